Source: an optimization exercise on an open RTL-to-GDS flow (aim: small area, a short achievable clock period and few clock cycles). Production flows keep margins and buffers that such runs may drop. Where RTL was checked, it was by simulation tests only, not by an equivalence proof against the original. Order is by start time. A run may have started before the one above it ended, and the first run may already hold edits. Some runs may be left out. An edit can pass the tests and still lose a function that they never use. Function not checked in runs 3 to 6, 9 to 11, 13, 16, 19, 23 to 25, 30, 32 to 34, 37, 39, 41 to 44 and 47 to 57: the RTL went through the layout flow alone. Power and IR drop assume default switching activity.

### design/flow/run.sh
#!/bin/bash
# synth_recipe.tcl (not shown) runs the flow's synth.tcl, then flattens the netlist and writes it again
# the make line also repeats each setting of config.mk as NAME=value (left out here)
make -C /OpenROAD-flow-scripts/flow DESIGN_CONFIG=/design/flow/config.mk WORK_HOME=/design/flow/orfs CLKGATE_MAP_FILE= SYNTH_SCRIPT=/design/flow/synth_recipe.tcl finish
### design/flow/config.mk
export PLATFORM = sky130hd
export DESIGN_NAME = maze
export DESIGN_NICKNAME = maze
export VERILOG_FILES = /design/flow/design.v
export SDC_FILE = /design/flow/constraint.sdc
export NUM_CORES = 4
export LEC_CHECK = 0
export CAP_MARGIN = 20
export CORE_MARGIN = 2
export CORE_UTILIZATION = 40
export SLEW_MARGIN = 20
### design/flow/constraint.sdc
create_clock -name core_clock -period 3.7 [get_ports {clk}]
set_input_delay 0.7400 -clock core_clock [delete_from_list [all_inputs] [get_ports {clk}]]
set_output_delay 0.7400 -clock core_clock [all_outputs]
set_load 0.01 [all_outputs]
### design/flow/design.v
module maze(clk, reset, start_i, row_i, action_o, coord_o);
    input clk,reset, start_i;
    input [15:0] row_i;
    output reg [1:0] action_o;
    output reg [5:0] coord_o;
    reg [1:0] map [64-1:0];
    reg [1:0] direction [64-1:0];
    (* fsm_encoding = "none" *) reg [1:0] state;
    reg [5:0] cnt;
    reg [5:0] START, END;
    reg [7:0] i;
    always @(posedge clk or posedge reset) begin
        if(reset) begin
            state <= 2'd0;
            action_o <= 2'b00;
        end
        else begin
            case (state)
                2'd0: begin
                   state <= start_i ? 2'd1 : 2'd0;
                   action_o <= start_i ? 2'b01 : 2'b00;
                   cnt <= 1'b0;
                   coord_o <= 6'b0; 
                end
                2'd1: begin
                    if(cnt!=8) begin
                        for(i = 0; i != 8; i = i + 1) begin
                            map[cnt + (i << 3)] <= row_i >> (14 - (i << 1)); 
                        end
                    end
                    else begin
                        START <= ((row_i[15:12]) << 3) + (row_i[11:8]);
                        END <= ((row_i[7:4]) << 3) + (row_i[3:0]);
                        state <= 2'd2;
                        action_o <= 2'b10;
                    end
                    cnt <= cnt + 1;
                end
                2'd2: begin
                    for (i = 0; i != 64; i = i + 1) begin
                        if(map[i] == 2'b11) begin
                            if(i < 56) begin
                                if(map[i+8] == 2'b00) begin
                                    map[i+8] <= 2'b11;
                                    direction[i+8] <= 2'b10;
                                end
                                if(map[i+8] == 2'b10) begin
                                    direction[i+8] <= 2'b10;
                                    state <= 2'd3;
                                    action_o <= 2'b11;
                                    coord_o  <= START;
                                end
                            end
                            if(i > 7) begin
                                if(map[i-8] == 2'b00) begin
                                    map[i-8] <= 2'b11;
                                    direction[i-8] <= 2'b11;
                                end
                                if(map[i-8] == 2'b10) begin
                                    direction[i-8] <= 2'b11;
                                    state <= 2'd3;
                                    action_o <= 2'b11;
                                    coord_o  <= START;
                                end
                            end
                            if(i[2:0] != 0) begin
                                if(map[i-1] == 2'b00) begin
                                    map[i-1] <= 2'b11;
                                    direction[i-1] <= 2'b01;
                                end
                                if(map[i-1] == 2'b10) begin
                                    direction[i-1] <= 2'b01;
                                    state <= 2'd3;
                                    action_o <= 2'b11;
                                    coord_o  <= START;
                                end
                            end
                            if(i[2:0] != 7) begin
                                if(map[i+1] == 2'b00) begin
                                    map[i+1] <= 2'b11;
                                    direction[i+1] <= 2'b00;
                                end
                                if(map[i+1] == 2'b10) begin
                                    direction[i+1] <= 2'b00;
                                    state <= 2'd3;
                                    action_o <= 2'b11;
                                    coord_o  <= START;
                                end
                            end
                            map[i] <= 2'b01;
                        end
                    end
                end
                2'd3: begin
                    if(coord_o != END) begin
                        if(direction[coord_o] == 2'b00) begin
                            coord_o <= coord_o - 1;
                        end
                        else if(direction[coord_o] == 2'b01) begin
                            coord_o <= coord_o + 1;
                        end
                        else if(direction[coord_o] == 2'b10) begin
                            coord_o <= coord_o - 8;
                        end
                        else if(direction[coord_o] == 2'b11) begin
                            coord_o <= coord_o + 8;
                        end
                    end
                    else begin
                        action_o <= 2'b00;
                        state <= 2'd0;
                    end
                end
                default: begin
                end
            endcase
        end
    end
endmodule
==> parameters.txt, run 1 <==
Parameter                              Value

Yosys
  Post-synth ARST share ... 0.0141
  Fraction of synthesized cell area taken by the top area cell type ... 0.301
  Register bit total from synthesis ... 284
  Largest area contributor in the synthesized netlist ... sky130_fd_sc_hd__edfxtp_1
  Sequential cell area fraction in the yosys report ... 0.304
  Count of mapped cells out of synthesis ... 3735
  Mapped cell area ... 28000 um2
  Total nets after synthesis ... 3775
  Largest cells by area after synthesis ... sky130_fd_sc_hd__edfxtp_1, sky130_fd_sc_hd__a21oi_1, sky130_fd_sc_hd__nor2_1, sky130_fd_sc_hd__a211oi_1, sky130_fd_sc_hd__mux2i_1
  Yosys warning total ... 3
  Distinct cell type count of the synthesized netlist ... 76
  Dominant synthesized flop cell ... sky130_fd_sc_hd__edfxtp_1
  Average instance area after synthesis ... 7.49 um2
  Number of enable flip-flop cells after synthesis ... 280

STA
  Minimum clock period ... 3.57 ns
  Final hold violation count ... 0
  Final Setup Violations ... 0
  Final number of max-transition violations ... 0
  Timing-limited maximum frequency ... 280 MHz
  RSZ-0062 raised after global routing ... false
  Rel. slew slack ... 0.236
  Largest clock skew in the final design ... 0.0273 ns
  Part of the cycle the worst path needs ... 0.964
  Post-route setup TNS ... 0 ns
  Transition time of the tightest slew-check pin ... 1.15 ns

Power and ir drop
  Leakage power ... 11.6 nW
  Worst vdd ir ... 0.474 mV
  Pwr Density ... 815 nW/um2

Placement
  Global placement routability congestion ... 1.05
  Placed Instances ... 4591
  Area after detailed placement ... 30300 um2
  Placed wire-length estimate ... 97700 um
  Count of port buffers added during placement ... 26

CTS
  Clk sinks ... 284
  Clock transition at the registers of the reported paths ... 0.06 ns
  Number of setup buffers added after CTS ... 0
  Deepest level of the CTS H-tree ... 2
  Source-to-sink clock delay at the later pin of the worst-skew pair ... 0.58 ns
  CTS Buf Count ... 37
  Count of instances resized after the clock tree is built ... 0
  Clock tree from TritonCTS ... yes
  Maximum clock insertion buffer count ... 3
  Cell at the root of the clock tree ... sky130_fd_sc_hd__clkbuf_16
  CTS hold repair buffers ... 0

Hold path
  Min-Delay Path Class ... input pin to asynchronous set/reset pin

Finish
  Net count reported at finish ... 3739
  Commonest non-fill, non-tap cell in the layout ... sky130_fd_sc_hd__nor2_1
  Total inserted antenna cells ... 0
  Leading cell types in the layout, fill and taps excluded ... sky130_fd_sc_hd__nor2_1, sky130_fd_sc_hd__a21oi_1, sky130_fd_sc_hd__nand2_1, sky130_fd_sc_hd__edfxtp_1, sky130_fd_sc_hd__a211oi_1
  Fraction of final layout cells with drive strength greater than 1 ... 0.104
  Post-Layout Cell Count ... 4659
  Area Growth Syn to Fin ... 12.6%
  Final standard cell area without fillers ... 31500 um2

Worst setup path
  Type of the worst setup path ... flop to flop
  Worst R2R Path Depth ... 10
  CP max FO ... 17
  Slack of the worst reg-to-reg path ... 0.13 ns
  Worst setup EP type ... flop
  Startpoint of the lowest-slack register-to-register path ... coord_o[5]$_DFFE_PP_
  Signal arrival time at the worst endpoint ... 3.90 ns
  Endpoint of the lowest-slack register-to-register path ... coord_o[3]$_DFFE_PP_
  Worst Path Required ... 4.03 ns
  Kind of launch point of the worst setup path ... flop

Global routing
  Largest net degree at the start of global routing ... 115
  Wire length of the first global-routing pass ... 193000 um
  Overall track demand over capacity in global routing ... 0.359
  Number of global-route vias before repair ... 27900
  Number of antenna violations at the first check in global routing ... 0
  GR Overflow Total ... 0

Floorplan
  Std-Cell Rows ... 96
  Die Height ... 268 um
  Count of boundary I/O pins ... 27
  Core ar. ... 68900 um2
  Initial core utilization ... 0.406
  Die width ... 268 um
  Die area ... 72100 um2

Flow run
  Max-Cap Viols ... 0

Routing
  Drt drc ... 0
  Vias ... 31500
  DRC violation total after the first TritonRoute iteration ... 5616
  Number of antenna-violating nets in the routed design ... 0
  Final routed wirelength across all metal layers ... 132000 um
  Mean routed wirelength per cell ... 28.4 um
  Number of detailed-route iterations in the first pass ... 8
  Per-cell via count in the routed design ... 6.76

Run status
  Outcome ... finished clean
==> where the power goes <==
group          switching [W]  internal, W  total [W]
logic                 0.0103      0.00507     0.0154
registers            0.00138      0.00515    0.00653
clock network        0.00160      0.00218    0.00377
total                 0.0133       0.0124     0.0257
==> cell type report <==
cell class / instances / area, um2
Inverter: 87 / 327
Clock inverter: 20 / 219
Clock buffer: 48 / 1020
Sequential cell: 284 / 8510
Multi-Input combinational cell: 3012 / 17800
Tap cell: 931 / 1160
Fill cell: 6914 / 37400
Timing Repair Buffer: 277 / 2440
==> Yosys cell counts (all sizes together), types with 9 or more instances <==
library cell	count
o21ai	179
o21bai	25
a221oi	51
nand3b	13
xnor2	10
nor3	76
o22ai	33
clkbuf	304
edfxtp	280
buf	48
and3b	9
mux2	16
nor4	13
a22oi	92
nand2	308
mux2i	172
and3	16
a31oi	55
a41oi	32
nand2b	80
a211o	31
nand3	99
inv	87
o41ai	59
a21oi	487
and2	42
a211oi	230
o31ai	23
a221o	13
nand4	14
o32a	27
ha	21
nor2b	40
nor2	640
==> per-layer routing <==
layer  up-vias  part of all wire  track usage
li1      14000                 -            -
met1     14700              0.41        0.511
met2      2449              0.40        0.504
met3       348              0.14        0.104
met4         0             0.048        0.149
met5         -                 0            0
==> critical path, stage by stage (launching register included) <==
cell and delay [ns]:
sky130_fd_sc_hd__edfxtp_1 0.65, sky130_fd_sc_hd__buf_4 0.36, sky130_fd_sc_hd__mux2i_1 0.41, sky130_fd_sc_hd__o22ai_1 0.19, sky130_fd_sc_hd__a32o_1 0.29, sky130_fd_sc_hd__a21o_1 0.18
sky130_fd_sc_hd__nor3_1 0.19, sky130_fd_sc_hd__a41o_1 0.27, sky130_fd_sc_hd__mux2i_1 0.35, sky130_fd_sc_hd__nand3_1 0.12, sky130_fd_sc_hd__a32o_1 0.29
==> through the flow <==
stage          power (W)  hold slack (ns)   util  setup slack (ns)
3_5_place_dp      0.0211            0.485  0.439             0.140
2_1_floorplan     0.0151            0.520      -             0.389
6_report          0.0257            0.503  0.457             0.133
5_1_grt           0.0267            0.535  0.457            0.0142
4_1_cts           0.0249            0.502  0.457             0.107
3_3_place_gp      0.0211            0.491  0.439             0.220
==> cells by family (layout without fill, tap and decap cells) <==
family | Yosys count | count (layout) | share of synthesized area
compound gates | 1410 | 1410 | 0.329
buf+inv | 439 | 432 | 0.0609
fa+ha+maj | 21 | 21 | 0.00939
flops | 284 | 284 | 0.304
simple gates | 1375 | 1375 | 0.223
xor+xnor | 18 | 18 | 0.00590
mux | 188 | 188 | 0.0680
==> how the worst max path moves through the flow <==
stage                               from              endpoint  slack [ns]  cells after the start
floorplan           cnt[3]$_SDFFCE_PN0P_  map[47][0]$_DFFE_PP_        0.39                     13
global placement    coord_o[0]$_DFFE_PP_  coord_o[2]$_DFFE_PP_        0.22                     10
detailed placement  coord_o[0]$_DFFE_PP_  coord_o[0]$_DFFE_PP_        0.14                     10
CTS                 coord_o[0]$_DFFE_PP_  coord_o[1]$_DFFE_PP_        0.11                     10
global route        coord_o[5]$_DFFE_PP_  coord_o[3]$_DFFE_PP_        0.01                     10
finish              coord_o[5]$_DFFE_PP_  coord_o[3]$_DFFE_PP_        0.13                     10
==> run 2, diff against run 1 <==
==> design/flow/design.v (replaced) <==
module maze(clk, reset, start_i, row_i, action_o, coord_o);
    input clk, reset, start_i;
    input [15:0] row_i;
    output reg [1:0] action_o;
    output reg [5:0] coord_o;
    localparam [1:0] A_IDLE = 2'b00, A_IN = 2'b01, A_CAL = 2'b10, A_OUT = 2'b11;
    reg [63:0] s1, s0;
    reg [3:0]  cnt;
    reg [1:0]  T;       
    reg [1:0]  dm;      
    reg        tgt;     
    reg        pe;      
    reg [5:0]  endc;
    wire load = (action_o == A_IN) & ~cnt[3];
    wire w8   = (action_o == A_IN) &  cnt[3];
    wire [63:0] ROW0 = 64'h0101010101010101;
    wire [63:0] ROW7 = 64'h8080808080808080;
    function [63:0] nbor(input [63:0] v);
        nbor = ((v >> 1) & ~ROW7) | ((v << 1) & ~ROW0) | (v >> 8) | (v << 8);
    endfunction
    wire        lab  = w8 ? 1'b0 : (T[1] ^ T[0]);       
    wire [63:0] nw   = nbor(s1) & ~s1 & ~s0;
    wire [63:0] v1   = s1 | nw;
    wire [7:0] in1, in0, isst;
    genvar g;
    generate for (g = 0; g < 8; g = g + 1) begin : col
        assign in1[g]  =  row_i[15-2*g] &  row_i[14-2*g];
        assign in0[g]  = ~row_i[15-2*g] &  row_i[14-2*g];
        assign isst[g] =  row_i[15-2*g] & ~row_i[14-2*g];
    end endgenerate
    wire [2:0] stcol = {|isst[7:4], isst[2]|isst[3]|isst[6]|isst[7], isst[1]|isst[3]|isst[5]|isst[7]};
    reg [63:0] sh1, sh0;
    integer k;
    always @* begin
        for (k = 0; k < 64; k = k + 1) begin
            if (k[2:0] == 3'd7) begin
                sh1[k] = in1[k >> 3];
                sh0[k] = in0[k >> 3];
            end else begin
                sh1[k] = s1[k+1];
                sh0[k] = s0[k+1];
            end
        end
    end
    always @(posedge clk) begin
        if (load) begin
            s1 <= sh1;
            s0 <= sh0;
        end else begin
            s1 <= v1;
            s0 <= s0 | (nw & {64{lab}});
        end
    end
    wire [2:0] cc = coord_o[5:3];
    wire [2:0] cr = coord_o[2:0];
    wire [63:0] n1 = nbor(v1);
    wire reach = n1[coord_o];
    wire [63:0] G = s1 & ~(s0 ^ {64{tgt}});
    wire up   = (cr != 3'd0) & G[{cc, cr - 3'd1}];
    wire down = (cr != 3'd7) & G[{cc, cr + 3'd1}];
    wire left = (cc != 3'd0) & G[{cc - 3'd1, cr}];
    wire [2:0] nrow = up ? cr - 3'd1 : down ? cr + 3'd1 : cr;
    wire [2:0] ncol = (up | down) ? cc : left ? cc - 3'd1 : cc + 3'd1;
    wire [1:0] d0 = w8 ? 2'd1 + {1'b0, ~(coord_o[3] ^ coord_o[0] ^ row_i[4] ^ row_i[0])} : T + 2'd2;
    wire [1:0] dn = d0 - 2'd1;
    always @(posedge clk) begin
        T <= w8 ? 2'd1 : T + 2'd1;
        if (w8) begin
            endc <= {row_i[6:4], row_i[2:0]};
            pe   <= row_i[4] ^ row_i[0];
        end
        case (action_o)
            A_IN: if (~cnt[3] & |isst) coord_o <= {stcol, cnt[2:0]};
            A_OUT: coord_o <= {ncol, nrow};
            default: ;
        endcase
        if (action_o == A_OUT) begin
            dm  <= dm - 2'd1;
            tgt <= ~dm[1];
        end else begin
            dm  <= d0;
            tgt <= dn[1];
        end
    end
    always @(posedge clk or posedge reset) begin
        if (reset) begin
            action_o <= A_IDLE;
            cnt <= 4'd0;
        end else begin
            case (action_o)
                A_IDLE: begin
                    cnt <= 4'd0;
                    if (start_i) action_o <= A_IN;
                end
                A_IN: begin
                    cnt <= cnt + 4'd1;
                    if (cnt[3]) action_o <= reach ? A_OUT : A_CAL;
                end
                A_CAL: if (reach) action_o <= A_OUT;
                A_OUT: if (coord_o == endc) action_o <= A_IDLE;
            endcase
        end
    end
endmodule
==> run 2 against run 1 <==
  * Still clean on timing, DRC and antenna
  * Clock skew decreased by 0.016 ns
  * Register-to-register slack improved by 0.08 ns
  * Setup slack improved by 0.082 ns
  * Sequential share of layout area increased by 1.2 points
  * Via count decreased by 68%
  * Critical path type unchanged
  * Highest routed layer unchanged
==> parameters.txt, run 2 <==
Parameter                              Value

STA
  Post-route setup TNS ... 0 ns (unchanged)
  RSZ-0062 raised after global routing ... false (unchanged)
  Least setup slack across all paths after layout ... 0.215 ns (was 0.133 ns)
  Rel. slew slack ... 0.303 (was 0.236)
  Timing-limited maximum frequency ... 287 MHz (was 280 MHz)
  Final Setup Violations ... 0 (unchanged)

Yosys
  Largest area contributor in the synthesized netlist ... sky130_fd_sc_hd__dfxtp_1 (was sky130_fd_sc_hd__edfxtp_1)
  Dominant synthesized flop cell ... sky130_fd_sc_hd__dfxtp_1 (was sky130_fd_sc_hd__edfxtp_1)
  Post-synth ARST share ... 0.0397 (was 0.0141)

Worst setup path
  CP max stage cell ... sky130_fd_sc_hd__mux4_2 (was sky130_fd_sc_hd__edfxtp_1)
  Worst Path Required ... 3.81 ns (was 4.03 ns)
  CP max FO ... 9 (was 17)
  First element of the critical path ... coord_o[0]$_DFFE_PP_ (was coord_o[5]$_DFFE_PP_)
  Type of the worst setup path ... flop to flop (unchanged)

Floorplan
  Core ar. ... 25000 um2 (was 68900 um2)
  Initial core utilization ... 0.406 (about the same)
  Die area ... 26700 um2 (was 72100 um2)
  Count of boundary I/O pins ... 27 (unchanged)

CTS
  Deepest level of the CTS H-tree ... 4 (was 2)
  Number of setup buffers added after CTS ... 0 (unchanged)
  Maximum clock insertion buffer count ... 2 (was 3)
  Cell at the root of the clock tree ... sky130_fd_sc_hd__clkbuf_16 (unchanged)
  Clock transition at the registers of the reported paths ... 0.06 ns (about the same)

Routing
  Per-cell via count in the routed design ... 6.06 (was 6.76)
  Number of antenna-violating nets in the routed design ... 0 (unchanged)
  Drt drc ... 0 (unchanged)
  Number of detailed-route iterations in the first pass ... 5 (was 8)

Global routing
  Wire length of the first global-routing pass ... 54400 um (was 193000 um)
  Number of antenna violations at the first check in global routing ... 0 (unchanged)

Placement
  Area after detailed placement ... 10600 um2 (was 30300 um2)
  Count of port buffers added during placement ... 26 (unchanged)

Run status
  Outcome ... finished clean (unchanged)

Hold path
  Min-Delay Path Class ... flop to flop (was input pin to asynchronous set/reset pin)

Finish
  Net count reported at finish ... 1346 (was 3739)
[run 2: cell types whose count changed in the layout (fill, tap and decap cells not counted), moves of 132 or more]
cell	change
sky130_fd_sc_hd__a211oi_1	-226
sky130_fd_sc_hd__a21oi_1	-370
sky130_fd_sc_hd__buf_4	-197
sky130_fd_sc_hd__dfxtp_1	+132
sky130_fd_sc_hd__edfxtp_1	-268
sky130_fd_sc_hd__mux2i_1	-166
sky130_fd_sc_hd__nand2_1	-174
sky130_fd_sc_hd__nor2_1	-360
[run 2: metal layers]
metal  track usage  vias up  routed length (um)
met1         0.375     4790               15400
li1              -     4727                   -
met2         0.400      449               15600
met3        0.0343       80                2370
met5             0        -                   0
met4         0.113        0                1210
[run 2: through the flow]
| stage | instances | hold slack [ns] | util |
|---|---|---|---|
| global route | 1658 | 0.426 | 0.450 |
| finish | 1658 | 0.414 | 0.450 |
| detailed placement | 1626 | 0.403 | 0.425 |
| floorplan | 1356 | 0.385 | - |
| global placement | 1626 | 0.397 | 0.425 |
| CTS | 1658 | 0.417 | 0.450 |
[run 2: final timing paths]
check                                          endpoint  slack, ns  cells after the start
worst max-delay path               coord_o[3]$_DFFE_PP_       0.21                      9
max in group asynchronous       action_o[0]$_DFFE_PP0P_       2.99                      2
min in group asynchronous            cnt[0]$_DFFE_PP0P_       0.51                      2
worst min register to register          T[0]$_SDFF_PP1_       0.41                      1
worst min-delay path                    T[0]$_SDFF_PP1_       0.41                      1
worst max register to register     coord_o[3]$_DFFE_PP_       0.21                      9
[run 2: area by class of cell]
type                    instances  area [um2]
fillers                      2549       13800
multi-input cells            1066        6440
flip-flops and latches        151        3180
repair buffers                 54         508
clock buffers                  21         472
well taps                     330         413
clock inverters                11         148
inverters                      25        93.8
[run 2: critical path: cells and delay by family (launching register included)]
kind                     cells  cell delay, ns
multiplexers                 3            1.29
AO/OA/AOI/OAI                3            0.59
flip-flops                   1            0.47
XOR/XNOR                     1            0.45
adder cells (fa/ha/maj)      1            0.24
buffers and inverters        1            0.11
Testbench counts for the RTL of run 2, summed over its fixed seeds: cycles 39,396.
Power of run 2 is not shown: the default activity estimate is doubtful for this run.
==> run 3, diff against run 2 <==
--- a/design/flow/design.v
+++ b/design/flow/design.v
@@ -9,18 +9,14 @@
     reg [1:0]  T;       
     reg [1:0]  dm;      
     reg        tgt;     
-    reg        pe;      
     reg [5:0]  endc;
     wire load = (action_o == A_IN) & ~cnt[3];
-    wire w8   = (action_o == A_IN) &  cnt[3];
+    wire walk = (action_o == A_OUT);
     wire [63:0] ROW0 = 64'h0101010101010101;
     wire [63:0] ROW7 = 64'h8080808080808080;
-    function [63:0] nbor(input [63:0] v);
-        nbor = ((v >> 1) & ~ROW7) | ((v << 1) & ~ROW0) | (v >> 8) | (v << 8);
-    endfunction
-    wire        lab  = w8 ? 1'b0 : (T[1] ^ T[0]);       
-    wire [63:0] nw   = nbor(s1) & ~s1 & ~s0;
-    wire [63:0] v1   = s1 | nw;
+    wire [63:0] nb  = ((s1 >> 1) & ~ROW7) | ((s1 << 1) & ~ROW0) | (s1 >> 8) | (s1 << 8);
+    wire [63:0] nw  = nb & ~s1 & ~s0;
+    wire        lab = T[1] ^ T[0];       
     wire [7:0] in1, in0, isst;
     genvar g;
     generate for (g = 0; g < 8; g = g + 1) begin : col
@@ -47,39 +43,47 @@
             s1 <= sh1;
             s0 <= sh0;
         end else begin
-            s1 <= v1;
+            s1 <= s1 | nw;
             s0 <= s0 | (nw & {64{lab}});
         end
     end
     wire [2:0] cc = coord_o[5:3];
     wire [2:0] cr = coord_o[2:0];
-    wire [63:0] n1 = nbor(v1);
-    wire reach = n1[coord_o];
+    wire [7:0] cdec = 8'd1 << cc;
+    wire [7:0] rdec = 8'd1 << cr;
     wire [63:0] G = s1 & ~(s0 ^ {64{tgt}});
-    wire up   = (cr != 3'd0) & G[{cc, cr - 3'd1}];
-    wire down = (cr != 3'd7) & G[{cc, cr + 3'd1}];
-    wire left = (cc != 3'd0) & G[{cc - 3'd1, cr}];
+    reg  [7:0] cv, rv;    
+    integer a, b;
+    always @* begin
+        for (a = 0; a < 8; a = a + 1) begin
+            cv[a] = 1'b0;
+            rv[a] = 1'b0;
+            for (b = 0; b < 8; b = b + 1) begin
+                cv[a] = cv[a] | (cdec[b] & G[b*8+a]);
+                rv[a] = rv[a] | (rdec[b] & G[a*8+b]);
+            end
+        end
+    end
+    wire up    = |(rdec[7:1] & cv[6:0]);
+    wire down  = |(rdec[6:0] & cv[7:1]);
+    wire left  = |(cdec[7:1] & rv[6:0]);
+    wire right = |(cdec[6:0] & rv[7:1]);
+    wire reach = up | down | left | right;
     wire [2:0] nrow = up ? cr - 3'd1 : down ? cr + 3'd1 : cr;
     wire [2:0] ncol = (up | down) ? cc : left ? cc - 3'd1 : cc + 3'd1;
-    wire [1:0] d0 = w8 ? 2'd1 + {1'b0, ~(coord_o[3] ^ coord_o[0] ^ row_i[4] ^ row_i[0])} : T + 2'd2;
-    wire [1:0] dn = d0 - 2'd1;
     always @(posedge clk) begin
-        T <= w8 ? 2'd1 : T + 2'd1;
-        if (w8) begin
-            endc <= {row_i[6:4], row_i[2:0]};
-            pe   <= row_i[4] ^ row_i[0];
-        end
-        case (action_o)
-            A_IN: if (~cnt[3] & |isst) coord_o <= {stcol, cnt[2:0]};
-            A_OUT: coord_o <= {ncol, nrow};
-            default: ;
-        endcase
-        if (action_o == A_OUT) begin
+        if (load) T <= 2'd0;
+        else      T <= T + 2'd1;
+        if (action_o == A_IN & cnt[3]) endc <= {row_i[6:4], row_i[2:0]};
+        if (load & |isst) coord_o <= {stcol, cnt[2:0]};
+        else if (walk)    coord_o <= {ncol, nrow};
+        if (walk) begin
             dm  <= dm - 2'd1;
             tgt <= ~dm[1];
         end else begin
-            dm  <= d0;
-            tgt <= dn[1];
+            dm  <= T + 2'd1;
+            if (load)       tgt <= 1'b0;
+            else if (!reach) tgt <= lab;
         end
     end
     always @(posedge clk or posedge reset) begin
--- a/design/flow/config.mk
+++ b/design/flow/config.mk
@@ -8,4 +8,5 @@
 export CAP_MARGIN = 20
 export CORE_MARGIN = 2
 export CORE_UTILIZATION = 40
+export SETUP_SLACK_MARGIN = 1.5
 export SLEW_MARGIN = 20
==> run 3 against run 2 <==
  * Still clean on timing, DRC and antenna
  * Synthesized cell count is 9.6% lower
  * Flip-flop and latch count stayed put
  * Routed wire length is 12% lower
  * Design area is 2.9% lower
  * Setup slack better by 0.38 ns
  * Synthesized area is 14% lower
  * Worst hold slack better by 0.050 ns
  * Clock skew is 0.0031 ns higher
  * First-iteration DRC count is 19% lower
  * Utilization is 5.4 points higher
  * Via count is 10% lower
  * Final cell count is 6.9% lower
  * Critical endpoint is now coord_o[5]$_DFFE_PP_
  * Highest routed layer unchanged
==> parameters.txt, run 3 <==
Parameter                              Value

Routing
  Number of antenna-violating nets in the routed design ... 0 (unchanged)
  Mean routed wirelength per cell ... 19.8 um (was 20.9 um)
  Drt drc ... 0 (unchanged)
  DRC violation total after the first TritonRoute iteration ... 958 (was 1180)
  Number of detailed-route iterations in the first pass ... 7 (was 5)
  Final routed wirelength across all metal layers ... 30500 um (was 34600 um)

CTS
  Source-to-sink clock delay at the later pin of the worst-skew pair ... 0.44 ns (about the same)
  Deepest level of the CTS H-tree ... 4 (unchanged)
  Clock tree from TritonCTS ... yes (unchanged)
  Number of setup buffers added after CTS ... 47 (was 0)
  Clock transition at the registers of the reported paths ... 0.07 ns (was 0.06 ns)
  CTS Buf Count ... 17 (unchanged)
  Clk sinks ... 151 (unchanged)
  Maximum clock insertion buffer count ... 2 (unchanged)

Yosys
  Total nets after synthesis ... 1252 (was 1387)
  Post-synth ARST share ... 0.0397 (unchanged)
  Mapped cell area ... 8770 um2 (was 10200 um2)
  Average instance area after synthesis ... 7.15 um2 (was 7.50 um2)
  Dominant synthesized flop cell ... sky130_fd_sc_hd__dfxtp_1 (unchanged)
  Largest cells by area after synthesis ... sky130_fd_sc_hd__dfxtp_1, sky130_fd_sc_hd__nor2_1, sky130_fd_sc_hd__nor3_1, sky130_fd_sc_hd__nand3_1, sky130_fd_sc_hd__xnor2_1 (was sky130_fd_sc_hd__dfxtp_1, sky130_fd_sc_hd__nor2_1, sky130_fd_sc_hd__mux4_2, sky130_fd_sc_hd__xnor2_1, sky130_fd_sc_hd__a21oi_1)
  Most frequent cell after synthesis ... sky130_fd_sc_hd__nor2_1 (unchanged)

Global routing
  Met2 global-route usage ... 0.415 (was 0.400)
  Largest net degree at the start of global routing ... 74 (was 102)
  Global-route track usage on met3 ... 0.0414 (was 0.0343)
  Most used routing layer in global routing ... met2 (unchanged)
  Number of global-route vias before repair ... 8345 (was 9293)
  GR Overflow Total ... 0 (unchanged)

Worst setup path
  Delay of the slowest cell on the worst path ... 0.47 ns (was 0.58 ns)
  Endpoint of the lowest-slack register-to-register path ... coord_o[5]$_DFFE_PP_ (was coord_o[3]$_DFFE_PP_)
  End point of the critical path ... coord_o[5]$_DFFE_PP_ (was coord_o[3]$_DFFE_PP_)
  Worst path top cell family by delay ... simple AND/OR/NAND/NOR gates (was multiplexers)
  Type of the worst setup path ... flop to flop (unchanged)
  Kind of launch point of the worst setup path ... flop (unchanged)
  Worst Path Required ... 3.89 ns (was 3.81 ns)
  Bufs and invs on worst path ... 2 (was 1)
  WP depth ... 12 (was 9)

Floorplan
  Die width ... 152 um (was 163 um)
  Die Height ... 152 um (was 163 um)
  Die area ... 23100 um2 (was 26700 um2)

Run status
  Outcome ... finished clean (unchanged)

STA
  Rel. slew slack ... 0.497 (was 0.303)
  Transition time of the tightest slew-check pin ... 0.755 ns (was 1.04 ns)
  Least setup slack across all paths after layout ... 0.597 ns (was 0.215 ns)
  Minimum clock period ... 3.10 ns (was 3.49 ns)
  Timing-limited maximum frequency ... 322 MHz (was 287 MHz)

Finish
  Fraction of final layout cells with drive strength greater than 1 ... 0.162 (was 0.0828)
  Net count reported at finish ... 1276 (was 1346)
  Total inserted antenna cells ... 0 (unchanged)

Placement
  Global placement routability congestion ... 0.966 (was 0.924)
run 3: cell count changes in the layout (fill, tap and decap cells not counted), sizes merged, moves of 8 or more:
| cell | before | now |
|---|---|---|
| nor3 | 52 | 199 |
| nand3 | 39 | 131 |
| a21oi | 117 | 27 |
| nand2 | 134 | 52 |
| o21ai | 115 | 42 |
| buf | 28 | 91 |
| o21bai | 46 | 1 |
| mux4 | 38 | 0 |
| nor4 | 57 | 37 |
| nand4 | 8 | 25 |
| clkdlybuf4s50 | 26 | 18 |
| nor3b | 0 | 8 |
run 3: through the flow:
| step | cell area, um2 | util |
|---|---|---|
| after floorplan | 8900 | - |
| after global placement | 9120 | 0.421 |
| after detailed placement | 9120 | 0.421 |
| after CTS | 10500 | 0.483 |
| after global routing | 10900 | 0.504 |
| final | 10900 | 0.504 |
run 3: cell families after synthesis:
logic type | after synthesis | share of synthesized area
AOI/OAI and AO/OA | 102 | 0.0688
xor gates and xnor gates | 77 | 0.0769
muxes | 7 | 0.00856
DFF | 151 | 0.363
adders and majority gates | 7 | 0.0117
buffers and inverters | 129 | 0.0641
and+or+nand+nor | 753 | 0.407
run 3: routing by layer:
metal | up-vias | routed length (um)
li1 | 4326 | -
met1 | 4297 | 13500
met3 | 67 | 2000
met4 | 0 | 739
met2 | 341 | 14300
met5 | - | 0
run 3: worst reg2reg max path, delay by kind of cell (launching register included):
family	cells	cell delay (ns)
AO/OA/AOI/OAI	2	0.47
XOR/XNOR	3	0.50
adder cells (fa/ha/maj)	1	0.38
buffers and inverters	2	0.38
flip-flops	1	0.47
multiplexers	1	0.10
AND/OR/NAND/NOR	3	0.55
run 3: cell type report:
class / count / area, um2
repair buffers: 115 / 1140
inverters: 19 / 71.3
clock buffers: 18 / 429
fillers: 2157 / 10800
well taps: 280 / 350
multi-input cells: 946 / 5610
clock inverters: 14 / 143
flip-flops and latches: 151 / 3180
Power of run 3 is not shown: the default activity estimate is doubtful for this run.
==> run 4, diff against run 3 <==
--- a/design/flow/config.mk
+++ b/design/flow/config.mk
@@ -8,5 +8,4 @@
 export CAP_MARGIN = 20
 export CORE_MARGIN = 2
 export CORE_UTILIZATION = 40
-export SETUP_SLACK_MARGIN = 1.5
 export SLEW_MARGIN = 20
==> run 4 against run 3 <==
  * Still clean
  * Global-route usage is 0.81 points lower
  * Non-clock buffer count is 64 lower
  * Die area stayed put
  * Flip-flop and latch count stayed put
  * Maximum frequency is 10% lower
  * Register-to-register slack worse by 0.36 ns
  * Critical path depth is 4 lower
  * Design area is 11% lower
  * Clock skew is 0.00063 ns lower
  * Synthesized cell count stayed put
  * Sequential share of layout area is 3.6 points higher
  * First-iteration DRC count is 15% lower
==> parameters.txt, run 4 <==
Parameter                              Value

Finish
  Total inserted antenna cells ... 0 (unchanged)
  Commonest non-fill, non-tap cell in the layout ... sky130_fd_sc_hd__nor2_1 (unchanged)
  Final standard cell area without fillers ... 9720 um2 (was 10900 um2)
  Fraction of final layout cells with drive strength greater than 1 ... 0.0601 (was 0.162)

Yosys
  Total nets after synthesis ... 1252 (unchanged)
  Count of mapped cells out of synthesis ... 1226 (unchanged)
  Average instance area after synthesis ... 7.15 um2 (unchanged)
  Largest cells by area after synthesis ... sky130_fd_sc_hd__dfxtp_1, sky130_fd_sc_hd__nor2_1, sky130_fd_sc_hd__nor3_1, sky130_fd_sc_hd__nand3_1, sky130_fd_sc_hd__xnor2_1 (unchanged)
  Dominant synthesized flop cell ... sky130_fd_sc_hd__dfxtp_1 (unchanged)

Global routing
  Number of global-route vias before repair ... 8020 (was 8345)
  Largest net degree at the start of global routing ... 70 (was 74)
  Number of antenna violations at the first check in global routing ... 0 (unchanged)

Worst setup path
  Worst Path Required ... 3.88 ns (was 3.89 ns)
  Type of the worst setup path ... flop to flop (unchanged)
  Endpoint of the lowest-slack register-to-register path ... coord_o[1]$_DFFE_PP_ (was coord_o[5]$_DFFE_PP_)
  Worst setup EP type ... flop (unchanged)
  Cell breakdown of the critical path ... nor3b_1 -> nand3_1 -> nand4_1 -> o21ai_0 -> nand3_1 -> or2_2 -> fa_1 -> mux2_2 (was buf_6 -> buf_16 -> xnor2_4 -> nand3_1 -> nand2_1 -> nor3_2 -> o32ai_2 -> a211o_1 -> fa_2 -> xor2_2 -> xnor2_1 -> mux2i_1)
  Slack of the worst reg-to-reg path ... 0.24 ns (was 0.60 ns)
  Delay of the slowest cell on the worst path ... 0.98 ns (was 0.47 ns)

STA
  RSZ-0062 raised after global routing ... false (was true)

Routing
  Drt drc ... 0 (unchanged)
  Max layer used ... met4 (unchanged)
  DRC violation total after the first TritonRoute iteration ... 813 (was 958)
  Final routed wirelength across all metal layers ... 28900 um (was 30500 um)
  Mean routed wirelength per cell ... 19.6 um (was 19.8 um)

CTS
  Clock tree from TritonCTS ... yes (unchanged)
  Maximum clock insertion buffer count ... 2 (unchanged)
  Source-to-sink clock delay at the later pin of the worst-skew pair ... 0.44 ns (about the same)
  CTS hold repair buffers ... 0 (unchanged)

Hold path
  Number of stages on the worst hold path ... 1 (unchanged)

Placement
  Count of port buffers added during placement ... 26 (unchanged)

Run status
  Outcome ... finished clean (unchanged)

Floorplan
  Initial core utilization ... 0.404 (unchanged)
  Die area ... 23100 um2 (unchanged)
[run 4: routing by layer]
layer,vias up,global-route usage
met1,3972,0.348
met4,0,0.0779
met3,38,0.0425
met2,285,0.395
li1,4175,-
met5,-,0
[run 4: cell families after synthesis]
kind of cell | synth area share
AND/OR/NAND/NOR | 0.407
flip-flops | 0.363
buffers and inverters | 0.0641
AO/OA/AOI/OAI | 0.0688
XOR/XNOR | 0.0769
multiplexers | 0.00856
adder cells (fa/ha/maj) | 0.0117
[run 4: layout make-up]
class / instances / area, um2
clock buffers: 18 / 429
well taps: 280 / 350
clock inverters: 14 / 149
repair buffers: 51 / 485
fillers: 2218 / 12000
multi-input cells: 946 / 5050
inverters: 19 / 71.3
flip-flops and latches: 151 / 3180
[run 4: worst max path at each step]
stage                          from              endpoint  cells past startpoint
2_1_floorplan  coord_o[4]$_DFFE_PP_  coord_o[2]$_DFFE_PP_                     12
3_3_place_gp   coord_o[4]$_DFFE_PP_  coord_o[2]$_DFFE_PP_                     11
3_5_place_dp   coord_o[4]$_DFFE_PP_  coord_o[2]$_DFFE_PP_                     11
4_1_cts        coord_o[4]$_DFFE_PP_  coord_o[2]$_DFFE_PP_                     11
5_1_grt        coord_o[4]$_DFFE_PP_  coord_o[2]$_DFFE_PP_                     11
6_report       coord_o[5]$_DFFE_PP_  coord_o[1]$_DFFE_PP_                      8
[run 4: worst reg2reg max path, cell delays in order, from the launching register on]
cell	delay [ns]
sky130_fd_sc_hd__edfxtp_1	0.65
sky130_fd_sc_hd__nor3b_1	0.98
sky130_fd_sc_hd__nand3_1	0.24
sky130_fd_sc_hd__nand4_1	0.19
sky130_fd_sc_hd__o21ai_0	0.12
sky130_fd_sc_hd__nand3_1	0.17
sky130_fd_sc_hd__or2_2	0.17
sky130_fd_sc_hd__fa_1	0.41
sky130_fd_sc_hd__mux2_2	0.28
Power of run 4 is not shown: the default activity estimate is doubtful for this run.
==> run 5, diff against run 4 <==
--- a/design/flow/design.v
+++ b/design/flow/design.v
@@ -10,6 +10,7 @@
     reg [1:0]  dm;      
     reg        tgt;     
     reg [5:0]  endc;
+    reg [7:0]  cpos, rpos;
     wire load = (action_o == A_IN) & ~cnt[3];
     wire walk = (action_o == A_OUT);
     wire [63:0] ROW0 = 64'h0101010101010101;
@@ -47,10 +48,6 @@
             s0 <= s0 | (nw & {64{lab}});
         end
     end
-    wire [2:0] cc = coord_o[5:3];
-    wire [2:0] cr = coord_o[2:0];
-    wire [7:0] cdec = 8'd1 << cc;
-    wire [7:0] rdec = 8'd1 << cr;
     wire [63:0] G = s1 & ~(s0 ^ {64{tgt}});
     reg  [7:0] cv, rv;    
     integer a, b;
@@ -59,24 +56,34 @@
             cv[a] = 1'b0;
             rv[a] = 1'b0;
             for (b = 0; b < 8; b = b + 1) begin
-                cv[a] = cv[a] | (cdec[b] & G[b*8+a]);
-                rv[a] = rv[a] | (rdec[b] & G[a*8+b]);
+                cv[a] = cv[a] | (cpos[b] & G[b*8+a]);
+                rv[a] = rv[a] | (rpos[b] & G[a*8+b]);
             end
         end
     end
-    wire up    = |(rdec[7:1] & cv[6:0]);
-    wire down  = |(rdec[6:0] & cv[7:1]);
-    wire left  = |(cdec[7:1] & rv[6:0]);
-    wire right = |(cdec[6:0] & rv[7:1]);
+    wire up    = |(rpos[7:1] & cv[6:0]);
+    wire down  = |(rpos[6:0] & cv[7:1]);
+    wire left  = |(cpos[7:1] & rv[6:0]);
+    wire right = |(cpos[6:0] & rv[7:1]);
     wire reach = up | down | left | right;
-    wire [2:0] nrow = up ? cr - 3'd1 : down ? cr + 3'd1 : cr;
-    wire [2:0] ncol = (up | down) ? cc : left ? cc - 3'd1 : cc + 3'd1;
+    wire [2:0] cc = coord_o[5:3];
+    wire [2:0] cr = coord_o[2:0];
+    wire [2:0] crm = cr - 3'd1, crp = cr + 3'd1, ccm = cc - 3'd1, ccp = cc + 3'd1;
+    wire       vert = up | down;
     always @(posedge clk) begin
         if (load) T <= 2'd0;
         else      T <= T + 2'd1;
         if (action_o == A_IN & cnt[3]) endc <= {row_i[6:4], row_i[2:0]};
-        if (load & |isst) coord_o <= {stcol, cnt[2:0]};
-        else if (walk)    coord_o <= {ncol, nrow};
+        if (load & |isst) begin
+            coord_o <= {stcol, cnt[2:0]};
+            cpos    <= isst;
+            rpos    <= 8'd1 << cnt[2:0];
+        end else if (walk) begin
+            coord_o[2:0] <= up ? crm : down ? crp : cr;
+            coord_o[5:3] <= vert ? cc : left ? ccm : ccp;
+            rpos <= up ? rpos >> 1 : down ? rpos << 1 : rpos;
+            cpos <= vert ? cpos : left ? cpos >> 1 : cpos << 1;
+        end
         if (walk) begin
             dm  <= dm - 2'd1;
             tgt <= ~dm[1];
==> run 5 against run 4 <==
  * Utilization rose by 0.41 points
  * First-iteration DRC count is 20% higher
  * Clock skew grew 0.0042 ns
  * Register-to-register slack about the same
  * Routed wire length increased by 2.1%
  * Via count rose by 4.5%
  * Die area up 6.8%
  * Sequential share of layout area rose by 2.1 points
  * Global-route usage down 0.55 points
  * Count of clock-buffer cells in the layout unchanged
  * Flip-flop and latch count increased by 16
  * Non-clock buffer count up 16
  * Critical path type unchanged
==> parameters.txt, run 5 <==
Parameter                              Value

Finish
  Commonest non-fill, non-tap cell in the layout ... sky130_fd_sc_hd__nor2_1 (unchanged)
  Total inserted antenna cells ... 0 (unchanged)
  Multi-input gate area ... 5230 um2 (was 5050 um2)
  Leading cell types in the layout, fill and taps excluded ... sky130_fd_sc_hd__nor2_1, sky130_fd_sc_hd__nor3_1, sky130_fd_sc_hd__dfxtp_1, sky130_fd_sc_hd__nand3_1, sky130_fd_sc_hd__xnor2_1 (unchanged)
  Area Growth Syn to Fin ... 12.1% (was 10.8%)

Routing
  Final routed wirelength across all metal layers ... 29500 um (was 28900 um)
  Drt drc ... 0 (unchanged)
  Vias ... 8852 (was 8470)

Yosys
  Most frequent cell after synthesis ... sky130_fd_sc_hd__nor2_1 (unchanged)
  Mapped cell area ... 9390 um2 (was 8770 um2)
  Average instance area after synthesis ... 7.57 um2 (was 7.15 um2)
  Number of enable flip-flop cells after synthesis ... 29 (was 13)
  Count of mapped cells out of synthesis ... 1240 (was 1226)
  Sequential cell area fraction in the yosys report ... 0.390 (was 0.363)
  Dominant synthesized flop cell ... sky130_fd_sc_hd__dfxtp_1 (unchanged)
  Synth top cells by count ... sky130_fd_sc_hd__nor2_1, sky130_fd_sc_hd__nor3_1, sky130_fd_sc_hd__dfxtp_1 (unchanged)
  Largest area contributor in the synthesized netlist ... sky130_fd_sc_hd__dfxtp_1 (unchanged)
  Distinct cell type count of the synthesized netlist ... 53 (was 56)
  Post-synth ARST share ... 0.0359 (was 0.0397)

Hold path
  Min-Delay Path Class ... flop to flop (unchanged)
  Number of stages on the worst hold path ... 1 (unchanged)

STA
  RSZ-0062 raised after global routing ... false (unchanged)
  Post-route setup TNS ... 0 ns (unchanged)
  Rel. slew slack ... 0.434 (was 0.267)
  Largest clock skew in the final design ... 0.0181 ns (was 0.0139 ns)
  Final Setup Violations ... 0 (unchanged)
  Minimum clock period ... 3.45 ns (was 3.46 ns)
  Timing-limited maximum frequency ... 290 MHz (was 289 MHz)
  Transition time of the tightest slew-check pin ... 0.844 ns (was 1.10 ns)

Run status
  Outcome ... finished clean (unchanged)

CTS
  Deepest level of the CTS H-tree ... 4 (unchanged)
  CTS hold repair buffers ... 0 (unchanged)

Worst setup path
  Worst path most repeated cell ... sky130_fd_sc_hd__xnor2_1 (was sky130_fd_sc_hd__nand3_1)
  Signal arrival time at the worst endpoint ... 3.62 ns (was 3.64 ns)
  Delay of the slowest cell on the worst path ... 0.42 ns (was 0.98 ns)
  Worst Path Required ... 3.87 ns (was 3.88 ns)
  CP max stage cell ... sky130_fd_sc_hd__edfxtp_1 (was sky130_fd_sc_hd__nor3b_1)
  Startpoint of the lowest-slack register-to-register path ... tgt$_DFFE_PP_ (was coord_o[5]$_DFFE_PP_)
  Type of the worst setup path ... flop to flop (unchanged)
  WP depth ... 12 (was 8)
  CP max FO ... 33 (was 15)

Floorplan
  Die width ... 157 um (was 152 um)
  Die area ... 24700 um2 (was 23100 um2)
  Initial core utilization ... 0.404 (about the same)

Global routing
  Number of global-route vias before repair ... 8270 (was 8020)
  GR Overflow Total ... 0 (unchanged)
  Overall track demand over capacity in global routing ... 0.244 (was 0.249)

Placement
  Global placement routability congestion ... 0.999 (was 0.983)
  Count of port buffers added during placement ... 26 (unchanged)
-- run 5: cell count changes after synthesis, sizes merged, moves of 10 or more --
cell,previous run,this run
nand3,131,85
edfxtp,13,29
nand4,25,12
clkbuf,76,101
a32o,0,12
nor3,199,187
and4,1,11
buf,34,12
and2,2,22
-- run 5: routing by layer --
metal / wire length (um) / vias to the layer above / share of wire / track usage
met5: 0 / - / 0 / 0
li1: - / 4288 / - / -
met4: 939 / 0 / 0.032 / 0.0991
met2: 13600 / 344 / 0.46 / 0.388
met1: 13500 / 4155 / 0.46 / 0.335
met3: 1540 / 65 / 0.052 / 0.0306
-- run 5: worst register-to-register path: cells and delay by family, from the launching register on --
kind	cells	cell delay [ns]
compound gates	5	1.34
buf+inv	3	0.54
xor+xnor	3	0.49
flops	1	0.42
fa+ha+maj	1	0.39
-- run 5: cell families after synthesis --
logic type	Yosys count	share of synthesized area
muxes	15	0.0164
adders and majority gates	12	0.0176
DFF	167	0.390
AOI/OAI and AO/OA	132	0.0938
buffers and inverters	130	0.0569
xor gates and xnor gates	77	0.0718
and+or+nand+nor	707	0.353
-- run 5: metrics by stage --
| step | cells | setup slack (ns) | hold slack (ns) | instance area (um2) | util |
|---|---|---|---|---|---|
| 2_1_floorplan | 1240 | 0.408 | 0.436 | 9390 | - |
| 3_3_place_gp | 1513 | 0.226 | 0.453 | 9920 | 0.426 |
| 3_5_place_dp | 1513 | 0.248 | 0.457 | 9920 | 0.426 |
| 4_1_cts | 1545 | 0.220 | 0.467 | 10500 | 0.452 |
| 5_1_grt | 1545 | 0.0602 | 0.499 | 10500 | 0.452 |
| 6_report | 1545 | 0.249 | 0.462 | 10500 | 0.452 |
-- run 5: area by class of cell --
cell class,count,share of cell area
Tap cell,319,0.0379
Clock buffer,18,0.0408
Timing Repair Buffer,67,0.0552
Sequential cell,167,0.348
Clock inverter,14,0.0149
Multi-Input combinational cell,943,0.497
Inverter,17,0.00607
Power of run 5 is not shown: the default activity estimate is doubtful for this run.
==> run 6, diff against run 5 <==
--- a/design/flow/config.mk
+++ b/design/flow/config.mk
@@ -8,4 +8,5 @@
 export CAP_MARGIN = 20
 export CORE_MARGIN = 2
 export CORE_UTILIZATION = 40
+export SETUP_SLACK_MARGIN = 2.0
 export SLEW_MARGIN = 20
==> run 6 against run 5 <==
  * Design area grew 21%
  * Count of clock-buffer cells in the layout grew 2
  * Register-to-register slack gained 0.15 ns
  * First-iteration DRC count grew 21%
  * Synthesized cell count is the same
  * Highest routed layer unchanged
  * Clock skew shrank 0.0044 ns
  * Final cell count grew 4.8%
  * Still clean
  * Flip-flop and latch count is the same
  * Critical path type unchanged
==> parameters.txt, run 6 <==
Parameter                              Value

Worst setup path
  Kind of launch point of the worst setup path ... flop (unchanged)
  Endpoint of the lowest-slack register-to-register path ... coord_o[5]$_DFFE_PP_ (unchanged)
  Worst R2R Path Depth ... 14 (was 12)
  Type of the worst setup path ... flop to flop (unchanged)
  Worst path top cell family by delay ... buffers and inverters (was compound AO/OA/AOI/OAI gates)
  Worst path most repeated cell ... sky130_fd_sc_hd__buf_12 (was sky130_fd_sc_hd__xnor2_1)
  Delay of the slowest cell on the worst path ... 0.44 ns (was 0.42 ns)

CTS
  Source-to-sink clock delay at the later pin of the worst-skew pair ... 0.44 ns (about the same)
  CTS hold repair buffers ... 0 (unchanged)
  Deepest level of the CTS H-tree ... 4 (unchanged)

Global routing
  Wire length of the first global-routing pass ... 51100 um (was 46800 um)
  Number of antenna violations at the first check in global routing ... 0 (unchanged)
  GR Overflow Total ... 0 (unchanged)

Yosys
  Largest family of logic cells by synthesized area ... simple AND/OR/NAND/NOR gates (unchanged)
  Share of the synthesized netlist area taken by xor and xnor gates ... 0.0718 (unchanged)
  Proportion of synthesized area in mux cells ... 0.0164 (unchanged)
  Most frequent cell after synthesis ... sky130_fd_sc_hd__nor2_1 (unchanged)
  Post-synth ARST share ... 0.0359 (unchanged)
  Synth top cells by count ... sky130_fd_sc_hd__nor2_1, sky130_fd_sc_hd__nor3_1, sky130_fd_sc_hd__dfxtp_1 (unchanged)
  Adder-cell area share of the yosys netlist ... 0.0176 (unchanged)
  Mapped cell area ... 9390 um2 (unchanged)
  Area fraction in and, or, nand and nor cells after synthesis ... 0.353 (unchanged)
  Number of enable flip-flop cells after synthesis ... 29 (unchanged)
  Yosys warning total ... 1 (unchanged)

Finish
  Area Growth Syn to Fin ... 35.9% (was 12.1%)
  Total inserted antenna cells ... 0 (unchanged)
  Multi-input combinational gate total ... 946 (was 943)
  Number of signal-net inverters in the final layout ... 17 (unchanged)
  Commonest non-fill, non-tap cell in the layout ... sky130_fd_sc_hd__nor2_1 (unchanged)
  Layout sequential cell count ... 167 (unchanged)
  Layout non-clock buf frac ... 0.132 (was 0.0552)
  Plain + repair buffers ... 138 (was 67)
  Proportion of cell area occupied by multi-input gates ... 0.495 (was 0.497)
  Multi-input gate area ... 6310 um2 (was 5230 um2)

Routing
  Drt drc ... 0 (unchanged)
  Final routed wirelength across all metal layers ... 34800 um (was 29500 um)
  Number of antenna-violating nets in the routed design ... 0 (unchanged)

STA
  Worst hold-check slack ... 0.477 ns (was 0.462 ns)
  Final number of max-transition violations ... 0 (unchanged)
  Part of the cycle the worst path needs ... 0.891 (was 0.933)
  Final Setup Violations ... 0 (unchanged)
  Rel. slew slack ... 0.568 (was 0.434)

Hold path
  Min-Delay Path Class ... flop to flop (unchanged)

Floorplan
  Count of boundary I/O pins ... 27 (unchanged)
  Tap cells ... 319 (unchanged)
  Core ar. ... 23300 um2 (unchanged)
  Die width ... 157 um (unchanged)

Run status
  Outcome ... finished clean (unchanged)

Flow run
  Max-Cap Viols ... 0 (unchanged)
[run 6: changes by cell type in the layout (fill, tap and decap cells not counted), sizes merged, moves of 2 or more]
cell and change:
nand2 +3, clkdlybuf4s15 +2, clkbuf +11, inv -4, clkdlybuf4s50 -22, dlymetal6s2s +4
buf +70, dlygate4sd2 +7
[run 6: through the flow]
stage | std cells | util | instance area, um2 | setup WS, ns
after floorplan | 1240 | - | 9590 | 0.569
after global placement | 1499 | 0.427 | 9930 | 0.300
after detailed placement | 1499 | 0.427 | 9930 | 0.198
after CTS | 1590 | 0.508 | 11800 | 0.508
after global routing | 1619 | 0.548 | 12800 | 0.276
final | 1619 | 0.548 | 12800 | 0.404
[run 6: worst max path at each step]
| stage | start | to | slack [ns] | depth (start not counted) |
|---|---|---|---|---|
| 5_1_grt | tgt$_DFFE_PP_ | coord_o[5]$_DFFE_PP_ | 0.28 | 14 |
| 3_5_place_dp | tgt$_DFFE_PP_ | coord_o[5]$_DFFE_PP_ | 0.20 | 12 |
| 3_3_place_gp | tgt$_DFFE_PP_ | coord_o[5]$_DFFE_PP_ | 0.30 | 12 |
| 6_report | tgt$_DFFE_PP_ | coord_o[5]$_DFFE_PP_ | 0.40 | 14 |
| 2_1_floorplan | tgt$_DFFE_PP_ | coord_o[5]$_DFFE_PP_ | 0.57 | 13 |
| 4_1_cts | tgt$_DFFE_PP_ | coord_o[5]$_DFFE_PP_ | 0.51 | 13 |
[run 6: cell families after synthesis]
logic type	count (synthesis)
AOI/OAI and AO/OA	132
DFF	167
adders and majority gates	12
xor gates and xnor gates	77
buffers and inverters	130
muxes	15
and+or+nand+nor	707
[run 6: routing by layer]
layer	track usage	vias to the layer above	share of wire
met5	0	-	0
li1	-	4455	-
met3	0.0372	103	0.079
met4	0.118	0	0.039
met2	0.424	552	0.46
met1	0.365	4677	0.42
[run 6: timing repair]
item	4_1_cts	5_1_grt
resized for setup	182	129
setup endpoints to repair	187	183
setup buffers	47	16
cloned	12	13
endpoints found under the hold margin	0	0
pin swaps	39	23
Power of run 6 is not shown: the default activity estimate is doubtful for this run.
==> run 7, diff against run 6 <==
--- a/design/flow/design.v
+++ b/design/flow/design.v
@@ -26,6 +26,7 @@
         assign isst[g] =  row_i[15-2*g] & ~row_i[14-2*g];
     end endgenerate
     wire [2:0] stcol = {|isst[7:4], isst[2]|isst[3]|isst[6]|isst[7], isst[1]|isst[3]|isst[5]|isst[7]};
+    wire       found = load & |isst;
     reg [63:0] sh1, sh0;
     integer k;
     always @* begin
@@ -66,32 +67,44 @@
     wire left  = |(cpos[7:1] & rv[6:0]);
     wire right = |(cpos[6:0] & rv[7:1]);
     wire reach = up | down | left | right;
+    function [2:0] dec3(input [2:0] x);
+        case (x)
+            3'd0: dec3 = 3'd7; 3'd1: dec3 = 3'd0; 3'd2: dec3 = 3'd1; 3'd3: dec3 = 3'd2;
+            3'd4: dec3 = 3'd3; 3'd5: dec3 = 3'd4; 3'd6: dec3 = 3'd5; default: dec3 = 3'd6;
+        endcase
+    endfunction
+    function [2:0] inc3(input [2:0] x);
+        case (x)
+            3'd0: inc3 = 3'd1; 3'd1: inc3 = 3'd2; 3'd2: inc3 = 3'd3; 3'd3: inc3 = 3'd4;
+            3'd4: inc3 = 3'd5; 3'd5: inc3 = 3'd6; 3'd6: inc3 = 3'd7; default: inc3 = 3'd0;
+        endcase
+    endfunction
     wire [2:0] cc = coord_o[5:3];
     wire [2:0] cr = coord_o[2:0];
-    wire [2:0] crm = cr - 3'd1, crp = cr + 3'd1, ccm = cc - 3'd1, ccp = cc + 3'd1;
-    wire       vert = up | down;
+    wire [2:0] crm = dec3(cr), crp = inc3(cr), ccm = dec3(cc), ccp = inc3(cc);
+    wire mu = walk & up;
+    wire md = walk & ~up & down;
+    wire mv = walk & ~(up | down);           
+    wire ml = mv & left;
+    wire mr = mv & ~left;
+    wire hold = ~found & ~walk;
+    always @(posedge clk) begin
+        rpos <= ({8{found}} & (8'd1 << cnt[2:0])) | ({8{hold | mv}} & rpos)
+              | ({8{mu}} & (rpos >> 1)) | ({8{md}} & (rpos << 1));
+        cpos <= ({8{found}} & isst) | ({8{hold | mu | md}} & cpos)
+              | ({8{ml}} & (cpos >> 1)) | ({8{mr}} & (cpos << 1));
+        coord_o[2:0] <= ({3{found}} & cnt[2:0]) | ({3{hold | mv}} & cr)
+                      | ({3{mu}} & crm) | ({3{md}} & crp);
+        coord_o[5:3] <= ({3{found}} & stcol) | ({3{hold | mu | md}} & cc)
+                      | ({3{ml}} & ccm) | ({3{mr}} & ccp);
+    end
     always @(posedge clk) begin
         if (load) T <= 2'd0;
         else      T <= T + 2'd1;
         if (action_o == A_IN & cnt[3]) endc <= {row_i[6:4], row_i[2:0]};
-        if (load & |isst) begin
-            coord_o <= {stcol, cnt[2:0]};
-            cpos    <= isst;
-            rpos    <= 8'd1 << cnt[2:0];
-        end else if (walk) begin
-            coord_o[2:0] <= up ? crm : down ? crp : cr;
-            coord_o[5:3] <= vert ? cc : left ? ccm : ccp;
-            rpos <= up ? rpos >> 1 : down ? rpos << 1 : rpos;
-            cpos <= vert ? cpos : left ? cpos >> 1 : cpos << 1;
-        end
-        if (walk) begin
-            dm  <= dm - 2'd1;
-            tgt <= ~dm[1];
-        end else begin
-            dm  <= T + 2'd1;
-            if (load)       tgt <= 1'b0;
-            else if (!reach) tgt <= lab;
-        end
+        if (walk) dm <= dm - 2'd1;
+        else      dm <= T + 2'd1;
+        tgt <= (walk & ~dm[1]) | (~walk & ~load & ((reach & tgt) | (~reach & lab)));
     end
     always @(posedge clk or posedge reset) begin
         if (reset) begin
--- a/design/flow/config.mk
+++ b/design/flow/config.mk
@@ -8,5 +8,4 @@
 export CAP_MARGIN = 20
 export CORE_MARGIN = 2
 export CORE_UTILIZATION = 40
-export SETUP_SLACK_MARGIN = 2.0
 export SLEW_MARGIN = 20
==> run 7 against run 6 <==
  * Clock skew up 0.0078 ns
  * Maximum frequency is 5.5% higher
  * Non-clock buffer count fell by 95
  * Global-route usage shrank 2.2 points
  * Critical path type unchanged
  * Critical endpoint is now action_o[1]$_DFFE_PP0P_
  * Largest cell class unchanged
  * Highest routed layer is now met5
==> parameters.txt, run 7 <==
Parameter                              Value

STA
  Final number of max-transition violations ... 0 (unchanged)
  Rel. slew slack ... 0.429 (was 0.568)
  Final Setup Violations ... 0 (unchanged)
  Largest clock skew in the final design ... 0.0215 ns (was 0.0137 ns)
  Part of the cycle the worst path needs ... 0.844 (was 0.891)
  Minimum clock period ... 3.12 ns (was 3.30 ns)
  Timing-limited maximum frequency ... 320 MHz (was 303 MHz)
  Worst hold-check slack ... 0.475 ns (was 0.477 ns)

Global routing
  Wire length of the first global-routing pass ... 49600 um (was 51100 um)
  Number of antenna violations at the first check in global routing ... 2 (was 0)

Flow run
  Max-Cap Viols ... 0 (unchanged)

Routing
  Drt drc ... 0 (unchanged)
  Final routed wirelength across all metal layers ... 31400 um (was 34800 um)
  Vias ... 9238 (was 9787)
  Number of antenna-violating nets in the routed design ... 0 (unchanged)
  DRC violation total after the first TritonRoute iteration ... 1014 (was 1181)

Worst setup path
  Cell breakdown of the critical path ... buf_12 -> buf_4 -> xor2_1 -> o22ai_1 -> nor3_2 -> a21oi_1 -> nor3_2 -> nand4_4 -> o31a_1 -> mux2_4 (was buf_6 -> buf_12 -> buf_12 -> buf_12 -> xnor2_1 -> a31oi_1 -> nand4_1 -> a2111oi_4 -> buf_4 -> inv_2 -> fa_2 -> xnor2_2 -> xnor2_1 -> a21oi_1)
  CP max stage cell ... sky130_fd_sc_hd__dfxtp_4 (was sky130_fd_sc_hd__a2111oi_4)
  Worst R2R Path Depth ... 10 (was 14)
  Worst Path Required ... 4.04 ns (was 3.88 ns)
  Delay of the slowest cell on the worst path ... 0.62 ns (was 0.44 ns)
  Endpoint of the lowest-slack register-to-register path ... action_o[1]$_DFFE_PP0P_ (was coord_o[5]$_DFFE_PP_)
  CP max FO ... 24 (was 8)
  Signal arrival time at the worst endpoint ... 3.47 ns (about the same)
  Worst setup EP type ... flop (unchanged)

Placement
  Global placement routability congestion ... 0.973 (was 0.985)
  Area after detailed placement ... 9980 um2 (was 9930 um2)
  Count of port buffers added during placement ... 26 (unchanged)
  Placed Instances ... 1545 (was 1499)

Floorplan
  Core ar. ... 23600 um2 (was 23300 um2)
  Die area ... 25500 um2 (was 24700 um2)
  Die width ... 160 um (was 157 um)
  Count of boundary I/O pins ... 27 (unchanged)

CTS
  CTS hold repair buffers ... 0 (unchanged)
  CTS Buf Count ... 17 (unchanged)
  Clock transition at the registers of the reported paths ... 0.07 ns (about the same)
  Cell at the root of the clock tree ... sky130_fd_sc_hd__clkbuf_16 (unchanged)

Finish
  Final standard cell area without fillers ... 10600 um2 (was 12800 um2)
  Post-Layout Cell Count ... 1577 (was 1619)
  Total inserted antenna cells ... 0 (unchanged)
  Net count reported at finish ... 1274 (was 1318)

Yosys
  Largest cells by area after synthesis ... sky130_fd_sc_hd__dfxtp_1, sky130_fd_sc_hd__nor2_1, sky130_fd_sc_hd__nor3_1, sky130_fd_sc_hd__xnor2_1, sky130_fd_sc_hd__clkbuf_1 (was sky130_fd_sc_hd__dfxtp_1, sky130_fd_sc_hd__nor2_1, sky130_fd_sc_hd__nor3_1, sky130_fd_sc_hd__edfxtp_1, sky130_fd_sc_hd__xnor2_1)
  Total nets after synthesis ... 1332 (was 1271)
  Register bit total from synthesis ... 167 (unchanged)
  Synth top cells by count ... sky130_fd_sc_hd__nor2_1, sky130_fd_sc_hd__nor3_1, sky130_fd_sc_hd__dfxtp_1 (unchanged)
  Count of mapped cells out of synthesis ... 1303 (was 1240)
  Yosys warning total ... 1 (unchanged)
  Distinct cell type count of the synthesized netlist ... 68 (was 53)

Run status
  Outcome ... finished clean (unchanged)
-- run 7: worst max-delay path, delay by kind of cell, from the launching register on --
kind | cells | cell delay, ns
compound gates | 3 | 0.70
xor+xnor | 1 | 0.20
buf+inv | 2 | 0.43
flops | 1 | 0.62
mux | 1 | 0.30
simple gates | 3 | 0.75
-- run 7: final cells by class --
type                            instances  area (um2)
Fill cell                            2408       13000
Multi-Input combinational cell        993        5660
Sequential cell                       167        3440
Clock buffer                           17         425
Timing Repair Buffer                   43         400
Tap cell                              319         399
Clock inverter                         15         174
Inverter                               23        86.3
-- run 7: logic make-up (layout without fill, tap and decap cells) --
group / count (synthesis) / in the layout / share of synthesized area
simple gates: 733 / 733 / 0.369
flops: 167 / 167 / 0.354
compound gates: 166 / 166 / 0.121
buf+inv: 143 / 98 / 0.0645
xor+xnor: 76 / 76 / 0.0702
fa+ha+maj: 10 / 10 / 0.0129
mux: 8 / 8 / 0.00877
-- run 7: worst min-delay path by stage --
stage                       start             to  cells after the start
CTS                 dm[0]$_DFF_P_  dm[0]$_DFF_P_                      1
global placement    dm[0]$_DFF_P_  dm[0]$_DFF_P_                      1
floorplan           dm[0]$_DFF_P_  dm[0]$_DFF_P_                      1
finish              dm[0]$_DFF_P_  dm[0]$_DFF_P_                      1
detailed placement  dm[0]$_DFF_P_  dm[0]$_DFF_P_                      1
global route        dm[0]$_DFF_P_  dm[0]$_DFF_P_                      1
-- run 7: stage by stage --
stage          utilization  setup WS [ns]
2_1_floorplan            -           1.18
3_3_place_gp         0.423          0.673
3_5_place_dp         0.423          0.598
4_1_cts              0.448          0.592
5_1_grt              0.448          0.385
6_report             0.448          0.576
-- run 7: routing by layer --
layer	vias up	GRT usage	share of wire
li1	4479	-	-
met1	4398	0.351	0.47
met2	316	0.376	0.44
met3	43	0.0506	0.069
met4	2	0.0669	0.017
met5	-	0	0.00041
Testbench counts for the RTL of run 7, summed over its fixed seeds: cycles 40,888.
Power of run 7 is not shown: the default activity estimate is doubtful for this run.
==> run 8, diff against run 7 <==
--- a/design/flow/config.mk
+++ b/design/flow/config.mk
@@ -8,4 +8,5 @@
 export CAP_MARGIN = 20
 export CORE_MARGIN = 2
 export CORE_UTILIZATION = 40
+export SETUP_SLACK_MARGIN = 2.0
 export SLEW_MARGIN = 20
==> run 8 against run 7 <==
  * Routed wire length rose by 37%
  * Setup slack gained 0.22 ns
  * First-iteration DRC count is 42% higher
  * Utilization up 15 points
  * Maximum frequency rose by 7.5%
  * Non-clock buffer count up 100
  * Design area increased by 34%
  * Sequential share of layout area is 8.1 points lower
  * Register-to-register slack better by 0.22 ns
  * Global-route usage is 6.5 points higher
  * Critical endpoint unchanged
  * Clock skew decreased by 0.011 ns
==> parameters.txt, run 8 <==
Parameter                              Value

Yosys
  Share of the synthesized netlist area taken by xor and xnor gates ... 0.0702 (unchanged)
  Post-synth ARST share ... 0.0359 (unchanged)
  Average instance area after synthesis ... 7.44 um2 (unchanged)
  Count of mapped cells out of synthesis ... 1303 (unchanged)
  Proportion of synthesized area in mux cells ... 0.00877 (unchanged)
  Synth top cells by count ... sky130_fd_sc_hd__nor2_1, sky130_fd_sc_hd__nor3_1, sky130_fd_sc_hd__dfxtp_1 (unchanged)
  Register bit total from synthesis ... 167 (unchanged)
  Area fraction in and, or, nand and nor cells after synthesis ... 0.369 (unchanged)
  Yosys warning total ... 1 (unchanged)
  Sequential cell area fraction in the yosys report ... 0.354 (unchanged)
  Number of enable flip-flop cells after synthesis ... 6 (unchanged)
  Adder-cell area share of the yosys netlist ... 0.0129 (unchanged)

STA
  Timing-limited maximum frequency ... 344 MHz (was 320 MHz)
  Final Setup Violations ... 0 (unchanged)
  Rel. slew slack ... 0.462 (was 0.429)
  Least setup slack across all paths after layout ... 0.793 ns (was 0.576 ns)
  Part of the cycle the worst path needs ... 0.786 (was 0.844)
  Final number of max-transition violations ... 0 (unchanged)
  Transition time of the tightest slew-check pin ... 0.807 ns (was 0.856 ns)
  Post-route setup TNS ... 0 ns (unchanged)

Finish
  Fraction of final layout cells with drive strength greater than 1 ... 0.281 (was 0.0588)
  Sequential cell area in the final layout ... 3460 um2 (was 3440 um2)
  Post-Layout Cell Count ... 1677 (was 1577)

Floorplan
  Initial core utilization ... 0.411 (unchanged)
  Die area ... 25500 um2 (unchanged)
  Die Height ... 160 um (unchanged)

Placement
  Placed wire-length estimate ... 21900 um (was 22300 um)
  Global placement routability congestion ... 1.02 (was 0.973)
  Area after detailed placement ... 9990 um2 (was 9980 um2)
  Worst slack at placement ... 0.710 ns (was 0.598 ns)

Routing
  Mean routed wirelength per cell ... 25.6 um (was 19.9 um)
  Drt drc ... 0 (unchanged)
  Vias ... 11000 (was 9238)
  Final routed wirelength across all metal layers ... 42900 um (was 31400 um)
  Number of antenna-violating nets in the routed design ... 0 (unchanged)

Global routing
  GR Overflow Total ... 0 (unchanged)
  Number of antenna violations at the first check in global routing ... 0 (was 2)
  Largest net degree at the start of global routing ... 65 (was 78)

CTS
  Clock transition at the registers of the reported paths ... 0.07 ns (about the same)
  Clk sinks ... 167 (unchanged)
  Cell at the root of the clock tree ... sky130_fd_sc_hd__clkbuf_16 (unchanged)
  Source-to-sink clock delay at the later pin of the worst-skew pair ... 0.44 ns (was 0.45 ns)

Worst setup path
  Worst setup EP type ... flop (unchanged)
  Type of the worst setup path ... flop to flop (unchanged)
  First element of the critical path ... tgt$_DFF_P_ (unchanged)
  Startpoint of the lowest-slack register-to-register path ... tgt$_DFF_P_ (unchanged)

Hold path
  Worst Hold Launch ... dm[0]$_DFF_P_ (unchanged)
  Min-Delay Path Class ... flop to flop (unchanged)

Run status
  Outcome ... finished clean (unchanged)
run 8: what timing repair did:
| action | CTS | global route |
|---|---|---|
| setup endpoints to repair | 169 | 164 |
| pin swaps | 102 | 66 |
| gates cloned | 30 | 6 |
| resized for setup | 291 | 161 |
| setup buffers | 54 | 16 |
run 8: kinds of logic (layout without fill, tap and decap cells):
family,after synthesis,in the layout
simple gates,733,733
flops,167,167
fa+ha+maj,10,10
xor+xnor,76,76
buf+inv,143,198
compound gates,166,166
mux,8,8
run 8: per-layer routing:
metal | vias up | share of wire | global-route usage
li1 | 4688 | - | -
met1 | 5287 | 0.38 | 0.424
met2 | 767 | 0.43 | 0.457
met3 | 213 | 0.13 | 0.0795
met4 | 0 | 0.063 | 0.152
met5 | - | 0 | 0
run 8: worst max-delay path, cell delays in order (launching register included):
cell	delay (ns)
sky130_fd_sc_hd__dfxtp_4	0.44
sky130_fd_sc_hd__buf_12	0.15
sky130_fd_sc_hd__buf_6	0.19
sky130_fd_sc_hd__xor2_4	0.21
sky130_fd_sc_hd__nor2_1	0.07
sky130_fd_sc_hd__nand4b_1	0.20
sky130_fd_sc_hd__o21ai_0	0.39
sky130_fd_sc_hd__and4_4	0.34
sky130_fd_sc_hd__nand3_2	0.15
sky130_fd_sc_hd__o31a_1	0.32
sky130_fd_sc_hd__mux2_4	0.32
run 8: cell type report:
class | count | share of cell area
Multi-Input combinational cell | 993 | 0.512
Sequential cell | 167 | 0.243
Timing Repair Buffer | 143 | 0.161
Clock buffer | 23 | 0.0366
Tap cell | 319 | 0.0281
Clock inverter | 9 | 0.0128
Inverter | 23 | 0.00625
run 8: final timing paths:
kind / to / slack [ns]
min: dm[0]$_DFF_P_ / 0.46
max: action_o[1]$_DFFE_PP0P_ / 0.79
min in group asynchronous: cnt[3]$_DFFE_PP0P_ / 0.52
min reg2reg: dm[0]$_DFF_P_ / 0.46
max reg2reg: action_o[1]$_DFFE_PP0P_ / 0.79
max in group asynchronous: action_o[0]$_DFFE_PP0P_ / 2.97
Power of run 8 is not shown: the default activity estimate is doubtful for this run.
==> run 9, diff against run 8 <==
--- a/design/flow/design.v
+++ b/design/flow/design.v
@@ -13,11 +13,6 @@
     reg [7:0]  cpos, rpos;
     wire load = (action_o == A_IN) & ~cnt[3];
     wire walk = (action_o == A_OUT);
-    wire [63:0] ROW0 = 64'h0101010101010101;
-    wire [63:0] ROW7 = 64'h8080808080808080;
-    wire [63:0] nb  = ((s1 >> 1) & ~ROW7) | ((s1 << 1) & ~ROW0) | (s1 >> 8) | (s1 << 8);
-    wire [63:0] nw  = nb & ~s1 & ~s0;
-    wire        lab = T[1] ^ T[0];       
     wire [7:0] in1, in0, isst;
     genvar g;
     generate for (g = 0; g < 8; g = g + 1) begin : col
@@ -27,26 +22,32 @@
     end endgenerate
     wire [2:0] stcol = {|isst[7:4], isst[2]|isst[3]|isst[6]|isst[7], isst[1]|isst[3]|isst[5]|isst[7]};
     wire       found = load & |isst;
-    reg [63:0] sh1, sh0;
+    wire       last  = load & (cnt[2:0] == 3'd7);    
+    wire [7:0] ldr   = {8{load}} & (8'd1 << cnt[2:0]);
+    reg [63:0] x1, x0;
     integer k;
     always @* begin
-        for (k = 0; k < 64; k = k + 1) begin
-            if (k[2:0] == 3'd7) begin
-                sh1[k] = in1[k >> 3];
-                sh0[k] = in0[k >> 3];
-            end else begin
-                sh1[k] = s1[k+1];
-                sh0[k] = s0[k+1];
-            end
+        x1 = s1;
+        x0 = s0;
+        for (k = 7; k < 64; k = k + 8) begin
+            x1[k] = last ? in1[k >> 3] : s1[k];
+            x0[k] = last ? in0[k >> 3] : s0[k];
         end
     end
+    wire [63:0] ROW0 = 64'h0101010101010101;
+    wire [63:0] ROW7 = 64'h8080808080808080;
+    wire [63:0] nb  = ((x1 >> 1) & ~ROW7) | ((x1 << 1) & ~ROW0) | (x1 >> 8) | (x1 << 8);
+    wire [63:0] nw  = nb & ~x1 & ~x0 & {64{~load | last}};
+    wire        lab = T[1] ^ T[0];       
     always @(posedge clk) begin
-        if (load) begin
-            s1 <= sh1;
-            s0 <= sh0;
-        end else begin
-            s1 <= s1 | nw;
-            s0 <= s0 | (nw & {64{lab}});
+        for (k = 0; k < 64; k = k + 1) begin
+            if (ldr[k & 7] & ((k & 7) != 7)) begin
+                s1[k] <= in1[k >> 3];
+                s0[k] <= in0[k >> 3];
+            end else begin
+                s1[k] <= x1[k] | nw[k];
+                s0[k] <= x0[k] | (nw[k] & lab);
+            end
         end
     end
     wire [63:0] G = s1 & ~(s0 ^ {64{tgt}});
@@ -88,6 +89,7 @@
     wire ml = mv & left;
     wire mr = mv & ~left;
     wire hold = ~found & ~walk;
+    wire pd = cc[0] ^ cr[0] ^ row_i[4] ^ row_i[0];    
     always @(posedge clk) begin
         rpos <= ({8{found}} & (8'd1 << cnt[2:0])) | ({8{hold | mv}} & rpos)
               | ({8{mu}} & (rpos >> 1)) | ({8{md}} & (rpos << 1));
@@ -99,11 +101,12 @@
                       | ({3{ml}} & ccm) | ({3{mr}} & ccp);
     end
     always @(posedge clk) begin
-        if (load) T <= 2'd0;
-        else      T <= T + 2'd1;
+        if (load & ~last) T <= 2'd0;
+        else              T <= T + 2'd1;
         if (action_o == A_IN & cnt[3]) endc <= {row_i[6:4], row_i[2:0]};
-        if (walk) dm <= dm - 2'd1;
-        else      dm <= T + 2'd1;
+        if (walk)                  dm <= dm - 2'd1;
+        else if (action_o == A_IN) dm <= {~pd, pd};
+        else                       dm <= T + 2'd1;
         tgt <= (walk & ~dm[1]) | (~walk & ~load & ((reach & tgt) | (~reach & lab)));
     end
     always @(posedge clk or posedge reset) begin
--- a/design/flow/config.mk
+++ b/design/flow/config.mk
@@ -8,5 +8,5 @@
 export CAP_MARGIN = 20
 export CORE_MARGIN = 2
 export CORE_UTILIZATION = 40
-export SETUP_SLACK_MARGIN = 2.0
+export SETUP_SLACK_MARGIN = 1.5
 export SLEW_MARGIN = 20
==> run 9 against run 8 <==
  * Count of clock-buffer cells in the layout shrank 1
  * Still clean on timing, DRC and antenna
  * Non-clock buffer count stayed put
  * Via count fell by 7.4%
  * Largest cell class unchanged
  * Critical endpoint unchanged
  * Final cell count decreased by 4.7%
  * Setup slack worse by 0.12 ns
  * Highest routed layer unchanged
==> parameters.txt, run 9 <==
Parameter                              Value

Run status
  Outcome ... finished clean (unchanged)

Yosys
  Fraction of synthesized cell area taken by the top area cell type ... 0.330 (was 0.320)
  Sequential cell area fraction in the yosys report ... 0.365 (was 0.354)
  Largest cells by area after synthesis ... sky130_fd_sc_hd__dfxtp_1, sky130_fd_sc_hd__xnor2_1, sky130_fd_sc_hd__o21ai_0, sky130_fd_sc_hd__a21oi_1, sky130_fd_sc_hd__nor3_1 (was sky130_fd_sc_hd__dfxtp_1, sky130_fd_sc_hd__nor2_1, sky130_fd_sc_hd__nor3_1, sky130_fd_sc_hd__xnor2_1, sky130_fd_sc_hd__clkbuf_1)
  Synth top cells by count ... sky130_fd_sc_hd__dfxtp_1, sky130_fd_sc_hd__o21ai_0, sky130_fd_sc_hd__a21oi_1 (was sky130_fd_sc_hd__nor2_1, sky130_fd_sc_hd__nor3_1, sky130_fd_sc_hd__dfxtp_1)
  Count of mapped cells out of synthesis ... 1198 (was 1303)
  Total nets after synthesis ... 1227 (was 1332)
  Post-synth ARST share ... 0.0359 (unchanged)
  Dominant synthesized flop cell ... sky130_fd_sc_hd__dfxtp_1 (unchanged)

Finish
  End-of-flow core utilization ... 0.532 (was 0.602)

Hold path
  Hold Crit Endpoint ... dm[0]$_DFF_P_ (unchanged)

STA
  Final number of max-transition violations ... 0 (unchanged)
  Timing-limited maximum frequency ... 330 MHz (was 344 MHz)
  RSZ-0062 raised after global routing ... true (unchanged)

CTS
  Clk sinks ... 167 (unchanged)
  Source-to-sink clock delay at the later pin of the worst-skew pair ... 0.44 ns (about the same)
  Clock tree from TritonCTS ... yes (unchanged)
  Cell at the root of the clock tree ... sky130_fd_sc_hd__clkbuf_16 (unchanged)

Floorplan
  Die Height ... 157 um (was 160 um)
  Die width ... 157 um (was 160 um)
  Core ar. ... 23300 um2 (was 23600 um2)
  Std-Cell Rows ... 56 (unchanged)
  Initial core utilization ... 0.404 (was 0.411)

Routing
  Per-cell via count in the routed design ... 6.35 (was 6.53)
  DRC violation total after the first TritonRoute iteration ... 1286 (was 1437)
  Number of detailed-route iterations in the first pass ... 5 (was 9)
  Mean routed wirelength per cell ... 23.5 um (was 25.6 um)
  Final routed wirelength across all metal layers ... 37600 um (was 42900 um)
  Drt drc ... 0 (unchanged)

Worst setup path
  Startpoint of the lowest-slack register-to-register path ... tgt$_DFF_P_ (unchanged)
  Delay of the slowest cell on the worst path ... 0.51 ns (was 0.44 ns)
  Worst R2R Path Depth ... 11 (was 10)

Global routing
  Wire length of the first global-routing pass ... 54600 um (was 61100 um)

Placement
  Placed wire-length estimate ... 24300 um (was 21900 um)
-- run 9: worst max path at each step --
stage	end	cells past startpoint
6_report	action_o[1]$_DFFE_PP0P_	11
2_1_floorplan	coord_o[2]$_DFF_P_	12
5_1_grt	action_o[1]$_DFFE_PP0P_	12
4_1_cts	tgt$_DFF_P_	13
3_3_place_gp	coord_o[2]$_DFF_P_	10
3_5_place_dp	action_o[1]$_DFFE_PP0P_	10
-- run 9: logic make-up (layout without fill, tap and decap cells) --
kind of cell / Yosys count / after routing / synth area share
multiplexers: 18 / 18 / 0.0202
XOR/XNOR: 77 / 77 / 0.0718
buffers and inverters: 118 / 197 / 0.0538
adder cells (fa/ha/maj): 10 / 10 / 0.0133
flip-flops: 167 / 167 / 0.365
AND/OR/NAND/NOR: 490 / 492 / 0.272
AO/OA/AOI/OAI: 318 / 318 / 0.203
-- run 9: area by class of cell --
cell class,count,area (um2),area share
repair buffers,143,1470,0.119
flip-flops and latches,167,3460,0.280
inverters,23,86.3,0.00698
clock inverters,9,103,0.00830
multi-input cells,915,6390,0.517
well taps,319,399,0.0323
clock buffers,22,454,0.0367
-- run 9: what timing repair did --
item | CTS | global route
endpoints found under the setup margin | 161 | 114
setup buffers | 38 | 42
gates resized for setup | 97 | 140
pin swaps | 21 | 57
hold endpoints to repair | 0 | 0
cloned | 3 | 7
-- run 9: per-layer routing --
layer | GRT usage | vias to the layer above | part of all wire | wire (um)
li1 | - | 4566 | - | -
met1 | 0.401 | 4875 | 0.42 | 15700
met2 | 0.453 | 596 | 0.45 | 16800
met3 | 0.0515 | 105 | 0.096 | 3600
met4 | 0.0983 | 0 | 0.037 | 1400
met5 | 0 | - | 0 | 0
-- run 9: per-stage QoR --
stage,area (um2),hold slack [ns],cells
global placement,9940,0.450,1477
CTS,11200,0.485,1549
finish,12400,0.483,1598
floorplan,9450,0.431,1198
global route,12400,0.501,1598
detailed placement,9940,0.476,1477
Power of run 9 is not shown: the default activity estimate is doubtful for this run.
==> run 10, diff against run 9 <==
--- a/design/flow/config.mk
+++ b/design/flow/config.mk
@@ -8,5 +8,5 @@
 export CAP_MARGIN = 20
 export CORE_MARGIN = 2
 export CORE_UTILIZATION = 40
-export SETUP_SLACK_MARGIN = 1.5
+export SETUP_SLACK_MARGIN = 1.0
 export SLEW_MARGIN = 20
==> run 10 against run 9 <==
  * Critical endpoint is now coord_o[2]$_DFF_P_
  * Synthesized cell count unchanged
  * Clock skew down 0.00085 ns
  * Final cell count fell by 3.3%
  * Sequential share of layout area grew 2.3 points
  * Via count fell by 3.6%
  * Worst hold slack worse by 0.0067 ns
  * Count of clock-buffer cells in the layout down 1
  * Critical path type unchanged
  * Still clean
  * Utilization is 4.3 points lower
  * First-iteration DRC count shrank 16%
==> parameters.txt, run 10 <==
Parameter                              Value

CTS
  CTS Buf Count ... 17 (unchanged)
  Count of instances resized after the clock tree is built ... 26 (was 97)

Yosys
  Post-synth ARST share ... 0.0359 (unchanged)
  Most frequent cell after synthesis ... sky130_fd_sc_hd__dfxtp_1 (unchanged)
  Distinct cell type count of the synthesized netlist ... 62 (unchanged)
  Dominant synthesized flop cell ... sky130_fd_sc_hd__dfxtp_1 (unchanged)
  Adder-cell area share of the yosys netlist ... 0.0133 (unchanged)
  Largest area contributor in the synthesized netlist ... sky130_fd_sc_hd__dfxtp_1 (unchanged)
  Total nets after synthesis ... 1227 (unchanged)
  Register bit total from synthesis ... 167 (unchanged)
  Sequential cell area fraction in the yosys report ... 0.365 (unchanged)
  Share of the synthesized netlist area taken by xor and xnor gates ... 0.0718 (unchanged)
  Number of enable flip-flop cells after synthesis ... 6 (unchanged)

Worst setup path
  Kind of launch point of the worst setup path ... flop (unchanged)
  Startpoint of the lowest-slack register-to-register path ... tgt$_DFF_P_ (unchanged)
  Worst R2R Path Depth ... 11 (unchanged)
  Worst Path Required ... 4.01 ns (about the same)
  WP depth ... 11 (unchanged)
  End point of the critical path ... coord_o[2]$_DFF_P_ (was action_o[1]$_DFFE_PP0P_)
  Cell breakdown of the critical path ... buf_12 -> clkbuf_16 -> xnor2_1 -> nand3_1 -> nand4_1 -> nand4b_1 -> a2111o_1 -> a211o_4 -> nand2_4 -> nor4_1 -> or4_1 (was buf_12 -> xnor2_1 -> nand3_1 -> nand4_1 -> o21a_1 -> a2111o_1 -> a211o_4 -> nor4_4 -> buf_4 -> a21oi_2 -> mux2_4)
  Bufs and invs on worst path ... 2 (unchanged)
  Signal arrival time at the worst endpoint ... 3.29 ns (was 3.34 ns)

Run status
  Outcome ... finished clean (unchanged)

STA
  Minimum clock period ... 2.98 ns (was 3.03 ns)
  Timing-limited maximum frequency ... 335 MHz (was 330 MHz)
  Final hold violation count ... 0 (unchanged)
  Part of the cycle the worst path needs ... 0.806 (was 0.818)

Placement
  Count of port buffers added during placement ... 26 (unchanged)

Finish
  Net count reported at finish ... 1244 (was 1296)

Routing
  Mean routed wirelength per cell ... 22.9 um (was 23.5 um)
  Final routed wirelength across all metal layers ... 35400 um (was 37600 um)

Global routing
  GR Overflow Total ... 0 (unchanged)

Floorplan
  Core ar. ... 23300 um2 (unchanged)
  Die Height ... 157 um (unchanged)
==> run 10: cell count changes in the layout (fill, tap and decap cells not counted), moves of 9 or more <==
cell and change:
sky130_fd_sc_hd__a2111oi_0 +12, sky130_fd_sc_hd__buf_4 -34, sky130_fd_sc_hd__nand2_1 +9, sky130_fd_sc_hd__nor4_1 +13
sky130_fd_sc_hd__nor4_2 -9, sky130_fd_sc_hd__o21ai_0 +11
==> run 10: final cells by class <==
type / instances / share of cell area
multi-input cells: 914 / 0.520
flip-flops and latches: 167 / 0.303
repair buffers: 92 / 0.0817
clock buffers: 21 / 0.0423
well taps: 319 / 0.0351
clock inverters: 10 / 0.0106
inverters: 23 / 0.00760
==> run 10: stage by stage <==
step / area (um2) / worst slack, ns / util / hold slack [ns] / instances
after floorplan: 9410 / 1.00 / - / 0.431 / 1198
after global placement: 9940 / 0.495 / 0.427 / 0.456 / 1478
after detailed placement: 9940 / 0.436 / 0.427 / 0.457 / 1478
after CTS: 10800 / 0.812 / 0.466 / 0.469 / 1530
after global routing: 11400 / 0.656 / 0.489 / 0.502 / 1546
final: 11400 / 0.719 / 0.489 / 0.477 / 1546
==> run 10: worst min path at each step <==
stage                        startpoint            end  cells past startpoint
after floorplan           dm[0]$_DFF_P_  dm[0]$_DFF_P_                      1
after global placement    dm[0]$_DFF_P_  dm[0]$_DFF_P_                      1
after detailed placement  dm[0]$_DFF_P_  dm[0]$_DFF_P_                      1
after CTS                 dm[0]$_DFF_P_  dm[0]$_DFF_P_                      1
after global routing      dm[1]$_DFF_P_    tgt$_DFF_P_                      1
final                     dm[0]$_DFF_P_  dm[0]$_DFF_P_                      1
==> run 10: metal layers <==
metal	part of all wire	routed length (um)	vias up	track usage
met5	0	0	-	0
met4	0.039	1380	0	0.111
met3	0.10	3640	103	0.0653
met2	0.44	15400	569	0.433
met1	0.42	14900	4650	0.382
li1	-	-	4459	-
Power of run 10 is not shown: the default activity estimate is doubtful for this run.
==> run 11, diff against run 10 <==
--- a/design/flow/design.v
+++ b/design/flow/design.v
@@ -50,19 +50,24 @@
             end
         end
     end
-    wire [63:0] G = s1 & ~(s0 ^ {64{tgt}});
-    reg  [7:0] cv, rv;    
+    wire [63:0] P = s1 &  s0;      
+    wire [63:0] Q = s1 & ~s0;      
+    reg  [7:0] cv1, cv0, rv1, rv0;    
     integer a, b;
     always @* begin
         for (a = 0; a < 8; a = a + 1) begin
-            cv[a] = 1'b0;
-            rv[a] = 1'b0;
+            cv1[a] = 1'b0; cv0[a] = 1'b0;
+            rv1[a] = 1'b0; rv0[a] = 1'b0;
             for (b = 0; b < 8; b = b + 1) begin
-                cv[a] = cv[a] | (cpos[b] & G[b*8+a]);
-                rv[a] = rv[a] | (rpos[b] & G[a*8+b]);
+                cv1[a] = cv1[a] | (cpos[b] & P[b*8+a]);
+                cv0[a] = cv0[a] | (cpos[b] & Q[b*8+a]);
+                rv1[a] = rv1[a] | (rpos[b] & P[a*8+b]);
+                rv0[a] = rv0[a] | (rpos[b] & Q[a*8+b]);
             end
         end
     end
+    wire [7:0] cv = tgt ? cv1 : cv0;
+    wire [7:0] rv = tgt ? rv1 : rv0;
     wire up    = |(rpos[7:1] & cv[6:0]);
     wire down  = |(rpos[6:0] & cv[7:1]);
     wire left  = |(cpos[7:1] & rv[6:0]);
==> run 11 against run 10 <==
  * Still clean on timing, DRC and antenna
  * Setup slack improved by 0.26 ns
  * First-iteration DRC count rose by 54%
  * Sequential share of layout area fell by 0.49 points
  * Critical path type unchanged
  * Largest cell class unchanged
==> parameters.txt, run 11 <==
Parameter                              Value

Run status
  Outcome ... finished clean (unchanged)

CTS
  Cell at the root of the clock tree ... sky130_fd_sc_hd__clkbuf_16 (unchanged)

Routing
  DRC violation total after the first TritonRoute iteration ... 1665 (was 1080)
  Number of detailed-route iterations in the first pass ... 6 (unchanged)

Placement
  Placed wire-length estimate ... 30300 um (was 23900 um)
  Count of port buffers added during placement ... 26 (unchanged)
  Area after detailed placement ... 10700 um2 (was 9940 um2)
  Placed Instances ... 1690 (was 1478)

Global routing
  Wire length of the first global-routing pass ... 65800 um (was 52900 um)
  Number of antenna violations at the first check in global routing ... 0 (unchanged)
  Largest net degree at the start of global routing ... 58 (was 48)
  Overall track demand over capacity in global routing ... 0.320 (was 0.282)
  GR Overflow Total ... 0 (unchanged)

Floorplan
  Die area ... 27300 um2 (was 24700 um2)
  Count of boundary I/O pins ... 27 (unchanged)
  Die width ... 165 um (was 157 um)
  Core ar. ... 25800 um2 (was 23300 um2)

Flow run
  Max-Cap Viols ... 0 (unchanged)

STA
  Timing-limited maximum frequency ... 367 MHz (was 335 MHz)
  Part of the cycle the worst path needs ... 0.737 (was 0.806)
  Rel. slew slack ... 0.382 (was 0.392)
  Worst hold-check slack ... 0.475 ns (was 0.477 ns)
  Minimum clock period ... 2.73 ns (was 2.98 ns)
  Transition time of the tightest slew-check pin ... 0.925 ns (was 0.909 ns)
  Final number of max-transition violations ... 0 (unchanged)

Worst setup path
  Worst setup EP type ... flop (unchanged)
  Cell breakdown of the critical path ... buf_6 -> nand2_1 -> o22ai_1 -> nor4_2 -> a31oi_2 -> a222oi_1 -> buf_4 -> nand2_2 -> nor4_4 -> buf_4 -> a21o_1 -> mux2_1 (was buf_12 -> clkbuf_16 -> xnor2_1 -> nand3_1 -> nand4_1 -> nand4b_1 -> a2111o_1 -> a211o_4 -> nand2_4 -> nor4_1 -> or4_1)
  Type of the worst setup path ... flop to flop (unchanged)
  Slack of the worst reg-to-reg path ... 0.97 ns (was 0.72 ns)
  End point of the critical path ... action_o[1]$_DFFE_PP0P_ (was coord_o[2]$_DFF_P_)
  Startpoint of the lowest-slack register-to-register path ... rpos[0]$_DFF_P_ (was tgt$_DFF_P_)
  First element of the critical path ... rpos[0]$_DFF_P_ (was tgt$_DFF_P_)
  Worst path top cell family by delay ... compound AO/OA/AOI/OAI gates (was simple AND/OR/NAND/NOR gates)
  Worst path most repeated cell ... sky130_fd_sc_hd__buf_4
  Worst Path Required ... 4.04 ns (was 4.01 ns)

Yosys
  Sequential cell area fraction in the yosys report ... 0.330 (was 0.365)
  Register bit total from synthesis ... 167 (unchanged)
  Yosys warning total ... 1 (unchanged)
  Total nets after synthesis ... 1469 (was 1227)
  Most frequent cell after synthesis ... sky130_fd_sc_hd__nand2_1 (was sky130_fd_sc_hd__dfxtp_1)
  Fraction of synthesized cell area taken by the top area cell type ... 0.298 (was 0.330)
  Proportion of synthesized area in mux cells ... 0.0177 (was 0.0202)
  Largest area contributor in the synthesized netlist ... sky130_fd_sc_hd__dfxtp_1 (unchanged)
  Dominant synthesized flop cell ... sky130_fd_sc_hd__dfxtp_1 (unchanged)
  Post-synth ARST share ... 0.0359 (unchanged)

Hold path
  Min-Delay Path Class ... flop to flop (unchanged)
  Number of stages on the worst hold path ... 1 (unchanged)

Finish
  Net count reported at finish ... 1433 (was 1244)
  End-of-flow core utilization ... 0.464 (was 0.489)
## run 11: area by class of cell
| class | instances | area, um2 |
|---|---|---|
| Multi-Input combinational cell | 1098 | 6460 |
| Fill cell | 2619 | 13800 |
| Timing Repair inverter | 1 | 6.26 |
| Tap cell | 335 | 419 |
| Clock buffer | 18 | 429 |
| Clock inverter | 14 | 168 |
| Timing Repair Buffer | 91 | 830 |
| Sequential cell | 167 | 3570 |
| Inverter | 28 | 110 |
## run 11: repair_timing
| item | in CTS | in global routing |
|---|---|---|
| setup endpoints to repair | 25 | 34 |
| setup buffers | 14 | 15 |
| pin swaps | 12 | 26 |
| gates resized for setup | 57 | 111 |
| gates cloned | 0 | 1 |
## run 11: how the worst min path moves through the flow
stage / from / end
after floorplan: dm[0]$_DFF_P_ / dm[0]$_DFF_P_
after global placement: dm[0]$_DFF_P_ / dm[0]$_DFF_P_
after detailed placement: dm[0]$_DFF_P_ / dm[0]$_DFF_P_
after CTS: dm[0]$_DFF_P_ / dm[0]$_DFF_P_
after global routing: dm[0]$_DFF_P_ / dm[0]$_DFF_P_
final: dm[0]$_DFF_P_ / dm[0]$_DFF_P_
## run 11: logic make-up (layout without fill, tap and decap cells)
kind of cell    after synthesis  count (layout)
fa+ha+maj                    10              10
buf+inv                     175             152
mux                          18              18
flops                       167             167
compound gates              329             329
simple gates                728             728
xor+xnor                     13              13
## run 11: routing by layer
| layer | vias up | global-route usage | routed length [um] |
|---|---|---|---|
| li1 | 5202 | - | - |
| met1 | 5589 | 0.441 | 18300 |
| met2 | 692 | 0.493 | 19500 |
| met3 | 143 | 0.0490 | 4210 |
| met4 | 0 | 0.146 | 2050 |
| met5 | - | 0 | 0 |
Power of run 11 is not shown: the default activity estimate is doubtful for this run.
==> run 12, diff against run 11 <==
==> design/flow/design.v: back to that of run 7 <==
==> run 12 against run 11 <==
  * Non-clock buffer count fell by 34
  * First-iteration DRC count fell by 43%
  * Worst hold slack got worse by 0.0011 ns
  * Global-route usage fell by 7.2 points
  * Design area fell by 9.0%
  * Utilization fell by 0.17 points
  * Count of clock-buffer cells in the layout fell by 1
==> parameters.txt, run 12 <==
Parameter                              Value

Yosys
  Average instance area after synthesis ... 7.44 um2 (was 7.23 um2)
  Largest area contributor in the synthesized netlist ... sky130_fd_sc_hd__dfxtp_1 (unchanged)
  Fraction of synthesized cell area taken by the top area cell type ... 0.320 (was 0.298)
  Synth top cells by count ... sky130_fd_sc_hd__nor2_1, sky130_fd_sc_hd__nor3_1, sky130_fd_sc_hd__dfxtp_1 (was sky130_fd_sc_hd__nand2_1, sky130_fd_sc_hd__nor3_1, sky130_fd_sc_hd__dfxtp_1)
  Largest cells by area after synthesis ... sky130_fd_sc_hd__dfxtp_1, sky130_fd_sc_hd__nor2_1, sky130_fd_sc_hd__nor3_1, sky130_fd_sc_hd__xnor2_1, sky130_fd_sc_hd__clkbuf_1 (was sky130_fd_sc_hd__dfxtp_1, sky130_fd_sc_hd__nor3_1, sky130_fd_sc_hd__nand2_1, sky130_fd_sc_hd__nand3_1, sky130_fd_sc_hd__o21ai_0)
  Register bit total from synthesis ... 167 (unchanged)
  Dominant synthesized flop cell ... sky130_fd_sc_hd__dfxtp_1 (unchanged)

Finish
  Final standard cell area without fillers ... 10900 um2 (was 12000 um2)
  Sequential cell area in the final layout ... 3440 um2 (was 3570 um2)
  Commonest non-fill, non-tap cell in the layout ... sky130_fd_sc_hd__nor2_1 (was sky130_fd_sc_hd__nand2_1)
  End-of-flow core utilization ... 0.463 (was 0.464)

Global routing
  Wire length of the first global-routing pass ... 50100 um (was 65800 um)
  Met2 global-route usage ... 0.379 (was 0.493)
  Met1 Use GR ... 0.355 (was 0.441)
  Overall track demand over capacity in global routing ... 0.249 (was 0.320)

Run status
  Outcome ... finished clean (unchanged)

Flow run
  Max-Cap Viols ... 0 (unchanged)

Worst setup path
  Signal arrival time at the worst endpoint ... 3.05 ns (was 3.06 ns)
  CP max FO ... 10 (was 6)
  Bufs and invs on worst path ... 3 (unchanged)
  First element of the critical path ... tgt$_DFF_P_ (was rpos[0]$_DFF_P_)
  Startpoint of the lowest-slack register-to-register path ... tgt$_DFF_P_ (was rpos[0]$_DFF_P_)
  Type of the worst setup path ... flop to flop (unchanged)
  Worst Path Required ... 4.02 ns (was 4.04 ns)

Routing
  Max layer used ... met5 (was met4)
  Total routed wire length on the met1 layer ... 14800 um (was 18300 um)
  Routed met3 length ... 2400 um (was 4210 um)
  Per-cell via count in the routed design ... 5.87 (was 6.64)
  Final routed wirelength across all metal layers ... 32000 um (was 44000 um)
  Vias ... 9344 (was 11600)

Floorplan
  Initial core utilization ... 0.411 (was 0.403)
  Die area ... 25500 um2 (was 27300 um2)
  Std-Cell Rows ... 56 (was 59)
  Core ar. ... 23600 um2 (was 25800 um2)
  Count of boundary I/O pins ... 27 (unchanged)

STA
  RSZ-0062 raised after global routing ... true (unchanged)
  Minimum clock period ... 2.74 ns (was 2.73 ns)
  Timing-limited maximum frequency ... 365 MHz (was 367 MHz)
  Post-route setup TNS ... 0 ns (unchanged)
  Part of the cycle the worst path needs ... 0.740 (was 0.737)
  Transition time of the tightest slew-check pin ... 0.851 ns (was 0.925 ns)
  Final hold violation count ... 0 (unchanged)

CTS
  Clk sinks ... 167 (unchanged)
  Maximum clock insertion buffer count ... 2 (unchanged)
  Clock tree from TritonCTS ... yes (unchanged)
  CTS Buf Count ... 17 (unchanged)
  Deepest level of the CTS H-tree ... 4 (unchanged)

Hold path
  Worst Hold Launch ... dm[0]$_DFF_P_ (unchanged)

Placement
  Global placement routability congestion ... 0.973 (was 1.02)
==> run 12: changes by cell type in the layout (fill, tap and decap cells not counted), moves of 27 or more <==
cell,before,now
sky130_fd_sc_hd__o21ai_0,93,31
sky130_fd_sc_hd__buf_4,51,21
sky130_fd_sc_hd__nor3_1,163,190
sky130_fd_sc_hd__dfxtp_1,82,154
sky130_fd_sc_hd__dfxtp_2,55,0
sky130_fd_sc_hd__nand2_1,187,66
sky130_fd_sc_hd__a21oi_1,76,25
sky130_fd_sc_hd__xnor2_1,4,52
sky130_fd_sc_hd__nor2_1,76,268
sky130_fd_sc_hd__nand3_1,104,71
sky130_fd_sc_hd__nand3b_1,45,15
==> run 12: cell families after synthesis <==
| group | after synthesis | synth area share |
|---|---|---|
| xor gates and xnor gates | 76 | 0.0702 |
| buffers and inverters | 143 | 0.0645 |
| AOI/OAI and AO/OA | 166 | 0.121 |
| and+or+nand+nor | 733 | 0.369 |
| muxes | 8 | 0.00877 |
| adders and majority gates | 10 | 0.0129 |
| DFF | 167 | 0.354 |
==> run 12: path summary, 6_finish.rpt <==
path                                           end  slack [ns]  cells past startpoint
max                             coord_o[5]$_DFF_P_        0.96                     11
min                                  dm[0]$_DFF_P_        0.47                      1
max reg2reg                     coord_o[5]$_DFF_P_        0.96                     11
min reg2reg                          dm[0]$_DFF_P_        0.47                      1
max in group asynchronous       cnt[0]$_DFFE_PP0P_        2.97                      2
min in group asynchronous  action_o[1]$_DFFE_PP0P_        0.52                      2
==> run 12: area by class of cell <==
| class | instances | share of cell area |
|---|---|---|
| Multi-Input combinational cell | 993 | 0.534 |
| Sequential cell | 167 | 0.315 |
| Timing Repair Buffer | 57 | 0.0519 |
| Clock buffer | 17 | 0.0390 |
| Tap cell | 319 | 0.0365 |
| Clock inverter | 15 | 0.0159 |
| Inverter | 23 | 0.00790 |
Testbench counts for the RTL of run 12, summed over its fixed seeds: cycles 40,888.
Power of run 12 is not shown: the default activity estimate is doubtful for this run.
==> run 13, diff against run 12 <==
==> design/flow/design.v: back to that of run 11 <==
--- a/design/flow/config.mk
+++ b/design/flow/config.mk
@@ -8,5 +8,5 @@
 export CAP_MARGIN = 20
 export CORE_MARGIN = 2
 export CORE_UTILIZATION = 40
-export SETUP_SLACK_MARGIN = 1.0
+export SETUP_SLACK_MARGIN = 1.3
 export SLEW_MARGIN = 20
==> run 13 against run 12 <==
  * Still clean on timing, DRC and antenna
  * Worst hold slack lost 0.014 ns
  * Synthesized area grew 7.4%
  * Synthesized cell count grew 11%
  * Maximum frequency grew 3.4%
  * Critical path depth shrank 2
  * Routed wire length grew 45%
==> parameters.txt, run 13 <==
Parameter                              Value

Global routing
  Number of global-route vias before repair ... 11100 (was 8531)
  Wire length of the first global-routing pass ... 68500 um (was 50100 um)
  Most used routing layer in global routing ... met2 (unchanged)
  Met2 global-route usage ... 0.525 (was 0.379)
  Overall track demand over capacity in global routing ... 0.336 (was 0.249)
  Global-route track usage on met3 ... 0.0579 (was 0.0494)

Yosys
  Yosys warning total ... 1 (unchanged)
  Count of mapped cells out of synthesis ... 1440 (was 1303)
  Register bit total from synthesis ... 167 (unchanged)
  Synth top cells by count ... sky130_fd_sc_hd__nand2_1, sky130_fd_sc_hd__nor3_1, sky130_fd_sc_hd__dfxtp_1 (was sky130_fd_sc_hd__nor2_1, sky130_fd_sc_hd__nor3_1, sky130_fd_sc_hd__dfxtp_1)
  Dominant synthesized flop cell ... sky130_fd_sc_hd__dfxtp_1 (unchanged)
  Total nets after synthesis ... 1469 (was 1332)
  Average instance area after synthesis ... 7.23 um2 (was 7.44 um2)

Run status
  Outcome ... finished clean (unchanged)

Floorplan
  Core ar. ... 25800 um2 (was 23600 um2)
  Die area ... 27300 um2 (was 25500 um2)
  Die Height ... 165 um (was 160 um)
  Count of boundary I/O pins ... 27 (unchanged)
  Die width ... 165 um (was 160 um)

STA
  Largest clock skew in the final design ... 0.0205 ns (was 0.0220 ns)

Finish
  Sequential cell area in the final layout ... 3610 um2 (was 3440 um2)
  Leading cell types in the layout, fill and taps excluded ... sky130_fd_sc_hd__nand2_1, sky130_fd_sc_hd__nor3_1, sky130_fd_sc_hd__nand3_1, sky130_fd_sc_hd__o21ai_0, sky130_fd_sc_hd__nor2_1 (was sky130_fd_sc_hd__nor2_1, sky130_fd_sc_hd__nor3_1, sky130_fd_sc_hd__dfxtp_1, sky130_fd_sc_hd__nand3_1, sky130_fd_sc_hd__nand2_1)
  Area Growth Syn to Fin ... 23.3% (was 12.6%)
  Commonest non-fill, non-tap cell in the layout ... sky130_fd_sc_hd__nand2_1 (was sky130_fd_sc_hd__nor2_1)
  Net count reported at finish ... 1474 (was 1288)

Routing
  Number of detailed-route iterations in the first pass ... 8 (was 5)
  Per-cell via count in the routed design ... 6.65 (was 5.87)
  Final routed wirelength across all metal layers ... 46300 um (was 32000 um)
  Drt drc ... 0 (unchanged)

Worst setup path
  Worst setup EP type ... flop (unchanged)
  Type of the worst setup path ... flop to flop (unchanged)

CTS
  Maximum clock insertion buffer count ... 2 (unchanged)
  Clock tree from TritonCTS ... yes (unchanged)

Placement
  Placed Instances ... 1687 (was 1545)
## run 13: timing repair
action / 4_1_cts / 5_1_grt
cloned: 0 / 1
setup endpoints to repair: 148 / 47
gates resized for setup: 200 / 91
pin swaps: 30 / 22
setup buffers: 48 / 25
## run 13: layout make-up
type,instances,share of cell area
timing repair buffer,133,0.101
tap,335,0.0326
multi-input combinational,1098,0.532
clock inverter,11,0.00896
clock buffer,21,0.0366
inverter,28,0.00857
sequential,167,0.281
## run 13: path summary, 6_finish.rpt
check                                     from                      end  slack, ns  cells after the start
worst max-delay path            s0[55]$_DFF_P_  action_o[1]$_DFFE_PP0P_       1.05                      9
worst max register to register  s0[55]$_DFF_P_  action_o[1]$_DFFE_PP0P_       1.05                      9
min in group asynchronous                reset       cnt[0]$_DFFE_PP0P_       0.53                      2
worst min-delay path             dm[0]$_DFF_P_            dm[0]$_DFF_P_       0.46                      1
worst min register to register   dm[0]$_DFF_P_            dm[0]$_DFF_P_       0.46                      1
max in group asynchronous                reset       cnt[0]$_DFFE_PP0P_       2.91                      2
## run 13: stage by stage
| stage | hold slack (ns) | area (um2) | util |
|---|---|---|---|
| final | 0.461 | 12800 | 0.497 |
| after global routing | 0.496 | 12800 | 0.497 |
| after CTS | 0.467 | 12300 | 0.475 |
| after detailed placement | 0.454 | 10700 | 0.413 |
| after global placement | 0.450 | 10700 | 0.413 |
| after floorplan | 0.431 | 10400 | - |
## run 13: worst max-delay path, delay by kind of cell, from the launching register on
kind | cells | cell delay, ns
AO/OA/AOI/OAI | 2 | 0.53
flip-flops | 1 | 0.40
multiplexers | 1 | 0.30
AND/OR/NAND/NOR | 6 | 1.29
## run 13: logic make-up (layout without fill, tap and decap cells)
group                    count (synthesis)  count (layout)  synth area share
AND/OR/NAND/NOR                        728             728             0.352
AO/OA/AOI/OAI                          329             329             0.197
buffers and inverters                  175             193            0.0809
flip-flops                             167             167             0.330
multiplexers                            18              18            0.0177
XOR/XNOR                                13              13            0.0109
adder cells (fa/ha/maj)                 10              10            0.0120
Power of run 13 is not shown: the default activity estimate is doubtful for this run.
==> run 14, diff against run 13 <==
==> design/flow/design.v (replaced) <==
module maze(clk, reset, start_i, row_i, action_o, coord_o);
    input clk, reset, start_i;
    input [15:0] row_i;
    output reg [1:0] action_o;
    output [5:0] coord_o;
    localparam [1:0] A_IDLE = 2'b00, A_IN = 2'b01, A_CAL = 2'b10, A_OUT = 2'b11;
    reg [63:0] s1, s0;
    reg [3:0]  cnt;
    reg [1:0]  T;       
    reg [1:0]  dm;      
    reg        tgt;     
    reg [7:0]  cpos, rpos;
    wire load = (action_o == A_IN) & ~cnt[3];
    wire walk = (action_o == A_OUT);
    wire [7:0] in1, in0, isst;
    genvar g;
    generate for (g = 0; g < 8; g = g + 1) begin : col
        assign in1[g]  =  row_i[15-2*g] &  row_i[14-2*g];
        assign in0[g]  = ~row_i[15-2*g] &  row_i[14-2*g];
        assign isst[g] =  row_i[15-2*g] & ~row_i[14-2*g];
    end endgenerate
    wire       found = load & |isst;
    wire       last  = load & (cnt[2:0] == 3'd7);    
    wire [7:0] ldr   = {8{load}} & (8'd1 << cnt[2:0]);
    reg [63:0] x1, x0;
    integer k;
    always @* begin
        x1 = s1;
        x0 = s0;
        for (k = 7; k < 64; k = k + 8) begin
            x1[k] = last ? in1[k >> 3] : s1[k];
            x0[k] = last ? in0[k >> 3] : s0[k];
        end
    end
    wire [63:0] ROW0 = 64'h0101010101010101;
    wire [63:0] ROW7 = 64'h8080808080808080;
    wire [63:0] nb  = ((x1 >> 1) & ~ROW7) | ((x1 << 1) & ~ROW0) | (x1 >> 8) | (x1 << 8);
    wire [63:0] nw  = nb & ~x1 & ~x0 & {64{~load | last}};
    wire        lab = T[1] ^ T[0];       
    always @(posedge clk) begin
        for (k = 0; k < 64; k = k + 1) begin
            if (ldr[k & 7] & ((k & 7) != 7)) begin
                s1[k] <= in1[k >> 3];
                s0[k] <= in0[k >> 3];
            end else begin
                s1[k] <= x1[k] | nw[k];
                s0[k] <= x0[k] | (nw[k] & lab);
            end
        end
    end
    wire [63:0] G = s1 & ~(s0 ^ {64{tgt}});
    reg  [7:0] cv, rv;    
    integer a, b;
    always @* begin
        for (a = 0; a < 8; a = a + 1) begin
            cv[a] = 1'b0;
            rv[a] = 1'b0;
            for (b = 0; b < 8; b = b + 1) begin
                cv[a] = cv[a] | (cpos[b] & G[b*8+a]);
                rv[a] = rv[a] | (rpos[b] & G[a*8+b]);
            end
        end
    end
    wire up    = |(rpos[7:1] & cv[6:0]);
    wire down  = |(rpos[6:0] & cv[7:1]);
    wire left  = |(cpos[7:1] & rv[6:0]);
    wire right = |(cpos[6:0] & rv[7:1]);
    wire reach = up | down | left | right;
    function [2:0] enc(input [7:0] x);
        enc = {|x[7:4], x[2] | x[3] | x[6] | x[7], x[1] | x[3] | x[5] | x[7]};
    endfunction
    wire [2:0] cc = enc(cpos);
    wire [2:0] cr = enc(rpos);
    assign coord_o = {cc, cr};
    wire mu = walk & up;
    wire md = walk & ~up & down;
    wire mv = walk & ~(up | down);           
    wire ml = mv & left;
    wire mr = mv & ~left;
    wire hold = ~found & ~walk;
    wire pd = cc[0] ^ cr[0] ^ row_i[4] ^ row_i[0];    
    always @(posedge clk) begin
        rpos <= ({8{found}} & (8'd1 << cnt[2:0])) | ({8{hold | mv}} & rpos)
              | ({8{mu}} & (rpos >> 1)) | ({8{md}} & (rpos << 1));
        cpos <= ({8{found}} & isst) | ({8{hold | mu | md}} & cpos)
              | ({8{ml}} & (cpos >> 1)) | ({8{mr}} & (cpos << 1));
    end
    always @(posedge clk) begin
        if (load & ~last) T <= 2'd0;
        else              T <= T + 2'd1;
        if (walk)                  dm <= dm - 2'd1;
        else if (action_o == A_IN) dm <= {~pd, pd};
        else                       dm <= T + 2'd1;
        tgt <= (walk & ~dm[1]) | (~walk & ~load & ((reach & tgt) | (~reach & lab)));
    end
    always @(posedge clk or posedge reset) begin
        if (reset) begin
            action_o <= A_IDLE;
            cnt <= 4'd0;
        end else begin
            case (action_o)
                A_IDLE: begin
                    cnt <= 4'd0;
                    if (start_i) action_o <= A_IN;
                end
                A_IN: begin
                    cnt <= cnt + 4'd1;
                    if (cnt[3]) action_o <= reach ? A_OUT : A_CAL;
                end
                A_CAL: if (reach) action_o <= A_OUT;
                A_OUT: if (!reach) action_o <= A_IDLE;    
            endcase
        end
    end
endmodule
--- a/design/flow/config.mk
+++ b/design/flow/config.mk
@@ -8,5 +8,5 @@
 export CAP_MARGIN = 20
 export CORE_MARGIN = 2
 export CORE_UTILIZATION = 40
-export SETUP_SLACK_MARGIN = 1.3
+export SETUP_SLACK_MARGIN = 1.0
 export SLEW_MARGIN = 20
==> run 14 against run 13 <==
  * Still clean
  * Global-route usage decreased by 4.3 points
  * Critical path depth increased by 4
  * Design area decreased by 20%
  * Die area decreased by 16%
  * Utilization decreased by 0.95 points
  * Critical path type unchanged
==> parameters.txt, run 14 <==
Parameter                              Value

Finish
  Area Growth Syn to Fin ... 19.1% (was 23.3%)
  Net count reported at finish ... 1168 (was 1474)
  Multi-input combinational gate total ... 867 (was 1098)
  Number of filler cells placed in the layout ... 2053 (was 2569)
  End-of-flow core utilization ... 0.488 (was 0.497)
  Leading cell types in the layout, fill and taps excluded ... sky130_fd_sc_hd__dfxtp_1, sky130_fd_sc_hd__o21ai_0, sky130_fd_sc_hd__nand3_1, sky130_fd_sc_hd__a21oi_1, sky130_fd_sc_hd__nand2_1 (was sky130_fd_sc_hd__nand2_1, sky130_fd_sc_hd__nor3_1, sky130_fd_sc_hd__nand3_1, sky130_fd_sc_hd__o21ai_0, sky130_fd_sc_hd__nor2_1)
  Sequential fraction of total cell area ... 0.305 (was 0.281)
  Largest cell class by area ... multi-input gates (unchanged)

Placement
  Worst slack at placement ... 0.405 ns (was 0.565 ns)
  Area after detailed placement ... 9100 um2 (was 10700 um2)
  Global placement routability congestion ... 1.02 (about the same)

Floorplan
  Core ar. ... 21200 um2 (was 25800 um2)
  Initial core utilization ... 0.409 (was 0.403)
  Count of boundary I/O pins ... 27 (unchanged)
  Die width ... 151 um (was 165 um)
  Die Height ... 151 um (was 165 um)

Yosys
  Share of the synthesized netlist area taken by xor and xnor gates ... 0.0714 (was 0.0109)
  Largest cells by area after synthesis ... sky130_fd_sc_hd__dfxtp_1, sky130_fd_sc_hd__o21ai_0, sky130_fd_sc_hd__xnor2_1, sky130_fd_sc_hd__nand3_1, sky130_fd_sc_hd__a21oi_1 (was sky130_fd_sc_hd__dfxtp_1, sky130_fd_sc_hd__nor3_1, sky130_fd_sc_hd__nand2_1, sky130_fd_sc_hd__nand3_1, sky130_fd_sc_hd__o21ai_0)
  Largest family of logic cells by synthesized area ... simple AND/OR/NAND/NOR gates (unchanged)
  Average instance area after synthesis ... 7.60 um2 (was 7.23 um2)
  Distinct cell type count of the synthesized netlist ... 51 (was 71)
  Most frequent cell after synthesis ... sky130_fd_sc_hd__dfxtp_1 (was sky130_fd_sc_hd__nand2_1)
  Largest area contributor in the synthesized netlist ... sky130_fd_sc_hd__dfxtp_1 (unchanged)
  Proportion of synthesized area in mux cells ... 0.0105 (was 0.0177)
  Register bit total from synthesis ... 155 (was 167)
  Number of enable flip-flop cells after synthesis ... 0 (was 6)

STA
  Largest clock skew in the final design ... 0.0113 ns (was 0.0205 ns)
  Final number of max-transition violations ... 0 (unchanged)
  Post-route setup TNS ... 0 ns (unchanged)
  Rel. slew slack ... 0.346 (was 0.273)
  Transition time of the tightest slew-check pin ... 0.979 ns (was 1.09 ns)

CTS
  CTS hold repair buffers ... 0 (unchanged)
  Clock tree from TritonCTS ... yes (unchanged)
  CTS Buf Count ... 17 (unchanged)
  Clk sinks ... 155 (was 167)

Worst setup path
  Cell breakdown of the critical path ... buf_6 -> xnor2_2 -> and3_4 -> nor4_4 -> nand4_1 -> buf_4 -> a22oi_1 -> nand4_1 -> nor4_4 -> buf_6 -> mux2i_4 -> a21oi_2 -> a31o_1 (was nand3b_1 -> nand4_1 -> nor4_4 -> nor2_1 -> a221oi_2 -> nand3_2 -> nor4_4 -> a21o_1 -> mux2_4)
  Worst Path Required ... 4.04 ns (was 4.03 ns)
  Type of the worst setup path ... flop to flop (unchanged)
  CP max FO ... 7 (was 6)
  CP max stage cell ... sky130_fd_sc_hd__dfxtp_4 (was sky130_fd_sc_hd__dfxtp_2)
  Signal arrival time at the worst endpoint ... 3.31 ns (was 2.97 ns)
  Bufs and invs on worst path ... 3 (was 0)
  Kind of launch point of the worst setup path ... flop (unchanged)

Global routing
  Number of global-route vias before repair ... 8240 (was 11100)
  Largest net degree at the start of global routing ... 58 (was 57)

Routing
  Per-cell via count in the routed design ... 6.37 (was 6.65)

Hold path
  Min-Delay Path Class ... flop to flop (unchanged)

Run status
  Outcome ... finished clean (unchanged)

Flow run
  Max-Cap Viols ... 0 (unchanged)
-- run 14: worst paths after layout --
kind,startpoint,to,slack [ns]
max,tgt$_DFF_P_,action_o[1]$_DFFE_PP0P_,0.74
min,dm[0]$_DFF_P_,dm[0]$_DFF_P_,0.48
max reg2reg,tgt$_DFF_P_,action_o[1]$_DFFE_PP0P_,0.74
min in group asynchronous,reset,action_o[0]$_DFFE_PP0P_,0.51
min reg2reg,dm[0]$_DFF_P_,dm[0]$_DFF_P_,0.48
max in group asynchronous,reset,cnt[0]$_DFFE_PP0P_,2.99
-- run 14: worst register-to-register path, stage by stage, from the launching register on --
cell                      delay, ns
sky130_fd_sc_hd__dfxtp_4       0.47
sky130_fd_sc_hd__buf_6         0.17
sky130_fd_sc_hd__xnor2_2       0.08
sky130_fd_sc_hd__and3_4        0.19
sky130_fd_sc_hd__nor4_4        0.28
sky130_fd_sc_hd__nand4_1       0.18
sky130_fd_sc_hd__buf_4         0.18
sky130_fd_sc_hd__a22oi_1       0.13
sky130_fd_sc_hd__nand4_1       0.26
sky130_fd_sc_hd__nor4_4        0.23
sky130_fd_sc_hd__buf_6         0.16
sky130_fd_sc_hd__mux2i_4       0.26
sky130_fd_sc_hd__a21oi_2       0.08
sky130_fd_sc_hd__a31o_1        0.20
-- run 14: per-layer routing --
| layer | global-route usage | share of wire |
|---|---|---|
| met1 | 0.404 | 0.44 |
| met3 | 0.0596 | 0.083 |
| met4 | 0.126 | 0.037 |
| met2 | 0.444 | 0.44 |
| met5 | 0 | 0 |
-- run 14: timing repair --
item	4_1_cts	5_1_grt
hold endpoints to repair	0	0
buffers inserted	9	15
cloned	1	1
pin swaps	11	11
resized for setup	35	42
endpoints found under the setup margin	34	60
Testbench counts for the RTL of run 14, summed over its fixed seeds: cycles 39,396.
Power of run 14 is not shown: the default activity estimate is doubtful for this run.
==> run 15, diff against run 14 <==
--- a/design/flow/config.mk
+++ b/design/flow/config.mk
@@ -8,5 +8,5 @@
 export CAP_MARGIN = 20
 export CORE_MARGIN = 2
 export CORE_UTILIZATION = 40
-export SETUP_SLACK_MARGIN = 1.0
+export SETUP_SLACK_MARGIN = 1.3
 export SLEW_MARGIN = 20
==> run 15 against run 14 <==
  * Utilization rose by 1.4 points
  * Synthesized cell count did not move
  * Final cell count rose by 0.70%
  * Still clean on timing, DRC and antenna
  * Die area did not move
  * Clock skew fell by 0.0025 ns
  * Count of clock-buffer cells in the layout rose by 3
  * Flip-flop and latch count did not move
  * Critical path type unchanged
  * Sequential share of layout area fell by 0.66 points
  * Routed wire length rose by 2.3%
  * Synthesized area did not move
==> parameters.txt, run 15 <==
Parameter                              Value

Finish
  Leading cell types in the layout, fill and taps excluded ... sky130_fd_sc_hd__dfxtp_1, sky130_fd_sc_hd__o21ai_0, sky130_fd_sc_hd__nand3_1, sky130_fd_sc_hd__a21oi_1, sky130_fd_sc_hd__nand2_1 (unchanged)
  Sequential cell area in the final layout ... 3170 um2 (was 3150 um2)
  Net count reported at finish ... 1178 (was 1168)
  Area Growth Syn to Fin ... 22.6% (was 19.1%)
  Multi-input gate area ... 5570 um2 (was 5330 um2)
  Final standard cell area without fillers ... 10600 um2 (was 10300 um2)

Yosys
  Yosys warning total ... 1 (unchanged)
  Largest area contributor in the synthesized netlist ... sky130_fd_sc_hd__dfxtp_1 (unchanged)
  Synth top cells by count ... sky130_fd_sc_hd__dfxtp_1, sky130_fd_sc_hd__o21ai_0, sky130_fd_sc_hd__nand3_1 (unchanged)
  Number of enable flip-flop cells after synthesis ... 0 (unchanged)
  Count of mapped cells out of synthesis ... 1139 (unchanged)
  Sequential cell area fraction in the yosys report ... 0.362 (unchanged)
  Total nets after synthesis ... 1168 (unchanged)
  Mapped cell area ... 8660 um2 (unchanged)

Worst setup path
  Type of the worst setup path ... flop to flop (unchanged)
  Worst setup EP type ... flop (unchanged)
  CP max FO ... 12 (was 7)

Flow run
  Max-Cap Viols ... 0 (unchanged)

STA
  Final hold violation count ... 0 (unchanged)
  Timing-limited maximum frequency ... 337 MHz (about the same)
  Rel. slew slack ... 0.417 (was 0.346)
  Part of the cycle the worst path needs ... 0.802 (was 0.801)
  Least setup slack across all paths after layout ... 0.733 ns (was 0.735 ns)
  Final Setup Violations ... 0 (unchanged)
  Largest clock skew in the final design ... 0.00887 ns (was 0.0113 ns)
  RSZ-0062 raised after global routing ... true (unchanged)

Floorplan
  Die Height ... 151 um (unchanged)
  Die width ... 151 um (unchanged)
  Std-Cell Rows ... 53 (unchanged)
  Initial core utilization ... 0.409 (unchanged)

Placement
  Count of port buffers added during placement ... 26 (unchanged)
  Area after detailed placement ... 9140 um2 (was 9100 um2)
  Worst slack at placement ... 0.477 ns (was 0.405 ns)
  Placed wire-length estimate ... 23100 um (was 23000 um)

Routing
  Mean routed wirelength per cell ... 23.7 um (was 23.3 um)
  Vias ... 9218 (was 9094)
  Drt drc ... 0 (unchanged)
  DRC violation total after the first TritonRoute iteration ... 1076 (was 1184)
  Number of antenna-violating nets in the routed design ... 0 (unchanged)

Global routing
  GR Overflow Total ... 0 (unchanged)
  Met2 global-route usage ... 0.455 (was 0.444)
  Overall track demand over capacity in global routing ... 0.294 (was 0.293)

CTS
  Clock tree from TritonCTS ... yes (unchanged)
  Clock transition at the registers of the reported paths ... 0.07 ns (about the same)
  Clk sinks ... 155 (unchanged)
  Deepest level of the CTS H-tree ... 4 (unchanged)

Run status
  Outcome ... finished clean (unchanged)

Hold path
  Number of stages on the worst hold path ... 1 (unchanged)
  Min-Delay Path Class ... flop to flop (unchanged)
-- run 15: cell counts after synthesis --
No cell type changed its count.
-- run 15: per-layer routing --
layer  wire, um  part of all wire
met4       1030             0.030
met2      15300              0.45
met5          0                 0
met1      14800              0.43
met3       2910             0.085
-- run 15: logic make-up (layout without fill, tap and decap cells) --
group / count (synthesis) / after routing / share of synthesized area
fa+ha+maj: 10 / 10 / 0.0145
flops: 155 / 155 / 0.362
xor+xnor: 69 / 69 / 0.0714
mux: 9 / 9 / 0.0105
simple gates: 490 / 492 / 0.293
buf+inv: 117 / 138 / 0.0571
compound gates: 289 / 289 / 0.192
-- run 15: worst max-delay path, stage by stage, from the launching register on --
cell and delay (ns):
sky130_fd_sc_hd__dfxtp_4 0.39, sky130_fd_sc_hd__buf_12 0.16, sky130_fd_sc_hd__xnor2_1 0.14, sky130_fd_sc_hd__and3_1 0.22, sky130_fd_sc_hd__a31oi_1 0.16, sky130_fd_sc_hd__nand4b_1 0.16, sky130_fd_sc_hd__a222oi_1 0.39, sky130_fd_sc_hd__nand4_1 0.22
sky130_fd_sc_hd__nor4_4 0.38, sky130_fd_sc_hd__buf_4 0.22, sky130_fd_sc_hd__nand4b_1 0.09, sky130_fd_sc_hd__a31oi_1 0.17, sky130_fd_sc_hd__mux2i_1 0.11
-- run 15: worst paths after layout --
path	from	to
worst min-delay path	dm[0]$_DFF_P_	dm[0]$_DFF_P_
worst max register to register	tgt$_DFF_P_	action_o[0]$_DFFE_PP0P_
worst min register to register	dm[0]$_DFF_P_	dm[0]$_DFF_P_
max in group asynchronous	reset	action_o[0]$_DFFE_PP0P_
min in group asynchronous	reset	cnt[3]$_DFFE_PP0P_
worst max-delay path	tgt$_DFF_P_	action_o[0]$_DFFE_PP0P_
-- run 15: final cells by class --
cell class | count | area share
clock inverters | 9 | 0.00802
inverters | 22 | 0.00825
well taps | 275 | 0.0324
multi-input cells | 869 | 0.525
clock buffers | 23 | 0.0479
repair buffers | 84 | 0.0798
flip-flops and latches | 155 | 0.299
Power of run 15 is not shown: the default activity estimate is doubtful for this run.
==> run 16, diff against run 15 <==
--- a/design/flow/design.v
+++ b/design/flow/design.v
@@ -6,11 +6,10 @@
     localparam [1:0] A_IDLE = 2'b00, A_IN = 2'b01, A_CAL = 2'b10, A_OUT = 2'b11;
     reg [63:0] s1, s0;
     reg [3:0]  cnt;
-    reg [1:0]  T;       
-    reg [1:0]  dm;      
     reg        tgt;     
     reg [7:0]  cpos, rpos;
-    wire load = (action_o == A_IN) & ~cnt[3];
+    wire in   = (action_o == A_IN);
+    wire load = in & ~cnt[3];
     wire walk = (action_o == A_OUT);
     wire [7:0] in1, in0, isst;
     genvar g;
@@ -35,8 +34,9 @@
     wire [63:0] ROW0 = 64'h0101010101010101;
     wire [63:0] ROW7 = 64'h8080808080808080;
     wire [63:0] nb  = ((x1 >> 1) & ~ROW7) | ((x1 << 1) & ~ROW0) | (x1 >> 8) | (x1 << 8);
-    wire [63:0] nw  = nb & ~x1 & ~x0 & {64{~load | last}};
-    wire        lab = T[1] ^ T[0];       
+    wire        en  = (~load | last) & ~walk;
+    wire [63:0] nw  = nb & ~x1 & ~x0 & {64{en}};
+    wire        lab = ~cnt[1];           
     always @(posedge clk) begin
         for (k = 0; k < 64; k = k + 1) begin
             if (ldr[k & 7] & ((k & 7) != 7)) begin
@@ -78,37 +78,32 @@
     wire ml = mv & left;
     wire mr = mv & ~left;
     wire hold = ~found & ~walk;
-    wire pd = cc[0] ^ cr[0] ^ row_i[4] ^ row_i[0];    
     always @(posedge clk) begin
         rpos <= ({8{found}} & (8'd1 << cnt[2:0])) | ({8{hold | mv}} & rpos)
               | ({8{mu}} & (rpos >> 1)) | ({8{md}} & (rpos << 1));
         cpos <= ({8{found}} & isst) | ({8{hold | mu | md}} & cpos)
               | ({8{ml}} & (cpos >> 1)) | ({8{mr}} & (cpos << 1));
     end
+    wire       pd   = cc[0] ^ cr[0] ^ row_i[4] ^ row_i[0];
+    wire       w8   = in & cnt[3];
+    wire [3:0] cinc = cnt + 4'd1;
+    wire [3:0] cdec = cnt - 4'd1;
     always @(posedge clk) begin
-        if (load & ~last) T <= 2'd0;
-        else              T <= T + 2'd1;
-        if (walk)                  dm <= dm - 2'd1;
-        else if (action_o == A_IN) dm <= {~pd, pd};
-        else                       dm <= T + 2'd1;
-        tgt <= (walk & ~dm[1]) | (~walk & ~load & ((reach & tgt) | (~reach & lab)));
+        if (action_o == A_IDLE)  cnt <= 4'd0;
+        else if (walk)           cnt <= cdec;
+        else if (w8 & reach)     cnt <= {3'd0, ~pd};
+        else                     cnt <= cinc;
+        tgt <= (walk & (cnt[1] ^ ~cnt[0])) | (~walk & ((reach & ~load & tgt) | (~(reach & ~load) & ~cnt[1])));
     end
     always @(posedge clk or posedge reset) begin
         if (reset) begin
             action_o <= A_IDLE;
-            cnt <= 4'd0;
         end else begin
             case (action_o)
-                A_IDLE: begin
-                    cnt <= 4'd0;
-                    if (start_i) action_o <= A_IN;
-                end
-                A_IN: begin
-                    cnt <= cnt + 4'd1;
-                    if (cnt[3]) action_o <= reach ? A_OUT : A_CAL;
-                end
-                A_CAL: if (reach) action_o <= A_OUT;
-                A_OUT: if (!reach) action_o <= A_IDLE;    
+                A_IDLE: if (start_i) action_o <= A_IN;
+                A_IN:   if (cnt[3]) action_o <= reach ? A_OUT : A_CAL;
+                A_CAL:  if (reach) action_o <= A_OUT;
+                A_OUT:  if (!reach) action_o <= A_IDLE;
             endcase
         end
     end
--- a/design/flow/config.mk
+++ b/design/flow/config.mk
@@ -8,5 +8,5 @@
 export CAP_MARGIN = 20
 export CORE_MARGIN = 2
 export CORE_UTILIZATION = 40
-export SETUP_SLACK_MARGIN = 1.3
+export SETUP_SLACK_MARGIN = 1.0
 export SLEW_MARGIN = 20
==> run 16 against run 15 <==
  * Final cell count increased by 0.42%
  * Flip-flop and latch count decreased by 4
  * Routed wire length is 1.7% lower
  * Highest routed layer unchanged
==> parameters.txt, run 16 <==
Parameter                              Value

Placement
  Count of port buffers added during placement ... 26 (unchanged)
  Placed wire-length estimate ... 23300 um (was 23100 um)
  Global placement routability congestion ... 0.987 (was 0.980)
  Worst slack at placement ... 0.382 ns (was 0.477 ns)

Global routing
  Largest net degree at the start of global routing ... 46 (was 48)
  Number of global-route vias before repair ... 8305 (was 8288)
  Number of antenna violations at the first check in global routing ... 0 (unchanged)
  Wire length of the first global-routing pass ... 51100 um (was 50300 um)
  GR Overflow Total ... 0 (unchanged)

Yosys
  Mapped cell area ... 8810 um2 (was 8660 um2)
  Register bit total from synthesis ... 151 (was 155)
  Largest family of logic cells by synthesized area ... simple AND/OR/NAND/NOR gates (unchanged)
  Largest area contributor in the synthesized netlist ... sky130_fd_sc_hd__dfxtp_1 (unchanged)
  Proportion of synthesized area in mux cells ... 0.0277 (was 0.0105)
  Total nets after synthesis ... 1179 (was 1168)
  Most frequent cell after synthesis ... sky130_fd_sc_hd__dfxtp_1 (unchanged)
  Count of mapped cells out of synthesis ... 1149 (was 1139)
  Yosys warning total ... 1 (unchanged)
  Number of enable flip-flop cells after synthesis ... 1 (was 0)
  Adder-cell area share of the yosys netlist ... 0.0156 (was 0.0145)
  Largest cells by area after synthesis ... sky130_fd_sc_hd__dfxtp_1, sky130_fd_sc_hd__xnor2_1, sky130_fd_sc_hd__nand3_1, sky130_fd_sc_hd__o21ai_0, sky130_fd_sc_hd__a21oi_1 (was sky130_fd_sc_hd__dfxtp_1, sky130_fd_sc_hd__o21ai_0, sky130_fd_sc_hd__xnor2_1, sky130_fd_sc_hd__nand3_1, sky130_fd_sc_hd__a21oi_1)

Run status
  Outcome ... finished clean (unchanged)

CTS
  Clock transition at the registers of the reported paths ... 0.06 ns (was 0.07 ns)
  Cell at the root of the clock tree ... sky130_fd_sc_hd__clkbuf_16 (unchanged)
  Source-to-sink clock delay at the later pin of the worst-skew pair ... 0.44 ns (about the same)
  Clk sinks ... 151 (was 155)

Routing
  Per-cell via count in the routed design ... 6.35 (was 6.41)
  Vias ... 9162 (was 9218)
  Number of antenna-violating nets in the routed design ... 0 (unchanged)
  Mean routed wirelength per cell ... 23.2 um (was 23.7 um)

Floorplan
  Die Height ... 152 um (was 151 um)
  Die width ... 152 um (was 151 um)
  Core ar. ... 21800 um2 (was 21200 um2)
  Die area ... 23200 um2 (was 22800 um2)
  Count of boundary I/O pins ... 27 (unchanged)

Finish
  Fraction of final layout cells with drive strength greater than 1 ... 0.149 (was 0.165)
  Area Growth Syn to Fin ... 19.7% (was 22.6%)
  Total inserted antenna cells ... 0 (unchanged)
  Net count reported at finish ... 1181 (was 1178)

Worst setup path
  Worst R2R Path Depth ... 15 (was 12)
  Worst Path Required ... 4.06 ns (was 4.01 ns)
  Worst path top cell family by delay ... buffers and inverters (was simple AND/OR/NAND/NOR gates)
  Signal arrival time at the worst endpoint ... 3.71 ns (was 3.28 ns)
  Bufs and invs on worst path ... 6 (was 2)

Flow run
  Max-Cap Viols ... 0 (unchanged)

STA
  Least setup slack across all paths after layout ... 0.345 ns (was 0.733 ns)
  Rel. slew slack ... 0.388 (was 0.417)
  Final Setup Violations ... 0 (unchanged)

Hold path
  Min-Delay Path Class ... input pin to asynchronous set/reset pin (was flop to flop)
==> run 16: cell types whose count changed after synthesis, sizes merged, moves of 6 or more <==
cell	change
a21o	+12
inv	-7
mux2	+18
nand2	-18
nand4	-6
nor2	+53
nor3	-39
o21ai	-26
or4	+16
==> run 16: repair_timing <==
action	4_1_cts	5_1_grt
resized for setup	44	53
endpoints found under the hold margin	0	0
gates cloned	3	1
pin swaps	22	17
buffers inserted	12	9
setup endpoints to repair	35	112
==> run 16: worst max path at each step <==
stage,start,endpoint,depth (start not counted)
2_1_floorplan,flop,action_o[1]$_DFFE_PP0P_,12
3_3_place_gp,flop,action_o[0]$_DFFE_PP0P_,11
3_5_place_dp,flop,action_o[0]$_DFFE_PP0P_,11
4_1_cts,flop,action_o[1]$_DFFE_PP0P_,13
5_1_grt,flop,action_o[1]$_DFFE_PP0P_,13
6_report,flop,action_o[0]$_DFFE_PP0P_,15
==> run 16: final cells by class <==
cell class | instances | area [um2]
Multi-Input combinational cell | 882 | 5580
Tap cell | 280 | 350
Timing Repair Buffer | 82 | 886
Fill cell | 2155 | 11200
Clock buffer | 17 | 425
Sequential cell | 151 | 3070
Clock inverter | 14 | 174
Inverter | 17 | 63.8
==> run 16: cells by family after synthesis <==
logic type	count (synthesis)
xor gates and xnor gates	68
and+or+nand+nor	495
muxes	22
DFF	151
adders and majority gates	11
buffers and inverters	116
AOI/OAI and AO/OA	286
==> run 16: metrics by stage <==
step                      instances  hold WS [ns]  instance area, um2   util
after floorplan                1149         0.480                8830      -
after global placement         1387         0.510                9290  0.427
after detailed placement       1387         0.534                9290  0.427
after CTS                      1433         0.448               10300  0.471
after global routing           1443         0.479               10600  0.485
final                          1443         0.455               10600  0.485
==> run 16: layer usage <==
layer / vias to the layer above / routed length [um] / track usage
li1: 4250 / - / -
met1: 4432 / 14900 / 0.393
met2: 415 / 15200 / 0.441
met3: 65 / 2510 / 0.0415
met4: 0 / 860 / 0.0908
met5: - / 0 / 0
Power of run 16 is not shown: the default activity estimate is doubtful for this run.
==> run 17, diff against run 16 <==
==> design/flow/design.v: back to that of run 14 <==
--- a/design/flow/config.mk
+++ b/design/flow/config.mk
@@ -5,8 +5,9 @@
 export SDC_FILE = /design/flow/constraint.sdc
 export NUM_CORES = 4
 export LEC_CHECK = 0
+export ABC_AREA = 1
 export CAP_MARGIN = 20
 export CORE_MARGIN = 2
 export CORE_UTILIZATION = 40
-export SETUP_SLACK_MARGIN = 1.0
+export SETUP_SLACK_MARGIN = 1.3
 export SLEW_MARGIN = 20
==> run 17 against run 16 <==
  * Via count rose by 17%
  * Setup slack improved by 0.81 ns
  * Non-clock buffer count rose by 10
  * Routed wire length rose by 13%
  * First-iteration DRC count rose by 5.2%
  * Highest routed layer unchanged
  * Critical path type unchanged
  * Synthesized cell count rose by 26%
==> parameters.txt, run 17 <==
Parameter                              Value

Run status
  Outcome ... finished clean (unchanged)

Worst setup path
  CP max FO ... 8 (unchanged)
  Endpoint of the lowest-slack register-to-register path ... cpos[6]$_DFF_P_ (was action_o[0]$_DFFE_PP0P_)
  Worst Path Required ... 4.08 ns (was 4.06 ns)
  Slack of the worst reg-to-reg path ... 1.16 ns (was 0.35 ns)
  Type of the worst setup path ... flop to flop (unchanged)
  Signal arrival time at the worst endpoint ... 2.92 ns (was 3.71 ns)
  Kind of launch point of the worst setup path ... flop (unchanged)

CTS
  CTS Buf Count ... 17 (unchanged)
  Source-to-sink clock delay at the later pin of the worst-skew pair ... 0.43 ns (was 0.44 ns)
  CTS hold repair buffers ... 0 (unchanged)
  Deepest level of the CTS H-tree ... 4 (unchanged)
  Clk sinks ... 155 (was 151)

STA
  Worst hold-check slack ... 0.460 ns (was 0.455 ns)
  Final hold violation count ... 0 (unchanged)
  Part of the cycle the worst path needs ... 0.688 (was 0.907)
  Least setup slack across all paths after layout ... 1.16 ns (was 0.345 ns)
  Largest clock skew in the final design ... 0.0132 ns (was 0.0121 ns)
  Rel. slew slack ... 0.561 (was 0.388)

Finish
  Sequential cell area in the final layout ... 3180 um2 (was 3070 um2)
  Final standard cell area without fillers ... 11300 um2 (was 10600 um2)
  Post-Layout Cell Count ... 1814 (was 1443)
  Area Growth Syn to Fin ... 20.5% (was 19.7%)
  Net count reported at finish ... 1517 (was 1181)

Yosys
  Number of enable flip-flop cells after synthesis ... 0 (was 1)
  Dominant synthesized flop cell ... sky130_fd_sc_hd__dfxtp_1 (unchanged)
  Fraction of synthesized cell area taken by the top area cell type ... 0.319 (was 0.336)
  Largest area contributor in the synthesized netlist ... sky130_fd_sc_hd__dfxtp_1 (unchanged)
  Largest family of logic cells by synthesized area ... simple AND/OR/NAND/NOR gates (unchanged)
  Sequential cell area fraction in the yosys report ... 0.335 (was 0.345)
  Count of mapped cells out of synthesis ... 1444 (was 1149)
  Area fraction in and, or, nand and nor cells after synthesis ... 0.378 (was 0.290)
  Adder-cell area share of the yosys netlist ... 0.0134 (was 0.0156)
  Synth top cells by count ... sky130_fd_sc_hd__nand2_1, sky130_fd_sc_hd__inv_1, sky130_fd_sc_hd__dfxtp_1 (was sky130_fd_sc_hd__dfxtp_1, sky130_fd_sc_hd__nor2_1, sky130_fd_sc_hd__nand3_1)
  Post-synth ARST share ... 0.0387 (was 0.0132)
  Yosys warning total ... 1 (unchanged)

Routing
  Per-cell via count in the routed design ... 5.91 (was 6.35)
  DRC violation total after the first TritonRoute iteration ... 1325 (was 1260)
  Number of antenna-violating nets in the routed design ... 0 (unchanged)
  Final routed wirelength across all metal layers ... 37700 um (was 33500 um)
  Vias ... 10700 (was 9162)

Global routing
  Wire length of the first global-routing pass ... 55900 um (was 51100 um)

Floorplan
  Std-Cell Rows ... 55 (was 54)
  Initial core utilization ... 0.410 (was 0.405)
  Die width ... 157 um (was 152 um)

Placement
  Global placement routability congestion ... 0.897 (was 0.987)
  Placed Instances ... 1737 (was 1387)
  Placed wire-length estimate ... 24600 um (was 23300 um)
  Worst slack at placement ... 0.776 ns (was 0.382 ns)
[run 17: cell types whose count changed in the layout (fill, tap and decap cells not counted), moves of 27 or more]
cell,delta
sky130_fd_sc_hd__nand2_1,+279
sky130_fd_sc_hd__nand4_1,+92
sky130_fd_sc_hd__inv_1,+146
sky130_fd_sc_hd__a21oi_1,-30
sky130_fd_sc_hd__xnor2_1,-55
sky130_fd_sc_hd__o21ai_0,+49
sky130_fd_sc_hd__nand3_1,-27
[run 17: final cells by class]
type                            instances  share of cell area
Timing Repair Buffer                   92              0.0887
Multi-Input combinational cell       1052               0.483
Inverter                              170              0.0595
Tap cell                              313              0.0348
Sequential cell                       155               0.282
Clock inverter                         13              0.0119
Clock buffer                           19              0.0402
[run 17: what timing repair did]
| item | CTS | global route |
|---|---|---|
| setup buffers | 18 | 18 |
| gates cloned | 7 | 2 |
| pin swaps | 24 | 26 |
| endpoints found under the setup margin | 89 | 88 |
| resized for setup | 67 | 44 |
[run 17: worst max-delay path: stages (launching register included)]
cell and delay [ns]:
sky130_fd_sc_hd__dfxtp_4 0.46, sky130_fd_sc_hd__buf_8 0.16, sky130_fd_sc_hd__buf_12 0.16, sky130_fd_sc_hd__nand2_4 0.05, sky130_fd_sc_hd__nand4_1 0.09, sky130_fd_sc_hd__nand2_1 0.10, sky130_fd_sc_hd__nor2_1 0.14, sky130_fd_sc_hd__nand2_1 0.14
sky130_fd_sc_hd__nand2_1 0.09, sky130_fd_sc_hd__nand2_1 0.06, sky130_fd_sc_hd__nor2_2 0.11, sky130_fd_sc_hd__nand2_2 0.10, sky130_fd_sc_hd__nor2_4 0.26, sky130_fd_sc_hd__nand2_4 0.16, sky130_fd_sc_hd__clkinv_4 0.12, sky130_fd_sc_hd__buf_4 0.11
sky130_fd_sc_hd__nand3_1 0.06, sky130_fd_sc_hd__nand3_1 0.08
[run 17: routing by layer]
layer  vias to the layer above  track usage
li1                       5065            -
met4                         0        0.122
met2                       646        0.456
met5                         -            0
met3                        74       0.0551
met1                      4940        0.419
Testbench counts for the RTL of run 17, summed over its fixed seeds: cycles 39,396.
Power of run 17 is not shown: the default activity estimate is doubtful for this run.
==> run 18, diff against run 17 <==
--- a/design/flow/config.mk
+++ b/design/flow/config.mk
@@ -9,5 +9,5 @@
 export CAP_MARGIN = 20
 export CORE_MARGIN = 2
 export CORE_UTILIZATION = 40
-export SETUP_SLACK_MARGIN = 1.3
+export SETUP_SLACK_MARGIN = 1.6
 export SLEW_MARGIN = 20
==> run 18 against run 17 <==
  * Still clean on timing, DRC and antenna
  * Via count increased by 2.9%
  * Sequential share of layout area decreased by 1.8 points
  * Maximum frequency increased by 4.6%
  * Register-to-register slack improved by 0.11 ns
  * First-iteration DRC count grew 7.5%
  * Non-clock buffer count up 32
  * Routed wire length rose by 4.6%
  * Final cell count is 1.9% higher
  * Count of clock-buffer cells in the layout did not move
  * Global-route usage is 1.4 points higher
  * Critical path type unchanged
  * Largest cell class unchanged
  * Highest routed layer unchanged
==> parameters.txt, run 18 <==
Parameter                              Value

Hold path
  Min-Delay Path Class ... flop to flop (unchanged)

Yosys
  Average instance area after synthesis ... 6.47 um2 (unchanged)
  Proportion of synthesized area in mux cells ... 0 (unchanged)
  Share of the synthesized netlist area taken by xor and xnor gates ... 0.00562 (unchanged)
  Sequential cell area fraction in the yosys report ... 0.335 (unchanged)
  Number of enable flip-flop cells after synthesis ... 0 (unchanged)
  Synth top cells by count ... sky130_fd_sc_hd__nand2_1, sky130_fd_sc_hd__inv_1, sky130_fd_sc_hd__dfxtp_1 (unchanged)
  Count of mapped cells out of synthesis ... 1444 (unchanged)
  Post-synth ARST share ... 0.0387 (unchanged)
  Adder-cell area share of the yosys netlist ... 0.0134 (unchanged)

Finish
  Number of filler cells placed in the layout ... 2286 (was 2292)
  Post-Layout Cell Count ... 1848 (was 1814)
  End-of-flow core utilization ... 0.529 (was 0.495)

Power and ir drop
  Comb power frac ... 0.540
  Sequential cell fraction of total power ... 0.296
  Switching part of the total ... 0.496
  P_sw ... 0.00611 W
  Total Power ... 0.0123 W

Global routing
  Number of antenna violations at the first check in global routing ... 1 (was 0)
  Met2 global-route usage ... 0.480 (was 0.456)
  Met1 Use GR ... 0.424 (was 0.419)
  GR Overflow Total ... 0 (unchanged)
  Most used routing layer in global routing ... met2 (unchanged)

CTS
  CTS Buf Count ... 17 (unchanged)
  Clock tree from TritonCTS ... yes (unchanged)
  Cell at the root of the clock tree ... sky130_fd_sc_hd__clkbuf_16 (unchanged)
  Deepest level of the CTS H-tree ... 4 (unchanged)

Routing
  Drt drc ... 0 (unchanged)
  Number of antenna-violating nets in the routed design ... 0 (unchanged)
  Routed met3 length ... 4360 um (was 4510 um)
  Total routed wire length on the met1 layer ... 16100 um (was 15600 um)
  Vias ... 11000 (was 10700)

Placement
  Global placement routability congestion ... 0.979 (was 0.897)
  Count of port buffers added during placement ... 26 (unchanged)

Worst setup path
  CP max FO ... 13 (was 8)
  Bufs and invs on worst path ... 2 (was 4)
  Delay of the slowest cell on the worst path ... 0.45 ns (was 0.46 ns)
  Slack of the worst reg-to-reg path ... 1.27 ns (was 1.16 ns)
  Worst path top cell family by delay ... simple AND/OR/NAND/NOR gates (unchanged)
  Startpoint of the lowest-slack register-to-register path ... tgt$_DFF_P_ (unchanged)
  Worst Path Required ... 4.01 ns (was 4.08 ns)

Floorplan
  Std-Cell Rows ... 55 (unchanged)
  Core ar. ... 22800 um2 (unchanged)

STA
  Transition time of the tightest slew-check pin ... 0.728 ns (was 0.658 ns)
  Post-route setup TNS ... 0 ns (unchanged)
  Part of the cycle the worst path needs ... 0.657 (was 0.688)
  Least setup slack across all paths after layout ... 1.27 ns (was 1.16 ns)

Flow run
  Max-Cap Viols ... 0 (unchanged)

Run status
  Outcome ... finished clean (unchanged)
[run 18: cell type report]
| type | count | area, um2 | area share |
|---|---|---|---|
| antenna | 1 | 2.50 | 0.000208 |
| clock buffer | 19 | 453 | 0.0376 |
| clock inverter | 13 | 214 | 0.0178 |
| inverter | 170 | 723 | 0.0600 |
| multi-input combinational | 1052 | 5730 | 0.476 |
| sequential | 155 | 3180 | 0.264 |
| tap | 313 | 392 | 0.0325 |
| timing repair buffer | 124 | 1350 | 0.112 |
| timing repair inverter | 1 | 6.26 | 0.000519 |
[run 18: kinds of logic after synthesis]
family                     Yosys count
buffers and inverters              238
AOI/OAI and AO/OA                  278
and+or+nand+nor                    757
xor gates and xnor gates             6
adders and majority gates           10
DFF                                155
[run 18: timing repair]
item | 4_1_cts | 5_1_grt
gates cloned | 7 | 4
setup buffers | 30 | 35
resized for setup | 107 | 156
pin swaps | 31 | 39
endpoints found under the setup margin | 155 | 88
[run 18: power groups by stage]
stage	Clock (W)	Combinational, W	Sequential, W
2_1_floorplan	0	0.00376	0.00306
3_3_place_gp	0	0.00496	0.00363
3_5_place_dp	0	0.00503	0.00363
4_1_cts	0.00201	0.00578	0.00354
5_1_grt	0.00209	0.00722	0.00373
6_report	0.00201	0.00665	0.00365
[run 18: how the worst max path moves through the flow]
| stage | endpoint | cells after the start | start | slack [ns] |
|---|---|---|---|---|
| 4_1_cts | cpos[0]$_DFF_P_ | 17 | tgt$_DFF_P_ | 1.36 |
| 3_3_place_gp | s0[54]$_DFF_P_ | 12 | action_o[0]$_DFFE_PP0P_ | 0.88 |
| 3_5_place_dp | cpos[0]$_DFF_P_ | 16 | tgt$_DFF_P_ | 0.91 |
| 2_1_floorplan | s0[62]$_DFF_P_ | 13 | action_o[0]$_DFFE_PP0P_ | 1.61 |
| 6_report | rpos[0]$_DFF_P_ | 14 | tgt$_DFF_P_ | 1.27 |
| 5_1_grt | action_o[0]$_DFFE_PP0P_ | 18 | tgt$_DFF_P_ | 1.14 |
==> run 19, diff against run 18 <==
--- a/design/flow/design.v
+++ b/design/flow/design.v
@@ -48,19 +48,24 @@
             end
         end
     end
-    wire [63:0] G = s1 & ~(s0 ^ {64{tgt}});
-    reg  [7:0] cv, rv;    
+    wire [63:0] P = s1 &  s0;      
+    wire [63:0] Q = s1 & ~s0;      
+    reg  [7:0] cv1, cv0, rv1, rv0;    
     integer a, b;
     always @* begin
         for (a = 0; a < 8; a = a + 1) begin
-            cv[a] = 1'b0;
-            rv[a] = 1'b0;
+            cv1[a] = 1'b0; cv0[a] = 1'b0;
+            rv1[a] = 1'b0; rv0[a] = 1'b0;
             for (b = 0; b < 8; b = b + 1) begin
-                cv[a] = cv[a] | (cpos[b] & G[b*8+a]);
-                rv[a] = rv[a] | (rpos[b] & G[a*8+b]);
+                cv1[a] = cv1[a] | (cpos[b] & P[b*8+a]);
+                cv0[a] = cv0[a] | (cpos[b] & Q[b*8+a]);
+                rv1[a] = rv1[a] | (rpos[b] & P[a*8+b]);
+                rv0[a] = rv0[a] | (rpos[b] & Q[a*8+b]);
             end
         end
     end
+    wire [7:0] cv = tgt ? cv1 : cv0;
+    wire [7:0] rv = tgt ? rv1 : rv0;
     wire up    = |(rpos[7:1] & cv[6:0]);
     wire down  = |(rpos[6:0] & cv[7:1]);
     wire left  = |(cpos[7:1] & rv[6:0]);
--- a/design/flow/config.mk
+++ b/design/flow/config.mk
@@ -9,5 +9,5 @@
 export CAP_MARGIN = 20
 export CORE_MARGIN = 2
 export CORE_UTILIZATION = 40
-export SETUP_SLACK_MARGIN = 1.6
+export SETUP_SLACK_MARGIN = 1.0
 export SLEW_MARGIN = 20
==> run 19 against run 18 <==
  * Clock skew fell by 0.0013 ns
  * First-iteration DRC count increased by 8.8%
  * Final cell count grew 4.0%
  * Synthesized cell count rose by 8.0%
  * Synthesized area increased by 7.7%
  * Register-to-register slack worse by 0.09 ns
  * Die area grew 7.5%
  * Total power fell by 12%
  * Via count rose by 5.9%
==> parameters.txt, run 19 <==
Parameter                              Value

Run status
  Outcome ... finished clean (unchanged)

Global routing
  GR Overflow Total ... 0 (unchanged)
  Wire length of the first global-routing pass ... 62500 um (was 58300 um)
  Number of antenna violations at the first check in global routing ... 1 (unchanged)

Finish
  Total inserted antenna cells ... 0 (was 1)
  End-of-flow core utilization ... 0.454 (was 0.529)
  Fraction of final layout cells with drive strength greater than 1 ... 0.0773 (was 0.185)
  Net count reported at finish ... 1608 (was 1550)
  Final standard cell area without fillers ... 11300 um2 (was 12000 um2)

Floorplan
  Die Height ... 163 um (was 157 um)
  Std-Cell Rows ... 58 (was 55)

CTS
  Deepest level of the CTS H-tree ... 4 (unchanged)
  CTS Buf Count ... 17 (unchanged)
  Cell at the root of the clock tree ... sky130_fd_sc_hd__clkbuf_16 (unchanged)
  Clock transition at the registers of the reported paths ... 0.07 ns (was 0.06 ns)
  Clock tree from TritonCTS ... yes (unchanged)
  CTS hold repair buffers ... 0 (unchanged)

Power and ir drop
  Comb power frac ... 0.514 (was 0.540)
  P_seq ... 0.00338 W (was 0.00365 W)
  P_sw ... 0.00565 W (was 0.00611 W)
  Clock network fraction of design power ... 0.175 (was 0.163)
  Total Power ... 0.0109 W (was 0.0123 W)
  Group drawing the most power ... combinational logic (unchanged)
  Pwr Density ... 960 nW/um2 (was 1020 nW/um2)

Routing
  Vias ... 11700 (was 11000)
  DRC violation total after the first TritonRoute iteration ... 1549 (was 1424)
  Number of antenna-violating nets in the routed design ... 0 (unchanged)
  Max layer used ... met4 (unchanged)
  Drt drc ... 0 (unchanged)

Yosys
  Most frequent cell after synthesis ... sky130_fd_sc_hd__nand3_1 (was sky130_fd_sc_hd__nand2_1)
  Synth top cells by count ... sky130_fd_sc_hd__nand3_1, sky130_fd_sc_hd__nand2_1, sky130_fd_sc_hd__inv_1 (was sky130_fd_sc_hd__nand2_1, sky130_fd_sc_hd__inv_1, sky130_fd_sc_hd__dfxtp_1)
  Number of enable flip-flop cells after synthesis ... 0 (unchanged)
  Area fraction in and, or, nand and nor cells after synthesis ... 0.429 (was 0.378)
  Register bit total from synthesis ... 155 (unchanged)
  Share of the synthesized area in compound gates (AO/OA/AOI/OAI) ... 0.130 (was 0.165)
  Dominant synthesized flop cell ... sky130_fd_sc_hd__dfxtp_1 (unchanged)
  Yosys warning total ... 1 (unchanged)
  Adder-cell area share of the yosys netlist ... 0.0124 (was 0.0134)
  Largest area contributor in the synthesized netlist ... sky130_fd_sc_hd__dfxtp_1 (unchanged)

Worst setup path
  CP max stage cell ... sky130_fd_sc_hd__clkdlybuf4s50_1 (was sky130_fd_sc_hd__dfxtp_4)
  Signal arrival time at the worst endpoint ... 2.05 ns (was 2.74 ns)
  Cell breakdown of the critical path ... buf_4 -> inv_1 -> nand4_1 -> clkdlybuf4s50_1 (was clkinv_8 -> buf_8 -> nand2_1 -> nand4_1 -> nand2_1 -> nor2_1 -> a21boi_1 -> nor2_2 -> nand2_2 -> nor2_4 -> nand2_4 -> o21ai_4 -> nand2_1 -> nand3_1)
  Delay of the slowest cell on the worst path ... 0.60 ns (was 0.45 ns)
  Worst path top cell family by delay ... buffers and inverters (was simple AND/OR/NAND/NOR gates)

Placement
  Placed wire-length estimate ... 31600 um (was 26200 um)
  Area after detailed placement ... 10600 um2 (was 9900 um2)

Flow run
  Max-Cap Viols ... 0 (unchanged)

STA
  RSZ-0062 raised after global routing ... true (unchanged)
  Transition time of the tightest slew-check pin ... 0.890 ns (was 0.728 ns)
[run 19: changes by cell type in the layout (fill, tap and decap cells not counted), moves of 29 or more]
| cell | delta |
|---|---|
| sky130_fd_sc_hd__nor4_1 | -44 |
| sky130_fd_sc_hd__nor2_1 | +88 |
| sky130_fd_sc_hd__a31oi_1 | +36 |
| sky130_fd_sc_hd__inv_1 | +43 |
| sky130_fd_sc_hd__o21ai_0 | -82 |
| sky130_fd_sc_hd__nand3_1 | +308 |
| sky130_fd_sc_hd__nand2_1 | -78 |
| sky130_fd_sc_hd__a311oi_1 | +36 |
| sky130_fd_sc_hd__nand4_1 | -55 |
| sky130_fd_sc_hd__buf_4 | -29 |
[run 19: cell type report]
type | count | share of cell area
multi-input cells | 1139 | 0.513
flip-flops and latches | 155 | 0.279
inverters | 202 | 0.0683
repair buffers | 63 | 0.0486
clock buffers | 21 | 0.0406
well taps | 330 | 0.0364
clock inverters | 11 | 0.0139
repair inverters | 1 | 0.000662
[run 19: through the flow]
step	hold slack, ns	setup WS, ns	std cells
2_1_floorplan	0.433	1.62	1560
3_3_place_gp	0.451	0.757	1886
3_5_place_dp	0.461	0.694	1886
4_1_cts	0.469	0.864	1918
5_1_grt	0.504	0.879	1922
6_report	0.465	0.907	1922
[run 19: worst paths after layout]
kind	start	endpoint	slack (ns)
hold / removal	dm[1]$_DFF_P_	tgt$_DFF_P_	0.46
hold reg to reg	dm[1]$_DFF_P_	tgt$_DFF_P_	0.46
max in group asynchronous	reset	cnt[3]$_DFFE_PP0P_	3.00
min in group asynchronous	reset	action_o[0]$_DFFE_PP0P_	0.51
setup reg to reg	action_o[1]$_DFFE_PP0P_	s1[40]$_DFF_P_	1.18
setup / recovery	rpos[1]$_DFF_P_	coord_o[0]	0.91
[run 19: repair_timing]
item / in CTS / in global routing
pin swaps: 0 / 2
buffers inserted: 0 / 3
resized for setup: 11 / 17
endpoints found under the setup margin: 112 / 101
cloned: 0 / 1
==> run 20, diff against run 19 <==
--- a/design/flow/design.v
+++ b/design/flow/design.v
@@ -48,24 +48,19 @@
             end
         end
     end
-    wire [63:0] P = s1 &  s0;      
-    wire [63:0] Q = s1 & ~s0;      
-    reg  [7:0] cv1, cv0, rv1, rv0;    
+    wire [63:0] G = s1 & ~(s0 ^ {64{tgt}});
+    reg  [7:0] cv, rv;    
     integer a, b;
     always @* begin
         for (a = 0; a < 8; a = a + 1) begin
-            cv1[a] = 1'b0; cv0[a] = 1'b0;
-            rv1[a] = 1'b0; rv0[a] = 1'b0;
+            cv[a] = 1'b0;
+            rv[a] = 1'b0;
             for (b = 0; b < 8; b = b + 1) begin
-                cv1[a] = cv1[a] | (cpos[b] & P[b*8+a]);
-                cv0[a] = cv0[a] | (cpos[b] & Q[b*8+a]);
-                rv1[a] = rv1[a] | (rpos[b] & P[a*8+b]);
-                rv0[a] = rv0[a] | (rpos[b] & Q[a*8+b]);
+                cv[a] = cv[a] | (cpos[b] & G[b*8+a]);
+                rv[a] = rv[a] | (rpos[b] & G[a*8+b]);
             end
         end
     end
-    wire [7:0] cv = tgt ? cv1 : cv0;
-    wire [7:0] rv = tgt ? rv1 : rv0;
     wire up    = |(rpos[7:1] & cv[6:0]);
     wire down  = |(rpos[6:0] & cv[7:1]);
     wire left  = |(cpos[7:1] & rv[6:0]);
==> run 20 against run 19 <==
  * Still clean on timing, DRC and antenna
  * First-iteration DRC count shrank 9.8%
  * Worst hold slack got worse by 0.0046 ns
  * Synthesized area down 7.2%
  * Total power is 0.20% lower
  * Critical path depth did not move
  * Flip-flop and latch count unchanged
  * Global-route usage shrank 2.8 points
  * Die area shrank 7.0%
  * Final cell count is 7.5% lower
  * Largest power group unchanged
  * Highest routed layer unchanged
==> parameters.txt, run 20 <==
Parameter                              Value

Power and ir drop
  Switching part of the total ... 0.520 (was 0.519)
  Total Power ... 0.0109 W (about the same)

Routing
  Max layer used ... met4 (unchanged)
  Total routed wire length on the met1 layer ... 15500 um (was 17000 um)
  Mean routed wirelength per cell ... 20.0 um (was 21.5 um)
  DRC violation total after the first TritonRoute iteration ... 1397 (was 1549)
  Vias ... 10400 (was 11700)
  Final routed wirelength across all metal layers ... 35500 um (was 41400 um)

STA
  Worst hold-check slack ... 0.460 ns (was 0.465 ns)

Worst setup path
  Bufs and invs on worst path ... 3 (unchanged)

Floorplan
  Tap cells ... 313 (was 330)
  Std-Cell Rows ... 55 (was 58)
  Initial core utilization ... 0.410 (was 0.403)

Finish
  Total inserted antenna cells ... 0 (unchanged)
  Layout sequential cell count ... 155 (unchanged)
  Final standard cell area without fillers ... 10700 um2 (was 11300 um2)
  Multi-input combinational gate total ... 1052 (was 1139)
  Post-Layout Cell Count ... 1777 (was 1922)
  Leading cell types in the layout, fill and taps excluded ... sky130_fd_sc_hd__nand2_1, sky130_fd_sc_hd__inv_1, sky130_fd_sc_hd__dfxtp_1, sky130_fd_sc_hd__o21ai_0, sky130_fd_sc_hd__nand4_1 (was sky130_fd_sc_hd__nand3_1, sky130_fd_sc_hd__nand2_1, sky130_fd_sc_hd__inv_1, sky130_fd_sc_hd__nor2_1, sky130_fd_sc_hd__dfxtp_1)
  Sequential fraction of total cell area ... 0.296 (was 0.279)

Yosys
  Sequential cell area fraction in the yosys report ... 0.335 (was 0.311)
  Yosys warning total ... 1 (unchanged)
  Post-synth ARST share ... 0.0387 (unchanged)
  Dominant synthesized flop cell ... sky130_fd_sc_hd__dfxtp_1 (unchanged)
  Total nets after synthesis ... 1473 (was 1589)

Run status
  Outcome ... finished clean (unchanged)

Global routing
  Met1 Use GR ... 0.403 (was 0.415)
  Most used routing layer in global routing ... met2 (unchanged)
  Largest net degree at the start of global routing ... 66 (was 35)
  Wire length of the first global-routing pass ... 53400 um (was 62500 um)

CTS
  Source-to-sink clock delay at the later pin of the worst-skew pair ... 0.43 ns (was 0.44 ns)
  Clock tree from TritonCTS ... yes (unchanged)
  CTS Buf Count ... 17 (unchanged)

Placement
  Placed wire-length estimate ... 24600 um (was 31600 um)
run 20: cell types whose count changed after synthesis, moves of 11 or more:
cell and delta:
sky130_fd_sc_hd__a211oi_1 +12, sky130_fd_sc_hd__nor2_1 -62, sky130_fd_sc_hd__buf_6 -11, sky130_fd_sc_hd__nand3_1 -297, sky130_fd_sc_hd__nand2_1 +99, sky130_fd_sc_hd__buf_2 -33, sky130_fd_sc_hd__o21ai_0 +105, sky130_fd_sc_hd__nand4_1 +55
sky130_fd_sc_hd__a311oi_1 -36, sky130_fd_sc_hd__a31oi_1 -35, sky130_fd_sc_hd__buf_4 +11, sky130_fd_sc_hd__clkbuf_1 +36, sky130_fd_sc_hd__inv_1 -27, sky130_fd_sc_hd__nor4_1 +49
run 20: final timing paths:
kind / startpoint / end / slack (ns) / depth (start not counted)
min in group asynchronous: reset / cnt[0]$_DFFE_PP0P_ / 0.51 / 2
min: dm[0]$_DFF_P_ / dm[0]$_DFF_P_ / 0.46 / 1
min reg2reg: dm[0]$_DFF_P_ / dm[0]$_DFF_P_ / 0.46 / 1
max: cpos[3]$_DFF_P_ / coord_o[3] / 1.02 / 4
max reg2reg: tgt$_DFF_P_ / cpos[1]$_DFF_P_ / 1.12 / 18
max in group asynchronous: reset / cnt[2]$_DFFE_PP0P_ / 3.00 / 2
run 20: cell families (layout without fill, tap and decap cells):
family                   after synthesis  count (layout)  share of synthesized area
flip-flops                           155             155                      0.335
AO/OA/AOI/OAI                        278             278                      0.165
AND/OR/NAND/NOR                      757             758                      0.378
XOR/XNOR                               6               6                    0.00562
buffers and inverters                238             257                      0.103
adder cells (fa/ha/maj)               10              10                     0.0134
run 20: power groups by stage:
stage / combinational, W / clock [W] / sequential, W
final: 0.00540 / 0.00178 / 0.00367
after global placement: 0.00495 / 0 / 0.00360
after detailed placement: 0.00499 / 0 / 0.00360
after CTS: 0.00502 / 0.00179 / 0.00358
after global routing: 0.00595 / 0.00186 / 0.00376
after floorplan: 0.00375 / 0 / 0.00305
Testbench counts for the RTL of run 20, summed over its fixed seeds: cycles 39,396.
==> run 21, diff against run 20 <==
--- a/design/flow/config.mk
+++ b/design/flow/config.mk
@@ -8,6 +8,7 @@
 export ABC_AREA = 1
 export CAP_MARGIN = 20
 export CORE_MARGIN = 2
-export CORE_UTILIZATION = 40
+export CORE_UTILIZATION = 60
+export PLACE_DENSITY = 0.75
 export SETUP_SLACK_MARGIN = 1.0
 export SLEW_MARGIN = 20
==> run 21 against run 20 <==
  * Still clean on timing, DRC and antenna
  * Routed wire length fell by 4.5%
  * Synthesized area did not move
  * Flip-flop and latch count did not move
  * Worst hold slack improved by 0.0032 ns
  * Via count rose by 4.4%
  * Combinational power fell by 0.7%
  * Clock power rose by 8%
  * Critical path depth did not move
  * Die area fell by 33%
  * Largest power group unchanged
==> parameters.txt, run 21 <==
Parameter                              Value

CTS
  CTS Buf Count ... 17 (unchanged)
  Maximum clock insertion buffer count ... 2 (unchanged)
  Clock tree from TritonCTS ... yes (unchanged)
  Deepest level of the CTS H-tree ... 4 (unchanged)
  Clock transition at the registers of the reported paths ... 0.07 ns (about the same)

STA
  Minimum clock period ... 2.67 ns (was 2.68 ns)
  RSZ-0062 raised after global routing ... false (was true)
  Transition time of the tightest slew-check pin ... 0.722 ns (was 0.709 ns)
  Final Setup Violations ... 0 (unchanged)
  Least setup slack across all paths after layout ... 1.03 ns (was 1.02 ns)

Finish
  End-of-flow core utilization ... 0.693 (was 0.468)
  Final standard cell area without fillers ... 10500 um2 (was 10700 um2)
  Number of filler cells placed in the layout ... 1367 (was 2350)
  Area Growth Syn to Fin ... 12.6% (was 14.0%)
  Leading cell types in the layout, fill and taps excluded ... sky130_fd_sc_hd__nand2_1, sky130_fd_sc_hd__inv_1, sky130_fd_sc_hd__dfxtp_1, sky130_fd_sc_hd__o21ai_0, sky130_fd_sc_hd__nand4_1 (unchanged)
  Fraction of final layout cells with drive strength greater than 1 ... 0.0710 (was 0.0751)
  Post-Layout Cell Count ... 1653 (was 1777)

Yosys
  Synth top cells by count ... sky130_fd_sc_hd__nand2_1, sky130_fd_sc_hd__inv_1, sky130_fd_sc_hd__dfxtp_1 (unchanged)
  Yosys warning total ... 1 (unchanged)
  Sequential cell area fraction in the yosys report ... 0.335 (unchanged)
  Most frequent cell after synthesis ... sky130_fd_sc_hd__nand2_1 (unchanged)
  Number of enable flip-flop cells after synthesis ... 0 (unchanged)
  Register bit total from synthesis ... 155 (unchanged)
  Post-synth ARST share ... 0.0387 (unchanged)
  Fraction of synthesized cell area taken by the top area cell type ... 0.319 (unchanged)
  Total nets after synthesis ... 1473 (unchanged)
  Distinct cell type count of the synthesized netlist ... 44 (unchanged)

Global routing
  Overall track demand over capacity in global routing ... 0.403 (was 0.284)
  Number of global-route vias before repair ... 9574 (was 9244)
  Largest net degree at the start of global routing ... 65 (was 66)
  Wire length of the first global-routing pass ... 51700 um (was 53400 um)
  GR Overflow Total ... 0 (unchanged)

Power and ir drop
  Worst vdd ir ... 1.03 mV (was 0.358 mV)
  P_sw ... 0.00552 W (was 0.00564 W)
  Clock group ... 0.00193 W (was 0.00178 W)

Worst setup path
  Type of the worst setup path ... flop to output pin (unchanged)
  Cell breakdown of the critical path ... buf_4 -> inv_1 -> nand4_1 -> clkdlybuf4s50_1 (was buf_6 -> inv_1 -> nand4_1 -> clkdlybuf4s50_1)
  Kind of launch point of the worst setup path ... flop (unchanged)
  Worst setup EP type ... output pin (unchanged)
  CP max FO ... 11 (was 9)

Run status
  Outcome ... finished clean (unchanged)

Placement
  Count of port buffers added during placement ... 26 (unchanged)

Floorplan
  Die width ... 129 um (was 157 um)
  Die Height ... 129 um (was 157 um)
  Core ar. ... 15200 um2 (was 22800 um2)

Routing
  Vias ... 10800 (was 10400)
  Number of detailed-route iterations in the first pass ... 6 (unchanged)

Flow run
  Max-Cap Viols ... 0 (unchanged)

Hold path
  Min-Delay Path Class ... flop to flop (unchanged)
==> run 21: cell types whose count changed in the layout (fill, tap and decap cells not counted), sizes merged <==
cell      before  now
clkinvlp       5    2
clkbuf        22   24
clkinv         2    4
bufinv         1    4
nand2        361  360
inv          175  171
buf           26   28
==> run 21: path summary, 6_finish.rpt <==
path / start / endpoint / cells after the start
setup / recovery: cpos[7]$_DFF_P_ / coord_o[3] / 4
hold reg to reg: dm[0]$_DFF_P_ / dm[0]$_DFF_P_ / 1
max in group asynchronous: reset / cnt[1]$_DFFE_PP0P_ / 2
hold / removal: dm[0]$_DFF_P_ / dm[0]$_DFF_P_ / 1
setup reg to reg: tgt$_DFF_P_ / action_o[1]$_DFFE_PP0P_ / 17
min in group asynchronous: reset / action_o[0]$_DFFE_PP0P_ / 2
==> run 21: logic make-up (layout without fill, tap and decap cells) <==
group                    Yosys count  after routing  synth area share
AO/OA/AOI/OAI                    278            278             0.165
AND/OR/NAND/NOR                  757            757             0.378
XOR/XNOR                           6              6           0.00562
adder cells (fa/ha/maj)           10             10            0.0134
buffers and inverters            238            259             0.103
flip-flops                       155            155             0.335
==> run 21: what timing repair did <==
action                                  CTS  global route
buffers inserted                          3             3
pin swaps                                 1             2
gates resized for setup                  10            17
endpoints found under the setup margin   26            82
gates cloned                              0             3
hold buffers                              0             0
==> run 21: routing by layer <==
metal / vias up / GRT usage / share of wire
met5: - / 0 / 0.00080
met4: 2 / 0.205 / 0.048
met3: 130 / 0.0886 / 0.12
met2: 721 / 0.610 / 0.44
met1: 4952 / 0.542 / 0.40
li1: 5000 / - / -
==> run 21: final cells by class <==
type / count / share of cell area
Clock buffer: 22 / 0.0450
Multi-Input combinational cell: 1051 / 0.501
Clock inverter: 10 / 0.0155
Timing Repair Buffer: 56 / 0.0541
Inverter: 170 / 0.0623
Sequential cell: 155 / 0.299
Tap cell: 188 / 0.0223
Timing Repair inverter: 1 / 0.000832
==> run 22, diff against run 21 <==
--- a/design/flow/config.mk
+++ b/design/flow/config.mk
@@ -8,7 +8,9 @@
 export ABC_AREA = 1
 export CAP_MARGIN = 20
 export CORE_MARGIN = 2
-export CORE_UTILIZATION = 60
-export PLACE_DENSITY = 0.75
+export CORE_UTILIZATION = 40
+export CTS_BUF_LIST = sky130_fd_sc_hd__clkbuf_4 sky130_fd_sc_hd__clkbuf_8
+export CTS_CLUSTER_DIAMETER = 80
+export CTS_CLUSTER_SIZE = 30
 export SETUP_SLACK_MARGIN = 1.0
 export SLEW_MARGIN = 20
==> run 22 against run 21 <==
  * Count of clock-buffer cells in the layout shrank 3
  * Worst hold slack got worse by 0.0033 ns
  * First-iteration DRC count down 21%
  * Global-route usage shrank 12 points
  * Non-clock buffer count is 1 lower
  * Highest routed layer is now met4
==> parameters.txt, run 22 <==
Parameter                              Value

Power and ir drop
  Sequential cell fraction of total power ... 0.354 (was 0.332)
  Worst vdd ir ... 0.313 mV (was 1.03 mV)
  Internal portion of total power ... 0.00479 W (was 0.00540 W)

Yosys
  Fraction of synthesized cell area taken by the top area cell type ... 0.319 (unchanged)
  Average instance area after synthesis ... 6.47 um2 (unchanged)
  Post-synth ARST share ... 0.0387 (unchanged)
  Number of enable flip-flop cells after synthesis ... 0 (unchanged)
  Mapped cell area ... 9350 um2 (unchanged)
  Yosys warning total ... 1 (unchanged)

Worst setup path
  Worst R2R Path Depth ... 17 (unchanged)
  CP max stage cell ... sky130_fd_sc_hd__clkdlybuf4s50_1 (unchanged)
  CP max FO ... 9 (was 11)
  Endpoint of the lowest-slack register-to-register path ... cpos[7]$_DFF_P_ (was action_o[1]$_DFFE_PP0P_)
  Slack of the worst reg-to-reg path ... 1.10 ns (was 1.13 ns)
  Worst Path Required ... 2.96 ns (about the same)
  Delay of the slowest cell on the worst path ... 0.58 ns (was 0.57 ns)
  Type of the worst setup path ... flop to output pin (unchanged)

STA
  Final hold violation count ... 0 (unchanged)
  Timing-limited maximum frequency ... 366 MHz (was 374 MHz)
  Rel. slew slack ... 0.531 (was 0.506)
  Final number of max-transition violations ... 0 (unchanged)
  RSZ-0062 raised after global routing ... true (was false)

Routing
  Per-cell via count in the routed design ... 5.82 (was 6.54)
  Vias ... 10300 (was 10800)
  Drt drc ... 0 (unchanged)
  DRC violation total after the first TritonRoute iteration ... 1224 (was 1546)
  Number of antenna-violating nets in the routed design ... 0 (unchanged)

CTS
  Clock transition at the registers of the reported paths ... 0.10 ns (was 0.07 ns)
  Source-to-sink clock delay at the later pin of the worst-skew pair ... 0.47 ns (was 0.45 ns)
  Clk sinks ... 155 (unchanged)
  Cell at the root of the clock tree ... sky130_fd_sc_hd__clkbuf_8 (was sky130_fd_sc_hd__clkbuf_16)
  Deepest level of the CTS H-tree ... 4 (unchanged)
  Clock tree from TritonCTS ... yes (unchanged)

Placement
  Global placement routability congestion ... 0.897 (was 1.02)
  Placed wire-length estimate ... 24600 um (was 23000 um)
  Worst slack at placement ... 0.776 ns (was 0.912 ns)

Finish
  Total inserted antenna cells ... 0 (unchanged)
  Net count reported at finish ... 1479 (was 1481)
  Leading cell types in the layout, fill and taps excluded ... sky130_fd_sc_hd__nand2_1, sky130_fd_sc_hd__inv_1, sky130_fd_sc_hd__dfxtp_1, sky130_fd_sc_hd__o21ai_0, sky130_fd_sc_hd__nand4_1 (unchanged)
  Area Growth Syn to Fin ... 11.9% (was 12.6%)
  Commonest non-fill, non-tap cell in the layout ... sky130_fd_sc_hd__nand2_1 (unchanged)
  Final standard cell area without fillers ... 10500 um2 (about the same)

Run status
  Outcome ... finished clean (unchanged)

Global routing
  Overall track demand over capacity in global routing ... 0.284 (was 0.403)

Hold path
  Min-Delay Path Class ... input pin to asynchronous set/reset pin (was flop to flop)

Flow run
  Max-Cap Viols ... 0 (unchanged)

Floorplan
  Die Height ... 157 um (was 129 um)
  Die width ... 157 um (was 129 um)
  Die area ... 24600 um2 (was 16600 um2)
run 22: cell counts after synthesis:
Identical to the previous run, type by type.
run 22: logic make-up (layout without fill, tap and decap cells):
group | Yosys count | after routing | share of synthesized area
simple gates | 757 | 757 | 0.378
compound gates | 278 | 278 | 0.165
buf+inv | 238 | 257 | 0.103
flops | 155 | 155 | 0.335
fa+ha+maj | 10 | 10 | 0.0134
xor+xnor | 6 | 6 | 0.00562
run 22: timing repair:
item	4_1_cts	5_1_grt
pin swaps	1	1
hold buffers	0	0
gates cloned	0	4
gates resized for setup	18	17
buffers inserted	3	0
endpoints found under the setup margin	14	30
run 22: final cells by class:
class,count,area [um2],area share
Multi-Input combinational cell,1051,5290,0.506
Clock buffer,19,262,0.0250
Timing Repair Buffer,55,571,0.0546
Inverter,170,649,0.0621
Tap cell,313,392,0.0374
Sequential cell,155,3160,0.302
Clock inverter,13,134,0.0128
run 22: power groups by stage:
stage	sequential (W)	clock [W]	combinational (W)
floorplan	0.00305	0	0.00375
global placement	0.00360	0	0.00495
detailed placement	0.00360	0	0.00499
CTS	0.00358	0.00135	0.00503
global route	0.00376	0.00141	0.00589
finish	0.00367	0.00134	0.00536
run 22: worst max path at each step:
stage | slack (ns) | cells after the start | from | endpoint
after floorplan | 1.50 | 11 | action_o[1]$_DFFE_PP0P_ | s1[58]$_DFF_P_
after global placement | 0.87 | 11 | action_o[1]$_DFFE_PP0P_ | s0[6]$_DFF_P_
after detailed placement | 0.78 | 11 | action_o[1]$_DFFE_PP0P_ | s0[6]$_DFF_P_
after CTS | 0.85 | 3 | cpos[7]$_DFF_P_ | coord_o[3]
after global routing | 0.94 | 4 | cpos[3]$_DFF_P_ | coord_o[3]
final | 0.97 | 4 | cpos[3]$_DFF_P_ | coord_o[3]
run 22: metal layers:
metal	GRT usage	wire length, um	up-vias
li1	-	-	4974
met4	0.113	1190	0
met1	0.409	15600	4784
met2	0.423	15400	527
met5	0	0	-
met3	0.0457	3410	55
==> run 23, diff against run 22 <==
--- a/design/flow/design.v
+++ b/design/flow/design.v
@@ -48,19 +48,22 @@
             end
         end
     end
-    wire [63:0] G = s1 & ~(s0 ^ {64{tgt}});
-    reg  [7:0] cv, rv;    
+    reg  [7:0] c1, c0, r1, r0;    
     integer a, b;
     always @* begin
         for (a = 0; a < 8; a = a + 1) begin
-            cv[a] = 1'b0;
-            rv[a] = 1'b0;
+            c1[a] = 1'b0; c0[a] = 1'b0;
+            r1[a] = 1'b0; r0[a] = 1'b0;
             for (b = 0; b < 8; b = b + 1) begin
-                cv[a] = cv[a] | (cpos[b] & G[b*8+a]);
-                rv[a] = rv[a] | (rpos[b] & G[a*8+b]);
+                c1[a] = c1[a] | (cpos[b] & s1[b*8+a]);
+                c0[a] = c0[a] | (cpos[b] & s0[b*8+a]);
+                r1[a] = r1[a] | (rpos[b] & s1[a*8+b]);
+                r0[a] = r0[a] | (rpos[b] & s0[a*8+b]);
             end
         end
     end
+    wire [7:0] cv = c1 & ~(c0 ^ {8{tgt}});
+    wire [7:0] rv = r1 & ~(r0 ^ {8{tgt}});
     wire up    = |(rpos[7:1] & cv[6:0]);
     wire down  = |(rpos[6:0] & cv[7:1]);
     wire left  = |(cpos[7:1] & rv[6:0]);
--- a/design/flow/config.mk
+++ b/design/flow/config.mk
@@ -9,8 +9,5 @@
 export CAP_MARGIN = 20
 export CORE_MARGIN = 2
 export CORE_UTILIZATION = 40
-export CTS_BUF_LIST = sky130_fd_sc_hd__clkbuf_4 sky130_fd_sc_hd__clkbuf_8
-export CTS_CLUSTER_DIAMETER = 80
-export CTS_CLUSTER_SIZE = 30
 export SETUP_SLACK_MARGIN = 1.0
 export SLEW_MARGIN = 20
==> run 23 against run 22 <==
  * Routed wire length increased by 7.7%
  * Setup slack improved by 0.089 ns
  * Design area up 3.3%
  * Sequential share of layout area shrank 0.89 points
  * First-iteration DRC count shrank 6.5%
  * Global-route usage grew 1.4 points
  * Utilization about the same
  * Clock skew down 0.0068 ns
  * Critical path type unchanged
  * Critical endpoint unchanged
  * Highest routed layer unchanged
==> parameters.txt, run 23 <==
Parameter                              Value

Finish
  Clk cell area share ... 0.0499 (was 0.0378)
  Total inserted antenna cells ... 0 (unchanged)
  Multi-input gate area ... 5630 um2 (was 5290 um2)
  Multi-input combinational gate total ... 1176 (was 1051)
  Commonest non-fill, non-tap cell in the layout ... sky130_fd_sc_hd__nand2_1 (unchanged)
  Proportion of cell area occupied by multi-input gates ... 0.521 (was 0.506)
  Fraction of final layout cells with drive strength greater than 1 ... 0.0837 (was 0.0752)
  Largest cell class by area ... multi-input gates (unchanged)
  Sequential fraction of total cell area ... 0.293 (was 0.302)

Worst setup path
  Worst Path Required ... 2.96 ns (about the same)
  Worst setup EP type ... output pin (unchanged)
  CP max FO ... 12 (was 9)

CTS
  Clock transition at the registers of the reported paths ... 0.07 ns (was 0.10 ns)
  Deepest level of the CTS H-tree ... 4 (unchanged)
  CTS Buf Count ... 17 (unchanged)
  Cell at the root of the clock tree ... sky130_fd_sc_hd__clkbuf_16 (was sky130_fd_sc_hd__clkbuf_8)
  Maximum clock insertion buffer count ... 2 (unchanged)

STA
  Part of the cycle the worst path needs ... 0.715 (was 0.739)
  Rel. slew slack ... 0.345 (was 0.531)
  RSZ-0062 raised after global routing ... false (was true)
  Post-route setup TNS ... 0 ns (unchanged)
  Transition time of the tightest slew-check pin ... 0.979 ns (was 0.702 ns)

Yosys
  Adder-cell area share of the yosys netlist ... 0.0130 (was 0.0134)
  Average instance area after synthesis ... 6.29 um2 (was 6.47 um2)
  Share of the synthesized netlist area taken by xor and xnor gates ... 0.00454 (was 0.00562)
  Largest cells by area after synthesis ... sky130_fd_sc_hd__dfxtp_1, sky130_fd_sc_hd__nand2_1, sky130_fd_sc_hd__o21ai_0, sky130_fd_sc_hd__nor2_1, sky130_fd_sc_hd__inv_1 (was sky130_fd_sc_hd__dfxtp_1, sky130_fd_sc_hd__nand2_1, sky130_fd_sc_hd__nand4_1, sky130_fd_sc_hd__o21ai_0, sky130_fd_sc_hd__inv_1)
  Count of mapped cells out of synthesis ... 1533 (was 1444)
  Mapped cell area ... 9640 um2 (was 9350 um2)
  Largest area contributor in the synthesized netlist ... sky130_fd_sc_hd__dfxtp_1 (unchanged)
  Total nets after synthesis ... 1562 (was 1473)
  Distinct cell type count of the synthesized netlist ... 45 (was 44)
  Fraction of synthesized cell area taken by the top area cell type ... 0.309 (was 0.319)
  Synth top cells by count ... sky130_fd_sc_hd__nand2_1, sky130_fd_sc_hd__nor2_1, sky130_fd_sc_hd__dfxtp_1 (was sky130_fd_sc_hd__nand2_1, sky130_fd_sc_hd__inv_1, sky130_fd_sc_hd__dfxtp_1)
  Post-synth ARST share ... 0.0387 (unchanged)

Routing
  Number of detailed-route iterations in the first pass ... 5 (was 6)
  Per-cell via count in the routed design ... 5.76 (was 5.82)
  Drt drc ... 0 (unchanged)
  Final routed wirelength across all metal layers ... 38300 um (was 35500 um)
  DRC violation total after the first TritonRoute iteration ... 1145 (was 1224)
  Mean routed wirelength per cell ... 20.4 um (was 20.0 um)
  Total routed wire length on the met1 layer ... 16800 um (was 15600 um)

Hold path
  Min-Delay Path Class ... flop to flop (was input pin to asynchronous set/reset pin)

Run status
  Outcome ... finished clean (unchanged)

Global routing
  Global-route track usage on met3 ... 0.0547 (was 0.0457)
  Number of global-route vias before repair ... 10000 (was 9231)
  Met1 Use GR ... 0.407 (was 0.409)

Floorplan
  Count of boundary I/O pins ... 27 (unchanged)
  Tap cells ... 319 (was 313)
  Std-Cell Rows ... 56 (was 55)
==> run 23: cell types whose count changed after synthesis, moves of 13 or more <==
cell                       previous run  this run
sky130_fd_sc_hd__nand2_1            357       511
sky130_fd_sc_hd__inv_1              164       119
sky130_fd_sc_hd__buf_2                5        21
sky130_fd_sc_hd__clkbuf_1            49        36
sky130_fd_sc_hd__nand4_1            115        40
sky130_fd_sc_hd__a31oi_1             28        46
sky130_fd_sc_hd__a21oi_1             60        40
sky130_fd_sc_hd__nor2_1             103       150
==> run 23: repair_timing <==
action	CTS	global route
cloned	0	3
resized for setup	17	25
setup buffers	4	7
endpoints found under the setup margin	16	112
==> run 23: worst paths after layout <==
| check | cells after the start | end | start | slack, ns |
|---|---|---|---|---|
| worst max-delay path | 3 | coord_o[3] | cpos[3]$_DFF_P_ | 1.06 |
| worst min-delay path | 1 | dm[0]$_DFF_P_ | dm[0]$_DFF_P_ | 0.46 |
| worst max register to register | 12 | s0[20]$_DFF_P_ | action_o[1]$_DFFE_PP0P_ | 1.20 |
| worst min register to register | 1 | dm[0]$_DFF_P_ | dm[0]$_DFF_P_ | 0.46 |
| max in group asynchronous | 2 | cnt[0]$_DFFE_PP0P_ | reset | 2.98 |
| min in group asynchronous | 2 | action_o[1]$_DFFE_PP0P_ | reset | 0.52 |
==> run 23: critical path: stages, from the launching register on <==
cell,delay [ns]
sky130_fd_sc_hd__dfxtp_4,0.46
sky130_fd_sc_hd__inv_1,0.13
sky130_fd_sc_hd__nand4_1,0.26
sky130_fd_sc_hd__clkdlybuf4s50_1,0.60
==> run 23: stage by stage <==
step	hold slack, ns	instances	cell area (um2)	util
2_1_floorplan	0.433	1533	9640	-
3_3_place_gp	0.459	1827	10100	0.427
3_5_place_dp	0.452	1827	10100	0.427
4_1_cts	0.465	1862	10700	0.453
5_1_grt	0.521	1872	10800	0.459
6_report	0.457	1872	10800	0.459
Power of run 23 is not shown: the default activity estimate is doubtful for this run.
==> run 24, diff against run 23 <==
--- a/design/flow/config.mk
+++ b/design/flow/config.mk
@@ -9,5 +9,5 @@
 export CAP_MARGIN = 20
 export CORE_MARGIN = 2
 export CORE_UTILIZATION = 40
-export SETUP_SLACK_MARGIN = 1.0
+export SETUP_SLACK_MARGIN = 1.3
 export SLEW_MARGIN = 20
==> run 24 against run 23 <==
  * Still clean on timing, DRC and antenna
  * Worst hold slack got worse by 0.00068 ns
  * Register-to-register slack improved by 0.17 ns
  * Synthesized area unchanged
  * Setup slack improved by 0.27 ns
  * Flip-flop and latch count unchanged
  * Via count increased by 3.1%
  * Non-clock buffer count increased by 30
  * Critical path depth unchanged
  * Routed wire length increased by 5.5%
  * Critical path type unchanged
==> parameters.txt, run 24 <==
Parameter                              Value

Yosys
  Mapped cell area ... 9640 um2 (unchanged)
  Dominant synthesized flop cell ... sky130_fd_sc_hd__dfxtp_1 (unchanged)
  Synth top cells by count ... sky130_fd_sc_hd__nand2_1, sky130_fd_sc_hd__nor2_1, sky130_fd_sc_hd__dfxtp_1 (unchanged)
  Sequential cell area fraction in the yosys report ... 0.325 (unchanged)
  Register bit total from synthesis ... 155 (unchanged)
  Count of mapped cells out of synthesis ... 1533 (unchanged)
  Proportion of synthesized area in mux cells ... 0.0114 (unchanged)
  Average instance area after synthesis ... 6.29 um2 (unchanged)
  Number of enable flip-flop cells after synthesis ... 0 (unchanged)
  Post-synth ARST share ... 0.0387 (unchanged)

Worst setup path
  Worst setup EP type ... output pin (unchanged)
  Worst Path Required ... 2.96 ns (about the same)
  CP max FO ... 12 (unchanged)
  Worst path top cell family by delay ... buffers and inverters (unchanged)
  Kind of launch point of the worst setup path ... flop (unchanged)
  CP max stage cell ... sky130_fd_sc_hd__clkdlybuf4s50_1 (unchanged)

Routing
  Drt drc ... 0 (unchanged)
  Per-cell via count in the routed design ... 5.84 (was 5.76)
  Number of detailed-route iterations in the first pass ... 6 (was 5)
  Mean routed wirelength per cell ... 21.2 um (was 20.4 um)
  Final routed wirelength across all metal layers ... 40400 um (was 38300 um)

Placement
  Global placement routability congestion ... 0.970 (unchanged)
  Area after detailed placement ... 10100 um2 (unchanged)
  Placed wire-length estimate ... 27600 um (unchanged)
  Count of port buffers added during placement ... 26 (unchanged)

STA
  Minimum clock period ... 2.38 ns (was 2.64 ns)
  Post-route setup TNS ... 0 ns (unchanged)
  Part of the cycle the worst path needs ... 0.642 (was 0.715)
  Largest clock skew in the final design ... 0.00942 ns (was 0.00985 ns)

Global routing
  Number of global-route vias before repair ... 10300 (was 10000)
  GR Overflow Total ... 0 (unchanged)

Flow run
  Max-Cap Viols ... 0 (unchanged)

Floorplan
  Die Height ... 159 um (unchanged)
  Std-Cell Rows ... 56 (unchanged)
  Core ar. ... 23500 um2 (unchanged)
  Initial core utilization ... 0.410 (unchanged)

CTS
  Deepest level of the CTS H-tree ... 4 (unchanged)
  Cell at the root of the clock tree ... sky130_fd_sc_hd__clkbuf_16 (unchanged)
  CTS hold repair buffers ... 0 (unchanged)
  Clock transition at the registers of the reported paths ... 0.07 ns (about the same)
  Clk sinks ... 155 (unchanged)

Finish
  Number of filler cells placed in the layout ... 2466 (was 2520)
  Sequential cell area in the final layout ... 3190 um2 (was 3170 um2)
  Fraction of final layout cells with drive strength greater than 1 ... 0.124 (was 0.0837)
  End-of-flow core utilization ... 0.482 (was 0.459)
  Total inserted antenna cells ... 0 (unchanged)
  Final standard cell area without fillers ... 11300 um2 (was 10800 um2)
  Commonest non-fill, non-tap cell in the layout ... sky130_fd_sc_hd__nand2_1 (unchanged)

Run status
  Outcome ... finished clean (unchanged)
run 24: cell types whose count changed in the layout (fill, tap and decap cells not counted), sizes merged:
cell / change
buf: +30
clkdlybuf4s15: +1
clkdlybuf4s50: -6
clkinvlp: -1
dlygate4sd2: +1
dlymetal6s2s: +4
nand2: +1
run 24: path summary, 6_finish.rpt:
path	startpoint	endpoint	slack, ns	depth (start not counted)
max	rpos[6]$_DFF_P_	coord_o[1]	1.32	3
min	dm[0]$_DFF_P_	dm[0]$_DFF_P_	0.46	1
max reg2reg	action_o[1]$_DFFE_PP0P_	s1[48]$_DFF_P_	1.37	12
min reg2reg	dm[0]$_DFF_P_	dm[0]$_DFF_P_	0.46	1
max in group asynchronous	reset	cnt[0]$_DFFE_PP0P_	2.96	2
min in group asynchronous	reset	action_o[1]$_DFFE_PP0P_	0.51	2
run 24: layout make-up:
cell class,count,area share
Clock buffer,17,0.0375
Clock inverter,14,0.0100
Timing Repair inverter,2,0.00132
Sequential cell,155,0.281
Multi-Input combinational cell,1177,0.514
Tap cell,319,0.0352
Timing Repair Buffer,92,0.0774
Inverter,126,0.0433
run 24: kinds of logic (layout without fill, tap and decap cells):
logic type,after synthesis,in the layout
adder cells (fa/ha/maj),10,10
multiplexers,11,11
AND/OR/NAND/NOR,882,883
AO/OA/AOI/OAI,268,268
XOR/XNOR,5,5
flip-flops,155,155
buffers and inverters,202,251
run 24: layer usage:
| metal | GRT usage | vias up | share of wire |
|---|---|---|---|
| met5 | 0 | - | 0 |
| met4 | 0.138 | 0 | 0.049 |
| met3 | 0.0534 | 124 | 0.10 |
| met2 | 0.483 | 649 | 0.43 |
| met1 | 0.421 | 5155 | 0.42 |
| li1 | - | 5187 | - |
run 24: timing repair:
item,4_1_cts,5_1_grt
setup endpoints to repair,133,129
resized for setup,48,69
gates cloned,1,4
buffers inserted,22,17
pin swaps,1,19
Power of run 24 is not shown: the default activity estimate is doubtful for this run.
==> run 25, diff against run 24 <==
--- a/design/flow/config.mk
+++ b/design/flow/config.mk
@@ -9,5 +9,8 @@
 export CAP_MARGIN = 20
 export CORE_MARGIN = 2
 export CORE_UTILIZATION = 40
-export SETUP_SLACK_MARGIN = 1.3
+export CTS_BUF_LIST = sky130_fd_sc_hd__clkbuf_4 sky130_fd_sc_hd__clkbuf_8
+export CTS_CLUSTER_DIAMETER = 80
+export CTS_CLUSTER_SIZE = 30
+export SETUP_SLACK_MARGIN = 1.6
 export SLEW_MARGIN = 20
==> run 25 against run 24 <==
  * Still clean
  * Count of clock-buffer cells in the layout unchanged
  * Maximum frequency increased by 4.1%
  * Die area unchanged
  * Clock skew increased by 0.011 ns
  * Sequential share of layout area decreased by 3.0 points
  * Worst hold slack got worse by 0.0043 ns
  * Register-to-register slack improved by 0.05 ns
  * Critical path type is now flop to flop
==> parameters.txt, run 25 <==
Parameter                              Value

STA
  Rel. slew slack ... 0.341 (was 0.368)
  Post-route setup TNS ... 0 ns (unchanged)
  Part of the cycle the worst path needs ... 0.617 (was 0.642)
  Final hold violation count ... 0 (unchanged)
  Transition time of the tightest slew-check pin ... 0.984 ns (was 0.945 ns)
  Worst hold-check slack ... 0.452 ns (was 0.456 ns)
  Timing-limited maximum frequency ... 438 MHz (was 421 MHz)
  Largest clock skew in the final design ... 0.0203 ns (was 0.00942 ns)
  RSZ-0062 raised after global routing ... true (was false)

Floorplan
  Die width ... 159 um (unchanged)
  Die Height ... 159 um (unchanged)
  Die area ... 25400 um2 (unchanged)
  Std-Cell Rows ... 56 (unchanged)

Yosys
  Post-synth ARST share ... 0.0387 (unchanged)
  Sequential cell area fraction in the yosys report ... 0.325 (unchanged)
  Register bit total from synthesis ... 155 (unchanged)
  Total nets after synthesis ... 1562 (unchanged)
  Largest cells by area after synthesis ... sky130_fd_sc_hd__dfxtp_1, sky130_fd_sc_hd__nand2_1, sky130_fd_sc_hd__o21ai_0, sky130_fd_sc_hd__nor2_1, sky130_fd_sc_hd__inv_1 (unchanged)
  Fraction of synthesized cell area taken by the top area cell type ... 0.309 (unchanged)
  Synth top cells by count ... sky130_fd_sc_hd__nand2_1, sky130_fd_sc_hd__nor2_1, sky130_fd_sc_hd__dfxtp_1 (unchanged)
  Most frequent cell after synthesis ... sky130_fd_sc_hd__nand2_1 (unchanged)
  Average instance area after synthesis ... 6.29 um2 (unchanged)

Worst setup path
  CP max stage cell ... sky130_fd_sc_hd__dfxtp_4 (was sky130_fd_sc_hd__clkdlybuf4s50_1)
  Type of the worst setup path ... flop to flop (was flop to output pin)
  Worst Path Required ... 4.08 ns (was 2.96 ns)
  CP max FO ... 11 (was 12)
  Worst path most repeated cell ... sky130_fd_sc_hd__nand2_1
  Bufs and invs on worst path ... 3 (was 1)
  Worst path top cell family by delay ... simple AND/OR/NAND/NOR gates (was buffers and inverters)

CTS
  CTS hold repair buffers ... 0 (unchanged)
  Cell at the root of the clock tree ... sky130_fd_sc_hd__clkbuf_8 (was sky130_fd_sc_hd__clkbuf_16)
  Deepest level of the CTS H-tree ... 4 (unchanged)
  Clock tree from TritonCTS ... yes (unchanged)
  Clk sinks ... 155 (unchanged)

Global routing
  Number of antenna violations at the first check in global routing ... 0 (was 1)
  Wire length of the first global-routing pass ... 63400 um (was 61000 um)
  Largest net degree at the start of global routing ... 45 (unchanged)
  Overall track demand over capacity in global routing ... 0.325 (was 0.310)

Routing
  Vias ... 11700 (was 11100)
  DRC violation total after the first TritonRoute iteration ... 1534 (was 1511)
  Met2 Wirelength ... 18900 um (was 17500 um)
  Number of detailed-route iterations in the first pass ... 8 (was 6)

Finish
  Total inserted antenna cells ... 0 (unchanged)
  Net count reported at finish ... 1659 (was 1600)
  Final standard cell area without fillers ... 12700 um2 (was 11300 um2)
  Commonest non-fill, non-tap cell in the layout ... sky130_fd_sc_hd__nand2_1 (unchanged)

Run status
  Outcome ... finished clean (unchanged)

Placement
  Count of port buffers added during placement ... 26 (unchanged)

Hold path
  Min-Delay Path Class ... flop to flop (unchanged)
## run 25: cell families after synthesis
family          Yosys count  synth area share
flops                   155             0.325
mux                      11            0.0114
buf+inv                 202            0.0938
compound gates          268             0.155
fa+ha+maj                10            0.0130
xor+xnor                  5           0.00454
simple gates            882             0.398
## run 25: cell type report
type	instances	area, um2
fill	2331	10800
multi-input combinational	1177	6510
sequential	155	3190
timing repair buffer	152	1740
inverter	126	519
tap	319	399
clock buffer	17	234
clock inverter	14	114
timing repair inverter	1	7.51
## run 25: through the flow
| stage | utilization | cells | setup slack, ns |
|---|---|---|---|
| global placement | 0.427 | 1827 | 0.817 |
| global route | 0.540 | 1961 | 1.33 |
| floorplan | - | 1533 | 1.67 |
| detailed placement | 0.427 | 1827 | 0.743 |
| finish | 0.540 | 1961 | 1.42 |
| CTS | 0.492 | 1927 | 1.48 |
## run 25: path summary, 6_finish.rpt
path,startpoint,endpoint,slack (ns),cells past startpoint
max,cpos[5]$_DFF_P_,action_o[1]$_DFFE_PP0P_,1.42,17
min,dm[0]$_DFF_P_,dm[0]$_DFF_P_,0.45,1
max reg2reg,cpos[5]$_DFF_P_,action_o[1]$_DFFE_PP0P_,1.42,17
min reg2reg,dm[0]$_DFF_P_,dm[0]$_DFF_P_,0.45,1
max in group asynchronous,reset,cnt[2]$_DFFE_PP0P_,3.00,2
min in group asynchronous,reset,action_o[1]$_DFFE_PP0P_,0.47,2
## run 25: routing by layer
metal,track usage,up-vias
li1,-,5303
met1,0.435,5449
met2,0.502,792
met3,0.0565,173
met4,0.167,0
met5,0,-
## run 25: timing repair
action / CTS / global route
buffers inserted: 64 / 26
endpoints found under the setup margin: 159 / 151
resized for setup: 212 / 197
gates cloned: 5 / 8
pin swaps: 54 / 95
## run 25: worst reg2reg max path, delay by kind of cell (launching register included)
family | cells | cell delay, ns
buffers and inverters | 3 | 0.45
and+or+nand+nor | 14 | 1.35
DFF | 1 | 0.37
Power of run 25 is not shown: the default activity estimate is doubtful for this run.
==> run 26, diff against run 25 <==
--- a/design/flow/design.v
+++ b/design/flow/design.v
@@ -5,12 +5,13 @@
     output [5:0] coord_o;
     localparam [1:0] A_IDLE = 2'b00, A_IN = 2'b01, A_CAL = 2'b10, A_OUT = 2'b11;
     reg [63:0] s1, s0;
-    reg [3:0]  cnt;
+    reg [8:0]  ph;      
+    reg        ld;      
     reg [1:0]  T;       
     reg [1:0]  dm;      
     reg        tgt;     
     reg [7:0]  cpos, rpos;
-    wire load = (action_o == A_IN) & ~cnt[3];
+    wire load = ld | ph[7];
     wire walk = (action_o == A_OUT);
     wire [7:0] in1, in0, isst;
     genvar g;
@@ -20,8 +21,8 @@
         assign isst[g] =  row_i[15-2*g] & ~row_i[14-2*g];
     end endgenerate
     wire       found = load & |isst;
-    wire       last  = load & (cnt[2:0] == 3'd7);    
-    wire [7:0] ldr   = {8{load}} & (8'd1 << cnt[2:0]);
+    wire       last  = ph[7];    
+    wire [7:0] ldr   = ph[7:0];
     reg [63:0] x1, x0;
     integer k;
     always @* begin
@@ -35,7 +36,7 @@
     wire [63:0] ROW0 = 64'h0101010101010101;
     wire [63:0] ROW7 = 64'h8080808080808080;
     wire [63:0] nb  = ((x1 >> 1) & ~ROW7) | ((x1 << 1) & ~ROW0) | (x1 >> 8) | (x1 << 8);
-    wire [63:0] nw  = nb & ~x1 & ~x0 & {64{~load | last}};
+    wire [63:0] nw  = nb & ~x1 & ~x0 & {64{~ld}};
     wire        lab = T[1] ^ T[0];       
     always @(posedge clk) begin
         for (k = 0; k < 64; k = k + 1) begin
@@ -83,33 +84,33 @@
     wire hold = ~found & ~walk;
     wire pd = cc[0] ^ cr[0] ^ row_i[4] ^ row_i[0];    
     always @(posedge clk) begin
-        rpos <= ({8{found}} & (8'd1 << cnt[2:0])) | ({8{hold | mv}} & rpos)
+        rpos <= ({8{found}} & ph[7:0]) | ({8{hold | mv}} & rpos)
               | ({8{mu}} & (rpos >> 1)) | ({8{md}} & (rpos << 1));
         cpos <= ({8{found}} & isst) | ({8{hold | mu | md}} & cpos)
               | ({8{ml}} & (cpos >> 1)) | ({8{mr}} & (cpos << 1));
     end
     always @(posedge clk) begin
-        if (load & ~last) T <= 2'd0;
-        else              T <= T + 2'd1;
+        if (ld) T <= 2'd0;
+        else    T <= T + 2'd1;
         if (walk)                  dm <= dm - 2'd1;
         else if (action_o == A_IN) dm <= {~pd, pd};
         else                       dm <= T + 2'd1;
         tgt <= (walk & ~dm[1]) | (~walk & ~load & ((reach & tgt) | (~reach & lab)));
     end
+    always @(posedge clk) begin
+        case (action_o)
+            A_IDLE:  begin ph <= {8'd0, start_i}; ld <= start_i; end
+            A_IN:    begin ph <= ph << 1;         ld <= ld & ~ph[6]; end
+            default: begin ph <= 9'd0;            ld <= 1'b0; end
+        endcase
+    end
     always @(posedge clk or posedge reset) begin
         if (reset) begin
             action_o <= A_IDLE;
-            cnt <= 4'd0;
         end else begin
             case (action_o)
-                A_IDLE: begin
-                    cnt <= 4'd0;
-                    if (start_i) action_o <= A_IN;
-                end
-                A_IN: begin
-                    cnt <= cnt + 4'd1;
-                    if (cnt[3]) action_o <= reach ? A_OUT : A_CAL;
-                end
+                A_IDLE: if (start_i) action_o <= A_IN;
+                A_IN:   if (ph[8]) action_o <= reach ? A_OUT : A_CAL;
                 A_CAL: if (reach) action_o <= A_OUT;
                 A_OUT: if (!reach) action_o <= A_IDLE;    
             endcase
==> design/flow/config.mk (replaced) <==
export PLATFORM = sky130hd
export DESIGN_NAME = maze
export DESIGN_NICKNAME = maze
export VERILOG_FILES = /design/flow/design.v
export SDC_FILE = /design/flow/constraint.sdc
export NUM_CORES = 4
export LEC_CHECK = 0
export ABC_AREA = 1
export CAP_MARGIN = 20
export CORE_MARGIN = 2
export CORE_UTILIZATION = 40
export SETUP_SLACK_MARGIN = 1.0
export SLEW_MARGIN = 20
==> run 26 against run 25 <==
  * Utilization down 8.9 points
  * Synthesized cell count up 0.13%
  * Largest cell class unchanged
  * Flip-flop and latch count is 6 higher
  * First-iteration DRC count down 2.3%
  * Critical path type is now flop to output pin
  * Final cell count is 5.9% lower
==> parameters.txt, run 26 <==
Parameter                              Value

Run status
  Outcome ... finished clean (unchanged)

Worst setup path
  Worst Path Required ... 2.96 ns (was 4.08 ns)
  Delay of the slowest cell on the worst path ... 0.58 ns (was 0.37 ns)
  Kind of launch point of the worst setup path ... flop (unchanged)
  Worst setup EP type ... output pin (was flop)
  Worst R2R Path Depth ... 16 (was 17)
  Type of the worst setup path ... flop to output pin (was flop to flop)
  CP max FO ... 20 (was 11)
  CP max stage cell ... sky130_fd_sc_hd__clkdlybuf4s50_1 (was sky130_fd_sc_hd__dfxtp_4)

Flow run
  Max-Cap Viols ... 0 (unchanged)

Yosys
  Share of the synthesized netlist area taken by xor and xnor gates ... 0.00459 (was 0.00454)
  Synth top cells by count ... sky130_fd_sc_hd__nand2_1, sky130_fd_sc_hd__nor2_1, sky130_fd_sc_hd__dfxtp_1 (unchanged)
  Largest family of logic cells by synthesized area ... simple AND/OR/NAND/NOR gates (unchanged)
  Distinct cell type count of the synthesized netlist ... 42 (was 45)
  Proportion of synthesized area in mux cells ... 0 (was 0.0114)
  Area fraction in and, or, nand and nor cells after synthesis ... 0.429 (was 0.398)
  Most frequent cell after synthesis ... sky130_fd_sc_hd__nand2_1 (unchanged)
  Adder-cell area share of the yosys netlist ... 0.00525 (was 0.0130)
  Average instance area after synthesis ... 6.22 um2 (was 6.29 um2)
  Dominant synthesized flop cell ... sky130_fd_sc_hd__dfxtp_1 (unchanged)

Global routing
  Largest net degree at the start of global routing ... 52 (was 45)
  Wire length of the first global-routing pass ... 59000 um (was 63400 um)
  Number of global-route vias before repair ... 9587 (was 10600)
  GR Overflow Total ... 0 (unchanged)
  Number of antenna violations at the first check in global routing ... 0 (unchanged)

STA
  Final Setup Violations ... 0 (unchanged)
  Timing-limited maximum frequency ... 368 MHz (was 438 MHz)
  Transition time of the tightest slew-check pin ... 1.12 ns (was 0.984 ns)
  Final hold violation count ... 0 (unchanged)
  Least setup slack across all paths after layout ... 0.983 ns (was 1.42 ns)

Finish
  Fraction of final layout cells with drive strength greater than 1 ... 0.0721 (was 0.232)
  End-of-flow core utilization ... 0.451 (was 0.540)
  Commonest non-fill, non-tap cell in the layout ... sky130_fd_sc_hd__nand2_1 (unchanged)

Routing
  Number of antenna-violating nets in the routed design ... 0 (unchanged)
  Drt drc ... 0 (unchanged)
  DRC violation total after the first TritonRoute iteration ... 1499 (was 1534)
  Number of detailed-route iterations in the first pass ... 6 (was 8)

CTS
  Count of instances resized after the clock tree is built ... 15 (was 212)
  Source-to-sink clock delay at the later pin of the worst-skew pair ... 0.44 ns (was 0.49 ns)
  CTS hold repair buffers ... 0 (unchanged)
  Clock transition at the registers of the reported paths ... 0.07 ns (was 0.10 ns)

Power and ir drop
  Switching part of the total ... 0.500
  Clock network fraction of design power ... 0.185
  Leakage power ... 4.73 nW

Hold path
  Min-Delay Path Class ... input pin to asynchronous set/reset pin (was flop to flop)

Floorplan
  Die Height ... 158 um (was 159 um)
  Initial core utilization ... 0.406 (was 0.410)
  Die area ... 25100 um2 (was 25400 um2)
  Std-Cell Rows ... 56 (unchanged)
-- run 26: cell count changes in the layout (fill, tap and decap cells not counted), moves of 28 or more --
cell and change:
sky130_fd_sc_hd__o21ai_0 +44, sky130_fd_sc_hd__a31oi_1 -39, sky130_fd_sc_hd__nand2_1 +100, sky130_fd_sc_hd__nor4_1 +53
sky130_fd_sc_hd__nor2_1 +38, sky130_fd_sc_hd__a22oi_1 +45, sky130_fd_sc_hd__o21ai_1 -51, sky130_fd_sc_hd__inv_1 -31
sky130_fd_sc_hd__nand2_2 -28, sky130_fd_sc_hd__buf_6 -32
-- run 26: logic make-up (layout without fill, tap and decap cells) --
family / count (synthesis) / count (layout)
fa+ha+maj: 4 / 4
flops: 161 / 161
simple gates: 954 / 954
xor+xnor: 5 / 5
buf+inv: 185 / 176
compound gates: 226 / 226
-- run 26: power by group through the flow --
stage,logic [W],clock network [W],registers [W]
after global routing,0.00430,0.00182,0.00385
final,0.00388,0.00175,0.00380
after floorplan,0.00320,0,0.00286
after CTS,0.00380,0.00175,0.00371
after detailed placement,0.00379,0,0.00374
after global placement,0.00375,0,0.00372
-- run 26: per-stage QoR --
stage	power [W]	std cells
4_1_cts	0.00926	1845
3_3_place_gp	0.00747	1813
5_1_grt	0.00998	1845
3_5_place_dp	0.00753	1813
2_1_floorplan	0.00605	1535
6_report	0.00943	1845
-- run 26: area by class of cell --
type / count / area [um2] / area share
Multi-Input combinational cell: 1189 / 5510 / 0.520
Sequential cell: 161 / 3270 / 0.309
Timing Repair Buffer: 64 / 553 / 0.0522
Clock buffer: 23 / 478 / 0.0451
Tap cell: 319 / 399 / 0.0377
Inverter: 80 / 300 / 0.0284
Clock inverter: 9 / 81.3 / 0.00768
-- run 26: layer usage --
layer,vias up,global-route usage,wire length [um]
met1,5019,0.430,16500
met4,0,0.147,1680
met5,-,0,0
li1,5057,-,-
met2,640,0.484,17100
met3,109,0.0626,3880
Testbench counts for the RTL of run 26, summed over its fixed seeds: cycles 39,396.
==> run 27, diff against run 26 <==
--- a/design/flow/config.mk
+++ b/design/flow/config.mk
@@ -9,5 +9,5 @@
 export CAP_MARGIN = 20
 export CORE_MARGIN = 2
 export CORE_UTILIZATION = 40
-export SETUP_SLACK_MARGIN = 1.0
+export SETUP_SLACK_MARGIN = 1.3
 export SLEW_MARGIN = 20
==> run 27 against run 26 <==
  * Count of clock-buffer cells in the layout stayed put
  * Synthesized area unchanged
  * Routed wire length grew 2.9%
  * Critical endpoint is now coord_o[4]
  * Still clean on timing, DRC and antenna
  * Sequential share of layout area is 0.72 points lower
  * Combinational power rose by 11%
  * Maximum frequency is 14% higher
  * Critical path type unchanged
  * Total power up 3.1%
==> parameters.txt, run 27 <==
Parameter                              Value

Run status
  Outcome ... finished clean (unchanged)

Floorplan
  Die Height ... 158 um (unchanged)
  Die area ... 25100 um2 (unchanged)

Flow run
  Max-Cap Viols ... 0 (unchanged)

STA
  Final Setup Violations ... 0 (unchanged)
  Largest clock skew in the final design ... 0.0117 ns (was 0.0103 ns)
  Transition time of the tightest slew-check pin ... 1.13 ns (was 1.12 ns)
  Timing-limited maximum frequency ... 421 MHz (was 368 MHz)
  Final number of max-transition violations ... 0 (unchanged)
  Rel. slew slack ... 0.244 (was 0.251)
  RSZ-0062 raised after global routing ... true (unchanged)

Global routing
  GR Overflow Total ... 0 (unchanged)
  Number of antenna violations at the first check in global routing ... 0 (unchanged)
  Wire length of the first global-routing pass ... 60000 um (was 59000 um)
  Largest net degree at the start of global routing ... 52 (unchanged)

Worst setup path
  First element of the critical path ... cpos[3]$_DFF_P_ (unchanged)
  Signal arrival time at the worst endpoint ... 1.63 ns (was 1.98 ns)
  Worst Path Required ... 2.96 ns (about the same)
  Kind of launch point of the worst setup path ... flop (unchanged)
  Cell breakdown of the critical path ... buf_12 -> clkinvlp_4 -> nand3_1 -> dlygate4sd2_1 (was buf_8 -> inv_1 -> nand4_1 -> clkdlybuf4s50_1)
  Type of the worst setup path ... flop to output pin (unchanged)

Yosys
  Yosys warning total ... 1 (unchanged)
  Dominant synthesized flop cell ... sky130_fd_sc_hd__dfxtp_1 (unchanged)
  Fraction of synthesized cell area taken by the top area cell type ... 0.334 (unchanged)
  Number of enable flip-flop cells after synthesis ... 0 (unchanged)
  Share of the synthesized netlist area taken by xor and xnor gates ... 0.00459 (unchanged)
  Largest area contributor in the synthesized netlist ... sky130_fd_sc_hd__dfxtp_1 (unchanged)
  Synth top cells by count ... sky130_fd_sc_hd__nand2_1, sky130_fd_sc_hd__nor2_1, sky130_fd_sc_hd__dfxtp_1 (unchanged)
  Distinct cell type count of the synthesized netlist ... 42 (unchanged)
  Proportion of synthesized area in mux cells ... 0 (unchanged)
  Share of the synthesized area in compound gates (AO/OA/AOI/OAI) ... 0.138 (unchanged)
  Largest family of logic cells by synthesized area ... simple AND/OR/NAND/NOR gates (unchanged)
  Count of mapped cells out of synthesis ... 1535 (unchanged)
  Total nets after synthesis ... 1558 (unchanged)

Routing
  Per-cell via count in the routed design ... 5.89 (was 5.87)
  Number of antenna-violating nets in the routed design ... 0 (unchanged)
  Drt drc ... 0 (unchanged)
  Mean routed wirelength per cell ... 21.6 um (was 21.2 um)
  Number of detailed-route iterations in the first pass ... 6 (unchanged)

Power and ir drop
  Total Power ... 0.00973 W (was 0.00943 W)
  Internal portion of total power ... 0.00487 W (was 0.00472 W)
  Pwr Density ... 892 nW/um2 (was 890 nW/um2)
  Leakage power ... 4.90 nW (was 4.73 nW)

Finish
  Area Growth Syn to Fin ... 14.2% (was 11.0%)
  Commonest non-fill, non-tap cell in the layout ... sky130_fd_sc_hd__nand2_1 (unchanged)

CTS
  Maximum clock insertion buffer count ... 2 (unchanged)
  Cell at the root of the clock tree ... sky130_fd_sc_hd__clkbuf_16 (unchanged)
  Clock transition at the registers of the reported paths ... 0.07 ns (about the same)
  Source-to-sink clock delay at the later pin of the worst-skew pair ... 0.44 ns (about the same)
## run 27: cell counts after synthesis
No cell type changed its count.
## run 27: area by class of cell
| cell class | count | area, um2 |
|---|---|---|
| fillers | 2471 | 12600 |
| well taps | 319 | 399 |
| inverters | 80 | 308 |
| clock buffers | 23 | 478 |
| clock inverters | 9 | 81.3 |
| repair buffers | 87 | 761 |
| flip-flops and latches | 161 | 3290 |
| multi-input cells | 1190 | 5580 |
## run 27: cells by family (layout without fill, tap and decap cells)
| logic type | after synthesis | count (layout) |
|---|---|---|
| compound gates | 226 | 226 |
| xor+xnor | 5 | 5 |
| fa+ha+maj | 4 | 4 |
| buf+inv | 185 | 199 |
| flops | 161 | 161 |
| simple gates | 954 | 955 |
## run 27: routing by layer
metal | track usage | wire [um] | part of all wire | up-vias
met4 | 0.164 | 2030 | 0.050 | 0
met1 | 0.439 | 16700 | 0.41 | 5071
met5 | 0 | 0 | 0 | -
met2 | 0.485 | 17300 | 0.43 | 699
li1 | - | - | - | 5099
met3 | 0.0683 | 4270 | 0.11 | 137
## run 27: through the flow
step / std cells / worst slack [ns] / utilization / cell area [um2] / hold WS (ns)
finish: 1869 / 1.33 / 0.464 / 10900 / 0.443
global route: 1869 / 1.28 / 0.464 / 10900 / 0.454
CTS: 1860 / 1.30 / 0.458 / 10700 / 0.447
detailed placement: 1813 / 0.896 / 0.426 / 9990 / 0.461
global placement: 1813 / 0.888 / 0.426 / 9990 / 0.447
floorplan: 1535 / 1.87 / - / 9540 / 0.410
## run 27: worst max-delay path, delay by kind of cell (launching register included)
family	cells	cell delay, ns
DFF	1	0.36
and+or+nand+nor	1	0.17
buffers and inverters	3	0.66
## run 27: timing repair
action,4_1_cts,5_1_grt
cloned,0,1
pin swaps,1,7
buffers inserted,15,8
setup endpoints to repair,25,24
hold buffers,0,0
gates resized for setup,36,24
==> run 28, diff against run 27 <==
--- a/design/flow/config.mk
+++ b/design/flow/config.mk
@@ -9,5 +9,5 @@
 export CAP_MARGIN = 20
 export CORE_MARGIN = 2
 export CORE_UTILIZATION = 40
-export SETUP_SLACK_MARGIN = 1.3
+export SETUP_SLACK_MARGIN = 1.5
 export SLEW_MARGIN = 20
==> run 28 against run 27 <==
  * Clock skew is essentially flat
  * Via count grew 2.2%
  * Clock power is essentially flat
  * Maximum frequency grew 3.2%
  * Flip-flop and latch count is the same
  * Routed wire length grew 3.0%
  * Count of clock-buffer cells in the layout is the same
  * Design area grew 4.7%
  * Critical endpoint is now cpos[5]$_DFF_P_
  * Largest power group unchanged
  * First-iteration DRC count grew 6.2%
  * Die area is the same
  * Utilization grew 2.2 points
  * Largest cell class unchanged
  * Setup slack gained 0.073 ns
==> parameters.txt, run 28 <==
Parameter                              Value

Run status
  Outcome ... finished clean (unchanged)

Worst setup path
  CP max FO ... 7 (was 20)
  Bufs and invs on worst path ... 3 (unchanged)
  Worst R2R Path Depth ... 15 (unchanged)
  Delay of the slowest cell on the worst path ... 0.35 ns (was 0.36 ns)
  Kind of launch point of the worst setup path ... flop (unchanged)
  Type of the worst setup path ... flop to flop (was flop to output pin)
  CP max stage cell ... sky130_fd_sc_hd__dfxtp_4 (was sky130_fd_sc_hd__dfxtp_1)

Finish
  Area Growth Syn to Fin ... 19.6% (was 14.2%)
  Commonest non-fill, non-tap cell in the layout ... sky130_fd_sc_hd__nand2_1 (unchanged)
  Leading cell types in the layout, fill and taps excluded ... sky130_fd_sc_hd__nand2_1, sky130_fd_sc_hd__dfxtp_1, sky130_fd_sc_hd__nor2_1, sky130_fd_sc_hd__o21ai_0, sky130_fd_sc_hd__nor4_1 (was sky130_fd_sc_hd__nand2_1, sky130_fd_sc_hd__nor2_1, sky130_fd_sc_hd__dfxtp_1, sky130_fd_sc_hd__o21ai_0, sky130_fd_sc_hd__nor4_1)
  Number of filler cells placed in the layout ... 2407 (was 2471)
  Fraction of final layout cells with drive strength greater than 1 ... 0.150 (was 0.0974)
  Net count reported at finish ... 1578 (was 1560)

Yosys
  Largest area contributor in the synthesized netlist ... sky130_fd_sc_hd__dfxtp_1 (unchanged)
  Average instance area after synthesis ... 6.22 um2 (unchanged)
  Register bit total from synthesis ... 161 (unchanged)
  Count of mapped cells out of synthesis ... 1535 (unchanged)
  Total nets after synthesis ... 1558 (unchanged)
  Distinct cell type count of the synthesized netlist ... 42 (unchanged)

CTS
  Clock tree from TritonCTS ... yes (unchanged)
  Clock transition at the registers of the reported paths ... 0.07 ns (about the same)

STA
  Post-route setup TNS ... 0 ns (unchanged)
  Part of the cycle the worst path needs ... 0.622 (was 0.642)
  Timing-limited maximum frequency ... 435 MHz (was 421 MHz)
  Final hold violation count ... 0 (unchanged)
  Largest clock skew in the final design ... 0.0116 ns (was 0.0117 ns)
  Worst hold-check slack ... 0.443 ns (about the same)
  Transition time of the tightest slew-check pin ... 1.13 ns (about the same)

Power and ir drop
  Clock network fraction of design power ... 0.171 (was 0.179)
  Logic power comb ... 0.00480 W (was 0.00431 W)
  Clock group ... 0.00175 W (about the same)
  Switching part of the total ... 0.499 (about the same)
  Worst vdd ir ... 0.425 mV (was 0.453 mV)

Floorplan
  Die Height ... 158 um (unchanged)
  Die width ... 158 um (unchanged)
  Die area ... 25100 um2 (unchanged)
  Initial core utilization ... 0.406 (unchanged)
  Core ar. ... 23500 um2 (unchanged)

Placement
  Count of port buffers added during placement ... 26 (unchanged)
  Global placement routability congestion ... 1.00 (unchanged)

Global routing
  Overall track demand over capacity in global routing ... 0.328 (was 0.324)
  Wire length of the first global-routing pass ... 60900 um (was 60000 um)

Routing
  Number of antenna-violating nets in the routed design ... 0 (unchanged)
  DRC violation total after the first TritonRoute iteration ... 1778 (was 1674)
  Vias ... 11200 (was 11000)
  Per-cell via count in the routed design ... 5.96 (was 5.89)

Hold path
  Min-Delay Path Class ... input pin to asynchronous set/reset pin (unchanged)

Flow run
  Max-Cap Viols ... 0 (unchanged)
run 28: final cells by class:
class | instances | area [um2] | share of cell area
Sequential cell | 161 | 3290 | 0.289
Inverter | 80 | 310 | 0.0272
Clock inverter | 9 | 81.3 | 0.00713
Timing Repair Buffer | 105 | 1010 | 0.0890
Tap cell | 319 | 399 | 0.0350
Multi-Input combinational cell | 1190 | 5830 | 0.511
Clock buffer | 23 | 478 | 0.0419
run 28: per-stage QoR:
stage	instances	power (W)	cell area (um2)	utilization
3_5_place_dp	1813	0.00753	9990	0.426
3_3_place_gp	1813	0.00747	9990	0.426
5_1_grt	1887	0.0108	11400	0.486
6_report	1887	0.0102	11400	0.486
4_1_cts	1873	0.00958	10900	0.466
2_1_floorplan	1535	0.00605	9540	-
run 28: path summary, 6_finish.rpt:
kind	start	endpoint	slack, ns
max in group asynchronous	reset	action_o[0]$_DFFE_PP0P_	3.15
max reg2reg	cpos[3]$_DFF_P_	cpos[5]$_DFF_P_	1.40
max	cpos[3]$_DFF_P_	cpos[5]$_DFF_P_	1.40
min	reset	action_o[1]$_DFFE_PP0P_	0.44
min in group core_clock	dm[0]$_DFF_P_	dm[0]$_DFF_P_	0.47
min reg2reg	dm[0]$_DFF_P_	dm[0]$_DFF_P_	0.47
run 28: repair_timing:
item	in CTS	in global routing
resized for setup	64	109
endpoints found under the setup margin	30	31
hold buffers	0	0
cloned	2	1
buffers inserted	26	13
pin swaps	7	54
run 28: kinds of logic (layout without fill, tap and decap cells):
kind of cell    after synthesis  in the layout  synth area share
compound gates              226            226             0.138
xor+xnor                      5              5           0.00459
fa+ha+maj                     4              4           0.00525
buf+inv                     185            217            0.0837
flops                       161            161             0.339
simple gates                954            955             0.429
run 28: metal layers:
layer,part of all wire,routed length (um),GRT usage,up-vias
li1,-,-,-,5153
met4,0.054,2240,0.181,0
met5,0,0,0,-
met3,0.11,4630,0.0724,140
met2,0.43,17700,0.485,753
met1,0.41,17000,0.443,5200
==> run 29, diff against run 28 <==
--- a/design/flow/config.mk
+++ b/design/flow/config.mk
@@ -9,5 +9,8 @@
 export CAP_MARGIN = 20
 export CORE_MARGIN = 2
 export CORE_UTILIZATION = 40
-export SETUP_SLACK_MARGIN = 1.5
+export CTS_BUF_LIST = sky130_fd_sc_hd__clkbuf_4 sky130_fd_sc_hd__clkbuf_8
+export CTS_CLUSTER_DIAMETER = 80
+export CTS_CLUSTER_SIZE = 30
+export SETUP_SLACK_MARGIN = 1.3
 export SLEW_MARGIN = 20
==> run 29 against run 28 <==
  * Clock power is 25% lower
  * Synthesized area stayed put
  * Flip-flop and latch count stayed put
  * Via count is 2.3% lower
  * Register-to-register slack worse by 0.03 ns
  * Combinational power is 11% lower
  * Final cell count is 1.2% lower
  * Count of clock-buffer cells in the layout stayed put
  * Largest cell class unchanged
==> parameters.txt, run 29 <==
Parameter                              Value

Run status
  Outcome ... finished clean (unchanged)

STA
  Worst hold-check slack ... 0.383 ns (was 0.443 ns)
  Least setup slack across all paths after layout ... 1.32 ns (was 1.40 ns)
  Minimum clock period ... 2.38 ns (was 2.30 ns)
  Transition time of the tightest slew-check pin ... 1.13 ns (about the same)
  Part of the cycle the worst path needs ... 0.644 (was 0.622)
  Largest clock skew in the final design ... 0.0182 ns (was 0.0116 ns)

Yosys
  Share of the synthesized netlist area taken by xor and xnor gates ... 0.00459 (unchanged)
  Register bit total from synthesis ... 161 (unchanged)
  Fraction of synthesized cell area taken by the top area cell type ... 0.334 (unchanged)
  Dominant synthesized flop cell ... sky130_fd_sc_hd__dfxtp_1 (unchanged)
  Synth top cells by count ... sky130_fd_sc_hd__nand2_1, sky130_fd_sc_hd__nor2_1, sky130_fd_sc_hd__dfxtp_1 (unchanged)
  Largest area contributor in the synthesized netlist ... sky130_fd_sc_hd__dfxtp_1 (unchanged)
  Most frequent cell after synthesis ... sky130_fd_sc_hd__nand2_1 (unchanged)
  Total nets after synthesis ... 1558 (unchanged)

Worst setup path
  CP max stage cell ... sky130_fd_sc_hd__dfxtp_4 (unchanged)
  End point of the critical path ... coord_o[4] (was cpos[5]$_DFF_P_)
  Signal arrival time at the worst endpoint ... 1.64 ns (was 2.67 ns)
  First element of the critical path ... cpos[3]$_DFF_P_ (unchanged)
  WP depth ... 4 (was 15)
  Bufs and invs on worst path ... 3 (unchanged)
  Slack of the worst reg-to-reg path ... 1.37 ns (was 1.40 ns)

Power and ir drop
  Sequential cell fraction of total power ... 0.395 (was 0.359)
  Clock group ... 0.00132 W (was 0.00175 W)
  P_seq ... 0.00366 W (was 0.00368 W)
  Group drawing the most power ... combinational logic (unchanged)
  Worst vdd ir ... 0.443 mV (was 0.425 mV)
  Clock network fraction of design power ... 0.143 (was 0.171)

Global routing
  GR Overflow Total ... 0 (unchanged)
  Overall track demand over capacity in global routing ... 0.325 (was 0.328)
  Wire length of the first global-routing pass ... 60200 um (was 60900 um)

CTS
  Source-to-sink clock delay at the later pin of the worst-skew pair ... 0.49 ns (was 0.44 ns)
  Deepest level of the CTS H-tree ... 4 (unchanged)
  Clock tree from TritonCTS ... yes (unchanged)
  CTS Buf Count ... 17 (unchanged)

Finish
  Leading cell types in the layout, fill and taps excluded ... sky130_fd_sc_hd__nand2_1, sky130_fd_sc_hd__nor2_1, sky130_fd_sc_hd__dfxtp_1, sky130_fd_sc_hd__o21ai_0, sky130_fd_sc_hd__nor4_1 (was sky130_fd_sc_hd__nand2_1, sky130_fd_sc_hd__dfxtp_1, sky130_fd_sc_hd__nor2_1, sky130_fd_sc_hd__o21ai_0, sky130_fd_sc_hd__nor4_1)
  Commonest non-fill, non-tap cell in the layout ... sky130_fd_sc_hd__nand2_1 (unchanged)
  End-of-flow core utilization ... 0.455 (was 0.486)
  Final standard cell area without fillers ... 10700 um2 (was 11400 um2)
  Net count reported at finish ... 1556 (was 1578)
  Fraction of final layout cells with drive strength greater than 1 ... 0.0977 (was 0.150)

Routing
  Drt drc ... 0 (unchanged)
  Number of detailed-route iterations in the first pass ... 6 (was 8)
  Per-cell via count in the routed design ... 5.89 (was 5.96)
  Vias ... 11000 (was 11200)

Placement
  Global placement routability congestion ... 1.00 (unchanged)

Hold path
  Min-Delay Path Class ... input pin to asynchronous set/reset pin (unchanged)

Flow run
  Max-Cap Viols ... 0 (unchanged)

Floorplan
  Std-Cell Rows ... 56 (unchanged)
[run 29: metal layers]
| layer | vias up | share of wire | global-route usage |
|---|---|---|---|
| met1 | 5060 | 0.41 | 0.445 |
| met2 | 701 | 0.43 | 0.486 |
| met3 | 129 | 0.12 | 0.0705 |
| met5 | - | 0 | 0 |
| li1 | 5095 | - | - |
| met4 | 0 | 0.048 | 0.154 |
[run 29: worst register-to-register path: stages (launching register included)]
cell and delay (ns):
sky130_fd_sc_hd__dfxtp_4 0.40, sky130_fd_sc_hd__buf_12 0.16, sky130_fd_sc_hd__clkinvlp_4 0.16, sky130_fd_sc_hd__buf_4 0.17
sky130_fd_sc_hd__o21ai_1 0.13, sky130_fd_sc_hd__nor2_1 0.08, sky130_fd_sc_hd__nand2_1 0.08, sky130_fd_sc_hd__nand4_1 0.23
sky130_fd_sc_hd__nand2_2 0.16, sky130_fd_sc_hd__nor2_4 0.06, sky130_fd_sc_hd__nand2_4 0.11, sky130_fd_sc_hd__nor2_4 0.06
sky130_fd_sc_hd__nand2_8 0.14, sky130_fd_sc_hd__o21ai_4 0.12, sky130_fd_sc_hd__nand2_1 0.09, sky130_fd_sc_hd__nand4_1 0.08
[run 29: final cells by class]
| class | count | area (um2) |
|---|---|---|
| fillers | 2503 | 12800 |
| multi-input cells | 1189 | 5570 |
| flip-flops and latches | 161 | 3290 |
| repair buffers | 84 | 729 |
| well taps | 319 | 399 |
| inverters | 80 | 308 |
| clock buffers | 23 | 298 |
| clock inverters | 9 | 81.3 |
[run 29: kinds of logic (layout without fill, tap and decap cells)]
family,after synthesis,in the layout
AOI/OAI and AO/OA,226,226
adders and majority gates,4,4
and+or+nand+nor,954,954
xor gates and xnor gates,5,5
DFF,161,161
buffers and inverters,185,196
[run 29: timing repair]
item                                    CTS  global route
pin swaps                                 1             4
gates cloned                              0             1
endpoints found under the setup margin   25            24
resized for setup                        37            25
buffers inserted                         17             2
==> run 30, diff against run 29 <==
--- a/design/flow/design.v
+++ b/design/flow/design.v
@@ -2,7 +2,7 @@
     input clk, reset, start_i;
     input [15:0] row_i;
     output reg [1:0] action_o;
-    output [5:0] coord_o;
+    output reg [5:0] coord_o;
     localparam [1:0] A_IDLE = 2'b00, A_IN = 2'b01, A_CAL = 2'b10, A_OUT = 2'b11;
     reg [63:0] s1, s0;
     reg [8:0]  ph;      
@@ -73,9 +73,21 @@
     function [2:0] enc(input [7:0] x);
         enc = {|x[7:4], x[2] | x[3] | x[6] | x[7], x[1] | x[3] | x[5] | x[7]};
     endfunction
-    wire [2:0] cc = enc(cpos);
-    wire [2:0] cr = enc(rpos);
-    assign coord_o = {cc, cr};
+    function [2:0] dec3(input [2:0] x);
+        case (x)
+            3'd0: dec3 = 3'd7; 3'd1: dec3 = 3'd0; 3'd2: dec3 = 3'd1; 3'd3: dec3 = 3'd2;
+            3'd4: dec3 = 3'd3; 3'd5: dec3 = 3'd4; 3'd6: dec3 = 3'd5; default: dec3 = 3'd6;
+        endcase
+    endfunction
+    function [2:0] inc3(input [2:0] x);
+        case (x)
+            3'd0: inc3 = 3'd1; 3'd1: inc3 = 3'd2; 3'd2: inc3 = 3'd3; 3'd3: inc3 = 3'd4;
+            3'd4: inc3 = 3'd5; 3'd5: inc3 = 3'd6; 3'd6: inc3 = 3'd7; default: inc3 = 3'd0;
+        endcase
+    endfunction
+    wire [2:0] cc = coord_o[5:3];
+    wire [2:0] cr = coord_o[2:0];
+    wire [2:0] crm = dec3(cr), crp = inc3(cr), ccm = dec3(cc), ccp = inc3(cc);
     wire mu = walk & up;
     wire md = walk & ~up & down;
     wire mv = walk & ~(up | down);           
@@ -88,6 +100,10 @@
               | ({8{mu}} & (rpos >> 1)) | ({8{md}} & (rpos << 1));
         cpos <= ({8{found}} & isst) | ({8{hold | mu | md}} & cpos)
               | ({8{ml}} & (cpos >> 1)) | ({8{mr}} & (cpos << 1));
+        coord_o[2:0] <= ({3{found}} & enc(ph[7:0])) | ({3{hold | mv}} & cr)
+                      | ({3{mu}} & crm) | ({3{md}} & crp);
+        coord_o[5:3] <= ({3{found}} & enc(isst)) | ({3{hold | mu | md}} & cc)
+                      | ({3{ml}} & ccm) | ({3{mr}} & ccp);
     end
     always @(posedge clk) begin
         if (ld) T <= 2'd0;
--- a/design/flow/config.mk
+++ b/design/flow/config.mk
@@ -9,8 +9,5 @@
 export CAP_MARGIN = 20
 export CORE_MARGIN = 2
 export CORE_UTILIZATION = 40
-export CTS_BUF_LIST = sky130_fd_sc_hd__clkbuf_4 sky130_fd_sc_hd__clkbuf_8
-export CTS_CLUSTER_DIAMETER = 80
-export CTS_CLUSTER_SIZE = 30
 export SETUP_SLACK_MARGIN = 1.3
 export SLEW_MARGIN = 20
==> run 30 against run 29 <==
  * First-iteration DRC count decreased by 11%
  * Total power increased by 5.4%
  * Flip-flop and latch count increased by 6
  * Utilization about the same
  * Worst hold slack improved by 0.048 ns
  * Sequential power increased by 6.0%
  * Register-to-register slack improved by 0.02 ns
  * Synthesized area increased by 3.3%
  * Non-clock buffer count decreased by 16
==> parameters.txt, run 30 <==
Parameter                              Value

Yosys
  Dominant synthesized flop cell ... sky130_fd_sc_hd__dfxtp_1 (unchanged)
  Synth top cells by count ... sky130_fd_sc_hd__nand2_1, sky130_fd_sc_hd__nor2_1, sky130_fd_sc_hd__dfxtp_1 (unchanged)
  Fraction of synthesized cell area taken by the top area cell type ... 0.335 (was 0.334)
  Mapped cell area ... 9860 um2 (was 9540 um2)
  Post-synth ARST share ... 0.0120 (was 0.0124)
  Register bit total from synthesis ... 167 (was 161)
  Largest cells by area after synthesis ... sky130_fd_sc_hd__dfxtp_1, sky130_fd_sc_hd__nand2_1, sky130_fd_sc_hd__o21ai_0, sky130_fd_sc_hd__nor2_1, sky130_fd_sc_hd__nor4_1 (unchanged)
  Average instance area after synthesis ... 6.23 um2 (was 6.22 um2)

Finish
  Commonest non-fill, non-tap cell in the layout ... sky130_fd_sc_hd__nand2_1 (unchanged)
  Final standard cell area without fillers ... 11000 um2 (was 10700 um2)
  Area Growth Syn to Fin ... 11.9% (about the same)
  Leading cell types in the layout, fill and taps excluded ... sky130_fd_sc_hd__nand2_1, sky130_fd_sc_hd__nor2_1, sky130_fd_sc_hd__dfxtp_1, sky130_fd_sc_hd__o21ai_0, sky130_fd_sc_hd__inv_1 (was sky130_fd_sc_hd__nand2_1, sky130_fd_sc_hd__nor2_1, sky130_fd_sc_hd__dfxtp_1, sky130_fd_sc_hd__o21ai_0, sky130_fd_sc_hd__nor4_1)

Worst setup path
  Delay of the slowest cell on the worst path ... 0.58 ns (was 0.40 ns)
  CP max FO ... 19 (was 10)
  Worst path top cell family by delay ... compound AO/OA/AOI/OAI gates (was buffers and inverters)
  Worst setup EP type ... flop (was output pin)
  Kind of launch point of the worst setup path ... flop (unchanged)
  Type of the worst setup path ... flop to flop (was flop to output pin)
  Worst Path Required ... 4.04 ns (was 2.96 ns)
  Signal arrival time at the worst endpoint ... 2.65 ns (was 1.64 ns)

Floorplan
  Core ar. ... 24200 um2 (was 23500 um2)
  Count of boundary I/O pins ... 27 (unchanged)
  Die Height ... 161 um (was 158 um)
  Die area ... 25900 um2 (was 25100 um2)

Power and ir drop
  Leakage power ... 4.88 nW (was 4.79 nW)

CTS
  CTS Buf Count ... 17 (unchanged)
  Deepest level of the CTS H-tree ... 4 (unchanged)
  Clock tree from TritonCTS ... yes (unchanged)
  Clock transition at the registers of the reported paths ... 0.08 ns (was 0.10 ns)
  Clk sinks ... 167 (was 161)

Global routing
  Largest net degree at the start of global routing ... 52 (unchanged)
  Wire length of the first global-routing pass ... 60600 um (was 60200 um)
  Met1 Use GR ... 0.427 (was 0.445)
  GR Overflow Total ... 0 (unchanged)
  Met2 global-route usage ... 0.461 (was 0.486)
  Number of antenna violations at the first check in global routing ... 0 (unchanged)
  Most used routing layer in global routing ... met2 (unchanged)

STA
  Minimum clock period ... 2.31 ns (was 2.38 ns)
  Least setup slack across all paths after layout ... 1.39 ns (was 1.32 ns)
  Transition time of the tightest slew-check pin ... 0.994 ns (was 1.13 ns)
  Rel. slew slack ... 0.335 (was 0.246)
  Final number of max-transition violations ... 0 (unchanged)
  Largest clock skew in the final design ... 0.0113 ns (was 0.0182 ns)

Placement
  Area after detailed placement ... 10300 um2 (was 9990 um2)
  Placed Instances ... 1866 (was 1813)
  Worst slack at placement ... 0.896 ns (about the same)

Routing
  Per-cell via count in the routed design ... 5.83 (was 5.89)
  Vias ... 11100 (was 11000)

Run status
  Outcome ... finished clean (unchanged)
==> run 30: area by class of cell <==
class | instances | area, um2
antenna | 1 | 2.50
clock buffer | 20 | 457
sequential | 167 | 3400
inverter | 83 | 319
multi-input combinational | 1231 | 5740
timing repair buffer | 68 | 583
tap | 324 | 405
timing repair inverter | 1 | 7.51
fill | 2604 | 13200
clock inverter | 12 | 118
==> run 30: power breakdown <==
| group | switching [W] | total, W | internal [W] | leakage [nW] |
|---|---|---|---|---|
| clock | 0.000837 | 0.00181 | 0.000972 | 0.270 |
| combinational | 0.00268 | 0.00406 | 0.00138 | 3.21 |
| sequential | 0.00135 | 0.00388 | 0.00253 | 1.40 |
==> run 30: layer usage <==
layer | wire length, um | vias to the layer above
met3 | 3860 | 82
met5 | 0 | -
met4 | 1190 | 0
met2 | 17000 | 611
met1 | 17200 | 5178
li1 | - | 5250
==> run 30: worst paths after layout <==
path	from	cells past startpoint	end	slack, ns
max	ph[7]$_DFF_P_	6	s0[54]$_DFF_P_	1.39
min	reset	2	action_o[1]$_DFFE_PP0P_	0.43
max reg2reg	ph[7]$_DFF_P_	6	s0[54]$_DFF_P_	1.39
min reg2reg	T[0]$_SDFF_PP0_	1	T[0]$_SDFF_PP0_	0.46
max in group asynchronous	reset	2	action_o[0]$_DFFE_PP0P_	3.16
min in group core_clock	T[0]$_SDFF_PP0_	1	T[0]$_SDFF_PP0_	0.46
==> run 30: logic make-up (layout without fill, tap and decap cells) <==
logic type	after synthesis	count (layout)	synth area share
fa+ha+maj	4	4	0.00508
compound gates	248	248	0.147
xor+xnor	6	6	0.00533
simple gates	973	973	0.418
buf+inv	184	184	0.0848
other cells	0	1	0
flops	167	167	0.340
==> run 30: repair_timing <==
item                       CTS  global route
gates resized for setup     18            33
setup endpoints to repair   26            26
cloned                       0             1
buffers inserted             4             3
pin swaps                    2             4
hold endpoints to repair     0             0
==> run 31, diff against run 30 <==
--- a/design/flow/design.v
+++ b/design/flow/design.v
@@ -2,7 +2,7 @@
     input clk, reset, start_i;
     input [15:0] row_i;
     output reg [1:0] action_o;
-    output reg [5:0] coord_o;
+    output [5:0] coord_o;
     localparam [1:0] A_IDLE = 2'b00, A_IN = 2'b01, A_CAL = 2'b10, A_OUT = 2'b11;
     reg [63:0] s1, s0;
     reg [8:0]  ph;      
@@ -73,21 +73,9 @@
     function [2:0] enc(input [7:0] x);
         enc = {|x[7:4], x[2] | x[3] | x[6] | x[7], x[1] | x[3] | x[5] | x[7]};
     endfunction
-    function [2:0] dec3(input [2:0] x);
-        case (x)
-            3'd0: dec3 = 3'd7; 3'd1: dec3 = 3'd0; 3'd2: dec3 = 3'd1; 3'd3: dec3 = 3'd2;
-            3'd4: dec3 = 3'd3; 3'd5: dec3 = 3'd4; 3'd6: dec3 = 3'd5; default: dec3 = 3'd6;
-        endcase
-    endfunction
-    function [2:0] inc3(input [2:0] x);
-        case (x)
-            3'd0: inc3 = 3'd1; 3'd1: inc3 = 3'd2; 3'd2: inc3 = 3'd3; 3'd3: inc3 = 3'd4;
-            3'd4: inc3 = 3'd5; 3'd5: inc3 = 3'd6; 3'd6: inc3 = 3'd7; default: inc3 = 3'd0;
-        endcase
-    endfunction
-    wire [2:0] cc = coord_o[5:3];
-    wire [2:0] cr = coord_o[2:0];
-    wire [2:0] crm = dec3(cr), crp = inc3(cr), ccm = dec3(cc), ccp = inc3(cc);
+    wire [2:0] cc = enc(cpos);
+    wire [2:0] cr = enc(rpos);
+    assign coord_o = {cc, cr};
     wire mu = walk & up;
     wire md = walk & ~up & down;
     wire mv = walk & ~(up | down);           
@@ -100,10 +88,6 @@
               | ({8{mu}} & (rpos >> 1)) | ({8{md}} & (rpos << 1));
         cpos <= ({8{found}} & isst) | ({8{hold | mu | md}} & cpos)
               | ({8{ml}} & (cpos >> 1)) | ({8{mr}} & (cpos << 1));
-        coord_o[2:0] <= ({3{found}} & enc(ph[7:0])) | ({3{hold | mv}} & cr)
-                      | ({3{mu}} & crm) | ({3{md}} & crp);
-        coord_o[5:3] <= ({3{found}} & enc(isst)) | ({3{hold | mu | md}} & cc)
-                      | ({3{ml}} & ccm) | ({3{mr}} & ccp);
     end
     always @(posedge clk) begin
         if (ld) T <= 2'd0;
--- a/design/flow/config.mk
+++ b/design/flow/config.mk
@@ -9,5 +9,9 @@
 export CAP_MARGIN = 20
 export CORE_MARGIN = 2
 export CORE_UTILIZATION = 40
+export CTS_BUF_LIST = sky130_fd_sc_hd__clkbuf_4 sky130_fd_sc_hd__clkbuf_8
+export CTS_CLUSTER_DIAMETER = 80
+export CTS_CLUSTER_SIZE = 30
+export GPL_ROUTABILITY_DRIVEN = 0
 export SETUP_SLACK_MARGIN = 1.3
 export SLEW_MARGIN = 20
==> run 31 against run 30 <==
  * Flip-flop and latch count decreased by 6
  * Still clean
  * Critical path type unchanged
  * Sequential share of layout area decreased by 0.063 points
  * Synthesized cell count decreased by 3.0%
  * Global-route usage increased by 1.8 points
  * Register-to-register slack about the same
==> parameters.txt, run 31 <==
Parameter                              Value

Flow run
  Max-Cap Viols ... 0 (unchanged)

Finish
  Final standard cell area without fillers ... 10700 um2 (was 11000 um2)
  Net count reported at finish ... 1553 (was 1592)
  End-of-flow core utilization ... 0.456 (was 0.455)
  Area Growth Syn to Fin ... 12.1% (was 11.9%)
  Commonest non-fill, non-tap cell in the layout ... sky130_fd_sc_hd__nand2_1 (unchanged)

Power and ir drop
  Pwr Density ... 868 nW/um2 (was 884 nW/um2)
  Total Power ... 0.00929 W (was 0.00975 W)

Worst setup path
  Worst Path Required ... 4.12 ns (was 4.04 ns)
  Type of the worst setup path ... flop to flop (unchanged)
  Bufs and invs on worst path ... 1 (unchanged)
  Slack of the worst reg-to-reg path ... 1.37 ns (was 1.39 ns)

STA
  Final number of max-transition violations ... 0 (unchanged)
  Transition time of the tightest slew-check pin ... 1.00 ns (was 0.994 ns)
  Worst hold-check slack ... 0.395 ns (was 0.431 ns)
  Timing-limited maximum frequency ... 430 MHz (was 432 MHz)
  Post-route setup TNS ... 0 ns (unchanged)
  Minimum clock period ... 2.33 ns (was 2.31 ns)
  Least setup slack across all paths after layout ... 1.37 ns (was 1.39 ns)

CTS
  Deepest level of the CTS H-tree ... 4 (unchanged)
  Source-to-sink clock delay at the later pin of the worst-skew pair ... 0.48 ns (was 0.45 ns)
  CTS Buf Count ... 17 (unchanged)
  Maximum clock insertion buffer count ... 2 (unchanged)

Routing
  Per-cell via count in the routed design ... 5.82 (was 5.83)
  Number of detailed-route iterations in the first pass ... 6 (unchanged)
  Vias ... 10800 (was 11100)
  Mean routed wirelength per cell ... 21.3 um (was 20.6 um)
  Drt drc ... 0 (unchanged)
  Final routed wirelength across all metal layers ... 39600 um (was 39200 um)
  Met2 Wirelength ... 17100 um (was 17000 um)

Yosys
  Largest area contributor in the synthesized netlist ... sky130_fd_sc_hd__dfxtp_1 (unchanged)
  Sequential cell area fraction in the yosys report ... 0.339 (was 0.340)
  Distinct cell type count of the synthesized netlist ... 42 (was 47)
  Synth top cells by count ... sky130_fd_sc_hd__nand2_1, sky130_fd_sc_hd__nor2_1, sky130_fd_sc_hd__dfxtp_1 (unchanged)
  Mapped cell area ... 9540 um2 (was 9860 um2)
  Average instance area after synthesis ... 6.22 um2 (was 6.23 um2)
  Register bit total from synthesis ... 161 (was 167)
  Most frequent cell after synthesis ... sky130_fd_sc_hd__nand2_1 (unchanged)
  Largest cells by area after synthesis ... sky130_fd_sc_hd__dfxtp_1, sky130_fd_sc_hd__nand2_1, sky130_fd_sc_hd__o21ai_0, sky130_fd_sc_hd__nor2_1, sky130_fd_sc_hd__nor4_1 (unchanged)

Global routing
  Number of global-route vias before repair ... 9728 (was 10200)
  GR Overflow Total ... 0 (unchanged)
  Wire length of the first global-routing pass ... 60000 um (was 60600 um)
  Number of antenna violations at the first check in global routing ... 0 (unchanged)

Placement
  Area after detailed placement ... 9960 um2 (was 10300 um2)
  Count of port buffers added during placement ... 26 (unchanged)

Floorplan
  Std-Cell Rows ... 56 (was 57)
  Count of boundary I/O pins ... 27 (unchanged)
  Core ar. ... 23500 um2 (was 24200 um2)

Run status
  Outcome ... finished clean (unchanged)
-- run 31: changes by cell type in the layout (fill, tap and decap cells not counted), sizes merged, moves of 9 or more --
cell	change
nand4	-9
a21oi	-9
nand3	+10
nor4	+12
buf	+12
nor2	-15
nand2	-14
-- run 31: cells by family after synthesis --
| family | share of synthesized area |
|---|---|
| buf+inv | 0.0837 |
| flops | 0.339 |
| xor+xnor | 0.00459 |
| fa+ha+maj | 0.00525 |
| simple gates | 0.429 |
| compound gates | 0.138 |
-- run 31: power by group --
part,switching (W),total (W),internal (W)
combinational,0.00281,0.00423,0.00142
clock,0.000719,0.00141,0.000694
sequential,0.00121,0.00365,0.00243
total,0.00474,0.00929,0.00454
-- run 31: area by class of cell --
type | instances | area (um2)
well taps | 319 | 399
fillers | 2525 | 12800
clock inverters | 13 | 161
repair buffers | 81 | 732
clock buffers | 19 | 255
flip-flops and latches | 161 | 3290
inverters | 80 | 304
multi-input cells | 1189 | 5560
-- run 31: layer usage --
metal  vias to the layer above  track usage
li1                       5083            -
met2                       648        0.486
met1                      4990        0.433
met3                       119       0.0740
met4                         0        0.157
met5                         -            0
-- run 31: repair_timing --
action | CTS | global route
setup endpoints to repair | 25 | 22
setup buffers | 16 | 3
endpoints found under the hold margin | 0 | 0
cloned | 1 | 0
gates resized for setup | 40 | 18
-- run 31: worst max path at each step --
stage                          startpoint                       to
final                     rpos[0]$_DFF_P_  action_o[0]$_DFFE_PP0P_
after detailed placement         row_i[5]          cpos[2]$_DFF_P_
after CTS                 cpos[7]$_DFF_P_               coord_o[3]
after global placement           row_i[5]          cpos[1]$_DFF_P_
after global routing      cpos[2]$_DFF_P_          rpos[4]$_DFF_P_
after floorplan                  row_i[2]           s0[54]$_DFF_P_
Testbench counts for the RTL of run 31, summed over its fixed seeds: cycles 39,396.
==> run 32, diff against run 31 <==
--- a/design/flow/design.v
+++ b/design/flow/design.v
@@ -49,22 +49,19 @@
             end
         end
     end
-    reg  [7:0] c1, c0, r1, r0;    
+    wire [63:0] G = s1 & ~(s0 ^ {64{tgt}});
+    reg  [7:0] cv, rv;    
     integer a, b;
     always @* begin
         for (a = 0; a < 8; a = a + 1) begin
-            c1[a] = 1'b0; c0[a] = 1'b0;
-            r1[a] = 1'b0; r0[a] = 1'b0;
+            cv[a] = 1'b0;
+            rv[a] = 1'b0;
             for (b = 0; b < 8; b = b + 1) begin
-                c1[a] = c1[a] | (cpos[b] & s1[b*8+a]);
-                c0[a] = c0[a] | (cpos[b] & s0[b*8+a]);
-                r1[a] = r1[a] | (rpos[b] & s1[a*8+b]);
-                r0[a] = r0[a] | (rpos[b] & s0[a*8+b]);
+                cv[a] = cv[a] | (cpos[b] & G[b*8+a]);
+                rv[a] = rv[a] | (rpos[b] & G[a*8+b]);
             end
         end
     end
-    wire [7:0] cv = c1 & ~(c0 ^ {8{tgt}});
-    wire [7:0] rv = r1 & ~(r0 ^ {8{tgt}});
     wire up    = |(rpos[7:1] & cv[6:0]);
     wire down  = |(rpos[6:0] & cv[7:1]);
     wire left  = |(cpos[7:1] & rv[6:0]);
--- a/design/flow/config.mk
+++ b/design/flow/config.mk
@@ -12,6 +12,5 @@
 export CTS_BUF_LIST = sky130_fd_sc_hd__clkbuf_4 sky130_fd_sc_hd__clkbuf_8
 export CTS_CLUSTER_DIAMETER = 80
 export CTS_CLUSTER_SIZE = 30
-export GPL_ROUTABILITY_DRIVEN = 0
 export SETUP_SLACK_MARGIN = 1.3
 export SLEW_MARGIN = 20
==> run 32 against run 31 <==
  * Clock skew up 0.0044 ns
  * Routed wire length fell by 12%
  * Combinational power rose by about 20%
  * Synthesized cell count fell by 5.5%
  * Register-to-register slack worse by 0.12 ns
  * Maximum frequency down 5.1%
  * Worst hold slack improved by 0.0092 ns
  * Final cell count is 4.3% lower
  * Count of clock-buffer cells in the layout increased by 1
  * Non-clock buffer count is 4 lower
  * Utilization up 2.3 points
  * Sequential power shrank 6.6%
  * Critical path type unchanged
  * Critical endpoint is now action_o[1]$_DFFE_PP0P_
  * Highest routed layer unchanged
==> parameters.txt, run 32 <==
Parameter                              Value

Floorplan
  Die Height ... 157 um (was 158 um)
  Std-Cell Rows ... 55 (was 56)
  Core ar. ... 22800 um2 (was 23500 um2)

Worst setup path
  Delay of the slowest cell on the worst path ... 0.47 ns (was 0.56 ns)
  Signal arrival time at the worst endpoint ... 2.83 ns (was 2.75 ns)
  Slack of the worst reg-to-reg path ... 1.25 ns (was 1.37 ns)
  Kind of launch point of the worst setup path ... flop (unchanged)
  Endpoint of the lowest-slack register-to-register path ... action_o[1]$_DFFE_PP0P_ (was action_o[0]$_DFFE_PP0P_)
  Worst path top cell family by delay ... simple AND/OR/NAND/NOR gates (unchanged)

Yosys
  Dominant synthesized flop cell ... sky130_fd_sc_hd__dfxtp_1 (unchanged)
  Post-synth ARST share ... 0.0124 (unchanged)
  Synth top cells by count ... sky130_fd_sc_hd__nand2_1, sky130_fd_sc_hd__dfxtp_1, sky130_fd_sc_hd__nor2_1 (was sky130_fd_sc_hd__nand2_1, sky130_fd_sc_hd__nor2_1, sky130_fd_sc_hd__dfxtp_1)
  Average instance area after synthesis ... 6.43 um2 (was 6.22 um2)
  Total nets after synthesis ... 1473 (was 1558)
  Largest cells by area after synthesis ... sky130_fd_sc_hd__dfxtp_1, sky130_fd_sc_hd__nand2_1, sky130_fd_sc_hd__nand4_1, sky130_fd_sc_hd__o21ai_0, sky130_fd_sc_hd__nor2_1 (was sky130_fd_sc_hd__dfxtp_1, sky130_fd_sc_hd__nand2_1, sky130_fd_sc_hd__o21ai_0, sky130_fd_sc_hd__nor2_1, sky130_fd_sc_hd__nor4_1)

CTS
  Maximum clock insertion buffer count ... 2 (unchanged)
  CTS hold repair buffers ... 0 (unchanged)
  CTS Buf Count ... 17 (unchanged)

Global routing
  Overall track demand over capacity in global routing ... 0.269 (was 0.322)
  GR Overflow Total ... 0 (unchanged)
  Most used routing layer in global routing ... met2 (unchanged)
  Largest net degree at the start of global routing ... 65 (was 52)
  Wire length of the first global-routing pass ... 51500 um (was 60000 um)

Power and ir drop
  Pwr Density ... 904 nW/um2 (was 868 nW/um2)
  Internal portion of total power ... 0.00491 W (was 0.00454 W)
  Comb power frac ... 0.517 (was 0.455)
  Sequential cell fraction of total power ... 0.346 (was 0.393)
  Switching part of the total ... 0.502 (was 0.511)
  Clock network fraction of design power ... 0.137 (was 0.152)

Placement
  Placed wire-length estimate ... 22300 um (was 27200 um)

Run status
  Outcome ... finished clean (unchanged)

Finish
  Area Growth Syn to Fin ... 16.9% (was 12.1%)
  Fraction of final layout cells with drive strength greater than 1 ... 0.122 (was 0.0946)

STA
  Largest clock skew in the final design ... 0.0144 ns (was 0.0101 ns)
-- run 32: cell types whose count changed after synthesis, moves of 11 or more --
cell                      change
sky130_fd_sc_hd__nand2_1    -173
sky130_fd_sc_hd__nand4_1     +69
sky130_fd_sc_hd__inv_1       +55
sky130_fd_sc_hd__a31oi_1     +44
sky130_fd_sc_hd__a22oi_1     -38
sky130_fd_sc_hd__nor2_1      -28
sky130_fd_sc_hd__buf_2       -25
sky130_fd_sc_hd__nand3_1     +17
sky130_fd_sc_hd__nor4_1      -11
-- run 32: through the flow --
step,setup WS [ns],instances,total power [W],utilization,area [um2]
3_3_place_gp,0.954,1714,0.00730,0.425,9690
3_5_place_dp,0.920,1714,0.00733,0.425,9690
6_report,1.25,1782,0.00986,0.479,10900
4_1_cts,1.22,1756,0.00880,0.450,10200
5_1_grt,1.12,1782,0.0105,0.479,10900
2_1_floorplan,1.80,1450,0.00604,-,9320
-- run 32: worst max-delay path by stage --
| stage | to | slack, ns | cells after the start |
|---|---|---|---|
| floorplan | action_o[0]$_DFFE_PP0P_ | 1.80 | 19 |
| CTS | coord_o[3] | 1.22 | 3 |
| global placement | cpos[6]$_DFF_P_ | 0.95 | 11 |
| detailed placement | cpos[6]$_DFF_P_ | 0.92 | 11 |
| finish | action_o[1]$_DFFE_PP0P_ | 1.25 | 17 |
| global route | action_o[0]$_DFFE_PP0P_ | 1.12 | 19 |
-- run 32: kinds of logic (layout without fill, tap and decap cells) --
logic type	after synthesis	in the layout	share of synthesized area
compound gates	232	232	0.141
xor+xnor	5	5	0.00470
fa+ha+maj	4	4	0.00537
buf+inv	226	244	0.100
flops	161	161	0.347
simple gates	822	823	0.402
-- run 32: cell type report --
class / instances / area (um2) / share of cell area
clock buffer: 20 / 263 / 0.0241
clock inverter: 12 / 135 / 0.0124
inverter: 135 / 532 / 0.0488
multi-input combinational: 1064 / 5430 / 0.498
sequential: 161 / 3280 / 0.301
tap: 313 / 392 / 0.0359
timing repair buffer: 77 / 871 / 0.0799
==> run 33, diff against run 32 <==
--- a/design/flow/design.v
+++ b/design/flow/design.v
@@ -10,7 +10,8 @@
     reg [1:0]  T;       
     reg [1:0]  dm;      
     reg        tgt;     
-    reg [7:0]  cpos, rpos;
+    reg [7:0]  cpos, rpos;    
+    reg [7:0]  cq, rq;        
     wire load = ld | ph[7];
     wire walk = (action_o == A_OUT);
     wire [7:0] in1, in0, isst;
@@ -49,29 +50,32 @@
             end
         end
     end
-    wire [63:0] G = s1 & ~(s0 ^ {64{tgt}});
-    reg  [7:0] cv, rv;    
+    reg  [7:0] c1, c0, r1, r0;    
     integer a, b;
     always @* begin
         for (a = 0; a < 8; a = a + 1) begin
-            cv[a] = 1'b0;
-            rv[a] = 1'b0;
+            c1[a] = 1'b0; c0[a] = 1'b0;
+            r1[a] = 1'b0; r0[a] = 1'b0;
             for (b = 0; b < 8; b = b + 1) begin
-                cv[a] = cv[a] | (cpos[b] & G[b*8+a]);
-                rv[a] = rv[a] | (rpos[b] & G[a*8+b]);
+                c1[a] = c1[a] | (cpos[b] & s1[b*8+a]);
+                c0[a] = c0[a] | (cpos[b] & s0[b*8+a]);
+                r1[a] = r1[a] | (rpos[b] & s1[a*8+b]);
+                r0[a] = r0[a] | (rpos[b] & s0[a*8+b]);
             end
         end
     end
-    wire up    = |(rpos[7:1] & cv[6:0]);
-    wire down  = |(rpos[6:0] & cv[7:1]);
-    wire left  = |(cpos[7:1] & rv[6:0]);
-    wire right = |(cpos[6:0] & rv[7:1]);
+    wire [7:0] cv = c1 & ~(c0 ^ {8{tgt}});
+    wire [7:0] rv = r1 & ~(r0 ^ {8{tgt}});
+    wire up    = |(rq[7:1] & cv[6:0]);
+    wire down  = |(rq[6:0] & cv[7:1]);
+    wire left  = |(cq[7:1] & rv[6:0]);
+    wire right = |(cq[6:0] & rv[7:1]);
     wire reach = up | down | left | right;
     function [2:0] enc(input [7:0] x);
         enc = {|x[7:4], x[2] | x[3] | x[6] | x[7], x[1] | x[3] | x[5] | x[7]};
     endfunction
-    wire [2:0] cc = enc(cpos);
-    wire [2:0] cr = enc(rpos);
+    wire [2:0] cc = enc(cq);
+    wire [2:0] cr = enc(rq);
     assign coord_o = {cc, cr};
     wire mu = walk & up;
     wire md = walk & ~up & down;
@@ -85,6 +89,10 @@
               | ({8{mu}} & (rpos >> 1)) | ({8{md}} & (rpos << 1));
         cpos <= ({8{found}} & isst) | ({8{hold | mu | md}} & cpos)
               | ({8{ml}} & (cpos >> 1)) | ({8{mr}} & (cpos << 1));
+        rq   <= ({8{found}} & ph[7:0]) | ({8{hold | mv}} & rq)
+              | ({8{mu}} & (rq >> 1)) | ({8{md}} & (rq << 1));
+        cq   <= ({8{found}} & isst) | ({8{hold | mu | md}} & cq)
+              | ({8{ml}} & (cq >> 1)) | ({8{mr}} & (cq << 1));
     end
     always @(posedge clk) begin
         if (ld) T <= 2'd0;
--- a/design/flow/config.mk
+++ b/design/flow/config.mk
@@ -12,5 +12,5 @@
 export CTS_BUF_LIST = sky130_fd_sc_hd__clkbuf_4 sky130_fd_sc_hd__clkbuf_8
 export CTS_CLUSTER_DIAMETER = 80
 export CTS_CLUSTER_SIZE = 30
-export SETUP_SLACK_MARGIN = 1.3
+export SETUP_SLACK_MARGIN = 1.5
 export SLEW_MARGIN = 20
==> run 33 against run 32 <==
  * Sequential share of layout area grew 1.1 points
  * Utilization decreased by 1.2 points
  * Largest cell class unchanged
  * Still clean
  * Register-to-register slack improved by 0.23 ns
  * Flip-flop and latch count rose by 16
  * Critical path depth shrank 1
  * Die area increased by 9.9%
  * Maximum frequency increased by 10%
  * First-iteration DRC count increased by 18%
  * Clock power increased by 16%
  * Design area rose by 7.8%
  * Via count increased by 9.2%
  * Routed wire length rose by 19%
==> parameters.txt, run 33 <==
Parameter                              Value

Run status
  Outcome ... finished clean (unchanged)

Placement
  Placed wire-length estimate ... 29100 um (was 22300 um)
  Area after detailed placement ... 10600 um2 (was 9690 um2)
  Global placement routability congestion ... 0.967 (was 0.901)

Floorplan
  Die width ... 164 um (was 157 um)
  Std-Cell Rows ... 58 (was 55)
  Count of boundary I/O pins ... 27 (unchanged)

CTS
  Clk sinks ... 177 (was 161)
  Cell at the root of the clock tree ... sky130_fd_sc_hd__clkbuf_8 (unchanged)
  Clock tree from TritonCTS ... yes (unchanged)
  CTS hold repair buffers ... 0 (unchanged)
  Source-to-sink clock delay at the later pin of the worst-skew pair ... 0.49 ns (was 0.47 ns)
  Clock transition at the registers of the reported paths ... 0.11 ns (was 0.10 ns)
  Deepest level of the CTS H-tree ... 4 (unchanged)

Power and ir drop
  Internal portion of total power ... 0.00514 W (was 0.00491 W)
  Logic power comb ... 0.00465 W (was 0.00509 W)
  Switching part of the total ... 0.499 (was 0.502)
  Leakage power ... 5.17 nW (was 4.89 nW)
  P_seq ... 0.00404 W (was 0.00341 W)
  Comb power frac ... 0.453 (was 0.517)
  P_sw ... 0.00513 W (was 0.00495 W)
  Group drawing the most power ... combinational logic (unchanged)
  Pwr Density ... 873 nW/um2 (was 904 nW/um2)

Worst setup path
  Startpoint of the lowest-slack register-to-register path ... cpos[4]$_DFF_P_ (was tgt$_DFF_P_)
  Kind of launch point of the worst setup path ... flop (unchanged)
  Worst R2R Path Depth ... 16 (was 17)
  Type of the worst setup path ... flop to flop (unchanged)
  Worst setup EP type ... flop (unchanged)

STA
  Final Setup Violations ... 0 (unchanged)
  Timing-limited maximum frequency ... 450 MHz (was 408 MHz)
  Post-route setup TNS ... 0 ns (unchanged)
  Transition time of the tightest slew-check pin ... 1.12 ns (was 0.957 ns)
  Least setup slack across all paths after layout ... 1.48 ns (was 1.25 ns)
  Final number of max-transition violations ... 0 (unchanged)
  Rel. slew slack ... 0.256 (was 0.362)

Global routing
  GR Overflow Total ... 0 (unchanged)
  Wire length of the first global-routing pass ... 61800 um (was 51500 um)
  Largest net degree at the start of global routing ... 52 (was 65)

Routing
  DRC violation total after the first TritonRoute iteration ... 1596 (was 1356)
  Number of antenna-violating nets in the routed design ... 0 (unchanged)

Hold path
  Min-Delay Path Class ... input pin to asynchronous set/reset pin (unchanged)

Yosys
  Register bit total from synthesis ... 177 (was 161)
  Dominant synthesized flop cell ... sky130_fd_sc_hd__dfxtp_1 (unchanged)
  Yosys warning total ... 1 (unchanged)
  Post-synth ARST share ... 0.0113 (was 0.0124)
  Largest area contributor in the synthesized netlist ... sky130_fd_sc_hd__dfxtp_1 (unchanged)

Finish
  Commonest non-fill, non-tap cell in the layout ... sky130_fd_sc_hd__nand2_1 (unchanged)
  Post-Layout Cell Count ... 1949 (was 1782)
  Total inserted antenna cells ... 0 (unchanged)
run 33: cell count changes after synthesis, sizes merged, moves of 5 or more:
| cell | previous run | this run |
|---|---|---|
| inv | 131 | 74 |
| buf | 17 | 47 |
| nand4 | 115 | 59 |
| nand2 | 409 | 623 |
| o21ai | 141 | 134 |
| dfxtp | 159 | 175 |
| nor2 | 140 | 178 |
| a22oi | 8 | 46 |
| clkbuf | 74 | 58 |
| a31oi | 50 | 5 |
| a21oi | 11 | 16 |
run 33: kinds of logic after synthesis:
kind of cell    count (synthesis)  synth area share
flops                         177             0.346
buf+inv                       181            0.0845
compound gates                223             0.129
xor+xnor                        5           0.00426
simple gates                 1019             0.432
fa+ha+maj                       4           0.00487
run 33: layout make-up:
cell class	instances	area, um2
fillers	2568	13400
multi-input cells	1251	6100
flip-flops and latches	177	3660
repair buffers	83	832
well taps	330	413
inverters	76	295
clock buffers	19	255
clock inverters	13	198
run 33: routing by layer:
metal	share of wire	vias up	track usage
met5	0	-	0
met4	0.039	0	0.130
met3	0.096	85	0.0533
met2	0.43	622	0.446
met1	0.44	5349	0.436
li1	-	5350	-
run 33: worst max-delay path: stages (launching register included):
cell                      delay (ns)
sky130_fd_sc_hd__dfxtp_4        0.48
sky130_fd_sc_hd__buf_6          0.14
sky130_fd_sc_hd__buf_4          0.10
sky130_fd_sc_hd__nand2_1        0.04
sky130_fd_sc_hd__nand2_1        0.07
sky130_fd_sc_hd__nor2_1         0.04
sky130_fd_sc_hd__nand2_1        0.10
sky130_fd_sc_hd__nand4_1        0.18
sky130_fd_sc_hd__nand2_1        0.10
sky130_fd_sc_hd__nor2_1         0.05
sky130_fd_sc_hd__nand2_2        0.13
sky130_fd_sc_hd__inv_4          0.06
sky130_fd_sc_hd__buf_4          0.14
sky130_fd_sc_hd__nor3_4         0.19
sky130_fd_sc_hd__buf_12         0.16
sky130_fd_sc_hd__nand2_1        0.07
sky130_fd_sc_hd__nand4_2        0.09
==> run 34, diff against run 33 <==
--- a/design/flow/config.mk
+++ b/design/flow/config.mk
@@ -12,5 +12,5 @@
 export CTS_BUF_LIST = sky130_fd_sc_hd__clkbuf_4 sky130_fd_sc_hd__clkbuf_8
 export CTS_CLUSTER_DIAMETER = 80
 export CTS_CLUSTER_SIZE = 30
-export SETUP_SLACK_MARGIN = 1.5
+export SETUP_SLACK_MARGIN = 1.3
 export SLEW_MARGIN = 20
==> run 34 against run 33 <==
  * Count of clock-buffer cells in the layout did not move
  * Worst hold slack improved by 0.0021 ns
  * Setup slack got worse by 0.13 ns
  * Clock skew rose by 0.0021 ns
  * Largest power group unchanged
  * Utilization fell by 1.7 points
  * Die area did not move
  * Register-to-register slack got worse by 0.06 ns
  * Design area fell by 3.7%
==> parameters.txt, run 34 <==
Parameter                              Value

Power and ir drop
  P_seq ... 0.00404 W (about the same)
  Comb power frac ... 0.426 (was 0.453)
  P_sw ... 0.00490 W (was 0.00513 W)
  Switching part of the total ... 0.500 (was 0.499)
  Leakage power ... 5.00 nW (was 5.17 nW)
  Worst vdd ir ... 0.474 mV (was 0.472 mV)

CTS
  Maximum clock insertion buffer count ... 2 (unchanged)
  Cell at the root of the clock tree ... sky130_fd_sc_hd__clkbuf_8 (unchanged)
  Clk sinks ... 177 (unchanged)

Floorplan
  Die Height ... 164 um (unchanged)
  Initial core utilization ... 0.408 (unchanged)
  Core ar. ... 25200 um2 (unchanged)

STA
  Largest clock skew in the final design ... 0.0182 ns (was 0.0161 ns)
  RSZ-0062 raised after global routing ... true (unchanged)
  Final Setup Violations ... 0 (unchanged)
  Final hold violation count ... 0 (unchanged)
  Transition time of the tightest slew-check pin ... 1.15 ns (was 1.12 ns)
  Post-route setup TNS ... 0 ns (unchanged)
  Minimum clock period ... 2.35 ns (was 2.22 ns)
  Rel. slew slack ... 0.232 (was 0.256)
  Worst hold-check slack ... 0.395 ns (was 0.393 ns)
  Final number of max-transition violations ... 0 (unchanged)
  Least setup slack across all paths after layout ... 1.35 ns (was 1.48 ns)

Finish
  Area Growth Syn to Fin ... 10.2% (was 14.4%)
  Multi-input gate area ... 5910 um2 (was 6100 um2)
  Net count reported at finish ... 1614 (was 1629)

Worst setup path
  Startpoint of the lowest-slack register-to-register path ... cpos[4]$_DFF_P_ (unchanged)
  Kind of launch point of the worst setup path ... flop (unchanged)
  Worst R2R Path Depth ... 16 (unchanged)
  Signal arrival time at the worst endpoint ... 1.61 ns (was 2.64 ns)

Flow run
  Max-Cap Viols ... 0 (unchanged)

Routing
  Per-cell via count in the routed design ... 5.84 (was 5.85)
  Max layer used ... met4 (unchanged)
  Drt drc ... 0 (unchanged)
  Met2 Wirelength ... 17200 um (was 17900 um)
  Total routed wire length on the met1 layer ... 17800 um (was 18100 um)
  DRC violation total after the first TritonRoute iteration ... 1557 (was 1596)
  Number of antenna-violating nets in the routed design ... 0 (unchanged)

Yosys
  Largest area contributor in the synthesized netlist ... sky130_fd_sc_hd__dfxtp_1 (unchanged)
  Yosys warning total ... 1 (unchanged)
  Post-synth ARST share ... 0.0113 (unchanged)
  Average instance area after synthesis ... 6.39 um2 (unchanged)

Placement
  Placed wire-length estimate ... 29100 um (unchanged)
  Global placement routability congestion ... 0.967 (unchanged)
  Placed Instances ... 1892 (unchanged)

Global routing
  Largest net degree at the start of global routing ... 52 (unchanged)
  Overall track demand over capacity in global routing ... 0.300 (was 0.304)
  Wire length of the first global-routing pass ... 60900 um (was 61800 um)

Run status
  Outcome ... finished clean (unchanged)
run 34: changes by cell type in the layout (fill, tap and decap cells not counted), moves of 5 or more:
cell / delta
sky130_fd_sc_hd__nor2_2: -6
sky130_fd_sc_hd__nor2_1: +14
sky130_fd_sc_hd__nand3_2: -7
sky130_fd_sc_hd__nand2_1: +22
sky130_fd_sc_hd__nand2_2: -17
sky130_fd_sc_hd__buf_4: -7
sky130_fd_sc_hd__nor2_4: -8
sky130_fd_sc_hd__nand3_1: +7
sky130_fd_sc_hd__nand2_4: -5
sky130_fd_sc_hd__buf_12: -5
run 34: repair_timing:
item                                    in CTS  in global routing
endpoints found under the setup margin      41                 40
pin swaps                                    2                  1
hold buffers                                 0                  0
resized for setup                           40                 34
buffers inserted                             4                  6
run 34: cells by family after synthesis:
family                     Yosys count  synth area share
adders and majority gates            4           0.00487
buffers and inverters              181            0.0845
DFF                                177             0.346
and+or+nand+nor                   1019             0.432
AOI/OAI and AO/OA                  223             0.129
xor gates and xnor gates             5           0.00426
run 34: worst min-delay path by stage:
stage	to	slack (ns)
final	action_o[1]$_DFFE_PP0P_	0.40
after global routing	action_o[0]$_DFFE_PP0P_	0.40
after CTS	action_o[1]$_DFFE_PP0P_	0.38
after detailed placement	T[0]$_SDFF_PP0_	0.45
after global placement	T[0]$_SDFF_PP0_	0.45
after floorplan	T[0]$_SDFF_PP0_	0.41
run 34: critical path: stages (launching register included):
cell	delay, ns
sky130_fd_sc_hd__dfxtp_2	0.43
sky130_fd_sc_hd__nor2_1	0.08
sky130_fd_sc_hd__nand2_1	0.09
sky130_fd_sc_hd__clkdlybuf4s50_1	0.53
run 34: final cells by class:
class                   count  share of cell area
flip-flops and latches    177               0.322
clock inverters            13              0.0175
well taps                 330              0.0365
diodes                      1            0.000221
inverters                  76              0.0257
repair buffers             68              0.0542
clock buffers              19              0.0225
multi-input cells        1251               0.521
==> run 35, diff against run 34 <==
--- a/design/flow/design.v
+++ b/design/flow/design.v
@@ -10,8 +10,7 @@
     reg [1:0]  T;       
     reg [1:0]  dm;      
     reg        tgt;     
-    reg [7:0]  cpos, rpos;    
-    reg [7:0]  cq, rq;        
+    reg [7:0]  cpos, rpos;
     wire load = ld | ph[7];
     wire walk = (action_o == A_OUT);
     wire [7:0] in1, in0, isst;
@@ -66,16 +65,16 @@
     end
     wire [7:0] cv = c1 & ~(c0 ^ {8{tgt}});
     wire [7:0] rv = r1 & ~(r0 ^ {8{tgt}});
-    wire up    = |(rq[7:1] & cv[6:0]);
-    wire down  = |(rq[6:0] & cv[7:1]);
-    wire left  = |(cq[7:1] & rv[6:0]);
-    wire right = |(cq[6:0] & rv[7:1]);
+    wire up    = |(rpos[7:1] & cv[6:0]);
+    wire down  = |(rpos[6:0] & cv[7:1]);
+    wire left  = |(cpos[7:1] & rv[6:0]);
+    wire right = |(cpos[6:0] & rv[7:1]);
     wire reach = up | down | left | right;
     function [2:0] enc(input [7:0] x);
         enc = {|x[7:4], x[2] | x[3] | x[6] | x[7], x[1] | x[3] | x[5] | x[7]};
     endfunction
-    wire [2:0] cc = enc(cq);
-    wire [2:0] cr = enc(rq);
+    wire [2:0] cc = enc(cpos);
+    wire [2:0] cr = enc(rpos);
     assign coord_o = {cc, cr};
     wire mu = walk & up;
     wire md = walk & ~up & down;
@@ -89,10 +88,6 @@
               | ({8{mu}} & (rpos >> 1)) | ({8{md}} & (rpos << 1));
         cpos <= ({8{found}} & isst) | ({8{hold | mu | md}} & cpos)
               | ({8{ml}} & (cpos >> 1)) | ({8{mr}} & (cpos << 1));
-        rq   <= ({8{found}} & ph[7:0]) | ({8{hold | mv}} & rq)
-              | ({8{mu}} & (rq >> 1)) | ({8{md}} & (rq << 1));
-        cq   <= ({8{found}} & isst) | ({8{hold | mu | md}} & cq)
-              | ({8{ml}} & (cq >> 1)) | ({8{mr}} & (cq << 1));
     end
     always @(posedge clk) begin
         if (ld) T <= 2'd0;
--- a/design/flow/config.mk
+++ b/design/flow/config.mk
@@ -12,5 +12,5 @@
 export CTS_BUF_LIST = sky130_fd_sc_hd__clkbuf_4 sky130_fd_sc_hd__clkbuf_8
 export CTS_CLUSTER_DIAMETER = 80
 export CTS_CLUSTER_SIZE = 30
-export SETUP_SLACK_MARGIN = 1.3
+export SETUP_SLACK_MARGIN = 1.5
 export SLEW_MARGIN = 20
==> run 35 against run 34 <==
  * Still clean on timing, DRC and antenna
  * Total power grew 1.4%
  * Largest power group unchanged
  * Sequential share of layout area fell by 3.1 points
  * Register-to-register slack better by 0.04 ns
  * Largest cell class unchanged
  * Critical path depth is 1 higher
==> parameters.txt, run 35 <==
Parameter                              Value

Routing
  Number of antenna-violating nets in the routed design ... 0 (unchanged)
  Vias ... 11300 (about the same)
  Final routed wirelength across all metal layers ... 42000 um (was 40300 um)
  Mean routed wirelength per cell ... 22.2 um (was 20.8 um)
  Drt drc ... 0 (unchanged)

Finish
  Layout sequential cell count ... 161 (was 177)
  Final standard cell area without fillers ... 11300 um2 (about the same)
  Fraction of final layout cells with drive strength greater than 1 ... 0.160 (was 0.0960)
  Clk cell area share ... 0.0335 (was 0.0400)
  Plain + repair buffers ... 111 (was 68)
  Leading cell types in the layout, fill and taps excluded ... sky130_fd_sc_hd__nand2_1, sky130_fd_sc_hd__dfxtp_1, sky130_fd_sc_hd__nor2_1, sky130_fd_sc_hd__o21ai_0, sky130_fd_sc_hd__nor4_1 (was sky130_fd_sc_hd__nand2_1, sky130_fd_sc_hd__nor2_1, sky130_fd_sc_hd__dfxtp_1, sky130_fd_sc_hd__o21ai_0, sky130_fd_sc_hd__nand3_1)
  Post-Layout Cell Count ... 1893 (was 1935)
  Number of filler cells placed in the layout ... 2449 (was 2623)
  Net count reported at finish ... 1584 (was 1614)
  Multi-input gate area ... 5850 um2 (was 5910 um2)
  Commonest non-fill, non-tap cell in the layout ... sky130_fd_sc_hd__nand2_1 (unchanged)
  Area Growth Syn to Fin ... 18.5% (was 10.2%)
  Layout non-clock buf frac ... 0.0948 (was 0.0542)
  Proportion of cell area occupied by multi-input gates ... 0.517 (was 0.521)
  End-of-flow core utilization ... 0.482 (was 0.450)

STA
  Rel. slew slack ... 0.241 (was 0.232)
  Least setup slack across all paths after layout ... 1.43 ns (was 1.35 ns)
  Final hold violation count ... 0 (unchanged)
  Final number of max-transition violations ... 0 (unchanged)
  Timing-limited maximum frequency ... 441 MHz (was 426 MHz)

Run status
  Outcome ... finished clean (unchanged)

Yosys
  Adder-cell area share of the yosys netlist ... 0.00525 (was 0.00487)
  Fraction of synthesized cell area taken by the top area cell type ... 0.334 (was 0.341)
  Register bit total from synthesis ... 161 (was 177)
  Yosys warning total ... 1 (unchanged)
  Share of the synthesized area in compound gates (AO/OA/AOI/OAI) ... 0.138 (was 0.129)
  Mapped cell area ... 9540 um2 (was 10300 um2)

Placement
  Placed Instances ... 1813 (was 1892)
  Placed wire-length estimate ... 27800 um (was 29100 um)
  Global placement routability congestion ... 1.00 (was 0.967)

Global routing
  Largest net degree at the start of global routing ... 52 (unchanged)
  Met2 global-route usage ... 0.490 (was 0.438)
  Number of global-route vias before repair ... 9798 (was 10000)

Worst setup path
  Slack of the worst reg-to-reg path ... 1.46 ns (was 1.42 ns)
  Kind of launch point of the worst setup path ... flop (unchanged)
  Type of the worst setup path ... flop to output pin (unchanged)

Floorplan
  Die area ... 25100 um2 (was 27000 um2)
  Std-Cell Rows ... 56 (was 58)
  Core ar. ... 23500 um2 (was 25200 um2)

Power and ir drop
  Total Power ... 0.00993 W (was 0.00979 W)
  Worst vdd ir ... 0.412 mV (was 0.474 mV)

CTS
  Source-to-sink clock delay at the later pin of the worst-skew pair ... 0.49 ns (about the same)
  Cell at the root of the clock tree ... sky130_fd_sc_hd__clkbuf_8 (unchanged)
  CTS Buf Count ... 17 (unchanged)
==> run 35: changes by cell type in the layout (fill, tap and decap cells not counted), moves of 11 or more <==
cell                      change
sky130_fd_sc_hd__nor2_4      +11
sky130_fd_sc_hd__nand3_1     -32
sky130_fd_sc_hd__nand2_2     +26
sky130_fd_sc_hd__buf_4       +23
sky130_fd_sc_hd__nand3_2     +13
sky130_fd_sc_hd__nor4_1      +11
sky130_fd_sc_hd__nor2_1      -28
sky130_fd_sc_hd__nand2_1     -65
sky130_fd_sc_hd__nor2_2      +12
==> run 35: layer usage <==
| layer | vias to the layer above | share of wire |
|---|---|---|
| met4 | 0 | 0.054 |
| li1 | 5161 | - |
| met3 | 157 | 0.12 |
| met5 | - | 0 |
| met2 | 771 | 0.42 |
| met1 | 5222 | 0.41 |
==> run 35: timing repair <==
item                       4_1_cts  5_1_grt
gates resized for setup         75      120
buffers inserted                30       15
setup endpoints to repair       30       29
hold buffers                     0        0
cloned                           2        1
pin swaps                        6       59
==> run 35: where the power goes <==
group	leakage [nW]	total (W)	internal, W	switching [W]
clock network	0.192	0.00133	0.000605	0.000722
logic	3.50	0.00495	0.00177	0.00318
registers	1.35	0.00365	0.00243	0.00122
total	5.05	0.00993	0.00481	0.00512
==> run 35: critical path, stage by stage (launching register included) <==
cell and delay, ns:
sky130_fd_sc_hd__dfxtp_4 0.36, sky130_fd_sc_hd__buf_12 0.14, sky130_fd_sc_hd__clkinvlp_4 0.12, sky130_fd_sc_hd__nand4_1 0.21, sky130_fd_sc_hd__buf_2 0.21
==> run 35: worst paths after layout <==
check,start,end,cells after the start
worst min register to register,dm[0]$_DFF_P_,dm[0]$_DFF_P_,1
max in group asynchronous,reset,action_o[0]$_DFFE_PP0P_,2
worst max-delay path,cpos[3]$_DFF_P_,coord_o[3],4
min in group core_clock,dm[0]$_DFF_P_,dm[0]$_DFF_P_,1
worst max register to register,cpos[4]$_DFF_P_,cpos[6]$_DFF_P_,15
worst min-delay path,reset,action_o[1]$_DFFE_PP0P_,2
Testbench counts for the RTL of run 35, summed over its fixed seeds: cycles 39,396.
==> run 36, diff against run 35 <==
--- a/design/flow/config.mk
+++ b/design/flow/config.mk
@@ -12,5 +12,5 @@
 export CTS_BUF_LIST = sky130_fd_sc_hd__clkbuf_4 sky130_fd_sc_hd__clkbuf_8
 export CTS_CLUSTER_DIAMETER = 80
 export CTS_CLUSTER_SIZE = 30
-export SETUP_SLACK_MARGIN = 1.5
+export SETUP_SLACK_MARGIN = 1.4
 export SLEW_MARGIN = 20
==> run 36 against run 35 <==
  * Still clean
  * Design area fell by 3.3%
  * Flip-flop and latch count did not move
  * Die area did not move
  * Sequential power barely moved
  * Clock skew rose by 0.0033 ns
==> parameters.txt, run 36 <==
Parameter                              Value

Run status
  Outcome ... finished clean (unchanged)

Global routing
  Largest net degree at the start of global routing ... 52 (unchanged)
  Number of antenna violations at the first check in global routing ... 0 (unchanged)
  Number of global-route vias before repair ... 9721 (was 9798)
  Wire length of the first global-routing pass ... 60500 um (was 60900 um)

Placement
  Placed Instances ... 1813 (unchanged)
  Area after detailed placement ... 9990 um2 (unchanged)
  Worst slack at placement ... 0.896 ns (unchanged)

Finish
  Plain + repair buffers ... 94 (was 111)
  Final standard cell area without fillers ... 10900 um2 (was 11300 um2)
  Layout non-clock buf frac ... 0.0826 (was 0.0948)
  Multi-input gate area ... 5650 um2 (was 5850 um2)
  Sequential fraction of total cell area ... 0.301 (was 0.291)
  Number of filler cells placed in the layout ... 2474 (was 2449)
  Clk cell area share ... 0.0347 (was 0.0335)
  Largest cell class by area ... multi-input gates (unchanged)
  Layout sequential cell count ... 161 (unchanged)
  Total inserted antenna cells ... 0 (unchanged)

STA
  Final number of max-transition violations ... 0 (unchanged)
  Post-route setup TNS ... 0 ns (unchanged)
  RSZ-0062 raised after global routing ... true (unchanged)
  Transition time of the tightest slew-check pin ... 1.14 ns (about the same)
  Final hold violation count ... 0 (unchanged)
  Largest clock skew in the final design ... 0.0221 ns (was 0.0188 ns)

CTS
  Deepest level of the CTS H-tree ... 4 (unchanged)
  Clk sinks ... 161 (unchanged)
  Source-to-sink clock delay at the later pin of the worst-skew pair ... 0.49 ns (about the same)
  CTS hold repair buffers ... 0 (unchanged)

Floorplan
  Core ar. ... 23500 um2 (unchanged)
  Die Height ... 158 um (unchanged)
  Count of boundary I/O pins ... 27 (unchanged)

Yosys
  Average instance area after synthesis ... 6.22 um2 (unchanged)
  Largest area contributor in the synthesized netlist ... sky130_fd_sc_hd__dfxtp_1 (unchanged)
  Fraction of synthesized cell area taken by the top area cell type ... 0.334 (unchanged)
  Sequential cell area fraction in the yosys report ... 0.339 (unchanged)
  Largest cells by area after synthesis ... sky130_fd_sc_hd__dfxtp_1, sky130_fd_sc_hd__nand2_1, sky130_fd_sc_hd__o21ai_0, sky130_fd_sc_hd__nor2_1, sky130_fd_sc_hd__nor4_1 (unchanged)

Power and ir drop
  P_sw ... 0.00490 W (was 0.00512 W)
  Comb power frac ... 0.476 (was 0.499)
  Worst vdd ir ... 0.450 mV (was 0.412 mV)
  Clock network fraction of design power ... 0.139 (was 0.134)
  Logic power comb ... 0.00454 W (was 0.00495 W)
  Pwr Density ... 872 nW/um2 (was 878 nW/um2)
  Total Power ... 0.00953 W (was 0.00993 W)

Routing
  Drt drc ... 0 (unchanged)
  Final routed wirelength across all metal layers ... 40900 um (was 42000 um)
  Mean routed wirelength per cell ... 21.8 um (was 22.2 um)

Flow run
  Max-Cap Viols ... 0 (unchanged)

Worst setup path
  Signal arrival time at the worst endpoint ... 1.56 ns (was 1.53 ns)
  Type of the worst setup path ... flop to output pin (unchanged)
## run 36: cell counts after synthesis
Identical to the previous run, type by type.
## run 36: final timing paths
kind | cells after the start | endpoint | slack (ns) | start
setup reg to reg | 15 | cpos[1]$_DFF_P_ | 1.44 | cpos[3]$_DFF_P_
max in group asynchronous | 2 | action_o[0]$_DFFE_PP0P_ | 3.19 | reset
min in group core_clock | 1 | dm[0]$_DFF_P_ | 0.48 | dm[0]$_DFF_P_
setup / recovery | 4 | coord_o[4] | 1.40 | cpos[3]$_DFF_P_
hold reg to reg | 1 | dm[0]$_DFF_P_ | 0.48 | dm[0]$_DFF_P_
hold / removal | 2 | action_o[1]$_DFFE_PP0P_ | 0.38 | reset
## run 36: worst max-delay path: stages (launching register included)
cell and delay (ns):
sky130_fd_sc_hd__dfxtp_4 0.39, sky130_fd_sc_hd__buf_12 0.14, sky130_fd_sc_hd__clkinvlp_4 0.15, sky130_fd_sc_hd__nand3_1 0.14, sky130_fd_sc_hd__clkdlybuf4s15_2 0.24
## run 36: metal layers
| layer | GRT usage | vias up | routed length [um] |
|---|---|---|---|
| li1 | - | 5117 | - |
| met1 | 0.447 | 5148 | 17100 |
| met2 | 0.490 | 707 | 17300 |
| met3 | 0.0738 | 147 | 4370 |
| met4 | 0.150 | 0 | 2090 |
| met5 | 0 | - | 0 |
## run 36: logic make-up (layout without fill, tap and decap cells)
group / Yosys count / in the layout / share of synthesized area
AO/OA/AOI/OAI: 226 / 226 / 0.138
XOR/XNOR: 5 / 5 / 0.00459
adder cells (fa/ha/maj): 4 / 4 / 0.00525
buffers and inverters: 185 / 206 / 0.0837
flip-flops: 161 / 161 / 0.339
AND/OR/NAND/NOR: 954 / 955 / 0.429
## run 36: repair_timing
item,4_1_cts,5_1_grt
gates resized for setup,48,60
setup buffers,18,9
endpoints found under the hold margin,0,0
cloned,1,3
pin swaps,1,24
setup endpoints to repair,27,27
==> run 37, diff against run 36 <==
--- a/design/flow/design.v
+++ b/design/flow/design.v
@@ -8,7 +8,7 @@
     reg [8:0]  ph;      
     reg        ld;      
     reg [1:0]  T;       
-    reg [1:0]  dm;      
+    reg        lab;     
     reg        tgt;     
     reg [7:0]  cpos, rpos;
     wire load = ld | ph[7];
@@ -36,8 +36,7 @@
     wire [63:0] ROW0 = 64'h0101010101010101;
     wire [63:0] ROW7 = 64'h8080808080808080;
     wire [63:0] nb  = ((x1 >> 1) & ~ROW7) | ((x1 << 1) & ~ROW0) | (x1 >> 8) | (x1 << 8);
-    wire [63:0] nw  = nb & ~x1 & ~x0 & {64{~ld}};
-    wire        lab = T[1] ^ T[0];       
+    wire [63:0] nw  = nb & ~x1 & ~x0 & {64{~ld & ~walk}};
     always @(posedge clk) begin
         for (k = 0; k < 64; k = k + 1) begin
             if (ldr[k & 7] & ((k & 7) != 7)) begin
@@ -90,12 +89,12 @@
               | ({8{ml}} & (cpos >> 1)) | ({8{mr}} & (cpos << 1));
     end
     always @(posedge clk) begin
-        if (ld) T <= 2'd0;
-        else    T <= T + 2'd1;
-        if (walk)                  dm <= dm - 2'd1;
-        else if (action_o == A_IN) dm <= {~pd, pd};
-        else                       dm <= T + 2'd1;
-        tgt <= (walk & ~dm[1]) | (~walk & ~load & ((reach & tgt) | (~reach & lab)));
+        if (ld)                      T <= 2'd0;
+        else if (walk)               T <= T - 2'd1;
+        else if (ph[8] & reach)      T <= {~pd, pd};
+        else                         T <= T + 2'd1;
+        lab <= ~ld & ~T[1];
+        tgt <= (walk & ~T[1]) | (~walk & ~load & ((reach & tgt) | (~reach & lab)));
     end
     always @(posedge clk) begin
         case (action_o)
==> run 37 against run 36 <==
  * Clock skew decreased by 0.0072 ns
  * Sequential share of layout area decreased by 0.57 points
  * Die area decreased by 1.1%
  * Highest routed layer unchanged
  * Largest power group unchanged
==> parameters.txt, run 37 <==
Parameter                              Value

Power and ir drop
  Logic power comb ... 0.00473 W (was 0.00454 W)
  Leakage power ... 4.74 nW (was 4.89 nW)
  Clock network fraction of design power ... 0.131 (was 0.139)
  Total Power ... 0.00970 W (was 0.00953 W)
  Comb power frac ... 0.488 (was 0.476)
  P_seq ... 0.00370 W (was 0.00367 W)

Worst setup path
  Worst path most repeated cell ... sky130_fd_sc_hd__nand2_1
  Endpoint of the lowest-slack register-to-register path ... cpos[7]$_DFF_P_ (was cpos[1]$_DFF_P_)
  First element of the critical path ... cpos[2]$_DFF_P_ (was cpos[3]$_DFF_P_)
  Slack of the worst reg-to-reg path ... 1.41 ns (was 1.44 ns)
  Worst Path Required ... 4.10 ns (was 2.96 ns)
  Worst path top cell family by delay ... simple AND/OR/NAND/NOR gates (was buffers and inverters)
  CP max FO ... 9 (was 5)
  Type of the worst setup path ... flop to flop (was flop to output pin)
  CP max stage cell ... sky130_fd_sc_hd__dfxtp_4 (unchanged)

STA
  Worst hold-check slack ... 0.401 ns (was 0.384 ns)
  Rel. slew slack ... 0.489 (was 0.239)
  Final hold violation count ... 0 (unchanged)
  Part of the cycle the worst path needs ... 0.619 (was 0.620)
  Final Setup Violations ... 0 (unchanged)

Routing
  Per-cell via count in the routed design ... 5.90 (was 5.93)
  Mean routed wirelength per cell ... 21.1 um (was 21.8 um)
  DRC violation total after the first TritonRoute iteration ... 1412 (was 1706)
  Vias ... 11000 (was 11100)

Floorplan
  Initial core utilization ... 0.404 (was 0.406)
  Die Height ... 158 um (about the same)

Placement
  Area after detailed placement ... 9920 um2 (was 9990 um2)
  Placed Instances ... 1797 (was 1813)
  Count of port buffers added during placement ... 26 (unchanged)
  Placed wire-length estimate ... 27800 um (about the same)

Yosys
  Number of enable flip-flop cells after synthesis ... 0 (unchanged)
  Sequential cell area fraction in the yosys report ... 0.341 (was 0.339)
  Fraction of synthesized cell area taken by the top area cell type ... 0.335 (was 0.334)
  Register bit total from synthesis ... 160 (was 161)
  Synth top cells by count ... sky130_fd_sc_hd__nand2_1, sky130_fd_sc_hd__dfxtp_1, sky130_fd_sc_hd__nor2_1 (was sky130_fd_sc_hd__nand2_1, sky130_fd_sc_hd__nor2_1, sky130_fd_sc_hd__dfxtp_1)
  Largest area contributor in the synthesized netlist ... sky130_fd_sc_hd__dfxtp_1 (unchanged)
  Mapped cell area ... 9440 um2 (was 9540 um2)
  Total nets after synthesis ... 1530 (was 1558)

Hold path
  Min-Delay Path Class ... input pin to asynchronous set/reset pin (unchanged)

CTS
  CTS Buf Count ... 17 (unchanged)
  Cell at the root of the clock tree ... sky130_fd_sc_hd__clkbuf_8 (unchanged)
  Source-to-sink clock delay at the later pin of the worst-skew pair ... 0.48 ns (was 0.49 ns)

Finish
  Total inserted antenna cells ... 0 (unchanged)
  Post-Layout Cell Count ... 1861 (was 1876)

Global routing
  Met2 global-route usage ... 0.481 (was 0.490)
  Wire length of the first global-routing pass ... 58700 um (was 60500 um)
  Most used routing layer in global routing ... met2 (unchanged)
  Met1 Use GR ... 0.441 (was 0.447)

Run status
  Outcome ... finished clean (unchanged)
-- run 37: cell types whose count changed after synthesis, moves of 8 or more --
cell | before | now
sky130_fd_sc_hd__nand2_1 | 575 | 553
sky130_fd_sc_hd__clkbuf_1 | 67 | 47
sky130_fd_sc_hd__nand4_1 | 46 | 62
sky130_fd_sc_hd__buf_1 | 2 | 11
sky130_fd_sc_hd__nor2_1 | 161 | 153
sky130_fd_sc_hd__nor4_1 | 75 | 67
-- run 37: layer usage --
metal | up-vias | part of all wire
met4 | 0 | 0.048
li1 | 5092 | -
met3 | 134 | 0.10
met5 | - | 0
met1 | 5102 | 0.42
met2 | 647 | 0.43
-- run 37: cell type report --
type / count / area, um2
timing repair buffer: 97 / 915
fill: 2425 / 12300
tap: 319 / 399
clock buffer: 19 / 249
clock inverter: 13 / 106
sequential: 160 / 3270
inverter: 82 / 325
multi-input combinational: 1171 / 5780
-- run 37: worst min path at each step --
stage	to	cells after the start	from
floorplan	lab$_DFF_P_	1	T[1]$_SDFF_PP0_
global placement	T[0]$_SDFF_PP0_	1	T[0]$_SDFF_PP0_
detailed placement	lab$_DFF_P_	1	T[1]$_SDFF_PP0_
CTS	action_o[1]$_DFFE_PP0P_	2	reset
global route	action_o[0]$_DFFE_PP0P_	2	reset
finish	action_o[1]$_DFFE_PP0P_	2	reset
-- run 37: cell families after synthesis --
| kind of cell | synth area share |
|---|---|
| AND/OR/NAND/NOR | 0.424 |
| AO/OA/AOI/OAI | 0.144 |
| buffers and inverters | 0.0826 |
| flip-flops | 0.341 |
| XOR/XNOR | 0.00371 |
| adder cells (fa/ha/maj) | 0.00530 |
-- run 37: what timing repair did --
action,CTS,global route
resized for setup,62,95
gates cloned,1,1
hold buffers,0,0
setup buffers,12,18
hold endpoints to repair,0,0
endpoints found under the setup margin,32,118
pin swaps,6,11
==> run 38, diff against run 37 <==
--- a/design/flow/design.v
+++ b/design/flow/design.v
@@ -8,7 +8,7 @@
     reg [8:0]  ph;      
     reg        ld;      
     reg [1:0]  T;       
-    reg        lab;     
+    reg [1:0]  dm;      
     reg        tgt;     
     reg [7:0]  cpos, rpos;
     wire load = ld | ph[7];
@@ -36,7 +36,8 @@
     wire [63:0] ROW0 = 64'h0101010101010101;
     wire [63:0] ROW7 = 64'h8080808080808080;
     wire [63:0] nb  = ((x1 >> 1) & ~ROW7) | ((x1 << 1) & ~ROW0) | (x1 >> 8) | (x1 << 8);
-    wire [63:0] nw  = nb & ~x1 & ~x0 & {64{~ld & ~walk}};
+    wire [63:0] nw  = nb & ~x1 & ~x0 & {64{~ld}};
+    wire        lab = T[1] ^ T[0];       
     always @(posedge clk) begin
         for (k = 0; k < 64; k = k + 1) begin
             if (ldr[k & 7] & ((k & 7) != 7)) begin
@@ -89,12 +90,12 @@
               | ({8{ml}} & (cpos >> 1)) | ({8{mr}} & (cpos << 1));
     end
     always @(posedge clk) begin
-        if (ld)                      T <= 2'd0;
-        else if (walk)               T <= T - 2'd1;
-        else if (ph[8] & reach)      T <= {~pd, pd};
-        else                         T <= T + 2'd1;
-        lab <= ~ld & ~T[1];
-        tgt <= (walk & ~T[1]) | (~walk & ~load & ((reach & tgt) | (~reach & lab)));
+        if (ld) T <= 2'd0;
+        else    T <= T + 2'd1;
+        if (walk)                  dm <= dm - 2'd1;
+        else if (action_o == A_IN) dm <= {~pd, pd};
+        else                       dm <= T + 2'd1;
+        tgt <= (walk & ~dm[1]) | (~walk & ~load & ((reach & tgt) | (~reach & lab)));
     end
     always @(posedge clk) begin
         case (action_o)
--- a/design/flow/config.mk
+++ b/design/flow/config.mk
@@ -8,9 +8,10 @@
 export ABC_AREA = 1
 export CAP_MARGIN = 20
 export CORE_MARGIN = 2
-export CORE_UTILIZATION = 40
+export CORE_UTILIZATION = 65
 export CTS_BUF_LIST = sky130_fd_sc_hd__clkbuf_4 sky130_fd_sc_hd__clkbuf_8
 export CTS_CLUSTER_DIAMETER = 80
 export CTS_CLUSTER_SIZE = 30
+export PLACE_DENSITY = 0.85
 export SETUP_SLACK_MARGIN = 1.4
 export SLEW_MARGIN = 20
==> run 38 against run 37 <==
  * First-iteration DRC count rose by 42%
  * Sequential power barely moved
  * Register-to-register slack got worse by 0.02 ns
  * Critical endpoint is now rpos[1]$_DFF_P_
  * Largest cell class unchanged
  * Largest power group unchanged
==> parameters.txt, run 38 <==
Parameter                              Value

Yosys
  Count of mapped cells out of synthesis ... 1535 (was 1507)
  Largest cells by area after synthesis ... sky130_fd_sc_hd__dfxtp_1, sky130_fd_sc_hd__nand2_1, sky130_fd_sc_hd__o21ai_0, sky130_fd_sc_hd__nor2_1, sky130_fd_sc_hd__nor4_1 (unchanged)
  Number of enable flip-flop cells after synthesis ... 0 (unchanged)
  Post-synth ARST share ... 0.0124 (was 0.0125)
  Distinct cell type count of the synthesized netlist ... 42 (was 40)
  Most frequent cell after synthesis ... sky130_fd_sc_hd__nand2_1 (unchanged)
  Yosys warning total ... 1 (unchanged)
  Mapped cell area ... 9540 um2 (was 9440 um2)

CTS
  Maximum clock insertion buffer count ... 2 (unchanged)
  Number of setup buffers added after CTS ... 18 (was 12)
  Clock transition at the registers of the reported paths ... 0.09 ns (was 0.10 ns)
  Clock tree from TritonCTS ... yes (unchanged)
  Cell at the root of the clock tree ... sky130_fd_sc_hd__clkbuf_8 (unchanged)
  Count of instances resized after the clock tree is built ... 39 (was 62)

STA
  Final number of max-transition violations ... 0 (unchanged)
  Timing-limited maximum frequency ... 432 MHz (was 437 MHz)
  Largest clock skew in the final design ... 0.0173 ns (was 0.0148 ns)
  Least setup slack across all paths after layout ... 1.39 ns (was 1.41 ns)
  Final Setup Violations ... 0 (unchanged)
  Final hold violation count ... 0 (unchanged)
  Transition time of the tightest slew-check pin ... 1.01 ns (was 0.765 ns)
  Part of the cycle the worst path needs ... 0.626 (was 0.619)

Power and ir drop
  Pwr Density ... 888 nW/um2 (was 879 nW/um2)
  P_sw ... 0.00485 W (was 0.00505 W)
  Comb power frac ... 0.462 (was 0.488)
  P_seq ... 0.00368 W (was 0.00370 W)

Floorplan
  Die width ... 125 um (was 158 um)

Finish
  Fraction of final layout cells with drive strength greater than 1 ... 0.105 (was 0.133)
  Net count reported at finish ... 1550 (was 1552)

Worst setup path
  Slack of the worst reg-to-reg path ... 1.39 ns (was 1.41 ns)
  Worst path most repeated cell ... sky130_fd_sc_hd__nand2_1 (unchanged)
  Cell breakdown of the critical path ... buf_4 -> nand2_1 -> nand2_1 -> nor2_2 -> nand3_1 -> nand4_1 -> nand2_1 -> nor2_2 -> nand2_2 -> nor2_4 -> nand2_8 -> o21ai_4 -> nand2_1 -> nand4_1 (was buf_12 -> buf_8 -> nand2_1 -> nand2_1 -> nor2_1 -> nand2_1 -> nand4_1 -> nand2_1 -> nor2_4 -> nand2_4 -> nor2_8 -> buf_6 -> nand2_8 -> nor2_4 -> nand2_1 -> o211ai_1)
  Worst Path Required ... 4.10 ns (about the same)
  Type of the worst setup path ... flop to flop (unchanged)

Routing
  Met2 Wirelength ... 16200 um (was 16800 um)
  Routed met3 length ... 5650 um (was 4070 um)
  Drt drc ... 0 (unchanged)
  Max layer used ... met4 (unchanged)
  Number of detailed-route iterations in the first pass ... 9 (was 5)
  DRC violation total after the first TritonRoute iteration ... 2010 (was 1412)

Global routing
  Met1 Use GR ... 0.613 (was 0.441)
  Number of antenna violations at the first check in global routing ... 0 (unchanged)
  Largest net degree at the start of global routing ... 52 (was 35)
  Wire length of the first global-routing pass ... 57200 um (was 58700 um)
  Met2 global-route usage ... 0.715 (was 0.481)

Flow run
  Max-Cap Viols ... 0 (unchanged)

Run status
  Outcome ... finished clean (unchanged)

Placement
  Placed wire-length estimate ... 25500 um (was 27800 um)
  Area after detailed placement ... 9740 um2 (was 9920 um2)
## run 38: cell count changes after synthesis, sizes merged, moves of 6 or more
cell / change
buf: -10
nand2: +25
clkbuf: +20
nor4: +8
nand4: -16
a22oi: -6
nor2: +10
## run 38: stage by stage
stage	std cells	utilization	power (W)	hold slack [ns]
2_1_floorplan	1535	-	0.00605	0.410
3_3_place_gp	1667	0.675	0.00730	0.433
3_5_place_dp	1667	0.675	0.00739	0.459
4_1_cts	1717	0.718	0.00887	0.399
5_1_grt	1724	0.733	0.00986	0.399
6_report	1724	0.733	0.00938	0.406
## run 38: layout make-up
class,count,area [um2],area share
Clock buffer,19,255,0.0242
Clock inverter,13,153,0.0144
Inverter,80,314,0.0297
Multi-Input combinational cell,1190,5630,0.533
Sequential cell,161,3290,0.311
Tap cell,184,230,0.0218
Timing Repair Buffer,77,698,0.0661
## run 38: final timing paths
kind | startpoint | endpoint | cells after the start
worst max-delay path | cpos[0]$_DFF_P_ | rpos[1]$_DFF_P_ | 14
worst min-delay path | reset | action_o[1]$_DFFE_PP0P_ | 2
worst max register to register | cpos[0]$_DFF_P_ | rpos[1]$_DFF_P_ | 14
worst min register to register | dm[0]$_DFF_P_ | dm[0]$_DFF_P_ | 1
max in group asynchronous | reset | action_o[0]$_DFFE_PP0P_ | 2
min in group core_clock | dm[0]$_DFF_P_ | dm[0]$_DFF_P_ | 1
## run 38: worst max-delay path, delay by kind of cell (launching register included)
kind | cells | cell delay [ns]
flops | 1 | 0.41
buf+inv | 1 | 0.18
simple gates | 12 | 1.52
compound gates | 1 | 0.13
## run 38: kinds of logic after synthesis
| kind of cell | count (synthesis) | synth area share |
|---|---|---|
| buffers and inverters | 185 | 0.0837 |
| AOI/OAI and AO/OA | 226 | 0.138 |
| adders and majority gates | 4 | 0.00525 |
| and+or+nand+nor | 954 | 0.429 |
| xor gates and xnor gates | 5 | 0.00459 |
| DFF | 161 | 0.339 |
Testbench counts for the RTL of run 38, summed over its fixed seeds: cycles 39,396.
==> run 39, diff against run 38 <==
--- a/design/flow/design.v
+++ b/design/flow/design.v
@@ -8,7 +8,7 @@
     reg [8:0]  ph;      
     reg        ld;      
     reg [1:0]  T;       
-    reg [1:0]  dm;      
+    reg        lab;     
     reg        tgt;     
     reg [7:0]  cpos, rpos;
     wire load = ld | ph[7];
@@ -36,8 +36,7 @@
     wire [63:0] ROW0 = 64'h0101010101010101;
     wire [63:0] ROW7 = 64'h8080808080808080;
     wire [63:0] nb  = ((x1 >> 1) & ~ROW7) | ((x1 << 1) & ~ROW0) | (x1 >> 8) | (x1 << 8);
-    wire [63:0] nw  = nb & ~x1 & ~x0 & {64{~ld}};
-    wire        lab = T[1] ^ T[0];       
+    wire [63:0] nw  = nb & ~x1 & ~x0 & {64{~ld & ~walk}};
     always @(posedge clk) begin
         for (k = 0; k < 64; k = k + 1) begin
             if (ldr[k & 7] & ((k & 7) != 7)) begin
@@ -90,12 +89,12 @@
               | ({8{ml}} & (cpos >> 1)) | ({8{mr}} & (cpos << 1));
     end
     always @(posedge clk) begin
-        if (ld) T <= 2'd0;
-        else    T <= T + 2'd1;
-        if (walk)                  dm <= dm - 2'd1;
-        else if (action_o == A_IN) dm <= {~pd, pd};
-        else                       dm <= T + 2'd1;
-        tgt <= (walk & ~dm[1]) | (~walk & ~load & ((reach & tgt) | (~reach & lab)));
+        if (ld)                      T <= 2'd0;
+        else if (walk)               T <= T - 2'd1;
+        else if (ph[8] & reach)      T <= {~pd, pd};
+        else                         T <= T + 2'd1;
+        lab <= ~ld & ~T[1];
+        tgt <= (walk & ~T[1]) | (~walk & ~load & ((reach & tgt) | (~reach & lab)));
     end
     always @(posedge clk) begin
         case (action_o)
--- a/design/flow/config.mk
+++ b/design/flow/config.mk
@@ -8,10 +8,10 @@
 export ABC_AREA = 1
 export CAP_MARGIN = 20
 export CORE_MARGIN = 2
-export CORE_UTILIZATION = 65
+export CORE_UTILIZATION = 55
 export CTS_BUF_LIST = sky130_fd_sc_hd__clkbuf_4 sky130_fd_sc_hd__clkbuf_8
 export CTS_CLUSTER_DIAMETER = 80
 export CTS_CLUSTER_SIZE = 30
-export PLACE_DENSITY = 0.85
+export PLACE_DENSITY = 0.75
 export SETUP_SLACK_MARGIN = 1.4
 export SLEW_MARGIN = 20
==> run 39 against run 38 <==
  * Critical path type unchanged
  * Clock skew about the same
  * Die area rose by 16%
  * Maximum frequency is 2.2% higher
  * Utilization shrank 9.5 points
  * Critical path depth rose by 2
  * Setup slack improved by 0.049 ns
==> parameters.txt, run 39 <==
Parameter                              Value

Worst setup path
  Signal arrival time at the worst endpoint ... 2.65 ns (was 2.72 ns)
  Kind of launch point of the worst setup path ... flop (unchanged)
  Worst setup EP type ... flop (unchanged)
  CP max FO ... 10 (was 9)
  Worst path top cell family by delay ... simple AND/OR/NAND/NOR gates (unchanged)
  Cell breakdown of the critical path ... buf_6 -> buf_4 -> nand2_1 -> nand2_1 -> nor2_1 -> nand3_1 -> nand4_1 -> nand2_1 -> nor2_2 -> nand2_4 -> nor2_4 -> nand3_1 -> nand2_1 -> nor2_1 -> nand2_1 -> nand2_1 (was buf_4 -> nand2_1 -> nand2_1 -> nor2_2 -> nand3_1 -> nand4_1 -> nand2_1 -> nor2_2 -> nand2_2 -> nor2_4 -> nand2_8 -> o21ai_4 -> nand2_1 -> nand4_1)

CTS
  Clock tree from TritonCTS ... yes (unchanged)
  Clk sinks ... 160 (was 161)
  CTS hold repair buffers ... 0 (unchanged)
  Clock transition at the registers of the reported paths ... 0.09 ns (about the same)

Placement
  Placed wire-length estimate ... 26000 um (was 25500 um)
  Global placement routability congestion ... 1.06 (was 1.03)
  Count of port buffers added during placement ... 26 (unchanged)
  Placed Instances ... 1685 (was 1667)

Routing
  Drt drc ... 0 (unchanged)
  Per-cell via count in the routed design ... 6.49 (was 6.64)
  Mean routed wirelength per cell ... 22.2 um (was 22.1 um)
  Number of antenna-violating nets in the routed design ... 0 (unchanged)

Run status
  Outcome ... finished clean (unchanged)

Yosys
  Total nets after synthesis ... 1530 (was 1558)
  Fraction of synthesized cell area taken by the top area cell type ... 0.335 (was 0.334)
  Dominant synthesized flop cell ... sky130_fd_sc_hd__dfxtp_1 (unchanged)
  Proportion of synthesized area in mux cells ... 0 (unchanged)

STA
  Part of the cycle the worst path needs ... 0.612 (was 0.626)
  Minimum clock period ... 2.27 ns (was 2.31 ns)
  Worst hold-check slack ... 0.391 ns (was 0.406 ns)

Global routing
  Number of antenna violations at the first check in global routing ... 1 (was 0)
  Wire length of the first global-routing pass ... 58500 um (was 57200 um)

Finish
  Area Growth Syn to Fin ... 12.8% (was 10.8%)
  Fraction of final layout cells with drive strength greater than 1 ... 0.102 (was 0.105)
  Number of filler cells placed in the layout ... 1589 (was 1214)
  Leading cell types in the layout, fill and taps excluded ... sky130_fd_sc_hd__nand2_1, sky130_fd_sc_hd__dfxtp_1, sky130_fd_sc_hd__nor2_1, sky130_fd_sc_hd__o21ai_0, sky130_fd_sc_hd__inv_1 (was sky130_fd_sc_hd__nand2_1, sky130_fd_sc_hd__nor2_1, sky130_fd_sc_hd__dfxtp_1, sky130_fd_sc_hd__o21ai_0, sky130_fd_sc_hd__nor4_1)

Floorplan
  Die width ... 135 um (was 125 um)

Power and ir drop
  Pwr Density ... 900 nW/um2 (was 888 nW/um2)
==> run 39: cell types whose count changed after synthesis, sizes merged, moves of 8 or more <==
cell / change
clkbuf: -20
nand4: +16
nor4: -8
buf: +10
nor2: -10
nand2: -25
==> run 39: power breakdown <==
part	internal, W	switching [W]	total (W)
combinational	0.00152	0.00290	0.00442
clock	0.000763	0.000745	0.00151
sequential	0.00242	0.00122	0.00365
total	0.00471	0.00487	0.00958
==> run 39: per-layer routing <==
metal	share of wire	vias up	global-route usage	routed length (um)
li1	-	5065	-	-
met1	0.37	5134	0.553	14600
met2	0.42	934	0.626	16300
met3	0.15	203	0.145	5700
met4	0.059	0	0.233	2300
met5	0	-	0	0
==> run 39: how the worst max path moves through the flow <==
stage / from / slack, ns / depth (start not counted) / to
CTS: cpos[3]$_DFF_P_ / 1.38 / 3 / coord_o[3]
global placement: cpos[5]$_DFF_P_ / 1.05 / 3 / coord_o[3]
finish: rpos[4]$_DFF_P_ / 1.43 / 16 / action_o[0]$_DFFE_PP0P_
detailed placement: row_i[13] / 1.01 / 10 / cpos[7]$_DFF_P_
floorplan: action_o[0]$_DFFE_PP0P_ / 1.63 / 9 / s0[29]$_DFF_P_
global route: rpos[5]$_DFF_P_ / 1.36 / 16 / action_o[0]$_DFFE_PP0P_
==> run 39: timing repair <==
item | CTS | global route
setup endpoints to repair | 27 | 53
cloned | 1 | 0
pin swaps | 7 | 22
gates resized for setup | 53 | 50
setup buffers | 23 | 5
==> run 39: metrics by stage <==
stage	instance area (um2)	power, W
4_1_cts	10500	0.00912
5_1_grt	10600	0.0101
3_3_place_gp	9700	0.00732
2_1_floorplan	9440	0.00605
6_report	10600	0.00958
3_5_place_dp	9700	0.00741
==> run 39: final cells by class <==
class                      count  area, um2  area share
multi-input combinational   1171       5580       0.524
clock inverter                14        201      0.0189
clock buffer                  18        248      0.0233
inverter                      82        319      0.0300
antenna                        2       5.00    0.000470
timing repair buffer          81        741      0.0696
sequential                   160       3270       0.308
tap                          220        275      0.0259
==> run 40, diff against run 39 <==
--- a/design/flow/design.v
+++ b/design/flow/design.v
@@ -8,7 +8,7 @@
     reg [8:0]  ph;      
     reg        ld;      
     reg [1:0]  T;       
-    reg        lab;     
+    reg [1:0]  dm;      
     reg        tgt;     
     reg [7:0]  cpos, rpos;
     wire load = ld | ph[7];
@@ -36,7 +36,8 @@
     wire [63:0] ROW0 = 64'h0101010101010101;
     wire [63:0] ROW7 = 64'h8080808080808080;
     wire [63:0] nb  = ((x1 >> 1) & ~ROW7) | ((x1 << 1) & ~ROW0) | (x1 >> 8) | (x1 << 8);
-    wire [63:0] nw  = nb & ~x1 & ~x0 & {64{~ld & ~walk}};
+    wire [63:0] nw  = nb & ~x1 & ~x0 & {64{~ld}};
+    wire        lab = T[1] ^ T[0];       
     always @(posedge clk) begin
         for (k = 0; k < 64; k = k + 1) begin
             if (ldr[k & 7] & ((k & 7) != 7)) begin
@@ -89,12 +90,12 @@
               | ({8{ml}} & (cpos >> 1)) | ({8{mr}} & (cpos << 1));
     end
     always @(posedge clk) begin
-        if (ld)                      T <= 2'd0;
-        else if (walk)               T <= T - 2'd1;
-        else if (ph[8] & reach)      T <= {~pd, pd};
-        else                         T <= T + 2'd1;
-        lab <= ~ld & ~T[1];
-        tgt <= (walk & ~T[1]) | (~walk & ~load & ((reach & tgt) | (~reach & lab)));
+        if (ld) T <= 2'd0;
+        else    T <= T + 2'd1;
+        if (walk)                  dm <= dm - 2'd1;
+        else if (action_o == A_IN) dm <= {~pd, pd};
+        else                       dm <= T + 2'd1;
+        tgt <= (walk & ~dm[1]) | (~walk & ~load & ((reach & tgt) | (~reach & lab)));
     end
     always @(posedge clk) begin
         case (action_o)
==> run 40 against run 39 <==
  * Flip-flop and latch count grew 1
  * Global-route usage shrank 1.3 points
  * Critical endpoint is now coord_o[3]
  * Still clean on timing, DRC and antenna
  * Design area grew 0.58%
  * Synthesized cell count grew 1.9%
  * Routed wire length shrank 2.2%
==> parameters.txt, run 40 <==
Parameter                              Value

Finish
  Commonest non-fill, non-tap cell in the layout ... sky130_fd_sc_hd__nand2_1 (unchanged)
  Total inserted antenna cells ... 0 (was 2)
  Fraction of final layout cells with drive strength greater than 1 ... 0.104 (was 0.102)

Global routing
  Met1 Use GR ... 0.552 (was 0.553)
  Overall track demand over capacity in global routing ... 0.414 (was 0.427)
  Global-route track usage on met3 ... 0.0954 (was 0.145)
  Wire length of the first global-routing pass ... 57600 um (was 58500 um)
  Met2 global-route usage ... 0.625 (was 0.626)
  GR Overflow Total ... 0 (unchanged)

STA
  Part of the cycle the worst path needs ... 0.607 (was 0.612)
  Minimum clock period ... 2.24 ns (was 2.27 ns)
  Post-route setup TNS ... 0 ns (unchanged)
  Worst hold-check slack ... 0.389 ns (was 0.391 ns)
  Largest clock skew in the final design ... 0.0162 ns (was 0.0168 ns)
  RSZ-0062 raised after global routing ... false (was true)
  Final Setup Violations ... 0 (unchanged)
  Timing-limited maximum frequency ... 445 MHz (was 441 MHz)

Power and ir drop
  Pwr Density ... 882 nW/um2 (was 900 nW/um2)
  Leakage power ... 4.81 nW (was 4.68 nW)

Yosys
  Mapped cell area ... 9540 um2 (was 9440 um2)
  Average instance area after synthesis ... 6.22 um2 (was 6.26 um2)
  Yosys warning total ... 1 (unchanged)
  Sequential cell area fraction in the yosys report ... 0.339 (was 0.341)
  Distinct cell type count of the synthesized netlist ... 42 (was 40)
  Total nets after synthesis ... 1558 (was 1530)
  Largest cells by area after synthesis ... sky130_fd_sc_hd__dfxtp_1, sky130_fd_sc_hd__nand2_1, sky130_fd_sc_hd__o21ai_0, sky130_fd_sc_hd__nor2_1, sky130_fd_sc_hd__nor4_1 (unchanged)
  Number of enable flip-flop cells after synthesis ... 0 (unchanged)
  Count of mapped cells out of synthesis ... 1535 (was 1507)

CTS
  Number of setup buffers added after CTS ... 10 (was 23)
  Source-to-sink clock delay at the later pin of the worst-skew pair ... 0.49 ns (about the same)
  Deepest level of the CTS H-tree ... 4 (unchanged)
  CTS Buf Count ... 17 (unchanged)
  Clock tree from TritonCTS ... yes (unchanged)
  Clock transition at the registers of the reported paths ... 0.10 ns (was 0.09 ns)
  Clk sinks ... 161 (was 160)

Floorplan
  Core ar. ... 17100 um2 (was 16700 um2)
  Die area ... 18400 um2 (was 18200 um2)

Routing
  DRC violation total after the first TritonRoute iteration ... 1704 (was 1839)
  Number of antenna-violating nets in the routed design ... 0 (unchanged)
  Drt drc ... 0 (unchanged)

Worst setup path
  Worst path top cell family by delay ... buffers and inverters (was simple AND/OR/NAND/NOR gates)
  Worst setup EP type ... output pin (was flop)
  Cell breakdown of the critical path ... inv_1 -> nand4_1 -> clkdlybuf4s15_1 (was buf_6 -> buf_4 -> nand2_1 -> nand2_1 -> nor2_1 -> nand3_1 -> nand4_1 -> nand2_1 -> nor2_2 -> nand2_4 -> nor2_4 -> nand3_1 -> nand2_1 -> nor2_1 -> nand2_1 -> nand2_1)
  Type of the worst setup path ... flop to output pin (was flop to flop)
  Bufs and invs on worst path ... 2 (unchanged)
  CP max stage cell ... sky130_fd_sc_hd__dfxtp_4 (unchanged)

Run status
  Outcome ... finished clean (unchanged)

Placement
  Area after detailed placement ... 9810 um2 (was 9700 um2)

Flow run
  Max-Cap Viols ... 0 (unchanged)
-- run 40: kinds of logic after synthesis --
| kind of cell | count (synthesis) | synth area share |
|---|---|---|
| AND/OR/NAND/NOR | 954 | 0.429 |
| AO/OA/AOI/OAI | 226 | 0.138 |
| buffers and inverters | 185 | 0.0837 |
| flip-flops | 161 | 0.339 |
| XOR/XNOR | 5 | 0.00459 |
| adder cells (fa/ha/maj) | 4 | 0.00525 |
-- run 40: layout make-up --
class | instances | area (um2)
fill | 1674 | 6410
multi-input combinational | 1190 | 5640
sequential | 161 | 3290
timing repair buffer | 78 | 774
inverter | 80 | 312
tap | 225 | 282
clock buffer | 18 | 248
clock inverter | 14 | 155
-- run 40: per-layer routing --
metal / vias to the layer above / routed length, um
li1: 5076 / -
met1: 5129 / 15200
met2: 802 / 16300
met3: 171 / 4450
met4: 0 / 2030
met5: - / 0
-- run 40: power by group --
part,internal [W],total (W),switching [W]
Clock,0.000626,0.00137,0.000747
Combinational,0.00153,0.00447,0.00295
Sequential,0.00243,0.00359,0.00116
-- run 40: through the flow --
step                std cells  utilization  worst slack (ns)  total power, W
CTS                      1755        0.609              1.40         0.00891
detailed placement       1711        0.573             0.954         0.00746
global route             1766        0.625              1.38         0.00997
global placement         1711        0.573             0.995         0.00738
finish                   1766        0.625              1.46         0.00944
floorplan                1535            -              1.87         0.00605
-- run 40: path summary, 6_finish.rpt --
kind	start	to	slack, ns	cells after the start
max reg2reg	rpos[5]$_DFF_P_	action_o[1]$_DFFE_PP0P_	1.46	15
min in group core_clock	T[0]$_SDFF_PP0_	T[0]$_SDFF_PP0_	0.46	1
min reg2reg	T[0]$_SDFF_PP0_	T[0]$_SDFF_PP0_	0.46	1
max	cpos[1]$_DFF_P_	coord_o[3]	1.46	3
max in group asynchronous	reset	action_o[1]$_DFFE_PP0P_	3.19	2
min	reset	action_o[0]$_DFFE_PP0P_	0.39	2
Testbench counts for the RTL of run 40, summed over its fixed seeds: cycles 39,396.
==> run 41, diff against run 40 <==
--- a/design/flow/design.v
+++ b/design/flow/design.v
@@ -2,7 +2,7 @@
     input clk, reset, start_i;
     input [15:0] row_i;
     output reg [1:0] action_o;
-    output [5:0] coord_o;
+    output reg [5:0] coord_o;
     localparam [1:0] A_IDLE = 2'b00, A_IN = 2'b01, A_CAL = 2'b10, A_OUT = 2'b11;
     reg [63:0] s1, s0;
     reg [8:0]  ph;      
@@ -73,9 +73,21 @@
     function [2:0] enc(input [7:0] x);
         enc = {|x[7:4], x[2] | x[3] | x[6] | x[7], x[1] | x[3] | x[5] | x[7]};
     endfunction
-    wire [2:0] cc = enc(cpos);
-    wire [2:0] cr = enc(rpos);
-    assign coord_o = {cc, cr};
+    function [2:0] dec3(input [2:0] x);
+        case (x)
+            3'd0: dec3 = 3'd7; 3'd1: dec3 = 3'd0; 3'd2: dec3 = 3'd1; 3'd3: dec3 = 3'd2;
+            3'd4: dec3 = 3'd3; 3'd5: dec3 = 3'd4; 3'd6: dec3 = 3'd5; default: dec3 = 3'd6;
+        endcase
+    endfunction
+    function [2:0] inc3(input [2:0] x);
+        case (x)
+            3'd0: inc3 = 3'd1; 3'd1: inc3 = 3'd2; 3'd2: inc3 = 3'd3; 3'd3: inc3 = 3'd4;
+            3'd4: inc3 = 3'd5; 3'd5: inc3 = 3'd6; 3'd6: inc3 = 3'd7; default: inc3 = 3'd0;
+        endcase
+    endfunction
+    wire [2:0] cc = coord_o[5:3];
+    wire [2:0] cr = coord_o[2:0];
+    wire [2:0] crm = dec3(cr), crp = inc3(cr), ccm = dec3(cc), ccp = inc3(cc);
     wire mu = walk & up;
     wire md = walk & ~up & down;
     wire mv = walk & ~(up | down);           
@@ -88,6 +100,10 @@
               | ({8{mu}} & (rpos >> 1)) | ({8{md}} & (rpos << 1));
         cpos <= ({8{found}} & isst) | ({8{hold | mu | md}} & cpos)
               | ({8{ml}} & (cpos >> 1)) | ({8{mr}} & (cpos << 1));
+        coord_o[2:0] <= ({3{found}} & enc(ph[7:0])) | ({3{hold | mv}} & cr)
+                      | ({3{mu}} & crm) | ({3{md}} & crp);
+        coord_o[5:3] <= ({3{found}} & enc(isst)) | ({3{hold | mu | md}} & cc)
+                      | ({3{ml}} & ccm) | ({3{mr}} & ccp);
     end
     always @(posedge clk) begin
         if (ld) T <= 2'd0;
==> run 41 against run 40 <==
  * Still clean
  * Worst hold slack gained 0.052 ns
  * Final cell count increased by 2.7%
  * Utilization down 0.21 points
  * Routed wire length decreased by 1.7%
  * Critical path type is now flop to flop
  * Highest routed layer unchanged
==> parameters.txt, run 41 <==
Parameter                              Value

Routing
  Number of detailed-route iterations in the first pass ... 8 (was 12)
  DRC violation total after the first TritonRoute iteration ... 1721 (was 1704)
  Met2 Wirelength ... 15500 um (was 16300 um)
  Number of antenna-violating nets in the routed design ... 0 (unchanged)
  Routed met3 length ... 4910 um (was 4450 um)
  Total routed wire length on the met1 layer ... 14900 um (was 15200 um)
  Per-cell via count in the routed design ... 6.25 (was 6.33)
  Vias ... 11300 (was 11200)

Global routing
  Largest net degree at the start of global routing ... 52 (unchanged)
  Global-route track usage on met3 ... 0.102 (was 0.0954)
  Number of antenna violations at the first check in global routing ... 1 (was 0)
  Met2 global-route usage ... 0.586 (was 0.625)
  Most used routing layer in global routing ... met2 (unchanged)
  Number of global-route vias before repair ... 10100 (was 10200)

CTS
  Source-to-sink clock delay at the later pin of the worst-skew pair ... 0.48 ns (was 0.49 ns)
  Maximum clock insertion buffer count ... 2 (unchanged)
  Deepest level of the CTS H-tree ... 4 (unchanged)
  Cell at the root of the clock tree ... sky130_fd_sc_hd__clkbuf_8 (unchanged)
  CTS Buf Count ... 17 (unchanged)
  Clock transition at the registers of the reported paths ... 0.10 ns (about the same)

STA
  RSZ-0062 raised after global routing ... true (was false)
  Rel. slew slack ... 0.241 (was 0.270)
  Post-route setup TNS ... 0 ns (unchanged)
  Final Setup Violations ... 0 (unchanged)

Worst setup path
  CP max FO ... 9 (was 4)
  Kind of launch point of the worst setup path ... flop (unchanged)
  Worst R2R Path Depth ... 14 (was 15)
  WP depth ... 14 (was 3)

Run status
  Outcome ... finished clean (unchanged)

Power and ir drop
  Sequential cell fraction of total power ... 0.401 (was 0.381)
  Internal portion of total power ... 0.00465 W (was 0.00459 W)
  Leakage power ... 4.86 nW (was 4.81 nW)
  Switching part of the total ... 0.508 (was 0.514)
  P_seq ... 0.00378 W (was 0.00359 W)
  Worst vdd ir ... 0.550 mV (was 0.732 mV)
  Pwr Density ... 869 nW/um2 (was 882 nW/um2)
  Clock network fraction of design power ... 0.149 (was 0.145)

Flow run
  Max-Cap Viols ... 0 (unchanged)

Yosys
  Distinct cell type count of the synthesized netlist ... 47 (was 42)
  Total nets after synthesis ... 1605 (was 1558)
  Register bit total from synthesis ... 167 (was 161)
  Count of mapped cells out of synthesis ... 1582 (was 1535)
  Fraction of synthesized cell area taken by the top area cell type ... 0.335 (was 0.334)

Placement
  Global placement routability congestion ... 1.03 (was 1.02)

Floorplan
  Std-Cell Rows ... 48 (unchanged)
  Count of boundary I/O pins ... 27 (unchanged)
  Die area ... 19000 um2 (was 18400 um2)
  Die Height ... 138 um (was 136 um)

Finish
  Net count reported at finish ... 1597 (was 1551)
## run 41: cell count changes in the layout (fill, tap and decap cells not counted), sizes merged, moves of 9 or more
cell / delta
nor2: +15
nand4: +9
nand3: -10
nand2: +13
a21oi: +9
nor4: -12
## run 41: final timing paths
kind,end,slack [ns],start
worst max-delay path,cpos[7]$_DFF_P_,1.44,cpos[0]$_DFF_P_
worst min-delay path,action_o[1]$_DFFE_PP0P_,0.44,reset
worst max register to register,cpos[7]$_DFF_P_,1.44,cpos[0]$_DFF_P_
worst min register to register,T[0]$_SDFF_PP0_,0.46,T[0]$_SDFF_PP0_
max in group asynchronous,action_o[1]$_DFFE_PP0P_,3.13,reset
min in group core_clock,T[0]$_SDFF_PP0_,0.46,T[0]$_SDFF_PP0_
## run 41: area by class of cell
class                           instances  area, um2
Clock buffer                           18        248
Antenna cell                            1       2.50
Timing Repair Buffer                   74        657
Inverter                               83        318
Tap cell                              225        282
Multi-Input combinational cell       1231       5780
Fill cell                            1649       6560
Sequential cell                       167       3400
Clock inverter                         14        164
## run 41: kinds of logic after synthesis
| kind of cell | count (synthesis) | share of synthesized area |
|---|---|---|
| simple gates | 973 | 0.418 |
| compound gates | 248 | 0.147 |
| buf+inv | 184 | 0.0848 |
| flops | 167 | 0.340 |
| xor+xnor | 6 | 0.00533 |
| fa+ha+maj | 4 | 0.00508 |
## run 41: repair_timing
item,CTS,global route
endpoints found under the setup margin,27,33
pin swaps,1,8
gates resized for setup,22,50
buffers inserted,4,6
hold buffers,0,0
## run 41: through the flow
step / hold slack [ns] / cell area (um2) / power, W / worst slack [ns] / std cells
finish: 0.441 / 10900 / 0.00944 / 1.44 / 1813
detailed placement: 0.434 / 10200 / 0.00758 / 0.911 / 1770
global placement: 0.429 / 10200 / 0.00749 / 0.973 / 1770
global route: 0.445 / 10900 / 0.0100 / 1.30 / 1812
floorplan: 0.410 / 9860 / 0.00621 / 1.66 / 1582
CTS: 0.435 / 10700 / 0.00903 / 1.40 / 1806
==> run 42, diff against run 41 <==
--- a/design/flow/config.mk
+++ b/design/flow/config.mk
@@ -13,5 +13,5 @@
 export CTS_CLUSTER_DIAMETER = 80
 export CTS_CLUSTER_SIZE = 30
 export PLACE_DENSITY = 0.75
-export SETUP_SLACK_MARGIN = 1.4
+export SETUP_SLACK_MARGIN = 1.6
 export SLEW_MARGIN = 20
==> run 42 against run 41 <==
  * Sequential share of layout area down 1.7 points
  * Via count up 5.7%
  * Critical path type unchanged
  * First-iteration DRC count up 19%
  * Critical endpoint is now cpos[4]$_DFF_P_
  * Count of clock-buffer cells in the layout is the same
  * Die area unchanged
  * Setup slack got worse by 0.068 ns
  * Sequential power about the same
  * Critical path depth rose by 3
  * Still clean on timing, DRC and antenna
==> parameters.txt, run 42 <==
Parameter                              Value

Placement
  Count of port buffers added during placement ... 26 (unchanged)
  Worst slack at placement ... 0.911 ns (unchanged)

Run status
  Outcome ... finished clean (unchanged)

Yosys
  Largest area contributor in the synthesized netlist ... sky130_fd_sc_hd__dfxtp_1 (unchanged)
  Fraction of synthesized cell area taken by the top area cell type ... 0.335 (unchanged)
  Dominant synthesized flop cell ... sky130_fd_sc_hd__dfxtp_1 (unchanged)
  Area fraction in and, or, nand and nor cells after synthesis ... 0.418 (unchanged)
  Total nets after synthesis ... 1605 (unchanged)
  Adder-cell area share of the yosys netlist ... 0.00508 (unchanged)

STA
  Least setup slack across all paths after layout ... 1.37 ns (was 1.44 ns)
  Largest clock skew in the final design ... 0.0131 ns (was 0.0124 ns)
  Final Setup Violations ... 0 (unchanged)
  Timing-limited maximum frequency ... 429 MHz (was 442 MHz)

Flow run
  Max-Cap Viols ... 0 (unchanged)

Worst setup path
  Worst path top cell family by delay ... simple AND/OR/NAND/NOR gates (unchanged)
  Delay of the slowest cell on the worst path ... 0.45 ns (was 0.39 ns)
  Signal arrival time at the worst endpoint ... 2.77 ns (was 2.66 ns)

CTS
  Clock tree from TritonCTS ... yes (unchanged)
  Cell at the root of the clock tree ... sky130_fd_sc_hd__clkbuf_8 (unchanged)
  Maximum clock insertion buffer count ... 2 (unchanged)
  Deepest level of the CTS H-tree ... 4 (unchanged)
  CTS hold repair buffers ... 0 (unchanged)

Finish
  Net count reported at finish ... 1636 (was 1597)
  Fraction of final layout cells with drive strength greater than 1 ... 0.148 (was 0.0945)

Floorplan
  Std-Cell Rows ... 48 (unchanged)
  Count of boundary I/O pins ... 27 (unchanged)

Global routing
  GR Overflow Total ... 0 (unchanged)
  Overall track demand over capacity in global routing ... 0.403 (was 0.399)
  Wire length of the first global-routing pass ... 57600 um (was 56900 um)
  Number of antenna violations at the first check in global routing ... 1 (unchanged)

Routing
  DRC violation total after the first TritonRoute iteration ... 2041 (was 1721)
  Final routed wirelength across all metal layers ... 41000 um (was 37300 um)
  Total routed wire length on the met1 layer ... 15300 um (was 14900 um)
  Max layer used ... met4 (unchanged)
[run 42: how the worst max path moves through the flow]
stage                          startpoint                  to  slack (ns)  cells after the start
after floorplan                  row_i[1]  coord_o[0]$_DFF_P_        1.66                      9
after detailed placement         row_i[0]     rpos[7]$_DFF_P_        0.91                      8
after CTS                 cpos[0]$_DFF_P_  coord_o[2]$_DFF_P_        1.56                     13
final                     cpos[6]$_DFF_P_     cpos[4]$_DFF_P_        1.37                     17
after global routing      cpos[6]$_DFF_P_     cpos[4]$_DFF_P_        1.34                     17
after global placement           row_i[0]     rpos[7]$_DFF_P_        0.97                      8
[run 42: layout make-up]
type | count | area [um2]
Antenna cell | 2 | 5.00
Clock buffer | 18 | 248
Clock inverter | 14 | 164
Fill cell | 1548 | 5880
Inverter | 83 | 334
Multi-Input combinational cell | 1232 | 5990
Sequential cell | 167 | 3420
Tap cell | 225 | 282
Timing Repair Buffer | 112 | 1100
[run 42: kinds of logic after synthesis]
kind of cell    count (synthesis)
xor+xnor                        6
simple gates                  973
fa+ha+maj                       4
compound gates                248
buf+inv                       184
flops                         167
[run 42: layer usage]
layer,up-vias,global-route usage
li1,5333,-
met1,5402,0.547
met2,1010,0.592
met3,224,0.103
met4,0,0.200
met5,-,0
[run 42: metrics by stage]
step,cells,area (um2),total power (W),utilization
6_report,1853,11500,0.0103,0.662
5_1_grt,1851,11500,0.0108,0.662
4_1_cts,1816,10900,0.00920,0.625
3_5_place_dp,1770,10200,0.00758,0.584
3_3_place_gp,1770,10200,0.00749,0.584
2_1_floorplan,1582,9860,0.00621,-
[run 42: what timing repair did]
item | 4_1_cts | 5_1_grt
pin swaps | 13 | 50
resized for setup | 81 | 93
buffers inserted | 14 | 31
cloned | 0 | 4
setup endpoints to repair | 39 | 31
[run 42: report_power, final]
part | switching, W | internal (W) | total [W]
clock | 0.000778 | 0.000635 | 0.00141
sequential | 0.00122 | 0.00254 | 0.00376
combinational | 0.00327 | 0.00185 | 0.00513
total | 0.00527 | 0.00503 | 0.0103
==> run 43, diff against run 42 <==
--- a/design/flow/design.v
+++ b/design/flow/design.v
@@ -2,7 +2,7 @@
     input clk, reset, start_i;
     input [15:0] row_i;
     output reg [1:0] action_o;
-    output reg [5:0] coord_o;
+    output [5:0] coord_o;
     localparam [1:0] A_IDLE = 2'b00, A_IN = 2'b01, A_CAL = 2'b10, A_OUT = 2'b11;
     reg [63:0] s1, s0;
     reg [8:0]  ph;      
@@ -63,31 +63,20 @@
             end
         end
     end
-    wire [7:0] cv = c1 & ~(c0 ^ {8{tgt}});
-    wire [7:0] rv = r1 & ~(r0 ^ {8{tgt}});
-    wire up    = |(rpos[7:1] & cv[6:0]);
-    wire down  = |(rpos[6:0] & cv[7:1]);
-    wire left  = |(cpos[7:1] & rv[6:0]);
-    wire right = |(cpos[6:0] & rv[7:1]);
+    wire [7:0] cv1 = c1 & c0, cv0 = c1 & ~c0, rv1 = r1 & r0, rv0 = r1 & ~r0;
+    wire [7:0] rt = rpos & {8{tgt}}, rn = rpos & {8{~tgt}};
+    wire [7:0] ct = cpos & {8{tgt}}, cn = cpos & {8{~tgt}};
+    wire up    = |(rt[7:1] & cv1[6:0]) | |(rn[7:1] & cv0[6:0]);
+    wire down  = |(rt[6:0] & cv1[7:1]) | |(rn[6:0] & cv0[7:1]);
+    wire left  = |(ct[7:1] & rv1[6:0]) | |(cn[7:1] & rv0[6:0]);
+    wire right = |(ct[6:0] & rv1[7:1]) | |(cn[6:0] & rv0[7:1]);
     wire reach = up | down | left | right;
     function [2:0] enc(input [7:0] x);
         enc = {|x[7:4], x[2] | x[3] | x[6] | x[7], x[1] | x[3] | x[5] | x[7]};
     endfunction
-    function [2:0] dec3(input [2:0] x);
-        case (x)
-            3'd0: dec3 = 3'd7; 3'd1: dec3 = 3'd0; 3'd2: dec3 = 3'd1; 3'd3: dec3 = 3'd2;
-            3'd4: dec3 = 3'd3; 3'd5: dec3 = 3'd4; 3'd6: dec3 = 3'd5; default: dec3 = 3'd6;
-        endcase
-    endfunction
-    function [2:0] inc3(input [2:0] x);
-        case (x)
-            3'd0: inc3 = 3'd1; 3'd1: inc3 = 3'd2; 3'd2: inc3 = 3'd3; 3'd3: inc3 = 3'd4;
-            3'd4: inc3 = 3'd5; 3'd5: inc3 = 3'd6; 3'd6: inc3 = 3'd7; default: inc3 = 3'd0;
-        endcase
-    endfunction
-    wire [2:0] cc = coord_o[5:3];
-    wire [2:0] cr = coord_o[2:0];
-    wire [2:0] crm = dec3(cr), crp = inc3(cr), ccm = dec3(cc), ccp = inc3(cc);
+    wire [2:0] cc = enc(cpos);
+    wire [2:0] cr = enc(rpos);
+    assign coord_o = {cc, cr};
     wire mu = walk & up;
     wire md = walk & ~up & down;
     wire mv = walk & ~(up | down);           
@@ -100,10 +89,6 @@
               | ({8{mu}} & (rpos >> 1)) | ({8{md}} & (rpos << 1));
         cpos <= ({8{found}} & isst) | ({8{hold | mu | md}} & cpos)
               | ({8{ml}} & (cpos >> 1)) | ({8{mr}} & (cpos << 1));
-        coord_o[2:0] <= ({3{found}} & enc(ph[7:0])) | ({3{hold | mv}} & cr)
-                      | ({3{mu}} & crm) | ({3{md}} & crp);
-        coord_o[5:3] <= ({3{found}} & enc(isst)) | ({3{hold | mu | md}} & cc)
-                      | ({3{ml}} & ccm) | ({3{mr}} & ccp);
     end
     always @(posedge clk) begin
         if (ld) T <= 2'd0;
--- a/design/flow/config.mk
+++ b/design/flow/config.mk
@@ -8,10 +8,9 @@
 export ABC_AREA = 1
 export CAP_MARGIN = 20
 export CORE_MARGIN = 2
-export CORE_UTILIZATION = 55
+export CORE_UTILIZATION = 40
 export CTS_BUF_LIST = sky130_fd_sc_hd__clkbuf_4 sky130_fd_sc_hd__clkbuf_8
 export CTS_CLUSTER_DIAMETER = 80
 export CTS_CLUSTER_SIZE = 30
-export PLACE_DENSITY = 0.75
-export SETUP_SLACK_MARGIN = 1.6
+export SETUP_SLACK_MARGIN = 1.4
 export SLEW_MARGIN = 20
==> run 43 against run 42 <==
  * Non-clock buffer count is 10 lower
  * Largest power group unchanged
  * Design area is 1.9% higher
  * Setup slack better by 0.070 ns
  * Count of clock-buffer cells in the layout is 3 higher
  * Routed wire length is 4.5% higher
  * Still clean on timing, DRC and antenna
  * Clock skew is 0.0017 ns lower
  * Clock power is 4% higher
  * First-iteration DRC count is 8.9% lower
  * Final cell count is 7.5% higher
==> parameters.txt, run 43 <==
Parameter                              Value

Power and ir drop
  Pwr Density ... 859 nW/um2 (was 893 nW/um2)
  Worst vdd ir ... 0.533 mV (was 0.654 mV)

Routing
  Vias ... 11700 (was 12000)
  Mean routed wirelength per cell ... 21.5 um (was 22.1 um)

Yosys
  Sequential cell area fraction in the yosys report ... 0.325 (was 0.340)
  Proportion of synthesized area in mux cells ... 0 (unchanged)
  Fraction of synthesized cell area taken by the top area cell type ... 0.320 (was 0.335)
  Distinct cell type count of the synthesized netlist ... 44 (was 47)
  Number of enable flip-flop cells after synthesis ... 0 (unchanged)
  Share of the synthesized netlist area taken by xor and xnor gates ... 0.00440 (was 0.00533)
  Synth top cells by count ... sky130_fd_sc_hd__nand2_1, sky130_fd_sc_hd__nor2_1, sky130_fd_sc_hd__dfxtp_1 (unchanged)
  Area fraction in and, or, nand and nor cells after synthesis ... 0.449 (was 0.418)

CTS
  CTS hold repair buffers ... 0 (unchanged)
  Clk sinks ... 161 (was 167)

Global routing
  Largest net degree at the start of global routing ... 52 (unchanged)
  Overall track demand over capacity in global routing ... 0.319 (was 0.403)
  Wire length of the first global-routing pass ... 63200 um (was 57600 um)

Placement
  Placed wire-length estimate ... 29000 um (was 26400 um)
  Count of port buffers added during placement ... 26 (unchanged)

Finish
  Post-Layout Cell Count ... 1992 (was 1853)
  Commonest non-fill, non-tap cell in the layout ... sky130_fd_sc_hd__nand2_1 (unchanged)
  Fraction of final layout cells with drive strength greater than 1 ... 0.154 (was 0.148)
  Leading cell types in the layout, fill and taps excluded ... sky130_fd_sc_hd__nand2_1, sky130_fd_sc_hd__nor2_1, sky130_fd_sc_hd__dfxtp_1, sky130_fd_sc_hd__o21ai_0, sky130_fd_sc_hd__inv_1 (unchanged)

Hold path
  Min-Delay Path Class ... input pin to asynchronous set/reset pin (unchanged)

STA
  Final Setup Violations ... 0 (unchanged)
  Post-route setup TNS ... 0 ns (unchanged)

Worst setup path
  CP max FO ... 6 (unchanged)
  Worst path top cell family by delay ... buffers and inverters (was simple AND/OR/NAND/NOR gates)
  Kind of launch point of the worst setup path ... flop (unchanged)
  CP max stage cell ... sky130_fd_sc_hd__dfxtp_4 (unchanged)
  Type of the worst setup path ... flop to output pin (was flop to flop)
  Worst setup EP type ... output pin (was flop)

Run status
  Outcome ... finished clean (unchanged)

Flow run
  Max-Cap Viols ... 0 (unchanged)
[run 43: layout make-up]
class / count / area, um2
clock inverters: 10 / 150
multi-input cells: 1270 / 6150
repair inverters: 1 / 5.00
clock buffers: 21 / 277
well taps: 324 / 405
fillers: 2567 / 12600
inverters: 103 / 390
repair buffers: 102 / 1070
flip-flops and latches: 161 / 3300
[run 43: worst paths after layout]
path / endpoint / slack (ns) / cells past startpoint / from
worst max-delay path: coord_o[3] / 1.44 / 3 / cpos[1]$_DFF_P_
worst min-delay path: action_o[1]$_DFFE_PP0P_ / 0.40 / 2 / reset
worst max register to register: action_o[0]$_DFFE_PP0P_ / 1.46 / 17 / cpos[4]$_DFF_P_
worst min register to register: dm[0]$_DFF_P_ / 0.47 / 1 / dm[0]$_DFF_P_
max in group asynchronous: action_o[0]$_DFFE_PP0P_ / 3.19 / 2 / reset
min in group core_clock: dm[0]$_DFF_P_ / 0.47 / 1 / dm[0]$_DFF_P_
[run 43: per-layer routing]
layer	share of wire	global-route usage	routed length (um)	up-vias
li1	-	-	-	5381
met1	0.41	0.427	17600	5416
met2	0.43	0.492	18400	742
met3	0.10	0.0651	4460	168
met4	0.056	0.154	2410	0
met5	0	0	0	-
[run 43: timing repair]
item / in CTS / in global routing
buffers inserted: 30 / 16
pin swaps: 4 / 56
gates cloned: 0 / 6
endpoints found under the setup margin: 26 / 28
resized for setup: 45 / 130
[run 43: power by group]
part / internal, W / switching [W] / total [W]
Sequential: 0.00243 / 0.00126 / 0.00369
Clock: 0.000726 / 0.000733 / 0.00146
Combinational: 0.00169 / 0.00326 / 0.00494
[run 43: stage by stage]
stage	worst slack (ns)	utilization	cell area (um2)	hold WS (ns)	total power [W]
2_1_floorplan	1.84	-	9950	0.410	0.00611
3_3_place_gp	0.991	0.422	10300	0.457	0.00762
3_5_place_dp	0.970	0.422	10300	0.452	0.00765
4_1_cts	1.20	0.453	11000	0.386	0.00929
5_1_grt	1.34	0.482	11800	0.399	0.0106
6_report	1.44	0.482	11800	0.402	0.0101
==> run 44, diff against run 43 <==
--- a/design/flow/config.mk
+++ b/design/flow/config.mk
@@ -8,9 +8,10 @@
 export ABC_AREA = 1
 export CAP_MARGIN = 20
 export CORE_MARGIN = 2
-export CORE_UTILIZATION = 40
+export CORE_UTILIZATION = 55
 export CTS_BUF_LIST = sky130_fd_sc_hd__clkbuf_4 sky130_fd_sc_hd__clkbuf_8
 export CTS_CLUSTER_DIAMETER = 80
 export CTS_CLUSTER_SIZE = 30
+export PLACE_DENSITY = 0.75
 export SETUP_SLACK_MARGIN = 1.4
 export SLEW_MARGIN = 20
==> run 44 against run 43 <==
  * Routed wire length shrank 5.9%
  * Still clean on timing, DRC and antenna
  * Combinational power shrank 4.5%
  * Critical path depth grew 13
  * Highest routed layer unchanged
  * Via count grew 1.4%
  * Synthesized cell count is the same
==> parameters.txt, run 44 <==
Parameter                              Value

Power and ir drop
  P_seq ... 0.00363 W (was 0.00369 W)
  Leakage power ... 5.32 nW (was 5.41 nW)
  Sequential cell fraction of total power ... 0.374 (was 0.365)
  P_sw ... 0.00510 W (was 0.00524 W)
  Comb power frac ... 0.486 (was 0.490)
  Worst vdd ir ... 0.690 mV (was 0.533 mV)
  Total Power ... 0.00970 W (was 0.0101 W)
  Group drawing the most power ... combinational logic (unchanged)

STA
  RSZ-0062 raised after global routing ... true (unchanged)
  Final Setup Violations ... 0 (unchanged)
  Largest clock skew in the final design ... 0.0174 ns (was 0.0113 ns)
  Transition time of the tightest slew-check pin ... 1.10 ns (was 0.852 ns)
  Final hold violation count ... 0 (unchanged)

Routing
  Routed met3 length ... 5550 um (was 4460 um)
  Number of antenna-violating nets in the routed design ... 0 (unchanged)
  Mean routed wirelength per cell ... 21.4 um (was 21.5 um)
  DRC violation total after the first TritonRoute iteration ... 1905 (was 1859)
  Max layer used ... met4 (unchanged)
  Total routed wire length on the met1 layer ... 14900 um (was 17600 um)

CTS
  CTS Buf Count ... 17 (unchanged)
  CTS hold repair buffers ... 0 (unchanged)
  Cell at the root of the clock tree ... sky130_fd_sc_hd__clkbuf_8 (unchanged)

Finish
  Number of filler cells placed in the layout ... 1616 (was 2567)
  Area Growth Syn to Fin ... 14.6% (was 18.1%)
  Leading cell types in the layout, fill and taps excluded ... sky130_fd_sc_hd__nand2_1, sky130_fd_sc_hd__nor2_1, sky130_fd_sc_hd__dfxtp_1, sky130_fd_sc_hd__o21ai_0, sky130_fd_sc_hd__inv_1 (unchanged)

Run status
  Outcome ... finished clean (unchanged)

Global routing
  Met1 Use GR ... 0.524 (was 0.427)
  Number of global-route vias before repair ... 10400 (was 10500)
  Met2 global-route usage ... 0.590 (was 0.492)
  Global-route track usage on met3 ... 0.0991 (was 0.0651)
  Number of antenna violations at the first check in global routing ... 0 (unchanged)

Flow run
  Max-Cap Viols ... 0 (unchanged)

Placement
  Worst slack at placement ... 0.993 ns (was 0.970 ns)

Worst setup path
  Worst Path Required ... 4.12 ns (was 2.96 ns)
  CP max FO ... 7 (was 6)
  Type of the worst setup path ... flop to flop (was flop to output pin)

Floorplan
  Core ar. ... 17800 um2 (was 24400 um2)
  Initial core utilization ... 0.558 (was 0.408)
  Count of boundary I/O pins ... 27 (unchanged)

Yosys
  Post-synth ARST share ... 0.0124 (unchanged)
  Mapped cell area ... 9950 um2 (unchanged)
  Largest area contributor in the synthesized netlist ... sky130_fd_sc_hd__dfxtp_1 (unchanged)
  Share of the synthesized netlist area taken by xor and xnor gates ... 0.00440 (unchanged)
  Adder-cell area share of the yosys netlist ... 0.00503 (unchanged)
  Distinct cell type count of the synthesized netlist ... 44 (unchanged)
  Average instance area after synthesis ... 6.09 um2 (unchanged)
  Number of enable flip-flop cells after synthesis ... 0 (unchanged)
  Sequential cell area fraction in the yosys report ... 0.325 (unchanged)
  Register bit total from synthesis ... 161 (unchanged)
## run 44: area by class of cell
type	count	area (um2)	area share
Clock buffer	20	275	0.0241
Inverter	103	387	0.0339
Timing Repair Buffer	92	945	0.0828
Clock inverter	12	123	0.0107
Sequential cell	161	3300	0.289
Tap cell	229	287	0.0251
Multi-Input combinational cell	1270	6100	0.534
## run 44: worst paths after layout
path	from	end	slack (ns)	depth (start not counted)
min	reset	action_o[0]$_DFFE_PP0P_	0.39	2
max in group asynchronous	reset	action_o[1]$_DFFE_PP0P_	3.20	2
min in group core_clock	dm[1]$_DFF_P_	tgt$_DFF_P_	0.45	1
min reg2reg	dm[1]$_DFF_P_	tgt$_DFF_P_	0.45	1
max reg2reg	rpos[3]$_DFF_P_	cpos[1]$_DFF_P_	1.39	16
max	rpos[3]$_DFF_P_	cpos[1]$_DFF_P_	1.39	16
## run 44: cells by family after synthesis
group	Yosys count
and+or+nand+nor	1046
adders and majority gates	4
DFF	161
buffers and inverters	203
xor gates and xnor gates	5
AOI/OAI and AO/OA	215
## run 44: repair_timing
item,CTS,global route
pin swaps,3,59
buffers inserted,31,12
cloned,0,5
resized for setup,40,104
endpoints found under the setup margin,27,22
## run 44: critical path, cell delays in order, from the launching register on
cell and delay (ns):
sky130_fd_sc_hd__dfxtp_4 0.40, sky130_fd_sc_hd__buf_12 0.15, sky130_fd_sc_hd__buf_6 0.14, sky130_fd_sc_hd__nand2_1 0.05, sky130_fd_sc_hd__nand2_1 0.07, sky130_fd_sc_hd__nor2_2 0.16, sky130_fd_sc_hd__nand2_2 0.13, sky130_fd_sc_hd__inv_1 0.16
sky130_fd_sc_hd__nand2_2 0.07, sky130_fd_sc_hd__nor2_1 0.11, sky130_fd_sc_hd__nor2_1 0.06, sky130_fd_sc_hd__nand2_1 0.10, sky130_fd_sc_hd__nor2_4 0.05, sky130_fd_sc_hd__buf_4 0.13, sky130_fd_sc_hd__nor2_4 0.20, sky130_fd_sc_hd__nand2_1 0.14
sky130_fd_sc_hd__nand4_1 0.11
==> run 45, diff against run 44 <==
--- a/design/flow/design.v
+++ b/design/flow/design.v
@@ -63,13 +63,12 @@
             end
         end
     end
-    wire [7:0] cv1 = c1 & c0, cv0 = c1 & ~c0, rv1 = r1 & r0, rv0 = r1 & ~r0;
-    wire [7:0] rt = rpos & {8{tgt}}, rn = rpos & {8{~tgt}};
-    wire [7:0] ct = cpos & {8{tgt}}, cn = cpos & {8{~tgt}};
-    wire up    = |(rt[7:1] & cv1[6:0]) | |(rn[7:1] & cv0[6:0]);
-    wire down  = |(rt[6:0] & cv1[7:1]) | |(rn[6:0] & cv0[7:1]);
-    wire left  = |(ct[7:1] & rv1[6:0]) | |(cn[7:1] & rv0[6:0]);
-    wire right = |(ct[6:0] & rv1[7:1]) | |(cn[6:0] & rv0[7:1]);
+    wire [7:0] cv = c1 & ~(c0 ^ {8{tgt}});
+    wire [7:0] rv = r1 & ~(r0 ^ {8{tgt}});
+    wire up    = |(rpos[7:1] & cv[6:0]);
+    wire down  = |(rpos[6:0] & cv[7:1]);
+    wire left  = |(cpos[7:1] & rv[6:0]);
+    wire right = |(cpos[6:0] & rv[7:1]);
     wire reach = up | down | left | right;
     function [2:0] enc(input [7:0] x);
         enc = {|x[7:4], x[2] | x[3] | x[6] | x[7], x[1] | x[3] | x[5] | x[7]};
--- a/design/flow/config.mk
+++ b/design/flow/config.mk
@@ -13,5 +13,5 @@
 export CTS_CLUSTER_DIAMETER = 80
 export CTS_CLUSTER_SIZE = 30
 export PLACE_DENSITY = 0.75
-export SETUP_SLACK_MARGIN = 1.4
+export SETUP_SLACK_MARGIN = 1.45
 export SLEW_MARGIN = 20
==> run 45 against run 44 <==
  * Sequential share of layout area up 1.7 points
  * Setup slack improved by 0.073 ns
  * Critical path depth fell by 8
  * Worst hold slack better by 0.0090 ns
  * Flip-flop and latch count is the same
  * Non-clock buffer count decreased by 12
  * Synthesized cell count decreased by 6.1%
  * Highest routed layer unchanged
==> parameters.txt, run 45 <==
Parameter                              Value

Yosys
  Post-synth ARST share ... 0.0124 (unchanged)
  Share of the synthesized area in compound gates (AO/OA/AOI/OAI) ... 0.138 (was 0.128)
  Count of mapped cells out of synthesis ... 1535 (was 1634)
  Fraction of synthesized cell area taken by the top area cell type ... 0.334 (was 0.320)
  Proportion of synthesized area in mux cells ... 0 (unchanged)
  Dominant synthesized flop cell ... sky130_fd_sc_hd__dfxtp_1 (unchanged)
  Mapped cell area ... 9540 um2 (was 9950 um2)
  Average instance area after synthesis ... 6.22 um2 (was 6.09 um2)

Power and ir drop
  Total Power ... 0.00947 W (was 0.00970 W)
  Internal portion of total power ... 0.00460 W (about the same)
  Worst vdd ir ... 0.740 mV (was 0.690 mV)
  Leakage power ... 4.83 nW (was 5.32 nW)
  P_sw ... 0.00487 W (was 0.00510 W)

STA
  Rel. slew slack ... 0.271 (was 0.268)
  Final hold violation count ... 0 (unchanged)
  Final Setup Violations ... 0 (unchanged)
  Timing-limited maximum frequency ... 448 MHz (was 434 MHz)
  Largest clock skew in the final design ... 0.0148 ns (was 0.0174 ns)
  Minimum clock period ... 2.23 ns (was 2.31 ns)
  RSZ-0062 raised after global routing ... true (unchanged)
  Worst hold-check slack ... 0.401 ns (was 0.392 ns)

Floorplan
  Core ar. ... 17100 um2 (was 17800 um2)
  Initial core utilization ... 0.557 (was 0.558)

Worst setup path
  CP max FO ... 8 (was 7)
  CP max stage cell ... sky130_fd_sc_hd__clkdlybuf4s50_1 (was sky130_fd_sc_hd__dfxtp_4)
  Type of the worst setup path ... input pin to flop (was flop to flop)
  Bufs and invs on worst path ... 1 (was 4)
  Delay of the slowest cell on the worst path ... 0.47 ns (was 0.40 ns)
  Cell breakdown of the critical path ... clkdlybuf4s50_1 -> nand2_2 -> nand2_1 -> o21ai_1 -> nand2_1 -> o31ai_1 -> nor2_1 -> o31a_1 (was buf_12 -> buf_6 -> nand2_1 -> nand2_1 -> nor2_2 -> nand2_2 -> inv_1 -> nand2_2 -> nor2_1 -> nor2_1 -> nand2_1 -> nor2_4 -> buf_4 -> nor2_4 -> nand2_1 -> nand4_1)

Global routing
  Overall track demand over capacity in global routing ... 0.415 (was 0.395)
  GR Overflow Total ... 0 (unchanged)

CTS
  Clock transition at the registers of the reported paths ... 0.10 ns (about the same)
  CTS hold repair buffers ... 0 (unchanged)

Routing
  Routed met3 length ... 4460 um (was 5550 um)
  Mean routed wirelength per cell ... 21.6 um (was 21.4 um)
  Per-cell via count in the routed design ... 6.37 (was 6.29)
  Total routed wire length on the met1 layer ... 15300 um (was 14900 um)
  Max layer used ... met4 (unchanged)

Finish
  Total inserted antenna cells ... 0 (unchanged)
  Sequential cell area in the final layout ... 3290 um2 (was 3300 um2)
  Fraction of final layout cells with drive strength greater than 1 ... 0.114 (was 0.138)
  Commonest non-fill, non-tap cell in the layout ... sky130_fd_sc_hd__nand2_1 (unchanged)
  Post-Layout Cell Count ... 1768 (was 1887)

Placement
  Worst slack at placement ... 0.954 ns (was 0.993 ns)
  Placed wire-length estimate ... 25900 um (was 25500 um)
  Placed Instances ... 1711 (was 1807)
  Count of port buffers added during placement ... 26 (unchanged)

Run status
  Outcome ... finished clean (unchanged)

Flow run
  Max-Cap Viols ... 0 (unchanged)
## run 45: power groups by stage
stage / Sequential [W] / Combinational [W] / Clock [W]
floorplan: 0.00286 / 0.00320 / 0
global placement: 0.00367 / 0.00372 / 0
detailed placement: 0.00367 / 0.00379 / 0
CTS: 0.00349 / 0.00409 / 0.00136
global route: 0.00363 / 0.00496 / 0.00142
finish: 0.00358 / 0.00452 / 0.00137
## run 45: metal layers
metal	vias up	track usage
li1	5093	-
met1	5173	0.552
met2	823	0.626
met3	166	0.0954
met4	0	0.216
met5	-	0
## run 45: final timing paths
check / startpoint / end / slack (ns) / cells after the start
min reg2reg: T[0]$_SDFF_PP0_ / T[0]$_SDFF_PP0_ / 0.46 / 1
min in group core_clock: T[0]$_SDFF_PP0_ / T[0]$_SDFF_PP0_ / 0.46 / 1
max reg2reg: cpos[4]$_DFF_P_ / cpos[1]$_DFF_P_ / 1.48 / 14
max: row_i[12] / s0[14]$_DFF_P_ / 1.47 / 8
max in group asynchronous: reset / action_o[0]$_DFFE_PP0P_ / 3.18 / 2
min: reset / action_o[1]$_DFFE_PP0P_ / 0.40 / 2
## run 45: cell families (layout without fill, tap and decap cells)
kind of cell,Yosys count,in the layout
adders and majority gates,4,4
and+or+nand+nor,954,955
xor gates and xnor gates,5,5
buffers and inverters,185,192
AOI/OAI and AO/OA,226,226
DFF,161,161
## run 45: cell type report
type,count,area share
inverter,80,0.0289
sequential,161,0.306
clock buffer,18,0.0230
multi-input combinational,1190,0.528
clock inverter,14,0.0144
timing repair buffer,80,0.0736
tap,225,0.0262
## run 45: what timing repair did
item,CTS,global route
pin swaps,1,32
setup endpoints to repair,29,28
gates cloned,2,1
setup buffers,12,10
resized for setup,44,78
Testbench counts for the RTL of run 45, summed over its fixed seeds: cycles 39,396.
==> run 46, diff against run 45 <==
==> design/flow/config.mk (replaced) <==
export PLATFORM = sky130hd
export DESIGN_NAME = maze
export DESIGN_NICKNAME = maze
export VERILOG_FILES = /design/flow/design.v
export SDC_FILE = /design/flow/constraint.sdc
export NUM_CORES = 4
export LEC_CHECK = 0
export ABC_AREA = 1
export CAP_MARGIN = 20
export CORE_MARGIN = 2
export CORE_UTILIZATION = 55
export CTS_BUF_LIST = sky130_fd_sc_hd__clkbuf_8
export CTS_CLUSTER_DIAMETER = 100
export CTS_CLUSTER_SIZE = 40
export PLACE_DENSITY = 0.75
export SETUP_SLACK_MARGIN = 1.4
export SLEW_MARGIN = 20
==> run 46 against run 45 <==
  * Clock skew rose by 0.0014 ns
  * Largest cell class unchanged
  * Utilization shrank 0.35 points
  * Design area fell by 0.56%
  * Non-clock buffer count decreased by 2
  * Count of clock-buffer cells in the layout stayed put
  * Synthesized area unchanged
  * First-iteration DRC count rose by 2.8%
  * Register-to-register slack worse by 0.02 ns
  * Synthesized cell count unchanged
  * Still clean on timing, DRC and antenna
  * Sequential share of layout area is 0.18 points higher
  * Via count decreased by 0.68%
==> parameters.txt, run 46 <==
Parameter                              Value

Run status
  Outcome ... finished clean (unchanged)

Power and ir drop
  P_sw ... 0.00485 W (was 0.00487 W)
  Comb power frac ... 0.474 (was 0.477)

Finish
  Fraction of final layout cells with drive strength greater than 1 ... 0.104 (was 0.114)
  Post-Layout Cell Count ... 1766 (was 1768)
  Area Growth Syn to Fin ... 12.2% (was 12.8%)

STA
  Final hold violation count ... 0 (unchanged)
  Timing-limited maximum frequency ... 445 MHz (was 448 MHz)
  Part of the cycle the worst path needs ... 0.607 (was 0.603)
  Final Setup Violations ... 0 (unchanged)
  Minimum clock period ... 2.24 ns (was 2.23 ns)
  Transition time of the tightest slew-check pin ... 1.10 ns (was 1.09 ns)

Global routing
  Overall track demand over capacity in global routing ... 0.414 (was 0.415)
  Wire length of the first global-routing pass ... 57600 um (about the same)
  Met1 Use GR ... 0.552 (about the same)
  Number of antenna violations at the first check in global routing ... 0 (unchanged)
  Global-route track usage on met3 ... 0.0954 (unchanged)

Yosys
  Dominant synthesized flop cell ... sky130_fd_sc_hd__dfxtp_1 (unchanged)
  Largest area contributor in the synthesized netlist ... sky130_fd_sc_hd__dfxtp_1 (unchanged)
  Mapped cell area ... 9540 um2 (unchanged)
  Post-synth ARST share ... 0.0124 (unchanged)
  Count of mapped cells out of synthesis ... 1535 (unchanged)
  Most frequent cell after synthesis ... sky130_fd_sc_hd__nand2_1 (unchanged)
  Distinct cell type count of the synthesized netlist ... 42 (unchanged)
  Average instance area after synthesis ... 6.22 um2 (unchanged)
  Largest cells by area after synthesis ... sky130_fd_sc_hd__dfxtp_1, sky130_fd_sc_hd__nand2_1, sky130_fd_sc_hd__o21ai_0, sky130_fd_sc_hd__nor2_1, sky130_fd_sc_hd__nor4_1 (unchanged)

Worst setup path
  End point of the critical path ... coord_o[3] (was s0[14]$_DFF_P_)
  Endpoint of the lowest-slack register-to-register path ... action_o[1]$_DFFE_PP0P_ (was cpos[1]$_DFF_P_)
  Worst setup EP type ... output pin (was flop)
  Kind of launch point of the worst setup path ... flop (was input pin)
  CP max stage cell ... sky130_fd_sc_hd__dfxtp_4 (was sky130_fd_sc_hd__clkdlybuf4s50_1)
  Type of the worst setup path ... flop to output pin (was input pin to flop)
  Worst R2R Path Depth ... 15 (was 14)
  Delay of the slowest cell on the worst path ... 0.37 ns (was 0.47 ns)

Routing
  Number of detailed-route iterations in the first pass ... 12 (was 18)
  Routed met3 length ... 4450 um (was 4460 um)
  Total routed wire length on the met1 layer ... 15200 um (was 15300 um)
  Met2 Wirelength ... 16300 um (was 16400 um)
  Drt drc ... 0 (unchanged)

CTS
  Clk sinks ... 161 (unchanged)
  Cell at the root of the clock tree ... sky130_fd_sc_hd__clkbuf_8 (unchanged)
  Clock transition at the registers of the reported paths ... 0.10 ns (about the same)
  CTS hold repair buffers ... 0 (unchanged)
  Clock tree from TritonCTS ... yes (unchanged)
  CTS Buf Count ... 17 (unchanged)

Floorplan
  Die width ... 136 um (unchanged)
  Die Height ... 136 um (unchanged)
  Count of boundary I/O pins ... 27 (unchanged)

Placement
  Global placement routability congestion ... 1.02 (unchanged)
## run 46: cell types whose count changed in the layout (fill, tap and decap cells not counted), moves of 2 or more
cell	before	now
sky130_fd_sc_hd__nand3_1	46	49
sky130_fd_sc_hd__nand3_2	7	4
sky130_fd_sc_hd__nor2_1	144	146
sky130_fd_sc_hd__nand2_1	564	569
sky130_fd_sc_hd__buf_6	4	7
sky130_fd_sc_hd__buf_4	40	38
sky130_fd_sc_hd__buf_8	3	0
sky130_fd_sc_hd__nor2_2	17	15
sky130_fd_sc_hd__nand2_2	17	12
sky130_fd_sc_hd__clkbuf_2	3	1
## run 46: layout make-up
class,instances,area (um2),share of cell area
Clock inverter,14,155,0.0145
Tap cell,225,282,0.0263
Multi-Input combinational cell,1190,5640,0.527
Inverter,80,312,0.0291
Sequential cell,161,3290,0.308
Clock buffer,18,248,0.0231
Timing Repair Buffer,78,774,0.0723
## run 46: cells by family (layout without fill, tap and decap cells)
logic type | Yosys count | in the layout | synth area share
buffers and inverters | 185 | 190 | 0.0837
xor gates and xnor gates | 5 | 5 | 0.00459
DFF | 161 | 161 | 0.339
adders and majority gates | 4 | 4 | 0.00525
AOI/OAI and AO/OA | 226 | 226 | 0.138
and+or+nand+nor | 954 | 955 | 0.429
## run 46: repair_timing
item,CTS,global route
resized for setup,40,61
pin swaps,0,17
cloned,2,1
buffers inserted,10,10
setup endpoints to repair,27,27
## run 46: power groups by stage
| stage | clock (W) | combinational (W) | sequential [W] |
|---|---|---|---|
| 6_report | 0.00137 | 0.00447 | 0.00359 |
| 5_1_grt | 0.00142 | 0.00491 | 0.00364 |
| 4_1_cts | 0.00136 | 0.00405 | 0.00350 |
| 3_5_place_dp | 0 | 0.00379 | 0.00367 |
| 3_3_place_gp | 0 | 0.00372 | 0.00367 |
| 2_1_floorplan | 0 | 0.00320 | 0.00286 |
## run 46: worst max-delay path: cells and delay by family (launching register included)
family / cells / cell delay [ns]
DFF: 1 / 0.37
buffers and inverters: 2 / 0.44
and+or+nand+nor: 1 / 0.20
==> run 47, diff against run 46 <==
--- a/design/flow/design.v
+++ b/design/flow/design.v
@@ -7,6 +7,8 @@
     reg [63:0] s1, s0;
     reg [8:0]  ph;      
     reg        ld;      
+    reg        ef;      
+    reg        bon;     
     reg [1:0]  T;       
     reg [1:0]  dm;      
     reg        tgt;     
@@ -22,7 +24,7 @@
     end endgenerate
     wire       found = load & |isst;
     wire       last  = ph[7];    
-    wire [7:0] ldr   = ph[7:0];
+    wire [7:0] ldr   = {1'b0, ph[6:0] | {ph[5:0], 1'b0}};
     reg [63:0] x1, x0;
     integer k;
     always @* begin
@@ -36,7 +38,8 @@
     wire [63:0] ROW0 = 64'h0101010101010101;
     wire [63:0] ROW7 = 64'h8080808080808080;
     wire [63:0] nb  = ((x1 >> 1) & ~ROW7) | ((x1 << 1) & ~ROW0) | (x1 >> 8) | (x1 << 8);
-    wire [63:0] nw  = nb & ~x1 & ~x0 & {64{~ld}};
+    wire        en  = ~ld | bon;
+    wire [63:0] nw  = nb & ~x1 & ~x0 & {64{en}};
     wire        lab = T[1] ^ T[0];       
     always @(posedge clk) begin
         for (k = 0; k < 64; k = k + 1) begin
@@ -70,6 +73,8 @@
     wire left  = |(cpos[7:1] & rv[6:0]);
     wire right = |(cpos[6:0] & rv[7:1]);
     wire reach = up | down | left | right;
+    wire sv = |(rpos & c1);
+    wire ls = |(rpos & c0);
     function [2:0] enc(input [7:0] x);
         enc = {|x[7:4], x[2] | x[3] | x[6] | x[7], x[1] | x[3] | x[5] | x[7]};
     endfunction
@@ -83,6 +88,7 @@
     wire mr = mv & ~left;
     wire hold = ~found & ~walk;
     wire pd = cc[0] ^ cr[0] ^ row_i[4] ^ row_i[0];    
+    wire w8 = ph[8];
     always @(posedge clk) begin
         rpos <= ({8{found}} & ph[7:0]) | ({8{hold | mv}} & rpos)
               | ({8{mu}} & (rpos >> 1)) | ({8{md}} & (rpos << 1));
@@ -90,17 +96,20 @@
               | ({8{ml}} & (cpos >> 1)) | ({8{mr}} & (cpos << 1));
     end
     always @(posedge clk) begin
-        if (ld) T <= 2'd0;
-        else    T <= T + 2'd1;
-        if (walk)                  dm <= dm - 2'd1;
-        else if (action_o == A_IN) dm <= {~pd, pd};
-        else                       dm <= T + 2'd1;
-        tgt <= (walk & ~dm[1]) | (~walk & ~load & ((reach & tgt) | (~reach & lab)));
+        if (en) T <= T + 2'd1;
+        else    T <= 2'd0;
+        if (walk)            dm <= dm - 2'd1;
+        else if (w8 & sv)    dm <= {ls, pd};
+        else                 dm <= T + 2'd1;
+        if (walk)               tgt <= ~dm[1];
+        else if (w8 & sv)       tgt <= ~(ls ^ pd);
+        else if (reach & ~load) tgt <= tgt;
+        else                    tgt <= en & lab;
     end
     always @(posedge clk) begin
         case (action_o)
-            A_IDLE:  begin ph <= {8'd0, start_i}; ld <= start_i; end
-            A_IN:    begin ph <= ph << 1;         ld <= ld & ~ph[6]; end
+            A_IDLE:  begin ph <= {8'd0, start_i}; ld <= start_i; ef <= 1'b0; bon <= 1'b0; end
+            A_IN:    begin ph <= ph << 1;         ld <= ld & ~ph[6]; ef <= ef | (load & |in1); bon <= ef; end
             default: begin ph <= 9'd0;            ld <= 1'b0; end
         endcase
     end
@@ -110,7 +119,7 @@
         end else begin
             case (action_o)
                 A_IDLE: if (start_i) action_o <= A_IN;
-                A_IN:   if (ph[8]) action_o <= reach ? A_OUT : A_CAL;
+                A_IN:   if (w8) action_o <= (sv | reach) ? A_OUT : A_CAL;
                 A_CAL: if (reach) action_o <= A_OUT;
                 A_OUT: if (!reach) action_o <= A_IDLE;    
             endcase
==> design/flow/config.mk (replaced) <==
export PLATFORM = sky130hd
export DESIGN_NAME = maze
export DESIGN_NICKNAME = maze
export VERILOG_FILES = /design/flow/design.v
export SDC_FILE = /design/flow/constraint.sdc
export NUM_CORES = 4
export LEC_CHECK = 0
export ABC_AREA = 1
export CAP_MARGIN = 20
export CORE_MARGIN = 2
export CORE_UTILIZATION = 40
export CTS_BUF_LIST = sky130_fd_sc_hd__clkbuf_4 sky130_fd_sc_hd__clkbuf_8
export CTS_CLUSTER_DIAMETER = 80
export CTS_CLUSTER_SIZE = 30
export SETUP_SLACK_MARGIN = 1.4
export SLEW_MARGIN = 20
==> run 47 against run 46 <==
  * First-iteration DRC count up 4.5%
  * Clock power increased by 4%
  * Register-to-register slack about the same
  * Count of clock-buffer cells in the layout is the same
  * Setup slack worse by 0.091 ns
  * Combinational power rose by 18%
  * Via count increased by 5.8%
  * Still clean
  * Highest routed layer unchanged
  * Non-clock buffer count is 21 higher
==> parameters.txt, run 47 <==
Parameter                              Value

CTS
  Clock tree from TritonCTS ... yes (unchanged)
  Clock transition at the registers of the reported paths ... 0.11 ns (was 0.10 ns)
  Deepest level of the CTS H-tree ... 4 (unchanged)
  Maximum clock insertion buffer count ... 2 (unchanged)

Worst setup path
  Bufs and invs on worst path ... 2 (unchanged)
  Worst R2R Path Depth ... 15 (unchanged)
  Endpoint of the lowest-slack register-to-register path ... cpos[1]$_DFF_P_ (was action_o[1]$_DFFE_PP0P_)
  Worst Path Required ... 2.96 ns (about the same)
  Worst setup EP type ... output pin (unchanged)
  Startpoint of the lowest-slack register-to-register path ... cpos[3]$_DFF_P_ (was rpos[5]$_DFF_P_)
  Type of the worst setup path ... flop to output pin (unchanged)

Yosys
  Number of enable flip-flop cells after synthesis ... 3 (was 0)
  Total nets after synthesis ... 1609 (was 1558)
  Post-synth ARST share ... 0.0123 (was 0.0124)
  Dominant synthesized flop cell ... sky130_fd_sc_hd__dfxtp_1 (unchanged)
  Distinct cell type count of the synthesized netlist ... 42 (unchanged)
  Synth top cells by count ... sky130_fd_sc_hd__nand2_1, sky130_fd_sc_hd__nor2_1, sky130_fd_sc_hd__dfxtp_1 (unchanged)
  Sequential cell area fraction in the yosys report ... 0.338 (was 0.339)
  Mapped cell area ... 9760 um2 (was 9540 um2)
  Most frequent cell after synthesis ... sky130_fd_sc_hd__nand2_1 (unchanged)
  Largest area contributor in the synthesized netlist ... sky130_fd_sc_hd__dfxtp_1 (unchanged)
  Register bit total from synthesis ... 163 (was 161)
  Average instance area after synthesis ... 6.15 um2 (was 6.22 um2)

Floorplan
  Die area ... 25700 um2 (was 18400 um2)
  Core ar. ... 24100 um2 (was 17100 um2)

Global routing
  Number of antenna violations at the first check in global routing ... 0 (unchanged)
  Most used routing layer in global routing ... met2 (unchanged)
  Overall track demand over capacity in global routing ... 0.329 (was 0.414)
  GR Overflow Total ... 0 (unchanged)
  Largest net degree at the start of global routing ... 52 (unchanged)

STA
  Final Setup Violations ... 0 (unchanged)
  Timing-limited maximum frequency ... 428 MHz (was 445 MHz)
  Minimum clock period ... 2.34 ns (was 2.24 ns)
  Final number of max-transition violations ... 0 (unchanged)
  Largest clock skew in the final design ... 0.0179 ns (was 0.0162 ns)
  Part of the cycle the worst path needs ... 0.631 (was 0.607)
  Post-route setup TNS ... 0 ns (unchanged)

Placement
  Count of port buffers added during placement ... 26 (unchanged)
  Placed wire-length estimate ... 29500 um (was 25900 um)
  Area after detailed placement ... 10200 um2 (was 9810 um2)

Routing
  Final routed wirelength across all metal layers ... 44000 um (was 38000 um)
  Mean routed wirelength per cell ... 22.6 um (was 21.5 um)
  Number of antenna-violating nets in the routed design ... 0 (unchanged)

Power and ir drop
  Leakage power ... 5.12 nW (was 4.81 nW)
  Pwr Density ... 913 nW/um2 (was 882 nW/um2)

Hold path
  Min-Delay Path Class ... input pin to asynchronous set/reset pin (unchanged)

Run status
  Outcome ... finished clean (unchanged)

Finish
  Net count reported at finish ... 1632 (was 1551)
  Final standard cell area without fillers ... 11600 um2 (was 10700 um2)
==> run 47: cell count changes after synthesis, sizes merged, moves of 4 or more <==
cell     delta
a22oi      -43
a31oi      +14
buf         -7
nand4       +9
nor3       +36
o21ai       +5
o211ai      +7
a2111oi     +5
nand3       -6
a21oi      +41
or2         +9
inv         +4
nor4        -8
nand2      -14
==> run 47: final cells by class <==
cell class,count,area (um2)
clock inverters,14,165
inverters,85,333
repair buffers,99,1060
flip-flops and latches,163,3360
multi-input cells,1243,6070
fillers,2565,12500
well taps,324,405
clock buffers,18,241
==> run 47: through the flow <==
step                instances  hold WS (ns)  total power [W]  worst slack, ns  utilization
finish                   1946         0.374           0.0106             1.36        0.482
CTS                      1926         0.384          0.00979             1.18        0.456
floorplan                1586         0.426          0.00639             1.74            -
detailed placement       1869         0.459          0.00811            0.678        0.424
global route             1946         0.393           0.0111             1.32        0.482
global placement         1868         0.451          0.00807            0.741        0.423
==> run 47: logic make-up after synthesis <==
kind of cell,count (synthesis),share of synthesized area
AND/OR/NAND/NOR,981,0.430
AO/OA/AOI/OAI,252,0.142
buffers and inverters,181,0.0795
flip-flops,163,0.338
XOR/XNOR,5,0.00449
adder cells (fa/ha/maj),4,0.00513
==> run 47: what timing repair did <==
action | in CTS | in global routing
gates cloned | 1 | 4
hold endpoints to repair | 0 | 0
setup endpoints to repair | 29 | 32
hold buffers | 0 | 0
pin swaps | 13 | 51
setup buffers | 24 | 16
gates resized for setup | 73 | 107
==> run 47: power by group <==
part | internal (W) | switching (W) | leakage (nW)
logic | 0.00185 | 0.00343 | 3.53
registers | 0.00258 | 0.00132 | 1.38
clock network | 0.000630 | 0.000805 | 0.207
total | 0.00506 | 0.00555 | 5.12
==> run 47: per-layer routing <==
metal  wire (um)  share of wire  up-vias
li1            -              -     5358
met1       17500           0.40     5430
met2       18900           0.43      873
met3        5430           0.12      166
met4        2150          0.049        0
met5           0              0        -
==> run 48, diff against run 47 <==
--- a/design/flow/config.mk
+++ b/design/flow/config.mk
@@ -8,9 +8,10 @@
 export ABC_AREA = 1
 export CAP_MARGIN = 20
 export CORE_MARGIN = 2
-export CORE_UTILIZATION = 40
+export CORE_UTILIZATION = 55
 export CTS_BUF_LIST = sky130_fd_sc_hd__clkbuf_4 sky130_fd_sc_hd__clkbuf_8
 export CTS_CLUSTER_DIAMETER = 80
 export CTS_CLUSTER_SIZE = 30
-export SETUP_SLACK_MARGIN = 1.4
+export PLACE_DENSITY = 0.75
+export SETUP_SLACK_MARGIN = 1.3
 export SLEW_MARGIN = 20
==> run 48 against run 47 <==
  * Clock skew is 0.0023 ns lower
  * Worst hold slack better by 0.018 ns
  * Utilization is 14 points higher
  * First-iteration DRC count is 0.62% lower
  * Maximum frequency is 2.0% lower
  * Final cell count is 6.6% lower
  * Flip-flop and latch count stayed put
  * Synthesized cell count stayed put
  * Critical path depth is 10 higher
  * Clock power is 3% lower
  * Highest routed layer unchanged
==> parameters.txt, run 48 <==
Parameter                              Value

STA
  Part of the cycle the worst path needs ... 0.644 (was 0.631)
  RSZ-0062 raised after global routing ... true (unchanged)
  Final number of max-transition violations ... 0 (unchanged)
  Final Setup Violations ... 0 (unchanged)
  Least setup slack across all paths after layout ... 1.32 ns (was 1.36 ns)
  Worst hold-check slack ... 0.392 ns (was 0.374 ns)
  Minimum clock period ... 2.38 ns (was 2.34 ns)
  Timing-limited maximum frequency ... 420 MHz (was 428 MHz)
  Transition time of the tightest slew-check pin ... 1.21 ns (was 1.06 ns)

Power and ir drop
  Pwr Density ... 912 nW/um2 (was 913 nW/um2)
  Leakage power ... 4.84 nW (was 5.12 nW)
  Worst vdd ir ... 0.601 mV (was 0.598 mV)

CTS
  CTS Buf Count ... 17 (unchanged)
  Number of setup buffers added after CTS ... 13 (was 24)
  Source-to-sink clock delay at the later pin of the worst-skew pair ... 0.49 ns (was 0.50 ns)
  Clock transition at the registers of the reported paths ... 0.09 ns (was 0.11 ns)
  CTS hold repair buffers ... 0 (unchanged)
  Count of instances resized after the clock tree is built ... 40 (was 73)

Global routing
  Met1 Use GR ... 0.567 (was 0.444)
  Global-route track usage on met3 ... 0.107 (was 0.0753)
  Overall track demand over capacity in global routing ... 0.427 (was 0.329)

Finish
  Clk cell area share ... 0.0375 (was 0.0350)
  Sequential fraction of total cell area ... 0.310 (was 0.289)
  Layout sequential cell count ... 163 (unchanged)
  Sequential cell area in the final layout ... 3350 um2 (was 3360 um2)
  Commonest non-fill, non-tap cell in the layout ... sky130_fd_sc_hd__nand2_1 (unchanged)
  Area Growth Syn to Fin ... 10.8% (was 19.2%)
  Final standard cell area without fillers ... 10800 um2 (was 11600 um2)

Floorplan
  Die Height ... 137 um (was 160 um)
  Std-Cell Rows ... 48 (was 57)
  Initial core utilization ... 0.564 (was 0.405)
  Count of boundary I/O pins ... 27 (unchanged)
  Tap cells ... 225 (was 324)

Run status
  Outcome ... finished clean (unchanged)

Worst setup path
  Startpoint of the lowest-slack register-to-register path ... cpos[5]$_DFF_P_ (was cpos[3]$_DFF_P_)
  Worst setup EP type ... flop (was output pin)

Placement
  Global placement routability congestion ... 0.999 (was 0.981)
  Placed Instances ... 1764 (was 1869)
  Placed wire-length estimate ... 27500 um (was 29500 um)

Yosys
  Sequential cell area fraction in the yosys report ... 0.338 (unchanged)
  Yosys warning total ... 1 (unchanged)
  Most frequent cell after synthesis ... sky130_fd_sc_hd__nand2_1 (unchanged)
  Largest cells by area after synthesis ... sky130_fd_sc_hd__dfxtp_1, sky130_fd_sc_hd__nand2_1, sky130_fd_sc_hd__o21ai_0, sky130_fd_sc_hd__nor2_1, sky130_fd_sc_hd__nor4_1 (unchanged)
  Largest area contributor in the synthesized netlist ... sky130_fd_sc_hd__dfxtp_1 (unchanged)
  Total nets after synthesis ... 1609 (unchanged)

Flow run
  Max-Cap Viols ... 0 (unchanged)

Routing
  DRC violation total after the first TritonRoute iteration ... 1769 (was 1780)
  Number of detailed-route iterations in the first pass ... 6 (was 9)
  Max layer used ... met4 (unchanged)
==> run 48: path summary, 6_finish.rpt <==
path | to | slack, ns
min | action_o[1]$_DFFE_PP0P_ | 0.39
min in group core_clock | dm[0]$_DFF_P_ | 0.47
max in group asynchronous | action_o[0]$_DFFE_PP0P_ | 3.20
max reg2reg | cpos[5]$_DFF_P_ | 1.32
min reg2reg | dm[0]$_DFF_P_ | 0.47
max | cpos[5]$_DFF_P_ | 1.32
==> run 48: logic make-up (layout without fill, tap and decap cells) <==
| family | after synthesis | after routing | synth area share |
|---|---|---|---|
| adders and majority gates | 4 | 4 | 0.00513 |
| AOI/OAI and AO/OA | 252 | 252 | 0.142 |
| buffers and inverters | 181 | 187 | 0.0795 |
| and+or+nand+nor | 981 | 982 | 0.430 |
| xor gates and xnor gates | 5 | 5 | 0.00449 |
| DFF | 163 | 163 | 0.338 |
==> run 48: critical path, cell delays in order, from the launching register on <==
cell and delay (ns):
sky130_fd_sc_hd__dfxtp_4 0.38, sky130_fd_sc_hd__buf_4 0.20, sky130_fd_sc_hd__nand2_1 0.07, sky130_fd_sc_hd__nand2_1 0.07, sky130_fd_sc_hd__nor2_2 0.23, sky130_fd_sc_hd__nand3_1 0.14
sky130_fd_sc_hd__nand4_1 0.12, sky130_fd_sc_hd__nand2_1 0.12, sky130_fd_sc_hd__nor2_4 0.16, sky130_fd_sc_hd__nand2_2 0.09, sky130_fd_sc_hd__nor2_4 0.20, sky130_fd_sc_hd__buf_4 0.15
sky130_fd_sc_hd__nand2_2 0.08, sky130_fd_sc_hd__o211ai_1 0.12, sky130_fd_sc_hd__nand4_1 0.11
==> run 48: power breakdown <==
part           leakage [nW]  internal [W]  switching (W)  total [W]
sequential             1.38       0.00258        0.00129    0.00386
combinational          3.26       0.00154        0.00308    0.00461
clock                 0.199      0.000619       0.000768    0.00139
==> run 49, diff against run 48 <==
--- a/design/flow/config.mk
+++ b/design/flow/config.mk
@@ -13,5 +13,5 @@
 export CTS_CLUSTER_DIAMETER = 80
 export CTS_CLUSTER_SIZE = 30
 export PLACE_DENSITY = 0.75
-export SETUP_SLACK_MARGIN = 1.3
+export SETUP_SLACK_MARGIN = 1.4
 export SLEW_MARGIN = 20
==> run 49 against run 48 <==
  * Count of clock-buffer cells in the layout is the same
  * Maximum frequency up 2.6%
  * Register-to-register slack better by 0.06 ns
  * Clock skew is 0.0017 ns lower
  * Combinational power rose by about 10%
  * Global-route usage increased by 0.18 points
  * Sequential share of layout area down 1.2 points
  * Setup slack improved by 0.060 ns
  * Total power is 4.8% higher
  * Flip-flop and latch count did not move
==> parameters.txt, run 49 <==
Parameter                              Value

Power and ir drop
  Worst vdd ir ... 0.557 mV (was 0.601 mV)
  Comb power frac ... 0.490 (was 0.468)

Run status
  Outcome ... finished clean (unchanged)

CTS
  Maximum clock insertion buffer count ... 2 (unchanged)
  CTS hold repair buffers ... 0 (unchanged)
  Count of instances resized after the clock tree is built ... 53 (was 40)
  Clk sinks ... 163 (unchanged)
  Cell at the root of the clock tree ... sky130_fd_sc_hd__clkbuf_8 (unchanged)
  Number of setup buffers added after CTS ... 15 (was 13)

Global routing
  Overall track demand over capacity in global routing ... 0.429 (was 0.427)

STA
  Post-route setup TNS ... 0 ns (unchanged)
  Part of the cycle the worst path needs ... 0.628 (was 0.644)
  Final hold violation count ... 0 (unchanged)
  Rel. slew slack ... 0.207 (was 0.196)
  Minimum clock period ... 2.32 ns (was 2.38 ns)
  RSZ-0062 raised after global routing ... true (unchanged)
  Timing-limited maximum frequency ... 430 MHz (was 420 MHz)
  Least setup slack across all paths after layout ... 1.38 ns (was 1.32 ns)
  Worst hold-check slack ... 0.391 ns (was 0.392 ns)
  Final number of max-transition violations ... 0 (unchanged)

Worst setup path
  Kind of launch point of the worst setup path ... flop (unchanged)
  Worst Path Required ... 4.13 ns (was 4.07 ns)
  CP max stage cell ... sky130_fd_sc_hd__dfxtp_4 (unchanged)
  Cell breakdown of the critical path ... buf_8 -> nand2_1 -> nand2_1 -> a21oi_1 -> nand3_1 -> nand4_1 -> nand2_1 -> nor2_4 -> nand2_2 -> nor2_4 -> nand2_4 -> a21oi_4 -> nand2_1 -> nand4_1 (was buf_4 -> nand2_1 -> nand2_1 -> nor2_2 -> nand3_1 -> nand4_1 -> nand2_1 -> nor2_4 -> nand2_2 -> nor2_4 -> buf_4 -> nand2_2 -> o211ai_1 -> nand4_1)
  Type of the worst setup path ... flop to flop (unchanged)

Finish
  End-of-flow core utilization ... 0.653 (was 0.625)
  Fraction of final layout cells with drive strength greater than 1 ... 0.134 (was 0.0910)
  Multi-input gate area ... 6020 um2 (was 5820 um2)
  Number of filler cells placed in the layout ... 1606 (was 1677)
  Post-Layout Cell Count ... 1834 (was 1818)
  Leading cell types in the layout, fill and taps excluded ... sky130_fd_sc_hd__nand2_1, sky130_fd_sc_hd__dfxtp_1, sky130_fd_sc_hd__o21ai_0, sky130_fd_sc_hd__nor2_1, sky130_fd_sc_hd__inv_1 (was sky130_fd_sc_hd__nand2_1, sky130_fd_sc_hd__nor2_1, sky130_fd_sc_hd__dfxtp_1, sky130_fd_sc_hd__o21ai_0, sky130_fd_sc_hd__inv_1)

Floorplan
  Die width ... 137 um (unchanged)
  Std-Cell Rows ... 48 (unchanged)
  Core ar. ... 17300 um2 (unchanged)
  Die area ... 18800 um2 (unchanged)
  Initial core utilization ... 0.564 (unchanged)

Yosys
  Share of the synthesized netlist area taken by xor and xnor gates ... 0.00449 (unchanged)
  Total nets after synthesis ... 1609 (unchanged)
  Distinct cell type count of the synthesized netlist ... 42 (unchanged)
  Largest area contributor in the synthesized netlist ... sky130_fd_sc_hd__dfxtp_1 (unchanged)
  Synth top cells by count ... sky130_fd_sc_hd__nand2_1, sky130_fd_sc_hd__nor2_1, sky130_fd_sc_hd__dfxtp_1 (unchanged)
  Register bit total from synthesis ... 163 (unchanged)
  Yosys warning total ... 1 (unchanged)
  Adder-cell area share of the yosys netlist ... 0.00513 (unchanged)
  Mapped cell area ... 9760 um2 (unchanged)

Placement
  Global placement routability congestion ... 0.999 (unchanged)

Routing
  Per-cell via count in the routed design ... 6.51 (was 6.39)
  Final routed wirelength across all metal layers ... 42100 um (was 40300 um)
  Number of detailed-route iterations in the first pass ... 14 (was 6)
run 49: cell families (layout without fill, tap and decap cells):
| kind of cell | Yosys count | after routing |
|---|---|---|
| XOR/XNOR | 5 | 5 |
| adder cells (fa/ha/maj) | 4 | 4 |
| buffers and inverters | 181 | 202 |
| other | 0 | 1 |
| AND/OR/NAND/NOR | 981 | 982 |
| flip-flops | 163 | 163 |
| AO/OA/AOI/OAI | 252 | 252 |
run 49: power groups by stage:
| stage | clock network [W] | logic [W] | registers [W] |
|---|---|---|---|
| after CTS | 0.00138 | 0.00430 | 0.00377 |
| final | 0.00139 | 0.00507 | 0.00388 |
| after detailed placement | 0 | 0.00402 | 0.00392 |
| after floorplan | 0 | 0.00327 | 0.00312 |
| after global routing | 0.00144 | 0.00546 | 0.00391 |
| after global placement | 0 | 0.00396 | 0.00392 |
run 49: cell type report:
class	instances	area share
Inverter	85	0.0295
Tap cell	225	0.0249
Clock buffer	17	0.0207
Timing Repair Buffer	85	0.0786
Antenna cell	1	0.000222
Multi-Input combinational cell	1243	0.533
Sequential cell	163	0.297
Clock inverter	15	0.0152
run 49: path summary, 6_finish.rpt:
check / from / to / slack [ns] / depth (start not counted)
max: cpos[1]$_DFF_P_ / cpos[1]$_DFF_P_ / 1.38 / 14
min: reset / action_o[1]$_DFFE_PP0P_ / 0.39 / 2
max reg2reg: cpos[1]$_DFF_P_ / cpos[1]$_DFF_P_ / 1.38 / 14
min reg2reg: dm[0]$_DFF_P_ / dm[0]$_DFF_P_ / 0.47 / 1
max in group asynchronous: reset / action_o[0]$_DFFE_PP0P_ / 3.19 / 2
min in group core_clock: dm[0]$_DFF_P_ / dm[0]$_DFF_P_ / 0.47 / 1
run 49: layer usage:
layer | track usage | vias up | routed length, um
met5 | 0 | - | 13
met4 | 0.245 | 2 | 2930
met3 | 0.110 | 265 | 5690
met2 | 0.635 | 977 | 17700
met1 | 0.565 | 5354 | 15800
li1 | - | 5337 | -
==> run 50, diff against run 49 <==
--- a/design/flow/config.mk
+++ b/design/flow/config.mk
@@ -8,10 +8,9 @@
 export ABC_AREA = 1
 export CAP_MARGIN = 20
 export CORE_MARGIN = 2
-export CORE_UTILIZATION = 55
+export CORE_UTILIZATION = 40
 export CTS_BUF_LIST = sky130_fd_sc_hd__clkbuf_4 sky130_fd_sc_hd__clkbuf_8
 export CTS_CLUSTER_DIAMETER = 80
 export CTS_CLUSTER_SIZE = 30
-export PLACE_DENSITY = 0.75
-export SETUP_SLACK_MARGIN = 1.4
+export SETUP_SLACK_MARGIN = 1.3
 export SLEW_MARGIN = 20
==> run 50 against run 49 <==
  * Clock power rose by 3%
  * Register-to-register slack lost 0.02 ns
  * Routed wire length grew 2.1%
  * Combinational power shrank 3%
  * Critical path depth down 10
  * Utilization fell by 19 points
  * Design area is 1.0% lower
  * Worst hold slack lost 0.011 ns
  * Count of clock-buffer cells in the layout is 1 higher
  * Synthesized cell count is the same
  * Critical path type is now flop to output pin
  * Critical endpoint is now coord_o[1]
==> parameters.txt, run 50 <==
Parameter                              Value

Worst setup path
  CP max FO ... 20 (was 16)
  Type of the worst setup path ... flop to output pin (was flop to flop)
  Kind of launch point of the worst setup path ... flop (unchanged)
  CP max stage cell ... sky130_fd_sc_hd__dfxtp_2 (was sky130_fd_sc_hd__dfxtp_4)
  Signal arrival time at the worst endpoint ... 1.65 ns (was 2.76 ns)
  Bufs and invs on worst path ... 3 (was 1)
  Worst setup EP type ... output pin (was flop)
  Worst path top cell family by delay ... buffers and inverters (was simple AND/OR/NAND/NOR gates)

Flow run
  Max-Cap Viols ... 0 (unchanged)

Finish
  Number of filler cells placed in the layout ... 2628 (was 1606)
  Layout sequential cell count ... 163 (unchanged)
  Total inserted antenna cells ... 0 (was 1)
  Clk cell area share ... 0.0364 (was 0.0359)
  Area Growth Syn to Fin ... 14.5% (was 15.7%)
  End-of-flow core utilization ... 0.464 (was 0.653)
  Fraction of final layout cells with drive strength greater than 1 ... 0.109 (was 0.134)

Power and ir drop
  Pwr Density ... 915 nW/um2 (was 916 nW/um2)
  Clock network fraction of design power ... 0.140 (was 0.135)
  Total Power ... 0.0102 W (was 0.0103 W)
  Comb power frac ... 0.482 (was 0.490)
  Worst vdd ir ... 0.602 mV (was 0.557 mV)
  Switching part of the total ... 0.523 (was 0.520)
  Leakage power ... 4.94 nW (was 4.99 nW)

Yosys
  Yosys warning total ... 1 (unchanged)
  Dominant synthesized flop cell ... sky130_fd_sc_hd__dfxtp_1 (unchanged)
  Distinct cell type count of the synthesized netlist ... 42 (unchanged)
  Count of mapped cells out of synthesis ... 1586 (unchanged)
  Post-synth ARST share ... 0.0123 (unchanged)
  Largest cells by area after synthesis ... sky130_fd_sc_hd__dfxtp_1, sky130_fd_sc_hd__nand2_1, sky130_fd_sc_hd__o21ai_0, sky130_fd_sc_hd__nor2_1, sky130_fd_sc_hd__nor4_1 (unchanged)
  Total nets after synthesis ... 1609 (unchanged)

Global routing
  Largest net degree at the start of global routing ... 52 (unchanged)
  Number of antenna violations at the first check in global routing ... 0 (was 3)

Placement
  Worst slack at placement ... 0.678 ns (was 0.736 ns)
  Area after detailed placement ... 10200 um2 (was 10000 um2)
  Placed wire-length estimate ... 29500 um (was 27500 um)

STA
  Timing-limited maximum frequency ... 419 MHz (was 430 MHz)
  Post-route setup TNS ... 0 ns (unchanged)

Run status
  Outcome ... finished clean (unchanged)

CTS
  Cell at the root of the clock tree ... sky130_fd_sc_hd__clkbuf_8 (unchanged)
  Clock tree from TritonCTS ... yes (unchanged)
  Source-to-sink clock delay at the later pin of the worst-skew pair ... 0.49 ns (was 0.50 ns)
  CTS hold repair buffers ... 0 (unchanged)

Floorplan
  Count of boundary I/O pins ... 27 (unchanged)
  Initial core utilization ... 0.405 (was 0.564)
  Tap cells ... 324 (was 225)

Routing
  Final routed wirelength across all metal layers ... 42900 um (was 42100 um)
  Mean routed wirelength per cell ... 22.2 um (was 22.9 um)
  Drt drc ... 0 (unchanged)
  Per-cell via count in the routed design ... 6.04 (was 6.51)
==> run 50: kinds of logic (layout without fill, tap and decap cells) <==
family / count (synthesis) / after routing / synth area share
fa+ha+maj: 4 / 4 / 0.00513
compound gates: 252 / 252 / 0.142
flops: 163 / 163 / 0.338
simple gates: 981 / 981 / 0.430
xor+xnor: 5 / 5 / 0.00449
buf+inv: 181 / 202 / 0.0795
==> run 50: final timing paths <==
path | startpoint | endpoint | slack, ns | cells past startpoint
min in group core_clock | T[0]$_SDFF_PP0_ | T[0]$_SDFF_PP0_ | 0.48 | 1
setup reg to reg | cpos[1]$_DFF_P_ | action_o[1]$_DFFE_PP0P_ | 1.36 | 20
hold reg to reg | T[0]$_SDFF_PP0_ | T[0]$_SDFF_PP0_ | 0.48 | 1
setup / recovery | rpos[2]$_DFF_P_ | coord_o[1] | 1.31 | 4
max in group asynchronous | reset | action_o[1]$_DFFE_PP0P_ | 3.22 | 2
hold / removal | reset | action_o[0]$_DFFE_PP0P_ | 0.38 | 2
==> run 50: power by group through the flow <==
| stage | Sequential, W | Clock [W] | Combinational (W) |
|---|---|---|---|
| global route | 0.00393 | 0.00150 | 0.00535 |
| finish | 0.00387 | 0.00143 | 0.00492 |
| detailed placement | 0.00394 | 0 | 0.00416 |
| global placement | 0.00396 | 0 | 0.00411 |
| CTS | 0.00381 | 0.00142 | 0.00442 |
| floorplan | 0.00312 | 0 | 0.00327 |
==> run 50: metal layers <==
metal	global-route usage	vias to the layer above	wire length, um
li1	-	5317	-
met1	0.449	5414	17100
met2	0.505	790	18500
met3	0.0675	149	5400
met4	0.130	0	1960
met5	0	-	0
==> run 50: what timing repair did <==
item	4_1_cts	5_1_grt
setup buffers	20	10
gates resized for setup	50	58
pin swaps	1	14
endpoints found under the setup margin	28	26
==> run 51, diff against run 50 <==
--- a/design/flow/config.mk
+++ b/design/flow/config.mk
@@ -8,9 +8,10 @@
 export ABC_AREA = 1
 export CAP_MARGIN = 20
 export CORE_MARGIN = 2
-export CORE_UTILIZATION = 40
+export CORE_UTILIZATION = 55
 export CTS_BUF_LIST = sky130_fd_sc_hd__clkbuf_4 sky130_fd_sc_hd__clkbuf_8
 export CTS_CLUSTER_DIAMETER = 80
 export CTS_CLUSTER_SIZE = 30
-export SETUP_SLACK_MARGIN = 1.3
+export PLACE_DENSITY = 0.75
+export SETUP_SLACK_MARGIN = 1.2
 export SLEW_MARGIN = 20
==> run 51 against run 50 <==
  * Largest power group unchanged
  * Routed wire length fell by 6.4%
  * Non-clock buffer count fell by 18
  * Synthesized cell count did not move
  * Critical endpoint is now cpos[5]$_DFF_P_
  * Die area fell by 27%
==> parameters.txt, run 51 <==
Parameter                              Value

Run status
  Outcome ... finished clean (unchanged)

Yosys
  Largest family of logic cells by synthesized area ... simple AND/OR/NAND/NOR gates (unchanged)
  Dominant synthesized flop cell ... sky130_fd_sc_hd__dfxtp_1 (unchanged)
  Share of the synthesized area in compound gates (AO/OA/AOI/OAI) ... 0.142 (unchanged)
  Average instance area after synthesis ... 6.15 um2 (unchanged)
  Distinct cell type count of the synthesized netlist ... 42 (unchanged)
  Register bit total from synthesis ... 163 (unchanged)
  Area fraction in and, or, nand and nor cells after synthesis ... 0.430 (unchanged)
  Share of the synthesized netlist area taken by xor and xnor gates ... 0.00449 (unchanged)
  Proportion of synthesized area in mux cells ... 0 (unchanged)
  Largest cells by area after synthesis ... sky130_fd_sc_hd__dfxtp_1, sky130_fd_sc_hd__nand2_1, sky130_fd_sc_hd__o21ai_0, sky130_fd_sc_hd__nor2_1, sky130_fd_sc_hd__nor4_1 (unchanged)
  Adder-cell area share of the yosys netlist ... 0.00513 (unchanged)
  Post-synth ARST share ... 0.0123 (unchanged)

Floorplan
  Std-Cell Rows ... 48 (was 57)
  Die area ... 18800 um2 (was 25700 um2)
  Count of boundary I/O pins ... 27 (unchanged)
  Initial core utilization ... 0.564 (was 0.405)

STA
  RSZ-0062 raised after global routing ... true (unchanged)
  Final number of max-transition violations ... 0 (unchanged)
  Timing-limited maximum frequency ... 403 MHz (was 419 MHz)
  Final hold violation count ... 0 (unchanged)
  Post-route setup TNS ... 0 ns (unchanged)
  Transition time of the tightest slew-check pin ... 1.17 ns (was 1.08 ns)

Worst setup path
  Cell breakdown of the critical path ... buf_6 -> nand2_1 -> nand2_1 -> nor2_1 -> nand3_1 -> nand4_1 -> nand2_1 -> nor2_4 -> nand2_2 -> nor2_4 -> nand2_4 -> a21oi_4 -> nand2_1 -> nand4_1 (was buf_12 -> inv_1 -> nand3_1 -> dlygate4sd2_1)
  Worst path most repeated cell ... sky130_fd_sc_hd__nand2_1
  WP depth ... 14 (was 4)
  Kind of launch point of the worst setup path ... flop (unchanged)
  Worst Path Required ... 4.12 ns (was 2.96 ns)
  Slack of the worst reg-to-reg path ... 1.22 ns (was 1.36 ns)

CTS
  CTS Buf Count ... 17 (unchanged)
  Deepest level of the CTS H-tree ... 4 (unchanged)
  Maximum clock insertion buffer count ... 2 (unchanged)

Power and ir drop
  Worst vdd ir ... 0.596 mV (was 0.602 mV)
  Switching part of the total ... 0.520 (was 0.523)
  Internal portion of total power ... 0.00469 W (was 0.00488 W)

Global routing
  Overall track demand over capacity in global routing ... 0.426 (was 0.328)
  Met1 Use GR ... 0.568 (was 0.449)
  Largest net degree at the start of global routing ... 52 (unchanged)
  Met2 global-route usage ... 0.635 (was 0.505)
  GR Overflow Total ... 0 (unchanged)
  Global-route track usage on met3 ... 0.112 (was 0.0675)
  Number of antenna violations at the first check in global routing ... 0 (unchanged)

Finish
  End-of-flow core utilization ... 0.619 (was 0.464)
  Fraction of final layout cells with drive strength greater than 1 ... 0.0793 (was 0.109)

Placement
  Global placement routability congestion ... 0.999 (was 0.981)
  Placed wire-length estimate ... 27500 um (was 29500 um)

Routing
  Vias ... 11600 (was 11700)
  DRC violation total after the first TritonRoute iteration ... 2004 (was 1571)

Flow run
  Max-Cap Viols ... 0 (unchanged)
-- run 51: cell counts after synthesis --
No cell type changed its count.
-- run 51: per-layer routing --
layer | routed length (um) | vias up
met5 | 0 | -
met4 | 2280 | 0
met3 | 5440 | 175
met2 | 17000 | 874
met1 | 15400 | 5217
li1 | - | 5293
-- run 51: area by class of cell --
cell class              instances  area [um2]
repair buffers                 67         591
well taps                     225         282
flip-flops and latches        163        3350
fillers                      1692        6590
multi-input cells            1242        5750
inverters                      85         325
clock buffers                  17         234
clock inverters                15         171
-- run 51: what timing repair did --
item	CTS	global route
endpoints found under the hold margin	0	0
buffers inserted	11	7
gates resized for setup	31	18
setup endpoints to repair	26	24
hold buffers	0	0
pin swaps	0	2
-- run 51: final timing paths --
path                            startpoint                       to
min in group core_clock      dm[0]$_DFF_P_            dm[0]$_DFF_P_
min                                  reset  action_o[1]$_DFFE_PP0P_
max                        cpos[4]$_DFF_P_          cpos[5]$_DFF_P_
max reg2reg                cpos[4]$_DFF_P_          cpos[5]$_DFF_P_
max in group asynchronous            reset  action_o[0]$_DFFE_PP0P_
min reg2reg                  dm[0]$_DFF_P_            dm[0]$_DFF_P_
-- run 51: kinds of logic after synthesis --
family                     Yosys count
adders and majority gates            4
AOI/OAI and AO/OA                  252
xor gates and xnor gates             5
buffers and inverters              181
DFF                                163
and+or+nand+nor                    981
-- run 51: power groups by stage --
stage                     logic (W)  registers, W  clock network (W)
after floorplan             0.00327       0.00312                  0
after global placement      0.00396       0.00392                  0
after detailed placement    0.00402       0.00392                  0
after CTS                   0.00420       0.00379            0.00138
after global routing        0.00491       0.00392            0.00143
final                       0.00450       0.00388            0.00138
-- run 51: per-stage QoR --
step	instances	area [um2]	power (W)
after detailed placement	1764	10000	0.00794
after global placement	1764	10000	0.00788
final	1814	10700	0.00976
after floorplan	1586	9760	0.00639
after CTS	1807	10600	0.00937
after global routing	1814	10700	0.0103
==> run 52, diff against run 51 <==
--- a/design/flow/config.mk
+++ b/design/flow/config.mk
@@ -13,5 +13,5 @@
 export CTS_CLUSTER_DIAMETER = 80
 export CTS_CLUSTER_SIZE = 30
 export PLACE_DENSITY = 0.75
-export SETUP_SLACK_MARGIN = 1.2
+export SETUP_SLACK_MARGIN = 1.35
 export SLEW_MARGIN = 20
==> run 52 against run 51 <==
  * Utilization is 2.0 points higher
  * Register-to-register slack better by 0.07 ns
  * Final cell count is 0.44% higher
  * Design area is 3.3% higher
  * Count of clock-buffer cells in the layout stayed put
  * Non-clock buffer count is 7 higher
  * Sequential power hardly changed
  * Largest power group unchanged
==> parameters.txt, run 52 <==
Parameter                              Value

Worst setup path
  Type of the worst setup path ... flop to flop (unchanged)
  Worst setup EP type ... flop (unchanged)
  Worst Path Required ... 4.06 ns (was 4.12 ns)
  Signal arrival time at the worst endpoint ... 2.78 ns (was 2.90 ns)
  Delay of the slowest cell on the worst path ... 0.39 ns (was 0.42 ns)
  CP max stage cell ... sky130_fd_sc_hd__dfxtp_4 (unchanged)
  CP max FO ... 12 (unchanged)
  Endpoint of the lowest-slack register-to-register path ... cpos[3]$_DFF_P_ (was cpos[5]$_DFF_P_)
  Worst R2R Path Depth ... 15 (was 14)

Yosys
  Distinct cell type count of the synthesized netlist ... 42 (unchanged)
  Adder-cell area share of the yosys netlist ... 0.00513 (unchanged)
  Proportion of synthesized area in mux cells ... 0 (unchanged)
  Count of mapped cells out of synthesis ... 1586 (unchanged)
  Mapped cell area ... 9760 um2 (unchanged)
  Dominant synthesized flop cell ... sky130_fd_sc_hd__dfxtp_1 (unchanged)
  Area fraction in and, or, nand and nor cells after synthesis ... 0.430 (unchanged)
  Share of the synthesized netlist area taken by xor and xnor gates ... 0.00449 (unchanged)
  Number of enable flip-flop cells after synthesis ... 3 (unchanged)
  Synth top cells by count ... sky130_fd_sc_hd__nand2_1, sky130_fd_sc_hd__nor2_1, sky130_fd_sc_hd__dfxtp_1 (unchanged)
  Average instance area after synthesis ... 6.15 um2 (unchanged)
  Share of the synthesized area in compound gates (AO/OA/AOI/OAI) ... 0.142 (unchanged)
  Total nets after synthesis ... 1609 (unchanged)

Global routing
  Met1 Use GR ... 0.572 (was 0.568)
  Most used routing layer in global routing ... met2 (unchanged)
  Number of antenna violations at the first check in global routing ... 0 (unchanged)
  Number of global-route vias before repair ... 10200 (about the same)

Floorplan
  Count of boundary I/O pins ... 27 (unchanged)
  Die width ... 137 um (unchanged)
  Initial core utilization ... 0.564 (unchanged)

STA
  Worst hold-check slack ... 0.388 ns (was 0.394 ns)
  Timing-limited maximum frequency ... 414 MHz (was 403 MHz)
  Largest clock skew in the final design ... 0.0161 ns (was 0.0126 ns)
  Final Setup Violations ... 0 (unchanged)
  Final hold violation count ... 0 (unchanged)
  Transition time of the tightest slew-check pin ... 1.14 ns (was 1.17 ns)

CTS
  Source-to-sink clock delay at the later pin of the worst-skew pair ... 0.50 ns (was 0.49 ns)
  Deepest level of the CTS H-tree ... 4 (unchanged)
  Clock transition at the registers of the reported paths ... 0.10 ns (was 0.09 ns)
  Clock tree from TritonCTS ... yes (unchanged)

Power and ir drop
  Leakage power ... 4.90 nW (was 4.81 nW)
  Internal portion of total power ... 0.00489 W (was 0.00469 W)

Placement
  Placed wire-length estimate ... 27500 um (unchanged)

Finish
  End-of-flow core utilization ... 0.639 (was 0.619)
  Area Growth Syn to Fin ... 13.3% (was 9.67%)

Run status
  Outcome ... finished clean (unchanged)

Routing
  DRC violation total after the first TritonRoute iteration ... 1921 (was 2004)
  Final routed wirelength across all metal layers ... 40800 um (was 40200 um)
  Per-cell via count in the routed design ... 6.45 (was 6.37)

Hold path
  Min-Delay Path Class ... input pin to asynchronous set/reset pin (unchanged)
-- run 52: cell counts after synthesis --
Identical to the previous run, type by type.
-- run 52: power groups by stage --
| stage | sequential, W | combinational [W] | clock, W |
|---|---|---|---|
| after CTS | 0.00377 | 0.00428 | 0.00138 |
| final | 0.00388 | 0.00489 | 0.00139 |
| after global routing | 0.00392 | 0.00529 | 0.00143 |
| after global placement | 0.00392 | 0.00396 | 0 |
| after detailed placement | 0.00392 | 0.00402 | 0 |
| after floorplan | 0.00312 | 0.00327 | 0 |
-- run 52: final cells by class --
class	instances	area, um2	area share
clock buffers	17	234	0.0212
clock inverters	15	171	0.0155
inverters	85	328	0.0296
multi-input cells	1243	5950	0.538
flip-flops and latches	163	3360	0.303
well taps	225	282	0.0255
repair buffers	74	734	0.0664
-- run 52: what timing repair did --
action | 4_1_cts | 5_1_grt
hold endpoints to repair | 0 | 0
gates cloned | 0 | 1
pin swaps | 1 | 36
gates resized for setup | 45 | 85
setup buffers | 15 | 10
endpoints found under the setup margin | 28 | 27
-- run 52: per-stage QoR --
step | power, W | worst slack [ns] | instance area (um2) | std cells
after floorplan | 0.00639 | 1.74 | 9760 | 1586
after global placement | 0.00788 | 0.781 | 10000 | 1764
after detailed placement | 0.00794 | 0.736 | 10000 | 1764
after CTS | 0.00943 | 1.35 | 10700 | 1811
after global routing | 0.0106 | 1.27 | 11100 | 1822
final | 0.0102 | 1.29 | 11100 | 1822
-- run 52: routing by layer --
metal	routed length, um	vias up
li1	-	5299
met1	15500	5340
met2	17400	910
met3	5360	204
met4	2540	0
met5	0	-
-- run 52: critical path: cells and delay by family (launching register included) --
family	cells	cell delay, ns
AOI/OAI and AO/OA	1	0.11
buffers and inverters	3	0.41
DFF	1	0.39
and+or+nand+nor	11	1.35
==> run 53, diff against run 52 <==
--- a/design/flow/design.v
+++ b/design/flow/design.v
@@ -9,6 +9,8 @@
     reg        ld;      
     reg        ef;      
     reg        bon;     
+    reg        sk;      
+    reg        pf;      
     reg [1:0]  T;       
     reg [1:0]  dm;      
     reg        tgt;     
@@ -24,7 +26,7 @@
     end endgenerate
     wire       found = load & |isst;
     wire       last  = ph[7];    
-    wire [7:0] ldr   = {1'b0, ph[6:0] | {ph[5:0], 1'b0}};
+    wire [7:0] ldr   = ph[7:0] | {ph[6:0], 1'b0};
     reg [63:0] x1, x0;
     integer k;
     always @* begin
@@ -43,7 +45,7 @@
     wire        lab = T[1] ^ T[0];       
     always @(posedge clk) begin
         for (k = 0; k < 64; k = k + 1) begin
-            if (ldr[k & 7] & ((k & 7) != 7)) begin
+            if (ldr[k & 7] & ~((k & 7) == 7 & last)) begin
                 s1[k] <= in1[k >> 3];
                 s0[k] <= in0[k >> 3];
             end else begin
@@ -73,8 +75,6 @@
     wire left  = |(cpos[7:1] & rv[6:0]);
     wire right = |(cpos[6:0] & rv[7:1]);
     wire reach = up | down | left | right;
-    wire sv = |(rpos & c1);
-    wire ls = |(rpos & c0);
     function [2:0] enc(input [7:0] x);
         enc = {|x[7:4], x[2] | x[3] | x[6] | x[7], x[1] | x[3] | x[5] | x[7]};
     endfunction
@@ -98,18 +98,19 @@
     always @(posedge clk) begin
         if (en) T <= T + 2'd1;
         else    T <= 2'd0;
-        if (walk)            dm <= dm - 2'd1;
-        else if (w8 & sv)    dm <= {ls, pd};
-        else                 dm <= T + 2'd1;
-        if (walk)               tgt <= ~dm[1];
-        else if (w8 & sv)       tgt <= ~(ls ^ pd);
-        else if (reach & ~load) tgt <= tgt;
-        else                    tgt <= en & lab;
+        if (walk)                          dm <= dm - 2'd1;
+        else if (pf)                       dm <= dm;
+        else if (w8 & (T == 2'd1) & pd)    dm <= 2'd1;
+        else                               dm <= T + 2'd1;
+        if (walk)                   tgt <= ~dm[1];
+        else if (pf | (reach & sk)) tgt <= tgt;
+        else                        tgt <= en & lab;
     end
     always @(posedge clk) begin
         case (action_o)
-            A_IDLE:  begin ph <= {8'd0, start_i}; ld <= start_i; ef <= 1'b0; bon <= 1'b0; end
-            A_IN:    begin ph <= ph << 1;         ld <= ld & ~ph[6]; ef <= ef | (load & |in1); bon <= ef; end
+            A_IDLE:  begin ph <= {8'd0, start_i}; ld <= start_i; ef <= 1'b0; bon <= 1'b0; sk <= 1'b0; pf <= 1'b0; end
+            A_IN:    begin ph <= ph << 1;         ld <= ld & ~ph[6]; ef <= ef | (load & |in1); bon <= ef;
+                           sk <= sk | found;      pf <= pf | (reach & sk); end
             default: begin ph <= 9'd0;            ld <= 1'b0; end
         endcase
     end
@@ -119,7 +120,7 @@
         end else begin
             case (action_o)
                 A_IDLE: if (start_i) action_o <= A_IN;
-                A_IN:   if (w8) action_o <= (sv | reach) ? A_OUT : A_CAL;
+                A_IN:   if (w8) action_o <= (pf | reach) ? A_OUT : A_CAL;
                 A_CAL: if (reach) action_o <= A_OUT;
                 A_OUT: if (!reach) action_o <= A_IDLE;    
             endcase
--- a/design/flow/config.mk
+++ b/design/flow/config.mk
@@ -13,5 +13,5 @@
 export CTS_CLUSTER_DIAMETER = 80
 export CTS_CLUSTER_SIZE = 30
 export PLACE_DENSITY = 0.75
-export SETUP_SLACK_MARGIN = 1.35
+export SETUP_SLACK_MARGIN = 1.4
 export SLEW_MARGIN = 20
==> run 53 against run 52 <==
  * Via count up 1.3%
  * Maximum frequency up 4.0%
  * Critical path depth down 7
  * Routed wire length down 3.3%
  * Final cell count up 2.3%
  * Global-route usage down 3.2 points
  * Clock power up 11%
==> parameters.txt, run 53 <==
Parameter                              Value

Power and ir drop
  Comb power frac ... 0.463 (was 0.481)
  Sequential cell fraction of total power ... 0.387 (was 0.382)
  Switching part of the total ... 0.500 (was 0.519)

STA
  Post-route setup TNS ... 0 ns (unchanged)
  Transition time of the tightest slew-check pin ... 1.01 ns (was 1.14 ns)

CTS
  Clk sinks ... 165 (was 163)
  CTS hold repair buffers ... 0 (unchanged)
  Source-to-sink clock delay at the later pin of the worst-skew pair ... 0.48 ns (was 0.50 ns)
  Clock tree from TritonCTS ... yes (unchanged)

Worst setup path
  Worst R2R Path Depth ... 16 (was 15)
  Worst Path Required ... 4.07 ns (was 4.06 ns)
  Delay of the slowest cell on the worst path ... 0.52 ns (was 0.39 ns)

Floorplan
  Core ar. ... 17900 um2 (was 17300 um2)
  Die Height ... 139 um (was 137 um)

Yosys
  Largest area contributor in the synthesized netlist ... sky130_fd_sc_hd__dfxtp_1 (unchanged)
  Mapped cell area ... 10000 um2 (was 9760 um2)
  Share of the synthesized netlist area taken by xor and xnor gates ... 0.00350 (was 0.00449)
  Count of mapped cells out of synthesis ... 1604 (was 1586)
  Yosys warning total ... 1 (unchanged)
  Area fraction in and, or, nand and nor cells after synthesis ... 0.417 (was 0.430)
  Synth top cells by count ... sky130_fd_sc_hd__nand2_1, sky130_fd_sc_hd__nor2_1, sky130_fd_sc_hd__dfxtp_1 (unchanged)

Finish
  Post-Layout Cell Count ... 1863 (was 1822)
  Area Growth Syn to Fin ... 13.3% (about the same)
  End-of-flow core utilization ... 0.634 (was 0.639)

Routing
  Mean routed wirelength per cell ... 21.2 um (was 22.4 um)
  Final routed wirelength across all metal layers ... 39500 um (was 40800 um)

Flow run
  Max-Cap Viols ... 0 (unchanged)

Global routing
  Number of antenna violations at the first check in global routing ... 0 (unchanged)
  Largest net degree at the start of global routing ... 57 (was 52)
  Number of global-route vias before repair ... 10600 (was 10200)

Placement
  Worst slack at placement ... 0.866 ns (was 0.736 ns)
  Global placement routability congestion ... 1.03 (was 0.999)
  Count of port buffers added during placement ... 26 (unchanged)

Run status
  Outcome ... finished clean (unchanged)
==> run 53: cell types whose count changed after synthesis, sizes merged, moves of 4 or more <==
cell,before,now
a21oi,58,71
a31oi,20,24
buf,31,41
clkbuf,65,57
edfxtp,3,7
inv,83,89
nand2,570,565
nand4,55,39
nor2,171,177
nor3,60,71
nor4,67,58
o211ai,10,4
o22ai,1,6
==> run 53: layer usage <==
layer | global-route usage | up-vias | routed length, um
li1 | - | 5392 | -
met1 | 0.537 | 5386 | 15000
met2 | 0.588 | 937 | 16600
met3 | 0.0977 | 190 | 5560
met4 | 0.202 | 0 | 2330
met5 | 0 | - | 0
==> run 53: cell families after synthesis <==
logic type               count (synthesis)
AND/OR/NAND/NOR                        970
AO/OA/AOI/OAI                          273
buffers and inverters                  187
flip-flops                             165
adder cells (fa/ha/maj)                  5
XOR/XNOR                                 4
==> run 53: worst max-delay path: cells and delay by family <==
kind	cells	cell delay, ns
buf+inv	2	0.63
compound gates	3	0.79
simple gates	3	0.53
==> run 53: repair_timing <==
action	4_1_cts	5_1_grt
pin swaps	2	32
buffers inserted	27	10
cloned	0	1
hold endpoints to repair	0	0
gates resized for setup	40	63
setup endpoints to repair	29	84
==> run 53: stage by stage <==
stage                     instance area, um2  hold slack, ns
after floorplan                        10000           0.417
after global placement                 10300           0.444
after detailed placement               10300           0.446
after CTS                              11000           0.395
after global routing                   11300           0.405
final                                  11300           0.403
==> run 53: area by class of cell <==
type	instances	area [um2]
timing repair buffer	96	863
clock buffer	19	249
fill	1678	6560
inverter	89	343
sequential	165	3440
clock inverter	13	205
multi-input combinational	1252	5960
tap	229	287
==> run 53: power by group through the flow <==
stage / clock network (W) / registers (W) / logic, W
2_1_floorplan: 0 / 0.00326 / 0.00329
3_3_place_gp: 0 / 0.00403 / 0.00389
3_5_place_dp: 0 / 0.00403 / 0.00397
4_1_cts: 0.00154 / 0.00386 / 0.00429
5_1_grt: 0.00161 / 0.00403 / 0.00518
6_report: 0.00154 / 0.00398 / 0.00475
==> run 54, diff against run 53 <==
--- a/design/flow/config.mk
+++ b/design/flow/config.mk
@@ -13,5 +13,5 @@
 export CTS_CLUSTER_DIAMETER = 80
 export CTS_CLUSTER_SIZE = 30
 export PLACE_DENSITY = 0.75
-export SETUP_SLACK_MARGIN = 1.4
+export SETUP_SLACK_MARGIN = 1.3
 export SLEW_MARGIN = 20
==> run 54 against run 53 <==
  * Still clean on timing, DRC and antenna
  * Setup slack lost 0.060 ns
  * Maximum frequency shrank 2.5%
  * Sequential share of layout area increased by 0.70 points
  * Highest routed layer unchanged
==> parameters.txt, run 54 <==
Parameter                              Value

Yosys
  Average instance area after synthesis ... 6.24 um2 (unchanged)
  Sequential cell area fraction in the yosys report ... 0.338 (unchanged)
  Largest area contributor in the synthesized netlist ... sky130_fd_sc_hd__dfxtp_1 (unchanged)
  Distinct cell type count of the synthesized netlist ... 44 (unchanged)
  Register bit total from synthesis ... 165 (unchanged)
  Largest cells by area after synthesis ... sky130_fd_sc_hd__dfxtp_1, sky130_fd_sc_hd__nand2_1, sky130_fd_sc_hd__o21ai_0, sky130_fd_sc_hd__nor2_1, sky130_fd_sc_hd__nor4_1 (unchanged)

Floorplan
  Count of boundary I/O pins ... 27 (unchanged)
  Die area ... 19300 um2 (unchanged)

Global routing
  Wire length of the first global-routing pass ... 59600 um (was 59700 um)
  GR Overflow Total ... 0 (unchanged)
  Global-route track usage on met3 ... 0.106 (was 0.0977)
  Most used routing layer in global routing ... met2 (unchanged)
  Largest net degree at the start of global routing ... 57 (unchanged)

Finish
  Fraction of final layout cells with drive strength greater than 1 ... 0.0987 (was 0.121)
  Commonest non-fill, non-tap cell in the layout ... sky130_fd_sc_hd__nand2_1 (unchanged)

STA
  RSZ-0062 raised after global routing ... true (unchanged)
  Final hold violation count ... 0 (unchanged)
  Final number of max-transition violations ... 0 (unchanged)
  Minimum clock period ... 2.38 ns (was 2.32 ns)
  Timing-limited maximum frequency ... 420 MHz (was 431 MHz)
  Post-route setup TNS ... 0 ns (unchanged)
  Transition time of the tightest slew-check pin ... 0.976 ns (was 1.01 ns)
  Rel. slew slack ... 0.347 (was 0.329)

Power and ir drop
  Clock group ... 0.00154 W (about the same)
  Group drawing the most power ... combinational logic (unchanged)
  Sequential cell fraction of total power ... 0.398 (was 0.387)
  P_seq ... 0.00397 W (was 0.00398 W)
  Total Power ... 0.00999 W (was 0.0103 W)
  Internal portion of total power ... 0.00499 W (was 0.00514 W)
  Leakage power ... 4.98 nW (was 5.07 nW)
  Pwr Density ... 902 nW/um2 (was 905 nW/um2)

CTS
  Maximum clock insertion buffer count ... 2 (unchanged)
  CTS hold repair buffers ... 0 (unchanged)
  Clk sinks ... 165 (unchanged)
  Clock tree from TritonCTS ... yes (unchanged)
  Clock transition at the registers of the reported paths ... 0.09 ns (about the same)

Worst setup path
  CP max FO ... 17 (was 9)
  Type of the worst setup path ... flop to flop (was input pin to flop)
  Delay of the slowest cell on the worst path ... 0.38 ns (was 0.52 ns)
  CP max stage cell ... sky130_fd_sc_hd__dfxtp_4 (was sky130_fd_sc_hd__o41ai_1)
  Worst path most repeated cell ... sky130_fd_sc_hd__nand2_1
  Endpoint of the lowest-slack register-to-register path ... tgt$_DFFE_PP_ (was action_o[0]$_DFFE_PP0P_)

Routing
  DRC violation total after the first TritonRoute iteration ... 1687 (was 1691)
  Vias ... 11800 (was 11900)
  Total routed wire length on the met1 layer ... 15000 um (about the same)
  Final routed wirelength across all metal layers ... 38700 um (was 39500 um)
  Number of detailed-route iterations in the first pass ... 7 (unchanged)
  Routed met3 length ... 5230 um (was 5560 um)

Run status
  Outcome ... finished clean (unchanged)
==> run 54: cell types whose count changed in the layout (fill, tap and decap cells not counted), moves of 3 or more <==
cell and delta:
sky130_fd_sc_hd__dlygate4sd2_1 -3, sky130_fd_sc_hd__nor2_2 -9, sky130_fd_sc_hd__clkdlybuf4s50_1 +3, sky130_fd_sc_hd__buf_6 -4
sky130_fd_sc_hd__buf_4 -5, sky130_fd_sc_hd__nor2_1 +9, sky130_fd_sc_hd__nand3_1 +3, sky130_fd_sc_hd__nand2_2 -8
sky130_fd_sc_hd__nand2_1 +10
==> run 54: stage by stage <==
step	worst slack, ns	util	hold WS [ns]	cells	area, um2
after global placement	0.962	0.575	0.444	1793	10300
after detailed placement	0.866	0.575	0.446	1793	10300
after CTS	1.29	0.613	0.395	1847	11000
final	1.32	0.619	0.401	1850	11100
after floorplan	1.66	-	0.417	1604	10000
after global routing	1.24	0.619	0.404	1850	11100
==> run 54: cell type report <==
| type | instances | share of cell area |
|---|---|---|
| repair buffers | 83 | 0.0636 |
| clock buffers | 19 | 0.0225 |
| clock inverters | 13 | 0.0185 |
| multi-input cells | 1252 | 0.528 |
| well taps | 229 | 0.0259 |
| flip-flops and latches | 165 | 0.310 |
| inverters | 89 | 0.0307 |
==> run 54: logic make-up (layout without fill, tap and decap cells) <==
| kind of cell | Yosys count | count (layout) | share of synthesized area |
|---|---|---|---|
| flip-flops | 165 | 165 | 0.338 |
| buffers and inverters | 187 | 204 | 0.0842 |
| XOR/XNOR | 4 | 4 | 0.00350 |
| AO/OA/AOI/OAI | 273 | 273 | 0.152 |
| AND/OR/NAND/NOR | 970 | 970 | 0.417 |
| adder cells (fa/ha/maj) | 5 | 5 | 0.00625 |
==> run 54: timing repair <==
item / CTS / global route
pin swaps: 0 / 1
setup buffers: 22 / 3
resized for setup: 33 / 23
setup endpoints to repair: 26 / 81
==> run 55, diff against run 54 <==
--- a/design/flow/config.mk
+++ b/design/flow/config.mk
@@ -8,10 +8,9 @@
 export ABC_AREA = 1
 export CAP_MARGIN = 20
 export CORE_MARGIN = 2
-export CORE_UTILIZATION = 55
+export CORE_UTILIZATION = 40
 export CTS_BUF_LIST = sky130_fd_sc_hd__clkbuf_4 sky130_fd_sc_hd__clkbuf_8
 export CTS_CLUSTER_DIAMETER = 80
 export CTS_CLUSTER_SIZE = 30
-export PLACE_DENSITY = 0.75
-export SETUP_SLACK_MARGIN = 1.3
+export SETUP_SLACK_MARGIN = 1.4
 export SLEW_MARGIN = 20
==> run 55 against run 54 <==
  * Still clean on timing, DRC and antenna
  * Final cell count rose by 5.7%
  * Worst hold slack improved by 0.00070 ns
  * Critical path depth up 1
  * Combinational power rose by 8.5%
  * Synthesized area unchanged
  * Synthesized cell count unchanged
  * Count of clock-buffer cells in the layout increased by 2
  * Total power rose by 3.8%
  * Critical path type is now input pin to flop
  * Largest power group unchanged
==> parameters.txt, run 55 <==
Parameter                              Value

Run status
  Outcome ... finished clean (unchanged)

CTS
  Clock transition at the registers of the reported paths ... 0.10 ns (was 0.09 ns)
  Deepest level of the CTS H-tree ... 4 (unchanged)
  Number of setup buffers added after CTS ... 23 (was 22)
  Cell at the root of the clock tree ... sky130_fd_sc_hd__clkbuf_8 (unchanged)
  Clock tree from TritonCTS ... yes (unchanged)

Floorplan
  Count of boundary I/O pins ... 27 (unchanged)
  Die Height ... 162 um (was 139 um)
  Std-Cell Rows ... 57 (was 49)

Yosys
  Share of the synthesized area in compound gates (AO/OA/AOI/OAI) ... 0.152 (unchanged)
  Total nets after synthesis ... 1628 (unchanged)
  Proportion of synthesized area in mux cells ... 0 (unchanged)
  Dominant synthesized flop cell ... sky130_fd_sc_hd__dfxtp_1 (unchanged)
  Adder-cell area share of the yosys netlist ... 0.00625 (unchanged)
  Yosys warning total ... 1 (unchanged)
  Average instance area after synthesis ... 6.24 um2 (unchanged)
  Sequential cell area fraction in the yosys report ... 0.338 (unchanged)
  Mapped cell area ... 10000 um2 (unchanged)
  Largest family of logic cells by synthesized area ... simple AND/OR/NAND/NOR gates (unchanged)
  Distinct cell type count of the synthesized netlist ... 44 (unchanged)

Worst setup path
  Signal arrival time at the worst endpoint ... 2.76 ns (was 2.57 ns)
  Worst setup EP type ... flop (unchanged)
  Bufs and invs on worst path ... 4 (was 1)
  Kind of launch point of the worst setup path ... input pin (was flop)
  CP max stage cell ... sky130_fd_sc_hd__clkdlybuf4s50_1 (was sky130_fd_sc_hd__dfxtp_4)
  Cell breakdown of the critical path ... clkdlybuf4s50_1 -> inv_1 -> nand2_1 -> o2111ai_1 -> nor3_1 -> nand3_1 -> nand2_4 -> clkinvlp_4 -> nand2_2 -> nand2_4 -> o22ai_1 -> inv_1 -> nand3_1 (was buf_4 -> nand2_1 -> nand2_1 -> nor2_2 -> nand3_1 -> nand4_1 -> nand2_1 -> nor2_4 -> nand2_2 -> nor2_4 -> nand2_1 -> o21ai_0)

Power and ir drop
  P_sw ... 0.00522 W (was 0.00500 W)
  Pwr Density ... 902 nW/um2 (about the same)
  Worst vdd ir ... 0.509 mV (was 0.563 mV)
  Switching part of the total ... 0.504 (was 0.500)
  Comb power frac ... 0.468 (was 0.448)
  Clock network fraction of design power ... 0.147 (was 0.154)

Global routing
  Wire length of the first global-routing pass ... 62800 um (was 59600 um)
  Number of global-route vias before repair ... 10500 (was 10600)
  Overall track demand over capacity in global routing ... 0.312 (was 0.395)
  Number of antenna violations at the first check in global routing ... 0 (unchanged)

Finish
  End-of-flow core utilization ... 0.470 (was 0.619)
  Net count reported at finish ... 1643 (was 1632)

Routing
  Drt drc ... 0 (unchanged)
  Final routed wirelength across all metal layers ... 41700 um (was 38700 um)
  Number of antenna-violating nets in the routed design ... 0 (unchanged)

STA
  Largest clock skew in the final design ... 0.0157 ns (was 0.0111 ns)
  Timing-limited maximum frequency ... 426 MHz (was 420 MHz)
  Final Setup Violations ... 0 (unchanged)
  Rel. slew slack ... 0.291 (was 0.347)
  RSZ-0062 raised after global routing ... true (unchanged)

Placement
  Count of port buffers added during placement ... 26 (unchanged)

Flow run
  Max-Cap Viols ... 0 (unchanged)

Hold path
  Min-Delay Path Class ... input pin to asynchronous set/reset pin (unchanged)
-- run 55: area by class of cell --
cell class	instances	area, um2
clock buffers	21	264
clock inverters	11	175
fillers	2556	13000
inverters	89	340
multi-input cells	1252	5990
flip-flops and latches	165	3440
well taps	324	405
repair buffers	94	876
-- run 55: power groups by stage --
stage | registers, W | clock network [W] | logic, W
after detailed placement | 0.00412 | 0 | 0.00404
after CTS | 0.00390 | 0.00152 | 0.00442
after global placement | 0.00411 | 0 | 0.00398
after floorplan | 0.00326 | 0 | 0.00329
after global routing | 0.00406 | 0.00160 | 0.00533
final | 0.00399 | 0.00152 | 0.00486
-- run 55: worst paths after layout --
kind | startpoint | endpoint | slack [ns] | depth (start not counted)
min in group core_clock | T[0]$_SDFF_PP0_ | T[0]$_SDFF_PP0_ | 0.46 | 1
max in group asynchronous | reset | action_o[0]$_DFFE_PP0P_ | 3.18 | 2
hold reg to reg | T[0]$_SDFF_PP0_ | T[0]$_SDFF_PP0_ | 0.46 | 1
setup / recovery | row_i[12] | cpos[6]$_DFF_P_ | 1.35 | 13
setup reg to reg | cpos[7]$_DFF_P_ | cpos[4]$_DFF_P_ | 1.41 | 14
hold / removal | reset | action_o[1]$_DFFE_PP0P_ | 0.40 | 2
-- run 55: layer usage --
metal / share of wire / routed length, um / vias to the layer above / GRT usage
met4: 0.039 / 1620 / 0 / 0.116
met5: 0 / 0 / - / 0
met2: 0.44 / 18300 / 713 / 0.485
met1: 0.42 / 17400 / 5450 / 0.428
met3: 0.11 / 4390 / 126 / 0.0651
li1: - / - / 5393 / -
-- run 55: metrics by stage --
step | hold slack [ns] | cells | setup slack, ns | total power, W
2_1_floorplan | 0.417 | 1604 | 1.66 | 0.00656
3_3_place_gp | 0.434 | 1889 | 0.922 | 0.00810
3_5_place_dp | 0.445 | 1889 | 0.834 | 0.00816
4_1_cts | 0.388 | 1944 | 1.38 | 0.00985
5_1_grt | 0.386 | 1956 | 1.29 | 0.0110
6_report | 0.401 | 1956 | 1.35 | 0.0104
==> run 56, diff against run 55 <==
==> design/flow/design.v: back to that of run 47 <==
--- a/design/flow/config.mk
+++ b/design/flow/config.mk
@@ -8,9 +8,10 @@
 export ABC_AREA = 1
 export CAP_MARGIN = 20
 export CORE_MARGIN = 2
-export CORE_UTILIZATION = 40
+export CORE_UTILIZATION = 50
 export CTS_BUF_LIST = sky130_fd_sc_hd__clkbuf_4 sky130_fd_sc_hd__clkbuf_8
 export CTS_CLUSTER_DIAMETER = 80
 export CTS_CLUSTER_SIZE = 30
-export SETUP_SLACK_MARGIN = 1.4
+export PLACE_DENSITY = 0.7
+export SETUP_SLACK_MARGIN = 1.3
 export SLEW_MARGIN = 20
==> run 56 against run 55 <==
  * Still clean on timing, DRC and antenna
  * Die area shrank 22%
  * Total power shrank 3.1%
  * Routed wire length grew 2.4%
  * First-iteration DRC count grew 20%
  * Clock power shrank 11%
  * Setup slack lost 0.024 ns
  * Maximum frequency shrank 1.0%
  * Synthesized area shrank 2.5%
  * Design area shrank 3.7%
  * Largest cell class unchanged
==> parameters.txt, run 56 <==
Parameter                              Value

Yosys
  Adder-cell area share of the yosys netlist ... 0.00513 (was 0.00625)
  Most frequent cell after synthesis ... sky130_fd_sc_hd__nand2_1 (unchanged)
  Number of enable flip-flop cells after synthesis ... 3 (was 7)
  Count of mapped cells out of synthesis ... 1586 (was 1604)
  Register bit total from synthesis ... 163 (was 165)
  Largest family of logic cells by synthesized area ... simple AND/OR/NAND/NOR gates (unchanged)
  Synth top cells by count ... sky130_fd_sc_hd__nand2_1, sky130_fd_sc_hd__nor2_1, sky130_fd_sc_hd__dfxtp_1 (unchanged)
  Share of the synthesized netlist area taken by xor and xnor gates ... 0.00449 (was 0.00350)
  Total nets after synthesis ... 1609 (was 1628)
  Proportion of synthesized area in mux cells ... 0 (unchanged)

Global routing
  Wire length of the first global-routing pass ... 63500 um (was 62800 um)
  Global-route track usage on met3 ... 0.125 (was 0.0651)
  Overall track demand over capacity in global routing ... 0.414 (was 0.312)
  GR Overflow Total ... 0 (unchanged)

Floorplan
  Std-Cell Rows ... 51 (was 57)
  Die area ... 20700 um2 (was 26300 um2)

Finish
  Leading cell types in the layout, fill and taps excluded ... sky130_fd_sc_hd__nand2_1, sky130_fd_sc_hd__nor2_1, sky130_fd_sc_hd__dfxtp_1, sky130_fd_sc_hd__o21ai_0, sky130_fd_sc_hd__inv_1 (unchanged)
  Net count reported at finish ... 1620 (was 1643)
  Post-Layout Cell Count ... 1875 (was 1956)

CTS
  Clk sinks ... 163 (was 165)
  Deepest level of the CTS H-tree ... 4 (unchanged)
  CTS Buf Count ... 17 (unchanged)
  Clock tree from TritonCTS ... yes (unchanged)
  Clock transition at the registers of the reported paths ... 0.10 ns (about the same)
  Source-to-sink clock delay at the later pin of the worst-skew pair ... 0.48 ns (about the same)
  Cell at the root of the clock tree ... sky130_fd_sc_hd__clkbuf_8 (unchanged)
  Maximum clock insertion buffer count ... 2 (unchanged)

Worst setup path
  Delay of the slowest cell on the worst path ... 0.41 ns (was 0.52 ns)
  Worst R2R Path Depth ... 16 (was 14)
  Cell breakdown of the critical path ... clkbuf_4 -> nor2_1 -> nand3_2 -> dlymetal6s2s_1 (was clkdlybuf4s50_1 -> inv_1 -> nand2_1 -> o2111ai_1 -> nor3_1 -> nand3_1 -> nand2_4 -> clkinvlp_4 -> nand2_2 -> nand2_4 -> o22ai_1 -> inv_1 -> nand3_1)
  Worst Path Required ... 2.96 ns (was 4.11 ns)
  Type of the worst setup path ... flop to output pin (was input pin to flop)

Power and ir drop
  Worst vdd ir ... 0.859 mV (was 0.509 mV)
  Switching part of the total ... 0.520 (was 0.504)

Placement
  Placed wire-length estimate ... 29100 um (about the same)
  Count of port buffers added during placement ... 26 (unchanged)

STA
  Part of the cycle the worst path needs ... 0.641 (was 0.635)
  Final Setup Violations ... 0 (unchanged)
  Worst hold-check slack ... 0.405 ns (was 0.401 ns)
  Timing-limited maximum frequency ... 422 MHz (was 426 MHz)
  Least setup slack across all paths after layout ... 1.33 ns (was 1.35 ns)
  RSZ-0062 raised after global routing ... true (unchanged)
  Final number of max-transition violations ... 0 (unchanged)
  Transition time of the tightest slew-check pin ... 0.939 ns (was 1.06 ns)

Routing
  Mean routed wirelength per cell ... 22.8 um (was 21.3 um)
  Vias ... 11700 (about the same)
  Met2 Wirelength ... 17700 um (was 18300 um)

Hold path
  Min-Delay Path Class ... input pin to asynchronous set/reset pin (unchanged)

Run status
  Outcome ... finished clean (unchanged)
-- run 56: cell count changes after synthesis, moves of 6 or more --
cell,delta
sky130_fd_sc_hd__nor3_1,-10
sky130_fd_sc_hd__nand4_1,+16
sky130_fd_sc_hd__nor2_4,-6
sky130_fd_sc_hd__nand2_1,+10
sky130_fd_sc_hd__a21oi_1,-12
sky130_fd_sc_hd__clkbuf_1,+8
sky130_fd_sc_hd__nor4_1,+9
-- run 56: area by class of cell --
| type | instances | area [um2] |
|---|---|---|
| clock buffers | 20 | 269 |
| multi-input cells | 1243 | 5870 |
| fillers | 1957 | 8260 |
| repair buffers | 87 | 792 |
| flip-flops and latches | 163 | 3360 |
| clock inverters | 12 | 121 |
| inverters | 85 | 329 |
| well taps | 265 | 332 |
-- run 56: timing repair --
| action | in CTS | in global routing |
|---|---|---|
| hold endpoints to repair | 0 | 0 |
| hold buffers | 0 | 0 |
| gates resized for setup | 42 | 62 |
| buffers inserted | 30 | 6 |
| pin swaps | 2 | 33 |
| gates cloned | 0 | 2 |
| setup endpoints to repair | 29 | 28 |
-- run 56: how the worst max path moves through the flow --
stage / startpoint / end / cells after the start
6_report: rpos[5]$_DFF_P_ / coord_o[0] / 4
2_1_floorplan: row_i[3] / cpos[0]$_DFF_P_ / 9
3_3_place_gp: row_i[0] / rpos[0]$_DFF_P_ / 9
4_1_cts: rpos[5]$_DFF_P_ / coord_o[0] / 3
3_5_place_dp: row_i[14] / rpos[0]$_DFF_P_ / 9
5_1_grt: rpos[1]$_DFF_P_ / action_o[0]$_DFFE_PP0P_ / 15
-- run 56: power by group through the flow --
| stage | Clock (W) | Sequential, W | Combinational, W |
|---|---|---|---|
| final | 0.00135 | 0.00392 | 0.00478 |
| after global placement | 0 | 0.00399 | 0.00396 |
| after floorplan | 0 | 0.00312 | 0.00327 |
| after global routing | 0.00142 | 0.00396 | 0.00522 |
| after detailed placement | 0 | 0.00400 | 0.00402 |
| after CTS | 0.00135 | 0.00380 | 0.00436 |
==> run 57, diff against run 56 <==
--- a/design/flow/config.mk
+++ b/design/flow/config.mk
@@ -8,10 +8,11 @@
 export ABC_AREA = 1
 export CAP_MARGIN = 20
 export CORE_MARGIN = 2
-export CORE_UTILIZATION = 50
+export CORE_UTILIZATION = 55
 export CTS_BUF_LIST = sky130_fd_sc_hd__clkbuf_4 sky130_fd_sc_hd__clkbuf_8
 export CTS_CLUSTER_DIAMETER = 80
 export CTS_CLUSTER_SIZE = 30
-export PLACE_DENSITY = 0.7
+export GPL_ROUTABILITY_DRIVEN = 0
+export PLACE_DENSITY = 0.75
 export SETUP_SLACK_MARGIN = 1.3
 export SLEW_MARGIN = 20
==> run 57 against run 56 <==
  * Flip-flop and latch count is the same
  * Largest power group unchanged
  * Routed wire length shrank 5.8%
  * Global-route usage is 1.6 points higher
  * Critical endpoint is now cpos[6]$_DFF_P_
  * Still clean
  * Register-to-register slack lost 0.09 ns
  * Largest cell class unchanged
  * Sequential power about the same
  * Via count fell by 0.18%
  * Final cell count decreased by 2.9%
  * Synthesized cell count unchanged
  * Count of clock-buffer cells in the layout fell by 3
==> parameters.txt, run 57 <==
Parameter                              Value

Finish
  Final standard cell area without fillers ... 10800 um2 (was 11100 um2)
  Net count reported at finish ... 1606 (was 1620)
  End-of-flow core utilization ... 0.627 (was 0.573)
  Leading cell types in the layout, fill and taps excluded ... sky130_fd_sc_hd__nand2_1, sky130_fd_sc_hd__nor2_1, sky130_fd_sc_hd__dfxtp_1, sky130_fd_sc_hd__o21ai_0, sky130_fd_sc_hd__inv_1 (unchanged)
  Area Growth Syn to Fin ... 11.1% (was 13.5%)

Floorplan
  Core ar. ... 17300 um2 (was 19300 um2)
  Die Height ... 137 um (was 144 um)
  Die area ... 18800 um2 (was 20700 um2)

Worst setup path
  Type of the worst setup path ... flop to flop (was flop to output pin)
  Worst Path Required ... 4.05 ns (was 2.96 ns)
  Endpoint of the lowest-slack register-to-register path ... cpos[6]$_DFF_P_ (was action_o[0]$_DFFE_PP0P_)
  CP max FO ... 12 (was 7)
  Kind of launch point of the worst setup path ... flop (unchanged)
  Signal arrival time at the worst endpoint ... 2.80 ns (was 1.63 ns)
  Worst R2R Path Depth ... 14 (was 16)
  Slack of the worst reg-to-reg path ... 1.25 ns (was 1.34 ns)
  Bufs and invs on worst path ... 2 (unchanged)
  Worst path top cell family by delay ... simple AND/OR/NAND/NOR gates (was buffers and inverters)

CTS
  CTS Buf Count ... 17 (unchanged)
  Clock transition at the registers of the reported paths ... 0.11 ns (was 0.10 ns)
  Count of instances resized after the clock tree is built ... 39 (was 42)
  Maximum clock insertion buffer count ... 2 (unchanged)
  Cell at the root of the clock tree ... sky130_fd_sc_hd__clkbuf_8 (unchanged)

Run status
  Outcome ... finished clean (unchanged)

Placement
  Count of port buffers added during placement ... 26 (unchanged)

STA
  Rel. slew slack ... 0.268 (was 0.373)
  Largest clock skew in the final design ... 0.0204 ns (was 0.0163 ns)
  Transition time of the tightest slew-check pin ... 1.10 ns (was 0.939 ns)
  RSZ-0062 raised after global routing ... true (unchanged)

Global routing
  Met1 Use GR ... 0.549 (was 0.543)
  Wire length of the first global-routing pass ... 60500 um (was 63500 um)
  GR Overflow Total ... 0 (unchanged)
  Global-route track usage on met3 ... 0.151 (was 0.125)
  Largest net degree at the start of global routing ... 52 (unchanged)
  Most used routing layer in global routing ... met2 (unchanged)

Routing
  Final routed wirelength across all metal layers ... 40300 um (was 42800 um)
  Mean routed wirelength per cell ... 22.1 um (was 22.8 um)
  DRC violation total after the first TritonRoute iteration ... 2109 (was 1760)
  Number of antenna-violating nets in the routed design ... 0 (unchanged)

Yosys
  Mapped cell area ... 9760 um2 (unchanged)
  Largest area contributor in the synthesized netlist ... sky130_fd_sc_hd__dfxtp_1 (unchanged)
  Synth top cells by count ... sky130_fd_sc_hd__nand2_1, sky130_fd_sc_hd__nor2_1, sky130_fd_sc_hd__dfxtp_1 (unchanged)
  Largest cells by area after synthesis ... sky130_fd_sc_hd__dfxtp_1, sky130_fd_sc_hd__nand2_1, sky130_fd_sc_hd__o21ai_0, sky130_fd_sc_hd__nor2_1, sky130_fd_sc_hd__nor4_1 (unchanged)
  Average instance area after synthesis ... 6.15 um2 (unchanged)
  Count of mapped cells out of synthesis ... 1586 (unchanged)
  Share of the synthesized area in compound gates (AO/OA/AOI/OAI) ... 0.142 (unchanged)

Hold path
  Min-Delay Path Class ... input pin to asynchronous set/reset pin (unchanged)

Power and ir drop
  Sequential cell fraction of total power ... 0.393 (was 0.390)
  Total Power ... 0.00995 W (was 0.0101 W)
-- run 57: cell count changes in the layout (fill, tap and decap cells not counted), moves of 6 or more --
cell                      before  now
sky130_fd_sc_hd__nand2_2      18    7
sky130_fd_sc_hd__nand3_1      41   47
sky130_fd_sc_hd__nand2_1     552  561
sky130_fd_sc_hd__buf_4        50   40
sky130_fd_sc_hd__nand3_2       6    0
-- run 57: power groups by stage --
stage / registers, W / logic, W / clock network [W]
6_report: 0.00391 / 0.00458 / 0.00147
3_5_place_dp: 0.00395 / 0.00399 / 0
2_1_floorplan: 0.00312 / 0.00327 / 0
4_1_cts: 0.00379 / 0.00425 / 0.00145
3_3_place_gp: 0.00394 / 0.00391 / 0
5_1_grt: 0.00394 / 0.00497 / 0.00152
-- run 57: worst max-delay path by stage --
stage                     from               to  slack [ns]  cells after the start
3_5_place_dp          row_i[0]  rpos[0]$_DFF_P_        0.76                      9
5_1_grt        cpos[6]$_DFF_P_  cpos[3]$_DFF_P_        1.19                     14
2_1_floorplan         row_i[3]  cpos[0]$_DFF_P_        1.74                      9
6_report       cpos[6]$_DFF_P_  cpos[6]$_DFF_P_        1.25                     14
3_3_place_gp          row_i[0]  rpos[0]$_DFF_P_        0.80                      9
4_1_cts        cpos[4]$_DFF_P_       coord_o[5]        1.30                      3
-- run 57: final cells by class --
cell class | instances | area [um2] | share of cell area
Tap cell | 225 | 282 | 0.0260
Clock buffer | 17 | 234 | 0.0216
Multi-Input combinational cell | 1242 | 5790 | 0.535
Sequential cell | 163 | 3350 | 0.309
Timing Repair Buffer | 74 | 657 | 0.0606
Clock inverter | 15 | 196 | 0.0181
Inverter | 85 | 323 | 0.0298
-- run 57: layer usage --
metal / wire (um) / vias to the layer above
met1: 14700 / 5222
li1: - / 5302
met2: 16600 / 937
met5: 0 / -
met4: 2710 / 0
met3: 6220 / 241
==> run 58, diff against run 57 <==
--- a/design/flow/design.v
+++ b/design/flow/design.v
@@ -9,11 +9,13 @@
     reg        ld;      
     reg        ef;      
     reg        bon;     
+    reg        sk;      
+    reg        pf;      
     reg [1:0]  T;       
     reg [1:0]  dm;      
     reg        tgt;     
     reg [7:0]  cpos, rpos;
-    wire load = ld | ph[7];
+    wire load = ld;
     wire walk = (action_o == A_OUT);
     wire [7:0] in1, in0, isst;
     genvar g;
@@ -23,32 +25,22 @@
         assign isst[g] =  row_i[15-2*g] & ~row_i[14-2*g];
     end endgenerate
     wire       found = load & |isst;
-    wire       last  = ph[7];    
-    wire [7:0] ldr   = {1'b0, ph[6:0] | {ph[5:0], 1'b0}};
-    reg [63:0] x1, x0;
-    integer k;
-    always @* begin
-        x1 = s1;
-        x0 = s0;
-        for (k = 7; k < 64; k = k + 8) begin
-            x1[k] = last ? in1[k >> 3] : s1[k];
-            x0[k] = last ? in0[k >> 3] : s0[k];
-        end
-    end
+    wire [7:0] ldr   = ph[7:0] | {ph[6:0], 1'b0};
     wire [63:0] ROW0 = 64'h0101010101010101;
     wire [63:0] ROW7 = 64'h8080808080808080;
-    wire [63:0] nb  = ((x1 >> 1) & ~ROW7) | ((x1 << 1) & ~ROW0) | (x1 >> 8) | (x1 << 8);
+    wire [63:0] nb  = ((s1 >> 1) & ~ROW7) | ((s1 << 1) & ~ROW0) | (s1 >> 8) | (s1 << 8);
     wire        en  = ~ld | bon;
-    wire [63:0] nw  = nb & ~x1 & ~x0 & {64{en}};
+    wire [63:0] nw  = nb & ~s1 & ~s0 & {64{en}};
     wire        lab = T[1] ^ T[0];       
+    integer k;
     always @(posedge clk) begin
         for (k = 0; k < 64; k = k + 1) begin
-            if (ldr[k & 7] & ((k & 7) != 7)) begin
+            if (ldr[k & 7]) begin
                 s1[k] <= in1[k >> 3];
                 s0[k] <= in0[k >> 3];
             end else begin
-                s1[k] <= x1[k] | nw[k];
-                s0[k] <= x0[k] | (nw[k] & lab);
+                s1[k] <= s1[k] | nw[k];
+                s0[k] <= s0[k] | (nw[k] & lab);
             end
         end
     end
@@ -73,8 +65,6 @@
     wire left  = |(cpos[7:1] & rv[6:0]);
     wire right = |(cpos[6:0] & rv[7:1]);
     wire reach = up | down | left | right;
-    wire sv = |(rpos & c1);
-    wire ls = |(rpos & c0);
     function [2:0] enc(input [7:0] x);
         enc = {|x[7:4], x[2] | x[3] | x[6] | x[7], x[1] | x[3] | x[5] | x[7]};
     endfunction
@@ -87,7 +77,6 @@
     wire ml = mv & left;
     wire mr = mv & ~left;
     wire hold = ~found & ~walk;
-    wire pd = cc[0] ^ cr[0] ^ row_i[4] ^ row_i[0];    
     wire w8 = ph[8];
     always @(posedge clk) begin
         rpos <= ({8{found}} & ph[7:0]) | ({8{hold | mv}} & rpos)
@@ -98,18 +87,18 @@
     always @(posedge clk) begin
         if (en) T <= T + 2'd1;
         else    T <= 2'd0;
-        if (walk)            dm <= dm - 2'd1;
-        else if (w8 & sv)    dm <= {ls, pd};
-        else                 dm <= T + 2'd1;
-        if (walk)               tgt <= ~dm[1];
-        else if (w8 & sv)       tgt <= ~(ls ^ pd);
-        else if (reach & ~load) tgt <= tgt;
-        else                    tgt <= en & lab;
+        if (walk)      dm <= dm - 2'd1;
+        else if (pf)   dm <= dm;
+        else           dm <= T + 2'd1;
+        if (walk)                   tgt <= ~dm[1];
+        else if (pf | (reach & sk)) tgt <= tgt;
+        else                        tgt <= en & lab;
     end
     always @(posedge clk) begin
         case (action_o)
-            A_IDLE:  begin ph <= {8'd0, start_i}; ld <= start_i; ef <= 1'b0; bon <= 1'b0; end
-            A_IN:    begin ph <= ph << 1;         ld <= ld & ~ph[6]; ef <= ef | (load & |in1); bon <= ef; end
+            A_IDLE:  begin ph <= {8'd0, start_i}; ld <= start_i; ef <= 1'b0; bon <= 1'b0; sk <= 1'b0; pf <= 1'b0; end
+            A_IN:    begin ph <= ph << 1;         ld <= ld & ~ph[7]; ef <= ef | (load & |in1); bon <= ef;
+                           sk <= sk | found;      pf <= pf | (reach & sk); end
             default: begin ph <= 9'd0;            ld <= 1'b0; end
         endcase
     end
@@ -119,7 +108,7 @@
         end else begin
             case (action_o)
                 A_IDLE: if (start_i) action_o <= A_IN;
-                A_IN:   if (w8) action_o <= (sv | reach) ? A_OUT : A_CAL;
+                A_IN:   if (w8) action_o <= (pf | reach) ? A_OUT : A_CAL;
                 A_CAL: if (reach) action_o <= A_OUT;
                 A_OUT: if (!reach) action_o <= A_IDLE;    
             endcase
--- a/design/flow/config.mk
+++ b/design/flow/config.mk
@@ -12,7 +12,6 @@
 export CTS_BUF_LIST = sky130_fd_sc_hd__clkbuf_4 sky130_fd_sc_hd__clkbuf_8
 export CTS_CLUSTER_DIAMETER = 80
 export CTS_CLUSTER_SIZE = 30
-export GPL_ROUTABILITY_DRIVEN = 0
 export PLACE_DENSITY = 0.75
 export SETUP_SLACK_MARGIN = 1.3
 export SLEW_MARGIN = 20
==> run 58 against run 57 <==
  * Flip-flop and latch count is 2 higher
  * Global-route usage shrank 2.7 points
  * Register-to-register slack better by 0.09 ns
  * Maximum frequency up 3.9%
  * Critical endpoint is now coord_o[1]
  * Clock skew down 0.0068 ns
  * Setup slack better by 0.092 ns
  * Synthesized area shrank 0.56%
  * Largest power group unchanged
  * Non-clock buffer count increased by 3
  * Clock power decreased by 15%
  * Sequential share of layout area grew 1.4 points
==> parameters.txt, run 58 <==
Parameter                              Value

Worst setup path
  Bufs and invs on worst path ... 1 (was 2)
  Delay of the slowest cell on the worst path ... 0.49 ns (was 0.43 ns)
  Worst path top cell family by delay ... buffers and inverters (was simple AND/OR/NAND/NOR gates)
  Startpoint of the lowest-slack register-to-register path ... ld$_DFF_P_ (was cpos[6]$_DFF_P_)
  Kind of launch point of the worst setup path ... flop (unchanged)
  Worst R2R Path Depth ... 6 (was 14)
  Worst Path Required ... 2.96 ns (was 4.05 ns)
  Worst setup EP type ... output pin (was flop)

Yosys
  Largest cells by area after synthesis ... sky130_fd_sc_hd__dfxtp_1, sky130_fd_sc_hd__nand2_1, sky130_fd_sc_hd__o21ai_0, sky130_fd_sc_hd__nor2_1, sky130_fd_sc_hd__nor4_1 (unchanged)
  Total nets after synthesis ... 1585 (was 1609)
  Mapped cell area ... 9700 um2 (was 9760 um2)
  Most frequent cell after synthesis ... sky130_fd_sc_hd__nand2_1 (unchanged)
  Post-synth ARST share ... 0.0121 (was 0.0123)
  Distinct cell type count of the synthesized netlist ... 40 (was 42)
  Register bit total from synthesis ... 165 (was 163)
  Dominant synthesized flop cell ... sky130_fd_sc_hd__dfxtp_1 (unchanged)

Finish
  Fraction of final layout cells with drive strength greater than 1 ... 0.0886 (was 0.0902)
  Leading cell types in the layout, fill and taps excluded ... sky130_fd_sc_hd__nand2_1, sky130_fd_sc_hd__nor2_1, sky130_fd_sc_hd__o21ai_0, sky130_fd_sc_hd__dfxtp_1, sky130_fd_sc_hd__nor4_1 (was sky130_fd_sc_hd__nand2_1, sky130_fd_sc_hd__nor2_1, sky130_fd_sc_hd__dfxtp_1, sky130_fd_sc_hd__o21ai_0, sky130_fd_sc_hd__inv_1)
  Multi-input gate area ... 5640 um2 (was 5790 um2)
  Commonest non-fill, non-tap cell in the layout ... sky130_fd_sc_hd__nand2_1 (unchanged)
  Net count reported at finish ... 1579 (was 1606)
  Number of filler cells placed in the layout ... 1699 (was 1665)
  Area Growth Syn to Fin ... 9.68% (was 11.1%)

CTS
  Cell at the root of the clock tree ... sky130_fd_sc_hd__clkbuf_8 (unchanged)
  CTS Buf Count ... 17 (unchanged)
  Clock transition at the registers of the reported paths ... 0.10 ns (was 0.11 ns)

Routing
  Mean routed wirelength per cell ... 20.6 um (was 22.1 um)
  Vias ... 11400 (was 11700)
  Number of detailed-route iterations in the first pass ... 9 (was 10)
  DRC violation total after the first TritonRoute iteration ... 1927 (was 2109)

Placement
  Placed wire-length estimate ... 24400 um (was 26800 um)
  Global placement routability congestion ... 1.04

Global routing
  Number of global-route vias before repair ... 10300 (was 10600)
  Overall track demand over capacity in global routing ... 0.403 (was 0.430)
  Number of antenna violations at the first check in global routing ... 0 (unchanged)
  Wire length of the first global-routing pass ... 57200 um (was 60500 um)
  Largest net degree at the start of global routing ... 43 (was 52)

Floorplan
  Std-Cell Rows ... 48 (unchanged)
  Die Height ... 137 um (about the same)
  Die width ... 137 um (about the same)

STA
  Minimum clock period ... 2.36 ns (was 2.45 ns)
  Worst hold-check slack ... 0.388 ns (was 0.394 ns)
  Part of the cycle the worst path needs ... 0.637 (was 0.662)
  Final hold violation count ... 0 (unchanged)
  Timing-limited maximum frequency ... 424 MHz (was 408 MHz)
  Transition time of the tightest slew-check pin ... 0.978 ns (was 1.10 ns)

Power and ir drop
  Leakage power ... 4.68 nW (was 4.85 nW)
  Pwr Density ... 892 nW/um2 (was 918 nW/um2)

Run status
  Outcome ... finished clean (unchanged)
-- run 58: changes by cell type after synthesis, sizes merged, moves of 4 or more --
cell / change
clkbuf: -6
edfxtp: +4
o211ai: -8
a31oi: -15
inv: -18
nor2: +11
nor3: +20
or2: -8
nor4: +17
nand3: -10
nand4: -18
nand2: -12
buf: +12
a21oi: +13
-- run 58: cells by family after synthesis --
family	synth area share
AO/OA/AOI/OAI	0.131
flip-flops	0.349
multiplexers	0.00103
adder cells (fa/ha/maj)	0.00516
AND/OR/NAND/NOR	0.434
buffers and inverters	0.0771
XOR/XNOR	0.00271
-- run 58: per-stage QoR --
stage | cells | worst slack, ns | util | instance area (um2) | total power, W
CTS | 1788 | 1.27 | 0.607 | 10500 | 0.00914
finish | 1794 | 1.34 | 0.615 | 10600 | 0.00950
global placement | 1731 | 0.909 | 0.573 | 9900 | 0.00769
global route | 1794 | 1.24 | 0.615 | 10600 | 0.0101
detailed placement | 1731 | 0.879 | 0.573 | 9900 | 0.00778
floorplan | 1562 | 1.67 | - | 9700 | 0.00642
-- run 58: area by class of cell --
type	count	area share
flip-flops and latches	165	0.323
clock inverters	15	0.0115
well taps	225	0.0264
inverters	66	0.0240
clock buffers	17	0.0220
multi-input cells	1229	0.530
repair buffers	77	0.0632
-- run 58: timing repair --
item                                    in CTS  in global routing
gates resized for setup                     31                 21
pin swaps                                    0                  3
setup buffers                               25                  6
endpoints found under the setup margin      26                 24
cloned                                       0                  0
-- run 58: power breakdown --
group / switching, W / leakage [nW] / internal, W / total (W)
Clock: 0.000776 / 0.176 / 0.000479 / 0.00125
Combinational: 0.00282 / 3.10 / 0.00152 / 0.00433
Sequential: 0.00129 / 1.41 / 0.00262 / 0.00391
-- run 58: layer usage --
metal	global-route usage	part of all wire	up-vias
met4	0.246	0.063	0
met5	0	0	-
li1	-	-	5203
met2	0.589	0.42	904
met3	0.114	0.13	176
met1	0.525	0.38	5113
Testbench counts for the RTL of run 58, summed over its fixed seeds: cycles 37,238.
==> run 59, diff against run 58 <==
--- a/design/flow/config.mk
+++ b/design/flow/config.mk
@@ -8,10 +8,9 @@
 export ABC_AREA = 1
 export CAP_MARGIN = 20
 export CORE_MARGIN = 2
-export CORE_UTILIZATION = 55
+export CORE_UTILIZATION = 40
 export CTS_BUF_LIST = sky130_fd_sc_hd__clkbuf_4 sky130_fd_sc_hd__clkbuf_8
 export CTS_CLUSTER_DIAMETER = 80
 export CTS_CLUSTER_SIZE = 30
-export PLACE_DENSITY = 0.75
-export SETUP_SLACK_MARGIN = 1.3
+export SETUP_SLACK_MARGIN = 1.4
 export SLEW_MARGIN = 20
==> run 59 against run 58 <==
  * Critical path depth up 1
  * First-iteration DRC count shrank 31%
  * Critical endpoint is now coord_o[2]
  * Sequential power hardly changed
  * Final cell count rose by 5.7%
  * Design area grew 4.2%
  * Worst hold slack worse by 0.018 ns
  * Via count is 0.38% lower
  * Maximum frequency is 3.0% higher
  * Synthesized cell count stayed put
  * Register-to-register slack improved by 0.099 ns
  * Highest routed layer unchanged
  * Count of clock-buffer cells in the layout is the same
  * Utilization decreased by 15 points
==> parameters.txt, run 59 <==
Parameter                              Value

Yosys
  Fraction of synthesized cell area taken by the top area cell type ... 0.322 (unchanged)
  Count of mapped cells out of synthesis ... 1562 (unchanged)
  Average instance area after synthesis ... 6.21 um2 (unchanged)
  Dominant synthesized flop cell ... sky130_fd_sc_hd__dfxtp_1 (unchanged)
  Distinct cell type count of the synthesized netlist ... 40 (unchanged)
  Post-synth ARST share ... 0.0121 (unchanged)
  Register bit total from synthesis ... 165 (unchanged)
  Mapped cell area ... 9700 um2 (unchanged)
  Largest area contributor in the synthesized netlist ... sky130_fd_sc_hd__dfxtp_1 (unchanged)
  Total nets after synthesis ... 1585 (unchanged)
  Yosys warning total ... 1 (unchanged)
  Most frequent cell after synthesis ... sky130_fd_sc_hd__nand2_1 (unchanged)

STA
  Transition time of the tightest slew-check pin ... 1.03 ns (was 0.978 ns)
  Worst hold-check slack ... 0.370 ns (was 0.388 ns)
  RSZ-0062 raised after global routing ... true (unchanged)

Placement
  Area after detailed placement ... 10100 um2 (was 9900 um2)
  Count of port buffers added during placement ... 26 (unchanged)
  Worst slack at placement ... 0.849 ns (was 0.879 ns)
  Placed Instances ... 1834 (was 1731)

Floorplan
  Die Height ... 160 um (was 137 um)
  Std-Cell Rows ... 57 (was 48)
  Count of boundary I/O pins ... 27 (unchanged)
  Die area ... 25500 um2 (was 18700 um2)
  Initial core utilization ... 0.404 (was 0.561)

Routing
  Number of antenna-violating nets in the routed design ... 0 (unchanged)
  Drt drc ... 0 (unchanged)
  Final routed wirelength across all metal layers ... 40700 um (was 37000 um)
  Number of detailed-route iterations in the first pass ... 6 (was 9)
  Vias ... 11400 (about the same)

CTS
  Deepest level of the CTS H-tree ... 4 (unchanged)
  CTS Buf Count ... 17 (unchanged)
  Source-to-sink clock delay at the later pin of the worst-skew pair ... 0.50 ns (was 0.49 ns)
  Cell at the root of the clock tree ... sky130_fd_sc_hd__clkbuf_8 (unchanged)
  Clock tree from TritonCTS ... yes (unchanged)
  Maximum clock insertion buffer count ... 2 (unchanged)

Worst setup path
  CP max FO ... 3 (was 2)
  Worst setup EP type ... output pin (unchanged)
  Kind of launch point of the worst setup path ... flop (unchanged)
  Endpoint of the lowest-slack register-to-register path ... pf$_DFFE_PN_ (was s1[5]$_DFF_P_)
  WP depth ... 4 (was 3)
  Cell breakdown of the critical path ... buf_12 -> nor2_2 -> nand2_1 -> dlygate4sd2_1 (was nor2_1 -> nand3_1 -> clkdlybuf4s50_1)
  Delay of the slowest cell on the worst path ... 0.38 ns (was 0.49 ns)

Finish
  Commonest non-fill, non-tap cell in the layout ... sky130_fd_sc_hd__nand2_1 (unchanged)
  Post-Layout Cell Count ... 1897 (was 1794)
  End-of-flow core utilization ... 0.461 (was 0.615)
  Net count reported at finish ... 1582 (was 1579)

Global routing
  Largest net degree at the start of global routing ... 42 (was 43)
  Number of antenna violations at the first check in global routing ... 1 (was 0)

Run status
  Outcome ... finished clean (unchanged)
==> run 59: cell counts after synthesis <==
No cell type changed its count.
==> run 59: cell type report <==
| type | instances | area (um2) | share of cell area |
|---|---|---|---|
| well taps | 324 | 405 | 0.0366 |
| multi-input cells | 1230 | 5760 | 0.520 |
| inverters | 66 | 263 | 0.0237 |
| diodes | 1 | 2.50 | 0.000226 |
| clock inverters | 15 | 209 | 0.0188 |
| repair buffers | 79 | 769 | 0.0694 |
| clock buffers | 17 | 234 | 0.0211 |
| flip-flops and latches | 165 | 3440 | 0.311 |
==> run 59: cells by family after synthesis <==
kind of cell / Yosys count / share of synthesized area
xor+xnor: 3 / 0.00271
compound gates: 241 / 0.131
mux: 1 / 0.00103
fa+ha+maj: 4 / 0.00516
flops: 165 / 0.349
simple gates: 980 / 0.434
buf+inv: 168 / 0.0771
==> run 59: what timing repair did <==
action,in CTS,in global routing
hold buffers,0,0
gates cloned,0,1
gates resized for setup,42,72
setup endpoints to repair,26,26
pin swaps,0,18
setup buffers,24,5
==> run 59: report_power, final <==
group,switching (W),internal [W],total [W]
combinational,0.00300,0.00156,0.00456
clock,0.000867,0.000647,0.00151
sequential,0.00129,0.00262,0.00391
total,0.00516,0.00483,0.00998
==> run 59: worst register-to-register path, delay by kind of cell, from the launching register on <==
kind	cells	cell delay, ns
AOI/OAI and AO/OA	2	0.23
DFF	1	0.39
buffers and inverters	1	0.18
and+or+nand+nor	10	1.24
==> run 59: per-layer routing <==
metal / part of all wire / global-route usage / vias up
li1: - / - / 5204
met2: 0.43 / 0.475 / 698
met4: 0.052 / 0.166 / 0
met5: 0 / 0 / -
met3: 0.10 / 0.0644 / 151
met1: 0.41 / 0.412 / 5300
==> run 60, diff against run 59 <==
--- a/design/flow/config.mk
+++ b/design/flow/config.mk
@@ -8,9 +8,10 @@
 export ABC_AREA = 1
 export CAP_MARGIN = 20
 export CORE_MARGIN = 2
-export CORE_UTILIZATION = 40
+export CORE_UTILIZATION = 55
 export CTS_BUF_LIST = sky130_fd_sc_hd__clkbuf_4 sky130_fd_sc_hd__clkbuf_8
 export CTS_CLUSTER_DIAMETER = 80
 export CTS_CLUSTER_SIZE = 30
+export PLACE_DENSITY = 0.75
 export SETUP_SLACK_MARGIN = 1.4
 export SLEW_MARGIN = 20
==> run 60 against run 59 <==
  * Critical path depth grew 10
  * Non-clock buffer count shrank 1
  * Maximum frequency grew 0.31%
  * Utilization grew 16 points
  * Count of clock-buffer cells in the layout is the same
  * Design area shrank 3.0%
  * Worst hold slack gained 0.015 ns
  * Total power shrank 3.3%
  * Synthesized area is the same
  * Still clean on timing, DRC and antenna
  * Setup slack gained 0.0070 ns
  * Via count grew 1.4%
  * Critical endpoint is now pf$_DFFE_PN_
==> parameters.txt, run 60 <==
Parameter                              Value

Run status
  Outcome ... finished clean (unchanged)

Yosys
  Synth top cells by count ... sky130_fd_sc_hd__nand2_1, sky130_fd_sc_hd__nor2_1, sky130_fd_sc_hd__dfxtp_1 (unchanged)
  Number of enable flip-flop cells after synthesis ... 7 (unchanged)
  Sequential cell area fraction in the yosys report ... 0.349 (unchanged)
  Post-synth ARST share ... 0.0121 (unchanged)
  Most frequent cell after synthesis ... sky130_fd_sc_hd__nand2_1 (unchanged)
  Total nets after synthesis ... 1585 (unchanged)
  Mapped cell area ... 9700 um2 (unchanged)
  Fraction of synthesized cell area taken by the top area cell type ... 0.322 (unchanged)
  Average instance area after synthesis ... 6.21 um2 (unchanged)

CTS
  Deepest level of the CTS H-tree ... 4 (unchanged)
  Maximum clock insertion buffer count ... 2 (unchanged)
  Clock transition at the registers of the reported paths ... 0.10 ns (was 0.12 ns)
  CTS Buf Count ... 17 (unchanged)

Floorplan
  Core ar. ... 17300 um2 (was 24000 um2)
  Die width ... 137 um (was 160 um)
  Std-Cell Rows ... 48 (was 57)
  Die Height ... 137 um (was 160 um)

Global routing
  Number of global-route vias before repair ... 10400 (was 10200)
  Number of antenna violations at the first check in global routing ... 0 (was 1)
  GR Overflow Total ... 0 (unchanged)
  Overall track demand over capacity in global routing ... 0.403 (was 0.311)

Routing
  Vias ... 11500 (was 11400)
  Per-cell via count in the routed design ... 6.41 (was 5.98)
  DRC violation total after the first TritonRoute iteration ... 2154 (was 1320)
  Total routed wire length on the met1 layer ... 14200 um (was 16900 um)
  Number of antenna-violating nets in the routed design ... 0 (unchanged)
  Routed met3 length ... 5250 um (was 4170 um)

Worst setup path
  Delay of the slowest cell on the worst path ... 0.38 ns (about the same)
  Worst path most repeated cell ... sky130_fd_sc_hd__nand2_1
  Kind of launch point of the worst setup path ... flop (unchanged)
  Signal arrival time at the worst endpoint ... 2.54 ns (was 1.55 ns)
  First element of the critical path ... rpos[6]$_DFF_P_ (was rpos[7]$_DFF_P_)
  Cell breakdown of the critical path ... buf_4 -> buf_6 -> nand2_1 -> o21ai_0 -> nor2_1 -> a21oi_1 -> nand2_1 -> nand2_1 -> nor2_4 -> nand2_2 -> nor2_4 -> nand2_1 -> o21ai_2 -> a21oi_1 (was buf_12 -> nor2_2 -> nand2_1 -> dlygate4sd2_1)
  End point of the critical path ... pf$_DFFE_PN_ (was coord_o[2])

STA
  Post-route setup TNS ... 0 ns (unchanged)
  RSZ-0062 raised after global routing ... true (unchanged)
  Minimum clock period ... 2.28 ns (was 2.29 ns)
  Final hold violation count ... 0 (unchanged)
  Timing-limited maximum frequency ... 438 MHz (was 437 MHz)
  Worst hold-check slack ... 0.385 ns (was 0.370 ns)

Power and ir drop
  Internal portion of total power ... 0.00466 W (was 0.00483 W)
  Sequential cell fraction of total power ... 0.407 (was 0.392)

Finish
  Post-Layout Cell Count ... 1796 (was 1897)
  Leading cell types in the layout, fill and taps excluded ... sky130_fd_sc_hd__nand2_1, sky130_fd_sc_hd__nor2_1, sky130_fd_sc_hd__o21ai_0, sky130_fd_sc_hd__dfxtp_1, sky130_fd_sc_hd__nor4_1 (unchanged)
  End-of-flow core utilization ... 0.622 (was 0.461)
  Commonest non-fill, non-tap cell in the layout ... sky130_fd_sc_hd__nand2_1 (unchanged)

Placement
  Placed Instances ... 1731 (was 1834)
  Area after detailed placement ... 9900 um2 (was 10100 um2)
## run 60: kinds of logic after synthesis
| logic type | after synthesis | synth area share |
|---|---|---|
| flops | 165 | 0.349 |
| compound gates | 241 | 0.131 |
| fa+ha+maj | 4 | 0.00516 |
| mux | 1 | 0.00103 |
| simple gates | 980 | 0.434 |
| buf+inv | 168 | 0.0771 |
| xor+xnor | 3 | 0.00271 |
## run 60: power groups by stage
stage	combinational (W)	sequential (W)	clock, W
2_1_floorplan	0.00323	0.00319	0
3_3_place_gp	0.00367	0.00402	0
3_5_place_dp	0.00375	0.00402	0
4_1_cts	0.00413	0.00381	0.00125
5_1_grt	0.00492	0.00398	0.00131
6_report	0.00448	0.00393	0.00125
## run 60: routing by layer
layer / global-route usage / vias to the layer above
met3: 0.108 / 197
met1: 0.527 / 5114
met5: 0 / -
met2: 0.591 / 974
li1: - / 5223
met4: 0.248 / 0
## run 60: worst min path at each step
stage / from / end / slack [ns] / depth (start not counted)
2_1_floorplan: T[0]$_SDFF_PP0_ / T[0]$_SDFF_PP0_ / 0.42 / 1
3_3_place_gp: T[0]$_SDFF_PP0_ / T[0]$_SDFF_PP0_ / 0.44 / 1
3_5_place_dp: T[0]$_SDFF_PP0_ / T[0]$_SDFF_PP0_ / 0.46 / 1
4_1_cts: reset / action_o[1]$_DFFE_PP0P_ / 0.39 / 2
5_1_grt: reset / action_o[1]$_DFFE_PP0P_ / 0.39 / 2
6_report: reset / action_o[1]$_DFFE_PP0P_ / 0.38 / 2
## run 60: final cells by class
class                      count  area, um2
multi-input combinational   1230       5720
fill                        1691       6530
clock buffer                  17        234
clock inverter                15        123
tap                          225        282
inverter                      66        260
sequential                   165       3440
timing repair buffer          78        697
## run 60: what timing repair did
action	4_1_cts	5_1_grt
endpoints found under the setup margin	26	48
gates cloned	0	1
setup buffers	30	2
gates resized for setup	41	55
pin swaps	0	14
==> run 61, diff against run 60 <==
--- a/design/flow/config.mk
+++ b/design/flow/config.mk
@@ -8,10 +8,9 @@
 export ABC_AREA = 1
 export CAP_MARGIN = 20
 export CORE_MARGIN = 2
-export CORE_UTILIZATION = 55
+export CORE_UTILIZATION = 40
 export CTS_BUF_LIST = sky130_fd_sc_hd__clkbuf_4 sky130_fd_sc_hd__clkbuf_8
 export CTS_CLUSTER_DIAMETER = 80
 export CTS_CLUSTER_SIZE = 30
-export PLACE_DENSITY = 0.75
-export SETUP_SLACK_MARGIN = 1.4
+export SETUP_SLACK_MARGIN = 1.45
 export SLEW_MARGIN = 20
==> run 61 against run 60 <==
  * Still clean
  * Via count fell by 0.60%
  * Final cell count rose by 6.3%
  * Combinational power rose by 8.0%
  * Synthesized area did not move
  * Clock power rose by 22%
  * Utilization fell by 15 points
  * Critical path type is now flop to output pin
  * Critical endpoint is now coord_o[2]
==> parameters.txt, run 61 <==
Parameter                              Value

Run status
  Outcome ... finished clean (unchanged)

Routing
  DRC violation total after the first TritonRoute iteration ... 1407 (was 2154)
  Number of antenna-violating nets in the routed design ... 0 (unchanged)

Global routing
  Number of antenna violations at the first check in global routing ... 1 (was 0)
  Largest net degree at the start of global routing ... 42 (was 43)
  Wire length of the first global-routing pass ... 61400 um (was 57300 um)
  Overall track demand over capacity in global routing ... 0.311 (was 0.403)
  Number of global-route vias before repair ... 10300 (was 10400)

Yosys
  Number of enable flip-flop cells after synthesis ... 7 (unchanged)
  Largest family of logic cells by synthesized area ... simple AND/OR/NAND/NOR gates (unchanged)
  Dominant synthesized flop cell ... sky130_fd_sc_hd__dfxtp_1 (unchanged)
  Share of the synthesized netlist area taken by xor and xnor gates ... 0.00271 (unchanged)
  Largest area contributor in the synthesized netlist ... sky130_fd_sc_hd__dfxtp_1 (unchanged)
  Largest cells by area after synthesis ... sky130_fd_sc_hd__dfxtp_1, sky130_fd_sc_hd__nand2_1, sky130_fd_sc_hd__o21ai_0, sky130_fd_sc_hd__nor2_1, sky130_fd_sc_hd__nor4_1 (unchanged)
  Proportion of synthesized area in mux cells ... 0.00103 (unchanged)
  Register bit total from synthesis ... 165 (unchanged)
  Mapped cell area ... 9700 um2 (unchanged)
  Count of mapped cells out of synthesis ... 1562 (unchanged)

Flow run
  Max-Cap Viols ... 0 (unchanged)

Finish
  Net count reported at finish ... 1596 (was 1581)
  Post-Layout Cell Count ... 1910 (was 1796)
  Number of filler cells placed in the layout ... 2520 (was 1691)
  Multi-input gate area ... 5870 um2 (was 5720 um2)
  Leading cell types in the layout, fill and taps excluded ... sky130_fd_sc_hd__nand2_1, sky130_fd_sc_hd__nor2_1, sky130_fd_sc_hd__o21ai_0, sky130_fd_sc_hd__dfxtp_1, sky130_fd_sc_hd__nor4_1 (unchanged)

Power and ir drop
  Switching part of the total ... 0.513 (was 0.518)
  Sequential cell fraction of total power ... 0.381 (was 0.407)
  P_seq ... 0.00392 W (was 0.00393 W)
  Internal portion of total power ... 0.00500 W (was 0.00466 W)
  Pwr Density ... 899 nW/um2 (was 897 nW/um2)
  Clock network fraction of design power ... 0.148 (was 0.129)

Placement
  Placed wire-length estimate ... 26900 um (was 24400 um)
  Count of port buffers added during placement ... 26 (unchanged)

STA
  Worst hold-check slack ... 0.366 ns (was 0.385 ns)
  RSZ-0062 raised after global routing ... true (unchanged)
  Part of the cycle the worst path needs ... 0.617 (about the same)
  Minimum clock period ... 2.28 ns (about the same)
  Final number of max-transition violations ... 0 (unchanged)
  Final hold violation count ... 0 (unchanged)

Floorplan
  Initial core utilization ... 0.404 (was 0.561)
  Count of boundary I/O pins ... 27 (unchanged)
  Die area ... 25500 um2 (was 18700 um2)
  Std-Cell Rows ... 57 (was 48)

Worst setup path
  CP max stage cell ... sky130_fd_sc_hd__dfxtp_4 (unchanged)
  Signal arrival time at the worst endpoint ... 1.54 ns (was 2.54 ns)
  Type of the worst setup path ... flop to output pin (was flop to flop)
  Worst Path Required ... 2.96 ns (was 3.96 ns)

CTS
  Clock transition at the registers of the reported paths ... 0.11 ns (was 0.10 ns)
  Source-to-sink clock delay at the later pin of the worst-skew pair ... 0.50 ns (about the same)
  CTS Buf Count ... 17 (unchanged)
-- run 61: per-stage QoR --
stage | area (um2) | power, W | util | setup slack, ns
2_1_floorplan | 9700 | 0.00642 | - | 1.67
3_3_place_gp | 10100 | 0.00783 | 0.419 | 0.888
3_5_place_dp | 10100 | 0.00791 | 0.419 | 0.849
4_1_cts | 10800 | 0.00959 | 0.450 | 1.45
5_1_grt | 11400 | 0.0109 | 0.476 | 1.38
6_report | 11400 | 0.0103 | 0.476 | 1.42
-- run 61: final timing paths --
kind	start	end	slack, ns
max in group asynchronous	reset	action_o[0]$_DFFE_PP0P_	3.23
setup / recovery	rpos[7]$_DFF_P_	coord_o[2]	1.42
min in group core_clock	T[0]$_SDFF_PP0_	T[0]$_SDFF_PP0_	0.46
hold / removal	reset	action_o[1]$_DFFE_PP0P_	0.37
setup reg to reg	rpos[1]$_DFF_P_	action_o[1]$_DFFE_PP0P_	1.49
hold reg to reg	T[0]$_SDFF_PP0_	T[0]$_SDFF_PP0_	0.46
-- run 61: cell type report --
cell class | instances | share of cell area
Multi-Input combinational cell | 1230 | 0.514
Sequential cell | 165 | 0.301
Timing Repair Buffer | 93 | 0.0867
Tap cell | 324 | 0.0355
Inverter | 66 | 0.0243
Clock buffer | 17 | 0.0205
Clock inverter | 15 | 0.0183
-- run 61: what timing repair did --
item                       CTS  global route
gates cloned                 0             2
resized for setup           49           129
pin swaps                    1            33
setup endpoints to repair   27            34
hold buffers                 0             0
setup buffers               25            17
-- run 61: layer usage --
| layer | GRT usage | share of wire | up-vias |
|---|---|---|---|
| li1 | - | - | 5255 |
| met1 | 0.413 | 0.42 | 5350 |
| met2 | 0.476 | 0.43 | 690 |
| met3 | 0.0642 | 0.097 | 142 |
| met4 | 0.167 | 0.052 | 2 |
| met5 | 0 | 0.00019 | - |
-- run 61: critical path: cells and delay by family (launching register included) --
family | cells | cell delay [ns]
DFF | 1 | 0.37
buffers and inverters | 2 | 0.47
and+or+nand+nor | 2 | 0.21
==> run 62, diff against run 61 <==
--- a/design/flow/config.mk
+++ b/design/flow/config.mk
@@ -8,9 +8,10 @@
 export ABC_AREA = 1
 export CAP_MARGIN = 20
 export CORE_MARGIN = 2
-export CORE_UTILIZATION = 40
+export CORE_UTILIZATION = 55
 export CTS_BUF_LIST = sky130_fd_sc_hd__clkbuf_4 sky130_fd_sc_hd__clkbuf_8
 export CTS_CLUSTER_DIAMETER = 80
 export CTS_CLUSTER_SIZE = 30
-export SETUP_SLACK_MARGIN = 1.45
+export PLACE_DENSITY = 0.75
+export SETUP_SLACK_MARGIN = 1.5
 export SLEW_MARGIN = 20
==> run 62 against run 61 <==
  * First-iteration DRC count rose by 60%
  * Maximum frequency fell by 8.6%
  * Synthesized area did not move
  * Global-route usage rose by 9.6 points
  * Critical path depth rose by 6
  * Sequential share of layout area fell by 0.072 points
==> parameters.txt, run 62 <==
Parameter                              Value

STA
  Largest clock skew in the final design ... 0.0154 ns (was 0.0178 ns)
  Rel. slew slack ... 0.330 (was 0.283)
  Minimum clock period ... 2.50 ns (was 2.28 ns)
  Timing-limited maximum frequency ... 400 MHz (was 438 MHz)
  RSZ-0062 raised after global routing ... true (unchanged)

Global routing
  GR Overflow Total ... 0 (unchanged)
  Overall track demand over capacity in global routing ... 0.407 (was 0.311)
  Most used routing layer in global routing ... met2 (unchanged)
  Wire length of the first global-routing pass ... 57900 um (was 61400 um)

Floorplan
  Die area ... 18700 um2 (was 25500 um2)
  Initial core utilization ... 0.561 (was 0.404)
  Std-Cell Rows ... 48 (was 57)
  Count of boundary I/O pins ... 27 (unchanged)
  Core ar. ... 17300 um2 (was 24000 um2)

Yosys
  Total nets after synthesis ... 1585 (unchanged)
  Most frequent cell after synthesis ... sky130_fd_sc_hd__nand2_1 (unchanged)
  Mapped cell area ... 9700 um2 (unchanged)
  Post-synth ARST share ... 0.0121 (unchanged)
  Dominant synthesized flop cell ... sky130_fd_sc_hd__dfxtp_1 (unchanged)

Worst setup path
  Kind of launch point of the worst setup path ... input pin (was flop)
  Cell breakdown of the critical path ... clkdlybuf4s50_1 -> inv_1 -> nand2_1 -> nand4_1 -> or4_4 -> nand2_4 -> inv_4 -> o21ai_4 -> nand2_1 -> o211ai_1 (was buf_4 -> nor2_4 -> nand2_1 -> dlygate4sd2_1)
  Bufs and invs on worst path ... 3 (was 2)
  Slack of the worst reg-to-reg path ... 1.25 ns (was 1.49 ns)
  Worst path most repeated cell ... sky130_fd_sc_hd__nand2_1
  CP max stage cell ... sky130_fd_sc_hd__or4_4 (was sky130_fd_sc_hd__dfxtp_4)
  Worst setup EP type ... flop (was output pin)
  Endpoint of the lowest-slack register-to-register path ... action_o[0]$_DFFE_PP0P_ (was action_o[1]$_DFFE_PP0P_)

Finish
  End-of-flow core utilization ... 0.662 (was 0.476)
  Number of filler cells placed in the layout ... 1546 (was 2520)
  Sequential cell area in the final layout ... 3440 um2 (unchanged)
  Leading cell types in the layout, fill and taps excluded ... sky130_fd_sc_hd__nand2_1, sky130_fd_sc_hd__dfxtp_1, sky130_fd_sc_hd__o21ai_0, sky130_fd_sc_hd__nor2_1, sky130_fd_sc_hd__nor4_1 (was sky130_fd_sc_hd__nand2_1, sky130_fd_sc_hd__nor2_1, sky130_fd_sc_hd__o21ai_0, sky130_fd_sc_hd__dfxtp_1, sky130_fd_sc_hd__nor4_1)

CTS
  Clock transition at the registers of the reported paths ... 0.10 ns (was 0.11 ns)
  CTS Buf Count ... 17 (unchanged)
  Cell at the root of the clock tree ... sky130_fd_sc_hd__clkbuf_8 (unchanged)
  Clock tree from TritonCTS ... yes (unchanged)
  Count of instances resized after the clock tree is built ... 52 (was 49)
  Maximum clock insertion buffer count ... 2 (unchanged)

Routing
  Met2 Wirelength ... 16800 um (was 17900 um)
  Total routed wire length on the met1 layer ... 14500 um (was 17100 um)
  Number of detailed-route iterations in the first pass ... 8 (was 6)
  Per-cell via count in the routed design ... 6.55 (was 5.99)
  Final routed wirelength across all metal layers ... 40700 um (was 41100 um)

Placement
  Area after detailed placement ... 9900 um2 (was 10100 um2)
  Placed wire-length estimate ... 24400 um (was 26900 um)
  Worst slack at placement ... 0.879 ns (was 0.849 ns)

Power and ir drop
  Pwr Density ... 902 nW/um2 (was 899 nW/um2)
  Internal portion of total power ... 0.00494 W (was 0.00500 W)
  Switching part of the total ... 0.522 (was 0.513)

Run status
  Outcome ... finished clean (unchanged)
==> run 62: cell types whose count changed in the layout (fill, tap and decap cells not counted), moves of 3 or more <==
cell	delta
sky130_fd_sc_hd__nand2_1	-3
sky130_fd_sc_hd__nor2_1	-9
sky130_fd_sc_hd__clkinvlp_4	+3
sky130_fd_sc_hd__buf_4	+10
sky130_fd_sc_hd__clkbuf_16	+3
sky130_fd_sc_hd__clkinv_8	-4
sky130_fd_sc_hd__nand3_2	-3
sky130_fd_sc_hd__nor2_2	+9
sky130_fd_sc_hd__nand3_1	+3
==> run 62: area by class of cell <==
type                       count  area share
multi-input combinational   1230       0.517
antenna                        2    0.000437
clock inverter                15      0.0107
sequential                   165       0.301
clock buffer                  17      0.0204
inverter                      66      0.0236
timing repair buffer         108       0.103
tap                          225      0.0246
==> run 62: cells by family after synthesis <==
| kind of cell | synth area share |
|---|---|
| compound gates | 0.131 |
| xor+xnor | 0.00271 |
| fa+ha+maj | 0.00516 |
| buf+inv | 0.0771 |
| flops | 0.349 |
| mux | 0.00103 |
| simple gates | 0.434 |
==> run 62: worst max-delay path by stage <==
stage                          from              end  slack, ns
floorplan                  row_i[0]  cpos[1]$_DFF_P_       1.67
CTS                 cpos[7]$_DFF_P_       coord_o[3]       1.38
global placement          row_i[10]  rpos[0]$_DFF_P_       0.91
finish                    row_i[12]  rpos[0]$_DFF_P_       1.20
global route              row_i[14]  rpos[0]$_DFF_P_       1.15
detailed placement        row_i[10]  cpos[2]$_DFF_P_       0.88
==> run 62: power groups by stage <==
| stage | clock [W] | combinational [W] | sequential [W] |
|---|---|---|---|
| after floorplan | 0 | 0.00323 | 0.00319 |
| after global placement | 0 | 0.00367 | 0.00402 |
| after detailed placement | 0 | 0.00375 | 0.00402 |
| after CTS | 0.00125 | 0.00419 | 0.00380 |
| after global routing | 0.00132 | 0.00554 | 0.00399 |
| final | 0.00126 | 0.00512 | 0.00396 |

re-timing with driven ports:
Ports are ideal in the flow. The routed layouts listed here were re-timed in OpenROAD.
Step 1 (the two cells are an assumption about what drives the block):
set clk [get_ports {clk}]
set_driving_cell -lib_cell sky130_fd_sc_hd__clkbuf_16 $clk
set_driving_cell -lib_cell sky130_fd_sc_hd__buf_2 [delete_from_list [all_inputs] $clk]
Step 2 also shifts input and output timing later by t, the mid clock arrival at the registers, as if the neighbouring blocks saw the same clock.
Three values: no drivers, after step 1, after step 2; two values: the first two.
| run | t, ns | slack for setup (ns) | worst register clock-pin slew, ns |
|---|---|---|---|
| run 1 | 0.633 | 0.133 / 0.133 / 0.133 | 0.06 / 0.06 |
| run 2 | 0.482 | 0.215 / 0.215 / 0.215 | 0.07 / 0.07 |
| run 3 | 0.484 | 0.597 / 0.597 / 0.597 | 0.07 / 0.07 |
| run 4 | 0.480 | 0.238 / 0.238 / 0.238 | 0.07 / 0.07 |
| run 5 | 0.481 | 0.249 / 0.249 / 0.249 | 0.07 / 0.07 |
| run 6 | 0.483 | 0.404 / 0.404 / 0.404 | 0.07 / 0.07 |
| run 7 | 0.490 | 0.576 / 0.576 / 0.576 | 0.07 / 0.07 |
| run 8 | 0.489 | 0.793 / 0.793 / 0.758 | 0.07 / 0.07 |
| run 9 | 0.481 | 0.673 / 0.673 / 0.370 | 0.07 / 0.07 |
| run 10 | 0.483 | 0.719 / 0.719 / 0.448 | 0.07 / 0.07 |
| run 11 | 0.491 | 0.974 / 0.974 / 0.670 | 0.08 / 0.08 |
| run 12 | 0.492 | 0.964 / 0.964 / 0.656 | 0.07 / 0.07 |
| run 13 | 0.487 | 1.054 / 1.054 / 0.694 | 0.08 / 0.08 |
| run 14 | 0.488 | 0.735 / 0.735 / 0.633 | 0.07 / 0.07 |
| run 15 | 0.481 | 0.733 / 0.733 / 0.533 | 0.07 / 0.07 |
| run 16 | 0.483 | 0.345 / 0.345 / 0.345 | 0.07 / 0.07 |
| run 17 | 0.475 | 1.156 / 1.156 / 0.969 | 0.07 / 0.07 |
| run 18 | 0.477 | 1.269 / 1.269 / 0.893 | 0.07 / 0.07 |
| run 19 | 0.484 | 0.907 / 0.861 / 0.605 | 0.07 / 0.07 |
| run 20 | 0.474 | 1.024 / 0.977 / 0.761 | 0.07 / 0.07 |
| run 21 | 0.487 | 1.030 / 0.983 / 0.852 | 0.07 / 0.07 |
| run 22 | 0.512 | 0.966 / 0.921 / 0.760 | 0.10 / 0.10 |
| run 23 | 0.487 | 1.055 / 1.003 / 0.853 | 0.07 / 0.07 |
| run 24 | 0.489 | 1.324 / 1.274 / 0.902 | 0.07 / 0.07 |
| run 25 | 0.524 | 1.418 / 1.397 / 1.034 | 0.11 / 0.11 |
| run 26 | 0.483 | 0.983 / 0.937 / 0.810 | 0.07 / 0.07 |
| run 27 | 0.487 | 1.326 / 1.274 / 1.009 | 0.07 / 0.07 |
| run 28 | 0.484 | 1.400 / 1.351 / 1.060 | 0.07 / 0.07 |
| run 29 | 0.524 | 1.317 / 1.276 / 0.894 | 0.10 / 0.10 |
| run 30 | 0.491 | 1.388 / 1.388 / 0.935 | 0.08 / 0.08 |
| run 31 | 0.518 | 1.374 / 1.333 / 1.004 | 0.10 / 0.10 |
| run 32 | 0.514 | 1.249 / 1.249 / 0.858 | 0.10 / 0.10 |
| run 33 | 0.526 | 1.478 / 1.478 / 0.994 | 0.11 / 0.11 |
| run 34 | 0.526 | 1.352 / 1.306 / 0.906 | 0.11 / 0.11 |
| run 35 | 0.524 | 1.430 / 1.390 / 1.027 | 0.10 / 0.10 |
| run 36 | 0.522 | 1.404 / 1.364 / 1.009 | 0.10 / 0.10 |
| run 37 | 0.518 | 1.410 / 1.378 / 1.042 | 0.10 / 0.10 |
| run 38 | 0.518 | 1.385 / 1.385 / 1.016 | 0.10 / 0.10 |
| run 39 | 0.530 | 1.435 / 1.408 / 1.014 | 0.10 / 0.10 |
| run 40 | 0.522 | 1.455 / 1.410 / 0.981 | 0.10 / 0.10 |
| run 41 | 0.514 | 1.437 / 1.400 / 0.965 | 0.10 / 0.10 |
| run 42 | 0.524 | 1.368 / 1.368 / 0.971 | 0.10 / 0.10 |
| run 43 | 0.506 | 1.438 / 1.398 / 1.056 | 0.10 / 0.10 |
| run 44 | 0.518 | 1.395 / 1.376 / 1.028 | 0.10 / 0.10 |
| run 45 | 0.518 | 1.468 / 1.452 / 0.966 | 0.10 / 0.10 |
| run 46 | 0.522 | 1.455 / 1.410 / 0.981 | 0.10 / 0.10 |
| run 47 | 0.542 | 1.364 / 1.315 / 0.989 | 0.11 / 0.11 |
| run 48 | 0.529 | 1.317 / 1.317 / 0.875 | 0.10 / 0.10 |
| run 49 | 0.533 | 1.376 / 1.365 / 0.908 | 0.10 / 0.10 |
| run 50 | 0.534 | 1.313 / 1.265 / 0.891 | 0.11 / 0.11 |
| run 51 | 0.526 | 1.220 / 1.220 / 0.781 | 0.10 / 0.10 |
| run 52 | 0.531 | 1.285 / 1.285 / 0.914 | 0.10 / 0.10 |
| run 53 | 0.514 | 1.377 / 1.353 / 0.876 | 0.10 / 0.10 |
| run 54 | 0.514 | 1.317 / 1.294 / 0.910 | 0.10 / 0.10 |
| run 55 | 0.512 | 1.352 / 1.365 / 0.857 | 0.10 / 0.10 |
| run 56 | 0.524 | 1.328 / 1.282 / 0.838 | 0.10 / 0.10 |
| run 57 | 0.516 | 1.250 / 1.250 / 0.779 | 0.11 / 0.11 |
| run 58 | 0.526 | 1.341 / 1.300 / 0.966 | 0.10 / 0.10 |
| run 59 | 0.528 | 1.409 / 1.367 / 0.954 | 0.12 / 0.12 |
| run 60 | 0.532 | 1.416 / 1.416 / 1.011 | 0.10 / 0.10 |
| run 61 | 0.533 | 1.418 / 1.376 / 0.980 | 0.11 / 0.11 |
| run 62 | 0.535 | 1.202 / 1.201 / 0.666 | 0.10 / 0.10 |
After both steps every run listed still meets setup and hold. For run 62, which loses most, drivers alone change the setup slack by -0.001 ns; drivers and shift together by -0.536 ns.
